Source: an optimization exercise on an open RTL-to-GDS flow (aim: small area and a short achievable clock period). Production flows keep margins and buffers that such runs may drop. Where RTL was checked, it was by simulation tests only, not by an equivalence proof against the original. Order is by start time. A run may have started before the one above it ended, and the first run may already hold edits. Not every run is shown, and edits may drop behaviour that the tests do not exercise. The RTL of runs 2 to 9, 14, 15, 19, 21, 30, 32, 33, 36 to 39, 41 and 49 was laid out without a check of its function. The flow treats the clock pin as an ideal source, which a real chip does not have. Power is estimated from default activity; no workload was simulated.

[flow/run.sh]
#!/bin/bash
# synth_recipe.tcl (not shown) runs the flow's synth.tcl, then flattens the netlist and writes it again
# the make line also repeats each setting of config.mk as NAME=value (left out here)
make -C /OpenROAD-flow-scripts/flow DESIGN_CONFIG=/design/flow/config.mk WORK_HOME=/design/flow/orfs CLKGATE_MAP_FILE= SYNTH_SCRIPT=/design/flow/synth_recipe.tcl finish
[flow/config.mk]
export PLATFORM = sky130hd
export DESIGN_NAME = fpadder
export DESIGN_NICKNAME = fpadder
export VERILOG_FILES = /design/flow/design.v
export SDC_FILE = /design/flow/constraint.sdc
export NUM_CORES = 4
export LEC_CHECK = 0
export CAP_MARGIN = 20
export CORE_MARGIN = 2
export CORE_UTILIZATION = 40
export SLEW_MARGIN = 20
[flow/constraint.sdc]
create_clock -name core_clock -period 4.0 [get_ports {clk}]
set_input_delay 0.8000 -clock core_clock [delete_from_list [all_inputs] [get_ports {clk}]]
set_output_delay 0.8000 -clock core_clock [all_outputs]
set_load 0.01 [all_outputs]
[flow/design.v]
module fpadder( input [15:0] A, input [15:0] B, input clk, input rst, output reg [15:0] C);
reg sign_a, sign_b, sign_a1, sign_b1;
reg sign_c,sign_c1,sign_c2,sign_c3;
reg [4:0] exp_a, exp_b, exp_c, exp_c1,exp_c2,exp_c3;
reg [9:0] man_a, man_b;
reg [10:0] nor_man_a, nor_man_b, nor_man_a1, nor_man_b1;
reg [11:0] sum_c,sum_c1,sum_c2;
reg [11:0] nor_sum_c,nor_sum_c1;
reg [4:0] nor_exp_c,nor_exp_c1;
reg zero_in, zero1, zero2, zero3, zero4;
parameter d0 = 4'b0000,
		    d1 = 4'b0001,
		    d2 = 4'b0010,
		    d3 = 4'b0011,
		    d4 = 4'b0100,
		    d5 = 4'b0101,
		    d6 = 4'b0110,
		    d7 = 4'b0111,
		    d8 = 4'b1000,
		    d9 = 4'b1001;
always @(*)
	begin
	sign_a = A[15];     
	exp_a = A[14:10];
	man_a = A[9:0];
	sign_b = B[15];
	exp_b = B[14:10];
	man_b = B[9:0];
	end
always @(*) begin
	if (exp_a > exp_b) begin   
		exp_c = exp_a;
		nor_man_a = {1'b1, man_a};
		nor_man_b = {1'b1, man_b} >> (exp_a - exp_b);
		end
	else begin
		exp_c = exp_b;
		nor_man_b = {1'b1, man_b};
		nor_man_a = {1'b1, man_a} >> (exp_b - exp_a);
		end
end
always @(*) zero_in = (A==0) && (B==0);
always @(posedge clk) begin   
		zero1 <= zero_in;
		nor_man_a1 <= nor_man_a;
		nor_man_b1 <= nor_man_b;
		exp_c1 <= exp_c;
		sign_a1 <= sign_a;
		sign_b1 <= sign_b;
end
always @(*) begin
	if (sign_a1 == sign_b1) begin   
		sign_c1 = sign_a1;
		sum_c = nor_man_a1 + nor_man_b1;
	end
	else if(nor_man_a1 > nor_man_b1) begin  
			sign_c1 = sign_a1;
			sum_c = nor_man_a1 + ((~nor_man_b1) + 1'b1);
		end
	else begin
			sign_c1 = sign_b1;
			sum_c = nor_man_b1 + ((~nor_man_a1) + 1'b1);
		end
end
always @(posedge clk) begin  
	exp_c2 <= exp_c1;
	sign_c2 <= sign_c1;
	sum_c1 <= sum_c;
	zero2 <= zero1;
end
always @(posedge clk) begin  
	exp_c3 <= exp_c2;
	sign_c3 <= sign_c2;
	sum_c2 <= sum_c1;
	zero3 <= zero2;
end
always @(*) begin
	if (sum_c2[11] == 1'b1) begin      
		nor_sum_c1 = sum_c2 >> 1'b1;
		nor_exp_c1 = (exp_c3  + 'b01);
		end
	else if (sum_c2[10] == 1'b1) begin
		nor_sum_c1 = sum_c2 ;
		nor_exp_c1 = exp_c3 ;
		end
	else if (sum_c2[9] == 1'b1) begin
		nor_sum_c1 = sum_c2 << 2'b01;
		nor_exp_c1 = (exp_c3 - 'b01);
		end
	else if (sum_c2[8] == 1'b1) begin
		nor_sum_c1 = sum_c2 << 3'b10;
		nor_exp_c1 = (exp_c3 - 'b10);
		end
	else if (sum_c2[7] == 1'b1) begin
		nor_sum_c1 = sum_c2 << 2'b11;
		nor_exp_c1 = (exp_c3 - 'b11);
		end
	else if (sum_c2[6] == 1'b1) begin
		nor_sum_c1 = sum_c2 << 3'b100;
		nor_exp_c1 = (exp_c3 - 'b100);
		end
	else if (sum_c2[5] == 1'b1) begin
		nor_sum_c1 = sum_c2 << 3'b101;
		nor_exp_c1 = (exp_c3 - 'b101);
		end
	else if (sum_c2[4] == 1'b1) begin
		nor_sum_c1 = sum_c2 << 3'b110;
		nor_exp_c1 = (exp_c3 - 'b110);
		end
	else if (sum_c2[3] == 1'b1) begin
		nor_sum_c1 = sum_c2 << 3'b111;
		nor_exp_c1 = (exp_c3 - 'b111);
		end
	else if (sum_c2[2] == 1'b1) begin
		nor_sum_c1 = sum_c2 << 4'b1000;
		nor_exp_c1 = (exp_c3 - 'b1000);
		end
	else if (sum_c2[1] == 1'b1) begin
		nor_sum_c1 = sum_c2 << 4'b1001;
		nor_exp_c1 = (exp_c3 - 'b1001);
		end
	else begin
		nor_sum_c1 = sum_c2;
		nor_exp_c1 = exp_c3;
	end
end
always @(posedge clk) begin    
		nor_sum_c <= nor_sum_c1;
		nor_exp_c <= nor_exp_c1;
		sign_c <= sign_c3;
		zero4 <= zero3;
end
always @(*) begin
		if(zero4) begin  
				C = 0; end 
			else begin
		 C = {sign_c,nor_exp_c[4:0], nor_sum_c[9:0]};  
		end
end
endmodule
==> out/metrics.cfg, run 1 <==
[status]
status = no timing/DRC/antenna violations

[critical_path]
r2r-start = nor_man_a1[4]$_DFF_P_
path_class = input pin to flop
start_kind = input pin
reg2reg_to = sum_c1[10]$_DFF_P_
cp.required_ns = 4.24
worstPathArrival_ns = 3.48
r2r_cells = 11
cp-end-kind = flop
worstPathMaxFanout = 15
r2r_slack_ns = 0.78

[min_path]
hold_path_class = flop to flop
hold_start = sum_c1[2]$_DFF_P_
hold_end = sum_c2[2]$_DFF_P_
holdPathStages = 0

[clocking]
cts_buffer_depth = 2
clock_latency_ns = 0.35
cts_hold_repair.buffers = 0
cts_setup_buffers = 0
cts-root-buf = clkbuf_16
clk_pin_slew_ns = 0.07
cts_made_buffers = 9
ctsResizeCount = 0
h-tree-depth = 3
cts_tree = built
cts_num_sinks = 85

[synthesis]
ys.flop_type = dfxtp_1
async_flop_share_pct = 0
synth_cells = 761
yosys_warnings = 1
synth-edff-count = 0
syn_nets = 853
synth_area_sq_mm = 0.00606
yosysUniqueCellTypes = 66
syn_area_per_cell_sq_um = 7.97
synth_seq_cells = 85
synth-seq-area-share_pct = 28.1

[timing]
fmax_ghz = 0.309
timing.hold.ws_ns = 0.327
setup_tns_ns = 0
finClkSkew_ns = 0.0103
setup_viol = 0
worst_pin_slew_ns = 0.989
finalMaxSlewViolations = 0
fin_crit_sh_pct = 81.0
max-slew-margin-rel_pct = 34.0
hold_violations = 0
rsz0062_at_grt = no
period_needed_ns = 3.24

[grt]
grt_max_degree = 31
grt_pass1_vias = 5211
use_met1_pct = 25.7
grt.total_usage_pct = 19.7
antenna_found_initial = 0
grtUsageMet2_pct = 33.0
grt_use_met3_pct = 2.35
grt.busiest_layer = met2
grt_pass1_wl_um = 25500
grt_overflow = 0

[place]
place.port_buffers = 48
globalplace.congestion = 0.906
placed_area_sq_mm = 0.00662
dp_hpwl_um = 12100

[floorplan]
pin_count = 50
dieArea_sq_mm = 0.0162
rows = 44
die_x_um = 127
initial_utilization_pct = 41.4
core-area_sq_mm = 0.0146
die_h_um = 127

[drt]
first_iter_violations = 468
wl_um = 15700
ant_nets = 0
vias = 5543
drc = 0
wl_per_cell_um = 16.3
drt_pass1_iterations = 5
via_per_inst = 5.73

[pwr]
ir_worst_vdd_v = 0.000232
total_power_mw = 4.41
p_leak_nw = 2.89
cellPowerDensity_mw_per_mm2 = 638

[final_layout]
nNetsFinal = 870
syn_to_final_growth_pct = 14.1
num_antenna_cells = 0
fin_area_sq_mm = 0.00692
fill_cells = 1445
seq_area_sq_mm = 0.00170
multi_input_area_sq_mm = 0.00393
final_layout_size_suffix_gt1_share_pct = 5.62

[flow_run]
cap_violations = 0

-- cells in the final DEF (no fill, tap or decap), types with 6 or more instances in the layout --
cell type        netlist  final
nand2_1               64     64
nand3_1               23     23
a211oi_1              11     11
clkbuf_16              0      9
inv_1                 56     56
nand2b_1               6      6
ha_1                  53     53
a21o_1                11     11
clkdlybuf4s50_1        0     48
o211ai_1               7      7
nor2b_1               29     29
nor4_1                12     12
buf_4                  1      8
dfxtp_1               85     85
o31ai_1               15     15
a21oi_1               71     71
o22ai_1                7      7
xnor2_1               16     16
a31oi_1                8      8
xor2_1                 6      6
mux2i_1               25     25
o21ai_0               49     48
nor2_1                57     57
nor3_1                13     13
mux4_2                 6      6
-- Yosys cell counts, types with 15 or more instances --
| master | count | area share, % |
|---|---|---|
| dfxtp_1 | 85 | 28 |
| a21oi_1 | 71 | 5.9 |
| nand2_1 | 64 | 4.0 |
| nor2_1 | 57 | 3.5 |
| inv_1 | 56 | 3.5 |
| ha_1 | 53 | 11 |
| o21ai_0 | 49 | 4.0 |
| clkbuf_1 | 37 | 2.3 |
| nor2b_1 | 29 | 3.0 |
| mux2i_1 | 25 | 4.1 |
| nand3_1 | 23 | 1.9 |
| xnor2_1 | 16 | 2.3 |
| o31ai_1 | 15 | 1.9 |
-- cell type report --
| class | instances | share of cell area [%] |
|---|---|---|
| clock buffers | 9 | 3.26 |
| multi-input cells | 570 | 56.9 |
| flip-flops and latches | 85 | 24.6 |
| clock inverters | 7 | 1.10 |
| well taps | 184 | 3.33 |
| inverters | 56 | 3.04 |
| repair buffers | 56 | 7.81 |
-- worst max path at each step --
| stage | slack (ns) | cells after the start | to | from |
|---|---|---|---|---|
| 5_1_grt | 0.54 | 9 | nor_man_a1[0]$_DFF_P_ | A[11] |
| 6_report | 0.76 | 9 | nor_man_a1[0]$_DFF_P_ | A[11] |
| 4_1_cts | 0.76 | 9 | nor_man_a1[0]$_DFF_P_ | A[11] |
| 3_5_place_dp | 0.38 | 9 | nor_man_a1[0]$_DFF_P_ | A[11] |
| 3_3_place_gp | 0.43 | 9 | nor_man_a1[0]$_DFF_P_ | A[11] |
| 2_1_floorplan | 1.11 | 11 | nor_man_a1[0]$_DFF_P_ | B[10] |
-- kinds of logic after synthesis --
logic type / Yosys count / share of synthesized area (%)
xor gates and xnor gates: 22 / 3.18
DFF: 85 / 28.1
buffers and inverters: 106 / 7.04
adders and majority gates: 58 / 12.6
muxes: 33 / 6.73
and+or+nand+nor: 233 / 18.7
AOI/OAI and AO/OA: 224 / 23.7
-- registers in the layout (all words and copies together), names as in the netlist --
signal and cells:
sign_c 1, zero3 1, nor_man_b1 11, nor_sum_c 10
zero4 1, exp_c2 5, nor_man_a1 11, nor_exp_c 5
sign_b1 1, zero1 1, sign_a1 1, sum_c2 12
sum_c1 12, sign_c3 1, sign_c2 1, exp_c1 5
zero2 1, exp_c3 5
-- per-layer routing --
layer / part of all wire [%] / up-vias / wire, um
met1: 45 / 2603 / 7040
met5: 0 / - / 0
li1: - / 2719 / -
met4: 2.3 / 0 / 359
met3: 5.4 / 25 / 857
met2: 48 / 196 / 7480
-- metrics by stage --
step / worst slack [ns] / util, % / cells
3_3_place_gp: 0.431 / 45.2 / 951
3_5_place_dp: 0.380 / 45.2 / 951
5_1_grt: 0.544 / 47.2 / 967
4_1_cts: 0.765 / 47.2 / 967
2_1_floorplan: 1.11 / - / 761
6_report: 0.761 / 47.2 / 967
-- power breakdown --
part	internal [mW]	switching (mW)	leakage, nW
logic	0.944	1.16	2.03
clock network	0.443	0.376	0.149
registers	1.12	0.367	0.714
total	2.51	1.90	2.89
-- worst max-delay path, cell delays in order --
cell and delay (ns):
clkdlybuf4s50_1 0.59, inv_1 0.12, fa_1 0.98, mux2i_1 0.19, a21oi_1 0.26, mux2i_1 0.11
nor2_1 0.11, a21oi_1 0.05, o31ai_1 0.27
==> run 2, diff against run 1 <==
==> flow/design.v (replaced) <==
module fpadder(input [15:0] A, input [15:0] B, input clk, input rst, output reg [15:0] C);
wire        a_big = A[14:0] > B[14:0];
wire [4:0]  dab = A[14:10] - B[14:10];
wire [4:0]  dba = B[14:10] - A[14:10];
wire [4:0]  d   = a_big ? dab : dba;
reg        sign1, sub1;
reg [4:0]  exp1;
reg [9:0]  xm1, ym1;
reg [3:0]  sh1;
always @(posedge clk) begin
	sign1 <= a_big ? A[15] : B[15];
	sub1  <= A[15] ^ B[15];
	exp1  <= a_big ? A[14:10] : B[14:10];
	xm1   <= a_big ? A[9:0] : B[9:0];
	ym1   <= a_big ? B[9:0] : A[9:0];
	sh1   <= d[4] ? 4'hf : d[3:0];
end
reg        sign2, sub2;
reg [4:0]  exp2;
reg [9:0]  xm2;
reg [10:0] ym2;
always @(posedge clk) begin
	sign2 <= sign1;
	sub2  <= sub1;
	exp2  <= exp1;
	xm2   <= xm1;
	ym2   <= {1'b1, ym1} >> sh1;
end
reg        sign3;
reg [4:0]  exp3;
reg [11:0] s3;
always @(posedge clk) begin
	sign3 <= sign2;
	exp3  <= exp2;
	s3    <= sub2 ? {1'b0, 1'b1, xm2} - {1'b0, ym2} : {1'b0, 1'b1, xm2} + {1'b0, ym2};
end
reg [9:0] m;
reg [4:0] e;
wire zero = ~sign3 && exp3 == 5'd0 && s3 == 12'h800;
always @(*) begin
	casez (s3)
	12'b1???????????: begin m = s3[10:1];         e = exp3 + 5'd1; end
	12'b01??????????: begin m = s3[9:0];          e = exp3;        end
	12'b001?????????: begin m = {s3[8:0], 1'b0};  e = exp3 - 5'd1; end
	12'b0001????????: begin m = {s3[7:0], 2'b0};  e = exp3 - 5'd2; end
	12'b00001???????: begin m = {s3[6:0], 3'b0};  e = exp3 - 5'd3; end
	12'b000001??????: begin m = {s3[5:0], 4'b0};  e = exp3 - 5'd4; end
	12'b0000001?????: begin m = {s3[4:0], 5'b0};  e = exp3 - 5'd5; end
	12'b00000001????: begin m = {s3[3:0], 6'b0};  e = exp3 - 5'd6; end
	12'b000000001???: begin m = {s3[2:0], 7'b0};  e = exp3 - 5'd7; end
	12'b0000000001??: begin m = {s3[1:0], 8'b0};  e = exp3 - 5'd8; end
	12'b00000000001?: begin m = {s3[0], 9'b0};    e = exp3 - 5'd9; end
	default:          begin m = s3[9:0];          e = exp3;        end
	endcase
end
always @(posedge clk)
	C <= {sign3, e[4:1], e[0] & ~zero, m};
endmodule
--- a/flow/config.mk
+++ b/flow/config.mk
@@ -5,7 +5,9 @@
 export SDC_FILE = /design/flow/constraint.sdc
 export NUM_CORES = 4
 export LEC_CHECK = 0
+export ABC_CLOCK_PERIOD_IN_PS = 1700
 export CAP_MARGIN = 20
 export CORE_MARGIN = 2
 export CORE_UTILIZATION = 40
+export SETUP_SLACK_MARGIN = 2.3
 export SLEW_MARGIN = 20
==> run 2 against run 1 <==
- sequential cell count is 8 higher
- setup slack gained 0.63 ns
- design area grew 5.6%
- non-clock buffer count up 73
- fmax up 24%
- highest routed layer unchanged
- combinational power grew 53%
- synthesized area shrank 20%
- hold slack got worse by 0.00089 ns
- total power increased by 26%
- critical path depth stayed put
- critical path type is now flop to flop
- first-iteration DRC count decreased by 54%
- largest power group unchanged
- sequential power is 3% higher
==> out/metrics.cfg, run 2 <==
[status]
status = no timing/DRC/antenna violations

[grt]
grt_max_degree = 19
antenna_found_initial = 0
grt_overflow = 0
grt_pass1_vias = 4168
grt.total_usage_pct = 19.1
grt_pass1_wl_um = 19600

[synthesis]
yosys.area.top_type_share_pct = 38.3
synth-seq-area-share_pct = 38.3
synth_most_common_cell = dfxtp_1
yosys.area.top_type = dfxtp_1
synth_cells = 533
yosysUniqueCellTypes = 69
netlist_top_cells_area = dfxtp_1 38%, ha_1 9.5%, nor2_1 3.7%
ys.flop_type = dfxtp_1
synth_area_sq_mm = 0.00486
yosys_warnings = 1
synth-edff-count = 0
syn_area_per_cell_sq_um = 9.12
synth_seq_cells = 93
ys_top_cells_by_count = 93 x dfxtp_1, 48 x nor2_1, 41 x inv_1
async_flop_share_pct = 0
syn_nets = 609

[final_layout]
num_antenna_cells = 0
syn_to_final_growth_pct = 50.3
nNetsFinal = 723
fin_cells = 798
final_layout_size_suffix_gt1_share_pct = 48.1
reg_top3 = C (16), s3 (12), ym2 (11)
most-common-layout-cells = 77 x dfxtp_1, 49 x buf_4, 37 x nor2_1, 27 x buf_6
mostFrequentLayoutCell = dfxtp_1
largest-register = C
largest_register_ff_count = 16

[critical_path]
r2r_slack_ns = 1.39
reg2reg_to = C[14]$_DFF_P_
cp.required_ns = 4.24
r2r-start = s3[9]$_DFF_P_
cp-end-kind = flop
critPathLaunch = s3[9]$_DFF_P_
crit_end = C[14]$_DFF_P_
start_kind = flop
worstPathMaxFanout = 4
r2r_cells = 9
path_class = flop to flop
worstPathArrival_ns = 2.85

[timing]
hold_violations = 0
setup_viol = 0
fmax_ghz = 0.384
fin_crit_sh_pct = 65.2
period_needed_ns = 2.61
worst_pin_slew_ns = 0.530
setup_tns_ns = 0
rsz0062_at_grt = yes
finClkSkew_ns = 0.00747
max-slew-margin-rel_pct = 64.7
finalMaxSlewViolations = 0

[clocking]
cts_made_buffers = 9
clock_latency_ns = 0.34
cts_num_sinks = 93
cts_tree = built
cts_buffer_depth = 2
cts-root-buf = clkbuf_16
h-tree-depth = 3
clk_pin_slew_ns = 0.06

[drt]
ant_nets = 0
wl_um = 13000
via_per_inst = 5.45
wl_per_cell_um = 16.3
first_iter_violations = 217
drc = 0
drt_pass1_iterations = 8
vias = 4352

[floorplan]
die_x_um = 114
die_h_um = 114
initial_utilization_pct = 40.6
pin_count = 50
core-area_sq_mm = 0.0120
dieArea_sq_mm = 0.0131
rows = 40

[place]
globalplace.congestion = 0.888
dp_hpwl_um = 7990
place.port_buffers = 48
dp.cells = 704

[pwr]
p_leak_nw = 3.11
ir_worst_vdd_v = 0.000380
cellPowerDensity_mw_per_mm2 = 758

[flow_run]
cap_violations = 0

[min_path]
hold_path_class = flop to flop

-- run 2: cell families after synthesis --
| group | synth area share (%) |
|---|---|
| compound gates | 18.1 |
| xor+xnor | 4.86 |
| fa+ha+maj | 11.6 |
| buf+inv | 5.76 |
| flops | 38.3 |
| mux | 5.97 |
| simple gates | 15.4 |
-- run 2: stage by stage --
stage          utilization, %  hold slack, ns  worst slack, ns  power, mW  cell area [sq um]
2_1_floorplan               -           0.310             1.47       3.21               5130
3_3_place_gp             47.2           0.310            0.704       3.66               5650
3_5_place_dp             47.2           0.312            0.663       3.70               5650
4_1_cts                  57.0           0.327             1.41       5.17               6820
5_1_grt                  61.1           0.328             1.27       5.87               7310
6_report                 61.1           0.326             1.39       5.54               7310
-- run 2: layer usage --
layer	wire (um)	track usage (%)	vias up
met1	5480	22.2	2053
met4	498	9.76	0
met5	0	0	-
li1	-	-	2125
met3	510	3.34	48
met2	6540	33.6	126
-- run 2: where the power goes --
group          leakage [nW]  switching [mW]  internal, mW  total (mW)
clock                 0.135           0.346         0.435       0.782
sequential            0.784           0.308          1.24        1.54
combinational          2.19            1.51          1.71        3.22
total                  3.11            2.16          3.38        5.54
-- run 2: area by class of cell --
type                    count  area (sq um)
multi-input cells         372          3570
repair buffers            129          1200
flip-flops and latches     93          1900
clock inverters             5          36.3
clock buffers              10           239
inverters                  42           176
fillers                   944          4650
well taps                 147           184
-- run 2: worst min path at each step --
stage                          from         endpoint  slack (ns)  cells past startpoint
floorplan           exp1[0]$_DFF_P_  exp2[0]$_DFF_P_        0.31                      0
global placement    exp2[3]$_DFF_P_  exp3[3]$_DFF_P_        0.31                      0
detailed placement    sign1$_DFF_P_    sign2$_DFF_P_        0.31                      0
CTS                   sign1$_DFF_P_    sign2$_DFF_P_        0.33                      0
global route          sign1$_DFF_P_    sign2$_DFF_P_        0.33                      0
finish              exp1[4]$_DFF_P_  exp2[4]$_DFF_P_        0.33                      0
-- run 2: repair_timing --
action	in CTS	in global routing
gates resized for setup	272	103
endpoints found under the setup margin	73	66
hold buffers	0	0
pin swaps	58	50
setup buffers	56	18
gates cloned	2	3
-- run 2: worst max-delay path, cell delays in order (launching register included) --
cell      delay [ns]
dfxtp_4         0.35
or4_4           0.58
nor3_4          0.23
a211oi_2        0.10
buf_4           0.17
fa_2            0.37
a21o_1          0.20
a21oi_2         0.17
nand4b_1        0.12
a31o_1          0.22
==> run 3, diff against run 2 <==
==> flow/config.mk (replaced) <==
export PLATFORM = sky130hd
export DESIGN_NAME = fpadder
export DESIGN_NICKNAME = fpadder
export VERILOG_FILES = /design/flow/design.v
export SDC_FILE = /design/flow/constraint.sdc
export NUM_CORES = 4
export LEC_CHECK = 0
export CAP_MARGIN = 20
export CORE_MARGIN = 2
export CORE_UTILIZATION = 40
export SLEW_MARGIN = 20
==> run 3 against run 2 <==
- total power shrank 22%
- first-iteration DRC count fell by 16%
- design area decreased by 21%
- synthesized cell count stayed put
- combinational power fell by 39%
- largest cell class unchanged
==> out/metrics.cfg, run 3 <==
[status]
status = no timing/DRC/antenna violations

[drt]
first_iter_violations = 182
drc = 0
drt_pass1_iterations = 6
vias = 3800
wl_per_cell_um = 13.8
wl_um = 10000
ant_nets = 0
via_per_inst = 5.26

[clocking]
cts_num_sinks = 93
cts_tree = built
cts_made_buffers = 9
cts_hold_repair.buffers = 0
cts-root-buf = clkbuf_16
ctsResizeCount = 0
cts_buffer_depth = 2
clk_pin_slew_ns = 0.07
clock_latency_ns = 0.35
cts_setup_buffers = 0
h-tree-depth = 3

[grt]
grt_overflow = 0
grt_pass1_vias = 3652
grt.total_usage_pct = 16.3
grt_max_degree = 34
grt_pass1_wl_um = 16900
antenna_found_initial = 0

[synthesis]
yosys.area.top_type_share_pct = 38.3
synth_cells = 533
yosys_warnings = 1
yosysUniqueCellTypes = 69
synth-edff-count = 0
netlist_top_cells_area = dfxtp_1 38%, ha_1 9.5%, nor2_1 3.7%
synth-seq-area-share_pct = 38.3
ys_top_cells_by_count = 93 x dfxtp_1, 48 x nor2_1, 41 x inv_1
synth_seq_cells = 93
synth_most_common_cell = dfxtp_1
async_flop_share_pct = 0
syn_area_per_cell_sq_um = 9.12
yosys.area.top_type = dfxtp_1
ys.flop_type = dfxtp_1
synth_area_sq_mm = 0.00486
syn_nets = 609

[final_layout]
most-common-layout-cells = 93 x dfxtp_1, 48 x nor2_1, 48 x clkdlybuf4s50_1, 41 x inv_1, 38 x nand2_1
utilization_pct = 48.0
largest-register = C
largest_register_ff_count = 16
reg_top3 = C (16), s3 (12), ym2 (11)
final_layout_size_suffix_gt1_share_pct = 8.68
nNetsFinal = 647
mostFrequentLayoutCell = dfxtp_1
syn_to_final_growth_pct = 18.1
num_antenna_cells = 0

[floorplan]
die_x_um = 114
dieArea_sq_mm = 0.0131
die_h_um = 114
core-area_sq_mm = 0.0120
pin_count = 50
initial_utilization_pct = 40.6
rows = 40

[critical_path]
worstPathMaxFanout = 9
start_kind = flop
path_class = flop to flop
cp.required_ns = 4.24
cp-end-kind = flop
worstPathArrival_ns = 3.56

[place]
dp_hpwl_um = 7660
globalplace.congestion = 0.855
place.port_buffers = 48

[timing]
max-slew-margin-rel_pct = 54.6
finalMaxSlewViolations = 0
setup_viol = 0
setup_tns_ns = 0
worst_pin_slew_ns = 0.676
hold_violations = 0
finClkSkew_ns = 0.00826
fmax_ghz = 0.301
period_needed_ns = 3.32
fin_crit_sh_pct = 83.0
rsz0062_at_grt = no
timing.hold.ws_ns = 0.320

[pwr]
ir_worst_vdd_v = 0.000280
cellPowerDensity_mw_per_mm2 = 752
total_power_mw = 4.32
p_leak_nw = 2.42

[min_path]
hold_path_class = flop to flop

[flow_run]
cap_violations = 0

## run 3: cell families after synthesis
| family | share of synthesized area, % |
|---|---|
| buffers and inverters | 5.76 |
| and+or+nand+nor | 15.4 |
| DFF | 38.3 |
| AOI/OAI and AO/OA | 18.1 |
| xor gates and xnor gates | 4.86 |
| muxes | 5.97 |
| adders and majority gates | 11.6 |
## run 3: power by group
part | internal, mW | switching [mW]
Clock | 0.438 | 0.393
Sequential | 1.21 | 0.321
Combinational | 0.969 | 0.990
Total | 2.62 | 1.70
## run 3: metrics by stage
step	area (sq um)	setup WS [ns]	instances
4_1_cts	5740	0.677	723
3_3_place_gp	5450	0.349	707
3_5_place_dp	5450	0.310	707
6_report	5740	0.681	723
2_1_floorplan	4860	1.20	533
5_1_grt	5740	0.408	723
## run 3: path summary, 6_finish.rpt
| check | startpoint | to | slack [ns] | cells after the start |
|---|---|---|---|---|
| worst max-delay path | s3[10]$_DFF_P_ | C[13]$_DFF_P_ | 0.68 | 13 |
| worst min-delay path | exp2[0]$_DFF_P_ | exp3[0]$_DFF_P_ | 0.32 | 0 |
| worst max register to register | s3[10]$_DFF_P_ | C[13]$_DFF_P_ | 0.68 | 13 |
| worst min register to register | exp2[0]$_DFF_P_ | exp3[0]$_DFF_P_ | 0.32 | 0 |
## run 3: final cells by class
type                            instances  area [sq um]
Tap cell                              147           184
Fill cell                            1165          6220
Clock inverter                          7          66.3
Inverter                               42           159
Sequential cell                        93          1860
Multi-Input combinational cell        372          2730
Clock buffer                            9           225
Timing Repair Buffer                   53           518
## run 3: routing by layer
layer	vias to the layer above	wire [um]	GRT usage (%)
met5	-	0	0
li1	1957	-	-
met4	0	201	6.67
met1	1702	4540	20.2
met2	119	4760	27.5
met3	22	512	3.71
## run 3: worst max-delay path, cell delays in order (launching register included)
cell	delay [ns]
dfxtp_1	0.44
or4_4	0.59
nor2_4	0.21
o21ai_1	0.17
inv_1	0.10
nor3_1	0.05
buf_4	0.15
a211oi_1	0.39
ha_1	0.32
a21o_1	0.18
a21oi_1	0.16
xor2_1	0.19
nand2_1	0.07
a21o_1	0.19
==> run 4, diff against run 3 <==
==> flow/design.v (replaced) <==
module fpadder(input [15:0] A, input [15:0] B, input clk, input rst, output reg [15:0] C);
reg        sa1, sb1, abig1;
reg [4:0]  exp1, d1;
reg [9:0]  ma1, mb1;
always @(posedge clk) begin
	sa1   <= A[15];
	sb1   <= B[15];
	abig1 <= A[14:0] > B[14:0];
	exp1  <= (A[14:10] > B[14:10]) ? A[14:10] : B[14:10];
	d1    <= A[14:10] - B[14:10];
	ma1   <= A[9:0];
	mb1   <= B[9:0];
end
wire [9:0]  x  = abig1 ? ma1 : mb1;
wire [9:0]  y  = abig1 ? mb1 : ma1;
wire [4:0]  ad = abig1 ? d1 : -d1;           
wire [10:0] ys = {1'b1, y} >> ad[3:0];
reg        sign2, sub2;
reg [4:0]  exp2;
reg [9:0]  xm2;
reg [10:0] ym2;
always @(posedge clk) begin
	sign2 <= abig1 ? sa1 : sb1;
	sub2  <= sa1 ^ sb1;
	exp2  <= exp1;
	xm2   <= x;
	ym2   <= ad[4] ? 11'd0 : ys;
end
reg        sign3;
reg [4:0]  exp3;
reg [11:0] s3;
always @(posedge clk) begin
	sign3 <= sign2;
	exp3  <= exp2;
	s3    <= {1'b0, 1'b1, xm2} + ({1'b0, ym2} ^ {12{sub2}}) + {11'd0, sub2};
end
reg [3:0] k;
always @(*) begin
	casez (s3[11:1])
	11'b1??????????: k = 4'd0;
	11'b01?????????: k = 4'd1;
	11'b001????????: k = 4'd2;
	11'b0001???????: k = 4'd3;
	11'b00001??????: k = 4'd4;
	11'b000001?????: k = 4'd5;
	11'b0000001????: k = 4'd6;
	11'b00000001???: k = 4'd7;
	11'b000000001??: k = 4'd8;
	11'b0000000001?: k = 4'd9;
	11'b00000000001: k = 4'd10;
	default:         k = 4'd1;
	endcase
end
wire [12:0] w = {s3, 1'b0} << k;
wire [4:0]  e = exp3 + 5'd1 - {1'b0, k};
wire zero = ~sign3 && exp3 == 5'd0 && s3 == 12'h800;
always @(posedge clk)
	C <= {sign3, e[4:1], e[0] & ~zero, w[11:2]};
endmodule
--- a/flow/config.mk
+++ b/flow/config.mk
@@ -8,4 +8,5 @@
 export CAP_MARGIN = 20
 export CORE_MARGIN = 2
 export CORE_UTILIZATION = 40
+export SETUP_SLACK_MARGIN = 2.0
 export SLEW_MARGIN = 20
==> run 4 against run 3 <==
- synthesized area is 8.2% lower
- still clean
- register-to-register slack better by 1.0 ns
- clock power is 22% lower
- hold slack better by 0.015 ns
- setup slack better by 1.0 ns
- highest routed layer unchanged
- cell count is 5.9% lower
- sequential cell count is 2 higher
- total power is 4.9% higher
==> out/metrics.cfg, run 4 <==
[status]
status = no timing/DRC/antenna violations

[final_layout]
fin_cells = 680
largest_register_ff_count = 16
fill_cells = 933
final_layout_size_suffix_gt1_share_pct = 32.4
reg_top3 = C (16), s3 (12), ym2 (11)
mostFrequentLayoutCell = dfxtp_1
largest-register = C
syn_to_final_growth_pct = 37.9
fin_area_sq_mm = 0.00616
most-common-layout-cells = 86 x dfxtp_1, 41 x buf_4, 28 x inv_1, 27 x nor2_1
nNetsFinal = 605
utilization_pct = 56.5
num_antenna_cells = 0

[drt]
via_per_inst = 5.03
first_iter_violations = 80
vias = 3418
wl_um = 9630
drt_pass1_iterations = 4
wl_per_cell_um = 14.2
ant_nets = 0
drc = 0

[synthesis]
ys_top_cells_by_count = 95 x dfxtp_1, 37 x inv_1, 33 x ha_1
async_flop_share_pct = 0
synth_most_common_cell = dfxtp_1
synth_compound_area_share_pct = 13.5
syn_nets = 505
synth-edff-count = 0
synth_xor_xnor_area_share_pct = 5.89
synth-seq-area-share_pct = 42.6
yosys.area.top_type_share_pct = 42.6
synth_cells = 435
synth-simple-area-share_pct = 10.3
synth_top_family_by_area = compound AO/OA/AOI/OAI gates
ys.flop_type = dfxtp_1
synth.area.mux_share_pct = 12.3
yosysUniqueCellTypes = 53
synthAdderAreaFrac_pct = 10.6
yosys.area.top_type = dfxtp_1
synth_area_sq_mm = 0.00446
yosys_warnings = 1
netlist_top_cells_area = dfxtp_1 43%, ha_1 9.2%, mux4_2 4.5%
synth_seq_cells = 95
syn_area_per_cell_sq_um = 10.3

[floorplan]
rows = 38
dieArea_sq_mm = 0.0120
pin_count = 50
die_x_um = 110
core-area_sq_mm = 0.0109
initial_utilization_pct = 41.0
die_h_um = 110

[pwr]
power_frac_clock_pct = 14.2
switchingPower_mw = 1.71
comb_power_share_pct = 54.5
cellPowerDensity_mw_per_mm2 = 736
p_leak_nw = 2.65
p_int_mw = 2.82
ir_worst_vdd_v = 0.000329
switching_share_pct = 37.7
power_frac_seq_pct = 31.3
total_power_mw = 4.53

[grt]
grt_overflow = 0
antenna_found_initial = 0
grt_max_degree = 18
use_met1_pct = 17.3
grt_pass1_wl_um = 15000
grt_pass1_vias = 3353
grt.total_usage_pct = 16.2
grt.busiest_layer = met2
grt_use_met3_pct = 4.68
grtUsageMet2_pct = 29.3

[timing]
hold_violations = 0
period_needed_ns = 2.29
setup_tns_ns = 0
finClkSkew_ns = 0.00868
fmax_ghz = 0.436
timing.final.ws_setup_ns = 1.71
rsz0062_at_grt = yes
worst_pin_slew_ns = 0.492
finalMaxSlewViolations = 0
fin_crit_sh_pct = 57.4
max-slew-margin-rel_pct = 67.2
setup_viol = 0
timing.hold.ws_ns = 0.334

[critical_path]
cp_slowest_cell = or4_4
cpMostUsedCell = inv_2
worstPathArrival_ns = 2.56
worstPathMaxFanout = 4
crit_chain = or4_4, o221ai_4, inv_2, ha_4, inv_2, ha_4, inv_2, fa_2, inv_1
start_kind = flop
cp-end-kind = flop
cp.required_ns = 4.27
cpPeakStageDelay_ns = 0.58
r2r-start = s3[9]$_DFF_P_
r2r_slack_ns = 1.71
r2r_cells = 9
path_class = flop to flop
reg2reg_to = C[12]$_DFF_P_

[flow_run]
cap_violations = 0

[clocking]
cts_buffer_depth = 2
cts_num_sinks = 95
cts_hold_repair.buffers = 0
cts_made_buffers = 9
h-tree-depth = 3
cts_tree = built
clock_latency_ns = 0.36
clk_pin_slew_ns = 0.09
ctsResizeCount = 98
cts-root-buf = clkbuf_8
cts_setup_buffers = 37

[min_path]
hold_path_class = flop to flop
hold_end = exp2[4]$_DFF_P_
hold_start = exp1[4]$_DFF_P_
holdPathStages = 0

[place]
placed_area_sq_mm = 0.00519
place.port_buffers = 48
dp.cells = 613
globalplace.congestion = 0.983
dp_hpwl_um = 6590
pre_cts_slack_ns = 0.953

-- run 4: changes by cell type in the layout (fill, tap and decap cells not counted), moves of 9 or more --
| cell | previous run | this run |
|---|---|---|
| dlygate4sd2_1 | 0 | 20 |
| nor2_1 | 48 | 27 |
| nand2_1 | 38 | 20 |
| ha_4 | 0 | 12 |
| buf_4 | 5 | 41 |
| o21ai_0 | 31 | 5 |
| buf_6 | 0 | 12 |
| clkdlybuf4s50_1 | 48 | 17 |
| clkbuf_8 | 0 | 9 |
| inv_1 | 41 | 28 |
| a21oi_1 | 35 | 21 |
| ha_1 | 37 | 21 |
-- run 4: worst max path at each step --
stage                  startpoint  cells after the start         endpoint  slack [ns]
finish              s3[9]$_DFF_P_                      9    C[12]$_DFF_P_        1.71
global route         sub2$_DFF_P_                     13    s3[4]$_DFF_P_        1.64
CTS                  sub2$_DFF_P_                     13    s3[4]$_DFF_P_        1.71
detailed placement          B[12]                      9  exp1[3]$_DFF_P_        0.95
global placement            B[12]                      9  exp1[3]$_DFF_P_        0.99
floorplan           s3[4]$_DFF_P_                     12    C[12]$_DFF_P_        1.56
-- run 4: logic make-up after synthesis --
| family | count (synthesis) |
|---|---|
| adders and majority gates | 36 |
| AOI/OAI and AO/OA | 90 |
| and+or+nand+nor | 93 |
| muxes | 41 |
| DFF | 95 |
| buffers and inverters | 50 |
| xor gates and xnor gates | 30 |
-- run 4: power by group through the flow --
stage	Clock (mW)	Sequential, mW	Combinational [mW]
after floorplan	0	1.39	1.34
after global placement	0	1.42	1.72
after detailed placement	0	1.42	1.74
after CTS	0.662	1.41	2.09
after global routing	0.705	1.45	2.69
final	0.645	1.42	2.47
-- run 4: layout make-up --
type / instances / area [sq um] / area share, %
Multi-Input combinational cell: 290 / 2760 / 44.8
Sequential cell: 95 / 1930 / 31.3
Timing Repair Buffer: 101 / 936 / 15.2
Tap cell: 140 / 175 / 2.85
Inverter: 38 / 158 / 2.56
Clock buffer: 9 / 124 / 2.01
Clock inverter: 7 / 78.8 / 1.28
-- run 4: critical path: cells and delay by family (launching register included) --
family / cells / cell delay [ns]
adder cells (fa/ha/maj): 3 / 0.85
buffers and inverters: 4 / 0.22
AO/OA/AOI/OAI: 1 / 0.22
flip-flops: 1 / 0.35
AND/OR/NAND/NOR: 1 / 0.58
-- run 4: per-layer routing --
metal / up-vias / part of all wire [%]
li1: 1735 / -
met4: 0 / 2.1
met2: 68 / 54
met3: 19 / 3.5
met5: - / 0
met1: 1596 / 41
==> run 5, diff against run 4 <==
--- a/flow/config.mk
+++ b/flow/config.mk
@@ -8,5 +8,4 @@
 export CAP_MARGIN = 20
 export CORE_MARGIN = 2
 export CORE_UTILIZATION = 40
-export SETUP_SLACK_MARGIN = 2.0
 export SLEW_MARGIN = 20
==> run 5 against run 4 <==
- die area did not move
- total power fell by 15%
- critical path depth did not move
- register-to-register slack got worse by 0.60 ns
- global-route usage fell by 1.8 points
- synthesized area did not move
- combinational power fell by 33%
- highest routed layer unchanged
==> out/metrics.cfg, run 5 <==
[timing]
finClkSkew_ns = 0.00761
fmax_ghz = 0.346
fin_crit_sh_pct = 72.3
timing.hold.ws_ns = 0.329
finalMaxSlewViolations = 0
rsz0062_at_grt = no
setup_tns_ns = 0
hold_violations = 0
setup_viol = 0
max-slew-margin-rel_pct = 47.7
period_needed_ns = 2.89
worst_pin_slew_ns = 0.781

[critical_path]
r2r_slack_ns = 1.11
worstPathArrival_ns = 3.15
worstPathMaxFanout = 17
path_class = flop to flop
r2r-start = s3[5]$_DFF_P_
crit_chain = or4_4, nor3b_2, o31ai_1, o21a_1, ha_1, ha_1, inv_1, fa_1, xnor2_1
reg2reg_to = C[13]$_DFF_P_
cpPeakStageDelay_ns = 0.62
cp_slowest_cell = o21a_1
start_kind = flop
cp-end-kind = flop
crit_family = compound AO/OA/AOI/OAI gates
cp.required_ns = 4.26
r2r_cells = 9
cp_num_buf_inv = 1
cpMostUsedCell = ha_1

[grt]
grt_pass1_wl_um = 13500
grt_max_degree = 18
grt.total_usage_pct = 14.4
antenna_found_initial = 0
grt_overflow = 0
grt_pass1_vias = 3053

[synthesis]
async_flop_share_pct = 0
yosys.area.top_type = dfxtp_1
ys.flop_type = dfxtp_1
synth-edff-count = 0
yosys_warnings = 1
ys_top_cells_by_count = 95 x dfxtp_1, 37 x inv_1, 33 x ha_1
yosys.area.top_type_share_pct = 42.6
synth_most_common_cell = dfxtp_1
synth_seq_cells = 95
netlist_top_cells_area = dfxtp_1 43%, ha_1 9.2%, mux4_2 4.5%
syn_nets = 505
yosysUniqueCellTypes = 53
synth-seq-area-share_pct = 42.6
syn_area_per_cell_sq_um = 10.3
synth_cells = 435
synth_area_sq_mm = 0.00446

[clocking]
cts_num_sinks = 95
ctsResizeCount = 0
cts_buffer_depth = 2
clock_latency_ns = 0.36
cts_made_buffers = 9
clk_pin_slew_ns = 0.09
cts_setup_buffers = 0
h-tree-depth = 3
cts-root-buf = clkbuf_8
cts_hold_repair.buffers = 0
cts_tree = built

[drt]
dr_wl_met2_um = 3950
vias = 3157
drc = 0
routed.top_layer = met4
ant_nets = 0
first_iter_violations = 76
via_per_inst = 5.02
drt-met1-wl_um = 3370
wl_per_cell_um = 12.5
wl_met3_um = 286
drt_pass1_iterations = 4
wl_um = 7870

[min_path]
hold_start = exp2[1]$_DFF_P_
hold_path_class = flop to flop
hold_end = exp3[1]$_DFF_P_
holdPathStages = 0

[place]
place.port_buffers = 48
globalplace.congestion = 0.901
dp_hpwl_um = 6360

[final_layout]
largest_register_ff_count = 16
num_antenna_cells = 0
syn_to_final_growth_pct = 19.4
most-common-layout-cells = 95 x dfxtp_1, 48 x clkdlybuf4s50_1, 37 x inv_1, 33 x ha_1, 29 x nor2_1
final_layout_size_suffix_gt1_share_pct = 11.0
fill_cells = 1012
nNetsFinal = 554
utilization_pct = 48.9
reg_top3 = C (16), s3 (12), ym2 (11)
largest-register = C
mostFrequentLayoutCell = dfxtp_1

[pwr]
p_leak_nw = 2.28
ir_worst_vdd_v = 0.000295
cellPowerDensity_mw_per_mm2 = 722
total_power_mw = 3.85

[flow_run]
cap_violations = 0

[floorplan]
rows = 38
dieArea_sq_mm = 0.0120
die_x_um = 110
initial_utilization_pct = 41.0
pin_count = 50
die_h_um = 110
core-area_sq_mm = 0.0109

[status]
status = no timing/DRC/antenna violations

## run 5: cell counts after synthesis
No cell type changed its count.
## run 5: layer usage
metal | vias to the layer above | track usage (%)
met5 | - | 0
met4 | 0 | 7.50
met3 | 25 | 3.14
met2 | 69 | 25.6
met1 | 1431 | 16.2
li1 | 1632 | -
## run 5: cell type report
type / instances / area [sq um] / share of cell area, %
Tap cell: 140 / 175 / 3.29
Inverter: 38 / 143 / 2.68
Clock buffer: 9 / 124 / 2.32
Multi-Input combinational cell: 290 / 2350 / 44.0
Sequential cell: 95 / 1900 / 35.7
Clock inverter: 7 / 144 / 2.70
Timing Repair Buffer: 50 / 495 / 9.30
## run 5: stage by stage
step                setup slack (ns)  instances  cell area, sq um
finish                          1.11        629              5330
floorplan                       1.36        435              4460
global route                   0.831        629              5330
global placement               0.841        613              5060
detailed placement             0.817        613              5060
CTS                             1.12        629              5330
## run 5: where the power goes
part           internal [mW]  switching, mW
sequential              1.20          0.188
combinational          0.811          0.842
clock                  0.480          0.321
total                   2.50           1.35
## run 5: worst register-to-register path, stage by stage (launching register included)
cell	delay [ns]
dfxtp_1	0.51
or4_4	0.22
nor3b_2	0.04
o31ai_1	0.40
o21a_1	0.62
ha_1	0.28
ha_1	0.16
inv_1	0.05
fa_1	0.37
xnor2_1	0.13
## run 5: cells by family (layout without fill, tap and decap cells)
family	after synthesis	count (layout)	synth area share, %
flops	95	95	42.6
simple gates	93	93	10.3
fa+ha+maj	36	36	10.6
xor+xnor	30	30	5.89
buf+inv	50	104	4.85
compound gates	90	90	13.5
mux	41	41	12.3
## run 5: how the worst max path moves through the flow
stage,from,endpoint,slack [ns],depth (start not counted)
floorplan,sub2$_DFF_P_,s3[10]$_DFF_P_,1.36,9
global placement,B[12],exp1[3]$_DFF_P_,0.84,9
detailed placement,B[12],exp1[3]$_DFF_P_,0.82,9
CTS,s3[5]$_DFF_P_,C[13]$_DFF_P_,1.12,9
global route,s3[4]$_DFF_P_,C[13]$_DFF_P_,0.83,9
finish,s3[5]$_DFF_P_,C[13]$_DFF_P_,1.11,9
==> run 6, diff against run 5 <==
==> flow/design.v (replaced) <==
module fpadder(input [15:0] A, input [15:0] B, input clk, input rst, output reg [15:0] C);
wire [4:0] ea = A[14:10], eb = B[14:10];
wire       gte = ea > eb;
wire [4:0] dab = ea - eb;
wire [4:0] dba = eb - ea;
reg        sign1, sub1, tie1;
reg [4:0]  exp1, sh1;
reg [9:0]  xm1, ym1;
always @(posedge clk) begin
	sign1 <= (A[14:0] > B[14:0]) ? A[15] : B[15];
	sub1  <= A[15] ^ B[15];
	tie1  <= (ea == eb) && (A[9:0] > B[9:0]);
	exp1  <= gte ? ea : eb;
	sh1   <= gte ? dab : dba;
	xm1   <= gte ? A[9:0] : B[9:0];
	ym1   <= gte ? B[9:0] : A[9:0];
end
wire [10:0] ys = {1'b1, ym1} >> sh1[3:0];
wire [10:0] yv = tie1 ? {1'b1, xm1} : (sh1[4] ? 11'd0 : ys);
reg        sign2, sub2;
reg [4:0]  exp2;    
reg [9:0]  xm2;
reg [10:0] ym2;
always @(posedge clk) begin
	sign2 <= sign1;
	sub2  <= sub1;
	exp2  <= exp1 + 5'd1;
	xm2   <= tie1 ? ym1 : xm1;
	ym2   <= yv ^ {11{sub1}};
end
reg        sign3;
reg [4:0]  exp3;    
reg [11:0] s3;
always @(posedge clk) begin
	sign3 <= sign2;
	exp3  <= exp2;
	s3    <= {2'b01, xm2} + {sub2, ym2} + {11'd0, sub2};
end
reg [3:0] k;
always @(*) begin
	casez (s3[11:1])
	11'b1??????????: k = 4'd0;
	11'b01?????????: k = 4'd1;
	11'b001????????: k = 4'd2;
	11'b0001???????: k = 4'd3;
	11'b00001??????: k = 4'd4;
	11'b000001?????: k = 4'd5;
	11'b0000001????: k = 4'd6;
	11'b00000001???: k = 4'd7;
	11'b000000001??: k = 4'd8;
	11'b0000000001?: k = 4'd9;
	11'b00000000001: k = 4'd10;
	default:         k = 4'd1;
	endcase
end
wire [12:0] w = {s3, 1'b0} << k;
wire [4:0]  e = exp3 - {1'b0, k};
wire zero = ~sign3 && exp3 == 5'd1 && s3 == 12'h800;
always @(posedge clk)
	C <= {sign3, e[4:1], e[0] & ~zero, w[11:2]};
endmodule
--- a/flow/config.mk
+++ b/flow/config.mk
@@ -8,4 +8,5 @@
 export CAP_MARGIN = 20
 export CORE_MARGIN = 2
 export CORE_UTILIZATION = 40
+export SETUP_SLACK_MARGIN = 2.3
 export SLEW_MARGIN = 20
==> run 6 against run 5 <==
- first-iteration DRC count rose to 2.7 times the previous value
- register-to-register slack better by 0.77 ns
- count of clock-buffer cells in the layout up 1
- fmax grew 34%
- clock skew down 0.0016 ns
- setup slack improved by 0.73 ns
- synthesized area up 7.2%
- hold slack worse by 0.0081 ns
- combinational power is 46% higher
- design area up 36%
- critical endpoint is now sh1[4]$_DFF_P_
==> out/metrics.cfg, run 6 <==
[status]
status = no timing/DRC/antenna violations

[floorplan]
core-area_sq_mm = 0.0116
dieArea_sq_mm = 0.0129
pin_count = 50
die_x_um = 113
initial_utilization_pct = 41.4
rows = 39
die_h_um = 113

[critical_path]
cp_num_buf_inv = 5
reg2reg_to = s3[10]$_DFF_P_
cp-end-kind = flop
start_kind = input pin
crit_family = buffers and inverters
cp.required_ns = 4.22
critPathLaunch = A[11]
worstPathArrival_ns = 2.39
path_depth = 12
crit_chain = buf_8, inv_8, ha_4, nand4_1, buf_4, nor2_4, o21ai_4, buf_12, buf_8, nor3_4, a21oi_2, xor2_1
cpPeakStageDelay_ns = 0.26
r2r_cells = 10
cp_slowest_cell = ha_4
worstPathMaxFanout = 6
r2r_slack_ns = 1.88
crit_end = sh1[4]$_DFF_P_
cpMostUsedCell = buf_8
r2r-start = sub2$_DFF_P_
path_class = input pin to flop

[final_layout]
mostFrequentLayoutCell = dfxtp_1
num_antenna_cells = 0
syn_to_final_growth_pct = 51.5
multi_input_area_sq_mm = 0.00343
seq_area_sq_mm = 0.00194
largest-register = C
most-common-layout-cells = 79 x dfxtp_1, 46 x buf_4, 29 x buf_6, 23 x inv_1
reg_top3 = C (16), s3 (12), ym2 (11)
nNetsFinal = 677
largest_register_ff_count = 16
final_layout_size_suffix_gt1_share_pct = 51.6
fill_cells = 891
utilization_pct = 62.7
fin_area_sq_mm = 0.00725

[drt]
first_iter_violations = 206
wl_per_cell_um = 16.0
drc = 0
via_per_inst = 5.24
wl_um = 12000
vias = 3944
ant_nets = 0
drt_pass1_iterations = 4

[clocking]
clock_latency_ns = 0.34
cts_made_buffers = 9
cts_hold_repair.buffers = 0
cts_buffer_depth = 2
cts_num_sinks = 95
h-tree-depth = 3
clk_pin_slew_ns = 0.06
cts_tree = built
cts-root-buf = clkbuf_16

[pwr]
cellPowerDensity_mw_per_mm2 = 659
ir_worst_vdd_v = 0.000239
p_leak_nw = 3.01

[place]
placed_area_sq_mm = 0.00561
dp_hpwl_um = 7100
globalplace.congestion = 0.897
place.port_buffers = 48

[synthesis]
yosys_warnings = 1
synth-simple-area-share_pct = 11.2
synth-edff-count = 0
synth.area.mux_share_pct = 11.3
yosys.area.top_type = dfxtp_1
synth_seq_cells = 95
synth-seq-area-share_pct = 39.7
yosysUniqueCellTypes = 57
syn_area_per_cell_sq_um = 9.77
synth_cells = 490
yosys.area.top_type_share_pct = 39.7
syn_nets = 563
ys.flop_type = dfxtp_1
synth_compound_area_share_pct = 15.6
netlist_top_cells_area = dfxtp_1 40%, ha_1 8.9%, inv_1 3.3%
ys_top_cells_by_count = 95 x dfxtp_1, 42 x inv_1, 34 x ha_1
async_flop_share_pct = 0
synth_xor_xnor_area_share_pct = 5.67
synth_top_family_by_area = compound AO/OA/AOI/OAI gates
synthAdderAreaFrac_pct = 11.0
synth_most_common_cell = dfxtp_1
synth_area_sq_mm = 0.00479

[flow_run]
cap_violations = 0

[timing]
period_needed_ns = 2.17
setup_viol = 0
hold_violations = 0
worst_pin_slew_ns = 0.743
fmax_ghz = 0.462
finalMaxSlewViolations = 0
setup_tns_ns = 0
max-slew-margin-rel_pct = 50.4
finClkSkew_ns = 0.00605
fin_crit_sh_pct = 54.1
rsz0062_at_grt = yes

[grt]
grt.total_usage_pct = 17.8
grt_max_degree = 26
grt_overflow = 0
grt_pass1_wl_um = 18300
antenna_found_initial = 0
grt_pass1_vias = 3970

[min_path]
hold_path_class = flop to flop

-- run 6: changes by cell type after synthesis, moves of 6 or more --
cell,previous run,this run
o21ai_1,3,25
mux2_1,0,11
o21ai_0,13,6
nand2_1,21,27
nand3_1,3,9
nor2_1,29,23
-- run 6: power by group --
part	leakage (nW)	switching [mW]	internal, mW	total (mW)
sequential	0.804	0.245	1.27	1.51
combinational	2.06	1.12	1.30	2.41
clock	0.149	0.357	0.499	0.856
total	3.01	1.72	3.06	4.78
-- run 6: worst min-delay path by stage --
stage / from / to / slack [ns] / cells after the start
after floorplan: exp2[0]$_DFF_P_ / exp3[0]$_DFF_P_ / 0.31 / 0
after global placement: exp2[4]$_DFF_P_ / exp3[4]$_DFF_P_ / 0.31 / 0
after detailed placement: exp2[3]$_DFF_P_ / exp3[3]$_DFF_P_ / 0.31 / 0
after CTS: exp2[3]$_DFF_P_ / exp3[3]$_DFF_P_ / 0.32 / 0
after global routing: exp2[3]$_DFF_P_ / exp3[3]$_DFF_P_ / 0.33 / 0
final: exp2[3]$_DFF_P_ / exp3[3]$_DFF_P_ / 0.32 / 0
-- run 6: stage by stage --
| stage | hold WS, ns | std cells | worst slack [ns] | power (mW) |
|---|---|---|---|---|
| detailed placement | 0.313 | 663 | 0.684 | 3.15 |
| CTS | 0.323 | 731 | 1.87 | 4.58 |
| finish | 0.321 | 752 | 1.83 | 4.78 |
| floorplan | 0.310 | 490 | 1.70 | 2.71 |
| global placement | 0.314 | 663 | 0.717 | 3.12 |
| global route | 0.328 | 752 | 1.73 | 5.07 |
-- run 6: area by class of cell --
type | count | area share, %
clock buffers | 10 | 3.29
clock inverters | 6 | 0.811
inverters | 45 | 3.12
multi-input cells | 332 | 47.3
flip-flops and latches | 95 | 26.7
well taps | 143 | 2.47
repair buffers | 121 | 16.2
-- run 6: logic make-up after synthesis --
family | after synthesis
XOR/XNOR | 31
AND/OR/NAND/NOR | 105
flip-flops | 95
multiplexers | 42
adder cells (fa/ha/maj) | 39
AO/OA/AOI/OAI | 114
buffers and inverters | 64
-- run 6: layer usage --
layer / track usage, % / share of wire, % / vias to the layer above
met2: 32.3 / 53 / 108
met3: 3.61 / 3.8 / 20
met5: 0 / 0 / -
met4: 10.3 / 2.5 / 0
met1: 19.2 / 40 / 1840
li1: - / - / 1976
-- run 6: repair_timing --
action	CTS	global route
pin swaps	64	46
setup buffers	49	19
setup endpoints to repair	77	72
resized for setup	277	100
cloned	3	2
==> run 7, diff against run 6 <==
--- a/flow/config.mk
+++ b/flow/config.mk
@@ -8,5 +8,5 @@
 export CAP_MARGIN = 20
 export CORE_MARGIN = 2
 export CORE_UTILIZATION = 40
-export SETUP_SLACK_MARGIN = 2.3
+export SETUP_SLACK_MARGIN = 2.1
 export SLEW_MARGIN = 20
==> run 7 against run 6 <==
- combinational power down about 20%
- largest cell class unchanged
- core utilization down 3.9 points
- largest power group unchanged
- critical endpoint is now s3[10]$_DFF_P_
- first-iteration DRC count down 33%
- cell count down 2.9%
==> out/metrics.cfg, run 7 <==
[synthesis]
ys_top_cells_by_count = 95 x dfxtp_1, 42 x inv_1, 34 x ha_1
yosysUniqueCellTypes = 57
syn_area_per_cell_sq_um = 9.77
synth_area_sq_mm = 0.00479
ys.flop_type = dfxtp_1
yosys.area.top_type_share_pct = 39.7
synth-seq-area-share_pct = 39.7
synth_xor_xnor_area_share_pct = 5.67
synthAdderAreaFrac_pct = 11.0
syn_nets = 563
synth_cells = 490
synth_compound_area_share_pct = 15.6
synth_top_family_by_area = compound AO/OA/AOI/OAI gates
yosys.area.top_type = dfxtp_1
netlist_top_cells_area = dfxtp_1 40%, ha_1 8.9%, inv_1 3.3%
yosys_warnings = 1
synth_most_common_cell = dfxtp_1
synth.area.mux_share_pct = 11.3
synth-edff-count = 0
synth_seq_cells = 95
synth-simple-area-share_pct = 11.2
async_flop_share_pct = 0

[grt]
grtUsageMet2_pct = 31.1
grt_pass1_wl_um = 17700
grt_use_met3_pct = 2.92
grt_overflow = 0
grt_max_degree = 26
grt_pass1_vias = 3882
grt.busiest_layer = met2
antenna_found_initial = 0
grt.total_usage_pct = 17.2
use_met1_pct = 18.7

[critical_path]
start_kind = flop
r2r_slack_ns = 1.87
cp-end-kind = flop
r2r_cells = 10
reg2reg_to = s3[10]$_DFF_P_
r2r-start = sub2$_DFF_P_
cp.required_ns = 4.28
worstPathArrival_ns = 2.41
path_class = flop to flop
worstPathMaxFanout = 2

[drt]
vias = 3843
drt_pass1_iterations = 4
drc = 0
wl_per_cell_um = 15.2
via_per_inst = 5.26
first_iter_violations = 138
ant_nets = 0
wl_um = 11100

[clocking]
cts_hold_repair.buffers = 0
clock_latency_ns = 0.35
cts-root-buf = clkbuf_16
cts_tree = built
clk_pin_slew_ns = 0.06
cts_made_buffers = 9
cts_buffer_depth = 2
cts_num_sinks = 95
h-tree-depth = 3

[final_layout]
largest-register = C
nNetsFinal = 656
fin_area_sq_mm = 0.00680
syn_to_final_growth_pct = 42.1
largest_register_ff_count = 16
final_layout_size_suffix_gt1_share_pct = 42.1
most-common-layout-cells = 84 x dfxtp_1, 39 x buf_4, 23 x inv_1, 21 x nor2_1
num_antenna_cells = 0
reg_top3 = C (16), s3 (12), ym2 (11)
mostFrequentLayoutCell = dfxtp_1

[place]
placed_area_sq_mm = 0.00558
pre_cts_slack_ns = 0.796
dp_hpwl_um = 7160
globalplace.congestion = 0.872
place.port_buffers = 48

[pwr]
cellPowerDensity_mw_per_mm2 = 638
ir_worst_vdd_v = 0.000232
p_leak_nw = 2.86

[timing]
max-slew-margin-rel_pct = 52.1
finalMaxSlewViolations = 0
period_needed_ns = 2.13
timing.final.ws_setup_ns = 1.87
setup_tns_ns = 0
fmax_ghz = 0.469
fin_crit_sh_pct = 53.3
setup_viol = 0
hold_violations = 0
worst_pin_slew_ns = 0.717
rsz0062_at_grt = yes
finClkSkew_ns = 0.00352

[floorplan]
initial_utilization_pct = 41.4
core-area_sq_mm = 0.0116
rows = 39
die_x_um = 113
die_h_um = 113
pin_count = 50
dieArea_sq_mm = 0.0129

[min_path]
holdPathStages = 0
hold_start = exp2[2]$_DFF_P_
hold_path_class = flop to flop
hold_end = exp3[2]$_DFF_P_

[flow_run]
cap_violations = 0

[status]
status = no timing/DRC/antenna violations

run 7: cell counts after synthesis:
No cell type changed its count.
run 7: cell families (layout without fill, tap and decap cells):
logic type | count (synthesis) | after routing
mux | 42 | 42
simple gates | 105 | 105
compound gates | 114 | 115
buf+inv | 64 | 160
fa+ha+maj | 39 | 39
xor+xnor | 31 | 31
flops | 95 | 95
run 7: report_power, final:
part	leakage (nW)	internal (mW)	switching (mW)
Sequential	0.802	1.25	0.259
Combinational	1.91	1.01	0.938
Clock	0.153	0.537	0.353
Total	2.86	2.79	1.55
run 7: layout make-up:
class	instances	area [sq um]
fillers	920	4760
multi-input cells	332	3210
flip-flops and latches	95	1920
repair buffers	100	977
clock buffers	11	264
inverters	45	201
well taps	143	179
clock inverters	4	51.3
run 7: how the worst max path moves through the flow:
stage | to | start | depth (start not counted)
2_1_floorplan | xm1[1]$_DFF_P_ | A[12] | 8
3_3_place_gp | xm1[9]$_DFF_P_ | A[11] | 8
3_5_place_dp | xm1[9]$_DFF_P_ | A[11] | 8
4_1_cts | s3[10]$_DFF_P_ | sub2$_DFF_P_ | 10
5_1_grt | s3[10]$_DFF_P_ | sub2$_DFF_P_ | 10
6_report | s3[10]$_DFF_P_ | sub2$_DFF_P_ | 10
run 7: worst max-delay path: stages (launching register included):
cell and delay [ns]:
dfxtp_2 0.32, inv_2 0.05, fa_2 0.21, inv_2 0.04, fa_2 0.38, a21oi_4 0.16
o21ai_2 0.11, a2111oi_4 0.34, o31ai_2 0.11, a21oi_1 0.19, xor2_1 0.15
run 7: per-layer routing:
| layer | wire length [um] | vias up |
|---|---|---|
| li1 | - | 1924 |
| met1 | 4590 | 1794 |
| met2 | 5790 | 91 |
| met3 | 396 | 34 |
| met4 | 359 | 0 |
| met5 | 0 | - |
run 7: per-stage QoR:
stage | total power, mW | instances | hold WS (ns) | util, %
2_1_floorplan | 2.69 | 490 | 0.310 | -
4_1_cts | 4.29 | 722 | 0.322 | 57.0
3_5_place_dp | 3.14 | 663 | 0.312 | 48.2
5_1_grt | 4.61 | 730 | 0.326 | 58.8
3_3_place_gp | 3.11 | 663 | 0.313 | 48.2
6_report | 4.34 | 730 | 0.323 | 58.8
run 7: what timing repair did:
| item | 4_1_cts | 5_1_grt |
|---|---|---|
| pin swaps | 42 | 26 |
| gates resized for setup | 217 | 68 |
| gates cloned | 4 | 0 |
| buffers inserted | 40 | 8 |
| setup endpoints to repair | 70 | 51 |
==> run 8, diff against run 7 <==
--- a/flow/design.v
+++ b/flow/design.v
@@ -1,22 +1,22 @@
 module fpadder(input [15:0] A, input [15:0] B, input clk, input rst, output reg [15:0] C);
 wire [4:0] ea = A[14:10], eb = B[14:10];
-wire       gte = ea > eb;
+wire       gte  = ea > eb;
+wire       abig = A[14:0] > B[14:0];
 wire [4:0] dab = ea - eb;
 wire [4:0] dba = eb - ea;
-reg        sign1, sub1, tie1;
+reg        sign1, sub1;
 reg [4:0]  exp1, sh1;
 reg [9:0]  xm1, ym1;
 always @(posedge clk) begin
-	sign1 <= (A[14:0] > B[14:0]) ? A[15] : B[15];
+	sign1 <= abig ? A[15] : B[15];
 	sub1  <= A[15] ^ B[15];
-	tie1  <= (ea == eb) && (A[9:0] > B[9:0]);
 	exp1  <= gte ? ea : eb;
 	sh1   <= gte ? dab : dba;
-	xm1   <= gte ? A[9:0] : B[9:0];
-	ym1   <= gte ? B[9:0] : A[9:0];
+	xm1   <= abig ? A[9:0] : B[9:0];
+	ym1   <= abig ? B[9:0] : A[9:0];
 end
 wire [10:0] ys = {1'b1, ym1} >> sh1[3:0];
-wire [10:0] yv = tie1 ? {1'b1, xm1} : (sh1[4] ? 11'd0 : ys);
+wire [10:0] yv = sh1[4] ? 11'd0 : ys;
 reg        sign2, sub2;
 reg [4:0]  exp2;    
 reg [9:0]  xm2;
@@ -25,7 +25,7 @@
 	sign2 <= sign1;
 	sub2  <= sub1;
 	exp2  <= exp1 + 5'd1;
-	xm2   <= tie1 ? ym1 : xm1;
+	xm2   <= xm1;
 	ym2   <= yv ^ {11{sub1}};
 end
 reg        sign3;
--- a/flow/config.mk
+++ b/flow/config.mk
@@ -8,5 +8,5 @@
 export CAP_MARGIN = 20
 export CORE_MARGIN = 2
 export CORE_UTILIZATION = 40
-export SETUP_SLACK_MARGIN = 2.1
+export SETUP_SLACK_MARGIN = 1.8
 export SLEW_MARGIN = 20
==> run 8 against run 7 <==
- non-clock buffer count fell by 27
- global-route usage fell by 1.8 points
- core utilization fell by 4.6 points
- synthesized cell count fell by 3.7%
- synthesized area fell by 6.1%
- wire length fell by 19%
- largest cell class unchanged
==> out/metrics.cfg, run 8 <==
[synthesis]
yosysUniqueCellTypes = 58
synth.area.mux_share_pct = 7.68
synth_area_sq_mm = 0.00450
netlist_top_cells_area = dfxtp_1 42%, ha_1 9.7%, inv_1 3.6%
synth-seq-area-share_pct = 41.9
async_flop_share_pct = 0
ys_top_cells_by_count = 94 x dfxtp_1, 43 x inv_1, 35 x ha_1
synth_most_common_cell = dfxtp_1
synth_cells = 472
synth_seq_cells = 94
synth-edff-count = 0
synth_top_family_by_area = compound AO/OA/AOI/OAI gates
syn_area_per_cell_sq_um = 9.52
yosys_warnings = 1
synth_xor_xnor_area_share_pct = 5.65
ys.flop_type = dfxtp_1
yosys.area.top_type_share_pct = 41.9
synth_compound_area_share_pct = 14.5
syn_nets = 546
synth-simple-area-share_pct = 12.8
yosys.area.top_type = dfxtp_1
synthAdderAreaFrac_pct = 12.0

[timing]
worst_pin_slew_ns = 0.604
setup_tns_ns = 0
timing.final.ws_setup_ns = 1.55
timing.hold.ws_ns = 0.323
finClkSkew_ns = 0.0180
fmax_ghz = 0.408
fin_crit_sh_pct = 61.3
period_needed_ns = 2.45
finalMaxSlewViolations = 0
max-slew-margin-rel_pct = 59.7
setup_viol = 0
rsz0062_at_grt = yes
hold_violations = 0

[floorplan]
die_h_um = 110
core-area_sq_mm = 0.0109
pin_count = 50
die_x_um = 110
dieArea_sq_mm = 0.0121
rows = 38
initial_utilization_pct = 41.3

[pwr]
ir_worst_vdd_v = 0.000291
p_leak_nw = 2.56
cellPowerDensity_mw_per_mm2 = 632

[final_layout]
fill_cells = 957
most-common-layout-cells = 87 x dfxtp_1, 32 x nand2_1, 29 x inv_1, 27 x nor2_1, 24 x a21oi_1
mostFrequentLayoutCell = dfxtp_1
fin_area_sq_mm = 0.00590
largest-register = C
num_antenna_cells = 0
nNetsFinal = 615
syn_to_final_growth_pct = 31.3
largest_register_ff_count = 16
reg_top3 = C (16), s3 (12), ym2 (11)
final_layout_size_suffix_gt1_share_pct = 26.9

[place]
placed_area_sq_mm = 0.00519
pre_cts_slack_ns = 0.527
globalplace.congestion = 0.854
dp_hpwl_um = 6510
place.port_buffers = 48

[clocking]
cts_num_sinks = 94
cts_made_buffers = 9
cts_buffer_depth = 2
ctsResizeCount = 143
cts-root-buf = clkbuf_8
h-tree-depth = 3
clock_latency_ns = 0.35
cts_hold_repair.buffers = 0
cts_setup_buffers = 12
clk_pin_slew_ns = 0.10
cts_tree = built

[min_path]
holdPathStages = 0
hold_path_class = flop to flop
hold_start = exp2[4]$_DFF_P_
hold_end = exp3[4]$_DFF_P_

[grt]
grt_pass1_vias = 3260
antenna_found_initial = 1
grt.total_usage_pct = 15.4
grt_max_degree = 17
grt_pass1_wl_um = 14600
grt_overflow = 0

[critical_path]
crit_chain = buf_6, inv_2, ha_4, nand4_1, or2_4, or4_4, o31ai_4, buf_4, buf_16, mux2_4
r2r-start = ym2[0]$_DFF_P_
path_class = input pin to flop
start_kind = input pin
r2r_cells = 9
cp.required_ns = 4.25
worstPathMaxFanout = 7
crit_family = simple AND/OR/NAND/NOR gates
cpPeakStageDelay_ns = 0.43
worstPathArrival_ns = 2.70
cp-end-kind = flop
reg2reg_to = s3[11]$_DFF_P_
cp_num_buf_inv = 4
cp_slowest_cell = or4_4
r2r_slack_ns = 1.92

[drt]
drt_pass1_iterations = 4
vias = 3353
first_iter_violations = 118
wl_um = 8970
via_per_inst = 4.89
drc = 0
wl_per_cell_um = 13.1
ant_nets = 0

[flow_run]
cap_violations = 0

[status]
status = no timing/DRC/antenna violations

==> run 8: cell types whose count changed in the layout (fill, tap and decap cells not counted), moves of 7 or more <==
cell,delta
nor3_1,+7
buf_4,-17
clkbuf_16,-10
nand2_4,-7
o21ai_0,+9
mux2_2,-9
buf_6,-11
nand2_1,+18
clkdlybuf4s50_1,+16
clkbuf_8,+9
==> run 8: cell type report <==
type | instances | area, sq um | share of cell area [%]
clock buffers | 10 | 138 | 2.33
clock inverters | 6 | 93.8 | 1.59
inverters | 44 | 188 | 3.18
multi-input cells | 319 | 2700 | 45.7
flip-flops and latches | 94 | 1890 | 32.1
well taps | 140 | 175 | 2.97
repair buffers | 73 | 719 | 12.2
==> run 8: how the worst max path moves through the flow <==
| stage | startpoint | endpoint | slack [ns] | cells after the start |
|---|---|---|---|---|
| floorplan | A[12] | sign1$_DFF_P_ | 1.31 | 9 |
| global placement | A[12] | xm1[9]$_DFF_P_ | 0.55 | 9 |
| detailed placement | A[12] | xm1[9]$_DFF_P_ | 0.53 | 9 |
| CTS | A[12] | xm1[3]$_DFF_P_ | 1.49 | 10 |
| global route | B[3] | xm1[0]$_DFF_P_ | 1.48 | 13 |
| finish | B[14] | xm1[5]$_DFF_P_ | 1.55 | 10 |
==> run 8: metrics by stage <==
stage / utilization [%] / power [mW] / instances
after floorplan: - / 2.43 / 472
final: 54.2 / 3.73 / 686
after global placement: 47.7 / 2.84 / 648
after global routing: 54.2 / 4.01 / 686
after detailed placement: 47.7 / 2.86 / 648
after CTS: 53.1 / 3.69 / 678
==> run 8: kinds of logic after synthesis <==
group,Yosys count
buffers and inverters,59
muxes,30
xor gates and xnor gates,29
AOI/OAI and AO/OA,99
DFF,94
adders and majority gates,40
and+or+nand+nor,121
==> run 8: routing by layer <==
metal | wire length (um) | up-vias | global-route usage [%] | part of all wire (%)
met5 | 0 | - | 0 | 0
met4 | 155 | 0 | 5.52 | 1.7
met3 | 343 | 12 | 2.82 | 3.8
met2 | 4560 | 74 | 28.0 | 51
met1 | 3910 | 1509 | 17.9 | 44
li1 | - | 1758 | - | -
==> run 8: power breakdown <==
part | total, mW | leakage [nW] | switching [mW] | internal (mW)
Combinational | 1.58 | 1.65 | 0.775 | 0.805
Clock | 0.701 | 0.118 | 0.326 | 0.375
Sequential | 1.45 | 0.793 | 0.219 | 1.23
Total | 3.73 | 2.56 | 1.32 | 2.41
==> run 9, diff against run 8 <==
--- a/flow/config.mk
+++ b/flow/config.mk
@@ -8,5 +8,5 @@
 export CAP_MARGIN = 20
 export CORE_MARGIN = 2
 export CORE_UTILIZATION = 40
-export SETUP_SLACK_MARGIN = 1.8
+export SETUP_SLACK_MARGIN = 2.0
 export SLEW_MARGIN = 20
==> run 9 against run 8 <==
- still clean
- first-iteration DRC count fell by 14%
- wire length rose by 6.0%
- sequential power barely moved
- die area did not move
- clock skew fell by 0.0094 ns
- highest routed layer unchanged
==> out/metrics.cfg, run 9 <==
[pwr]
p_leak_nw = 2.77
ir_worst_vdd_v = 0.000334
cellPowerDensity_mw_per_mm2 = 618

[floorplan]
initial_utilization_pct = 41.3
core-area_sq_mm = 0.0109
dieArea_sq_mm = 0.0121
rows = 38
die_x_um = 110
die_h_um = 110
pin_count = 50

[drt]
wl_per_cell_um = 13.2
first_iter_violations = 102
wl_um = 9500
via_per_inst = 4.96
vias = 3561
drc = 0
drt_pass1_iterations = 4
ant_nets = 0

[grt]
grtUsageMet2_pct = 29.8
grt_use_met3_pct = 3.35
grt.total_usage_pct = 16.2
grt_pass1_vias = 3513
grt_max_degree = 19
antenna_found_initial = 0
grt_overflow = 0
grt_pass1_wl_um = 15400
grt.busiest_layer = met2
use_met1_pct = 17.8

[place]
placed_area_sq_mm = 0.00523
globalplace.congestion = 0.902
dp_hpwl_um = 6560
place.port_buffers = 48

[clocking]
cts_hold_repair.buffers = 0
cts_made_buffers = 9
cts_buffer_depth = 2
clk_pin_slew_ns = 0.09
cts-root-buf = clkbuf_8
cts_tree = built
clock_latency_ns = 0.36
cts_num_sinks = 94
h-tree-depth = 3

[synthesis]
synth-edff-count = 0
ys.flop_type = dfxtp_1
yosys_warnings = 1
synth_cells = 472
synth-seq-area-share_pct = 41.9
synth_area_sq_mm = 0.00450
async_flop_share_pct = 0
yosys.area.top_type = dfxtp_1
yosysUniqueCellTypes = 58
netlist_top_cells_area = dfxtp_1 42%, ha_1 9.7%, inv_1 3.6%
ys_top_cells_by_count = 94 x dfxtp_1, 43 x inv_1, 35 x ha_1
yosys.area.top_type_share_pct = 41.9
syn_nets = 546
syn_area_per_cell_sq_um = 9.52
synth_most_common_cell = dfxtp_1
synth_seq_cells = 94

[min_path]
hold_path_class = flop to flop
hold_start = xm1[3]$_DFF_P_

[final_layout]
syn_to_final_growth_pct = 39.0
reg_top3 = C (16), s3 (12), ym2 (11)
utilization_pct = 57.4
nNetsFinal = 647
mostFrequentLayoutCell = dfxtp_1
final_layout_size_suffix_gt1_share_pct = 36.3
fin_area_sq_mm = 0.00625
most-common-layout-cells = 82 x dfxtp_1, 36 x buf_4, 27 x nor2_1, 26 x inv_1, 24 x dlygate4sd2_1
largest_register_ff_count = 16
fill_cells = 903
num_antenna_cells = 0
largest-register = C

[timing]
period_needed_ns = 2.54
max-slew-margin-rel_pct = 59.4
finClkSkew_ns = 0.00861
fin_crit_sh_pct = 63.6
timing.hold.ws_ns = 0.334
finalMaxSlewViolations = 0
setup_viol = 0
fmax_ghz = 0.393
rsz0062_at_grt = yes
worst_pin_slew_ns = 0.609
setup_tns_ns = 0
hold_violations = 0

[critical_path]
cp.required_ns = 4.25
path_class = input pin to flop
start_kind = input pin
r2r-start = sub2$_DFF_P_
r2r_slack_ns = 1.94
cp-end-kind = flop
critPathLaunch = A[12]
worstPathArrival_ns = 2.79
worstPathMaxFanout = 7

[status]
status = no timing/DRC/antenna violations

[flow_run]
cap_violations = 0

-- run 9: cell count changes in the layout (fill, tap and decap cells not counted), sizes merged, moves of 2 or more --
cell           change
buf               +28
clkinvlp           +2
dlygate4sd2       +14
dlymetal6s2s       +2
clkdlybuf4s50     -16
clkbuf             +3
bufinv             -2
inv                +2
-- run 9: timing repair --
action	4_1_cts	5_1_grt
cloned	1	0
buffers inserted	36	16
gates resized for setup	171	63
pin swaps	37	26
setup endpoints to repair	64	42
-- run 9: cell families (layout without fill, tap and decap cells) --
group / count (synthesis) / count (layout) / synth area share (%)
buffers and inverters: 59 / 165 / 5.57
AND/OR/NAND/NOR: 121 / 121 / 12.8
AO/OA/AOI/OAI: 99 / 99 / 14.5
adder cells (fa/ha/maj): 40 / 40 / 12.0
multiplexers: 30 / 30 / 7.68
XOR/XNOR: 29 / 29 / 5.65
flip-flops: 94 / 94 / 41.9
-- run 9: worst max-delay path, cell delays in order --
cell and delay, ns:
buf_12 0.09, inv_12 0.03, ha_4 0.25, nand4_1 0.18, or2_4 0.32, buf_6 0.12, a2111oi_4 0.31, o31ai_4 0.12
buf_6 0.14, buf_8 0.13, mux2_4 0.29
-- run 9: routing by layer --
layer  wire (um)  vias to the layer above  share of wire, %
li1            -                     1832                 -
met1        4050                     1632                43
met2        4890                       75                52
met3         285                       22               3.0
met4         274                        0               2.9
met5           0                        -                 0
-- run 9: area by class of cell --
cell class / count / area, sq um / share of cell area, %
Multi-Input combinational cell: 319 / 2810 / 45.0
Sequential cell: 94 / 1910 / 30.6
Timing Repair Buffer: 105 / 970 / 15.5
Inverter: 44 / 188 / 3.00
Tap cell: 140 / 175 / 2.80
Clock buffer: 9 / 124 / 1.98
Clock inverter: 7 / 67.6 / 1.08
-- run 9: through the flow --
stage / setup slack [ns] / cells / total power, mW
CTS: 1.44 / 702 / 3.68
floorplan: 1.31 / 472 / 2.49
detailed placement: 0.196 / 649 / 2.90
global placement: 0.293 / 649 / 2.88
global route: 1.45 / 718 / 4.14
finish: 1.46 / 718 / 3.86
-- run 9: final timing paths --
kind | endpoint | cells past startpoint
worst max register to register | s3[10]$_DFF_P_ | 11
worst max-delay path | xm1[3]$_DFF_P_ | 11
worst min register to register | xm2[3]$_DFF_P_ | 0
worst min-delay path | xm2[3]$_DFF_P_ | 0
-- run 9: where the power goes --
group	switching, mW	internal [mW]
combinational	0.871	0.935
sequential	0.222	1.24
clock	0.353	0.241
==> run 10, diff against run 9 <==
--- a/flow/design.v
+++ b/flow/design.v
@@ -4,17 +4,20 @@
 wire       abig = A[14:0] > B[14:0];
 wire [4:0] dab = ea - eb;
 wire [4:0] dba = eb - ea;
-reg        sign1, sub1;
+reg        sign1, sub1, abig1;
 reg [4:0]  exp1, sh1;
-reg [9:0]  xm1, ym1;
+reg [9:0]  ma1, mb1;
 always @(posedge clk) begin
 	sign1 <= abig ? A[15] : B[15];
 	sub1  <= A[15] ^ B[15];
+	abig1 <= abig;
 	exp1  <= gte ? ea : eb;
 	sh1   <= gte ? dab : dba;
-	xm1   <= abig ? A[9:0] : B[9:0];
-	ym1   <= abig ? B[9:0] : A[9:0];
+	ma1   <= A[9:0];
+	mb1   <= B[9:0];
 end
+wire [9:0]  xm1 = abig1 ? ma1 : mb1;
+wire [9:0]  ym1 = abig1 ? mb1 : ma1;
 wire [10:0] ys = {1'b1, ym1} >> sh1[3:0];
 wire [10:0] yv = sh1[4] ? 11'd0 : ys;
 reg        sign2, sub2;
==> run 10 against run 9 <==
- still clean on timing, DRC and antenna
- hold slack lost 0.011 ns
- synthesized area up 1.3%
- setup slack better by 0.34 ns
- register-to-register slack worse by 0.10 ns
- core utilization is 0.19 points lower
- fmax rose by 16%
- total power up 6.6%
- die area up 1.3%
- non-clock buffer count decreased by 21
- critical path depth is 3 lower
- wire length up 2.5%
- sequential cell count up 1
- critical path type unchanged
==> out/metrics.cfg, run 10 <==
[timing]
timing.final.ws_setup_ns = 1.80
fmax_ghz = 0.454
setup_tns_ns = 0
finClkSkew_ns = 0.00462
setup_viol = 0
rsz0062_at_grt = yes
finalMaxSlewViolations = 0
period_needed_ns = 2.20
fin_crit_sh_pct = 55.0
max-slew-margin-rel_pct = 60.3
hold_violations = 0
worst_pin_slew_ns = 0.594

[synthesis]
synth-seq-area-share_pct = 41.8
syn_area_per_cell_sq_um = 9.99
synth_seq_cells = 95
yosysUniqueCellTypes = 63
yosys.area.top_type = dfxtp_1
synth_area_sq_mm = 0.00455
yosys_warnings = 1
yosys.area.top_type_share_pct = 41.8
syn_nets = 530
synth_most_common_cell = dfxtp_1
synth_cells = 456
netlist_top_cells_area = dfxtp_1 42%, ha_1 9.6%, mux2_2 4.2%
ys_top_cells_by_count = 95 x dfxtp_1, 44 x inv_1, 35 x ha_1
ys.flop_type = dfxtp_1
synth-edff-count = 0
async_flop_share_pct = 0

[drt]
first_iter_violations = 125
drc = 0
ant_nets = 0
via_per_inst = 5.18
wl_um = 9740
wl_per_cell_um = 14.3
drt_pass1_iterations = 4
vias = 3535

[critical_path]
r2r_cells = 10
start_kind = input pin
r2r-start = s3[4]$_DFF_P_
worstPathMaxFanout = 3
cp.required_ns = 4.23
worstPathArrival_ns = 2.43
r2r_slack_ns = 1.84
cp-end-kind = flop
reg2reg_to = C[14]$_DFF_P_
path_class = input pin to flop

[place]
dp.cells = 631
dp_hpwl_um = 6840
place.port_buffers = 48
pre_cts_slack_ns = 0.760
globalplace.congestion = 0.850

[floorplan]
rows = 38
die_x_um = 111
die_h_um = 111
core-area_sq_mm = 0.0110
pin_count = 50
initial_utilization_pct = 41.5
dieArea_sq_mm = 0.0123

[grt]
grt_pass1_wl_um = 15800
grt_max_degree = 18
antenna_found_initial = 0
grt_overflow = 0
grt.total_usage_pct = 15.6
grt_pass1_vias = 3484

[final_layout]
fill_cells = 944
final_layout_size_suffix_gt1_share_pct = 34.3
nNetsFinal = 612
largest_register_ff_count = 16
num_antenna_cells = 0
fin_cells = 683
reg_top3 = C (16), s3 (12), ym2 (11)
largest-register = C
most-common-layout-cells = 80 x dfxtp_1, 30 x buf_4, 29 x inv_1, 27 x nor2_1, 26 x a21oi_1
mostFrequentLayoutCell = dfxtp_1
syn_to_final_growth_pct = 37.9

[status]
status = no timing/DRC/antenna violations

[min_path]
hold_start = exp2[4]$_DFF_P_
hold_path_class = flop to flop
hold_end = exp3[4]$_DFF_P_
holdPathStages = 0

[pwr]
total_power_mw = 4.12
switchingPower_mw = 1.47
ir_worst_vdd_v = 0.000351
cellPowerDensity_mw_per_mm2 = 656
p_leak_nw = 2.69
power_frac_seq_pct = 35.8
p_int_mw = 2.65
switching_share_pct = 35.6
power_frac_clock_pct = 19.6
comb_power_share_pct = 44.7

[flow_run]
cap_violations = 0

[clocking]
cts_num_sinks = 95
clk_pin_slew_ns = 0.06
cts_made_buffers = 9
clock_latency_ns = 0.34
h-tree-depth = 3
cts-root-buf = clkbuf_16
cts_buffer_depth = 2
cts_tree = built

## run 10: routing by layer
layer | vias to the layer above | global-route usage [%] | routed length, um
li1 | 1774 | - | -
met1 | 1670 | 17.1 | 3980
met2 | 68 | 29.0 | 5250
met3 | 23 | 2.52 | 266
met4 | 0 | 7.25 | 235
met5 | - | 0 | 0
## run 10: layout make-up
class,count,area [sq um],share of cell area [%]
multi-input cells,302,2880,45.8
inverters,46,195,3.11
clock buffers,11,253,4.02
repair buffers,84,815,13.0
flip-flops and latches,95,1940,30.8
clock inverters,5,31.3,0.498
well taps,140,175,2.79
## run 10: through the flow
stage,area (sq um),util (%),hold WS [ns]
finish,6280,57.2,0.324
global route,6280,57.2,0.334
CTS,5940,54.1,0.322
detailed placement,5250,47.8,0.312
global placement,5250,47.8,0.313
floorplan,4680,-,0.310
## run 10: critical path, cell delays in order
cell	delay, ns
buf_12	0.09
inv_12	0.03
ha_4	0.26
nand4_1	0.19
nor3_4	0.33
o2111ai_2	0.15
a21oi_2	0.25
mux2_4	0.32
## run 10: how the worst max path moves through the flow
stage / from / depth (start not counted) / end
6_report: A[12] / 8 / sign1$_DFF_P_
5_1_grt: sub2$_DFF_P_ / 10 / s3[10]$_DFF_P_
4_1_cts: A[12] / 8 / sign1$_DFF_P_
3_5_place_dp: A[11] / 8 / sign1$_DFF_P_
3_3_place_gp: A[12] / 8 / sign1$_DFF_P_
2_1_floorplan: A[12] / 8 / sign1$_DFF_P_
## run 10: power groups by stage
stage	combinational, mW	sequential [mW]	clock [mW]
2_1_floorplan	1.10	1.42	0
3_3_place_gp	1.45	1.48	0
3_5_place_dp	1.47	1.48	0
4_1_cts	1.61	1.46	0.824
5_1_grt	2.01	1.51	0.863
6_report	1.84	1.47	0.806
## run 10: kinds of logic (layout without fill, tap and decap cells)
logic type | Yosys count | count (layout) | share of synthesized area [%]
DFF | 95 | 95 | 41.8
adders and majority gates | 40 | 40 | 11.8
and+or+nand+nor | 95 | 95 | 10.2
muxes | 34 | 34 | 9.75
buffers and inverters | 60 | 146 | 5.47
AOI/OAI and AO/OA | 102 | 103 | 15.2
xor gates and xnor gates | 30 | 30 | 5.77
## run 10: timing repair
action / 4_1_cts / 5_1_grt
hold buffers: 0 / 0
pin swaps: 28 / 24
resized for setup: 121 / 61
setup endpoints to repair: 36 / 31
setup buffers: 21 / 14
cloned: 1 / 0
==> run 11, diff against run 10 <==
==> flow/flow/run.sh (new file) <==
#!/bin/bash
# Standard layout, with plain buffers (not delay cells) on the ports.
set -euo pipefail
export BUFFER_PORTS_ARGS="-buffer_cell sky130_fd_sc_hd__buf_2"
bash standard.sh > standard.log 2>&1
==> flow/standard.sh (new file) <==
#!/bin/bash
# synth_recipe.tcl (not shown) runs the flow's synth.tcl, then flattens the netlist and writes it again
# the make line also repeats each setting of config.mk as NAME=value (left out here)
make -C /OpenROAD-flow-scripts/flow DESIGN_CONFIG=/design/flow/config.mk WORK_HOME=/design/flow/orfs CLKGATE_MAP_FILE= SYNTH_SCRIPT=/design/flow/synth_recipe.tcl "${@:-finish}"
removed: flow/run.sh
==> run 11 against run 10 <==
- design area fell by 6.1%
- clock power rose by 7.9%
- setup slack improved by 0.027 ns
- largest power group unchanged
- wire length fell by 3.7%
- combinational power fell by 8%
- clock skew rose by 0.0041 ns
==> out/metrics.cfg, run 11 <==
[status]
status = no timing/DRC/antenna violations

[floorplan]
pin_count = 50
core-area_sq_mm = 0.0110
die_h_um = 111
initial_utilization_pct = 41.5
die_x_um = 111
dieArea_sq_mm = 0.0123
rows = 38

[drt]
via_per_inst = 5.07
first_iter_violations = 111
ant_nets = 0
drt_pass1_iterations = 4
vias = 3460
wl_met3_um = 352
routed.top_layer = met4
wl_um = 9380
drc = 0
drt-met1-wl_um = 3870
wl_per_cell_um = 13.8
dr_wl_met2_um = 4980

[synthesis]
yosys.area.top_type = dfxtp_1
ys.flop_type = dfxtp_1
syn_nets = 530
ys_top_cells_by_count = 95 x dfxtp_1, 44 x inv_1, 35 x ha_1
syn_area_per_cell_sq_um = 9.99
synth-seq-area-share_pct = 41.8
synth_most_common_cell = dfxtp_1
synth-edff-count = 0
synth_area_sq_mm = 0.00455
yosysUniqueCellTypes = 63
synth_seq_cells = 95
synth_cells = 456
netlist_top_cells_area = dfxtp_1 42%, ha_1 9.6%, mux2_2 4.2%
async_flop_share_pct = 0
yosys_warnings = 1
yosys.area.top_type_share_pct = 41.8

[clocking]
cts-root-buf = clkbuf_16
cts_tree = built
h-tree-depth = 3
cts_buffer_depth = 2
cts_num_sinks = 95
cts_made_buffers = 9
clock_latency_ns = 0.34
clk_pin_slew_ns = 0.07

[timing]
max-slew-margin-rel_pct = 59.7
worst_pin_slew_ns = 0.603
rsz0062_at_grt = yes
fin_crit_sh_pct = 54.3
finClkSkew_ns = 0.00875
finalMaxSlewViolations = 0
setup_tns_ns = 0
timing.hold.ws_ns = 0.320
period_needed_ns = 2.17
setup_viol = 0
hold_violations = 0
fmax_ghz = 0.460

[pwr]
ir_worst_vdd_v = 0.000383
power_frac_clock_pct = 21.5
switching_share_pct = 35.7
p_int_mw = 2.60
switchingPower_mw = 1.44
comb_power_share_pct = 42.1
cellPowerDensity_mw_per_mm2 = 686
power_frac_seq_pct = 36.5
p_leak_nw = 2.58

[grt]
grt.total_usage_pct = 15.3
grt_max_degree = 17
grt_pass1_wl_um = 15400
grt_overflow = 0
grt_pass1_vias = 3407
antenna_found_initial = 0

[final_layout]
num_antenna_cells = 0
final_layout_size_suffix_gt1_share_pct = 35.6
syn_to_final_growth_pct = 29.5
nNetsFinal = 611
mostFrequentLayoutCell = dfxtp_1
largest-register = C
most-common-layout-cells = 80 x dfxtp_1, 40 x buf_2, 34 x inv_1, 32 x buf_4
largest_register_ff_count = 16
fin_area_sq_mm = 0.00590
reg_top3 = C (16), s3 (12), ym2 (11)

[place]
place.port_buffers = 48
placed_area_sq_mm = 0.00501
dp_hpwl_um = 6760
globalplace.congestion = 0.847

[min_path]
hold_path_class = flop to flop

[critical_path]
start_kind = flop
cp-end-kind = flop
worstPathArrival_ns = 2.45
cp.required_ns = 4.27
worstPathMaxFanout = 7
path_class = flop to flop

[flow_run]
cap_violations = 0

[run 11: worst paths after layout]
path | endpoint | from | depth (start not counted) | slack, ns
min | exp3[3]$_DFF_P_ | exp2[3]$_DFF_P_ | 0 | 0.32
max | C[14]$_DFF_P_ | s3[7]$_DFF_P_ | 10 | 1.83
max reg2reg | C[14]$_DFF_P_ | s3[7]$_DFF_P_ | 10 | 1.83
min reg2reg | exp3[3]$_DFF_P_ | exp2[3]$_DFF_P_ | 0 | 0.32
[run 11: cells by family after synthesis]
family                     count (synthesis)  share of synthesized area [%]
AOI/OAI and AO/OA                        102                           15.2
xor gates and xnor gates                  30                           5.77
adders and majority gates                 40                           11.8
buffers and inverters                     60                           5.47
DFF                                       95                           41.8
muxes                                     34                           9.75
and+or+nand+nor                           95                           10.2
[run 11: layout make-up]
class,instances,area (sq um)
clock buffer,11,243
clock inverter,5,63.8
multi-input combinational,301,2680
fill,936,5090
tap,140,175
inverter,46,200
sequential,95,1930
timing repair buffer,84,601
[run 11: timing repair]
action                     in CTS  in global routing
pin swaps                      16                 28
setup buffers                  15                 20
setup endpoints to repair      31                 17
hold buffers                    0                  0
gates resized for setup        47                 38
[run 11: metal layers]
metal,vias to the layer above,GRT usage (%)
li1,1761,-
met1,1608,17.3
met2,78,27.5
met3,13,3.50
met4,0,6.50
met5,-,0
[run 11: power by group through the flow]
stage          Combinational (mW)  Clock [mW]  Sequential [mW]
6_report                     1.70       0.870             1.47
5_1_grt                      1.88       0.928             1.51
4_1_cts                      1.49       0.890             1.46
3_5_place_dp                 1.37           0             1.47
3_3_place_gp                 1.35           0             1.47
2_1_floorplan                1.10           0             1.42
[run 11: stage by stage]
step                      instances  util [%]  setup WS [ns]  total power, mW
after CTS                       662      51.2           1.81             3.84
final                           682      53.7           1.83             4.05
after global routing            682      53.7           1.75             4.31
after global placement          631      45.6           1.16             2.82
after floorplan                 456         -           1.74             2.52
after detailed placement        631      45.6           1.17             2.84
[run 11: critical path, stage by stage, from the launching register on]
cell and delay (ns):
dfxtp_4 0.37, or4_4 0.57, nor2b_4 0.19, o41ai_4 0.09
inv_2 0.10, ha_4 0.14, fa_2 0.21, inv_2 0.03
a21o_1 0.15, a21oi_2 0.13, xor2_1 0.14
==> run 12, diff against run 11 <==
==> flow/run.sh (new file) <==
#!/bin/bash
# synth_recipe.tcl (not shown) runs the flow's synth.tcl, then flattens the netlist and writes it again
# the make line also repeats each setting of config.mk as NAME=value (left out here)
make -C /OpenROAD-flow-scripts/flow DESIGN_CONFIG=/design/flow/config.mk WORK_HOME=/design/flow/orfs CLKGATE_MAP_FILE= SYNTH_SCRIPT=/design/flow/synth_recipe.tcl finish
--- a/flow/config.mk
+++ b/flow/config.mk
@@ -10,3 +10,4 @@
 export CORE_UTILIZATION = 40
 export SETUP_SLACK_MARGIN = 2.0
 export SLEW_MARGIN = 20
+export TNS_END_PERCENT = 0
removed: flow/flow/run.sh
removed: flow/standard.sh
==> run 12 against run 11 <==
- count of clock-buffer cells in the layout down 2
- register-to-register slack worse by 0.02 ns
- clock skew down 0.00054 ns
- sequential share of layout area up 0.12 points
- largest power group unchanged
==> out/metrics.cfg, run 12 <==
[clocking]
h-tree-depth = 3
cts_hold_repair.buffers = 0
cts_made_buffers = 9
cts-root-buf = clkbuf_16
clock_latency_ns = 0.34
cts_num_sinks = 95
cts_buffer_depth = 2
cts_tree = built
clk_pin_slew_ns = 0.07

[final_layout]
seq_area_sq_mm = 0.00191
syn_to_final_growth_pct = 27.8
final_layout_size_suffix_gt1_share_pct = 24.4
largest_register_ff_count = 16
utilization_pct = 53.0
largest-register = C
nNetsFinal = 593
num_antenna_cells = 0
fill_cells = 998
multi_input_area_sq_mm = 0.00268
fin_cells = 664
most-common-layout-cells = 88 x dfxtp_1, 33 x inv_1, 30 x nor2_1, 30 x a21oi_1, 26 x nand2_1
fin_area_sq_mm = 0.00582
mostFrequentLayoutCell = dfxtp_1
reg_top3 = C (16), s3 (12), ym2 (11)

[floorplan]
initial_utilization_pct = 41.5
dieArea_sq_mm = 0.0123
rows = 38
pin_count = 50
core-area_sq_mm = 0.0110
die_x_um = 111
die_h_um = 111

[synthesis]
synth_cells = 456
synth_seq_cells = 95
yosysUniqueCellTypes = 63
netlist_top_cells_area = dfxtp_1 42%, ha_1 9.6%, mux2_2 4.2%
ys.flop_type = dfxtp_1
synth_most_common_cell = dfxtp_1
synth_area_sq_mm = 0.00455
async_flop_share_pct = 0
synth-edff-count = 0
yosys_warnings = 1
ys_top_cells_by_count = 95 x dfxtp_1, 44 x inv_1, 35 x ha_1
yosys.area.top_type = dfxtp_1
yosys.area.top_type_share_pct = 41.8
synth-seq-area-share_pct = 41.8
syn_nets = 530
syn_area_per_cell_sq_um = 9.99

[drt]
drt_pass1_iterations = 7
drt-met1-wl_um = 3770
dr_wl_met2_um = 4630
via_per_inst = 5.13
vias = 3409
wl_um = 8990
routed.top_layer = met4
drc = 0
wl_met3_um = 351
ant_nets = 0
first_iter_violations = 87
wl_per_cell_um = 13.5

[grt]
grt_overflow = 0
grt_pass1_vias = 3456
grt_max_degree = 19
grt.total_usage_pct = 15.3
grt_pass1_wl_um = 15600
antenna_found_initial = 0

[timing]
fmax_ghz = 0.455
setup_viol = 0
period_needed_ns = 2.20
max-slew-margin-rel_pct = 58.7
setup_tns_ns = 0
finClkSkew_ns = 0.00821
finalMaxSlewViolations = 0
timing.final.ws_setup_ns = 1.80
fin_crit_sh_pct = 54.9
timing.hold.ws_ns = 0.325
rsz0062_at_grt = yes
worst_pin_slew_ns = 0.619
hold_violations = 0

[place]
globalplace.congestion = 0.870
dp_hpwl_um = 6760
pre_cts_slack_ns = 0.773
dp.cells = 632
place.port_buffers = 48
placed_area_sq_mm = 0.00520

[critical_path]
cpPeakStageDelay_ns = 0.43
r2r_cells = 11
worstPathArrival_ns = 2.42
path_class = input pin to flop
cp.required_ns = 4.22
cp_slowest_cell = clkdlybuf4s50_1
crit_chain = clkdlybuf4s50_1, ha_1, inv_1, a21oi_1, o21ai_2, o2111ai_2, a21oi_2, mux2_4
start_kind = input pin
worstPathMaxFanout = 2
cp-end-kind = flop

[pwr]
total_power_mw = 3.85
p_leak_nw = 2.46
cellPowerDensity_mw_per_mm2 = 662
ir_worst_vdd_v = 0.000317

[flow_run]
cap_violations = 0

[min_path]
holdPathStages = 0
hold_path_class = flop to flop

[status]
status = no timing/DRC/antenna violations

-- run 12: cell types whose count changed in the layout (fill, tap and decap cells not counted), sizes merged, moves of 2 or more --
cell	previous run	this run
clkbuf	11	9
clkinv	0	2
buf	84	26
clkdlybuf4s50	0	23
dlygate4sd2	0	16
-- run 12: power breakdown --
part	switching (mW)	leakage [nW]	internal (mW)	total [mW]
Clock	0.379	0.140	0.434	0.813
Sequential	0.228	0.802	1.23	1.45
Combinational	0.777	1.52	0.808	1.58
-- run 12: layout make-up --
type                            instances  area share (%)
Timing Repair Buffer                   66            9.82
Inverter                               46            3.31
Tap cell                              140            3.01
Clock buffer                            9            3.87
Clock inverter                          7            1.10
Multi-Input combinational cell        301            46.0
Sequential cell                        95            32.9
-- run 12: worst paths after layout --
path / from / end / slack [ns]
max reg2reg: s3[5]$_DFF_P_ / C[14]$_DFF_P_ / 1.80
min: exp2[1]$_DFF_P_ / exp3[1]$_DFF_P_ / 0.33
max: B[0] / sign1$_DFF_P_ / 1.80
min reg2reg: exp2[1]$_DFF_P_ / exp3[1]$_DFF_P_ / 0.33
-- run 12: routing by layer --
layer	vias up	global-route usage, %
li1	1724	-
met1	1576	17.9
met2	84	26.9
met3	25	3.34
met4	0	6.92
met5	-	0
-- run 12: repair_timing --
item / 4_1_cts / 5_1_grt
endpoints found under the setup margin: 37 / 47
gates resized for setup: 107 / 9
hold endpoints to repair: 0 / 0
pin swaps: 23 / 1
setup buffers: 16 / 0
-- run 12: logic make-up after synthesis --
family,synth area share (%)
compound gates,15.2
xor+xnor,5.77
fa+ha+maj,11.8
buf+inv,5.47
flops,41.8
mux,9.75
simple gates,10.2
-- run 12: critical path, delay by kind of cell --
kind	cells	cell delay, ns
buffers and inverters	2	0.49
muxes	1	0.32
AOI/OAI and AO/OA	4	0.62
adders and majority gates	1	0.20
==> run 13, diff against run 12 <==
==> flow/flow/run.sh (new file) <==
#!/bin/bash
# Standard layout, with plain buffers (not delay cells) on the ports.
set -euo pipefail
export BUFFER_PORTS_ARGS="-buffer_cell sky130_fd_sc_hd__buf_2"
bash standard.sh > standard.log 2>&1
==> flow/standard.sh (new file) <==
#!/bin/bash
# synth_recipe.tcl (not shown) runs the flow's synth.tcl, then flattens the netlist and writes it again
# the make line also repeats each setting of config.mk as NAME=value (left out here)
make -C /OpenROAD-flow-scripts/flow DESIGN_CONFIG=/design/flow/config.mk WORK_HOME=/design/flow/orfs CLKGATE_MAP_FILE= SYNTH_SCRIPT=/design/flow/synth_recipe.tcl "${@:-finish}"
--- a/flow/config.mk
+++ b/flow/config.mk
@@ -7,7 +7,7 @@
 export LEC_CHECK = 0
 export CAP_MARGIN = 20
 export CORE_MARGIN = 2
-export CORE_UTILIZATION = 40
+export CORE_UTILIZATION = 60
+export CTS_BUF_LIST = sky130_fd_sc_hd__clkbuf_4 sky130_fd_sc_hd__clkbuf_8
 export SETUP_SLACK_MARGIN = 2.0
 export SLEW_MARGIN = 20
-export TNS_END_PERCENT = 0
removed: flow/run.sh
==> run 13 against run 12 <==
- die area down 32%
- hold slack worse by 0.0026 ns
- largest power group unchanged
- critical endpoint is now C[14]$_DFF_P_
- sequential power about the same
- clock power down 19%
- highest routed layer unchanged
- still clean
- sequential share of layout area up 0.68 points
==> out/metrics.cfg, run 13 <==
[clocking]
h-tree-depth = 3
cts_buffer_depth = 2
cts_made_buffers = 9
cts_tree = built
clk_pin_slew_ns = 0.09
clock_latency_ns = 0.35
cts_num_sinks = 95
cts_hold_repair.buffers = 0
cts-root-buf = clkbuf_8

[final_layout]
most-common-layout-cells = 85 x dfxtp_1, 40 x buf_2, 33 x inv_1, 29 x buf_4, 28 x ha_1
final_layout_size_suffix_gt1_share_pct = 35.3
largest_register_ff_count = 16
seq_area_sq_mm = 0.00192
syn_to_final_growth_pct = 25.6
multi_input_area_sq_mm = 0.00272
num_antenna_cells = 0
reg_top3 = C (16), s3 (12), ym2 (11)
nNetsFinal = 608
fill_cells = 510
fin_cells = 638
mostFrequentLayoutCell = dfxtp_1
largest-register = C

[critical_path]
cp_num_buf_inv = 2
worstPathMaxFanout = 5
cpMostUsedCell = inv_2
worstPathArrival_ns = 2.47
crit_family = simple AND/OR/NAND/NOR gates
cpPeakStageDelay_ns = 0.57
cp_slowest_cell = or4_4
cp.required_ns = 4.28
r2r_slack_ns = 1.82
start_kind = flop
cp-end-kind = flop
crit_chain = or4_4, nor2b_4, o41ai_4, inv_2, ha_4, fa_2, inv_2, a21o_1, a21oi_2, xor2_1
path_class = flop to flop

[place]
dp_hpwl_um = 6750
globalplace.congestion = 0.896
place.port_buffers = 48
dp.cells = 590

[pwr]
p_leak_nw = 2.52
ir_worst_vdd_v = 0.000265
cellPowerDensity_mw_per_mm2 = 669

[drt]
drc = 0
via_per_inst = 5.59
drt_pass1_iterations = 4
dr_wl_met2_um = 4980
first_iter_violations = 90
wl_um = 9600
routed.top_layer = met4
wl_per_cell_um = 15.0
wl_met3_um = 427
drt-met1-wl_um = 4030
ant_nets = 0
vias = 3565

[timing]
setup_viol = 0
max-slew-margin-rel_pct = 61.6
rsz0062_at_grt = yes
period_needed_ns = 2.18
timing.hold.ws_ns = 0.323
setup_tns_ns = 0
finClkSkew_ns = 0.00867
worst_pin_slew_ns = 0.575
hold_violations = 0
fin_crit_sh_pct = 54.6
fmax_ghz = 0.458
finalMaxSlewViolations = 0

[synthesis]
synth_seq_cells = 95
yosysUniqueCellTypes = 63
ys.flop_type = dfxtp_1
synth_area_sq_mm = 0.00455
synth-edff-count = 0
synth_most_common_cell = dfxtp_1
yosys_warnings = 1
yosys.area.top_type = dfxtp_1
netlist_top_cells_area = dfxtp_1 42%, ha_1 9.6%, mux2_2 4.2%
synth_cells = 456
ys_top_cells_by_count = 95 x dfxtp_1, 44 x inv_1, 35 x ha_1
async_flop_share_pct = 0
yosys.area.top_type_share_pct = 41.8
syn_nets = 530
syn_area_per_cell_sq_um = 9.99
synth-seq-area-share_pct = 41.8

[floorplan]
core-area_sq_mm = 0.00729
die_x_um = 91.1
pin_count = 50
rows = 31
dieArea_sq_mm = 0.00830
die_h_um = 91.1
initial_utilization_pct = 62.5

[grt]
grt.total_usage_pct = 22.5
grt_overflow = 0
antenna_found_initial = 0
grt_max_degree = 24
grt_pass1_wl_um = 15100
grt_pass1_vias = 3419

[min_path]
hold_path_class = flop to flop

[flow_run]
cap_violations = 0

[status]
status = no timing/DRC/antenna violations

## run 13: repair_timing
item / in CTS / in global routing
gates cloned: 0 / 1
pin swaps: 19 / 26
setup buffers: 14 / 17
resized for setup: 39 / 37
setup endpoints to repair: 22 / 20
## run 13: final cells by class
class | instances | share of cell area (%)
multi-input combinational | 302 | 47.5
sequential | 95 | 33.5
timing repair buffer | 80 | 9.75
inverter | 46 | 3.37
clock buffer | 11 | 2.54
tap | 99 | 2.16
clock inverter | 5 | 1.09
## run 13: where the power goes
part           switching, mW  leakage [nW]  internal, mW
combinational          0.880          1.60         0.831
clock                  0.336         0.109         0.321
sequential             0.230         0.802          1.23
## run 13: cells by family after synthesis
logic type,share of synthesized area [%]
flops,41.8
simple gates,10.2
xor+xnor,5.77
mux,9.75
fa+ha+maj,11.8
buf+inv,5.47
compound gates,15.2
## run 13: through the flow
stage / power (mW) / instance area [sq um] / setup slack [ns] / util (%)
final: 3.83 / 5720 / 1.82 / 78.5
after global routing: 4.09 / 5720 / 1.74 / 78.5
after CTS: 3.62 / 5410 / 1.76 / 74.2
after detailed placement: 2.86 / 4960 / 1.26 / 68.0
after global placement: 2.82 / 4960 / 1.32 / 68.0
after floorplan: 2.52 / 4680 / 1.74 / -
## run 13: worst reg2reg max path, cell delays in order (launching register included)
cell and delay, ns:
dfxtp_4 0.37, or4_4 0.57, nor2b_4 0.16, o41ai_4 0.08
inv_2 0.11, ha_4 0.14, fa_2 0.21, inv_2 0.03
a21o_1 0.15, a21oi_2 0.12, xor2_1 0.17
## run 13: worst paths after layout
check | start | to | cells past startpoint
worst max register to register | s3[7]$_DFF_P_ | C[14]$_DFF_P_ | 10
worst min register to register | exp2[2]$_DFF_P_ | exp3[2]$_DFF_P_ | 0
worst min-delay path | exp2[2]$_DFF_P_ | exp3[2]$_DFF_P_ | 0
worst max-delay path | s3[7]$_DFF_P_ | C[14]$_DFF_P_ | 10
## run 13: layer usage
metal  global-route usage, %  vias up
met5                       0        -
met4                    7.70        0
met3                    4.40       18
met2                    40.0      111
met1                    27.1     1675
li1                        -     1761
==> run 14, diff against run 13 <==
==> flow/design.v (replaced) <==
module fpadder(input [15:0] A, input [15:0] B, input clk, input rst, output reg [15:0] C);
function gt15(input [14:0] a, input [14:0] b);
	reg [15:0] g, e;
	reg [7:0] g1, e1;
	reg [3:0] g2, e2;
	reg [1:0] g3, e3;
	integer i;
	begin
		g = {1'b0, a & ~b};
		e = {1'b1, ~(a ^ b)};
		for (i = 0; i < 8; i = i + 1) begin
			g1[i] = g[2*i+1] | (e[2*i+1] & g[2*i]);
			e1[i] = e[2*i+1] & e[2*i];
		end
		for (i = 0; i < 4; i = i + 1) begin
			g2[i] = g1[2*i+1] | (e1[2*i+1] & g1[2*i]);
			e2[i] = e1[2*i+1] & e1[2*i];
		end
		for (i = 0; i < 2; i = i + 1) begin
			g3[i] = g2[2*i+1] | (e2[2*i+1] & g2[2*i]);
			e3[i] = e2[2*i+1] & e2[2*i];
		end
		gt15 = g3[1] | (e3[1] & g3[0]);
	end
endfunction
wire [4:0] ea = A[14:10], eb = B[14:10];
wire       gte  = ea > eb;
wire       abig = gt15(A[14:0], B[14:0]);
wire [4:0] dab = ea - eb;
wire [4:0] dba = eb - ea;
reg        sign1, sub1, abig1;
reg [4:0]  exp1, sh1;
reg [9:0]  ma1, mb1;
always @(posedge clk) begin
	sign1 <= abig ? A[15] : B[15];
	sub1  <= A[15] ^ B[15];
	abig1 <= abig;
	exp1  <= gte ? ea : eb;
	sh1   <= gte ? dab : dba;
	ma1   <= A[9:0];
	mb1   <= B[9:0];
end
wire [9:0]  xm1 = abig1 ? ma1 : mb1;
wire [9:0]  ym1 = abig1 ? mb1 : ma1;
wire [10:0] ys = {1'b1, ym1} >> sh1[3:0];
wire [10:0] yv = sh1[4] ? 11'd0 : ys;
reg        sign2, sub2;
reg [4:0]  exp2;    
reg [9:0]  xm2;
reg [10:0] ym2;
always @(posedge clk) begin
	sign2 <= sign1;
	sub2  <= sub1;
	exp2  <= exp1 + 5'd1;
	xm2   <= xm1;
	ym2   <= yv ^ {11{sub1}};
end
reg        sign3;
reg [4:0]  exp3;    
reg [11:0] s3;
always @(posedge clk) begin
	sign3 <= sign2;
	exp3  <= exp2;
	s3    <= {2'b01, xm2} + {sub2, ym2} + {11'd0, sub2};
end
wire [15:0] v = {s3[11:1], 5'b10000};
wire [3:0] nz;
wire [1:0] c4 [0:3];
genvar gi;
generate
	for (gi = 0; gi < 4; gi = gi + 1) begin : grp
		wire [3:0] q = v[4*gi+3:4*gi];
		assign nz[gi] = |q;
		assign c4[gi] = q[3] ? 2'd0 : q[2] ? 2'd1 : q[1] ? 2'd2 : 2'd3;
	end
endgenerate
wire       z8 = ~(nz[3] | nz[2]);                  
wire       z4 = z8 ? ~nz[1] : ~nz[3];              
wire [1:0] lo = z8 ? (nz[1] ? c4[1] : c4[0]) : (nz[3] ? c4[3] : c4[2]);
wire       none = ~|s3[11:1];
wire [12:0] w0 = {s3, 1'b0};
wire [12:0] w1 = z8 ? {w0[4:0], 8'd0} : w0;
wire [12:0] w2 = z4 ? {w1[8:0], 4'd0} : w1;
wire [12:0] w3 = lo[1] ? {w2[10:0], 2'd0} : w2;
wire [12:0] w4 = lo[0] ? {w3[11:0], 1'd0} : w3;
wire [9:0] m = none ? s3[9:0] : w4[11:2];
wire [1:0] kh = none ? 2'd0 : {z8, z4};
wire [1:0] kl = none ? 2'd1 : lo;
wire [2:0] eh0 = exp3[4:2] - {1'b0, kh};
wire [2:0] eh1 = exp3[4:2] - {1'b0, kh} - 3'd1;
wire [2:0] el  = {1'b0, exp3[1:0]} - {1'b0, kl};
wire [4:0] e   = {el[2] ? eh1 : eh0, el[1:0]};
wire zero = ~sign3 && exp3 == 5'd1 && s3 == 12'h800;
always @(posedge clk)
	C <= {sign3, e[4:1], e[0] & ~zero, m};
endmodule
--- a/flow/config.mk
+++ b/flow/config.mk
@@ -11,3 +11,4 @@
 export CTS_BUF_LIST = sky130_fd_sc_hd__clkbuf_4 sky130_fd_sc_hd__clkbuf_8
 export SETUP_SLACK_MARGIN = 2.0
 export SLEW_MARGIN = 20
+export TNS_END_PERCENT = 0
==> run 14 against run 13 <==
- still clean
- clock skew increased by 0.0022 ns
- cell count decreased by 4.2%
- sequential cell count unchanged
- sequential power about the same
- wire length decreased by 7.0%
- non-clock buffer count decreased by 16
- sequential share of layout area increased by 2.1 points
- die area increased by 0.53%
- first-iteration DRC count increased by 43%
- critical endpoint unchanged
==> out/metrics.cfg, run 14 <==
[status]
status = no timing/DRC/antenna violations

[clocking]
cts_hold_repair.buffers = 0
cts_num_sinks = 95
cts_tree = built
cts_buffer_depth = 2
cts-root-buf = clkbuf_8
clk_pin_slew_ns = 0.09
h-tree-depth = 3
cts_made_buffers = 9
clock_latency_ns = 0.35

[critical_path]
worstPathMaxFanout = 4
start_kind = flop
cp-end-kind = flop
cpPeakStageDelay_ns = 0.59
crit_chain = or4_4, nand2_4, inv_4, ha_4, fa_1, ha_2, nor2b_4, xnor2_1
worstPathArrival_ns = 2.53
cp.required_ns = 4.24
cp_slowest_cell = or4_4
path_class = flop to flop

[synthesis]
synthAdderAreaFrac_pct = 11.1
synth-edff-count = 0
synth_xor_xnor_area_share_pct = 4.78
netlist_top_cells_area = dfxtp_1 42%, ha_1 8.5%, mux2i_1 4.2%
synth_seq_cells = 95
synth_cells = 447
yosysUniqueCellTypes = 62
syn_nets = 518
ys.flop_type = dfxtp_1
ys_top_cells_by_count = 95 x dfxtp_1, 39 x inv_1, 31 x ha_1
yosys_warnings = 1
syn_area_per_cell_sq_um = 10.2
yosys.area.top_type_share_pct = 41.5
yosys.area.top_type = dfxtp_1
synth-seq-area-share_pct = 41.5
synth_most_common_cell = dfxtp_1
synth_top_family_by_area = compound AO/OA/AOI/OAI gates
synth-simple-area-share_pct = 11.5
synth.area.mux_share_pct = 11.6
synth_compound_area_share_pct = 14.4
synth_area_sq_mm = 0.00458
async_flop_share_pct = 0

[floorplan]
die_h_um = 91.4
die_x_um = 91.4
pin_count = 50
core-area_sq_mm = 0.00733
initial_utilization_pct = 62.5
rows = 31
dieArea_sq_mm = 0.00835

[final_layout]
final_layout_size_suffix_gt1_share_pct = 26.2
num_antenna_cells = 0
syn_to_final_growth_pct = 17.4
largest-register = C
utilization_pct = 73.4
fin_area_sq_mm = 0.00538
most-common-layout-cells = 89 x dfxtp_1, 48 x buf_2, 37 x inv_1, 26 x ha_1, 23 x nand2_1
reg_top3 = C (16), s3 (12), ym2 (11)
fin_cells = 611
largest_register_ff_count = 16
nNetsFinal = 578
mostFrequentLayoutCell = dfxtp_1

[timing]
fin_crit_sh_pct = 57.1
rsz0062_at_grt = yes
setup_viol = 0
timing.final.ws_setup_ns = 1.71
finalMaxSlewViolations = 0
setup_tns_ns = 0
period_needed_ns = 2.29
worst_pin_slew_ns = 0.672
max-slew-margin-rel_pct = 54.8
fmax_ghz = 0.438
hold_violations = 0
finClkSkew_ns = 0.0109

[grt]
grt.total_usage_pct = 22.2
grt_pass1_vias = 3266
antenna_found_initial = 0
grt_pass1_wl_um = 14800
grt_max_degree = 22
grt_overflow = 0

[drt]
via_per_inst = 5.60
first_iter_violations = 129
drt_pass1_iterations = 5
ant_nets = 0
wl_per_cell_um = 14.6
wl_um = 8920
vias = 3420
drc = 0

[place]
placed_area_sq_mm = 0.00495
pre_cts_slack_ns = 1.19
globalplace.congestion = 0.895
dp.cells = 579
place.port_buffers = 48
dp_hpwl_um = 6730

[pwr]
p_leak_nw = 2.39
cellPowerDensity_mw_per_mm2 = 677
ir_worst_vdd_v = 0.000242

[flow_run]
cap_violations = 0

[min_path]
hold_path_class = flop to flop

-- run 14: repair_timing --
| item | 4_1_cts | 5_1_grt |
|---|---|---|
| setup buffers | 7 | 9 |
| resized for setup | 16 | 4 |
| setup endpoints to repair | 36 | 32 |
| pin swaps | 5 | 5 |
-- run 14: cells by family (layout without fill, tap and decap cells) --
group	after synthesis	in the layout
buf+inv	55	120
mux	42	42
fa+ha+maj	37	37
xor+xnor	25	25
simple gates	97	97
flops	95	95
compound gates	96	96
-- run 14: power breakdown --
| part | total [mW] | internal (mW) | switching, mW |
|---|---|---|---|
| Sequential | 1.48 | 1.23 | 0.256 |
| Clock | 0.705 | 0.396 | 0.309 |
| Combinational | 1.45 | 0.724 | 0.727 |
-- run 14: layout make-up --
class | count | area [sq um]
clock buffers | 12 | 159
clock inverters | 4 | 77.6
fillers | 542 | 1950
inverters | 40 | 159
multi-input cells | 297 | 2580
flip-flops and latches | 95 | 1910
well taps | 99 | 124
repair buffers | 64 | 360
-- run 14: per-layer routing --
metal  up-vias  part of all wire (%)  track usage (%)
li1       1713                     -                -
met1      1602                    44             26.9
met2        86                    50             38.8
met3        19                   3.6             2.99
met4         0                   2.3             11.0
met5         -                     0                0
-- run 14: worst max-delay path, delay by kind of cell (launching register included) --
kind / cells / cell delay, ns
adders and majority gates: 3 / 0.86
and+or+nand+nor: 3 / 0.82
DFF: 1 / 0.36
xor gates and xnor gates: 1 / 0.12
buffers and inverters: 1 / 0.04
-- run 14: metrics by stage --
stage | hold slack [ns] | power (mW)
6_report | 0.327 | 3.64
2_1_floorplan | 0.310 | 2.46
4_1_cts | 0.329 | 3.58
3_3_place_gp | 0.311 | 2.76
3_5_place_dp | 0.313 | 2.78
5_1_grt | 0.337 | 3.87
-- run 14: path summary, 6_finish.rpt --
kind              slack, ns       startpoint  depth (start not counted)              end
setup reg to reg       1.71    s3[7]$_DFF_P_                          8    C[14]$_DFF_P_
hold / removal         0.33  exp2[2]$_DFF_P_                          0  exp3[2]$_DFF_P_
hold reg to reg        0.33  exp2[2]$_DFF_P_                          0  exp3[2]$_DFF_P_
setup / recovery       1.71    s3[7]$_DFF_P_                          8    C[14]$_DFF_P_
==> run 15, diff against run 14 <==
--- a/flow/config.mk
+++ b/flow/config.mk
@@ -9,6 +9,6 @@
 export CORE_MARGIN = 2
 export CORE_UTILIZATION = 60
 export CTS_BUF_LIST = sky130_fd_sc_hd__clkbuf_4 sky130_fd_sc_hd__clkbuf_8
-export SETUP_SLACK_MARGIN = 2.0
+export SETUP_SLACK_MARGIN = 2.3
 export SLEW_MARGIN = 20
 export TNS_END_PERCENT = 0
==> run 15 against run 14 <==
- clock skew did not move
- critical endpoint unchanged
- non-clock buffer count did not move
- design area did not move
- core utilization did not move
- wire length did not move
- combinational power barely moved
- critical path type unchanged
- cell count did not move
- hold slack did not move
- clock power barely moved
- still clean
- count of clock-buffer cells in the layout did not move
- setup slack did not move
==> out/metrics.cfg, run 15 <==
[status]
status = no timing/DRC/antenna violations

[synthesis]
syn_nets = 518
synth_cells = 447
synth_most_common_cell = dfxtp_1
yosysUniqueCellTypes = 62
synth-seq-area-share_pct = 41.5
yosys_warnings = 1
synth-edff-count = 0
yosys.area.top_type = dfxtp_1
yosys.area.top_type_share_pct = 41.5
syn_area_per_cell_sq_um = 10.2
async_flop_share_pct = 0
synth_seq_cells = 95
ys_top_cells_by_count = 95 x dfxtp_1, 39 x inv_1, 31 x ha_1
netlist_top_cells_area = dfxtp_1 42%, ha_1 8.5%, mux2i_1 4.2%
ys.flop_type = dfxtp_1
synth_area_sq_mm = 0.00458

[final_layout]
num_antenna_cells = 0
largest-register = C
mostFrequentLayoutCell = dfxtp_1
fin_cells = 611
syn_to_final_growth_pct = 17.4
reg_top3 = C (16), s3 (12), ym2 (11)
utilization_pct = 73.4
largest_register_ff_count = 16
nNetsFinal = 578
final_layout_size_suffix_gt1_share_pct = 26.2
most-common-layout-cells = 89 x dfxtp_1, 48 x buf_2, 37 x inv_1, 26 x ha_1, 23 x nand2_1

[drt]
wl_per_cell_um = 14.6
vias = 3420
first_iter_violations = 129
drt_pass1_iterations = 5
wl_um = 8920
drc = 0
via_per_inst = 5.60
ant_nets = 0

[floorplan]
die_x_um = 91.4
dieArea_sq_mm = 0.00835
initial_utilization_pct = 62.5
core-area_sq_mm = 0.00733
rows = 31
pin_count = 50
die_h_um = 91.4

[grt]
grt_max_degree = 22
grt_overflow = 0
grt_pass1_wl_um = 14800
antenna_found_initial = 0
grt_pass1_vias = 3266
grt.total_usage_pct = 22.2

[timing]
timing.final.ws_setup_ns = 1.71
max-slew-margin-rel_pct = 54.8
timing.hold.ws_ns = 0.327
period_needed_ns = 2.29
fmax_ghz = 0.438
rsz0062_at_grt = yes
finalMaxSlewViolations = 0
setup_viol = 0
hold_violations = 0
fin_crit_sh_pct = 57.1
finClkSkew_ns = 0.0109
worst_pin_slew_ns = 0.672
setup_tns_ns = 0

[clocking]
clk_pin_slew_ns = 0.09
cts_num_sinks = 95
cts_tree = built
clock_latency_ns = 0.35
cts_made_buffers = 9
h-tree-depth = 3
cts_hold_repair.buffers = 0
cts-root-buf = clkbuf_8
cts_buffer_depth = 2

[critical_path]
start_kind = flop
cpPeakStageDelay_ns = 0.59
crit_chain = or4_4, nand2_4, inv_4, ha_4, fa_1, ha_2, nor2b_4, xnor2_1
worstPathMaxFanout = 4
r2r_cells = 8
path_class = flop to flop
worstPathArrival_ns = 2.53
cp.required_ns = 4.24
crit_end = C[14]$_DFF_P_
r2r-start = s3[7]$_DFF_P_
reg2reg_to = C[14]$_DFF_P_
critPathLaunch = s3[7]$_DFF_P_
cp_slowest_cell = or4_4
cp-end-kind = flop
r2r_slack_ns = 1.71

[place]
dp.cells = 579
place.port_buffers = 48
globalplace.congestion = 0.895
dp_hpwl_um = 6730
pre_cts_slack_ns = 1.19

[pwr]
p_leak_nw = 2.39
cellPowerDensity_mw_per_mm2 = 677
ir_worst_vdd_v = 0.000242

[min_path]
hold_path_class = flop to flop

[flow_run]
cap_violations = 0

run 15: cell counts in the layout (fill, tap and decap cells not counted):
No cell type changed its count.
run 15: cell type report:
| type | count | area (sq um) |
|---|---|---|
| tap | 99 | 124 |
| fill | 542 | 1950 |
| inverter | 40 | 159 |
| sequential | 95 | 1910 |
| timing repair buffer | 64 | 360 |
| multi-input combinational | 297 | 2580 |
| clock buffer | 12 | 159 |
| clock inverter | 4 | 77.6 |
run 15: per-layer routing:
metal / part of all wire (%) / global-route usage (%) / vias up
met5: 0 / 0 / -
met1: 44 / 26.9 / 1602
met3: 3.6 / 2.99 / 19
met2: 50 / 38.8 / 86
li1: - / - / 1713
met4: 2.3 / 11.0 / 0
run 15: logic make-up after synthesis:
family / synth area share [%]
fa+ha+maj: 11.1
simple gates: 11.5
flops: 41.5
buf+inv: 5.11
xor+xnor: 4.78
mux: 11.6
compound gates: 14.4
run 15: what timing repair did:
action	4_1_cts	5_1_grt
pin swaps	5	5
gates resized for setup	16	4
setup endpoints to repair	43	44
buffers inserted	7	9
run 15: power by group:
part,switching (mW),leakage [nW],internal [mW],total [mW]
sequential,0.256,0.802,1.23,1.48
clock,0.309,0.120,0.396,0.705
combinational,0.727,1.47,0.724,1.45
run 15: per-stage QoR:
stage                     cell area, sq um  total power, mW
after floorplan                       4670             2.46
after global placement                4950             2.76
after detailed placement              4950             2.78
after CTS                             5300             3.58
after global routing                  5380             3.87
final                                 5380             3.64
run 15: worst min-delay path by stage:
stage | from | end | cells past startpoint
4_1_cts | exp2[2]$_DFF_P_ | exp3[2]$_DFF_P_ | 0
3_3_place_gp | sign2$_DFF_P_ | sign3$_DFF_P_ | 0
6_report | exp2[2]$_DFF_P_ | exp3[2]$_DFF_P_ | 0
3_5_place_dp | exp2[4]$_DFF_P_ | exp3[4]$_DFF_P_ | 0
2_1_floorplan | exp2[0]$_DFF_P_ | exp3[0]$_DFF_P_ | 0
5_1_grt | exp2[1]$_DFF_P_ | exp3[1]$_DFF_P_ | 0
run 15: critical path: cells and delay by family, from the launching register on:
family,cells,cell delay (ns)
AND/OR/NAND/NOR,3,0.82
flip-flops,1,0.36
XOR/XNOR,1,0.12
buffers and inverters,1,0.04
adder cells (fa/ha/maj),3,0.86
==> run 16, diff against run 15 <==
==> flow/design.v (replaced) <==
module fpadder(input [15:0] A, input [15:0] B, input clk, input rst, output reg [15:0] C);
wire [4:0] ea = A[14:10], eb = B[14:10];
wire       gte  = ea > eb;
wire       abig = A[14:0] > B[14:0];
wire [4:0] dab = ea - eb;
wire [4:0] dba = eb - ea;
reg        sign1, sub1, abig1;
reg [4:0]  exp1, sh1;
reg [9:0]  ma1, mb1;
always @(posedge clk) begin
	sign1 <= abig ? A[15] : B[15];
	sub1  <= A[15] ^ B[15];
	abig1 <= abig;
	exp1  <= gte ? ea : eb;
	sh1   <= gte ? dab : dba;
	ma1   <= A[9:0];
	mb1   <= B[9:0];
end
wire [9:0]  xm1 = abig1 ? ma1 : mb1;
wire [9:0]  ym1 = abig1 ? mb1 : ma1;
wire [10:0] ys = {1'b1, ym1} >> sh1[3:0];
wire [10:0] yv = sh1[4] ? 11'd0 : ys;
reg        sign2, sub2;
reg [4:0]  exp2;    
reg [9:0]  xm2;
reg [10:0] ym2;
always @(posedge clk) begin
	sign2 <= sign1;
	sub2  <= sub1;
	exp2  <= exp1 + 5'd1;
	xm2   <= xm1;
	ym2   <= yv ^ {11{sub1}};
end
reg        sign3;
reg [4:0]  exp3;    
reg [11:0] s3;
always @(posedge clk) begin
	sign3 <= sign2;
	exp3  <= exp2;
	s3    <= {2'b01, xm2} + {sub2, ym2} + {11'd0, sub2};
end
reg [3:0] k;
always @(*) begin
	casez (s3[11:1])
	11'b1??????????: k = 4'd0;
	11'b01?????????: k = 4'd1;
	11'b001????????: k = 4'd2;
	11'b0001???????: k = 4'd3;
	11'b00001??????: k = 4'd4;
	11'b000001?????: k = 4'd5;
	11'b0000001????: k = 4'd6;
	11'b00000001???: k = 4'd7;
	11'b000000001??: k = 4'd8;
	11'b0000000001?: k = 4'd9;
	11'b00000000001: k = 4'd10;
	default:         k = 4'd1;
	endcase
end
wire [12:0] w = {s3, 1'b0} << k;
wire [4:0]  e = exp3 - {1'b0, k};
wire zero = ~sign3 && exp3 == 5'd1 && s3 == 12'h800;
always @(posedge clk)
	C <= {sign3, e[4:1], e[0] & ~zero, w[11:2]};
endmodule
==> flow/config.mk (replaced) <==
export PLATFORM = sky130hd
export DESIGN_NAME = fpadder
export DESIGN_NICKNAME = fpadder
export VERILOG_FILES = /design/flow/design.v
export SDC_FILE = /design/flow/constraint.sdc
export NUM_CORES = 4
export LEC_CHECK = 0
export CAP_MARGIN = 20
export CORE_MARGIN = 2
export CORE_UTILIZATION = 40
export SETUP_SLACK_MARGIN = 2.0
export SLEW_MARGIN = 20
export TNS_END_PERCENT = 0
==> run 16 against run 15 <==
- sequential share of layout area decreased by 1.2 points
- fmax increased by 3.4%
- setup slack improved by 0.076 ns
- non-clock buffer count decreased by 1
- critical endpoint is now s3[10]$_DFF_P_
- largest cell class unchanged
- largest power group is now combinational logic
==> out/metrics.cfg, run 16 <==
[status]
status = no timing/DRC/antenna violations

[critical_path]
worstPathArrival_ns = 2.47
cpPeakStageDelay_ns = 0.42
worstPathMaxFanout = 2
r2r_slack_ns = 1.79
cp-end-kind = flop
cp.required_ns = 4.26
crit_family = compound AO/OA/AOI/OAI gates
start_kind = flop
cp_slowest_cell = a2111oi_4
crit_chain = inv_1, fa_2, inv_1, fa_2, a21oi_4, o21ai_4, a2111oi_4, o31ai_2, a21oi_1, xor2_1
path_class = flop to flop
cp_num_buf_inv = 2

[floorplan]
core-area_sq_mm = 0.0110
die_x_um = 111
pin_count = 50
dieArea_sq_mm = 0.0123
initial_utilization_pct = 41.5
rows = 38
die_h_um = 111

[synthesis]
synth-seq-area-share_pct = 41.8
ys.flop_type = dfxtp_1
synth_most_common_cell = dfxtp_1
synth-edff-count = 0
async_flop_share_pct = 0
yosysUniqueCellTypes = 63
syn_nets = 530
synth_cells = 456
synth_seq_cells = 95
synth_area_sq_mm = 0.00455
syn_area_per_cell_sq_um = 9.99
yosys_warnings = 1
yosys.area.top_type_share_pct = 41.8
netlist_top_cells_area = dfxtp_1 42%, ha_1 9.6%, mux2_2 4.2%
yosys.area.top_type = dfxtp_1
ys_top_cells_by_count = 95 x dfxtp_1, 44 x inv_1, 35 x ha_1

[flow_run]
cap_violations = 0

[timing]
setup_viol = 0
fin_crit_sh_pct = 55.2
fmax_ghz = 0.453
timing.hold.ws_ns = 0.322
finClkSkew_ns = 0.00572
rsz0062_at_grt = yes
hold_violations = 0
setup_tns_ns = 0
worst_pin_slew_ns = 0.608
timing.final.ws_setup_ns = 1.79
finalMaxSlewViolations = 0
period_needed_ns = 2.21
max-slew-margin-rel_pct = 59.4

[min_path]
hold_path_class = flop to flop

[final_layout]
multi_input_area_sq_mm = 0.00255
num_antenna_cells = 0
seq_area_sq_mm = 0.00191
most-common-layout-cells = 90 x dfxtp_1, 40 x buf_2, 39 x inv_1, 31 x nor2_1
largest_register_ff_count = 16
syn_to_final_growth_pct = 21.8
fill_cells = 1002
largest-register = C
reg_top3 = C (16), s3 (12), ym2 (11)
final_layout_size_suffix_gt1_share_pct = 26.9
mostFrequentLayoutCell = dfxtp_1
nNetsFinal = 590
fin_area_sq_mm = 0.00555

[drt]
ant_nets = 0
wl_um = 8830
wl_per_cell_um = 13.4
drc = 0
drt_pass1_iterations = 4
first_iter_violations = 79
via_per_inst = 5.10
vias = 3369

[clocking]
clk_pin_slew_ns = 0.06
cts_hold_repair.buffers = 0
cts-root-buf = clkbuf_16
cts_tree = built
h-tree-depth = 3
cts_made_buffers = 9
cts_buffer_depth = 2
clock_latency_ns = 0.33
cts_num_sinks = 95

[pwr]
total_power_mw = 3.80
p_leak_nw = 2.43
cellPowerDensity_mw_per_mm2 = 684
ir_worst_vdd_v = 0.000367

[grt]
grt_max_degree = 15
grt_pass1_vias = 3317
grt_overflow = 0
grt_pass1_wl_um = 15000
antenna_found_initial = 0
grt.total_usage_pct = 14.7

[place]
placed_area_sq_mm = 0.00496
dp_hpwl_um = 6570
globalplace.congestion = 0.849
place.port_buffers = 48
pre_cts_slack_ns = 1.17

run 16: worst register-to-register path, stage by stage, from the launching register on:
cell	delay (ns)
dfxtp_1	0.30
inv_1	0.07
fa_2	0.21
inv_1	0.06
fa_2	0.40
a21oi_4	0.18
o21ai_4	0.10
a2111oi_4	0.42
o31ai_2	0.10
a21oi_1	0.15
xor2_1	0.15
run 16: path summary, 6_finish.rpt:
check	end	start	cells past startpoint
hold / removal	sign3$_DFF_P_	sign2$_DFF_P_	0
setup reg to reg	s3[10]$_DFF_P_	ym2[0]$_DFF_P_	10
setup / recovery	s3[10]$_DFF_P_	ym2[0]$_DFF_P_	10
hold reg to reg	sign3$_DFF_P_	sign2$_DFF_P_	0
run 16: what timing repair did:
| item | in CTS | in global routing |
|---|---|---|
| pin swaps | 15 | 8 |
| setup endpoints to repair | 27 | 31 |
| gates cloned | 0 | 0 |
| hold endpoints to repair | 0 | 0 |
| gates resized for setup | 43 | 8 |
| setup buffers | 13 | 0 |
run 16: kinds of logic after synthesis:
group                    share of synthesized area (%)
AND/OR/NAND/NOR                                   10.2
buffers and inverters                             5.47
AO/OA/AOI/OAI                                     15.2
flip-flops                                        41.8
adder cells (fa/ha/maj)                           11.8
multiplexers                                      9.75
XOR/XNOR                                          5.77
run 16: cell type report:
cell class                 instances  share of cell area [%]
multi-input combinational        301                    46.0
sequential                        95                    34.4
timing repair buffer              63                    7.49
clock buffer                      12                    4.62
inverter                          46                    3.47
tap                              140                    3.16
clock inverter                     3                   0.767
run 16: stage by stage:
| step | util [%] | std cells |
|---|---|---|
| after floorplan | - | 456 |
| after global placement | 45.1 | 632 |
| after detailed placement | 45.1 | 632 |
| after CTS | 50.2 | 660 |
| after global routing | 50.5 | 660 |
| final | 50.5 | 660 |
run 16: power breakdown:
| group | switching, mW | internal [mW] | leakage, nW | total (mW) |
|---|---|---|---|---|
| registers | 0.223 | 1.22 | 0.802 | 1.45 |
| logic | 0.777 | 0.723 | 1.49 | 1.50 |
| clock network | 0.334 | 0.514 | 0.145 | 0.848 |
run 16: routing by layer:
metal  vias up  GRT usage, %  share of wire, %  wire length [um]
met5         -             0                 0                 0
met4         0          6.25               2.2               190
met3        16          3.23               3.3               288
met2        68          25.7                51              4500
met1      1570          17.3                44              3850
li1       1715             -                 -                 -
==> run 17, diff against run 16 <==
--- a/flow/config.mk
+++ b/flow/config.mk
@@ -7,7 +7,10 @@
 export LEC_CHECK = 0
 export CAP_MARGIN = 20
 export CORE_MARGIN = 2
-export CORE_UTILIZATION = 40
+export CORE_UTILIZATION = 65
+export CTS_BUF_LIST = sky130_fd_sc_hd__clkbuf_4 sky130_fd_sc_hd__clkbuf_8
+export CTS_CLUSTER_DIAMETER = 80
+export CTS_CLUSTER_SIZE = 50
 export SETUP_SLACK_MARGIN = 2.0
 export SLEW_MARGIN = 20
 export TNS_END_PERCENT = 0
==> run 17 against run 16 <==
- still clean on timing, DRC and antenna
- clock skew up 0.0014 ns
- register-to-register slack lost 0.03 ns
- global-route usage rose by 9.8 points
- via count fell by 0.12%
- cell count is 7.3% lower
- critical path depth stayed put
- sequential share of layout area increased by 1.6 points
- count of clock-buffer cells in the layout is 2 lower
- design area decreased by 4.5%
- combinational power barely moved
==> out/metrics.cfg, run 17 <==
[critical_path]
r2r_cells = 10
crit_family = compound AO/OA/AOI/OAI gates
r2r-start = sub2$_DFF_P_
crit_chain = inv_1, fa_2, inv_1, fa_2, a21oi_2, o21ai_2, a2111oi_4, o31ai_1, a21oi_1, xor2_1
worstPathArrival_ns = 2.53
start_kind = flop
worstPathMaxFanout = 2
reg2reg_to = s3[10]$_DFF_P_
path_depth = 10
cp-end-kind = flop
critPathLaunch = sub2$_DFF_P_
cp.required_ns = 4.28
r2r_slack_ns = 1.76
cp_num_buf_inv = 2
crit_end = s3[10]$_DFF_P_
cpPeakStageDelay_ns = 0.38
cp_slowest_cell = a2111oi_4
path_class = flop to flop

[pwr]
ir_worst_vdd_v = 0.000264
p_leak_nw = 2.34
cellPowerDensity_mw_per_mm2 = 680

[clocking]
cts_num_sinks = 95
cts-root-buf = clkbuf_8
cts_buffer_depth = 2
h-tree-depth = 3
clock_latency_ns = 0.35
cts_made_buffers = 9
cts_tree = built
clk_pin_slew_ns = 0.09

[drt]
via_per_inst = 5.50
vias = 3365
ant_nets = 0
routed.top_layer = met4
first_iter_violations = 156
drt-met1-wl_um = 3860
wl_per_cell_um = 14.6
drt_pass1_iterations = 5
wl_um = 8950
wl_met3_um = 299
drc = 0
dr_wl_met2_um = 4650

[synthesis]
ys.flop_type = dfxtp_1
synth_seq_cells = 95
yosysUniqueCellTypes = 63
yosys.area.top_type = dfxtp_1
synth_most_common_cell = dfxtp_1
synth-seq-area-share_pct = 41.8
synth_cells = 456
synth_area_sq_mm = 0.00455
netlist_top_cells_area = dfxtp_1 42%, ha_1 9.6%, mux2_2 4.2%
synth-edff-count = 0
syn_nets = 530
ys_top_cells_by_count = 95 x dfxtp_1, 44 x inv_1, 35 x ha_1
async_flop_share_pct = 0
syn_area_per_cell_sq_um = 9.99
yosys.area.top_type_share_pct = 41.8
yosys_warnings = 1

[timing]
finClkSkew_ns = 0.00715
timing.hold.ws_ns = 0.325
setup_tns_ns = 0
rsz0062_at_grt = yes
worst_pin_slew_ns = 0.590
fmax_ghz = 0.446
max-slew-margin-rel_pct = 60.6
setup_viol = 0
timing.final.ws_setup_ns = 1.76
hold_violations = 0
period_needed_ns = 2.24
finalMaxSlewViolations = 0
fin_crit_sh_pct = 56.0

[grt]
grt_pass1_wl_um = 14800
grt_overflow = 0
antenna_found_initial = 0
grt_pass1_vias = 3238
grt.total_usage_pct = 24.4
grt_max_degree = 24

[place]
place.port_buffers = 48
dp_hpwl_um = 6620
dp.cells = 588
pre_cts_slack_ns = 1.27
globalplace.congestion = 0.907

[floorplan]
die_x_um = 87.7
rows = 30
initial_utilization_pct = 67.0
die_h_um = 87.7
pin_count = 50
core-area_sq_mm = 0.00679
dieArea_sq_mm = 0.00769

[final_layout]
largest-register = C
most-common-layout-cells = 92 x dfxtp_1, 47 x buf_2, 42 x inv_1
nNetsFinal = 586
mostFrequentLayoutCell = dfxtp_1
num_antenna_cells = 0
final_layout_size_suffix_gt1_share_pct = 25.6
fin_cells = 612
syn_to_final_growth_pct = 16.3
reg_top3 = C (16), s3 (12), ym2 (11)
largest_register_ff_count = 16

[min_path]
hold_path_class = flop to flop

[flow_run]
cap_violations = 0

[status]
status = no timing/DRC/antenna violations

==> run 17: how the worst min path moves through the flow <==
stage / slack, ns / cells past startpoint / start / end
detailed placement: 0.31 / 0 / exp2[4]$_DFF_P_ / exp3[4]$_DFF_P_
CTS: 0.32 / 0 / exp2[2]$_DFF_P_ / exp3[2]$_DFF_P_
finish: 0.32 / 0 / exp2[2]$_DFF_P_ / exp3[2]$_DFF_P_
global route: 0.33 / 0 / exp2[2]$_DFF_P_ / exp3[2]$_DFF_P_
floorplan: 0.31 / 0 / exp2[0]$_DFF_P_ / exp3[0]$_DFF_P_
global placement: 0.31 / 0 / sign2$_DFF_P_ / sign3$_DFF_P_
==> run 17: per-layer routing <==
metal / global-route usage, % / up-vias
met1: 29.7 / 1545
met4: 9.23 / 0
met5: 0 / -
met3: 3.58 / 15
li1: - / 1711
met2: 43.7 / 94
==> run 17: per-stage QoR <==
step                util, %  instance area (sq um)  total power [mW]
floorplan                 -                   4610              2.46
global placement       72.2                   4900              2.76
detailed placement     72.2                   4900              2.80
CTS                    77.7                   5280              3.59
global route           78.0                   5300              3.85
finish                 78.0                   5300              3.60
==> run 17: what timing repair did <==
item / in CTS / in global routing
gates resized for setup: 24 / 2
pin swaps: 12 / 8
hold buffers: 0 / 0
cloned: 0 / 0
endpoints found under the setup margin: 24 / 29
setup buffers: 8 / 1
==> run 17: area by class of cell <==
cell class | instances | area (sq um)
Clock buffer | 10 | 131
Tap cell | 96 | 120
Fill cell | 456 | 1500
Multi-Input combinational cell | 301 | 2540
Timing Repair Buffer | 59 | 325
Sequential cell | 95 | 1910
Clock inverter | 5 | 83.8
Inverter | 46 | 188
==> run 17: cells by family (layout without fill, tap and decap cells) <==
| group | count (synthesis) | after routing | share of synthesized area, % |
|---|---|---|---|
| AOI/OAI and AO/OA | 102 | 102 | 15.2 |
| DFF | 95 | 95 | 41.8 |
| and+or+nand+nor | 95 | 95 | 10.2 |
| buffers and inverters | 60 | 120 | 5.47 |
| adders and majority gates | 40 | 40 | 11.8 |
| muxes | 34 | 34 | 9.75 |
| xor gates and xnor gates | 30 | 30 | 5.77 |
==> run 17: report_power, final <==
group          internal, mW  leakage [nW]  total (mW)  switching, mW
registers              1.22         0.802        1.44          0.216
logic                 0.703          1.44        1.49          0.790
clock network         0.357         0.102       0.673          0.317
total                  2.28          2.34        3.60           1.32
==> run 18, diff against run 17 <==
==> flow/flow/run.sh (replaced) <==
#!/bin/bash
# Standard layout, with plain buffers (not delay cells) on the ports, and the
# platform's don't-use list extended by slow wide gates (flow/dont_use.txt).
set -euo pipefail
export BUFFER_PORTS_ARGS="-buffer_cell sky130_fd_sc_hd__buf_2"
bash standard.sh "DONT_USE_CELLS=$(cat flow/dont_use.txt)" finish > standard.log 2>&1
==> flow/flow/dont_use.txt (new file) <==
sky130_fd_sc_hd__lpflow_bleeder_1 sky130_fd_sc_hd__lpflow_clkbufkapwr_1 sky130_fd_sc_hd__lpflow_clkbufkapwr_16 sky130_fd_sc_hd__lpflow_clkbufkapwr_2 sky130_fd_sc_hd__lpflow_clkbufkapwr_4 sky130_fd_sc_hd__lpflow_clkbufkapwr_8 sky130_fd_sc_hd__lpflow_clkinvkapwr_1 sky130_fd_sc_hd__lpflow_clkinvkapwr_16 sky130_fd_sc_hd__lpflow_clkinvkapwr_2 sky130_fd_sc_hd__lpflow_clkinvkapwr_4 sky130_fd_sc_hd__lpflow_clkinvkapwr_8 sky130_fd_sc_hd__lpflow_decapkapwr_12 sky130_fd_sc_hd__lpflow_decapkapwr_3 sky130_fd_sc_hd__lpflow_decapkapwr_4 sky130_fd_sc_hd__lpflow_decapkapwr_6 sky130_fd_sc_hd__lpflow_decapkapwr_8 sky130_fd_sc_hd__lpflow_inputiso0n_1 sky130_fd_sc_hd__lpflow_inputiso0p_1 sky130_fd_sc_hd__lpflow_inputiso1n_1 sky130_fd_sc_hd__lpflow_inputiso1p_1 sky130_fd_sc_hd__lpflow_inputisolatch_1 sky130_fd_sc_hd__lpflow_isobufsrc_1 sky130_fd_sc_hd__lpflow_isobufsrc_16 sky130_fd_sc_hd__lpflow_isobufsrc_2 sky130_fd_sc_hd__lpflow_isobufsrc_4 sky130_fd_sc_hd__lpflow_isobufsrc_8 sky130_fd_sc_hd__lpflow_isobufsrckapwr_16 sky130_fd_sc_hd__lpflow_lsbuf_lh_hl_isowell_tap_1 sky130_fd_sc_hd__lpflow_lsbuf_lh_hl_isowell_tap_2 sky130_fd_sc_hd__lpflow_lsbuf_lh_hl_isowell_tap_4 sky130_fd_sc_hd__lpflow_lsbuf_lh_isowell_4 sky130_fd_sc_hd__lpflow_lsbuf_lh_isowell_tap_1 sky130_fd_sc_hd__lpflow_lsbuf_lh_isowell_tap_2 sky130_fd_sc_hd__lpflow_lsbuf_lh_isowell_tap_4 sky130_fd_sc_hd__probe_p_8 sky130_fd_sc_hd__probec_p_8  sky130_fd_sc_hd__or4_* sky130_fd_sc_hd__or4b_* sky130_fd_sc_hd__or4bb_* sky130_fd_sc_hd__or3_* sky130_fd_sc_hd__or3b_* sky130_fd_sc_hd__nor4_* sky130_fd_sc_hd__nor4b_* sky130_fd_sc_hd__nor4bb_* sky130_fd_sc_hd__a2111o_* sky130_fd_sc_hd__a2111oi_* sky130_fd_sc_hd__o2111a_* sky130_fd_sc_hd__o2111ai_* sky130_fd_sc_hd__mux4_*
==> flow/config.mk (replaced) <==
export PLATFORM = sky130hd
export DESIGN_NAME = fpadder
export DESIGN_NICKNAME = fpadder
export VERILOG_FILES = /design/flow/design.v
export SDC_FILE = /design/flow/constraint.sdc
export NUM_CORES = 4
export LEC_CHECK = 0
export CAP_MARGIN = 20
export CORE_MARGIN = 2
export CORE_UTILIZATION = 40
export SETUP_SLACK_MARGIN = 2.0
export SLEW_MARGIN = 20
export TNS_END_PERCENT = 0
==> run 18 against run 17 <==
- cell count is 12% higher
- clock skew decreased by 0.0021 ns
- core utilization is 28 points lower
- fmax rose by 0.55%
- register-to-register slack improved by 0.04 ns
- hold slack improved by 0.0018 ns
- clock power up 25%
- non-clock buffer count is 6 higher
- synthesized area rose by 1.1%
- setup slack improved by 0.012 ns
==> out/metrics.cfg, run 18 <==
[floorplan]
pin_count = 50
die_h_um = 111
rows = 39
core-area_sq_mm = 0.0113
die_x_um = 111
dieArea_sq_mm = 0.0124
initial_utilization_pct = 40.7

[flow_run]
cap_violations = 0

[synthesis]
netlist_top_cells_area = dfxtp_1 41%, ha_1 9.5%, mux2i_1 6.5%
yosysUniqueCellTypes = 60
synth_area_sq_mm = 0.00461
synth_compound_area_share_pct = 14.4
yosys.area.top_type = dfxtp_1
synth-simple-area-share_pct = 11.3
synth-seq-area-share_pct = 41.3
synth-edff-count = 0
syn_nets = 548
synth_xor_xnor_area_share_pct = 5.70
ys.flop_type = dfxtp_1
synth.area.mux_share_pct = 10.8
syn_area_per_cell_sq_um = 9.72
synth_cells = 474
synth_most_common_cell = dfxtp_1
synth_top_family_by_area = compound AO/OA/AOI/OAI gates
synth_seq_cells = 95
ys_top_cells_by_count = 95 x dfxtp_1, 39 x inv_1, 36 x nor2_1
async_flop_share_pct = 0
yosys_warnings = 1
yosys.area.top_type_share_pct = 41.3
synthAdderAreaFrac_pct = 11.7

[drt]
vias = 3397
ant_nets = 0
drt_pass1_iterations = 6
via_per_inst = 4.96
wl_per_cell_um = 13.0
drc = 0
wl_um = 8880
first_iter_violations = 88

[final_layout]
final_layout_size_suffix_gt1_share_pct = 27.9
largest-register = C
mostFrequentLayoutCell = dfxtp_1
seq_area_sq_mm = 0.00193
syn_to_final_growth_pct = 23.2
fill_cells = 1064
fin_cells = 685
most-common-layout-cells = 84 x dfxtp_1, 42 x buf_2, 33 x nand2_1, 32 x nor2_1, 30 x mux2i_1
largest_register_ff_count = 16
num_antenna_cells = 0
nNetsFinal = 611
reg_top3 = C (16), s3 (12), ym2 (11)
multi_input_area_sq_mm = 0.00266

[clocking]
clk_pin_slew_ns = 0.06
cts_made_buffers = 9
h-tree-depth = 3
cts_tree = built
clock_latency_ns = 0.34
cts_num_sinks = 95
cts_hold_repair.buffers = 0
cts-root-buf = clkbuf_16
cts_buffer_depth = 2

[critical_path]
r2r-start = ym2[0]$_DFF_P_
cp_slowest_cell = mux2_4
cpPeakStageDelay_ns = 0.31
r2r_cells = 10
reg2reg_to = s3[10]$_DFF_P_
cp-end-kind = flop
r2r_slack_ns = 1.80
cp.required_ns = 4.23
worstPathArrival_ns = 2.46
crit_chain = buf_2, ha_4, nand4_1, nor3_2, nand2_1, a211o_1, a2bb2oi_4, mux2_4
worstPathMaxFanout = 2
path_class = input pin to flop
start_kind = input pin

[pwr]
cellPowerDensity_mw_per_mm2 = 675
ir_worst_vdd_v = 0.000369
p_leak_nw = 2.50

[timing]
rsz0062_at_grt = yes
fin_crit_sh_pct = 55.7
hold_violations = 0
period_needed_ns = 2.23
fmax_ghz = 0.449
max-slew-margin-rel_pct = 60.1
timing.final.ws_setup_ns = 1.77
worst_pin_slew_ns = 0.598
timing.hold.ws_ns = 0.327
setup_tns_ns = 0
finClkSkew_ns = 0.00505
setup_viol = 0
finalMaxSlewViolations = 0

[place]
place.port_buffers = 48
dp_hpwl_um = 6760
pre_cts_slack_ns = 1.10
dp.cells = 654
globalplace.congestion = 0.889

[min_path]
holdPathStages = 0
hold_path_class = flop to flop
hold_end = exp3[4]$_DFF_P_
hold_start = exp2[4]$_DFF_P_

[grt]
grt.total_usage_pct = 14.7
grt_pass1_vias = 3247
grt_pass1_wl_um = 14800
antenna_found_initial = 0
grt_max_degree = 20
grt_overflow = 0

[status]
status = no timing/DRC/antenna violations

## run 18: cell count changes after synthesis, sizes merged, moves of 4 or more
cell	change
nand2	+6
mux2i	+19
a21oi	-6
o21ai	+4
inv	-6
mux4	-6
nand2b	+4
nor2	+5
clkbuf	-4
## run 18: metrics by stage
step                instance area [sq um]  util [%]  total power, mW
floorplan                            4660         -             2.47
global placement                     5010      44.3             2.79
detailed placement                   5010      44.3             2.81
CTS                                  5510      48.6             3.73
global route                         5670      50.1             4.12
finish                               5670      50.1             3.83
## run 18: critical path, delay by kind of cell
kind | cells | cell delay (ns)
buffers and inverters | 1 | 0.12
AOI/OAI and AO/OA | 2 | 0.47
muxes | 1 | 0.31
and+or+nand+nor | 3 | 0.48
adders and majority gates | 1 | 0.26
## run 18: area by class of cell
class,instances,area share (%)
Sequential cell,95,34.1
Timing Repair Buffer,65,7.50
Clock inverter,6,1.19
Tap cell,143,3.15
Clock buffer,10,4.04
Inverter,40,3.11
Multi-Input combinational cell,326,46.9
## run 18: worst max-delay path by stage
stage,from,endpoint,slack (ns),cells after the start
floorplan,A[12],sign1$_DFF_P_,1.61,9
global placement,A[11],sign1$_DFF_P_,1.15,9
detailed placement,A[11],sign1$_DFF_P_,1.10,9
CTS,A[12],sign1$_DFF_P_,1.68,9
global route,ym2[0]$_DFF_P_,s3[10]$_DFF_P_,1.68,10
finish,A[14],sign1$_DFF_P_,1.77,8
## run 18: logic make-up (layout without fill, tap and decap cells)
group	after synthesis	count (layout)
xor+xnor	30	30
compound gates	98	98
mux	47	47
simple gates	111	111
fa+ha+maj	40	40
flops	95	95
buf+inv	53	121
## run 18: per-layer routing
| metal | global-route usage [%] | wire length [um] | vias to the layer above |
|---|---|---|---|
| li1 | - | - | 1770 |
| met1 | 17.1 | 3880 | 1513 |
| met2 | 25.3 | 4330 | 90 |
| met3 | 3.88 | 392 | 24 |
| met4 | 6.83 | 283 | 0 |
| met5 | 0 | 0 | - |
## run 18: repair_timing
item / in CTS / in global routing
pin swaps: 10 / 11
setup buffers: 9 / 6
hold endpoints to repair: 0 / 0
endpoints found under the setup margin: 25 / 32
gates resized for setup: 39 / 35
## run 18: where the power goes
part / internal [mW] / switching, mW / total [mW]
Sequential: 1.24 / 0.236 / 1.48
Clock: 0.487 / 0.353 / 0.841
Combinational: 0.733 / 0.776 / 1.51
==> run 19, diff against run 18 <==
--- a/flow/design.v
+++ b/flow/design.v
@@ -1,33 +1,30 @@
 module fpadder(input [15:0] A, input [15:0] B, input clk, input rst, output reg [15:0] C);
-wire [4:0] ea = A[14:10], eb = B[14:10];
-wire       gte  = ea > eb;
-wire       abig = A[14:0] > B[14:0];
-wire [4:0] dab = ea - eb;
-wire [4:0] dba = eb - ea;
-reg        sign1, sub1, abig1;
-reg [4:0]  exp1, sh1;
+reg        sa1, sb1, abig1;
+reg [4:0]  eb1, d1;
 reg [9:0]  ma1, mb1;
 always @(posedge clk) begin
-	sign1 <= abig ? A[15] : B[15];
-	sub1  <= A[15] ^ B[15];
-	abig1 <= abig;
-	exp1  <= gte ? ea : eb;
-	sh1   <= gte ? dab : dba;
+	sa1   <= A[15];
+	sb1   <= B[15];
+	abig1 <= A[14:0] > B[14:0];
+	eb1   <= B[14:10];
+	d1    <= A[14:10] - B[14:10];
 	ma1   <= A[9:0];
 	mb1   <= B[9:0];
 end
 wire [9:0]  xm1 = abig1 ? ma1 : mb1;
 wire [9:0]  ym1 = abig1 ? mb1 : ma1;
+wire [4:0]  sh1 = abig1 ? d1 : -d1;
 wire [10:0] ys = {1'b1, ym1} >> sh1[3:0];
 wire [10:0] yv = sh1[4] ? 11'd0 : ys;
+wire        sub1 = sa1 ^ sb1;
 reg        sign2, sub2;
 reg [4:0]  exp2;    
 reg [9:0]  xm2;
 reg [10:0] ym2;
 always @(posedge clk) begin
-	sign2 <= sign1;
+	sign2 <= abig1 ? sa1 : sb1;
 	sub2  <= sub1;
-	exp2  <= exp1 + 5'd1;
+	exp2  <= eb1 + (abig1 ? d1 : 5'd0) + 5'd1;
 	xm2   <= xm1;
 	ym2   <= yv ^ {11{sub1}};
 end
==> flow/flow/run.sh (replaced) <==
#!/bin/bash
# Standard layout, with plain buffers (not delay cells) on the ports.
set -euo pipefail
export BUFFER_PORTS_ARGS="-buffer_cell sky130_fd_sc_hd__buf_2"
bash standard.sh > standard.log 2>&1
--- a/flow/config.mk
+++ b/flow/config.mk
@@ -7,7 +7,10 @@
 export LEC_CHECK = 0
 export CAP_MARGIN = 20
 export CORE_MARGIN = 2
-export CORE_UTILIZATION = 40
+export CORE_UTILIZATION = 65
+export CTS_BUF_LIST = sky130_fd_sc_hd__clkbuf_4 sky130_fd_sc_hd__clkbuf_8
+export CTS_CLUSTER_DIAMETER = 80
+export CTS_CLUSTER_SIZE = 50
 export SETUP_SLACK_MARGIN = 2.0
 export SLEW_MARGIN = 20
 export TNS_END_PERCENT = 0
removed: flow/flow/dont_use.txt
==> run 19 against run 18 <==
- still clean
- critical endpoint is now C[14]$_DFF_P_
- sequential power is essentially flat
- sequential share of layout area grew 3.1 points
- largest power group unchanged
- fmax shrank 13%
==> out/metrics.cfg, run 19 <==
[floorplan]
core-area_sq_mm = 0.00679
pin_count = 50
die_x_um = 87.6
die_h_um = 87.6
initial_utilization_pct = 66.8
dieArea_sq_mm = 0.00767
rows = 30

[critical_path]
cp-end-kind = flop
worstPathMaxFanout = 7
crit_family = compound AO/OA/AOI/OAI gates
start_kind = flop
path_class = flop to flop
cp.required_ns = 4.28
cp_slowest_cell = or4_4
cpPeakStageDelay_ns = 0.54
crit_chain = or4_4, o31ai_4, o21ba_4, o21ai_4, inv_2, ha_1, inv_1, fa_2, a21o_1, a21oi_2, xor2_1
worstPathArrival_ns = 2.83
cp_num_buf_inv = 2

[synthesis]
ys_top_cells_by_count = 95 x dfxtp_1, 43 x inv_1, 34 x ha_1
netlist_top_cells_area = dfxtp_1 42%, ha_1 9.4%, xnor2_1 5.0%
yosys_warnings = 1
yosysUniqueCellTypes = 62
synth_area_sq_mm = 0.00454
syn_area_per_cell_sq_um = 10.4
synth-seq-area-share_pct = 41.9
syn_nets = 510
synth-edff-count = 0
yosys.area.top_type = dfxtp_1
async_flop_share_pct = 0
ys.flop_type = dfxtp_1
synth_seq_cells = 95
synth_cells = 437
synth_most_common_cell = dfxtp_1
yosys.area.top_type_share_pct = 41.9

[pwr]
power_frac_clock_pct = 15.6
ir_worst_vdd_v = 0.000318
switching_share_pct = 38.1
p_leak_nw = 2.32
total_power_mw = 3.65
switchingPower_mw = 1.39
p_int_mw = 2.26
cellPowerDensity_mw_per_mm2 = 710
power_frac_seq_pct = 39.8
comb_power_share_pct = 44.6

[place]
placed_area_sq_mm = 0.00489
globalplace.congestion = 0.927
place.port_buffers = 48
dp_hpwl_um = 6660

[timing]
setup_tns_ns = 0
rsz0062_at_grt = yes
period_needed_ns = 2.55
fmax_ghz = 0.392
worst_pin_slew_ns = 0.806
hold_violations = 0
finClkSkew_ns = 0.00701
fin_crit_sh_pct = 63.8
setup_viol = 0
finalMaxSlewViolations = 0
max-slew-margin-rel_pct = 45.9

[clocking]
clk_pin_slew_ns = 0.09
cts-root-buf = clkbuf_8
cts_num_sinks = 95
cts_made_buffers = 9
clock_latency_ns = 0.35
cts_buffer_depth = 2
h-tree-depth = 3
cts_tree = built

[status]
status = no timing/DRC/antenna violations

[final_layout]
utilization_pct = 75.6
largest_register_ff_count = 16
nNetsFinal = 567
fin_area_sq_mm = 0.00513
mostFrequentLayoutCell = dfxtp_1
num_antenna_cells = 0
reg_top3 = C (16), s3 (12), ym2 (11)
most-common-layout-cells = 90 x dfxtp_1, 48 x buf_2, 42 x inv_1, 34 x ha_1, 26 x nor2_1
final_layout_size_suffix_gt1_share_pct = 22.9
syn_to_final_growth_pct = 13.1
largest-register = C

[flow_run]
cap_violations = 0

[drt]
wl_um = 8650
ant_nets = 0
drc = 0
first_iter_violations = 125
drt_pass1_iterations = 4
via_per_inst = 5.51
vias = 3275
wl_per_cell_um = 14.6

[min_path]
hold_path_class = flop to flop

[grt]
grt_pass1_vias = 3172
grt_pass1_wl_um = 14100
grt.total_usage_pct = 24.0
antenna_found_initial = 0
grt_max_degree = 22
grt_overflow = 0

run 19: cell types whose count changed after synthesis, sizes merged, moves of 6 or more:
| cell | before | now |
|---|---|---|
| and2 | 0 | 6 |
| mux2i | 30 | 15 |
| o21ai | 22 | 8 |
| xnor2 | 18 | 26 |
| a21o | 6 | 13 |
| nor2 | 37 | 27 |
| mux4 | 0 | 9 |
| nand2 | 34 | 16 |
| xor2 | 12 | 5 |
run 19: cell families after synthesis:
logic type	synth area share [%]
mux	12.1
fa+ha+maj	11.6
compound gates	14.3
buf+inv	4.88
flops	41.9
xor+xnor	5.98
simple gates	9.34
run 19: final timing paths:
path,start,end,slack [ns],cells past startpoint
worst max-delay path,s3[4]$_DFF_P_,C[14]$_DFF_P_,1.45,11
worst min register to register,exp2[4]$_DFF_P_,exp3[4]$_DFF_P_,0.33,0
worst max register to register,s3[4]$_DFF_P_,C[14]$_DFF_P_,1.45,11
worst min-delay path,exp2[4]$_DFF_P_,exp3[4]$_DFF_P_,0.33,0
run 19: area by class of cell:
class | count | area (sq um)
flip-flops and latches | 95 | 1910
well taps | 96 | 120
fillers | 498 | 1660
multi-input cells | 288 | 2460
inverters | 44 | 165
repair buffers | 56 | 300
clock inverters | 4 | 31.3
clock buffers | 11 | 145
run 19: timing repair:
item / CTS / global route
hold buffers: 0 / 0
buffers inserted: 5 / 0
setup endpoints to repair: 36 / 37
gates resized for setup: 6 / 4
pin swaps: 6 / 1
run 19: power by group through the flow:
stage                     sequential [mW]  clock [mW]  combinational, mW
after floorplan                      1.40           0               1.23
after global placement               1.45           0               1.51
after detailed placement             1.46           0               1.55
after CTS                            1.44       0.580               1.62
after global routing                 1.49       0.616               1.80
final                                1.45       0.568               1.63
run 19: stage by stage:
stage,setup WS [ns],instances,hold WS [ns]
final,1.45,594,0.327
after global routing,1.38,594,0.335
after CTS,1.41,594,0.327
after detailed placement,1.23,574,0.312
after global placement,1.30,574,0.311
after floorplan,1.48,437,0.310
run 19: layer usage:
metal	GRT usage [%]	share of wire (%)
met4	9.79	2.3
met5	0	0
met3	5.18	3.5
met2	43.0	51
met1	27.7	43
==> run 20, diff against run 19 <==
--- a/flow/design.v
+++ b/flow/design.v
@@ -1,30 +1,33 @@
 module fpadder(input [15:0] A, input [15:0] B, input clk, input rst, output reg [15:0] C);
-reg        sa1, sb1, abig1;
-reg [4:0]  eb1, d1;
+wire [4:0] ea = A[14:10], eb = B[14:10];
+wire       gte  = ea > eb;
+wire       abig = A[14:0] > B[14:0];
+wire [4:0] dab = ea - eb;
+wire [4:0] dba = eb - ea;
+reg        sign1, sub1, abig1;
+reg [4:0]  exp1, sh1;
 reg [9:0]  ma1, mb1;
 always @(posedge clk) begin
-	sa1   <= A[15];
-	sb1   <= B[15];
-	abig1 <= A[14:0] > B[14:0];
-	eb1   <= B[14:10];
-	d1    <= A[14:10] - B[14:10];
+	sign1 <= abig ? A[15] : B[15];
+	sub1  <= A[15] ^ B[15];
+	abig1 <= abig;
+	exp1  <= gte ? ea : eb;
+	sh1   <= gte ? dab : dba;
 	ma1   <= A[9:0];
 	mb1   <= B[9:0];
 end
 wire [9:0]  xm1 = abig1 ? ma1 : mb1;
 wire [9:0]  ym1 = abig1 ? mb1 : ma1;
-wire [4:0]  sh1 = abig1 ? d1 : -d1;
 wire [10:0] ys = {1'b1, ym1} >> sh1[3:0];
 wire [10:0] yv = sh1[4] ? 11'd0 : ys;
-wire        sub1 = sa1 ^ sb1;
 reg        sign2, sub2;
 reg [4:0]  exp2;    
 reg [9:0]  xm2;
 reg [10:0] ym2;
 always @(posedge clk) begin
-	sign2 <= abig1 ? sa1 : sb1;
+	sign2 <= sign1;
 	sub2  <= sub1;
-	exp2  <= eb1 + (abig1 ? d1 : 5'd0) + 5'd1;
+	exp2  <= exp1 + 5'd1;
 	xm2   <= xm1;
 	ym2   <= yv ^ {11{sub1}};
 end
==> flow/flow/run.sh (replaced) <==
#!/bin/bash
# Standard layout, with plain buffers (not delay cells) on the ports.
set -euo pipefail
export BUFFER_PORTS_ARGS="-buffer_cell sky130_fd_sc_hd__buf_1"
bash standard.sh > standard.log 2>&1
==> run 20 against run 19 <==
- sequential cell count did not move
- global-route usage rose by 0.81 points
- critical endpoint unchanged
- wire length rose by 4.5%
- fmax rose by 15%
==> out/metrics.cfg, run 20 <==
[status]
status = no timing/DRC/antenna violations

[critical_path]
cp.required_ns = 4.29
worstPathMaxFanout = 4
cp_slowest_cell = or4_4
r2r_slack_ns = 1.78
crit_family = simple AND/OR/NAND/NOR gates
start_kind = flop
crit_chain = or4_4, nor2b_4, o41ai_2, buf_4, inv_4, ha_4, fa_2, inv_1, a21o_1, a21oi_2, xor2_1
worstPathArrival_ns = 2.51
cp_num_buf_inv = 3
path_class = flop to flop
cpPeakStageDelay_ns = 0.57
cp-end-kind = flop

[floorplan]
initial_utilization_pct = 67.0
pin_count = 50
core-area_sq_mm = 0.00679
die_x_um = 87.7
rows = 30
die_h_um = 87.7
dieArea_sq_mm = 0.00769

[final_layout]
seq_area_sq_mm = 0.00191
nNetsFinal = 598
fin_area_sq_mm = 0.00534
largest-register = C
num_antenna_cells = 0
fill_cells = 463
utilization_pct = 78.6
mostFrequentLayoutCell = dfxtp_1
final_layout_size_suffix_gt1_share_pct = 19.7
largest_register_ff_count = 16
most-common-layout-cells = 90 x dfxtp_1, 46 x buf_1, 39 x inv_1, 31 x nor2_1
reg_top3 = C (16), s3 (12), ym2 (11)
multi_input_area_sq_mm = 0.00256
syn_to_final_growth_pct = 17.2

[drt]
wl_um = 9040
via_per_inst = 5.49
drc = 0
first_iter_violations = 75
wl_per_cell_um = 14.5
vias = 3433
drt_pass1_iterations = 4
ant_nets = 0

[synthesis]
synth-simple-area-share_pct = 10.2
async_flop_share_pct = 0
syn_nets = 530
synth_top_family_by_area = compound AO/OA/AOI/OAI gates
yosys.area.top_type_share_pct = 41.8
synth-seq-area-share_pct = 41.8
yosys_warnings = 1
synthAdderAreaFrac_pct = 11.8
synth_seq_cells = 95
synth_compound_area_share_pct = 15.2
synth.area.mux_share_pct = 9.75
synth_most_common_cell = dfxtp_1
syn_area_per_cell_sq_um = 9.99
netlist_top_cells_area = dfxtp_1 42%, ha_1 9.6%, mux2_2 4.2%
synth-edff-count = 0
yosys.area.top_type = dfxtp_1
synth_xor_xnor_area_share_pct = 5.77
synth_cells = 456
ys.flop_type = dfxtp_1
ys_top_cells_by_count = 95 x dfxtp_1, 44 x inv_1, 35 x ha_1
yosysUniqueCellTypes = 63
synth_area_sq_mm = 0.00455

[clocking]
cts_tree = built
clk_pin_slew_ns = 0.09
cts-root-buf = clkbuf_8
cts_num_sinks = 95
clock_latency_ns = 0.36
cts_made_buffers = 9
h-tree-depth = 3
cts_buffer_depth = 2

[timing]
timing.final.ws_setup_ns = 1.78
fin_crit_sh_pct = 55.5
setup_tns_ns = 0
period_needed_ns = 2.22
setup_viol = 0
finalMaxSlewViolations = 0
hold_violations = 0
rsz0062_at_grt = yes
max-slew-margin-rel_pct = 60.7
finClkSkew_ns = 0.00882
worst_pin_slew_ns = 0.589
fmax_ghz = 0.451

[pwr]
ir_worst_vdd_v = 0.000246
power_frac_clock_pct = 17.3
cellPowerDensity_mw_per_mm2 = 677
switching_share_pct = 37.6
switchingPower_mw = 1.36
p_int_mw = 2.26
p_leak_nw = 2.27
comb_power_share_pct = 42.8
total_power_mw = 3.61
power_frac_seq_pct = 40.0

[flow_run]
cap_violations = 0

[place]
pre_cts_slack_ns = 1.23
globalplace.congestion = 0.896
dp_hpwl_um = 6560
place.port_buffers = 48
placed_area_sq_mm = 0.00484

[grt]
grt.total_usage_pct = 24.8
antenna_found_initial = 0
grt_max_degree = 24
grt_pass1_wl_um = 14700
grt_pass1_vias = 3219
grt_overflow = 0

[min_path]
hold_path_class = flop to flop

==> run 20: cell types whose count changed after synthesis, moves of 4 or more <==
| cell | delta |
|---|---|
| xor2_1 | +9 |
| mux4_2 | -5 |
| mux2i_1 | -4 |
| and2_1 | -6 |
| nor2_1 | +5 |
| nor2b_1 | -4 |
| nand2_1 | +12 |
| a211oi_1 | -7 |
| o21ai_0 | +10 |
| xnor2_1 | -10 |
| a21oi_1 | +7 |
| a21o_1 | -7 |
==> run 20: layout make-up <==
cell class / count / area share [%]
repair buffers: 71 / 6.70
well taps: 96 / 2.25
flip-flops and latches: 95 / 35.8
clock inverters: 5 / 1.10
clock buffers: 11 / 2.60
multi-input cells: 301 / 48.0
inverters: 46 / 3.52
==> run 20: path summary, 6_finish.rpt <==
path | from | endpoint | depth (start not counted)
hold / removal | exp2[4]$_DFF_P_ | exp3[4]$_DFF_P_ | 0
setup reg to reg | s3[4]$_DFF_P_ | C[14]$_DFF_P_ | 11
hold reg to reg | exp2[4]$_DFF_P_ | exp3[4]$_DFF_P_ | 0
setup / recovery | s3[4]$_DFF_P_ | C[14]$_DFF_P_ | 11
==> run 20: stage by stage <==
step / cells / hold WS, ns
after floorplan: 456 / 0.310
after global placement: 588 / 0.310
after detailed placement: 588 / 0.313
after CTS: 615 / 0.323
after global routing: 625 / 0.329
final: 625 / 0.324
==> run 20: kinds of logic after synthesis <==
group / after synthesis
AO/OA/AOI/OAI: 102
XOR/XNOR: 30
adder cells (fa/ha/maj): 40
buffers and inverters: 60
flip-flops: 95
multiplexers: 34
AND/OR/NAND/NOR: 95
==> run 20: what timing repair did <==
action                                  in CTS  in global routing
pin swaps                                   17                 13
gates resized for setup                     25                 12
endpoints found under the setup margin      24                 30
setup buffers                               11                 10
endpoints found under the hold margin        0                  0
hold buffers                                 0                  0
==> run 20: routing by layer <==
layer  vias to the layer above  routed length, um  GRT usage, %
met5                         -                  0             0
met4                         0                206          10.2
met3                        22                308          3.86
met2                        96               4680          43.4
met1                      1590               3850          30.4
li1                       1725                  -             -
==> run 20: power groups by stage <==
stage | clock (mW) | combinational [mW] | sequential (mW)
after floorplan | 0 | 1.06 | 1.40
after global placement | 0 | 1.30 | 1.45
after detailed placement | 0 | 1.32 | 1.46
after CTS | 0.634 | 1.45 | 1.43
after global routing | 0.670 | 1.72 | 1.48
final | 0.624 | 1.55 | 1.44
==> run 21, diff against run 20 <==
--- a/flow/design.v
+++ b/flow/design.v
@@ -31,13 +31,14 @@
 	xm2   <= xm1;
 	ym2   <= yv ^ {11{sub1}};
 end
+wire [12:0] s = {2'b01, xm2, 1'b1} + {sub2, ym2, sub2};
 reg        sign3;
 reg [4:0]  exp3;    
 reg [11:0] s3;
 always @(posedge clk) begin
 	sign3 <= sign2;
 	exp3  <= exp2;
-	s3    <= {2'b01, xm2} + {sub2, ym2} + {11'd0, sub2};
+	s3    <= s[12:1];
 end
 reg [3:0] k;
 always @(*) begin
@@ -57,7 +58,8 @@
 	endcase
 end
 wire [12:0] w = {s3, 1'b0} << k;
-wire [4:0]  e = exp3 - {1'b0, k};
+wire [5:0]  en = {exp3, 1'b1} + {1'b1, ~k, 1'b1};    
+wire [4:0]  e = en[5:1];
 wire zero = ~sign3 && exp3 == 5'd1 && s3 == 12'h800;
 always @(posedge clk)
 	C <= {sign3, e[4:1], e[0] & ~zero, w[11:2]};
==> flow/flow/run.sh (replaced) <==
#!/bin/bash
# Standard layout, with plain buffers (not delay cells) on the ports.
set -euo pipefail
export BUFFER_PORTS_ARGS="-buffer_cell sky130_fd_sc_hd__buf_2"
bash standard.sh > standard.log 2>&1
==> run 21 against run 20 <==
- sequential cell count unchanged
- largest power group unchanged
- synthesized area up 2.9%
- sequential share of layout area down 1.7 points
- global-route usage up 1.1 points
- combinational power up 12%
- critical path depth down 4
- highest routed layer unchanged
- fmax up 3.8%
- total power up 8.4%
- register-to-register slack better by 0.099 ns
==> out/metrics.cfg, run 21 <==
[status]
status = no timing/DRC/antenna violations

[floorplan]
rows = 30
core-area_sq_mm = 0.00687
initial_utilization_pct = 68.2
dieArea_sq_mm = 0.00790
die_h_um = 88.9
pin_count = 50
die_x_um = 88.9

[grt]
grt.total_usage_pct = 25.9
grt_pass1_wl_um = 15600
grt_overflow = 0
grt_pass1_vias = 3435
antenna_found_initial = 0
grt_max_degree = 18

[critical_path]
path_class = input pin to flop
worstPathArrival_ns = 2.41
worstPathMaxFanout = 9
r2r_slack_ns = 1.88
r2r-start = s3[7]$_DFF_P_
critPathLaunch = B[11]
r2r_cells = 7
cpPeakStageDelay_ns = 0.29
reg2reg_to = C[6]$_SDFF_PP0_
cp_slowest_cell = ha_4
crit_chain = buf_2, ha_4, nand4_1, buf_4, o22ai_4, mux2i_1, xor2_1
cp.required_ns = 4.27
crit_end = sh1[4]$_DFF_P_
cp-end-kind = flop
start_kind = input pin

[synthesis]
synth_area_sq_mm = 0.00469
yosysUniqueCellTypes = 57
syn_area_per_cell_sq_um = 10.1
yosys.area.top_type_share_pct = 40.6
ys_top_cells_by_count = 95 x dfxtp_1, 44 x inv_1, 35 x ha_1
synth_most_common_cell = dfxtp_1
synth_cells = 464
synth-seq-area-share_pct = 40.6
synth-edff-count = 0
yosys_warnings = 1
async_flop_share_pct = 0
synth_seq_cells = 95
ys.flop_type = dfxtp_1
yosys.area.top_type = dfxtp_1
netlist_top_cells_area = dfxtp_1 41%, ha_1 9.3%, mux4_2 5.3%
syn_nets = 537

[place]
globalplace.congestion = 0.924
pre_cts_slack_ns = 1.29
place.port_buffers = 48
dp.cells = 593
dp_hpwl_um = 6890

[final_layout]
largest-register = C
fill_cells = 414
fin_cells = 633
largest_register_ff_count = 16
syn_to_final_growth_pct = 20.3
num_antenna_cells = 0
most-common-layout-cells = 83 x dfxtp_1, 45 x buf_2, 39 x inv_1, 32 x nor2_1, 28 x ha_1
final_layout_size_suffix_gt1_share_pct = 30.5
mostFrequentLayoutCell = dfxtp_1
nNetsFinal = 605
reg_top3 = C (16), s3 (12), ym2 (11)

[drt]
first_iter_violations = 127
ant_nets = 0
wl_um = 9900
drc = 0
via_per_inst = 5.69
drt_pass1_iterations = 4
wl_per_cell_um = 15.6
vias = 3601

[clocking]
clk_pin_slew_ns = 0.09
cts_tree = built
clock_latency_ns = 0.36
h-tree-depth = 3
cts_buffer_depth = 2
cts_hold_repair.buffers = 0
cts_made_buffers = 9
cts-root-buf = clkbuf_8
cts_num_sinks = 95

[timing]
finalMaxSlewViolations = 0
period_needed_ns = 2.14
timing.final.ws_setup_ns = 1.86
setup_tns_ns = 0
hold_violations = 0
timing.hold.ws_ns = 0.333
fmax_ghz = 0.468
worst_pin_slew_ns = 0.588
setup_viol = 0
fin_crit_sh_pct = 53.5
rsz0062_at_grt = yes
finClkSkew_ns = 0.0113
max-slew-margin-rel_pct = 60.7

[pwr]
p_leak_nw = 2.47
cellPowerDensity_mw_per_mm2 = 695
ir_worst_vdd_v = 0.000331

[flow_run]
cap_violations = 0

[min_path]
hold_path_class = flop to flop

[run 21: kinds of logic after synthesis]
| family | count (synthesis) | synth area share (%) |
|---|---|---|
| multiplexers | 50 | 14.2 |
| adder cells (fa/ha/maj) | 39 | 11.1 |
| XOR/XNOR | 26 | 4.86 |
| buffers and inverters | 61 | 5.50 |
| AO/OA/AOI/OAI | 88 | 12.7 |
| AND/OR/NAND/NOR | 105 | 11.1 |
| flip-flops | 95 | 40.6 |
[run 21: through the flow]
stage               power, mW  instance area (sq um)  utilization, %
floorplan                2.59                   4750               -
global placement         2.88                   5010            73.0
detailed placement       2.94                   5010            73.0
CTS                      3.81                   5530            80.5
global route             4.15                   5640            82.1
finish                   3.92                   5640            82.1
[run 21: power by group]
group	leakage [nW]	internal, mW	switching [mW]
sequential	0.803	1.23	0.262
combinational	1.55	0.854	0.875
clock	0.110	0.363	0.328
total	2.47	2.45	1.47
[run 21: how the worst min path moves through the flow]
stage                                from  slack [ns]         endpoint  cells past startpoint
after CTS                 exp2[2]$_DFF_P_        0.33  exp3[2]$_DFF_P_                      0
after global routing      exp2[4]$_DFF_P_        0.34  exp3[4]$_DFF_P_                      0
after global placement    exp2[4]$_DFF_P_        0.31  exp3[4]$_DFF_P_                      0
after floorplan           exp2[0]$_DFF_P_        0.31  exp3[0]$_DFF_P_                      0
after detailed placement  exp2[2]$_DFF_P_        0.31  exp3[2]$_DFF_P_                      0
final                       sign1$_DFF_P_        0.33    sign2$_DFF_P_                      0
[run 21: critical path, delay by kind of cell]
family	cells	cell delay, ns
compound gates	1	0.27
xor+xnor	1	0.22
fa+ha+maj	1	0.29
buf+inv	2	0.36
mux	1	0.28
simple gates	1	0.18
[run 21: layout make-up]
type	count	area (sq um)	share of cell area, %
timing repair buffer	73	470	8.34
multi-input combinational	308	2710	48.1
tap	96	120	2.13
inverter	45	184	3.26
clock buffer	10	131	2.33
sequential	95	1930	34.2
clock inverter	6	93.8	1.66
[run 21: what timing repair did]
action / 4_1_cts / 5_1_grt
resized for setup: 43 / 9
buffers inserted: 16 / 8
gates cloned: 0 / 0
pin swaps: 13 / 13
setup endpoints to repair: 37 / 23
[run 21: per-layer routing]
metal / up-vias / GRT usage, % / share of wire (%)
li1: 1779 / - / -
met1: 1702 / 29.7 / 41
met2: 106 / 46.9 / 53
met3: 14 / 6.28 / 4.3
met4: 0 / 9.37 / 1.5
met5: - / 0 / 0
==> run 22, diff against run 21 <==
--- a/flow/design.v
+++ b/flow/design.v
@@ -1,33 +1,30 @@
 module fpadder(input [15:0] A, input [15:0] B, input clk, input rst, output reg [15:0] C);
-wire [4:0] ea = A[14:10], eb = B[14:10];
-wire       gte  = ea > eb;
-wire       abig = A[14:0] > B[14:0];
-wire [4:0] dab = ea - eb;
-wire [4:0] dba = eb - ea;
-reg        sign1, sub1, abig1;
-reg [4:0]  exp1, sh1;
+reg        sa1, sb1, abig1;
+reg [4:0]  eb1, d1;
 reg [9:0]  ma1, mb1;
 always @(posedge clk) begin
-	sign1 <= abig ? A[15] : B[15];
-	sub1  <= A[15] ^ B[15];
-	abig1 <= abig;
-	exp1  <= gte ? ea : eb;
-	sh1   <= gte ? dab : dba;
+	sa1   <= A[15];
+	sb1   <= B[15];
+	abig1 <= A[14:0] > B[14:0];
+	eb1   <= B[14:10];
+	d1    <= A[14:10] - B[14:10];
 	ma1   <= A[9:0];
 	mb1   <= B[9:0];
 end
 wire [9:0]  xm1 = abig1 ? ma1 : mb1;
 wire [9:0]  ym1 = abig1 ? mb1 : ma1;
+wire [4:0]  sh1 = abig1 ? d1 : -d1;
 wire [10:0] ys = {1'b1, ym1} >> sh1[3:0];
 wire [10:0] yv = sh1[4] ? 11'd0 : ys;
+wire        sub1 = sa1 ^ sb1;
 reg        sign2, sub2;
 reg [4:0]  exp2;    
 reg [9:0]  xm2;
 reg [10:0] ym2;
 always @(posedge clk) begin
-	sign2 <= sign1;
+	sign2 <= abig1 ? sa1 : sb1;
 	sub2  <= sub1;
-	exp2  <= exp1 + 5'd1;
+	exp2  <= eb1 + (abig1 ? d1 : 5'd0) + 5'd1;
 	xm2   <= xm1;
 	ym2   <= yv ^ {11{sub1}};
 end
==> flow/flow/run.sh (replaced) <==
#!/bin/bash
# Standard layout, with plain buffers (not delay cells) on the ports, and the
# platform's don't-use list extended by slow wide gates (flow/dont_use.txt).
set -euo pipefail
export BUFFER_PORTS_ARGS="-buffer_cell sky130_fd_sc_hd__buf_2"
bash standard.sh "DONT_USE_CELLS=$(cat flow/dont_use.txt)" finish > standard.log 2>&1
==> flow/flow/dont_use.txt (new file) <==
sky130_fd_sc_hd__lpflow_bleeder_1 sky130_fd_sc_hd__lpflow_clkbufkapwr_1 sky130_fd_sc_hd__lpflow_clkbufkapwr_16 sky130_fd_sc_hd__lpflow_clkbufkapwr_2 sky130_fd_sc_hd__lpflow_clkbufkapwr_4 sky130_fd_sc_hd__lpflow_clkbufkapwr_8 sky130_fd_sc_hd__lpflow_clkinvkapwr_1 sky130_fd_sc_hd__lpflow_clkinvkapwr_16 sky130_fd_sc_hd__lpflow_clkinvkapwr_2 sky130_fd_sc_hd__lpflow_clkinvkapwr_4 sky130_fd_sc_hd__lpflow_clkinvkapwr_8 sky130_fd_sc_hd__lpflow_decapkapwr_12 sky130_fd_sc_hd__lpflow_decapkapwr_3 sky130_fd_sc_hd__lpflow_decapkapwr_4 sky130_fd_sc_hd__lpflow_decapkapwr_6 sky130_fd_sc_hd__lpflow_decapkapwr_8 sky130_fd_sc_hd__lpflow_inputiso0n_1 sky130_fd_sc_hd__lpflow_inputiso0p_1 sky130_fd_sc_hd__lpflow_inputiso1n_1 sky130_fd_sc_hd__lpflow_inputiso1p_1 sky130_fd_sc_hd__lpflow_inputisolatch_1 sky130_fd_sc_hd__lpflow_isobufsrc_1 sky130_fd_sc_hd__lpflow_isobufsrc_16 sky130_fd_sc_hd__lpflow_isobufsrc_2 sky130_fd_sc_hd__lpflow_isobufsrc_4 sky130_fd_sc_hd__lpflow_isobufsrc_8 sky130_fd_sc_hd__lpflow_isobufsrckapwr_16 sky130_fd_sc_hd__lpflow_lsbuf_lh_hl_isowell_tap_1 sky130_fd_sc_hd__lpflow_lsbuf_lh_hl_isowell_tap_2 sky130_fd_sc_hd__lpflow_lsbuf_lh_hl_isowell_tap_4 sky130_fd_sc_hd__lpflow_lsbuf_lh_isowell_4 sky130_fd_sc_hd__lpflow_lsbuf_lh_isowell_tap_1 sky130_fd_sc_hd__lpflow_lsbuf_lh_isowell_tap_2 sky130_fd_sc_hd__lpflow_lsbuf_lh_isowell_tap_4 sky130_fd_sc_hd__probe_p_8 sky130_fd_sc_hd__probec_p_8   sky130_fd_sc_hd__or4_* sky130_fd_sc_hd__or4b_* sky130_fd_sc_hd__or4bb_* sky130_fd_sc_hd__or3_* sky130_fd_sc_hd__or3b_*
==> run 22 against run 21 <==
- core utilization is 3.2 points lower
- register-to-register slack worse by 0.05 ns
- sequential cell count did not move
- critical path type is now flop to flop
- largest cell class unchanged
- largest power group unchanged
==> out/metrics.cfg, run 22 <==
[critical_path]
cp.required_ns = 4.23
r2r-start = s3[8]$_DFF_P_
cp-end-kind = flop
crit_end = C[5]$_SDFF_PP0_
start_kind = flop
crit_family = compound AO/OA/AOI/OAI gates
worstPathMaxFanout = 5
path_class = flop to flop
r2r_slack_ns = 1.83
cpPeakStageDelay_ns = 0.36
cp_num_buf_inv = 1
reg2reg_to = C[5]$_SDFF_PP0_
cp_slowest_cell = dfxtp_4
path_depth = 8
worstPathArrival_ns = 2.40
crit_chain = nor4_4, a21bo_4, o21ai_4, buf_4, mux2i_2, nor2_1, a31oi_1, o22ai_1
r2r_cells = 8
critPathLaunch = s3[8]$_DFF_P_

[clocking]
clk_pin_slew_ns = 0.09
cts_made_buffers = 9
cts-root-buf = clkbuf_8
cts_num_sinks = 95
cts_buffer_depth = 2
clock_latency_ns = 0.36
h-tree-depth = 3
cts_tree = built

[status]
status = no timing/DRC/antenna violations

[timing]
worst_pin_slew_ns = 0.447
finalMaxSlewViolations = 0
fmax_ghz = 0.460
max-slew-margin-rel_pct = 70.2
setup_viol = 0
fin_crit_sh_pct = 54.3
finClkSkew_ns = 0.0107
rsz0062_at_grt = yes
timing.hold.ws_ns = 0.332
timing.final.ws_setup_ns = 1.83
period_needed_ns = 2.17
hold_violations = 0
setup_tns_ns = 0

[floorplan]
pin_count = 50
rows = 30
die_h_um = 88.3
core-area_sq_mm = 0.00683
die_x_um = 88.3
initial_utilization_pct = 67.6
dieArea_sq_mm = 0.00780

[drt]
wl_per_cell_um = 14.2
vias = 3394
drt_pass1_iterations = 4
ant_nets = 0
via_per_inst = 5.45
drc = 0
first_iter_violations = 103
wl_um = 8870

[synthesis]
synth_area_sq_mm = 0.00462
synth_cells = 455
ys.flop_type = dfxtp_1
yosys.area.top_type_share_pct = 41.2
synth_seq_cells = 95
synth_most_common_cell = dfxtp_1
ys_top_cells_by_count = 95 x dfxtp_1, 45 x inv_1, 35 x ha_1, 35 x nor2_1, 24 x a21oi_1
synth-edff-count = 0
syn_area_per_cell_sq_um = 10.1
netlist_top_cells_area = dfxtp_1 41%, ha_1 9.5%, mux4_2 4.4%
yosys_warnings = 1
async_flop_share_pct = 0
synth-seq-area-share_pct = 41.2
yosys.area.top_type = dfxtp_1
yosysUniqueCellTypes = 60
syn_nets = 528

[grt]
grt_pass1_vias = 3294
grt_overflow = 0
grt_pass1_wl_um = 14600
grt_max_degree = 21
antenna_found_initial = 0
grt.total_usage_pct = 24.3

[final_layout]
reg_top3 = C (16), s3 (12), ym2 (11)
mostFrequentLayoutCell = dfxtp_1
final_layout_size_suffix_gt1_share_pct = 28.5
fill_cells = 482
largest_register_ff_count = 16
num_antenna_cells = 0
largest-register = C
syn_to_final_growth_pct = 16.7
nNetsFinal = 596
most-common-layout-cells = 87 x dfxtp_1, 48 x buf_2, 42 x inv_1, 34 x nor2_1, 34 x ha_1

[place]
globalplace.congestion = 0.890
pre_cts_slack_ns = 1.45
place.port_buffers = 48
dp_hpwl_um = 6670

[pwr]
cellPowerDensity_mw_per_mm2 = 732
p_leak_nw = 2.44
ir_worst_vdd_v = 0.000325

[flow_run]
cap_violations = 0

[min_path]
hold_path_class = flop to flop
holdPathStages = 0

## run 22: cell count changes after synthesis, sizes merged, moves of 5 or more
cell,previous run,this run
nand3,15,8
mux2,20,13
nor3,13,7
nor2b,3,8
o211ai,6,0
xnor2,14,20
a31oi,1,8
a211oi,3,8
## run 22: how the worst min path moves through the flow
stage                    start         endpoint  slack (ns)
2_1_floorplan  exp2[0]$_DFF_P_  exp3[0]$_DFF_P_        0.31
3_3_place_gp     sign2$_DFF_P_    sign3$_DFF_P_        0.31
5_1_grt        exp2[2]$_DFF_P_  exp3[2]$_DFF_P_        0.34
4_1_cts        exp2[0]$_DFF_P_  exp3[0]$_DFF_P_        0.33
6_report       exp2[2]$_DFF_P_  exp3[2]$_DFF_P_        0.33
3_5_place_dp   exp2[2]$_DFF_P_  exp3[2]$_DFF_P_        0.31
## run 22: power by group
part           switching (mW)  internal, mW  total (mW)  leakage (nW)
Combinational           0.986         0.892        1.88          1.54
Clock                   0.328         0.291       0.619        0.0965
Sequential              0.215          1.24        1.45         0.803
## run 22: cell families after synthesis
family,share of synthesized area [%]
AOI/OAI and AO/OA,14.3
xor gates and xnor gates,6.18
adders and majority gates,11.2
buffers and inverters,4.96
DFF,41.2
muxes,11.0
and+or+nand+nor,11.2
## run 22: routing by layer
layer  track usage, %  share of wire, %
met1             29.2                43
met3             5.13               3.3
met5                0                 0
met4             8.68               1.6
met2             42.9                52
## run 22: what timing repair did
item,4_1_cts,5_1_grt
buffers inserted,9,6
gates resized for setup,18,15
pin swaps,8,3
hold buffers,0,0
endpoints found under the setup margin,29,31
## run 22: area by class of cell
cell class	instances	area (sq um)	area share, %
Multi-Input combinational cell	304	2590	48.0
Sequential cell	95	1920	35.7
Timing Repair Buffer	67	390	7.24
Inverter	46	175	3.25
Clock buffer	9	124	2.30
Tap cell	96	120	2.23
Clock inverter	6	68.8	1.28
## run 22: stage by stage
stage / util [%] / instance area [sq um] / cells / power (mW)
global route: 78.9 / 5390 / 623 / 4.23
global placement: 72.8 / 4980 / 593 / 3.05
finish: 78.9 / 5390 / 623 / 3.95
CTS: 77.6 / 5300 / 617 / 3.85
detailed placement: 72.8 / 4980 / 593 / 3.11
floorplan: - / 4640 / 455 / 2.73
## run 22: worst register-to-register path: cells and delay by family (launching register included)
family	cells	cell delay, ns
muxes	1	0.35
DFF	1	0.36
and+or+nand+nor	2	0.40
AOI/OAI and AO/OA	4	0.76
buffers and inverters	1	0.20
==> run 23, diff against run 22 <==
==> flow/flow/run.sh (replaced) <==
#!/bin/bash
# Standard layout, with plain buffers (not delay cells) on the ports.
set -euo pipefail
export BUFFER_PORTS_ARGS="-buffer_cell sky130_fd_sc_hd__buf_2"
bash standard.sh > standard.log 2>&1
--- a/flow/config.mk
+++ b/flow/config.mk
@@ -11,6 +11,6 @@
 export CTS_BUF_LIST = sky130_fd_sc_hd__clkbuf_4 sky130_fd_sc_hd__clkbuf_8
 export CTS_CLUSTER_DIAMETER = 80
 export CTS_CLUSTER_SIZE = 50
-export SETUP_SLACK_MARGIN = 2.0
+export SETUP_SLACK_MARGIN = 1.7
 export SLEW_MARGIN = 20
 export TNS_END_PERCENT = 0
removed: flow/flow/dont_use.txt
==> run 23 against run 22 <==
- still clean on timing, DRC and antenna
- core utilization fell by 3.7 points
- combinational power fell by about 10%
- first-iteration DRC count shrank 16%
- synthesized area fell by 0.60%
- setup slack got worse by 0.22 ns
- wire length is 9.0% lower
- critical path depth grew 2
- total power fell by 7.3%
- sequential share of layout area increased by 1.4 points
- critical path type unchanged
==> out/metrics.cfg, run 23 <==
[place]
placed_area_sq_mm = 0.00492
place.port_buffers = 48
globalplace.congestion = 0.882
dp_hpwl_um = 6310

[synthesis]
synth-simple-area-share_pct = 12.3
syn_nets = 532
syn_area_per_cell_sq_um = 10.0
netlist_top_cells_area = dfxtp_1 41%, ha_1 9.5%, xnor2_1 5.5%
synth_cells = 459
synth_area_sq_mm = 0.00459
synthAdderAreaFrac_pct = 11.3
synth_seq_cells = 95
async_flop_share_pct = 0
synth.area.mux_share_pct = 11.2
synth-edff-count = 0
synth_compound_area_share_pct = 11.7
yosysUniqueCellTypes = 55
yosys.area.top_type = dfxtp_1
yosys_warnings = 1
synth_xor_xnor_area_share_pct = 6.62
yosys.area.top_type_share_pct = 41.4
synth-seq-area-share_pct = 41.4
synth_most_common_cell = dfxtp_1
ys_top_cells_by_count = 95 x dfxtp_1, 43 x inv_1, 38 x nor2_1
ys.flop_type = dfxtp_1
synth_top_family_by_area = simple AND/OR/NAND/NOR gates

[critical_path]
r2r_cells = 10
r2r-start = s3[11]$_DFF_P_
reg2reg_to = C[14]$_DFF_P_
cp-end-kind = flop
r2r_slack_ns = 1.60
cp.required_ns = 4.24
worstPathArrival_ns = 2.64
path_class = flop to flop
start_kind = flop
worstPathMaxFanout = 10

[final_layout]
syn_to_final_growth_pct = 12.0
largest-register = C
reg_top3 = C (16), s3 (12), ym2 (11)
fill_cells = 509
final_layout_size_suffix_gt1_share_pct = 22.2
mostFrequentLayoutCell = dfxtp_1
fin_area_sq_mm = 0.00514
nNetsFinal = 586
most-common-layout-cells = 91 x dfxtp_1, 48 x buf_2, 42 x inv_1, 38 x nor2_1, 34 x ha_1
num_antenna_cells = 0
largest_register_ff_count = 16

[pwr]
power_frac_clock_pct = 14.9
switching_share_pct = 38.5
comb_power_share_pct = 46.2
p_clk_mw = 0.545
ir_worst_vdd_v = 0.000247
cellPowerDensity_mw_per_mm2 = 712
power-top-group = combinational logic
switchingPower_mw = 1.41
p_leak_nw = 2.31
p_int_mw = 2.25
power_frac_seq_pct = 38.9
powerComb_mw = 1.69
seq_cell_power_mw = 1.43

[drt]
vias = 3313
first_iter_violations = 87
wl_um = 8070
ant_nets = 0
drc = 0
via_per_inst = 5.40
wl_per_cell_um = 13.2
drt_pass1_iterations = 4

[timing]
finClkSkew_ns = 0.00408
max-slew-margin-rel_pct = 41.9
fmax_ghz = 0.417
period_needed_ns = 2.40
setup_viol = 0
setup_tns_ns = 0
hold_violations = 0
worst_pin_slew_ns = 0.865
fin_crit_sh_pct = 59.9
finalMaxSlewViolations = 0
rsz0062_at_grt = yes

[floorplan]
pin_count = 50
core-area_sq_mm = 0.00683
initial_utilization_pct = 67.2
die_h_um = 88.0
die_x_um = 88.0
rows = 30
dieArea_sq_mm = 0.00775

[clocking]
cts_num_sinks = 95
clk_pin_slew_ns = 0.09
h-tree-depth = 3
cts-root-buf = clkbuf_8
clock_latency_ns = 0.34
cts_buffer_depth = 2
cts_made_buffers = 9
cts_tree = built

[min_path]
hold_path_class = flop to flop
hold_start = sign2$_DFF_P_
hold_end = sign3$_DFF_P_
holdPathStages = 0

[grt]
grt_pass1_wl_um = 13200
grt_overflow = 0
grt.total_usage_pct = 22.1
grt_max_degree = 18
antenna_found_initial = 0
grt_pass1_vias = 2936

[status]
status = no timing/DRC/antenna violations

[flow_run]
cap_violations = 0

[run 23: repair_timing]
action	4_1_cts	5_1_grt
pin swaps	1	2
hold buffers	0	0
resized for setup	3	4
buffers inserted	1	2
endpoints found under the setup margin	21	16
[run 23: logic make-up after synthesis]
family,Yosys count
and+or+nand+nor,115
DFF,95
AOI/OAI and AO/OA,83
buffers and inverters,56
xor gates and xnor gates,33
adders and majority gates,39
muxes,38
[run 23: per-layer routing]
| layer | GRT usage (%) | vias up | routed length [um] |
|---|---|---|---|
| li1 | - | 1707 | - |
| met1 | 26.3 | 1514 | 3580 |
| met2 | 39.4 | 81 | 4050 |
| met3 | 4.62 | 11 | 333 |
| met4 | 7.85 | 0 | 108 |
| met5 | 0 | - | 0 |
[run 23: cell type report]
| cell class | count | area [sq um] | area share [%] |
|---|---|---|---|
| multi-input combinational | 308 | 2490 | 48.4 |
| sequential | 95 | 1910 | 37.1 |
| timing repair buffer | 54 | 285 | 5.55 |
| inverter | 45 | 171 | 3.33 |
| clock buffer | 9 | 124 | 2.41 |
| tap | 96 | 120 | 2.34 |
| clock inverter | 6 | 45.0 | 0.876 |
[run 23: worst max-delay path: stages (launching register included)]
cell and delay, ns:
dfxtp_2 0.35, or4_4 0.57, a21oi_4 0.16, a21o_4 0.23, inv_4 0.06, ha_4 0.16
fa_2 0.39, inv_1 0.06, a21o_1 0.11, a21oi_2 0.05, xor2_1 0.14
[run 23: how the worst max path moves through the flow]
stage                   startpoint             end  cells after the start
floorplan           s3[11]$_DFF_P_   C[14]$_DFF_P_                     11
global placement    s3[11]$_DFF_P_   C[14]$_DFF_P_                     10
detailed placement  s3[11]$_DFF_P_   C[14]$_DFF_P_                     10
CTS                 s3[11]$_DFF_P_   C[14]$_DFF_P_                     10
global route          sub2$_DFF_P_  s3[11]$_DFF_P_                      9
finish              s3[11]$_DFF_P_   C[14]$_DFF_P_                     10
[run 23: metrics by stage]
stage | power (mW) | hold slack [ns] | instances | setup slack, ns | utilization [%]
4_1_cts | 3.64 | 0.335 | 611 | 1.60 | 74.8
5_1_grt | 3.92 | 0.340 | 613 | 1.53 | 75.2
3_3_place_gp | 3.01 | 0.310 | 595 | 1.23 | 72.0
3_5_place_dp | 3.07 | 0.312 | 595 | 1.17 | 72.0
2_1_floorplan | 2.70 | 0.310 | 459 | 1.67 | -
6_report | 3.66 | 0.331 | 613 | 1.60 | 75.2
==> run 24, diff against run 23 <==
--- a/flow/config.mk
+++ b/flow/config.mk
@@ -11,6 +11,6 @@
 export CTS_BUF_LIST = sky130_fd_sc_hd__clkbuf_4 sky130_fd_sc_hd__clkbuf_8
 export CTS_CLUSTER_DIAMETER = 80
 export CTS_CLUSTER_SIZE = 50
-export SETUP_SLACK_MARGIN = 1.7
+export SETUP_SLACK_MARGIN = 2.5
 export SLEW_MARGIN = 20
 export TNS_END_PERCENT = 0
==> run 24 against run 23 <==
- largest power group unchanged
- design area grew 2.7%
- still clean on timing, DRC and antenna
- via count rose by 2.2%
- highest routed layer unchanged
- sequential cell count did not move
==> out/metrics.cfg, run 24 <==
[grt]
grt_pass1_wl_um = 13500
grt_pass1_vias = 2990
antenna_found_initial = 0
grt_max_degree = 18
grt_overflow = 0
grt.total_usage_pct = 22.5

[final_layout]
utilization_pct = 77.3
largest_register_ff_count = 16
final_layout_size_suffix_gt1_share_pct = 25.2
most-common-layout-cells = 86 x dfxtp_1, 48 x buf_2, 42 x inv_1, 37 x nor2_1, 34 x ha_1
syn_to_final_growth_pct = 15.0
fin_area_sq_mm = 0.00528
reg_top3 = C (16), s3 (12), ym2 (11)
largest-register = C
fin_cells = 620
num_antenna_cells = 0
fill_cells = 486
mostFrequentLayoutCell = dfxtp_1
nNetsFinal = 593

[synthesis]
synth_cells = 459
synth_area_sq_mm = 0.00459
ys_top_cells_by_count = 95 x dfxtp_1, 43 x inv_1, 38 x nor2_1
syn_nets = 532
netlist_top_cells_area = dfxtp_1 41%, ha_1 9.5%, xnor2_1 5.5%
ys.flop_type = dfxtp_1
yosys.area.top_type_share_pct = 41.4
syn_area_per_cell_sq_um = 10.0
synth-edff-count = 0
synth_seq_cells = 95
yosys.area.top_type = dfxtp_1
yosysUniqueCellTypes = 55
yosys_warnings = 1
synth-seq-area-share_pct = 41.4
synth_most_common_cell = dfxtp_1
async_flop_share_pct = 0

[min_path]
hold_end = sign3$_DFF_P_
hold_start = sign2$_DFF_P_
holdPathStages = 0
hold_path_class = flop to flop

[critical_path]
cp_slowest_cell = or4_4
worstPathMaxFanout = 3
cpPeakStageDelay_ns = 0.56
r2r_cells = 10
worstPathArrival_ns = 2.47
r2r-start = s3[8]$_DFF_P_
cp-end-kind = flop
start_kind = flop
r2r_slack_ns = 1.78
reg2reg_to = C[14]$_DFF_P_
crit_chain = or4_4, a21oi_4, a21o_4, inv_4, ha_4, fa_2, inv_1, a21o_1, a21oi_2, xor2_1
path_class = flop to flop
cp.required_ns = 4.25

[drt]
via_per_inst = 5.46
wl_per_cell_um = 13.7
first_iter_violations = 95
wl_um = 8510
drt_pass1_iterations = 4
drc = 0
vias = 3386
ant_nets = 0

[timing]
finalMaxSlewViolations = 0
timing.final.ws_setup_ns = 1.78
hold_violations = 0
period_needed_ns = 2.22
setup_tns_ns = 0
finClkSkew_ns = 0.00588
fmax_ghz = 0.450
worst_pin_slew_ns = 0.876
max-slew-margin-rel_pct = 41.2
fin_crit_sh_pct = 55.5
setup_viol = 0
rsz0062_at_grt = yes
timing.hold.ws_ns = 0.331

[flow_run]
cap_violations = 0

[floorplan]
pin_count = 50
dieArea_sq_mm = 0.00775
die_x_um = 88.0
rows = 30
initial_utilization_pct = 67.2
core-area_sq_mm = 0.00683
die_h_um = 88.0

[clocking]
cts_made_buffers = 9
clk_pin_slew_ns = 0.09
cts_tree = built
cts-root-buf = clkbuf_8
h-tree-depth = 3
cts_setup_buffers = 9
cts_num_sinks = 95
clock_latency_ns = 0.35
cts_buffer_depth = 2
ctsResizeCount = 17
cts_hold_repair.buffers = 0

[place]
pre_cts_slack_ns = 1.17
dp.cells = 595
placed_area_sq_mm = 0.00492
dp_hpwl_um = 6310
place.port_buffers = 48
globalplace.congestion = 0.882

[pwr]
total_power_mw = 3.82
ir_worst_vdd_v = 0.000250
p_leak_nw = 2.36
cellPowerDensity_mw_per_mm2 = 725

[status]
status = no timing/DRC/antenna violations

run 24: changes by cell type in the layout (fill, tap and decap cells not counted), moves of 2 or more:
cell     before  now
dfxtp_4       0    4
dfxtp_1      91   86
buf_4         6   11
buf_6         0    2
run 24: area by class of cell:
| type | count | area (sq um) | share of cell area, % |
|---|---|---|---|
| Clock inverter | 6 | 45.0 | 0.853 |
| Clock buffer | 9 | 124 | 2.35 |
| Timing Repair Buffer | 61 | 345 | 6.54 |
| Tap cell | 96 | 120 | 2.28 |
| Sequential cell | 95 | 1920 | 36.4 |
| Inverter | 45 | 171 | 3.25 |
| Multi-Input combinational cell | 308 | 2550 | 48.3 |
run 24: worst max-delay path, delay by kind of cell, from the launching register on:
| kind | cells | cell delay [ns] |
|---|---|---|
| adder cells (fa/ha/maj) | 2 | 0.49 |
| XOR/XNOR | 1 | 0.14 |
| AO/OA/AOI/OAI | 4 | 0.49 |
| flip-flops | 1 | 0.33 |
| buffers and inverters | 2 | 0.10 |
| AND/OR/NAND/NOR | 1 | 0.56 |
run 24: layer usage:
metal	up-vias	routed length, um	GRT usage [%]
met1	1544	3780	27.3
li1	1725	-	-
met4	0	218	8.82
met3	23	314	4.24
met5	-	0	0
met2	94	4200	39.6
run 24: worst max path at each step:
stage / from / endpoint / depth (start not counted)
floorplan: s3[11]$_DFF_P_ / C[14]$_DFF_P_ / 11
global placement: s3[11]$_DFF_P_ / C[14]$_DFF_P_ / 10
detailed placement: s3[11]$_DFF_P_ / C[14]$_DFF_P_ / 10
CTS: s3[8]$_DFF_P_ / C[14]$_DFF_P_ / 10
global route: sub2$_DFF_P_ / s3[11]$_DFF_P_ / 9
finish: s3[8]$_DFF_P_ / C[14]$_DFF_P_ / 10
run 24: kinds of logic (layout without fill, tap and decap cells):
logic type | Yosys count | count (layout) | share of synthesized area [%]
and+or+nand+nor | 115 | 115 | 12.3
DFF | 95 | 95 | 41.4
AOI/OAI and AO/OA | 83 | 83 | 11.7
buffers and inverters | 56 | 121 | 5.37
adders and majority gates | 39 | 39 | 11.3
muxes | 38 | 38 | 11.2
xor gates and xnor gates | 33 | 33 | 6.62
run 24: power breakdown:
part	total, mW	internal [mW]	leakage (nW)	switching, mW
Clock	0.551	0.225	0.0781	0.325
Combinational	1.83	0.872	1.47	0.958
Sequential	1.44	1.24	0.803	0.205
Total	3.82	2.34	2.36	1.49
==> run 25, diff against run 24 <==
--- a/flow/config.mk
+++ b/flow/config.mk
@@ -11,6 +11,6 @@
 export CTS_BUF_LIST = sky130_fd_sc_hd__clkbuf_4 sky130_fd_sc_hd__clkbuf_8
 export CTS_CLUSTER_DIAMETER = 80
 export CTS_CLUSTER_SIZE = 50
-export SETUP_SLACK_MARGIN = 2.5
+export SETUP_SLACK_MARGIN = 2.0
 export SLEW_MARGIN = 20
 export TNS_END_PERCENT = 0
==> run 25 against run 24 <==
- first-iteration DRC count did not move
- die area unchanged
- critical path depth stayed put
- non-clock buffer count stayed put
- cell count unchanged
- clock skew unchanged
- design area unchanged
- hold slack is the same
- setup slack did not move
- combinational power is essentially flat
- total power unchanged
- critical endpoint unchanged
- largest cell class unchanged
- highest routed layer unchanged
==> out/metrics.cfg, run 25 <==
[clocking]
clock_latency_ns = 0.35
cts_made_buffers = 9
cts-root-buf = clkbuf_8
cts_buffer_depth = 2
h-tree-depth = 3
cts_num_sinks = 95
cts_tree = built
cts_hold_repair.buffers = 0
clk_pin_slew_ns = 0.09

[floorplan]
die_h_um = 88.0
die_x_um = 88.0
rows = 30
core-area_sq_mm = 0.00683
dieArea_sq_mm = 0.00775
initial_utilization_pct = 67.2
pin_count = 50

[timing]
fin_crit_sh_pct = 55.5
finalMaxSlewViolations = 0
worst_pin_slew_ns = 0.876
setup_tns_ns = 0
setup_viol = 0
finClkSkew_ns = 0.00588
rsz0062_at_grt = yes
max-slew-margin-rel_pct = 41.2
period_needed_ns = 2.22
fmax_ghz = 0.450
hold_violations = 0

[synthesis]
yosys.area.top_type = dfxtp_1
netlist_top_cells_area = dfxtp_1 41%, ha_1 9.5%, xnor2_1 5.5%
synth-seq-area-share_pct = 41.4
ys_top_cells_by_count = 95 x dfxtp_1, 43 x inv_1, 38 x nor2_1
async_flop_share_pct = 0
synth_most_common_cell = dfxtp_1
yosysUniqueCellTypes = 55
synth-edff-count = 0
ys.flop_type = dfxtp_1
synth_area_sq_mm = 0.00459
yosys.area.top_type_share_pct = 41.4
synth_cells = 459
syn_nets = 532
syn_area_per_cell_sq_um = 10.0
yosys_warnings = 1
synth_seq_cells = 95

[min_path]
holdPathStages = 0
hold_end = sign3$_DFF_P_
hold_start = sign2$_DFF_P_
hold_path_class = flop to flop

[drt]
routed.top_layer = met4
drc = 0
first_iter_violations = 95
ant_nets = 0
drt-met1-wl_um = 3780
via_per_inst = 5.46
wl_per_cell_um = 13.7
vias = 3386
wl_um = 8510
dr_wl_met2_um = 4200
wl_met3_um = 314
drt_pass1_iterations = 4

[critical_path]
r2r-start = s3[8]$_DFF_P_
cp_num_buf_inv = 2
reg2reg_to = C[14]$_DFF_P_
worstPathArrival_ns = 2.47
r2r_cells = 10
r2r_slack_ns = 1.78
cp.required_ns = 4.25
crit_chain = or4_4, a21oi_4, a21o_4, inv_4, ha_4, fa_2, inv_1, a21o_1, a21oi_2, xor2_1
start_kind = flop
cp-end-kind = flop
cp_slowest_cell = or4_4
crit_family = simple AND/OR/NAND/NOR gates
path_class = flop to flop
worstPathMaxFanout = 3
cpPeakStageDelay_ns = 0.56

[grt]
grt.total_usage_pct = 22.5
grt_max_degree = 18
grt_pass1_vias = 2990
grt_pass1_wl_um = 13500
use_met1_pct = 27.3
grt_use_met3_pct = 4.24
grt.busiest_layer = met2
grtUsageMet2_pct = 39.6
antenna_found_initial = 0
grt_overflow = 0

[final_layout]
mostFrequentLayoutCell = dfxtp_1
utilization_pct = 77.3
nNetsFinal = 593
most-common-layout-cells = 86 x dfxtp_1, 48 x buf_2, 42 x inv_1, 37 x nor2_1, 34 x ha_1
syn_to_final_growth_pct = 15.0
largest_register_ff_count = 16
largest-register = C
final_layout_size_suffix_gt1_share_pct = 25.2
num_antenna_cells = 0
fill_cells = 486
reg_top3 = C (16), s3 (12), ym2 (11)

[status]
status = no timing/DRC/antenna violations

[pwr]
cellPowerDensity_mw_per_mm2 = 725
ir_worst_vdd_v = 0.000250
p_leak_nw = 2.36

[place]
dp_hpwl_um = 6310
globalplace.congestion = 0.882
place.port_buffers = 48

[flow_run]
cap_violations = 0

-- run 25: cell counts in the layout (fill, tap and decap cells not counted) --
Identical to the previous run, type by type.
-- run 25: logic make-up after synthesis --
group | count (synthesis) | synth area share (%)
buffers and inverters | 56 | 5.37
and+or+nand+nor | 115 | 12.3
xor gates and xnor gates | 33 | 6.62
DFF | 95 | 41.4
AOI/OAI and AO/OA | 83 | 11.7
adders and majority gates | 39 | 11.3
muxes | 38 | 11.2
-- run 25: what timing repair did --
item,CTS,global route
setup buffers,9,1
resized for setup,17,12
pin swaps,4,3
gates cloned,0,0
endpoints found under the setup margin,31,30
-- run 25: final cells by class --
cell class	count	area (sq um)	share of cell area, %
multi-input cells	308	2550	48.3
flip-flops and latches	95	1920	36.4
repair buffers	61	345	6.54
inverters	45	171	3.25
clock buffers	9	124	2.35
well taps	96	120	2.28
clock inverters	6	45.0	0.853
-- run 25: worst max path at each step --
stage	startpoint	end	slack [ns]	depth (start not counted)
final	s3[8]$_DFF_P_	C[14]$_DFF_P_	1.78	10
after global routing	sub2$_DFF_P_	s3[11]$_DFF_P_	1.72	9
after CTS	s3[8]$_DFF_P_	C[14]$_DFF_P_	1.80	10
after detailed placement	s3[11]$_DFF_P_	C[14]$_DFF_P_	1.17	10
after global placement	s3[11]$_DFF_P_	C[14]$_DFF_P_	1.23	10
after floorplan	s3[11]$_DFF_P_	C[14]$_DFF_P_	1.67	11
-- run 25: worst reg2reg max path, stage by stage (launching register included) --
cell and delay (ns):
dfxtp_2 0.33, or4_4 0.57, a21oi_4 0.16, a21o_4 0.17, inv_4 0.04, ha_4 0.15
fa_2 0.34, inv_1 0.06, a21o_1 0.11, a21oi_2 0.05, xor2_1 0.14
-- run 25: metrics by stage --
| step | instance area, sq um | power, mW | worst slack, ns | instances | hold slack (ns) |
|---|---|---|---|---|---|
| floorplan | 4610 | 2.70 | 1.67 | 459 | 0.310 |
| global placement | 4920 | 3.01 | 1.23 | 595 | 0.310 |
| detailed placement | 4920 | 3.07 | 1.17 | 595 | 0.312 |
| CTS | 5220 | 3.75 | 1.80 | 619 | 0.335 |
| global route | 5280 | 4.07 | 1.72 | 620 | 0.340 |
| finish | 5280 | 3.82 | 1.78 | 620 | 0.331 |
-- run 25: report_power, final --
group	internal, mW	leakage [nW]	switching (mW)
registers	1.24	0.803	0.205
clock network	0.225	0.0781	0.325
logic	0.872	1.47	0.958
==> run 26, diff against run 25 <==
--- a/flow/design.v
+++ b/flow/design.v
@@ -1,13 +1,14 @@
 module fpadder(input [15:0] A, input [15:0] B, input clk, input rst, output reg [15:0] C);
+wire [5:0] dbo = {1'b0, A[14:10]} - {1'b0, B[14:10]};
 reg        sa1, sb1, abig1;
 reg [4:0]  eb1, d1;
 reg [9:0]  ma1, mb1;
 always @(posedge clk) begin
 	sa1   <= A[15];
 	sb1   <= B[15];
-	abig1 <= A[14:0] > B[14:0];
+	abig1 <= ~dbo[5] & ((|dbo[4:0]) | (A[9:0] > B[9:0]));
 	eb1   <= B[14:10];
-	d1    <= A[14:10] - B[14:10];
+	d1    <= dbo[4:0];
 	ma1   <= A[9:0];
 	mb1   <= B[9:0];
 end
--- a/flow/config.mk
+++ b/flow/config.mk
@@ -8,9 +8,9 @@
 export CAP_MARGIN = 20
 export CORE_MARGIN = 2
 export CORE_UTILIZATION = 65
-export CTS_BUF_LIST = sky130_fd_sc_hd__clkbuf_4 sky130_fd_sc_hd__clkbuf_8
-export CTS_CLUSTER_DIAMETER = 80
-export CTS_CLUSTER_SIZE = 50
+export CTS_BUF_LIST = sky130_fd_sc_hd__clkbuf_8 sky130_fd_sc_hd__clkbuf_16
+export CTS_CLUSTER_DIAMETER = 500
+export CTS_CLUSTER_SIZE = 100
 export SETUP_SLACK_MARGIN = 2.0
 export SLEW_MARGIN = 20
 export TNS_END_PERCENT = 0
==> run 26 against run 25 <==
- die area grew 0.15%
- total power is 0.64% higher
- first-iteration DRC count rose by 26%
- critical path depth decreased by 2
- core utilization rose by 1.0 points
- wire length increased by 4.3%
- critical endpoint is now C[13]$_DFF_P_
- largest cell class unchanged
- largest power group unchanged
==> out/metrics.cfg, run 26 <==
[status]
status = no timing/DRC/antenna violations

[pwr]
p_leak_nw = 2.41
comb_power_share_pct = 45.9
cellPowerDensity_mw_per_mm2 = 720
power_frac_clock_pct = 16.8
power_frac_seq_pct = 37.3
p_int_mw = 2.40
ir_worst_vdd_v = 0.000326
switchingPower_mw = 1.45
switching_share_pct = 37.5

[drt]
vias = 3404
ant_nets = 0
wl_per_cell_um = 14.5
via_per_inst = 5.54
first_iter_violations = 120
drt_pass1_iterations = 5
drc = 0
wl_um = 8880

[clocking]
cts_tree = built
cts_num_sinks = 95
cts_buffer_depth = 2
cts_made_buffers = 9
clock_latency_ns = 0.35
clk_pin_slew_ns = 0.09
cts-root-buf = clkbuf_8
h-tree-depth = 3

[flow_run]
cap_violations = 0

[critical_path]
path_depth = 8
path_class = flop to flop
r2r_cells = 8
cp_num_buf_inv = 1
start_kind = flop
r2r-start = s3[2]$_DFF_P_
worstPathMaxFanout = 10
worstPathArrival_ns = 2.44
critPathLaunch = s3[2]$_DFF_P_
cp-end-kind = flop
crit_chain = and2b_2, a211o_2, a21bo_4, inv_4, ha_1, a21o_1, a21oi_1, xnor2_1
cp.required_ns = 4.29
cpPeakStageDelay_ns = 0.39
crit_family = compound AO/OA/AOI/OAI gates
cp_slowest_cell = dfxtp_4

[floorplan]
rows = 30
dieArea_sq_mm = 0.00776
pin_count = 50
die_x_um = 88.1
core-area_sq_mm = 0.00683
die_h_um = 88.1
initial_utilization_pct = 67.3

[timing]
fin_crit_sh_pct = 53.7
finClkSkew_ns = 0.00686
fmax_ghz = 0.465
worst_pin_slew_ns = 0.648
period_needed_ns = 2.15
timing.final.ws_setup_ns = 1.85
max-slew-margin-rel_pct = 56.6
timing.hold.ws_ns = 0.327
setup_tns_ns = 0
setup_viol = 0
rsz0062_at_grt = yes
hold_violations = 0
finalMaxSlewViolations = 0

[synthesis]
syn_nets = 523
syn_area_per_cell_sq_um = 10.2
synth_cells = 451
synth-edff-count = 0
synthAdderAreaFrac_pct = 11.0
async_flop_share_pct = 0
synth_xor_xnor_area_share_pct = 5.90
synth_area_sq_mm = 0.00460
yosys_warnings = 1
yosysUniqueCellTypes = 64
ys_top_cells_by_count = 95 x dfxtp_1, 43 x inv_1, 34 x ha_1
yosys.area.top_type = dfxtp_1
ys.flop_type = dfxtp_1
netlist_top_cells_area = dfxtp_1 41%, ha_1 9.3%, xnor2_1 5.0%
synth.area.mux_share_pct = 11.2
yosys.area.top_type_share_pct = 41.4
synth-simple-area-share_pct = 10.6
synth_compound_area_share_pct = 14.8
synth_top_family_by_area = compound AO/OA/AOI/OAI gates
synth-seq-area-share_pct = 41.4
synth_seq_cells = 95
synth_most_common_cell = dfxtp_1

[place]
dp_hpwl_um = 6490
globalplace.congestion = 0.860
pre_cts_slack_ns = 1.42
dp.cells = 585
place.port_buffers = 48
placed_area_sq_mm = 0.00495

[grt]
grt_pass1_vias = 3157
grt.total_usage_pct = 23.4
grt_max_degree = 33
grt_pass1_wl_um = 14100
antenna_found_initial = 0
grt_overflow = 0

[final_layout]
fin_area_sq_mm = 0.00535
multi_input_area_sq_mm = 0.00255
most-common-layout-cells = 86 x dfxtp_1, 48 x buf_2, 43 x inv_1, 33 x ha_1, 32 x nor2_1
fill_cells = 458
nNetsFinal = 585
mostFrequentLayoutCell = dfxtp_1
syn_to_final_growth_pct = 16.3
fin_cells = 614
reg_top3 = C (16), s3 (12), ym2 (11)
largest-register = C
seq_area_sq_mm = 0.00192
largest_register_ff_count = 16
num_antenna_cells = 0
final_layout_size_suffix_gt1_share_pct = 26.1

[min_path]
holdPathStages = 0
hold_start = exp2[3]$_DFF_P_
hold_path_class = flop to flop

run 26: logic make-up (layout without fill, tap and decap cells):
logic type | count (synthesis) | count (layout)
buf+inv | 57 | 124
flops | 95 | 95
xor+xnor | 31 | 31
fa+ha+maj | 38 | 38
simple gates | 96 | 96
compound gates | 96 | 96
mux | 38 | 38
run 26: power by group through the flow:
stage          sequential [mW]  combinational, mW  clock (mW)
2_1_floorplan             1.42               1.25           0
3_3_place_gp              1.43               1.55           0
3_5_place_dp              1.44               1.60           0
4_1_cts                   1.42               1.73       0.653
5_1_grt                   1.46               1.94       0.694
6_report                  1.44               1.77       0.646
run 26: final timing paths:
check	slack [ns]	to
max	1.85	C[13]$_DFF_P_
min	0.33	exp3[3]$_DFF_P_
max reg2reg	1.85	C[13]$_DFF_P_
min reg2reg	0.33	exp3[3]$_DFF_P_
run 26: cell type report:
cell class,instances,share of cell area (%)
clock buffers,11,2.83
clock inverters,5,1.05
inverters,45,3.21
multi-input cells,299,47.8
flip-flops and latches,95,35.9
well taps,96,2.25
repair buffers,63,6.97
run 26: timing repair:
action / in CTS / in global routing
setup endpoints to repair: 26 / 28
hold buffers: 0 / 0
pin swaps: 6 / 1
buffers inserted: 11 / 2
gates resized for setup: 15 / 6
run 26: per-layer routing:
layer / vias up / routed length, um / GRT usage (%)
met5: - / 0 / 0
met4: 0 / 165 / 7.99
met3: 17 / 306 / 5.18
met2: 72 / 4530 / 41.6
met1: 1597 / 3880 / 28.0
li1: 1718 / - / -
run 26: through the flow:
| stage | total power [mW] | utilization (%) |
|---|---|---|
| global route | 4.09 | 78.3 |
| floorplan | 2.67 | - |
| CTS | 3.81 | 77.6 |
| finish | 3.85 | 78.3 |
| global placement | 2.98 | 72.5 |
| detailed placement | 3.04 | 72.5 |
==> run 27, diff against run 26 <==
==> flow/config.mk (replaced) <==
export PLATFORM = sky130hd
export DESIGN_NAME = fpadder
export DESIGN_NICKNAME = fpadder
export VERILOG_FILES = /design/flow/design.v
export SDC_FILE = /design/flow/constraint.sdc
export NUM_CORES = 4
export LEC_CHECK = 0
export ABC_AREA = 1
export CAP_MARGIN = 20
export CORE_MARGIN = 2
export CORE_UTILIZATION = 65
export CTS_BUF_LIST = sky130_fd_sc_hd__clkbuf_4 sky130_fd_sc_hd__clkbuf_8
export CTS_CLUSTER_DIAMETER = 80
export CTS_CLUSTER_SIZE = 50
export SETUP_SLACK_MARGIN = 2.0
export SLEW_MARGIN = 20
export TNS_END_PERCENT = 0
==> run 27 against run 26 <==
- critical endpoint is now C[14]$_DFF_P_
- fmax rose by 6.7%
- non-clock buffer count rose by 4
- design area rose by 3.1%
- cell count rose by 24%
- synthesized cell count rose by 32%
- highest routed layer unchanged
- sequential share of layout area fell by 0.94 points
- sequential power barely moved
- sequential cell count did not move
- clock power rose by 11%
- via count rose by 21%
==> out/metrics.cfg, run 27 <==
[floorplan]
die_x_um = 88.6
initial_utilization_pct = 67.8
core-area_sq_mm = 0.00687
rows = 30
dieArea_sq_mm = 0.00786
pin_count = 50
die_h_um = 88.6

[pwr]
switching_share_pct = 41.2
power_frac_seq_pct = 34.8
cellPowerDensity_mw_per_mm2 = 746
p_leak_nw = 2.75
switchingPower_mw = 1.69
p_int_mw = 2.42
ir_worst_vdd_v = 0.000291
comb_power_share_pct = 47.7
power_frac_clock_pct = 17.5

[final_layout]
seq_area_sq_mm = 0.00193
mostFrequentLayoutCell = nand2_1
largest_register_ff_count = 16
fin_cells = 763
nNetsFinal = 734
fill_cells = 478
num_antenna_cells = 0
reg_top3 = C (16), s3 (12), ym2 (11)
largest-register = C
final_layout_size_suffix_gt1_share_pct = 22.5
most-common-layout-cells = 151 x nand2_1, 86 x dfxtp_1, 56 x inv_1, 52 x nand3_1, 48 x buf_2
multi_input_area_sq_mm = 0.00255
syn_to_final_growth_pct = 18.4

[critical_path]
start_kind = flop
cp-end-kind = flop
worstPathMaxFanout = 5
path_class = flop to flop
worstPathArrival_ns = 2.30
cp.required_ns = 4.29

[grt]
grt_overflow = 0
grt_max_degree = 32
grt_pass1_vias = 3881
grt_pass1_wl_um = 16000
antenna_found_initial = 0
grt.total_usage_pct = 26.2

[clocking]
h-tree-depth = 3
cts_hold_repair.buffers = 0
clk_pin_slew_ns = 0.09
cts_made_buffers = 9
clock_latency_ns = 0.36
cts_tree = built
cts_num_sinks = 95
cts-root-buf = clkbuf_8
cts_buffer_depth = 2

[synthesis]
syn_nets = 667
synth_area_sq_mm = 0.00466
synth_cells = 595
synth-seq-area-share_pct = 40.8
yosys.area.top_type = dfxtp_1
ys_top_cells_by_count = 152 x nand2_1, 95 x dfxtp_1, 61 x inv_1
netlist_top_cells_area = dfxtp_1 41%, nand2_1 12%, ha_1 9.1%
yosys_warnings = 1
synth_most_common_cell = nand2_1
synth-edff-count = 0
yosysUniqueCellTypes = 36
synth_seq_cells = 95
async_flop_share_pct = 0
syn_area_per_cell_sq_um = 7.83
ys.flop_type = dfxtp_1
yosys.area.top_type_share_pct = 40.8

[timing]
finClkSkew_ns = 0.0157
setup_tns_ns = 0
fmax_ghz = 0.497
setup_viol = 0
fin_crit_sh_pct = 50.3
finalMaxSlewViolations = 0
hold_violations = 0
worst_pin_slew_ns = 0.708
rsz0062_at_grt = yes
max-slew-margin-rel_pct = 52.6
period_needed_ns = 2.01

[status]
status = no timing/DRC/antenna violations

[drt]
wl_um = 10100
drc = 0
wl_per_cell_um = 13.2
vias = 4135
via_per_inst = 5.42
first_iter_violations = 203
ant_nets = 0
drt_pass1_iterations = 5

[min_path]
hold_path_class = flop to flop

[place]
globalplace.congestion = 0.905
dp_hpwl_um = 7410
dp.cells = 730
place.port_buffers = 48

[flow_run]
cap_violations = 0

run 27: final timing paths:
kind | from | endpoint | slack (ns) | cells past startpoint
worst max-delay path | s3[10]$_DFF_P_ | C[14]$_DFF_P_ | 1.99 | 11
worst min-delay path | sign2$_DFF_P_ | sign3$_DFF_P_ | 0.33 | 0
worst max register to register | s3[10]$_DFF_P_ | C[14]$_DFF_P_ | 1.99 | 11
worst min register to register | sign2$_DFF_P_ | sign3$_DFF_P_ | 0.33 | 0
run 27: metrics by stage:
stage	hold WS [ns]	total power, mW	area, sq um	utilization (%)	worst slack, ns
after floorplan	0.310	2.72	4690	-	1.96
after global placement	0.310	3.08	5010	72.9	1.26
after detailed placement	0.313	3.14	5010	72.9	1.24
after CTS	0.327	3.94	5360	78.0	1.91
after global routing	0.337	4.40	5510	80.3	1.90
final	0.330	4.11	5510	80.3	1.99
run 27: cell families after synthesis:
kind of cell,after synthesis,share of synthesized area [%]
flops,95,40.8
compound gates,82,9.94
fa+ha+maj,38,10.9
buf+inv,85,7.17
xor+xnor,32,6.18
simple gates,262,24.8
mux,1,0.215
run 27: repair_timing:
action,CTS,global route
pin swaps,6,6
resized for setup,14,26
setup endpoints to repair,23,18
hold endpoints to repair,0,0
buffers inserted,7,10
run 27: final cells by class:
cell class | instances | area share, %
clock buffer | 11 | 2.75
clock inverter | 5 | 1.57
inverter | 74 | 5.22
multi-input combinational | 415 | 46.3
sequential | 95 | 35.0
tap | 96 | 2.18
timing repair buffer | 67 | 7.01
run 27: critical path: stages, from the launching register on:
cell,delay [ns]
dfxtp_4,0.39
inv_2,0.07
nand2_4,0.09
nor2_1,0.06
nand2_2,0.12
nand2_2,0.09
a21oi_4,0.22
nand2_8,0.09
ha_4,0.18
fa_2,0.36
o21ai_2,0.13
xor2_1,0.16
run 27: per-layer routing:
layer	vias up	part of all wire (%)	global-route usage, %
met4	0	4.3	12.3
met3	37	4.4	5.04
met1	1885	38	26.4
met2	147	54	50.8
li1	2066	-	-
met5	-	0	0
run 27: power groups by stage:
stage / combinational, mW / sequential, mW / clock (mW)
6_report: 1.96 / 1.43 / 0.720
3_5_place_dp: 1.71 / 1.42 / 0
3_3_place_gp: 1.66 / 1.42 / 0
4_1_cts: 1.80 / 1.41 / 0.728
5_1_grt: 2.17 / 1.45 / 0.773
2_1_floorplan: 1.30 / 1.42 / 0
==> run 28, diff against run 27 <==
--- a/flow/design.v
+++ b/flow/design.v
@@ -1,22 +1,22 @@
 module fpadder(input [15:0] A, input [15:0] B, input clk, input rst, output reg [15:0] C);
 wire [5:0] dbo = {1'b0, A[14:10]} - {1'b0, B[14:10]};
+wire [4:0] dba = B[14:10] - A[14:10];
 reg        sa1, sb1, abig1;
-reg [4:0]  eb1, d1;
+reg [4:0]  eb1, ad1;
 reg [9:0]  ma1, mb1;
 always @(posedge clk) begin
 	sa1   <= A[15];
 	sb1   <= B[15];
 	abig1 <= ~dbo[5] & ((|dbo[4:0]) | (A[9:0] > B[9:0]));
 	eb1   <= B[14:10];
-	d1    <= dbo[4:0];
+	ad1   <= dbo[5] ? dba : dbo[4:0];
 	ma1   <= A[9:0];
 	mb1   <= B[9:0];
 end
 wire [9:0]  xm1 = abig1 ? ma1 : mb1;
 wire [9:0]  ym1 = abig1 ? mb1 : ma1;
-wire [4:0]  sh1 = abig1 ? d1 : -d1;
-wire [10:0] ys = {1'b1, ym1} >> sh1[3:0];
-wire [10:0] yv = sh1[4] ? 11'd0 : ys;
+wire [10:0] ys = {1'b1, ym1} >> ad1[3:0];
+wire [10:0] yv = ad1[4] ? 11'd0 : ys;
 wire        sub1 = sa1 ^ sb1;
 reg        sign2, sub2;
 reg [4:0]  exp2;    
@@ -25,7 +25,7 @@
 always @(posedge clk) begin
 	sign2 <= abig1 ? sa1 : sb1;
 	sub2  <= sub1;
-	exp2  <= eb1 + (abig1 ? d1 : 5'd0) + 5'd1;
+	exp2  <= eb1 + (abig1 ? ad1 : 5'd0) + 5'd1;
 	xm2   <= xm1;
 	ym2   <= yv ^ {11{sub1}};
 end
--- a/flow/config.mk
+++ b/flow/config.mk
@@ -5,7 +5,6 @@
 export SDC_FILE = /design/flow/constraint.sdc
 export NUM_CORES = 4
 export LEC_CHECK = 0
-export ABC_AREA = 1
 export CAP_MARGIN = 20
 export CORE_MARGIN = 2
 export CORE_UTILIZATION = 65
==> run 28 against run 27 <==
- sequential share of layout area is 0.44 points lower
- sequential power is 4% higher
- total power is 5.4% lower
- count of clock-buffer cells in the layout is 1 lower
- still clean
- non-clock buffer count is 3 lower
- die area is 3.5% higher
- critical path type unchanged
- fmax is 5.9% lower
- highest routed layer unchanged
==> out/metrics.cfg, run 28 <==
[pwr]
ir_worst_vdd_v = 0.000268
p_leak_nw = 2.50
cellPowerDensity_mw_per_mm2 = 700

[timing]
fin_crit_sh_pct = 53.5
period_needed_ns = 2.14
rsz0062_at_grt = yes
fmax_ghz = 0.468
finalMaxSlewViolations = 0
timing.final.ws_setup_ns = 1.86
setup_tns_ns = 0
setup_viol = 0
finClkSkew_ns = 0.0114
worst_pin_slew_ns = 0.577
hold_violations = 0
max-slew-margin-rel_pct = 61.5

[synthesis]
synth_most_common_cell = dfxtp_1
yosys.area.top_type = dfxtp_1
synth-edff-count = 0
synth-seq-area-share_pct = 39.4
ys.flop_type = dfxtp_1
synth_seq_cells = 95
yosys.area.top_type_share_pct = 39.4
async_flop_share_pct = 0
synth_area_sq_mm = 0.00483
netlist_top_cells_area = dfxtp_1 39%, ha_1 9.6%, mux2i_1 5.0%
syn_nets = 568
syn_area_per_cell_sq_um = 9.82
yosys_warnings = 1
ys_top_cells_by_count = 95 x dfxtp_1, 42 x inv_1, 37 x ha_1
yosysUniqueCellTypes = 53
synth_cells = 492

[clocking]
cts_made_buffers = 9
clk_pin_slew_ns = 0.09
cts_tree = built
cts-root-buf = clkbuf_8
cts_num_sinks = 95
cts_hold_repair.buffers = 0
cts_buffer_depth = 2
clock_latency_ns = 0.35
h-tree-depth = 3

[floorplan]
pin_count = 50
initial_utilization_pct = 66.9
dieArea_sq_mm = 0.00814
die_h_um = 90.2
die_x_um = 90.2
rows = 31
core-area_sq_mm = 0.00721

[grt]
grt_pass1_wl_um = 16800
antenna_found_initial = 0
grt_max_degree = 23
grt.total_usage_pct = 25.1
grt_overflow = 0
grt_pass1_vias = 3802

[critical_path]
crit_chain = or4_4, o21ai_4, o21ai_4, buf_4, mux2i_4, o221ai_2, a311o_1
critPathLaunch = s3[4]$_DFF_P_
worstPathArrival_ns = 2.38
start_kind = flop
worstPathMaxFanout = 12
cp.required_ns = 4.24
crit_family = compound AO/OA/AOI/OAI gates
cpPeakStageDelay_ns = 0.56
reg2reg_to = C[9]$_DFF_P_
r2r-start = s3[4]$_DFF_P_
r2r_slack_ns = 1.86
r2r_cells = 7
cp_num_buf_inv = 1
path_class = flop to flop
cp-end-kind = flop
cp_slowest_cell = or4_4
cpMostUsedCell = o21ai_4

[place]
place.port_buffers = 48
globalplace.congestion = 0.909
pre_cts_slack_ns = 1.36
dp_hpwl_um = 7140

[drt]
drc = 0
wl_um = 9880
via_per_inst = 5.67
first_iter_violations = 85
drt_pass1_iterations = 4
ant_nets = 0
wl_per_cell_um = 15.2
vias = 3688

[final_layout]
syn_to_final_growth_pct = 15.0
largest-register = C
fill_cells = 509
nNetsFinal = 623
mostFrequentLayoutCell = dfxtp_1
final_layout_size_suffix_gt1_share_pct = 24.6
largest_register_ff_count = 16
num_antenna_cells = 0
utilization_pct = 77.0
reg_top3 = C (16), s3 (12), ym2 (11)
most-common-layout-cells = 86 x dfxtp_1, 48 x buf_2, 41 x inv_1, 35 x ha_1, 30 x nor2_1

[min_path]
hold_path_class = flop to flop
hold_end = exp3[1]$_DFF_P_
hold_start = exp2[1]$_DFF_P_
holdPathStages = 0

[flow_run]
cap_violations = 0

[status]
status = no timing/DRC/antenna violations

run 28: changes by cell type after synthesis, moves of 13 or more:
cell	before	now
mux2_2	0	13
o21ai_0	30	14
inv_1	61	42
nand3_1	53	7
mux2i_1	1	24
xnor2_1	6	19
inv_2	13	0
nand2_1	152	24
run 28: kinds of logic after synthesis:
logic type	share of synthesized area, %
AND/OR/NAND/NOR	11.7
flip-flops	39.4
AO/OA/AOI/OAI	14.4
buffers and inverters	5.36
multiplexers	11.7
adder cells (fa/ha/maj)	11.7
XOR/XNOR	5.80
run 28: layout make-up:
class	instances	area, sq um	area share [%]
Clock inverter	6	67.6	1.22
Tap cell	99	124	2.23
Clock buffer	10	131	2.37
Sequential cell	95	1920	34.5
Multi-Input combinational cell	334	2780	50.1
Timing Repair Buffer	64	364	6.56
Inverter	43	169	3.04
run 28: power by group:
part           leakage [nW]  total [mW]  switching [mW]  internal, mW
Clock                 0.102       0.626           0.325         0.300
Combinational          1.60        1.78           0.925         0.853
Sequential            0.802        1.49           0.250          1.23
Total                  2.50        3.89            1.50          2.39
run 28: metrics by stage:
stage / power [mW] / area (sq um) / instances / hold slack, ns
floorplan: 2.68 / 4850 / 492 / 0.310
global placement: 2.99 / 5130 / 621 / 0.311
detailed placement: 3.04 / 5130 / 621 / 0.316
CTS: 3.85 / 5530 / 649 / 0.336
global route: 4.13 / 5550 / 651 / 0.348
finish: 3.89 / 5550 / 651 / 0.334
run 28: routing by layer:
metal / share of wire, % / vias up / track usage [%] / wire (um)
met5: 0 / - / 0 / 0
met4: 1.4 / 0 / 7.95 / 142
met3: 4.0 / 18 / 5.20 / 394
met2: 54 / 110 / 49.1 / 5330
met1: 41 / 1725 / 26.7 / 4010
li1: - / 1835 / - / -
run 28: worst max-delay path by stage:
| stage | end | slack, ns | cells past startpoint |
|---|---|---|---|
| 4_1_cts | C[14]$_DFF_P_ | 1.85 | 10 |
| 5_1_grt | abig1$_DFF_P_ | 1.75 | 10 |
| 3_5_place_dp | C[14]$_DFF_P_ | 1.36 | 10 |
| 2_1_floorplan | C[14]$_DFF_P_ | 1.71 | 12 |
| 6_report | C[9]$_DFF_P_ | 1.86 | 7 |
| 3_3_place_gp | C[14]$_DFF_P_ | 1.39 | 8 |
run 28: repair_timing:
item | in CTS | in global routing
resized for setup | 29 | 3
pin swaps | 8 | 4
buffers inserted | 12 | 2
endpoints found under the setup margin | 33 | 28
==> run 29, diff against run 28 <==
--- a/flow/design.v
+++ b/flow/design.v
@@ -1,22 +1,22 @@
 module fpadder(input [15:0] A, input [15:0] B, input clk, input rst, output reg [15:0] C);
 wire [5:0] dbo = {1'b0, A[14:10]} - {1'b0, B[14:10]};
-wire [4:0] dba = B[14:10] - A[14:10];
 reg        sa1, sb1, abig1;
-reg [4:0]  eb1, ad1;
+reg [4:0]  eb1, d1;
 reg [9:0]  ma1, mb1;
 always @(posedge clk) begin
 	sa1   <= A[15];
 	sb1   <= B[15];
 	abig1 <= ~dbo[5] & ((|dbo[4:0]) | (A[9:0] > B[9:0]));
 	eb1   <= B[14:10];
-	ad1   <= dbo[5] ? dba : dbo[4:0];
+	d1    <= dbo[4:0];
 	ma1   <= A[9:0];
 	mb1   <= B[9:0];
 end
 wire [9:0]  xm1 = abig1 ? ma1 : mb1;
 wire [9:0]  ym1 = abig1 ? mb1 : ma1;
-wire [10:0] ys = {1'b1, ym1} >> ad1[3:0];
-wire [10:0] yv = ad1[4] ? 11'd0 : ys;
+wire [4:0]  sh1 = abig1 ? d1 : -d1;
+wire [10:0] ys = {1'b1, ym1} >> sh1[3:0];
+wire [10:0] yv = sh1[4] ? 11'd0 : ys;
 wire        sub1 = sa1 ^ sb1;
 reg        sign2, sub2;
 reg [4:0]  exp2;    
@@ -25,7 +25,7 @@
 always @(posedge clk) begin
 	sign2 <= abig1 ? sa1 : sb1;
 	sub2  <= sub1;
-	exp2  <= eb1 + (abig1 ? ad1 : 5'd0) + 5'd1;
+	exp2  <= eb1 + (abig1 ? d1 : 5'd0) + 5'd1;
 	xm2   <= xm1;
 	ym2   <= yv ^ {11{sub1}};
 end
==> run 29 against run 28 <==
- register-to-register slack hardly changed
- still clean
- largest power group unchanged
- fmax is 0.46% lower
- first-iteration DRC count is 41% higher
- highest routed layer unchanged
- via count is 7.7% lower
- largest cell class unchanged
- critical endpoint is now C[13]$_DFF_P_
==> out/metrics.cfg, run 29 <==
[status]
status = no timing/DRC/antenna violations

[pwr]
switchingPower_mw = 1.44
cellPowerDensity_mw_per_mm2 = 721
comb_power_share_pct = 45.8
power_frac_seq_pct = 37.3
switching_share_pct = 37.4
total_power_mw = 3.86
power_frac_clock_pct = 17.0
p_int_mw = 2.41
ir_worst_vdd_v = 0.000326
p_leak_nw = 2.41

[floorplan]
rows = 30
die_x_um = 88.1
pin_count = 50
core-area_sq_mm = 0.00683
dieArea_sq_mm = 0.00776
die_h_um = 88.1
initial_utilization_pct = 67.3

[drt]
drc = 0
via_per_inst = 5.55
first_iter_violations = 120
ant_nets = 0
wl_per_cell_um = 14.5
wl_um = 8880
vias = 3405
drt_pass1_iterations = 5

[grt]
grtUsageMet2_pct = 41.6
grt_pass1_vias = 3157
antenna_found_initial = 0
use_met1_pct = 28.0
grt_use_met3_pct = 5.18
grt_pass1_wl_um = 14100
grt_overflow = 0
grt_max_degree = 33
grt.total_usage_pct = 23.4
grt.busiest_layer = met2

[synthesis]
synth_seq_cells = 95
synth-seq-area-share_pct = 41.4
yosys.area.top_type_share_pct = 41.4
synth_cells = 451
synth_xor_xnor_area_share_pct = 5.90
synth.area.mux_share_pct = 11.2
yosys_warnings = 1
syn_nets = 523
synth_most_common_cell = dfxtp_1
syn_area_per_cell_sq_um = 10.2
ys_top_cells_by_count = 95 x dfxtp_1, 43 x inv_1, 34 x ha_1
synthAdderAreaFrac_pct = 11.0
synth-simple-area-share_pct = 10.6
yosysUniqueCellTypes = 64
synth-edff-count = 0
ys.flop_type = dfxtp_1
yosys.area.top_type = dfxtp_1
synth_top_family_by_area = compound AO/OA/AOI/OAI gates
synth_area_sq_mm = 0.00460
async_flop_share_pct = 0
netlist_top_cells_area = dfxtp_1 41%, ha_1 9.3%, xnor2_1 5.0%
synth_compound_area_share_pct = 14.8

[critical_path]
path_class = flop to flop
cpPeakStageDelay_ns = 0.39
crit_chain = and2b_2, a211o_2, a21bo_4, inv_4, ha_1, a21o_1, a21oi_1, xnor2_1
cp-end-kind = flop
start_kind = flop
cp_slowest_cell = dfxtp_4
worstPathArrival_ns = 2.44
cp.required_ns = 4.29
worstPathMaxFanout = 10

[clocking]
cts_tree = built
clk_pin_slew_ns = 0.09
clock_latency_ns = 0.35
cts_buffer_depth = 2
cts-root-buf = clkbuf_8
cts_made_buffers = 9
h-tree-depth = 3
cts_num_sinks = 95

[place]
place.port_buffers = 48
dp.cells = 585
globalplace.congestion = 0.860
dp_hpwl_um = 6490

[timing]
fmax_ghz = 0.465
hold_violations = 0
setup_viol = 0
setup_tns_ns = 0
finalMaxSlewViolations = 0
fin_crit_sh_pct = 53.7
finClkSkew_ns = 0.00686
rsz0062_at_grt = yes
worst_pin_slew_ns = 0.648
max-slew-margin-rel_pct = 56.6
period_needed_ns = 2.15

[final_layout]
largest_register_ff_count = 16
num_antenna_cells = 0
fill_cells = 456
mostFrequentLayoutCell = dfxtp_1
nNetsFinal = 585
largest-register = C
reg_top3 = C (16), s3 (12), ym2 (11)
utilization_pct = 78.3
syn_to_final_growth_pct = 16.4
fin_cells = 614
final_layout_size_suffix_gt1_share_pct = 26.3
most-common-layout-cells = 86 x dfxtp_1, 48 x buf_2, 42 x inv_1, 33 x ha_1, 32 x nor2_1

[flow_run]
cap_violations = 0

[min_path]
hold_path_class = flop to flop

-- run 29: cell count changes in the layout (fill, tap and decap cells not counted), moves of 6 or more --
cell and delta:
xnor2_1 +6, nor3_1 -6, nand2_1 -9, mux2i_1 -11, a21oi_1 -6, xor2_1 -8
-- run 29: per-stage QoR --
step	cell area [sq um]	hold slack, ns	worst slack, ns
after floorplan	4650	0.310	1.86
after global placement	4950	0.310	1.52
after detailed placement	4950	0.312	1.42
after CTS	5310	0.328	1.85
after global routing	5350	0.332	1.77
final	5350	0.326	1.85
-- run 29: worst paths after layout --
path / endpoint / cells after the start / slack [ns] / start
max: C[13]$_DFF_P_ / 8 / 1.85 / s3[2]$_DFF_P_
min: exp3[3]$_DFF_P_ / 0 / 0.33 / exp2[3]$_DFF_P_
max reg2reg: C[13]$_DFF_P_ / 8 / 1.85 / s3[2]$_DFF_P_
min reg2reg: exp3[3]$_DFF_P_ / 0 / 0.33 / exp2[3]$_DFF_P_
-- run 29: power by group through the flow --
stage / registers (mW) / logic, mW / clock network [mW]
2_1_floorplan: 1.42 / 1.25 / 0
3_3_place_gp: 1.43 / 1.55 / 0
3_5_place_dp: 1.44 / 1.60 / 0
4_1_cts: 1.42 / 1.73 / 0.663
5_1_grt: 1.46 / 1.94 / 0.703
6_report: 1.44 / 1.77 / 0.655
-- run 29: cell type report --
class	instances	area (sq um)	area share, %
Sequential cell	95	1920	35.9
Clock inverter	4	52.6	0.982
Multi-Input combinational cell	299	2550	47.7
Timing Repair Buffer	63	373	6.97
Inverter	45	171	3.20
Clock buffer	12	159	2.97
Tap cell	96	120	2.24
-- run 29: per-layer routing --
layer,wire [um],up-vias
met2,4530,72
met3,306,17
met1,3870,1598
met4,165,0
li1,-,1718
met5,0,-
-- run 29: worst max-delay path, delay by kind of cell, from the launching register on --
family	cells	cell delay, ns
AO/OA/AOI/OAI	4	0.95
flip-flops	1	0.39
adder cells (fa/ha/maj)	1	0.24
AND/OR/NAND/NOR	1	0.23
XOR/XNOR	1	0.14
buffers and inverters	1	0.13
-- run 29: cells by family after synthesis --
group,Yosys count
compound gates,96
xor+xnor,31
fa+ha+maj,38
buf+inv,57
flops,95
mux,38
simple gates,96
-- run 29: what timing repair did --
item	CTS	global route
setup endpoints to repair	26	28
resized for setup	15	6
buffers inserted	11	2
hold buffers	0	0
pin swaps	6	1
==> run 30, diff against run 29 <==
--- a/flow/design.v
+++ b/flow/design.v
@@ -56,9 +56,21 @@
 	endcase
 end
 wire [12:0] w = {s3, 1'b0} << k;
-wire [5:0]  en = {exp3, 1'b1} + {1'b1, ~k, 1'b1};    
-wire [4:0]  e = en[5:1];
+wire [3:0] el = {1'b0, exp3[2:0]} - {1'b0, k[2:0]};
 wire zero = ~sign3 && exp3 == 5'd1 && s3 == 12'h800;
-always @(posedge clk)
-	C <= {sign3, e[4:1], e[0] & ~zero, w[11:2]};
+reg        sign4, k34, b34;
+reg [1:0]  eh4;
+reg [2:0]  el4;
+reg [9:0]  m4;
+always @(posedge clk) begin
+	sign4 <= sign3;
+	m4    <= w[11:2];
+	el4   <= {el[2:1], el[0] & ~zero};
+	eh4   <= exp3[4:3];
+	k34   <= k[3];
+	b34   <= el[3];
+end
+wire [1:0] eh = eh4 - {1'b0, k34} - {1'b0, b34};
+always @(*)
+	C = {sign4, eh, el4, m4};
 endmodule
--- a/flow/config.mk
+++ b/flow/config.mk
@@ -5,6 +5,7 @@
 export SDC_FILE = /design/flow/constraint.sdc
 export NUM_CORES = 4
 export LEC_CHECK = 0
+export ABC_AREA = 1
 export CAP_MARGIN = 20
 export CORE_MARGIN = 2
 export CORE_UTILIZATION = 65
==> run 30 against run 29 <==
- non-clock buffer count shrank 12
- count of clock-buffer cells in the layout shrank 2
- register-to-register slack lost 0.18 ns
- synthesized area grew 3.9%
- via count grew 16%
- largest cell class unchanged
- highest routed layer unchanged
==> out/metrics.cfg, run 30 <==
[final_layout]
reg_top3 = s3 (12), ym2 (11)
mostFrequentLayoutCell = nand2_1
fill_cells = 544
syn_to_final_growth_pct = 11.1
largest-register = s3
nNetsFinal = 723
most-common-layout-cells = 137 x nand2_1, 95 x dfxtp_1, 71 x inv_1, 58 x nand3_1, 48 x buf_2
num_antenna_cells = 0
final_layout_size_suffix_gt1_share_pct = 15.3
fin_area_sq_mm = 0.00531
utilization_pct = 74.0
fin_cells = 753
largest_register_ff_count = 12

[floorplan]
die_x_um = 89.7
dieArea_sq_mm = 0.00805
rows = 31
pin_count = 50
core-area_sq_mm = 0.00718
die_h_um = 89.7
initial_utilization_pct = 66.6

[grt]
grt_pass1_vias = 3814
grt_overflow = 0
grt_pass1_wl_um = 16300
grt_max_degree = 31
antenna_found_initial = 0
grt.total_usage_pct = 24.6

[pwr]
cellPowerDensity_mw_per_mm2 = 739
total_power_mw = 3.92
p_leak_nw = 2.71
ir_worst_vdd_v = 0.000299

[critical_path]
crit_family = adder cells
cpPeakStageDelay_ns = 0.59
critPathLaunch = eh4[0]$_DFF_P_
r2r-start = d1[0]$_DFF_P_
worstPathArrival_ns = 1.91
cp.required_ns = 3.20
reg2reg_to = ym2[0]$_DFF_P_
cp_num_buf_inv = 3
crit_chain = inv_2, fa_1, inv_2, ha_4, xor2_2, buf_2
start_kind = flop
cpMostUsedCell = inv_2
path_class = flop to output pin
worstPathMaxFanout = 2
r2r_slack_ns = 1.67
cp-end-kind = output pin
r2r_cells = 12
cp_slowest_cell = fa_1

[drt]
wl_per_cell_um = 12.5
routed.top_layer = met4
first_iter_violations = 140
drc = 0
drt_pass1_iterations = 4
ant_nets = 0
drt-met1-wl_um = 3820
via_per_inst = 5.26
wl_met3_um = 321
dr_wl_met2_um = 4970
vias = 3959
wl_um = 9420

[place]
dp.cells = 737
globalplace.congestion = 0.886
place.port_buffers = 48
pre_cts_slack_ns = 1.56
placed_area_sq_mm = 0.00510
dp_hpwl_um = 7450

[timing]
fmax_ghz = 0.369
fin_crit_sh_pct = 67.8
setup_viol = 0
hold_violations = 0
finalMaxSlewViolations = 0
setup_tns_ns = 0
worst_pin_slew_ns = 0.701
timing.final.ws_setup_ns = 1.29
finClkSkew_ns = 0.00835
max-slew-margin-rel_pct = 53.1
rsz0062_at_grt = yes
period_needed_ns = 2.71
timing.hold.ws_ns = 0.334

[synthesis]
syn_area_per_cell_sq_um = 7.95
synth_most_common_cell = nand2_1
syn_nets = 675
synth-edff-count = 0
synth_area_sq_mm = 0.00478
yosys.area.top_type_share_pct = 40.6
ys.flop_type = dfxtp_1
synth_cells = 601
yosys.area.top_type = dfxtp_1
netlist_top_cells_area = dfxtp_1 41%, nand2_1 11%, ha_1 9.2%
ys_top_cells_by_count = 138 x nand2_1, 97 x dfxtp_1, 73 x inv_1
synth_seq_cells = 97
synth-seq-area-share_pct = 40.6
yosysUniqueCellTypes = 42
async_flop_share_pct = 0
yosys_warnings = 1

[clocking]
cts_num_sinks = 97
cts_hold_repair.buffers = 0
h-tree-depth = 3
cts_setup_buffers = 0
cts_made_buffers = 9
cts_tree = built
clk_pin_slew_ns = 0.10
cts_buffer_depth = 2
cts-root-buf = clkbuf_8
clock_latency_ns = 0.37

[flow_run]
cap_violations = 0

[min_path]
hold_end = exp3[3]$_DFF_P_
hold_start = exp2[3]$_DFF_P_
hold_path_class = flop to flop
holdPathStages = 0

[status]
status = no timing/DRC/antenna violations

## run 30: cell count changes after synthesis, moves of 7 or more
cell,before,now
a21o_1,10,2
inv_1,43,73
nand3_1,9,58
mux2i_1,15,2
o21a_1,8,0
o21ai_0,13,26
xor2_1,5,26
nor2b_1,7,0
nand2_1,15,138
xnor2_1,26,7
mux4_2,9,0
mux2_2,12,0
a211oi_1,12,2
## run 30: how the worst max path moves through the flow
stage,end,slack [ns],cells after the start
floorplan,C[13],1.86,4
global placement,ym2[0]$_DFF_P_,1.58,12
detailed placement,ym2[0]$_DFF_P_,1.56,12
CTS,C[14],1.27,6
global route,C[13],1.22,6
finish,C[13],1.29,6
## run 30: worst register-to-register path: stages, from the launching register on
cell     delay [ns]
dfxtp_2        0.45
inv_1          0.22
ha_1           0.34
a21oi_1        0.15
buf_4          0.19
inv_1          0.13
or2_2          0.33
o21ai_0        0.09
o21ai_0        0.11
nand2_1        0.09
nand2_1        0.05
nand2_1        0.05
nand2_1        0.05
## run 30: repair_timing
action | CTS | global route
pin swaps | 0 | 2
setup endpoints to repair | 18 | 31
gates resized for setup | 0 | 7
## run 30: layout make-up
class / count / area (sq um) / share of cell area [%]
Tap cell: 99 / 124 / 2.33
Timing Repair Buffer: 51 / 263 / 4.95
Clock inverter: 6 / 58.8 / 1.11
Clock buffer: 10 / 138 / 2.59
Sequential cell: 97 / 1940 / 36.6
Inverter: 80 / 300 / 5.66
Multi-Input combinational cell: 410 / 2480 / 46.7
## run 30: logic make-up (layout without fill, tap and decap cells)
family / Yosys count / in the layout / synth area share [%]
buffers and inverters: 94 / 147 / 8.04
AO/OA/AOI/OAI: 75 / 75 / 9.27
multiplexers: 2 / 2 / 0.419
AND/OR/NAND/NOR: 260 / 260 / 24.3
XOR/XNOR: 33 / 33 / 6.05
flip-flops: 97 / 97 / 40.6
adder cells (fa/ha/maj): 40 / 40 / 11.3
## run 30: per-layer routing
layer / track usage (%) / vias to the layer above
met2: 46.7 / 102
met3: 4.78 / 28
met4: 11.2 / 0
li1: - / 2046
met1: 26.2 / 1783
met5: 0 / -
## run 30: report_power, final
group / leakage [nW] / internal, mW / switching (mW)
registers: 0.818 / 1.26 / 0.176
clock network: 0.0988 / 0.259 / 0.356
logic: 1.79 / 0.720 / 1.15
total: 2.71 / 2.24 / 1.69
==> run 31, diff against run 30 <==
==> flow/design.v (replaced) <==
module fpadder(input [15:0] A, input [15:0] B, input clk, input rst, output reg [15:0] C);
wire [5:0] dbo = {1'b0, A[14:10]} - {1'b0, B[14:10]};
wire [4:0] dba = B[14:10] - A[14:10];
reg        sa1, sb1, abig1;
reg [4:0]  eb1, ad1;
reg [9:0]  ma1, mb1;
always @(posedge clk) begin
	sa1   <= A[15];
	sb1   <= B[15];
	abig1 <= ~dbo[5] & ((|dbo[4:0]) | (A[9:0] > B[9:0]));
	eb1   <= B[14:10];
	ad1   <= dbo[5] ? dba : dbo[4:0];
	ma1   <= A[9:0];
	mb1   <= B[9:0];
end
wire [9:0]  xm1 = abig1 ? ma1 : mb1;
wire [9:0]  ym1 = abig1 ? mb1 : ma1;
wire [10:0] ys = {1'b1, ym1} >> ad1[3:0];
wire [10:0] yv = ad1[4] ? 11'd0 : ys;
wire        sub1 = sa1 ^ sb1;
reg        sign2, sub2;
reg [4:0]  exp2;    
reg [9:0]  xm2;
reg [10:0] ym2;
always @(posedge clk) begin
	sign2 <= abig1 ? sa1 : sb1;
	sub2  <= sub1;
	exp2  <= eb1 + (abig1 ? ad1 : 5'd0) + 5'd1;
	xm2   <= xm1;
	ym2   <= yv ^ {11{sub1}};
end
wire [12:0] s = {2'b01, xm2, 1'b1} + {sub2, ym2, sub2};
reg        sign3;
reg [4:0]  exp3;    
reg [11:0] s3;
always @(posedge clk) begin
	sign3 <= sign2;
	exp3  <= exp2;
	s3    <= s[12:1];
end
reg [3:0] k;
always @(*) begin
	casez (s3[11:1])
	11'b1??????????: k = 4'd0;
	11'b01?????????: k = 4'd1;
	11'b001????????: k = 4'd2;
	11'b0001???????: k = 4'd3;
	11'b00001??????: k = 4'd4;
	11'b000001?????: k = 4'd5;
	11'b0000001????: k = 4'd6;
	11'b00000001???: k = 4'd7;
	11'b000000001??: k = 4'd8;
	11'b0000000001?: k = 4'd9;
	11'b00000000001: k = 4'd10;
	default:         k = 4'd1;
	endcase
end
wire [12:0] w = {s3, 1'b0} << k;
wire [5:0]  en = {exp3, 1'b1} + {1'b1, ~k, 1'b1};    
wire [4:0]  e = en[5:1];
wire zero = ~sign3 && exp3 == 5'd1 && s3 == 12'h800;
always @(posedge clk)
	C <= {sign3, e[4:1], e[0] & ~zero, w[11:2]};
endmodule
==> run 31 against run 30 <==
- critical path depth increased by 2
- critical endpoint is now s3[9]$_DFF_P_
- highest routed layer unchanged
- hold slack got worse by 0.0036 ns
- sequential share of layout area decreased by 1.5 points
- synthesized cell count decreased by 2.8%
- total power decreased by 4.3%
- clock power decreased by 1%
- global-route usage increased by 0.51 points
- die area decreased by 0.93%
- core utilization increased by 2.5 points
- fmax increased by 35%
- non-clock buffer count increased by 11
- setup slack improved by 0.70 ns
==> out/metrics.cfg, run 31 <==
[floorplan]
dieArea_sq_mm = 0.00798
rows = 31
die_x_um = 89.3
die_h_um = 89.3
core-area_sq_mm = 0.00714
initial_utilization_pct = 66.3
pin_count = 50

[drt]
ant_nets = 0
via_per_inst = 5.22
drc = 0
vias = 3919
first_iter_violations = 102
wl_um = 9380
wl_per_cell_um = 12.5
drt_pass1_iterations = 4

[final_layout]
utilization_pct = 76.5
largest_register_ff_count = 16
nNetsFinal = 723
fill_cells = 555
fin_area_sq_mm = 0.00546
fin_cells = 751
mostFrequentLayoutCell = nand2_1
reg_top3 = C (16), s3 (12), ym2 (11)
final_layout_size_suffix_gt1_share_pct = 20.2
largest-register = C
num_antenna_cells = 0
most-common-layout-cells = 121 x nand2_1, 87 x dfxtp_1, 60 x inv_1, 49 x nand3_1, 48 x buf_2
syn_to_final_growth_pct = 15.4

[grt]
antenna_found_initial = 0
grt.total_usage_pct = 25.1
grt_overflow = 0
grt_pass1_wl_um = 15600
grt_max_degree = 34
grt_pass1_vias = 3739

[clocking]
cts_buffer_depth = 2
clock_latency_ns = 0.37
cts_tree = built
cts_hold_repair.buffers = 0
cts_made_buffers = 9
cts-root-buf = clkbuf_8
h-tree-depth = 3
cts_num_sinks = 95
clk_pin_slew_ns = 0.10

[flow_run]
cap_violations = 0

[critical_path]
worstPathMaxFanout = 3
cp-end-kind = flop
start_kind = flop
r2r_slack_ns = 1.99
cp.required_ns = 4.29
crit_end = s3[9]$_DFF_P_
path_class = flop to flop
r2r_cells = 8
reg2reg_to = s3[9]$_DFF_P_
critPathLaunch = sub2$_DFF_P_
worstPathArrival_ns = 2.30
r2r-start = sub2$_DFF_P_

[synthesis]
synth_cells = 584
ys_top_cells_by_count = 122 x nand2_1, 95 x dfxtp_1, 65 x inv_1
yosysUniqueCellTypes = 44
synth_most_common_cell = nand2_1
yosys.area.top_type_share_pct = 40.2
netlist_top_cells_area = dfxtp_1 40%, ha_1 9.8%, nand2_1 9.7%
synth_seq_cells = 95
yosys_warnings = 1
syn_nets = 660
synth-edff-count = 0
synth_area_sq_mm = 0.00473
ys.flop_type = dfxtp_1
synth-seq-area-share_pct = 40.2
syn_area_per_cell_sq_um = 8.10
yosys.area.top_type = dfxtp_1
async_flop_share_pct = 0

[timing]
timing.final.ws_setup_ns = 1.99
max-slew-margin-rel_pct = 30.7
setup_viol = 0
finalMaxSlewViolations = 0
setup_tns_ns = 0
period_needed_ns = 2.01
timing.hold.ws_ns = 0.330
finClkSkew_ns = 0.0140
fin_crit_sh_pct = 50.2
worst_pin_slew_ns = 1.04
fmax_ghz = 0.498
rsz0062_at_grt = yes
hold_violations = 0

[place]
dp_hpwl_um = 7360
place.port_buffers = 48
globalplace.congestion = 0.921
pre_cts_slack_ns = 1.76
placed_area_sq_mm = 0.00510
dp.cells = 723

[pwr]
cellPowerDensity_mw_per_mm2 = 688
total_power_mw = 3.75
ir_worst_vdd_v = 0.000265
p_leak_nw = 2.71

[status]
status = no timing/DRC/antenna violations

[min_path]
hold_path_class = flop to flop

## run 31: cell count changes after synthesis, moves of 5 or more
cell     previous run  this run
nand2_1           138       122
nand3_1            58        49
o21ai_0            26        38
nor2_1             26        31
nand4_1             9         3
inv_1              73        65
buf_2               7         2
## run 31: repair_timing
item | CTS | global route
setup endpoints to repair | 5 | 21
resized for setup | 14 | 9
pin swaps | 9 | 3
buffers inserted | 12 | 0
## run 31: per-layer routing
| layer | part of all wire (%) | vias to the layer above | global-route usage [%] | wire length [um] |
|---|---|---|---|---|
| met4 | 2.3 | 0 | 9.50 | 212 |
| met1 | 41 | 1772 | 27.3 | 3830 |
| met2 | 54 | 86 | 47.5 | 5030 |
| li1 | - | 2039 | - | - |
| met5 | 0 | - | 0 | 0 |
| met3 | 3.3 | 22 | 5.17 | 307 |
## run 31: worst min path at each step
stage,startpoint,depth (start not counted),endpoint
after detailed placement,exp2[1]$_DFF_P_,0,exp3[1]$_DFF_P_
after global routing,sign2$_DFF_P_,0,sign3$_DFF_P_
after floorplan,exp2[0]$_DFF_P_,0,exp3[0]$_DFF_P_
after global placement,exp2[4]$_DFF_P_,0,exp3[4]$_DFF_P_
after CTS,sign2$_DFF_P_,0,sign3$_DFF_P_
final,sign2$_DFF_P_,0,sign3$_DFF_P_
## run 31: layout make-up
type                            instances  area [sq um]  area share (%)
Inverter                               74           292            5.34
Sequential cell                        95          1920            35.2
Multi-Input combinational cell        405          2570            47.1
Clock inverter                          7          73.8            1.35
Clock buffer                            9           124            2.27
Tap cell                               99           124            2.27
Timing Repair Buffer                   62           357            6.53
## run 31: worst max-delay path, stage by stage, from the launching register on
cell and delay [ns]:
dfxtp_1 0.39, inv_1 0.08, fa_1 0.48, nor3_1 0.21, nor2_1 0.10, o21ai_0 0.32
nand3_1 0.12, nand2_1 0.10, xor2_1 0.14
## run 31: kinds of logic after synthesis
kind of cell / after synthesis / synth area share (%)
AO/OA/AOI/OAI: 89 / 10.6
XOR/XNOR: 34 / 6.29
buffers and inverters: 84 / 7.19
adder cells (fa/ha/maj): 42 / 11.9
flip-flops: 95 / 40.2
AND/OR/NAND/NOR: 239 / 23.6
multiplexers: 1 / 0.212
## run 31: power breakdown
group	leakage (nW)	total [mW]	switching [mW]	internal (mW)
Clock	0.101	0.606	0.361	0.245
Combinational	1.80	1.73	1.04	0.693
Sequential	0.802	1.42	0.177	1.24
==> run 32, diff against run 31 <==
--- a/flow/design.v
+++ b/flow/design.v
@@ -56,9 +56,22 @@
 	endcase
 end
 wire [12:0] w = {s3, 1'b0} << k;
-wire [5:0]  en = {exp3, 1'b1} + {1'b1, ~k, 1'b1};    
-wire [4:0]  e = en[5:1];
+wire [3:0] el  = {1'b0, exp3[2:0]} - {1'b0, k[2:0]};
+wire [1:0] eh0 = exp3[4:3] - {1'b0, k[3]};
+wire [1:0] eh1 = exp3[4:3] - {1'b0, k[3]} - 2'd1;
 wire zero = ~sign3 && exp3 == 5'd1 && s3 == 12'h800;
-always @(posedge clk)
-	C <= {sign3, e[4:1], e[0] & ~zero, w[11:2]};
+reg        sign4, b4;
+reg [1:0]  eh04, eh14;
+reg [2:0]  el4;
+reg [9:0]  m4;
+always @(posedge clk) begin
+	sign4 <= sign3;
+	m4    <= w[11:2];
+	el4   <= {el[2:1], el[0] & ~zero};
+	eh04  <= eh0;
+	eh14  <= eh1;
+	b4    <= el[3];
+end
+always @(*)
+	C = {sign4, b4 ? eh14 : eh04, el4, m4};
 endmodule
==> run 32 against run 31 <==
- design area increased by 0.60%
- core utilization shrank 0.37 points
- critical path depth up 2
- critical path type is now input pin to flop
- cell count rose by 2.3%
- hold slack worse by 0.011 ns
- critical endpoint is now abig1$_DFF_P_
- via count grew 0.33%
==> out/metrics.cfg, run 32 <==
[floorplan]
rows = 31
core-area_sq_mm = 0.00721
die_h_um = 90.2
dieArea_sq_mm = 0.00814
initial_utilization_pct = 67.0
pin_count = 50
die_x_um = 90.2

[synthesis]
async_flop_share_pct = 0
synth_most_common_cell = nand2_1
yosys_warnings = 1
synth_seq_cells = 98
syn_nets = 686
ys_top_cells_by_count = 151 x nand2_1, 98 x dfxtp_1, 71 x inv_1
ys.flop_type = dfxtp_1
synth_cells = 610
yosys.area.top_type_share_pct = 40.6
synth-seq-area-share_pct = 40.6
yosysUniqueCellTypes = 42
synth_area_sq_mm = 0.00483
netlist_top_cells_area = dfxtp_1 41%, nand2_1 12%, ha_1 9.6%
syn_area_per_cell_sq_um = 7.92
yosys.area.top_type = dfxtp_1
synth-edff-count = 0

[final_layout]
mostFrequentLayoutCell = nand2_1
syn_to_final_growth_pct = 13.6
num_antenna_cells = 0
reg_top3 = s3 (12), ym2 (11)
largest-register = s3
final_layout_size_suffix_gt1_share_pct = 19.1
nNetsFinal = 740
largest_register_ff_count = 12
most-common-layout-cells = 148 x nand2_1, 91 x dfxtp_1, 68 x inv_1, 55 x nand3_1, 48 x buf_2

[place]
place.port_buffers = 48
pre_cts_slack_ns = 1.52
globalplace.congestion = 0.892
dp_hpwl_um = 7410

[timing]
max-slew-margin-rel_pct = 52.2
finalMaxSlewViolations = 0
period_needed_ns = 2.05
setup_tns_ns = 0
hold_violations = 0
finClkSkew_ns = 0.0148
fin_crit_sh_pct = 51.2
timing.final.ws_setup_ns = 1.95
fmax_ghz = 0.489
setup_viol = 0
worst_pin_slew_ns = 0.714
rsz0062_at_grt = yes

[min_path]
hold_path_class = flop to flop
holdPathStages = 0
hold_end = exp3[4]$_DFF_P_
hold_start = exp2[4]$_DFF_P_

[drt]
vias = 3932
via_per_inst = 5.12
first_iter_violations = 105
wl_per_cell_um = 12.5
drt_pass1_iterations = 5
wl_um = 9590
drc = 0
ant_nets = 0

[clocking]
cts_tree = built
clk_pin_slew_ns = 0.11
cts_buffer_depth = 2
cts-root-buf = clkbuf_8
cts_made_buffers = 9
cts_num_sinks = 98
h-tree-depth = 3
clock_latency_ns = 0.36

[critical_path]
reg2reg_to = el4[2]$_DFF_P_
r2r-start = s3[3]$_DFF_P_
cp.required_ns = 4.23
cp-end-kind = flop
worstPathArrival_ns = 2.28
start_kind = input pin
r2r_slack_ns = 2.07
r2r_cells = 11
worstPathMaxFanout = 2
path_class = input pin to flop

[flow_run]
cap_violations = 0

[pwr]
cellPowerDensity_mw_per_mm2 = 686
ir_worst_vdd_v = 0.000285
p_leak_nw = 2.76

[grt]
grt_pass1_wl_um = 16000
grt_max_degree = 21
grt_pass1_vias = 3823
antenna_found_initial = 0
grt_overflow = 0
grt.total_usage_pct = 23.8

[status]
status = no timing/DRC/antenna violations

-- run 32: worst max path at each step --
stage,to,from
floorplan,ad1[2]$_DFF_P_,B[12]
global placement,ad1[2]$_DFF_P_,A[11]
detailed placement,ad1[2]$_DFF_P_,A[11]
CTS,abig1$_DFF_P_,A[10]
global route,abig1$_DFF_P_,A[10]
finish,abig1$_DFF_P_,A[10]
-- run 32: cells by family (layout without fill, tap and decap cells) --
logic type / count (synthesis) / after routing / share of synthesized area, %
simple gates: 270 / 270 / 25.0
flops: 98 / 98 / 40.6
buf+inv: 89 / 148 / 7.46
compound gates: 75 / 75 / 8.62
fa+ha+maj: 42 / 42 / 11.7
xor+xnor: 33 / 33 / 5.98
mux: 3 / 3 / 0.699
-- run 32: timing repair --
item,4_1_cts,5_1_grt
hold buffers,0,0
pin swaps,2,9
setup buffers,2,4
endpoints found under the setup margin,8,21
gates resized for setup,3,24
-- run 32: power by group --
| part | switching [mW] | internal (mW) | leakage (nW) |
|---|---|---|---|
| sequential | 0.193 | 1.28 | 0.827 |
| clock | 0.358 | 0.244 | 0.0966 |
| combinational | 1.04 | 0.653 | 1.84 |
-- run 32: layout make-up --
type	count	area, sq um
clock buffers	9	124
clock inverters	7	72.6
fillers	561	1720
inverters	77	294
multi-input cells	423	2610
flip-flops and latches	98	1970
well taps	99	124
repair buffers	55	293
-- run 32: layer usage --
metal	routed length, um	vias to the layer above	GRT usage, %	share of wire [%]
met4	246	0	10.5	2.6
met1	3990	1749	27.3	42
met5	0	-	0	0
met2	5040	91	44.0	53
li1	-	2072	-	-
met3	314	20	3.44	3.3
-- run 32: per-stage QoR --
stage | hold slack, ns | total power [mW] | cells | util (%) | instance area [sq um]
after detailed placement | 0.312 | 3.09 | 746 | 71.6 | 5170
final | 0.319 | 3.77 | 768 | 76.1 | 5490
after global routing | 0.321 | 4.07 | 768 | 76.1 | 5490
after floorplan | 0.310 | 2.70 | 610 | - | 4870
after global placement | 0.311 | 3.04 | 746 | 71.6 | 5170
after CTS | 0.320 | 3.73 | 764 | 74.7 | 5390
-- run 32: worst max-delay path, stage by stage --
cell and delay, ns:
buf_2 0.11, inv_2 0.06, ha_4 0.13, inv_2 0.04
fa_2 0.40, a21oi_2 0.15, o21ai_2 0.11, xnor2_2 0.20
and3_4 0.23, a21oi_2 0.05
==> run 33, diff against run 32 <==
--- a/flow/design.v
+++ b/flow/design.v
@@ -26,17 +26,18 @@
 	sign2 <= abig1 ? sa1 : sb1;
 	sub2  <= sub1;
 	exp2  <= eb1 + (abig1 ? ad1 : 5'd0) + 5'd1;
-	xm2   <= xm1;
-	ym2   <= yv ^ {11{sub1}};
+	xm2   <= xm1 ^ {10{sub1}};
+	ym2   <= yv;
 end
-wire [12:0] s = {2'b01, xm2, 1'b1} + {sub2, ym2, sub2};
+wire [11:0] t = {sub2, ~sub2, xm2} + {1'b0, ym2};
+wire [11:0] s = t ^ {12{sub2}};
 reg        sign3;
 reg [4:0]  exp3;    
 reg [11:0] s3;
 always @(posedge clk) begin
 	sign3 <= sign2;
 	exp3  <= exp2;
-	s3    <= s[12:1];
+	s3    <= s;
 end
 reg [3:0] k;
 always @(*) begin
==> run 33 against run 32 <==
- still clean
- clock skew rose by 0.0010 ns
- setup slack got worse by 0.010 ns
- combinational power rose by 14%
- first-iteration DRC count rose by 10%
- sequential power barely moved
- largest cell class unchanged
- largest power group unchanged
- highest routed layer unchanged
==> out/metrics.cfg, run 33 <==
[grt]
grt_overflow = 0
grt_pass1_vias = 3844
antenna_found_initial = 0
grt_max_degree = 32
grt_pass1_wl_um = 16200
grt.total_usage_pct = 24.0

[final_layout]
largest-register = s3
seq_area_sq_mm = 0.00198
nNetsFinal = 741
fin_area_sq_mm = 0.00558
syn_to_final_growth_pct = 13.8
mostFrequentLayoutCell = nand2_1
reg_top3 = s3 (12), ym2 (11)
final_layout_size_suffix_gt1_share_pct = 19.7
multi_input_area_sq_mm = 0.00262
largest_register_ff_count = 12
most-common-layout-cells = 120 x nand2_1, 88 x dfxtp_1, 76 x inv_1, 48 x buf_2, 46 x nand3_1
utilization_pct = 76.5
fill_cells = 570
num_antenna_cells = 0

[synthesis]
synth_seq_cells = 98
syn_nets = 682
yosys_warnings = 1
netlist_top_cells_area = dfxtp_1 40%, ha_1 9.7%, nand2_1 9.3%
synth-edff-count = 0
synth_cells = 605
yosys.area.top_type_share_pct = 40.0
async_flop_share_pct = 0
ys.flop_type = dfxtp_1
ys_top_cells_by_count = 121 x nand2_1, 98 x dfxtp_1, 79 x inv_1
yosysUniqueCellTypes = 41
synth_area_sq_mm = 0.00490
synth-seq-area-share_pct = 40.0
syn_area_per_cell_sq_um = 8.10
synth_most_common_cell = nand2_1
yosys.area.top_type = dfxtp_1

[critical_path]
cpPeakStageDelay_ns = 0.38
cp-end-kind = flop
r2r_cells = 11
path_class = flop to flop
worstPathArrival_ns = 2.32
cp.required_ns = 4.26
worstPathMaxFanout = 14
start_kind = flop
cp_slowest_cell = fa_1
crit_chain = inv_1, nand2_1, nor2_2, nand2_4, nand3_4, nor2_2, nand2_4, nand2_8, ha_2, fa_1, xnor2_1

[drt]
drc = 0
first_iter_violations = 116
via_per_inst = 5.14
ant_nets = 0
vias = 3950
wl_per_cell_um = 12.7
wl_um = 9750
drt_pass1_iterations = 5

[floorplan]
core-area_sq_mm = 0.00729
initial_utilization_pct = 67.2
rows = 31
die_x_um = 90.8
die_h_um = 90.8
dieArea_sq_mm = 0.00825
pin_count = 50

[place]
pre_cts_slack_ns = 1.65
placed_area_sq_mm = 0.00524
place.port_buffers = 48
globalplace.congestion = 0.945
dp_hpwl_um = 7620

[timing]
timing.final.ws_setup_ns = 1.94
finalMaxSlewViolations = 0
setup_viol = 0
worst_pin_slew_ns = 0.492
rsz0062_at_grt = yes
setup_tns_ns = 0
max-slew-margin-rel_pct = 67.1
fin_crit_sh_pct = 51.4
hold_violations = 0
fmax_ghz = 0.486
period_needed_ns = 2.06
finClkSkew_ns = 0.0158

[flow_run]
cap_violations = 0

[clocking]
cts_tree = built
cts-root-buf = clkbuf_8
cts_hold_repair.buffers = 0
clk_pin_slew_ns = 0.10
cts_num_sinks = 98
cts_buffer_depth = 2
clock_latency_ns = 0.36
cts_made_buffers = 9
h-tree-depth = 3

[pwr]
p_leak_nw = 2.82
total_power_mw = 3.98
cellPowerDensity_mw_per_mm2 = 713
ir_worst_vdd_v = 0.000271

[min_path]
holdPathStages = 0
hold_path_class = flop to flop

[status]
status = no timing/DRC/antenna violations

run 33: changes by cell type after synthesis, moves of 3 or more:
cell and change:
o21ai_1 -5, nand2_1 -30, o211ai_1 -3, inv_1 +8
xor2_1 +6, nand3_1 -10, nor2_1 +6, nand3_2 +4
nor2_4 -3, clkbuf_1 +4, xnor2_1 +5, o21ai_0 +11
o2111ai_1 +3
run 33: kinds of logic (layout without fill, tap and decap cells):
family	after synthesis	after routing	share of synthesized area [%]
xor gates and xnor gates	44	44	7.87
buffers and inverters	98	162	7.97
and+or+nand+nor	235	235	21.8
muxes	4	4	0.868
AOI/OAI and AO/OA	83	83	9.73
adders and majority gates	43	43	11.7
DFF	98	98	40.0
run 33: final cells by class:
class	instances	area share (%)
clock buffer	9	2.22
clock inverter	7	1.08
inverter	84	5.95
multi-input combinational	409	46.9
sequential	98	35.4
tap	99	2.22
timing repair buffer	62	6.19
run 33: final timing paths:
path	from	slack, ns	endpoint
worst max-delay path	s3[5]$_DFF_P_	1.94	el4[2]$_DFF_P_
worst min-delay path	sign2$_DFF_P_	0.32	sign3$_DFF_P_
worst max register to register	s3[5]$_DFF_P_	1.94	el4[2]$_DFF_P_
worst min register to register	sign2$_DFF_P_	0.32	sign3$_DFF_P_
run 33: worst max-delay path, delay by kind of cell, from the launching register on:
kind	cells	cell delay, ns
fa+ha+maj	2	0.59
xor+xnor	1	0.14
simple gates	7	0.76
flops	1	0.37
buf+inv	1	0.09
run 33: where the power goes:
group / total (mW) / leakage [nW] / switching, mW / internal (mW)
sequential: 1.47 / 0.824 / 0.196 / 1.28
clock: 0.586 / 0.0932 / 0.350 / 0.236
combinational: 1.92 / 1.91 / 1.14 / 0.782
run 33: through the flow:
stage          instances  hold WS [ns]
6_report             768         0.315
5_1_grt              768         0.324
4_1_cts              756         0.317
3_5_place_dp         740         0.312
3_3_place_gp         740         0.311
2_1_floorplan        605         0.310
run 33: metal layers:
| metal | track usage [%] | routed length, um | share of wire [%] | vias to the layer above |
|---|---|---|---|---|
| met3 | 4.17 | 381 | 3.9 | 23 |
| met1 | 25.8 | 3890 | 40 | 1753 |
| met2 | 46.7 | 5230 | 54 | 107 |
| met4 | 8.33 | 251 | 2.6 | 0 |
| li1 | - | - | - | 2067 |
| met5 | 0 | 0 | 0 | - |
run 33: repair_timing:
action	CTS	global route
buffers inserted	0	12
cloned	0	0
endpoints found under the setup margin	10	25
pin swaps	0	5
gates resized for setup	1	21
==> run 34, diff against run 33 <==
--- a/flow/design.v
+++ b/flow/design.v
@@ -26,18 +26,17 @@
 	sign2 <= abig1 ? sa1 : sb1;
 	sub2  <= sub1;
 	exp2  <= eb1 + (abig1 ? ad1 : 5'd0) + 5'd1;
-	xm2   <= xm1 ^ {10{sub1}};
-	ym2   <= yv;
+	xm2   <= xm1;
+	ym2   <= yv ^ {11{sub1}};
 end
-wire [11:0] t = {sub2, ~sub2, xm2} + {1'b0, ym2};
-wire [11:0] s = t ^ {12{sub2}};
+wire [12:0] s = {2'b01, xm2, 1'b1} + {sub2, ym2, sub2};
 reg        sign3;
 reg [4:0]  exp3;    
 reg [11:0] s3;
 always @(posedge clk) begin
 	sign3 <= sign2;
 	exp3  <= exp2;
-	s3    <= s;
+	s3    <= s[12:1];
 end
 reg [3:0] k;
 always @(*) begin
@@ -57,22 +56,9 @@
 	endcase
 end
 wire [12:0] w = {s3, 1'b0} << k;
-wire [3:0] el  = {1'b0, exp3[2:0]} - {1'b0, k[2:0]};
-wire [1:0] eh0 = exp3[4:3] - {1'b0, k[3]};
-wire [1:0] eh1 = exp3[4:3] - {1'b0, k[3]} - 2'd1;
+wire [5:0]  en = {exp3, 1'b1} + {1'b1, ~k, 1'b1};    
+wire [4:0]  e = en[5:1];
 wire zero = ~sign3 && exp3 == 5'd1 && s3 == 12'h800;
-reg        sign4, b4;
-reg [1:0]  eh04, eh14;
-reg [2:0]  el4;
-reg [9:0]  m4;
-always @(posedge clk) begin
-	sign4 <= sign3;
-	m4    <= w[11:2];
-	el4   <= {el[2:1], el[0] & ~zero};
-	eh04  <= eh0;
-	eh14  <= eh1;
-	b4    <= el[3];
-end
-always @(*)
-	C = {sign4, b4 ? eh14 : eh04, el4, m4};
+always @(posedge clk)
+	C <= {sign3, e[4:1], e[0] & ~zero, w[11:2]};
 endmodule
--- a/flow/config.mk
+++ b/flow/config.mk
@@ -8,10 +8,10 @@
 export ABC_AREA = 1
 export CAP_MARGIN = 20
 export CORE_MARGIN = 2
-export CORE_UTILIZATION = 65
+export CORE_UTILIZATION = 50
 export CTS_BUF_LIST = sky130_fd_sc_hd__clkbuf_4 sky130_fd_sc_hd__clkbuf_8
 export CTS_CLUSTER_DIAMETER = 80
 export CTS_CLUSTER_SIZE = 50
-export SETUP_SLACK_MARGIN = 2.0
+export SETUP_SLACK_MARGIN = 2.3
 export SLEW_MARGIN = 20
 export TNS_END_PERCENT = 0
==> run 34 against run 33 <==
- non-clock buffer count increased by 9
- die area increased by 24%
- wire length fell by 3.7%
- synthesized cell count down 3.5%
- sequential share of layout area fell by 1.2 points
- global-route usage decreased by 4.9 points
- critical path type unchanged
==> out/metrics.cfg, run 34 <==
[timing]
hold_violations = 0
finalMaxSlewViolations = 0
fmax_ghz = 0.510
setup_tns_ns = 0
worst_pin_slew_ns = 0.999
rsz0062_at_grt = yes
period_needed_ns = 1.96
setup_viol = 0
max-slew-margin-rel_pct = 33.2
timing.final.ws_setup_ns = 2.04
fin_crit_sh_pct = 49.0
finClkSkew_ns = 0.0126
timing.hold.ws_ns = 0.321

[place]
dp_hpwl_um = 7320
placed_area_sq_mm = 0.00512
globalplace.congestion = 0.853
dp.cells = 735
pre_cts_slack_ns = 1.74
place.port_buffers = 48

[pwr]
ir_worst_vdd_v = 0.000248
cellPowerDensity_mw_per_mm2 = 697
p_leak_nw = 2.76
total_power_mw = 3.91

[clocking]
clock_latency_ns = 0.35
h-tree-depth = 3
clk_pin_slew_ns = 0.10
cts_buffer_depth = 2
cts-root-buf = clkbuf_8
cts_num_sinks = 95
cts_made_buffers = 9
cts_tree = built

[flow_run]
cap_violations = 0

[critical_path]
r2r_slack_ns = 2.04
crit_chain = nor2_4, inv_2, nor2_4, nand2_2, nand3_4, nor2_4, nand2_8, nand2_8, ha_4, fa_2, o21ai_2, xnor2_1
crit_family = simple AND/OR/NAND/NOR gates
crit_end = C[14]$_DFF_P_
critPathLaunch = s3[9]$_DFF_P_
start_kind = flop
cp_num_buf_inv = 1
path_class = flop to flop
cpMostUsedCell = nor2_4
reg2reg_to = C[14]$_DFF_P_
worstPathArrival_ns = 2.26
r2r_cells = 12
cp_slowest_cell = dfxtp_4
r2r-start = s3[9]$_DFF_P_
path_depth = 12
cp.required_ns = 4.30
cpPeakStageDelay_ns = 0.37
worstPathMaxFanout = 4
cp-end-kind = flop

[grt]
grt_pass1_wl_um = 15500
grt.total_usage_pct = 19.1
antenna_found_initial = 0
grt_overflow = 0
grt_pass1_vias = 3608
grt_max_degree = 34

[synthesis]
yosys_warnings = 1
ys_top_cells_by_count = 122 x nand2_1, 95 x dfxtp_1, 65 x inv_1
synth-seq-area-share_pct = 40.2
async_flop_share_pct = 0
yosysUniqueCellTypes = 44
ys.flop_type = dfxtp_1
syn_area_per_cell_sq_um = 8.10
netlist_top_cells_area = dfxtp_1 40%, ha_1 9.8%, nand2_1 9.7%
yosys.area.top_type = dfxtp_1
synth_area_sq_mm = 0.00473
yosys.area.top_type_share_pct = 40.2
syn_nets = 660
synth_seq_cells = 95
synth_cells = 584
synth_most_common_cell = nand2_1
synth-edff-count = 0

[final_layout]
syn_to_final_growth_pct = 18.6
largest_register_ff_count = 16
mostFrequentLayoutCell = nand2_1
fin_cells = 772
utilization_pct = 61.0
reg_top3 = C (16), s3 (12), ym2 (11)
final_layout_size_suffix_gt1_share_pct = 22.4
largest-register = C
nNetsFinal = 732
fill_cells = 845
most-common-layout-cells = 120 x nand2_1, 86 x dfxtp_1, 60 x inv_1, 50 x buf_2, 49 x nand3_1
fin_area_sq_mm = 0.00561
num_antenna_cells = 0

[drt]
vias = 3905
wl_per_cell_um = 12.2
first_iter_violations = 118
via_per_inst = 5.06
wl_um = 9390
ant_nets = 0
drt_pass1_iterations = 4
drc = 0

[floorplan]
die_x_um = 101
core-area_sq_mm = 0.00920
dieArea_sq_mm = 0.0103
rows = 35
pin_count = 50
initial_utilization_pct = 51.4
die_h_um = 101

[status]
status = no timing/DRC/antenna violations

[min_path]
hold_path_class = flop to flop

-- run 34: timing repair --
action                     CTS  global route
hold endpoints to repair     0             0
setup endpoints to repair   33            35
resized for setup           22            17
cloned                       0             1
pin swaps                    8            10
hold buffers                 0             0
buffers inserted             9            11
-- run 34: worst min-delay path by stage --
stage	from	end	cells after the start
global placement	exp2[4]$_DFF_P_	exp3[4]$_DFF_P_	0
global route	exp2[4]$_DFF_P_	exp3[4]$_DFF_P_	0
CTS	exp2[0]$_DFF_P_	exp3[0]$_DFF_P_	0
floorplan	exp2[0]$_DFF_P_	exp3[0]$_DFF_P_	0
detailed placement	exp2[0]$_DFF_P_	exp3[0]$_DFF_P_	0
finish	exp2[4]$_DFF_P_	exp3[4]$_DFF_P_	0
-- run 34: report_power, final --
group	internal [mW]	switching, mW
Clock	0.302	0.344
Sequential	1.24	0.179
Combinational	0.784	1.06
Total	2.33	1.58
-- run 34: area by class of cell --
type	count	area [sq um]	share of cell area, %
clock buffers	9	124	2.21
clock inverters	7	85.1	1.52
inverters	74	292	5.20
multi-input cells	405	2610	46.5
flip-flops and latches	95	1920	34.3
well taps	111	139	2.48
repair buffers	71	437	7.78
-- run 34: metal layers --
layer | vias to the layer above | track usage, % | routed length (um)
li1 | 2047 | - | -
met1 | 1759 | 21.0 | 3940
met2 | 81 | 35.6 | 4950
met3 | 18 | 4.49 | 311
met4 | 0 | 6.96 | 201
met5 | - | 0 | 0
-- run 34: cells by family (layout without fill, tap and decap cells) --
group	count (synthesis)	in the layout	share of synthesized area, %
AO/OA/AOI/OAI	89	89	10.6
XOR/XNOR	34	34	6.29
multiplexers	1	1	0.212
flip-flops	95	95	40.2
AND/OR/NAND/NOR	239	239	23.6
adder cells (fa/ha/maj)	42	42	11.9
buffers and inverters	84	161	7.19
==> run 35, diff against run 34 <==
--- a/flow/config.mk
+++ b/flow/config.mk
@@ -8,10 +8,11 @@
 export ABC_AREA = 1
 export CAP_MARGIN = 20
 export CORE_MARGIN = 2
-export CORE_UTILIZATION = 50
+export CORE_UTILIZATION = 65
 export CTS_BUF_LIST = sky130_fd_sc_hd__clkbuf_4 sky130_fd_sc_hd__clkbuf_8
 export CTS_CLUSTER_DIAMETER = 80
 export CTS_CLUSTER_SIZE = 50
-export SETUP_SLACK_MARGIN = 2.3
+export GPL_TIMING_DRIVEN = 1
+export SETUP_SLACK_MARGIN = 2.0
 export SLEW_MARGIN = 20
 export TNS_END_PERCENT = 0
==> run 35 against run 34 <==
- clock power is 6.2% lower
- critical path depth is 4 lower
- first-iteration DRC count decreased by 14%
- global-route usage increased by 6.0 points
- largest power group unchanged
- highest routed layer unchanged
==> out/metrics.cfg, run 35 <==
[timing]
finalMaxSlewViolations = 0
fin_crit_sh_pct = 50.2
period_needed_ns = 2.01
finClkSkew_ns = 0.0140
timing.final.ws_setup_ns = 1.99
setup_viol = 0
rsz0062_at_grt = yes
hold_violations = 0
worst_pin_slew_ns = 1.04
max-slew-margin-rel_pct = 30.7
fmax_ghz = 0.498
setup_tns_ns = 0

[drt]
drt_pass1_iterations = 4
ant_nets = 0
vias = 3919
first_iter_violations = 102
drc = 0
wl_per_cell_um = 12.5
via_per_inst = 5.22
wl_um = 9380

[final_layout]
most-common-layout-cells = 121 x nand2_1, 87 x dfxtp_1, 60 x inv_1, 49 x nand3_1, 48 x buf_2
mostFrequentLayoutCell = nand2_1
nNetsFinal = 723
reg_top3 = C (16), s3 (12), ym2 (11)
fill_cells = 555
seq_area_sq_mm = 0.00192
num_antenna_cells = 0
largest_register_ff_count = 16
syn_to_final_growth_pct = 15.4
multi_input_area_sq_mm = 0.00257
largest-register = C
final_layout_size_suffix_gt1_share_pct = 20.2

[clocking]
cts_buffer_depth = 2
cts_tree = built
h-tree-depth = 3
cts_made_buffers = 9
clock_latency_ns = 0.37
cts_num_sinks = 95
clk_pin_slew_ns = 0.10
cts-root-buf = clkbuf_8

[synthesis]
async_flop_share_pct = 0
yosys_warnings = 1
synth-seq-area-share_pct = 40.2
syn_nets = 660
synth_seq_cells = 95
yosys.area.top_type = dfxtp_1
synth_most_common_cell = nand2_1
yosysUniqueCellTypes = 44
syn_area_per_cell_sq_um = 8.10
netlist_top_cells_area = dfxtp_1 40%, ha_1 9.8%, nand2_1 9.7%
ys_top_cells_by_count = 122 x nand2_1, 95 x dfxtp_1, 65 x inv_1
synth_area_sq_mm = 0.00473
yosys.area.top_type_share_pct = 40.2
synth-edff-count = 0
ys.flop_type = dfxtp_1
synth_cells = 584

[place]
globalplace.congestion = 0.921
pre_cts_slack_ns = 1.76
dp_hpwl_um = 7360
place.port_buffers = 48

[critical_path]
worstPathArrival_ns = 2.30
path_class = flop to flop
cp.required_ns = 4.29
start_kind = flop
cp-end-kind = flop
cp_slowest_cell = fa_1
crit_chain = inv_1, fa_1, nor3_1, nor2_1, o21ai_0, nand3_1, nand2_1, xor2_1
cpPeakStageDelay_ns = 0.48
worstPathMaxFanout = 3

[floorplan]
pin_count = 50
rows = 31
die_h_um = 89.3
die_x_um = 89.3
core-area_sq_mm = 0.00714
dieArea_sq_mm = 0.00798
initial_utilization_pct = 66.3

[grt]
grt.total_usage_pct = 25.1
grt_pass1_vias = 3739
grt_overflow = 0
antenna_found_initial = 0
grt_pass1_wl_um = 15600
grt_max_degree = 34

[pwr]
ir_worst_vdd_v = 0.000265
cellPowerDensity_mw_per_mm2 = 688
total_power_mw = 3.75
p_leak_nw = 2.71

[min_path]
hold_path_class = flop to flop

[status]
status = no timing/DRC/antenna violations

[flow_run]
cap_violations = 0

## run 35: worst paths after layout
path / slack [ns] / cells after the start / to / start
min reg2reg: 0.33 / 0 / sign3$_DFF_P_ / sign2$_DFF_P_
max: 1.99 / 8 / s3[9]$_DFF_P_ / sub2$_DFF_P_
max reg2reg: 1.99 / 8 / s3[9]$_DFF_P_ / sub2$_DFF_P_
min: 0.33 / 0 / sign3$_DFF_P_ / sign2$_DFF_P_
## run 35: report_power, final
part / total [mW] / internal (mW) / switching (mW) / leakage (nW)
sequential: 1.42 / 1.24 / 0.177 / 0.802
combinational: 1.73 / 0.693 / 1.04 / 1.80
clock: 0.606 / 0.245 / 0.361 / 0.101
## run 35: repair_timing
| item | 4_1_cts | 5_1_grt |
|---|---|---|
| setup buffers | 12 | 0 |
| hold buffers | 0 | 0 |
| setup endpoints to repair | 5 | 21 |
| gates resized for setup | 14 | 9 |
| pin swaps | 9 | 3 |
## run 35: cell families after synthesis
group | count (synthesis) | synth area share, %
XOR/XNOR | 34 | 6.29
flip-flops | 95 | 40.2
multiplexers | 1 | 0.212
adder cells (fa/ha/maj) | 42 | 11.9
AND/OR/NAND/NOR | 239 | 23.6
AO/OA/AOI/OAI | 89 | 10.6
buffers and inverters | 84 | 7.19
## run 35: critical path, delay by kind of cell (launching register included)
kind | cells | cell delay (ns)
adders and majority gates | 1 | 0.48
DFF | 1 | 0.39
AOI/OAI and AO/OA | 1 | 0.32
xor gates and xnor gates | 1 | 0.14
buffers and inverters | 1 | 0.08
and+or+nand+nor | 4 | 0.53
## run 35: per-stage QoR
stage          hold slack, ns  util (%)  instances  cell area, sq um
4_1_cts                 0.333      76.3        751              5440
3_5_place_dp            0.313      71.5        723              5100
6_report                0.330      76.5        751              5460
5_1_grt                 0.339      76.5        751              5460
2_1_floorplan           0.310         -        584              4800
3_3_place_gp            0.312      71.5        723              5100
## run 35: final cells by class
cell class	count	share of cell area, %
multi-input cells	405	47.1
flip-flops and latches	95	35.2
repair buffers	62	6.53
inverters	74	5.34
clock buffers	9	2.27
well taps	99	2.27
clock inverters	7	1.35
## run 35: layer usage
layer  GRT usage (%)  part of all wire [%]  up-vias
li1                -                     -     2039
met1            27.3                    41     1772
met2            47.5                    54       86
met3            5.17                   3.3       22
met4            9.50                   2.3        0
met5               0                     0        -
==> run 36, diff against run 35 <==
--- a/flow/design.v
+++ b/flow/design.v
@@ -26,17 +26,18 @@
 	sign2 <= abig1 ? sa1 : sb1;
 	sub2  <= sub1;
 	exp2  <= eb1 + (abig1 ? ad1 : 5'd0) + 5'd1;
-	xm2   <= xm1;
-	ym2   <= yv ^ {11{sub1}};
+	xm2   <= xm1 ^ {10{sub1}};
+	ym2   <= yv;
 end
-wire [12:0] s = {2'b01, xm2, 1'b1} + {sub2, ym2, sub2};
+wire [11:0] t = {sub2, ~sub2, xm2} + {1'b0, ym2};
+wire [11:0] s = t ^ {12{sub2}};
 reg        sign3;
 reg [4:0]  exp3;    
 reg [11:0] s3;
 always @(posedge clk) begin
 	sign3 <= sign2;
 	exp3  <= exp2;
-	s3    <= s[12:1];
+	s3    <= s;
 end
 reg [3:0] k;
 always @(*) begin
@@ -56,9 +57,22 @@
 	endcase
 end
 wire [12:0] w = {s3, 1'b0} << k;
-wire [5:0]  en = {exp3, 1'b1} + {1'b1, ~k, 1'b1};    
-wire [4:0]  e = en[5:1];
+wire [2:0] el  = {1'b0, exp3[1:0]} - {1'b0, k[1:0]};
+wire [2:0] eh0 = exp3[4:2] - {1'b0, k[3:2]};
+wire [2:0] eh1 = exp3[4:2] - {1'b0, k[3:2]} - 3'd1;
 wire zero = ~sign3 && exp3 == 5'd1 && s3 == 12'h800;
-always @(posedge clk)
-	C <= {sign3, e[4:1], e[0] & ~zero, w[11:2]};
+reg        sign4, b4;
+reg [2:0]  eh04, eh14;
+reg [1:0]  el4;
+reg [9:0]  m4;
+always @(posedge clk) begin
+	sign4 <= sign3;
+	m4    <= w[11:2];
+	el4   <= {el[1], el[0] & ~zero};
+	eh04  <= eh0;
+	eh14  <= eh1;
+	b4    <= el[2];
+end
+always @(*)
+	C = {sign4, b4 ? eh14 : eh04, el4, m4};
 endmodule
--- a/flow/config.mk
+++ b/flow/config.mk
@@ -12,7 +12,6 @@
 export CTS_BUF_LIST = sky130_fd_sc_hd__clkbuf_4 sky130_fd_sc_hd__clkbuf_8
 export CTS_CLUSTER_DIAMETER = 80
 export CTS_CLUSTER_SIZE = 50
-export GPL_TIMING_DRIVEN = 1
 export SETUP_SLACK_MARGIN = 2.0
 export SLEW_MARGIN = 20
 export TNS_END_PERCENT = 0
==> run 36 against run 35 <==
- still clean on timing, DRC and antenna
- synthesized area rose by 4.2%
- die area rose by 4.0%
- sequential share of layout area rose by 0.90 points
- setup slack got worse by 0.11 ns
- critical path depth did not move
- critical path type unchanged
==> out/metrics.cfg, run 36 <==
[grt]
grt_pass1_vias = 3696
grt.total_usage_pct = 23.2
grt_pass1_wl_um = 15700
grt_overflow = 0
grt_max_degree = 32
antenna_found_initial = 0

[critical_path]
cp-end-kind = flop
worstPathArrival_ns = 2.37
r2r_slack_ns = 1.88
cp.required_ns = 4.24
path_class = flop to flop
worstPathMaxFanout = 4
start_kind = flop

[drt]
via_per_inst = 5.12
wl_per_cell_um = 12.2
drc = 0
wl_um = 9050
ant_nets = 0
drt_pass1_iterations = 4
vias = 3811
first_iter_violations = 125

[floorplan]
die_x_um = 91.1
die_h_um = 91.1
core-area_sq_mm = 0.00729
dieArea_sq_mm = 0.00830
rows = 31
pin_count = 50
initial_utilization_pct = 67.6

[timing]
setup_viol = 0
finalMaxSlewViolations = 0
hold_violations = 0
period_needed_ns = 2.12
finClkSkew_ns = 0.0134
setup_tns_ns = 0
fmax_ghz = 0.471
worst_pin_slew_ns = 0.685
rsz0062_at_grt = yes
fin_crit_sh_pct = 53.1
timing.hold.ws_ns = 0.328
max-slew-margin-rel_pct = 54.3

[synthesis]
netlist_top_cells_area = dfxtp_1 40%, ha_1 9.4%, nand2_1 7.9%
synth_seq_cells = 99
yosysUniqueCellTypes = 41
synth-seq-area-share_pct = 40.2
yosys_warnings = 1
synth_most_common_cell = nand2_1
syn_area_per_cell_sq_um = 8.31
yosys.area.top_type_share_pct = 40.2
synth_cells = 593
synth_area_sq_mm = 0.00493
async_flop_share_pct = 0
yosys.area.top_type = dfxtp_1
ys_top_cells_by_count = 104 x nand2_1, 99 x dfxtp_1, 77 x inv_1
synth-edff-count = 0
ys.flop_type = dfxtp_1
syn_nets = 670

[clocking]
h-tree-depth = 3
cts_num_sinks = 99
cts-root-buf = clkbuf_8
clock_latency_ns = 0.35
clk_pin_slew_ns = 0.09
cts_tree = built
cts_made_buffers = 9
cts_buffer_depth = 2
cts_hold_repair.buffers = 0

[place]
place.port_buffers = 48
dp_hpwl_um = 7110
placed_area_sq_mm = 0.00523
globalplace.congestion = 0.917
dp.cells = 723

[final_layout]
fin_area_sq_mm = 0.00552
num_antenna_cells = 0
nNetsFinal = 717
multi_input_area_sq_mm = 0.00257
mostFrequentLayoutCell = nand2_1
reg_top3 = s3 (12), ym2 (11)
final_layout_size_suffix_gt1_share_pct = 17.8
most-common-layout-cells = 104 x nand2_1, 92 x dfxtp_1, 75 x inv_1, 48 x buf_2, 42 x nand3_1
seq_area_sq_mm = 0.00199
largest_register_ff_count = 12
syn_to_final_growth_pct = 12.0
fin_cells = 744
largest-register = s3
fill_cells = 593

[flow_run]
cap_violations = 0

[status]
status = no timing/DRC/antenna violations

[pwr]
cellPowerDensity_mw_per_mm2 = 710
p_leak_nw = 2.81
ir_worst_vdd_v = 0.000280
total_power_mw = 3.92

[min_path]
hold_path_class = flop to flop

==> run 36: changes by cell type in the layout (fill, tap and decap cells not counted), sizes merged, moves of 4 or more <==
cell    change
nand2      -20
xor2       +11
buf         -9
inv         +8
dfxtp       +4
mux2i       +4
nand3       -4
nor3        -4
o21bai      +4
==> run 36: worst max-delay path, stage by stage (launching register included) <==
cell	delay [ns]
dfxtp_1	0.34
inv_1	0.11
nand2_1	0.08
nor2_1	0.14
nand3_1	0.19
nand3_1	0.28
fa_1	0.50
ha_1	0.21
xor2_1	0.15
==> run 36: routing by layer <==
layer	track usage (%)	wire length (um)	vias up
met5	0	0	-
met4	11.0	188	0
met2	41.0	4560	90
met1	27.1	3930	1697
li1	-	-	2008
met3	3.98	367	16
==> run 36: cells by family after synthesis <==
group / count (synthesis) / synth area share (%)
buffers and inverters: 101 / 8.33
multiplexers: 8 / 1.70
flip-flops: 99 / 40.2
AO/OA/AOI/OAI: 90 / 10.3
adder cells (fa/ha/maj): 43 / 11.8
XOR/XNOR: 42 / 7.46
AND/OR/NAND/NOR: 210 / 20.2
==> run 36: layout make-up <==
class                      instances  area share [%]
inverter                          84            5.80
timing repair buffer              53            5.03
tap                               99            2.24
clock inverter                     6            1.72
clock buffer                      10            2.49
multi-input combinational        393            46.6
sequential                        99            36.1
==> run 36: what timing repair did <==
item	CTS	global route
buffers inserted	5	0
endpoints found under the setup margin	20	33
pin swaps	3	0
gates resized for setup	8	1
==> run 36: report_power, final <==
group          internal, mW  switching (mW)
registers              1.29           0.198
clock network         0.375           0.331
logic                 0.680            1.04
==> run 36: final timing paths <==
path | depth (start not counted) | start | endpoint
worst max register to register | 8 | s3[11]$_DFF_P_ | eh14[2]$_DFF_P_
worst min register to register | 0 | exp2[3]$_DFF_P_ | exp3[3]$_DFF_P_
worst max-delay path | 8 | s3[11]$_DFF_P_ | eh14[2]$_DFF_P_
worst min-delay path | 0 | exp2[3]$_DFF_P_ | exp3[3]$_DFF_P_
==> run 36: per-stage QoR <==
| stage | setup WS, ns | utilization, % |
|---|---|---|
| finish | 1.88 | 75.7 |
| global route | 1.73 | 75.7 |
| CTS | 1.89 | 75.6 |
| detailed placement | 1.68 | 71.7 |
| global placement | 1.72 | 71.7 |
| floorplan | 1.91 | - |
==> run 37, diff against run 36 <==
--- a/flow/config.mk
+++ b/flow/config.mk
@@ -8,10 +8,10 @@
 export ABC_AREA = 1
 export CAP_MARGIN = 20
 export CORE_MARGIN = 2
-export CORE_UTILIZATION = 65
+export CORE_UTILIZATION = 50
 export CTS_BUF_LIST = sky130_fd_sc_hd__clkbuf_4 sky130_fd_sc_hd__clkbuf_8
 export CTS_CLUSTER_DIAMETER = 80
 export CTS_CLUSTER_SIZE = 50
-export SETUP_SLACK_MARGIN = 2.0
+export SETUP_SLACK_MARGIN = 2.3
 export SLEW_MARGIN = 20
 export TNS_END_PERCENT = 0
==> run 37 against run 36 <==
- via count increased by 2.1%
- first-iteration DRC count down 21%
- setup slack gained 0.15 ns
- sequential cell count unchanged
- sequential share of layout area fell by 1.5 points
- design area rose by 5.3%
- total power up 7.0%
- wire length rose by 6.7%
- global-route usage fell by 3.5 points
- largest cell class unchanged
- sequential power barely moved
- cell count grew 6.0%
==> out/metrics.cfg, run 37 <==
[pwr]
total_power_mw = 4.19
ir_worst_vdd_v = 0.000272
cellPowerDensity_mw_per_mm2 = 721
p_leak_nw = 2.92

[final_layout]
mostFrequentLayoutCell = nand2_1
nNetsFinal = 728
fin_cells = 789
reg_top3 = s3 (12), ym2 (11)
largest-register = s3
most-common-layout-cells = 103 x nand2_1, 88 x dfxtp_1, 72 x inv_1, 44 x buf_2, 40 x nand3_1
fill_cells = 886
largest_register_ff_count = 12
num_antenna_cells = 0
syn_to_final_growth_pct = 18.0
final_layout_size_suffix_gt1_share_pct = 22.4

[synthesis]
synth-seq-area-share_pct = 40.2
synth_seq_cells = 99
synth_cells = 593
yosys.area.top_type_share_pct = 40.2
yosys.area.top_type = dfxtp_1
async_flop_share_pct = 0
ys.flop_type = dfxtp_1
syn_nets = 670
synth_area_sq_mm = 0.00493
syn_area_per_cell_sq_um = 8.31
netlist_top_cells_area = dfxtp_1 40%, ha_1 9.4%, nand2_1 7.9%
ys_top_cells_by_count = 104 x nand2_1, 99 x dfxtp_1, 77 x inv_1
yosysUniqueCellTypes = 41
yosys_warnings = 1
synth_most_common_cell = nand2_1
synth-edff-count = 0

[drt]
ant_nets = 0
drt_pass1_iterations = 5
via_per_inst = 4.93
first_iter_violations = 99
vias = 3892
wl_per_cell_um = 12.2
drc = 0
wl_um = 9660

[floorplan]
rows = 36
initial_utilization_pct = 50.9
core-area_sq_mm = 0.00968
die_h_um = 103
dieArea_sq_mm = 0.0107
die_x_um = 103
pin_count = 50

[clocking]
cts_hold_repair.buffers = 0
cts_num_sinks = 99
cts-root-buf = clkbuf_8
cts_made_buffers = 9
cts_buffer_depth = 2
clk_pin_slew_ns = 0.09
clock_latency_ns = 0.36
cts_tree = built
h-tree-depth = 3

[critical_path]
path_class = flop to output pin
worstPathMaxFanout = 3
cp-end-kind = output pin
start_kind = flop
cp.required_ns = 3.20
worstPathArrival_ns = 1.18
r2r_slack_ns = 2.05
r2r_cells = 10

[timing]
fmax_ghz = 0.506
hold_violations = 0
finClkSkew_ns = 0.0140
fin_crit_sh_pct = 49.4
setup_viol = 0
finalMaxSlewViolations = 0
max-slew-margin-rel_pct = 52.9
rsz0062_at_grt = yes
period_needed_ns = 1.98
setup_tns_ns = 0
worst_pin_slew_ns = 0.706

[place]
globalplace.congestion = 0.847
dp_hpwl_um = 7460
dp.cells = 757
place.port_buffers = 48

[grt]
antenna_found_initial = 0
grt.total_usage_pct = 19.7
grt_pass1_vias = 3731
grt_max_degree = 32
grt_overflow = 0
grt_pass1_wl_um = 16500

[min_path]
holdPathStages = 0
hold_path_class = flop to flop

[status]
status = no timing/DRC/antenna violations

[flow_run]
cap_violations = 0

run 37: cell count changes in the layout (fill, tap and decap cells not counted), moves of 4 or more:
cell	previous run	this run
buf_4	5	14
dfxtp_4	0	6
nor2_1	28	22
buf_6	0	5
nor2_4	3	8
buf_2	48	44
dfxtp_1	92	88
run 37: cells by family after synthesis:
family / after synthesis / share of synthesized area (%)
simple gates: 210 / 20.2
buf+inv: 101 / 8.33
flops: 99 / 40.2
compound gates: 90 / 10.3
fa+ha+maj: 43 / 11.8
xor+xnor: 42 / 7.46
mux: 8 / 1.70
run 37: per-stage QoR:
step | util, % | worst slack (ns) | hold WS, ns | instance area [sq um]
after CTS | 59.1 | 2.02 | 0.334 | 5730
after global placement | 54.5 | 1.69 | 0.312 | 5270
after detailed placement | 54.5 | 1.62 | 0.312 | 5280
final | 60.1 | 2.02 | 0.332 | 5820
after floorplan | - | 1.91 | 0.310 | 4970
after global routing | 60.1 | 1.97 | 0.339 | 5820
run 37: path summary, 6_finish.rpt:
| path | startpoint | to |
|---|---|---|
| worst min-delay path | exp2[2]$_DFF_P_ | exp3[2]$_DFF_P_ |
| worst min register to register | exp2[2]$_DFF_P_ | exp3[2]$_DFF_P_ |
| worst max register to register | s3[7]$_DFF_P_ | eh14[2]$_DFF_P_ |
| worst max-delay path | b4$_DFF_P_ | C[12] |
run 37: final cells by class:
cell class	instances	area [sq um]	share of cell area [%]
timing repair buffer	64	402	6.91
sequential	99	2010	34.6
inverter	84	320	5.51
multi-input combinational	393	2700	46.4
tap	133	166	2.86
clock inverter	6	87.6	1.51
clock buffer	10	131	2.26
run 37: worst max-delay path: stages (launching register included):
cell,delay [ns]
dfxtp_4,0.38
mux2_4,0.31
buf_6,0.12
run 37: routing by layer:
layer | GRT usage, % | vias up | share of wire (%)
met1 | 22.1 | 1758 | 42
met3 | 3.49 | 21 | 3.3
li1 | - | 2030 | -
met5 | 0 | - | 0
met2 | 36.9 | 83 | 53
met4 | 7.49 | 0 | 2.0
run 37: power breakdown:
part | internal (mW) | total (mW) | switching, mW
clock network | 0.360 | 0.694 | 0.334
logic | 0.850 | 1.99 | 1.14
registers | 1.31 | 1.51 | 0.204
total | 2.52 | 4.19 | 1.67
run 37: repair_timing:
| action | CTS | global route |
|---|---|---|
| setup buffers | 13 | 3 |
| pin swaps | 9 | 10 |
| resized for setup | 37 | 19 |
| endpoints found under the setup margin | 51 | 40 |
| cloned | 0 | 0 |
==> run 38, diff against run 37 <==
--- a/flow/design.v
+++ b/flow/design.v
@@ -58,8 +58,12 @@
 end
 wire [12:0] w = {s3, 1'b0} << k;
 wire [2:0] el  = {1'b0, exp3[1:0]} - {1'b0, k[1:0]};
-wire [2:0] eh0 = exp3[4:2] - {1'b0, k[3:2]};
-wire [2:0] eh1 = exp3[4:2] - {1'b0, k[3:2]} - 3'd1;
+wire [2:0] x0 = exp3[4:2];
+wire [2:0] x1 = exp3[4:2] - 3'd1;
+wire [2:0] x2 = exp3[4:2] - 3'd2;
+wire [2:0] x3 = exp3[4:2] - 3'd3;
+wire [2:0] eh0 = k[3] ? x2 : (k[2] ? x1 : x0);
+wire [2:0] eh1 = k[3] ? x3 : (k[2] ? x2 : x1);
 wire zero = ~sign3 && exp3 == 5'd1 && s3 == 12'h800;
 reg        sign4, b4;
 reg [2:0]  eh04, eh14;
--- a/flow/config.mk
+++ b/flow/config.mk
@@ -8,10 +8,10 @@
 export ABC_AREA = 1
 export CAP_MARGIN = 20
 export CORE_MARGIN = 2
-export CORE_UTILIZATION = 50
+export CORE_UTILIZATION = 65
 export CTS_BUF_LIST = sky130_fd_sc_hd__clkbuf_4 sky130_fd_sc_hd__clkbuf_8
 export CTS_CLUSTER_DIAMETER = 80
 export CTS_CLUSTER_SIZE = 50
-export SETUP_SLACK_MARGIN = 2.3
+export SETUP_SLACK_MARGIN = 2.0
 export SLEW_MARGIN = 20
 export TNS_END_PERCENT = 0
==> run 38 against run 37 <==
- highest routed layer unchanged
- first-iteration DRC count increased by 63%
- register-to-register slack got worse by 0.07 ns
- sequential power about the same
- still clean
- clock skew increased by 0.0039 ns
- critical path depth unchanged
- design area decreased by 4.7%
- largest power group unchanged
- core utilization increased by 16 points
- die area decreased by 22%
- critical endpoint is now C[13]
- combinational power decreased by 9%
- non-clock buffer count decreased by 11
==> out/metrics.cfg, run 38 <==
[final_layout]
nNetsFinal = 734
mostFrequentLayoutCell = nand2_1
final_layout_size_suffix_gt1_share_pct = 16.5
largest_register_ff_count = 12
reg_top3 = s3 (12), ym2 (11)
syn_to_final_growth_pct = 11.8
num_antenna_cells = 0
most-common-layout-cells = 116 x nand2_1, 97 x dfxtp_1, 79 x inv_1, 48 x buf_2, 47 x nand3_1
fin_cells = 761
largest-register = s3
utilization_pct = 75.6

[synthesis]
netlist_top_cells_area = dfxtp_1 40%, ha_1 9.6%, nand2_1 8.8%
yosys.area.top_type = dfxtp_1
syn_nets = 685
synth_seq_cells = 99
synth-edff-count = 0
synth_cells = 608
synth_most_common_cell = nand2_1
ys.flop_type = dfxtp_1
synth_area_sq_mm = 0.00496
yosysUniqueCellTypes = 45
async_flop_share_pct = 0
syn_area_per_cell_sq_um = 8.16
yosys_warnings = 1
yosys.area.top_type_share_pct = 39.9
ys_top_cells_by_count = 116 x nand2_1, 99 x dfxtp_1, 82 x inv_1
synth-seq-area-share_pct = 39.9

[pwr]
cellPowerDensity_mw_per_mm2 = 705
switchingPower_mw = 1.66
ir_worst_vdd_v = 0.000288
power_frac_clock_pct = 15.5
p_leak_nw = 2.78
power_frac_seq_pct = 37.9
p_int_mw = 2.25
switching_share_pct = 42.5
comb_power_share_pct = 46.6

[drt]
drt_pass1_iterations = 6
drc = 0
via_per_inst = 5.20
first_iter_violations = 161
vias = 3959
wl_um = 9570
ant_nets = 0
wl_per_cell_um = 12.6

[critical_path]
reg2reg_to = el4[1]$_DFF_P_
worstPathArrival_ns = 1.23
critPathLaunch = b4$_DFF_P_
crit_end = C[13]
path_class = flop to output pin
r2r_cells = 10
r2r_slack_ns = 1.98
start_kind = flop
r2r-start = s3[10]$_DFF_P_
cp.required_ns = 3.20
worstPathMaxFanout = 3
cp-end-kind = output pin

[grt]
grt_pass1_wl_um = 16400
grt.total_usage_pct = 24.2
grt_overflow = 0
antenna_found_initial = 0
grt_max_degree = 32
grt_pass1_vias = 3950

[timing]
period_needed_ns = 2.03
fin_crit_sh_pct = 50.7
hold_violations = 0
finClkSkew_ns = 0.0180
fmax_ghz = 0.494
rsz0062_at_grt = yes
worst_pin_slew_ns = 0.750
setup_viol = 0
max-slew-margin-rel_pct = 50.0
setup_tns_ns = 0
finalMaxSlewViolations = 0

[floorplan]
die_x_um = 91.4
core-area_sq_mm = 0.00733
initial_utilization_pct = 67.7
dieArea_sq_mm = 0.00835
die_h_um = 91.4
pin_count = 50
rows = 31

[min_path]
holdPathStages = 0
hold_end = exp3[3]$_DFF_P_
hold_start = exp2[3]$_DFF_P_
hold_path_class = flop to flop

[clocking]
cts_hold_repair.buffers = 0
cts-root-buf = clkbuf_8
cts_made_buffers = 9
cts_buffer_depth = 2
h-tree-depth = 3
clock_latency_ns = 0.36
cts_tree = built
cts_num_sinks = 99
clk_pin_slew_ns = 0.10

[place]
globalplace.congestion = 0.914
dp_hpwl_um = 7420
place.port_buffers = 48
dp.cells = 740

[flow_run]
cap_violations = 0

[status]
status = no timing/DRC/antenna violations

==> run 38: cell types whose count changed after synthesis, sizes merged, moves of 2 or more <==
| cell | delta |
|---|---|
| o21bai | -6 |
| inv | +3 |
| nand2 | +11 |
| nand3 | +2 |
| o221ai | +2 |
| o21ai | +2 |
| mux2i | -2 |
| xnor2 | +5 |
| buf | -7 |
| nor2 | +2 |
| xor2 | -2 |
| clkbuf | +5 |
==> run 38: stage by stage <==
step	hold WS [ns]	setup slack [ns]	cell area (sq um)	power (mW)
final	0.331	1.97	5540	3.91
after detailed placement	0.312	1.64	5300	3.22
after floorplan	0.310	1.94	5010	2.82
after CTS	0.326	1.96	5540	3.90
after global placement	0.312	1.67	5290	3.17
after global routing	0.337	1.88	5540	4.21
==> run 38: power by group through the flow <==
stage | clock network (mW) | registers (mW) | logic (mW)
global placement | 0 | 1.49 | 1.68
finish | 0.604 | 1.48 | 1.82
detailed placement | 0 | 1.50 | 1.72
global route | 0.655 | 1.51 | 2.05
CTS | 0.620 | 1.48 | 1.80
floorplan | 0 | 1.45 | 1.37
==> run 38: layout make-up <==
type,instances,area [sq um]
fillers,563,1790
clock inverters,6,57.6
inverters,86,339
clock buffers,10,131
flip-flops and latches,99,1980
multi-input cells,408,2630
well taps,99,124
repair buffers,53,278
==> run 38: repair_timing <==
item                       in CTS  in global routing
setup buffers                   5                  0
pin swaps                       2                  0
setup endpoints to repair      14                 34
resized for setup               4                  1
==> run 38: logic make-up (layout without fill, tap and decap cells) <==
kind of cell	Yosys count	in the layout	share of synthesized area (%)
mux	6	6	1.29
simple gates	224	224	20.7
compound gates	90	90	10.5
xor+xnor	45	45	7.94
fa+ha+maj	43	43	11.6
buf+inv	101	155	8.02
flops	99	99	39.9
==> run 38: critical path, cell delays in order, from the launching register on <==
cell	delay [ns]
dfxtp_1	0.39
mux2_2	0.34
buf_2	0.14
==> run 38: per-layer routing <==
metal | global-route usage [%] | vias to the layer above | wire length (um)
met2 | 45.2 | 115 | 4860
met1 | 26.0 | 1754 | 4000
met4 | 10.2 | 0 | 265
met5 | 0 | - | 0
met3 | 5.31 | 27 | 440
li1 | - | 2063 | -
==> run 39, diff against run 38 <==
--- a/flow/design.v
+++ b/flow/design.v
@@ -64,19 +64,8 @@
 wire [2:0] x3 = exp3[4:2] - 3'd3;
 wire [2:0] eh0 = k[3] ? x2 : (k[2] ? x1 : x0);
 wire [2:0] eh1 = k[3] ? x3 : (k[2] ? x2 : x1);
+wire [2:0] eh  = el[2] ? eh1 : eh0;
 wire zero = ~sign3 && exp3 == 5'd1 && s3 == 12'h800;
-reg        sign4, b4;
-reg [2:0]  eh04, eh14;
-reg [1:0]  el4;
-reg [9:0]  m4;
-always @(posedge clk) begin
-	sign4 <= sign3;
-	m4    <= w[11:2];
-	el4   <= {el[1], el[0] & ~zero};
-	eh04  <= eh0;
-	eh14  <= eh1;
-	b4    <= el[2];
-end
-always @(*)
-	C = {sign4, b4 ? eh14 : eh04, el4, m4};
+always @(posedge clk)
+	C <= {sign3, eh, el[1], el[0] & ~zero, w[11:2]};
 endmodule
==> run 39 against run 38 <==
- via count is 0.23% higher
- hold slack better by 0.0011 ns
- largest power group unchanged
- sequential share of layout area shrank 1.7 points
==> out/metrics.cfg, run 39 <==
[critical_path]
path_depth = 12
r2r_cells = 12
start_kind = flop
cp-end-kind = flop
cp_slowest_cell = dfxtp_1
r2r_slack_ns = 1.86
crit_family = adder cells
path_class = flop to flop
worstPathArrival_ns = 2.43
worstPathMaxFanout = 3
cp.required_ns = 4.28
cpPeakStageDelay_ns = 0.41
cp_num_buf_inv = 2
crit_chain = nor2_1, nand2_1, nand2_1, nand2_2, nand3_2, o21ai_4, ha_1, inv_1, fa_2, xor2_1, xor2_1, inv_1

[drt]
ant_nets = 0
drc = 0
drt_pass1_iterations = 7
vias = 3968
first_iter_violations = 164
wl_per_cell_um = 12.4
via_per_inst = 5.11
wl_um = 9580

[timing]
setup_viol = 0
setup_tns_ns = 0
timing.hold.ws_ns = 0.332
fmax_ghz = 0.466
rsz0062_at_grt = yes
finClkSkew_ns = 0.0115
fin_crit_sh_pct = 53.6
timing.final.ws_setup_ns = 1.86
hold_violations = 0
worst_pin_slew_ns = 0.742
max-slew-margin-rel_pct = 50.5
period_needed_ns = 2.14
finalMaxSlewViolations = 0

[pwr]
p_leak_nw = 2.85
total_power_mw = 4.07
cellPowerDensity_mw_per_mm2 = 724
ir_worst_vdd_v = 0.000289

[grt]
grt_pass1_wl_um = 16400
grt_pass1_vias = 3836
grt_overflow = 0
antenna_found_initial = 0
grt_max_degree = 32
grt.total_usage_pct = 24.5

[final_layout]
fin_area_sq_mm = 0.00562
seq_area_sq_mm = 0.00192
nNetsFinal = 746
num_antenna_cells = 0
multi_input_area_sq_mm = 0.00274
fill_cells = 602
syn_to_final_growth_pct = 12.1
utilization_pct = 73.9
largest_register_ff_count = 16
reg_top3 = C (16), s3 (12), ym2 (11)
final_layout_size_suffix_gt1_share_pct = 18.7
most-common-layout-cells = 116 x nand2_1, 85 x dfxtp_1, 83 x inv_1, 48 x buf_2, 43 x nand3_1
mostFrequentLayoutCell = nand2_1
largest-register = C
fin_cells = 776

[synthesis]
synth-edff-count = 0
yosys_warnings = 1
yosysUniqueCellTypes = 46
yosys.area.top_type_share_pct = 37.9
synth_seq_cells = 95
synth_area_sq_mm = 0.00501
ys.flop_type = dfxtp_1
ys_top_cells_by_count = 117 x nand2_1, 95 x dfxtp_1, 83 x inv_1
synth_cells = 620
yosys.area.top_type = dfxtp_1
async_flop_share_pct = 0
synth_most_common_cell = nand2_1
syn_area_per_cell_sq_um = 8.09
syn_nets = 697
netlist_top_cells_area = dfxtp_1 38%, ha_1 9.5%, nand2_1 8.8%
synth-seq-area-share_pct = 37.9

[floorplan]
rows = 32
dieArea_sq_mm = 0.00843
core-area_sq_mm = 0.00761
pin_count = 50
initial_utilization_pct = 65.9
die_h_um = 91.8
die_x_um = 91.8

[clocking]
clk_pin_slew_ns = 0.10
cts_buffer_depth = 2
cts-root-buf = clkbuf_8
cts_num_sinks = 95
cts_made_buffers = 9
cts_tree = built
h-tree-depth = 3
cts_hold_repair.buffers = 0
clock_latency_ns = 0.38

[min_path]
hold_path_class = flop to flop
holdPathStages = 0

[status]
status = no timing/DRC/antenna violations

[place]
globalplace.congestion = 0.990
pre_cts_slack_ns = 1.36
dp_hpwl_um = 7460
place.port_buffers = 48
placed_area_sq_mm = 0.00533
dp.cells = 755

[flow_run]
cap_violations = 0

run 39: cell count changes after synthesis, moves of 3 or more:
cell / previous run / this run
clkbuf_1: 11 / 8
dfxtp_1: 99 / 95
nor2_1: 29 / 34
mux2_2: 3 / 0
inv_2: 3 / 6
nand2_4: 1 / 5
nand3_1: 47 / 43
nand4_1: 4 / 8
run 39: area by class of cell:
class | count | area share (%)
well taps | 102 | 2.27
clock inverters | 7 | 1.69
clock buffers | 9 | 2.20
repair buffers | 53 | 4.94
inverters | 90 | 6.01
multi-input cells | 420 | 48.8
flip-flops and latches | 95 | 34.1
run 39: cells by family (layout without fill, tap and decap cells):
family | Yosys count | count (layout) | synth area share, %
AO/OA/AOI/OAI | 89 | 89 | 10.1
XOR/XNOR | 44 | 44 | 7.69
adder cells (fa/ha/maj) | 43 | 43 | 11.5
buffers and inverters | 105 | 159 | 8.36
flip-flops | 95 | 95 | 37.9
multiplexers | 3 | 3 | 0.599
AND/OR/NAND/NOR | 241 | 241 | 23.9
run 39: path summary, 6_finish.rpt:
check,startpoint,endpoint
max,s3[2]$_DFF_P_,C[12]$_DFF_P_
min,sign2$_DFF_P_,sign3$_DFF_P_
max reg2reg,s3[2]$_DFF_P_,C[12]$_DFF_P_
min reg2reg,sign2$_DFF_P_,sign3$_DFF_P_
run 39: metal layers:
layer  track usage (%)  part of all wire [%]  up-vias
met1              24.6                    39     1742
met3              4.93                   4.1       25
met2              47.9                    54      111
met4              11.1                   2.7        0
li1                  -                     -     2090
met5                 0                     0        -
run 39: timing repair:
item,in CTS,in global routing
pin swaps,6,0
buffers inserted,5,0
gates resized for setup,13,1
cloned,0,0
endpoints found under the setup margin,14,32
hold endpoints to repair,0,0
run 39: worst reg2reg max path: stages, from the launching register on:
cell,delay (ns)
dfxtp_1,0.41
nor2_1,0.08
nand2_1,0.09
nand2_1,0.07
nand2_2,0.12
nand3_2,0.11
o21ai_4,0.21
ha_1,0.17
inv_1,0.05
fa_2,0.36
xor2_1,0.18
xor2_1,0.17
inv_1,0.05
run 39: power by group:
| part | total (mW) | switching (mW) | leakage, nW | internal [mW] |
|---|---|---|---|---|
| Sequential | 1.43 | 0.195 | 0.799 | 1.23 |
| Combinational | 1.96 | 1.20 | 1.94 | 0.754 |
| Clock | 0.679 | 0.370 | 0.111 | 0.309 |
| Total | 4.07 | 1.77 | 2.85 | 2.30 |
==> run 40, diff against run 39 <==
--- a/flow/design.v
+++ b/flow/design.v
@@ -26,18 +26,17 @@
 	sign2 <= abig1 ? sa1 : sb1;
 	sub2  <= sub1;
 	exp2  <= eb1 + (abig1 ? ad1 : 5'd0) + 5'd1;
-	xm2   <= xm1 ^ {10{sub1}};
-	ym2   <= yv;
+	xm2   <= xm1;
+	ym2   <= yv ^ {11{sub1}};
 end
-wire [11:0] t = {sub2, ~sub2, xm2} + {1'b0, ym2};
-wire [11:0] s = t ^ {12{sub2}};
+wire [12:0] s = {2'b01, xm2, 1'b1} + {sub2, ym2, sub2};
 reg        sign3;
 reg [4:0]  exp3;    
 reg [11:0] s3;
 always @(posedge clk) begin
 	sign3 <= sign2;
 	exp3  <= exp2;
-	s3    <= s;
+	s3    <= s[12:1];
 end
 reg [3:0] k;
 always @(*) begin
@@ -57,15 +56,9 @@
 	endcase
 end
 wire [12:0] w = {s3, 1'b0} << k;
-wire [2:0] el  = {1'b0, exp3[1:0]} - {1'b0, k[1:0]};
-wire [2:0] x0 = exp3[4:2];
-wire [2:0] x1 = exp3[4:2] - 3'd1;
-wire [2:0] x2 = exp3[4:2] - 3'd2;
-wire [2:0] x3 = exp3[4:2] - 3'd3;
-wire [2:0] eh0 = k[3] ? x2 : (k[2] ? x1 : x0);
-wire [2:0] eh1 = k[3] ? x3 : (k[2] ? x2 : x1);
-wire [2:0] eh  = el[2] ? eh1 : eh0;
+wire [5:0]  en = {exp3, 1'b1} + {1'b1, ~k, 1'b1};    
+wire [4:0]  e = en[5:1];
 wire zero = ~sign3 && exp3 == 5'd1 && s3 == 12'h800;
 always @(posedge clk)
-	C <= {sign3, eh, el[1], el[0] & ~zero, w[11:2]};
+	C <= {sign3, e[4:1], e[0] & ~zero, w[11:2]};
 endmodule
==> flow/flow/run.sh (replaced) <==
#!/bin/bash
# Standard layout, with plain buffers (not delay cells) on the ports.
set -euo pipefail
export BUFFER_PORTS_ARGS="-buffer_cell sky130_fd_sc_hd__buf_1"
bash standard.sh > standard.log 2>&1
==> run 40 against run 39 <==
- wire length is 3.3% lower
- register-to-register slack better by 0.11 ns
- setup slack better by 0.11 ns
- first-iteration DRC count decreased by 10%
- sequential cell count stayed put
- cell count is 3.2% lower
- global-route usage up 0.13 points
- largest cell class unchanged
==> out/metrics.cfg, run 40 <==
[pwr]
p_int_mw = 2.17
switching_share_pct = 42.2
cellPowerDensity_mw_per_mm2 = 694
power-top-group = combinational logic
p_leak_nw = 2.58
power_frac_clock_pct = 16.1
p_clk_mw = 0.607
ir_worst_vdd_v = 0.000275
power_frac_seq_pct = 37.8
switchingPower_mw = 1.59
seq_cell_power_mw = 1.42
comb_power_share_pct = 46.1
powerComb_mw = 1.73

[synthesis]
synth_cells = 584
syn_area_per_cell_sq_um = 8.10
ys.flop_type = dfxtp_1
synth_area_sq_mm = 0.00473
yosys.area.top_type_share_pct = 40.2
yosys.area.top_type = dfxtp_1
synth-edff-count = 0
synth_seq_cells = 95
synth_most_common_cell = nand2_1
syn_nets = 660
async_flop_share_pct = 0
netlist_top_cells_area = dfxtp_1 40%, ha_1 9.8%, nand2_1 9.7%
synth-seq-area-share_pct = 40.2
ys_top_cells_by_count = 122 x nand2_1, 95 x dfxtp_1, 65 x inv_1
yosysUniqueCellTypes = 44
yosys_warnings = 1

[timing]
finalMaxSlewViolations = 0
finClkSkew_ns = 0.00901
fmax_ghz = 0.492
setup_tns_ns = 0
max-slew-margin-rel_pct = 30.9
worst_pin_slew_ns = 1.03
hold_violations = 0
fin_crit_sh_pct = 50.8
period_needed_ns = 2.03
setup_viol = 0
rsz0062_at_grt = yes

[drt]
first_iter_violations = 147
vias = 3936
wl_um = 9270
wl_per_cell_um = 12.3
via_per_inst = 5.24
drt_pass1_iterations = 5
drc = 0
ant_nets = 0

[floorplan]
initial_utilization_pct = 66.3
core-area_sq_mm = 0.00714
die_h_um = 89.3
dieArea_sq_mm = 0.00798
pin_count = 50
die_x_um = 89.3
rows = 31

[critical_path]
worstPathMaxFanout = 13
start_kind = flop
crit_chain = inv_2, nand2_4, nor2_1, nand2_2, o21ai_0, nor2_1, buf_4, inv_2, fa_2, o21ai_2, xnor2_1
cp-end-kind = flop
cp_num_buf_inv = 3
path_depth = 11
critPathLaunch = s3[6]$_DFF_P_
r2r-start = s3[6]$_DFF_P_
cpPeakStageDelay_ns = 0.45
r2r_slack_ns = 1.97
path_class = flop to flop
reg2reg_to = C[14]$_DFF_P_
worstPathArrival_ns = 2.32
crit_family = flip-flops
crit_end = C[14]$_DFF_P_
r2r_cells = 11
cp.required_ns = 4.29
cp_slowest_cell = dfxtp_1

[place]
globalplace.congestion = 0.960
dp_hpwl_um = 7120
place.port_buffers = 48

[grt]
grt_pass1_wl_um = 15400
grt_pass1_vias = 3664
grt_max_degree = 34
grt_overflow = 0
grt.total_usage_pct = 24.6
antenna_found_initial = 0

[final_layout]
nNetsFinal = 723
syn_to_final_growth_pct = 14.6
num_antenna_cells = 0
final_layout_size_suffix_gt1_share_pct = 13.3
utilization_pct = 76.0
reg_top3 = C (16), s3 (12), ym2 (11)
largest_register_ff_count = 16
mostFrequentLayoutCell = nand2_1
most-common-layout-cells = 120 x nand2_1, 88 x dfxtp_1, 60 x inv_1, 49 x nand3_1, 48 x buf_1
largest-register = C

[clocking]
clock_latency_ns = 0.35
cts_num_sinks = 95
cts_tree = built
clk_pin_slew_ns = 0.10
cts_buffer_depth = 2
h-tree-depth = 3
cts-root-buf = clkbuf_8
cts_made_buffers = 9
cts_hold_repair.buffers = 0

[min_path]
hold_path_class = flop to flop

[status]
status = no timing/DRC/antenna violations

[flow_run]
cap_violations = 0

## run 40: cell count changes after synthesis, moves of 3 or more
cell      previous run  this run
a21oi_1             26        23
clkbuf_1             8         4
inv_1               83        65
nand2_1            117       122
nand3_1             43        49
nand4_1              8         3
nor2_1              34        31
nor2_2               5         2
nor3_1               4         9
xor2_1              34        24
## run 40: cell families after synthesis
| kind of cell | after synthesis | share of synthesized area (%) |
|---|---|---|
| flops | 95 | 40.2 |
| fa+ha+maj | 42 | 11.9 |
| simple gates | 239 | 23.6 |
| mux | 1 | 0.212 |
| xor+xnor | 34 | 6.29 |
| compound gates | 89 | 10.6 |
| buf+inv | 84 | 7.19 |
## run 40: layer usage
layer  global-route usage (%)  vias to the layer above  routed length (um)
li1                         -                     2034                   -
met1                     27.9                     1767                3760
met2                     46.0                      111                4940
met3                     3.23                       24                 310
met4                     10.4                        0                 257
met5                        0                        -                   0
## run 40: timing repair
item | 4_1_cts | 5_1_grt
endpoints found under the setup margin | 7 | 19
buffers inserted | 6 | 6
resized for setup | 9 | 19
pin swaps | 4 | 6
## run 40: layout make-up
| cell class | instances | area (sq um) |
|---|---|---|
| inverters | 74 | 292 |
| fillers | 559 | 1720 |
| well taps | 99 | 124 |
| repair buffers | 62 | 293 |
| clock inverters | 7 | 68.8 |
| multi-input cells | 405 | 2600 |
| clock buffers | 9 | 124 |
| flip-flops and latches | 95 | 1920 |
## run 40: worst min path at each step
| stage | from | cells past startpoint | end | slack (ns) |
|---|---|---|---|---|
| after floorplan | exp2[0]$_DFF_P_ | 0 | exp3[0]$_DFF_P_ | 0.31 |
| after global placement | exp2[4]$_DFF_P_ | 0 | exp3[4]$_DFF_P_ | 0.31 |
| after detailed placement | exp2[0]$_DFF_P_ | 0 | exp3[0]$_DFF_P_ | 0.31 |
| after CTS | exp2[0]$_DFF_P_ | 0 | exp3[0]$_DFF_P_ | 0.34 |
| after global routing | exp2[2]$_DFF_P_ | 0 | exp3[2]$_DFF_P_ | 0.34 |
| final | exp2[0]$_DFF_P_ | 0 | exp3[0]$_DFF_P_ | 0.34 |
## run 40: through the flow
stage | hold WS, ns | std cells | setup slack [ns] | total power, mW | area (sq um)
CTS | 0.336 | 745 | 1.93 | 3.64 | 5310
floorplan | 0.310 | 584 | 1.98 | 2.64 | 4800
global route | 0.344 | 751 | 1.89 | 4.05 | 5420
global placement | 0.312 | 723 | 1.73 | 2.95 | 5040
finish | 0.336 | 751 | 1.97 | 3.76 | 5420
detailed placement | 0.312 | 723 | 1.64 | 2.99 | 5040
==> run 41, diff against run 40 <==
--- a/flow/design.v
+++ b/flow/design.v
@@ -26,17 +26,18 @@
 	sign2 <= abig1 ? sa1 : sb1;
 	sub2  <= sub1;
 	exp2  <= eb1 + (abig1 ? ad1 : 5'd0) + 5'd1;
-	xm2   <= xm1;
-	ym2   <= yv ^ {11{sub1}};
+	xm2   <= xm1 ^ {10{sub1}};
+	ym2   <= yv;
 end
-wire [12:0] s = {2'b01, xm2, 1'b1} + {sub2, ym2, sub2};
+wire [11:0] t = {sub2, ~sub2, xm2} + {1'b0, ym2};
+wire [11:0] s = t ^ {12{sub2}};
 reg        sign3;
 reg [4:0]  exp3;    
 reg [11:0] s3;
 always @(posedge clk) begin
 	sign3 <= sign2;
 	exp3  <= exp2;
-	s3    <= s[12:1];
+	s3    <= s;
 end
 reg [3:0] k;
 always @(*) begin
==> flow/flow/run.sh (replaced) <==
#!/bin/bash
# Standard layout, with plain buffers (not delay cells) on the ports.
set -euo pipefail
export BUFFER_PORTS_ARGS="-buffer_cell sky130_fd_sc_hd__buf_2"
bash standard.sh > standard.log 2>&1
==> run 41 against run 40 <==
- setup slack improved by 0.024 ns
- still clean on timing, DRC and antenna
- die area increased by 2.7%
- synthesized area increased by 2.8%
- global-route usage increased by 0.27 points
- largest power group unchanged
- sequential cell count unchanged
- hold slack got worse by 0.0025 ns
==> out/metrics.cfg, run 41 <==
[place]
dp_hpwl_um = 7400
pre_cts_slack_ns = 1.56
globalplace.congestion = 0.939
place.port_buffers = 48

[final_layout]
mostFrequentLayoutCell = nand2_1
largest_register_ff_count = 16
syn_to_final_growth_pct = 15.4
multi_input_area_sq_mm = 0.00268
num_antenna_cells = 0
largest-register = C
final_layout_size_suffix_gt1_share_pct = 21.4
seq_area_sq_mm = 0.00193
reg_top3 = C (16), s3 (12), ym2 (11)
utilization_pct = 77.4
nNetsFinal = 740
fill_cells = 534
most-common-layout-cells = 117 x nand2_1, 84 x dfxtp_1, 65 x inv_1, 48 x nand3_1, 48 x buf_2

[critical_path]
path_depth = 12
cpMostUsedCell = nand2_4
worstPathMaxFanout = 4
start_kind = flop
cp_slowest_cell = dfxtp_4
worstPathArrival_ns = 2.30
r2r_cells = 12
r2r_slack_ns = 1.99
crit_chain = inv_1, nand2_4, nor2_2, nand3_2, nand2_4, inv_2, nand2_4, nand2_8, ha_2, fa_2, o21ai_2, xnor2_1
crit_family = simple AND/OR/NAND/NOR gates
cp_num_buf_inv = 2
cp-end-kind = flop
reg2reg_to = C[14]$_DFF_P_
r2r-start = s3[7]$_DFF_P_
cp.required_ns = 4.29
path_class = flop to flop
cpPeakStageDelay_ns = 0.37

[synthesis]
syn_nets = 679
synth_seq_cells = 95
ys.flop_type = dfxtp_1
yosys_warnings = 1
synth_most_common_cell = nand2_1
synthAdderAreaFrac_pct = 11.8
synth-edff-count = 0
synth-simple-area-share_pct = 23.6
yosys.area.top_type = dfxtp_1
synth-seq-area-share_pct = 39.1
netlist_top_cells_area = dfxtp_1 39%, ha_1 9.8%, nand2_1 9.2%
yosys.area.top_type_share_pct = 39.1
synth_xor_xnor_area_share_pct = 7.92
syn_area_per_cell_sq_um = 8.08
synth.area.mux_share_pct = 0.617
synth_cells = 602
yosysUniqueCellTypes = 40
synth_top_family_by_area = simple AND/OR/NAND/NOR gates
synth_area_sq_mm = 0.00486
ys_top_cells_by_count = 119 x nand2_1, 95 x dfxtp_1, 66 x inv_1
synth_compound_area_share_pct = 9.34
async_flop_share_pct = 0

[timing]
setup_tns_ns = 0
finClkSkew_ns = 0.0131
max-slew-margin-rel_pct = 51.4
timing.final.ws_setup_ns = 1.99
hold_violations = 0
setup_viol = 0
timing.hold.ws_ns = 0.333
finalMaxSlewViolations = 0
period_needed_ns = 2.01
fin_crit_sh_pct = 50.2
rsz0062_at_grt = yes
worst_pin_slew_ns = 0.728
fmax_ghz = 0.498

[drt]
wl_met3_um = 369
vias = 4024
first_iter_violations = 171
wl_per_cell_um = 12.8
drc = 0
drt-met1-wl_um = 3900
drt_pass1_iterations = 5
wl_um = 9790
via_per_inst = 5.25
ant_nets = 0
dr_wl_met2_um = 5200
routed.top_layer = met4

[pwr]
total_power_mw = 4.16
p_leak_nw = 2.82
cellPowerDensity_mw_per_mm2 = 741
ir_worst_vdd_v = 0.000308

[min_path]
holdPathStages = 0
hold_end = sign3$_DFF_P_
hold_path_class = flop to flop
hold_start = sign2$_DFF_P_

[floorplan]
pin_count = 50
die_x_um = 90.5
core-area_sq_mm = 0.00725
rows = 31
initial_utilization_pct = 67.1
dieArea_sq_mm = 0.00819
die_h_um = 90.5

[grt]
grt_overflow = 0
grt_max_degree = 30
grt_pass1_vias = 3847
antenna_found_initial = 0
grt_pass1_wl_um = 16500
grt.total_usage_pct = 24.9

[clocking]
cts_tree = built
cts_buffer_depth = 2
clk_pin_slew_ns = 0.10
h-tree-depth = 3
clock_latency_ns = 0.37
cts-root-buf = clkbuf_8
cts_num_sinks = 95
cts_made_buffers = 9

[flow_run]
cap_violations = 0

[status]
status = no timing/DRC/antenna violations

-- run 41: cell types whose count changed in the layout (fill, tap and decap cells not counted), moves of 4 or more --
cell and change:
buf_1 -48, buf_2 +48, xor2_1 +10, inv_1 +5, nor2_1 +5, nor3_1 -5, dfxtp_1 -4, inv_2 -4
o21ai_1 -4
-- run 41: layout make-up --
class                      instances  area share [%]
clock inverter                     7            1.74
tap                               99            2.21
clock buffer                       9            2.21
timing repair buffer              64            6.49
multi-input combinational        416            47.6
inverter                          77            5.42
sequential                        95            34.3
-- run 41: layer usage --
layer | global-route usage (%) | vias to the layer above
met5 | 0 | -
li1 | - | 2070
met4 | 12.9 | 0
met3 | 5.84 | 31
met2 | 46.4 | 104
met1 | 25.6 | 1819
-- run 41: through the flow --
step                      area, sq um  instances
after floorplan                  4900        602
after global placement           5180        736
after detailed placement         5180        736
after CTS                        5500        758
after global routing             5610        767
final                            5610        767
-- run 41: kinds of logic after synthesis --
logic type               count (synthesis)
AO/OA/AOI/OAI                           82
XOR/XNOR                                44
adder cells (fa/ha/maj)                 43
buffers and inverters                   91
flip-flops                              95
multiplexers                             3
AND/OR/NAND/NOR                        244
-- run 41: worst max-delay path by stage --
stage                              start        endpoint  slack, ns
final                      s3[7]$_DFF_P_   C[14]$_DFF_P_       1.99
after global routing      s3[11]$_DFF_P_   C[13]$_DFF_P_       1.89
after CTS                  s3[9]$_DFF_P_   C[13]$_DFF_P_       1.96
after detailed placement  s3[10]$_DFF_P_   C[13]$_DFF_P_       1.56
after global placement     s3[6]$_DFF_P_   C[13]$_DFF_P_       1.59
after floorplan                    B[12]  ad1[1]$_DFF_P_       1.91
-- run 41: report_power, final --
part	internal, mW	total [mW]	switching, mW	leakage (nW)
clock	0.309	0.670	0.361	0.112
combinational	0.823	2.06	1.24	1.91
sequential	1.24	1.43	0.191	0.800
total	2.37	4.16	1.79	2.82
-- run 41: repair_timing --
action                                 CTS  global route
endpoints found under the hold margin    0             0
resized for setup                       23            11
pin swaps                                5             1
setup endpoints to repair               17            18
hold buffers                             0             0
buffers inserted                         6             9
==> run 42, diff against run 41 <==
--- a/flow/design.v
+++ b/flow/design.v
@@ -1,22 +1,21 @@
 module fpadder(input [15:0] A, input [15:0] B, input clk, input rst, output reg [15:0] C);
-wire [5:0] dbo = {1'b0, A[14:10]} - {1'b0, B[14:10]};
-wire [4:0] dba = B[14:10] - A[14:10];
 reg        sa1, sb1, abig1;
-reg [4:0]  eb1, ad1;
+reg [4:0]  eb1, d1;
 reg [9:0]  ma1, mb1;
 always @(posedge clk) begin
 	sa1   <= A[15];
 	sb1   <= B[15];
-	abig1 <= ~dbo[5] & ((|dbo[4:0]) | (A[9:0] > B[9:0]));
+	abig1 <= A[14:0] > B[14:0];
 	eb1   <= B[14:10];
-	ad1   <= dbo[5] ? dba : dbo[4:0];
+	d1    <= A[14:10] - B[14:10];
 	ma1   <= A[9:0];
 	mb1   <= B[9:0];
 end
 wire [9:0]  xm1 = abig1 ? ma1 : mb1;
 wire [9:0]  ym1 = abig1 ? mb1 : ma1;
-wire [10:0] ys = {1'b1, ym1} >> ad1[3:0];
-wire [10:0] yv = ad1[4] ? 11'd0 : ys;
+wire [4:0]  sh1 = abig1 ? d1 : -d1;
+wire [10:0] ys = {1'b1, ym1} >> sh1[3:0];
+wire [10:0] yv = sh1[4] ? 11'd0 : ys;
 wire        sub1 = sa1 ^ sb1;
 reg        sign2, sub2;
 reg [4:0]  exp2;    
@@ -25,19 +24,18 @@
 always @(posedge clk) begin
 	sign2 <= abig1 ? sa1 : sb1;
 	sub2  <= sub1;
-	exp2  <= eb1 + (abig1 ? ad1 : 5'd0) + 5'd1;
-	xm2   <= xm1 ^ {10{sub1}};
-	ym2   <= yv;
+	exp2  <= eb1 + (abig1 ? d1 : 5'd0) + 5'd1;
+	xm2   <= xm1;
+	ym2   <= yv ^ {11{sub1}};
 end
-wire [11:0] t = {sub2, ~sub2, xm2} + {1'b0, ym2};
-wire [11:0] s = t ^ {12{sub2}};
+wire [12:0] s = {2'b01, xm2, 1'b1} + {sub2, ym2, sub2};
 reg        sign3;
 reg [4:0]  exp3;    
 reg [11:0] s3;
 always @(posedge clk) begin
 	sign3 <= sign2;
 	exp3  <= exp2;
-	s3    <= s;
+	s3    <= s[12:1];
 end
 reg [3:0] k;
 always @(*) begin
==> run 42 against run 41 <==
- still clean
- clock power increased by 4.2%
- first-iteration DRC count decreased by 9.9%
- via count increased by 0.27%
- sequential share of layout area increased by 0.83 points
- non-clock buffer count increased by 1
- hold slack improved by 0.00088 ns
- synthesized cell count decreased by 1.0%
- largest power group unchanged
==> out/metrics.cfg, run 42 <==
[critical_path]
r2r-start = abig1$_DFF_P_
cp-end-kind = flop
path_class = flop to flop
worstPathArrival_ns = 2.22
cp_slowest_cell = dfxtp_4
worstPathMaxFanout = 19
cpMostUsedCell = nand2_1
cp.required_ns = 4.27
cpPeakStageDelay_ns = 0.42
start_kind = flop
r2r_cells = 12
r2r_slack_ns = 2.05
reg2reg_to = ym2[0]$_DFF_P_
crit_end = ym2[0]$_DFF_P_
crit_chain = inv_2, nand2_1, o21ai_1, nand2_1, o21ai_1, nand2_1, o21ai_1, nand2_1, a21oi_2, nand2_1, nand2_1, nand2_1
critPathLaunch = abig1$_DFF_P_

[clocking]
cts_made_buffers = 9
clk_pin_slew_ns = 0.09
cts_tree = built
cts_num_sinks = 95
cts-root-buf = clkbuf_8
cts_hold_repair.buffers = 0
h-tree-depth = 3
clock_latency_ns = 0.36
cts_buffer_depth = 2

[synthesis]
synth_most_common_cell = nand2_1
ys.flop_type = dfxtp_1
synth-edff-count = 0
yosysUniqueCellTypes = 40
yosys_warnings = 1
synth_seq_cells = 95
synth_cells = 596
ys_top_cells_by_count = 144 x nand2_1, 95 x dfxtp_1, 66 x inv_1
yosys.area.top_type_share_pct = 40.3
netlist_top_cells_area = dfxtp_1 40%, nand2_1 11%, ha_1 9.3%
async_flop_share_pct = 0
synth-seq-area-share_pct = 40.3
syn_area_per_cell_sq_um = 7.93
syn_nets = 669
synth_area_sq_mm = 0.00472
yosys.area.top_type = dfxtp_1

[place]
dp_hpwl_um = 7330
place.port_buffers = 48
globalplace.congestion = 0.902
dp.cells = 730
placed_area_sq_mm = 0.00501

[pwr]
ir_worst_vdd_v = 0.000251
cellPowerDensity_mw_per_mm2 = 725
p_leak_nw = 2.76
total_power_mw = 3.99

[floorplan]
dieArea_sq_mm = 0.00797
die_x_um = 89.3
die_h_um = 89.3
initial_utilization_pct = 66.2
pin_count = 50
core-area_sq_mm = 0.00714
rows = 31

[timing]
setup_viol = 0
timing.hold.ws_ns = 0.334
setup_tns_ns = 0
finClkSkew_ns = 0.00793
fin_crit_sh_pct = 48.7
hold_violations = 0
worst_pin_slew_ns = 0.828
period_needed_ns = 1.95
finalMaxSlewViolations = 0
max-slew-margin-rel_pct = 44.6
fmax_ghz = 0.513
rsz0062_at_grt = yes

[grt]
grt_pass1_vias = 3515
grt_overflow = 0
use_met1_pct = 29.7
grt.busiest_layer = met2
antenna_found_initial = 0
grt_pass1_wl_um = 15300
grt_use_met3_pct = 4.99
grt_max_degree = 34
grtUsageMet2_pct = 44.1
grt.total_usage_pct = 24.7

[drt]
drt_pass1_iterations = 5
wl_per_cell_um = 12.9
vias = 4035
drc = 0
ant_nets = 0
via_per_inst = 5.29
first_iter_violations = 154
wl_um = 9860

[final_layout]
multi_input_area_sq_mm = 0.00257
final_layout_size_suffix_gt1_share_pct = 20.5
mostFrequentLayoutCell = nand2_1
seq_area_sq_mm = 0.00194
largest_register_ff_count = 16
most-common-layout-cells = 140 x nand2_1, 84 x dfxtp_1, 65 x inv_1, 60 x nand3_1, 48 x buf_2
fin_cells = 763
num_antenna_cells = 0
reg_top3 = C (16), s3 (12), ym2 (11)
fin_area_sq_mm = 0.00551
largest-register = C
nNetsFinal = 732
fill_cells = 580
syn_to_final_growth_pct = 16.6

[flow_run]
cap_violations = 0

[min_path]
hold_path_class = flop to flop

[status]
status = no timing/DRC/antenna violations

==> run 42: what timing repair did <==
action,4_1_cts,5_1_grt
pin swaps,4,5
gates resized for setup,20,25
setup buffers,4,13
endpoints found under the setup margin,20,20
==> run 42: final cells by class <==
class | count | share of cell area (%)
multi-input combinational | 414 | 46.6
sequential | 95 | 35.1
timing repair buffer | 65 | 6.79
inverter | 74 | 5.15
clock buffer | 9 | 2.25
tap | 99 | 2.25
clock inverter | 7 | 1.82
==> run 42: power breakdown <==
part           internal [mW]  switching, mW
clock network          0.360          0.338
registers               1.25          0.181
logic                  0.751           1.11
==> run 42: critical path, delay by kind of cell, from the launching register on <==
| kind | cells | cell delay [ns] |
|---|---|---|
| compound gates | 4 | 0.58 |
| buf+inv | 1 | 0.30 |
| flops | 1 | 0.42 |
| simple gates | 7 | 0.56 |
==> run 42: cells by family (layout without fill, tap and decap cells) <==
group	Yosys count	count (layout)	share of synthesized area, %
adder cells (fa/ha/maj)	39	39	11.0
XOR/XNOR	29	29	5.54
flip-flops	95	95	40.3
AND/OR/NAND/NOR	263	263	25.8
AO/OA/AOI/OAI	83	83	9.77
buffers and inverters	87	155	7.63
==> run 42: layer usage <==
metal	vias up	wire length, um	share of wire, %
met5	-	0	0
met4	0	157	1.6
met3	17	413	4.2
met2	110	5100	52
met1	1833	4190	43
li1	2075	-	-
==> run 42: how the worst min path moves through the flow <==
stage / start / to / slack [ns] / depth (start not counted)
after floorplan: exp2[0]$_DFF_P_ / exp3[0]$_DFF_P_ / 0.31 / 0
after global placement: sign2$_DFF_P_ / sign3$_DFF_P_ / 0.31 / 0
after detailed placement: sign2$_DFF_P_ / sign3$_DFF_P_ / 0.31 / 0
after CTS: exp2[1]$_DFF_P_ / exp3[1]$_DFF_P_ / 0.34 / 0
after global routing: exp2[0]$_DFF_P_ / exp3[0]$_DFF_P_ / 0.34 / 0
final: exp2[3]$_DFF_P_ / exp3[3]$_DFF_P_ / 0.33 / 0
==> run 42: stage by stage <==
step                      utilization [%]  worst slack (ns)
after floorplan                         -              2.00
after global placement               70.1              1.22
after detailed placement             70.1              1.15
after CTS                            74.5              1.89
after global routing                 77.2              1.92
final                                77.2              2.05
==> run 43, diff against run 42 <==
--- a/flow/config.mk
+++ b/flow/config.mk
@@ -8,10 +8,10 @@
 export ABC_AREA = 1
 export CAP_MARGIN = 20
 export CORE_MARGIN = 2
-export CORE_UTILIZATION = 65
+export CORE_UTILIZATION = 50
 export CTS_BUF_LIST = sky130_fd_sc_hd__clkbuf_4 sky130_fd_sc_hd__clkbuf_8
 export CTS_CLUSTER_DIAMETER = 80
 export CTS_CLUSTER_SIZE = 50
-export SETUP_SLACK_MARGIN = 2.0
+export SETUP_SLACK_MARGIN = 2.3
 export SLEW_MARGIN = 20
 export TNS_END_PERCENT = 0
==> run 43 against run 42 <==
- still clean
- wire length down 0.76%
- via count shrank 2.1%
- critical path depth fell by 1
- largest power group unchanged
- highest routed layer unchanged
==> out/metrics.cfg, run 43 <==
[clocking]
cts_num_sinks = 95
cts_tree = built
clk_pin_slew_ns = 0.09
cts_hold_repair.buffers = 0
cts_made_buffers = 9
cts_buffer_depth = 2
clock_latency_ns = 0.34
h-tree-depth = 3
cts-root-buf = clkbuf_8

[synthesis]
synth-seq-area-share_pct = 40.3
yosys.area.top_type_share_pct = 40.3
netlist_top_cells_area = dfxtp_1 40%, nand2_1 11%, ha_1 9.3%
synth_most_common_cell = nand2_1
yosys.area.top_type = dfxtp_1
syn_area_per_cell_sq_um = 7.93
yosysUniqueCellTypes = 40
synth-edff-count = 0
synth_cells = 596
ys_top_cells_by_count = 144 x nand2_1, 95 x dfxtp_1, 66 x inv_1
syn_nets = 669
async_flop_share_pct = 0
ys.flop_type = dfxtp_1
yosys_warnings = 1
synth_seq_cells = 95
synth_area_sq_mm = 0.00472

[pwr]
p_int_mw = 2.39
p_leak_nw = 2.78
power_frac_clock_pct = 16.3
power_frac_seq_pct = 35.5
cellPowerDensity_mw_per_mm2 = 710
ir_worst_vdd_v = 0.000216
comb_power_share_pct = 48.3
switching_share_pct = 40.4
switchingPower_mw = 1.62
total_power_mw = 4.01

[place]
place.port_buffers = 48
pre_cts_slack_ns = 1.41
globalplace.congestion = 0.883
dp_hpwl_um = 7630

[timing]
hold_violations = 0
worst_pin_slew_ns = 0.883
timing.final.ws_setup_ns = 2.15
fin_crit_sh_pct = 46.3
period_needed_ns = 1.85
setup_viol = 0
timing.hold.ws_ns = 0.335
finClkSkew_ns = 0.0105
setup_tns_ns = 0
max-slew-margin-rel_pct = 40.9
fmax_ghz = 0.540
finalMaxSlewViolations = 0
rsz0062_at_grt = yes

[critical_path]
path_class = flop to flop
worstPathArrival_ns = 2.13
cp-end-kind = flop
cpPeakStageDelay_ns = 0.37
start_kind = flop
cp_slowest_cell = dfxtp_4
cp.required_ns = 4.28
crit_chain = nor2_2, nand2_1, inv_2, nand2_4, nand2_2, nor2_4, nand2_8, ha_4, fa_2, o21ai_2, xnor2_1
worstPathMaxFanout = 3

[final_layout]
largest_register_ff_count = 16
mostFrequentLayoutCell = nand2_1
fill_cells = 846
num_antenna_cells = 0
reg_top3 = C (16), s3 (12), ym2 (11)
nNetsFinal = 738
most-common-layout-cells = 138 x nand2_1, 83 x dfxtp_1, 64 x inv_1, 60 x nand3_1, 48 x buf_2
largest-register = C
syn_to_final_growth_pct = 19.4
final_layout_size_suffix_gt1_share_pct = 22.8

[floorplan]
rows = 35
core-area_sq_mm = 0.00920
dieArea_sq_mm = 0.0102
initial_utilization_pct = 51.4
die_x_um = 101
pin_count = 50
die_h_um = 101

[flow_run]
cap_violations = 0

[drt]
wl_um = 9790
ant_nets = 0
wl_per_cell_um = 12.5
drt_pass1_iterations = 5
vias = 3951
first_iter_violations = 120
via_per_inst = 5.06
drc = 0

[grt]
grt_max_degree = 34
grt_pass1_vias = 3802
grt.total_usage_pct = 20.5
antenna_found_initial = 0
grt_pass1_wl_um = 16700
grt_overflow = 0

[min_path]
hold_path_class = flop to flop

[status]
status = no timing/DRC/antenna violations

-- run 43: cell counts after synthesis --
Identical to the previous run, type by type.
-- run 43: cell families (layout without fill, tap and decap cells) --
family                     after synthesis  count (layout)  synth area share (%)
AOI/OAI and AO/OA                       83              83                  9.77
xor gates and xnor gates                29              29                  5.54
adders and majority gates               39              39                  11.0
buffers and inverters                   87             161                  7.63
DFF                                     95              95                  40.3
and+or+nand+nor                        263             263                  25.8
-- run 43: cell type report --
cell class | count | area, sq um | share of cell area (%)
multi-input cells | 414 | 2610 | 46.3
flip-flops and latches | 95 | 1940 | 34.4
repair buffers | 71 | 438 | 7.77
inverters | 74 | 297 | 5.26
clock buffers | 11 | 151 | 2.68
well taps | 111 | 139 | 2.46
clock inverters | 5 | 63.8 | 1.13
-- run 43: repair_timing --
| action | in CTS | in global routing |
|---|---|---|
| pin swaps | 14 | 7 |
| resized for setup | 32 | 21 |
| buffers inserted | 21 | 1 |
| setup endpoints to repair | 31 | 31 |
-- run 43: routing by layer --
metal	global-route usage (%)	routed length [um]	up-vias
met3	3.11	321	21
met4	9.46	265	0
met2	36.5	4900	79
met5	0	0	-
li1	-	-	2082
met1	24.2	4300	1769
-- run 43: stage by stage --
stage | util [%] | cell area [sq um] | std cells
finish | 61.3 | 5640 | 781
global route | 61.3 | 5640 | 781
CTS | 60.5 | 5560 | 780
detailed placement | 55.2 | 5080 | 743
global placement | 55.2 | 5080 | 743
floorplan | - | 4780 | 596
-- run 43: power groups by stage --
stage	logic, mW	registers [mW]	clock network (mW)
global placement	1.64	1.44	0
detailed placement	1.66	1.44	0
global route	2.19	1.45	0.716
finish	1.93	1.42	0.651
floorplan	1.29	1.42	0
CTS	1.89	1.41	0.672
-- run 43: final timing paths --
| kind | from | end | slack, ns | cells past startpoint |
|---|---|---|---|---|
| worst min-delay path | exp2[4]$_DFF_P_ | exp3[4]$_DFF_P_ | 0.33 | 0 |
| worst min register to register | exp2[4]$_DFF_P_ | exp3[4]$_DFF_P_ | 0.33 | 0 |
| worst max register to register | s3[4]$_DFF_P_ | C[14]$_DFF_P_ | 2.15 | 11 |
| worst max-delay path | s3[4]$_DFF_P_ | C[14]$_DFF_P_ | 2.15 | 11 |
-- run 43: worst max-delay path, delay by kind of cell, from the launching register on --
kind                     cells  cell delay (ns)
AND/OR/NAND/NOR              6             0.56
adder cells (fa/ha/maj)      2             0.52
flip-flops                   1             0.37
AO/OA/AOI/OAI                1             0.14
XOR/XNOR                     1             0.13
buffers and inverters        1             0.06
==> run 44, diff against run 43 <==
--- a/flow/config.mk
+++ b/flow/config.mk
@@ -12,6 +12,6 @@
 export CTS_BUF_LIST = sky130_fd_sc_hd__clkbuf_4 sky130_fd_sc_hd__clkbuf_8
 export CTS_CLUSTER_DIAMETER = 80
 export CTS_CLUSTER_SIZE = 50
-export SETUP_SLACK_MARGIN = 2.3
+export SETUP_SLACK_MARGIN = 2.6
 export SLEW_MARGIN = 20
 export TNS_END_PERCENT = 0
==> run 44 against run 43 <==
- global-route usage stayed put
- core utilization did not move
- via count unchanged
- sequential power hardly changed
- synthesized cell count unchanged
- wire length unchanged
- hold slack unchanged
- first-iteration DRC count unchanged
- design area unchanged
- largest cell class unchanged
- largest power group unchanged
==> out/metrics.cfg, run 44 <==
[synthesis]
synth.area.mux_share_pct = 0
synthAdderAreaFrac_pct = 11.0
synth_top_family_by_area = simple AND/OR/NAND/NOR gates
async_flop_share_pct = 0
synth_cells = 596
synth-seq-area-share_pct = 40.3
synth_seq_cells = 95
synth_area_sq_mm = 0.00472
yosys.area.top_type_share_pct = 40.3
synth_xor_xnor_area_share_pct = 5.53
yosys.area.top_type = dfxtp_1
ys.flop_type = dfxtp_1
synth-simple-area-share_pct = 25.8
synth-edff-count = 0
syn_nets = 669
synth_most_common_cell = nand2_1
syn_area_per_cell_sq_um = 7.93
netlist_top_cells_area = dfxtp_1 40%, nand2_1 11%, ha_1 9.3%
synth_compound_area_share_pct = 9.77
yosysUniqueCellTypes = 40
yosys_warnings = 1
ys_top_cells_by_count = 144 x nand2_1, 95 x dfxtp_1, 66 x inv_1

[timing]
fin_crit_sh_pct = 46.3
timing.hold.ws_ns = 0.335
timing.final.ws_setup_ns = 2.15
setup_tns_ns = 0
max-slew-margin-rel_pct = 40.9
finalMaxSlewViolations = 0
finClkSkew_ns = 0.0105
period_needed_ns = 1.85
rsz0062_at_grt = yes
setup_viol = 0
worst_pin_slew_ns = 0.883
fmax_ghz = 0.540
hold_violations = 0

[final_layout]
mostFrequentLayoutCell = nand2_1
largest_register_ff_count = 16
syn_to_final_growth_pct = 19.4
largest-register = C
fin_cells = 781
nNetsFinal = 738
seq_area_sq_mm = 0.00194
fill_cells = 846
fin_area_sq_mm = 0.00564
reg_top3 = C (16), s3 (12), ym2 (11)
most-common-layout-cells = 138 x nand2_1, 83 x dfxtp_1, 64 x inv_1, 60 x nand3_1, 48 x buf_2
final_layout_size_suffix_gt1_share_pct = 22.8
utilization_pct = 61.3
multi_input_area_sq_mm = 0.00261
num_antenna_cells = 0

[grt]
antenna_found_initial = 0
grt_overflow = 0
grt_max_degree = 34
grt_pass1_vias = 3802
grt.total_usage_pct = 20.5
grt_pass1_wl_um = 16700

[floorplan]
pin_count = 50
die_h_um = 101
dieArea_sq_mm = 0.0102
die_x_um = 101
initial_utilization_pct = 51.4
core-area_sq_mm = 0.00920
rows = 35

[place]
place.port_buffers = 48
pre_cts_slack_ns = 1.41
dp.cells = 743
placed_area_sq_mm = 0.00508
globalplace.congestion = 0.883
dp_hpwl_um = 7630

[clocking]
cts-root-buf = clkbuf_8
cts_made_buffers = 9
cts_num_sinks = 95
clock_latency_ns = 0.34
cts_tree = built
h-tree-depth = 3
cts_buffer_depth = 2
clk_pin_slew_ns = 0.09

[drt]
first_iter_violations = 120
drc = 0
via_per_inst = 5.06
wl_um = 9790
drt_pass1_iterations = 5
vias = 3951
ant_nets = 0
wl_per_cell_um = 12.5

[critical_path]
start_kind = flop
worstPathMaxFanout = 3
path_class = flop to flop
worstPathArrival_ns = 2.13
cp.required_ns = 4.28
cp-end-kind = flop

[pwr]
cellPowerDensity_mw_per_mm2 = 710
total_power_mw = 4.01
p_leak_nw = 2.78
ir_worst_vdd_v = 0.000216

[flow_run]
cap_violations = 0

[min_path]
hold_path_class = flop to flop

[status]
status = no timing/DRC/antenna violations

-- run 44: cell counts after synthesis --
Identical to the previous run, type by type.
-- run 44: routing by layer --
layer	track usage, %	vias up	share of wire, %
li1	-	2082	-
met1	24.2	1769	44
met2	36.5	79	50
met3	3.11	21	3.3
met4	9.46	0	2.7
met5	0	-	0
-- run 44: repair_timing --
item / 4_1_cts / 5_1_grt
resized for setup: 32 / 21
hold buffers: 0 / 0
endpoints found under the setup margin: 60 / 60
pin swaps: 14 / 7
setup buffers: 21 / 1
-- run 44: critical path, stage by stage (launching register included) --
cell	delay, ns
dfxtp_4	0.37
nor2_2	0.05
nand2_1	0.10
inv_2	0.06
nand2_4	0.09
nand2_2	0.07
nor2_4	0.18
nand2_8	0.07
ha_4	0.16
fa_2	0.36
o21ai_2	0.14
xnor2_1	0.13
-- run 44: area by class of cell --
class / instances / area share, %
multi-input combinational: 414 / 46.3
sequential: 95 / 34.4
clock buffer: 11 / 2.68
inverter: 74 / 5.26
timing repair buffer: 71 / 7.77
clock inverter: 5 / 1.13
tap: 111 / 2.46
-- run 44: power by group --
| part | internal (mW) | switching, mW | total (mW) |
|---|---|---|---|
| registers | 1.26 | 0.164 | 1.42 |
| clock network | 0.328 | 0.324 | 0.651 |
| logic | 0.801 | 1.13 | 1.93 |
| total | 2.39 | 1.62 | 4.01 |
-- run 44: final timing paths --
| path | slack (ns) | cells past startpoint | endpoint | from |
|---|---|---|---|---|
| worst max-delay path | 2.15 | 11 | C[14]$_DFF_P_ | s3[4]$_DFF_P_ |
| worst min register to register | 0.33 | 0 | exp3[4]$_DFF_P_ | exp2[4]$_DFF_P_ |
| worst max register to register | 2.15 | 11 | C[14]$_DFF_P_ | s3[4]$_DFF_P_ |
| worst min-delay path | 0.33 | 0 | exp3[4]$_DFF_P_ | exp2[4]$_DFF_P_ |
-- run 44: cells by family (layout without fill, tap and decap cells) --
kind of cell / count (synthesis) / after routing
AND/OR/NAND/NOR: 263 / 263
flip-flops: 95 / 95
buffers and inverters: 87 / 161
AO/OA/AOI/OAI: 83 / 83
adder cells (fa/ha/maj): 39 / 39
XOR/XNOR: 29 / 29
==> run 45, diff against run 44 <==
--- a/flow/config.mk
+++ b/flow/config.mk
@@ -8,10 +8,10 @@
 export ABC_AREA = 1
 export CAP_MARGIN = 20
 export CORE_MARGIN = 2
-export CORE_UTILIZATION = 50
+export CORE_UTILIZATION = 40
 export CTS_BUF_LIST = sky130_fd_sc_hd__clkbuf_4 sky130_fd_sc_hd__clkbuf_8
 export CTS_CLUSTER_DIAMETER = 80
 export CTS_CLUSTER_SIZE = 50
-export SETUP_SLACK_MARGIN = 2.6
+export SETUP_SLACK_MARGIN = 2.3
 export SLEW_MARGIN = 20
 export TNS_END_PERCENT = 0
==> run 45 against run 44 <==
- still clean on timing, DRC and antenna
- sequential power about the same
- count of clock-buffer cells in the layout grew 2
- critical path depth down 1
- via count is 0.56% lower
- synthesized area unchanged
- sequential share of layout area rose by 0.17 points
- combinational power down 3%
- clock power shrank 7.1%
- setup slack better by 0.028 ns
- clock skew is 0.00061 ns higher
- largest cell class unchanged
==> out/metrics.cfg, run 45 <==
[timing]
fmax_ghz = 0.548
setup_viol = 0
fin_crit_sh_pct = 45.6
finalMaxSlewViolations = 0
hold_violations = 0
setup_tns_ns = 0
worst_pin_slew_ns = 0.883
max-slew-margin-rel_pct = 41.0
timing.final.ws_setup_ns = 2.18
finClkSkew_ns = 0.0111
rsz0062_at_grt = yes
period_needed_ns = 1.82

[floorplan]
pin_count = 50
dieArea_sq_mm = 0.0127
die_x_um = 113
die_h_um = 113
core-area_sq_mm = 0.0115
rows = 39
initial_utilization_pct = 41.2

[grt]
grt_pass1_vias = 3764
grt.total_usage_pct = 15.5
grt_max_degree = 33
antenna_found_initial = 0
grt_pass1_wl_um = 15900
grt_overflow = 0

[drt]
wl_um = 9530
vias = 3929
via_per_inst = 4.86
wl_met3_um = 329
drc = 0
dr_wl_met2_um = 4840
first_iter_violations = 206
ant_nets = 0
drt_pass1_iterations = 4
routed.top_layer = met4
drt-met1-wl_um = 4130
wl_per_cell_um = 11.8

[synthesis]
yosys.area.top_type = dfxtp_1
synth-edff-count = 0
ys_top_cells_by_count = 144 x nand2_1, 95 x dfxtp_1, 66 x inv_1
yosys.area.top_type_share_pct = 40.3
synth_area_sq_mm = 0.00472
synth-seq-area-share_pct = 40.3
syn_area_per_cell_sq_um = 7.93
syn_nets = 669
ys.flop_type = dfxtp_1
async_flop_share_pct = 0
synth_most_common_cell = nand2_1
yosys_warnings = 1
synth_cells = 596
synth_seq_cells = 95
netlist_top_cells_area = dfxtp_1 40%, nand2_1 11%, ha_1 9.3%
yosysUniqueCellTypes = 40

[critical_path]
cpPeakStageDelay_ns = 0.37
start_kind = flop
cp-end-kind = flop
cp_slowest_cell = dfxtp_4
cp.required_ns = 4.30
worstPathArrival_ns = 2.13
worstPathMaxFanout = 4
crit_chain = nor2_4, inv_2, nor2_4, nand2_4, nand4_4, nand2_8, ha_4, fa_2, o21ai_2, xnor2_1
path_class = flop to flop
cpMostUsedCell = nor2_4

[place]
pre_cts_slack_ns = 1.38
placed_area_sq_mm = 0.00512
dp_hpwl_um = 7500
place.port_buffers = 48
globalplace.congestion = 0.857
dp.cells = 775

[final_layout]
reg_top3 = C (16), s3 (12), ym2 (11)
syn_to_final_growth_pct = 18.5
fin_area_sq_mm = 0.00560
mostFrequentLayoutCell = nand2_1
final_layout_size_suffix_gt1_share_pct = 22.1
utilization_pct = 48.8
most-common-layout-cells = 137 x nand2_1, 83 x dfxtp_1, 62 x inv_1, 60 x nand3_1, 48 x buf_2
fin_cells = 808
num_antenna_cells = 0
largest-register = C
nNetsFinal = 733
largest_register_ff_count = 16

[clocking]
clk_pin_slew_ns = 0.09
cts_made_buffers = 9
h-tree-depth = 3
cts_buffer_depth = 2
cts_tree = built
cts_num_sinks = 95
cts_hold_repair.buffers = 0
cts-root-buf = clkbuf_8
clock_latency_ns = 0.37

[flow_run]
cap_violations = 0

[pwr]
p_leak_nw = 2.75
comb_power_share_pct = 48.2
ir_worst_vdd_v = 0.000334
cellPowerDensity_mw_per_mm2 = 696
switchingPower_mw = 1.59
power_frac_seq_pct = 36.3
p_int_mw = 2.30
power_frac_clock_pct = 15.6
switching_share_pct = 40.8

[status]
status = no timing/DRC/antenna violations

[min_path]
hold_path_class = flop to flop

[run 45: cell counts after synthesis]
No cell type changed its count.
[run 45: final timing paths]
| check | depth (start not counted) | slack [ns] | from | endpoint |
|---|---|---|---|---|
| setup / recovery | 10 | 2.18 | s3[10]$_DFF_P_ | C[14]$_DFF_P_ |
| hold / removal | 0 | 0.32 | sign2$_DFF_P_ | sign3$_DFF_P_ |
| setup reg to reg | 10 | 2.18 | s3[10]$_DFF_P_ | C[14]$_DFF_P_ |
| hold reg to reg | 0 | 0.32 | sign2$_DFF_P_ | sign3$_DFF_P_ |
[run 45: cell type report]
class,count,area [sq um]
Fill cell,1124,5870
Multi-Input combinational cell,414,2590
Sequential cell,95,1940
Timing Repair Buffer,66,400
Inverter,74,292
Clock buffer,13,179
Tap cell,143,179
Clock inverter,3,15.0
[run 45: routing by layer]
layer  vias to the layer above  global-route usage (%)
li1                       2080                       -
met1                      1761                    17.3
met2                        71                    28.3
met3                        17                    3.08
met4                         0                    6.83
met5                         -                       0
[run 45: cell families (layout without fill, tap and decap cells)]
logic type                 count (synthesis)  after routing  synth area share (%)
xor gates and xnor gates                  29             29                  5.54
and+or+nand+nor                          263            263                  25.8
adders and majority gates                 39             39                  11.0
AOI/OAI and AO/OA                         83             83                  9.77
buffers and inverters                     87            156                  7.63
DFF                                       95             95                  40.3
[run 45: critical path: cells and delay by family, from the launching register on]
kind            cells  cell delay, ns
simple gates        5            0.54
fa+ha+maj           2            0.51
xor+xnor            1            0.12
buf+inv             1            0.07
flops               1            0.37
compound gates      1            0.13
[run 45: timing repair]
item	4_1_cts	5_1_grt
setup buffers	10	7
setup endpoints to repair	31	32
gates resized for setup	21	27
pin swaps	9	10
[run 45: stage by stage]
step | hold slack, ns | power (mW)
3_5_place_dp | 0.312 | 3.10
4_1_cts | 0.323 | 3.82
6_report | 0.318 | 3.89
2_1_floorplan | 0.310 | 2.72
5_1_grt | 0.330 | 4.20
3_3_place_gp | 0.313 | 3.07
[run 45: power groups by stage]
stage | clock network [mW] | logic, mW | registers (mW)
6_report | 0.605 | 1.87 | 1.41
5_1_grt | 0.659 | 2.10 | 1.44
4_1_cts | 0.626 | 1.77 | 1.42
3_5_place_dp | 0 | 1.66 | 1.43
3_3_place_gp | 0 | 1.64 | 1.43
2_1_floorplan | 0 | 1.29 | 1.42
==> run 46, diff against run 45 <==
==> flow/flow/run.sh (replaced) <==
#!/bin/bash
# Standard layout, with plain buffers (not delay cells) on the ports and a
# second setup repair after clock tree synthesis.
set -euo pipefail
export BUFFER_PORTS_ARGS="-buffer_cell sky130_fd_sc_hd__buf_2"
export POST_CTS_TCL="$PWD/flow/extra_repair.tcl"
bash standard.sh > standard.log 2>&1
==> flow/flow/extra_repair.tcl (new file) <==
# A second setup repair after CTS, from where the first one stopped.
estimate_parasitics -placement
repair_timing -setup -setup_margin $::env(SETUP_SLACK_MARGIN) -repair_tns 0 -verbose
detailed_placement
==> run 46 against run 45 <==
- hold slack improved by 0.0013 ns
- cell count down 0.12%
- largest cell class unchanged
- critical path type unchanged
- non-clock buffer count down 1
- sequential share of layout area grew 0.079 points
- clock skew shrank 0.0012 ns
- total power down 0.49%
- synthesized area unchanged
==> out/metrics.cfg, run 46 <==
[timing]
timing.final.ws_setup_ns = 2.14
max-slew-margin-rel_pct = 41.5
fmax_ghz = 0.538
finalMaxSlewViolations = 0
setup_tns_ns = 0
period_needed_ns = 1.86
rsz0062_at_grt = yes
fin_crit_sh_pct = 46.4
worst_pin_slew_ns = 0.875
hold_violations = 0
setup_viol = 0
finClkSkew_ns = 0.00994

[synthesis]
yosysUniqueCellTypes = 40
synth-edff-count = 0
yosys.area.top_type_share_pct = 40.3
ys.flop_type = dfxtp_1
syn_area_per_cell_sq_um = 7.93
ys_top_cells_by_count = 144 x nand2_1, 95 x dfxtp_1, 66 x inv_1
synth_area_sq_mm = 0.00472
netlist_top_cells_area = dfxtp_1 40%, nand2_1 11%, ha_1 9.3%
synth_most_common_cell = nand2_1
synth_cells = 596
synth-seq-area-share_pct = 40.3
async_flop_share_pct = 0
yosys.area.top_type = dfxtp_1
yosys_warnings = 1
synth_seq_cells = 95
syn_nets = 669

[final_layout]
most-common-layout-cells = 137 x nand2_1, 84 x dfxtp_1, 63 x inv_1, 60 x nand3_1, 48 x buf_2
largest_register_ff_count = 16
syn_to_final_growth_pct = 18.1
fin_area_sq_mm = 0.00558
reg_top3 = C (16), s3 (12), ym2 (11)
nNetsFinal = 732
final_layout_size_suffix_gt1_share_pct = 21.8
fin_cells = 807
largest-register = C
num_antenna_cells = 0
fill_cells = 1120
mostFrequentLayoutCell = nand2_1

[clocking]
clock_latency_ns = 0.37
cts_tree = built
clk_pin_slew_ns = 0.09
cts_num_sinks = 95

[grt]
grt_pass1_vias = 3830
grt_pass1_wl_um = 16100
grt_max_degree = 33
antenna_found_initial = 0
grt.total_usage_pct = 15.6
grt_overflow = 0

[pwr]
ir_worst_vdd_v = 0.000338
p_leak_nw = 2.75
cellPowerDensity_mw_per_mm2 = 694

[drt]
ant_nets = 0
drc = 0
drt_pass1_iterations = 4
first_iter_violations = 182
vias = 3939
wl_per_cell_um = 11.7
wl_um = 9470
via_per_inst = 4.88

[floorplan]
die_x_um = 113
die_h_um = 113
core-area_sq_mm = 0.0115
rows = 39
initial_utilization_pct = 41.2
dieArea_sq_mm = 0.0127
pin_count = 50

[flow_run]
cap_violations = 0

[critical_path]
crit_chain = nor2_4, nand2_2, nor2_4, nand2_2, nand4_4, nand2_8, ha_4, fa_2, o21ai_2, xnor2_1
path_class = flop to flop
worstPathArrival_ns = 2.15
cpPeakStageDelay_ns = 0.37
cp-end-kind = flop
worstPathMaxFanout = 4
cp_slowest_cell = dfxtp_4
cp.required_ns = 4.30
start_kind = flop

[place]
place.port_buffers = 48
placed_area_sq_mm = 0.00512
dp_hpwl_um = 7500
pre_cts_slack_ns = 1.38
globalplace.congestion = 0.857
dp.cells = 775

[status]
status = no timing/DRC/antenna violations

[min_path]
hold_path_class = flop to flop

==> run 46: cell count changes in the layout (fill, tap and decap cells not counted), sizes merged <==
| cell | previous run | this run |
|---|---|---|
| buf | 66 | 65 |
==> run 46: power breakdown <==
part | switching [mW] | internal [mW] | leakage [nW]
clock network | 0.311 | 0.291 | 0.105
logic | 1.11 | 0.750 | 1.84
registers | 0.161 | 1.25 | 0.804
==> run 46: worst max-delay path, delay by kind of cell (launching register included) <==
family	cells	cell delay, ns
simple gates	6	0.65
fa+ha+maj	2	0.51
flops	1	0.37
compound gates	1	0.13
xor+xnor	1	0.12
==> run 46: per-stage QoR <==
| stage | util, % | hold slack [ns] | total power, mW |
|---|---|---|---|
| after floorplan | - | 0.310 | 2.72 |
| after global placement | 44.6 | 0.313 | 3.07 |
| after detailed placement | 44.6 | 0.312 | 3.10 |
| after global routing | 48.7 | 0.330 | 4.19 |
| final | 48.7 | 0.319 | 3.87 |
==> run 46: area by class of cell <==
class	instances	area, sq um	share of cell area [%]
multi-input cells	414	2600	46.6
flip-flops and latches	95	1940	34.7
repair buffers	65	384	6.88
inverters	74	289	5.18
clock buffers	13	179	3.21
well taps	143	179	3.21
clock inverters	3	15.0	0.269
==> run 46: cell families (layout without fill, tap and decap cells) <==
kind of cell	Yosys count	after routing	share of synthesized area, %
AO/OA/AOI/OAI	83	83	9.77
flip-flops	95	95	40.3
XOR/XNOR	29	29	5.54
AND/OR/NAND/NOR	263	263	25.8
adder cells (fa/ha/maj)	39	39	11.0
buffers and inverters	87	155	7.63
==> run 46: final timing paths <==
kind	from	to	slack, ns	cells past startpoint
setup / recovery	s3[10]$_DFF_P_	C[14]$_DFF_P_	2.14	10
hold / removal	sign2$_DFF_P_	sign3$_DFF_P_	0.32	0
setup reg to reg	s3[10]$_DFF_P_	C[14]$_DFF_P_	2.14	10
hold reg to reg	sign2$_DFF_P_	sign3$_DFF_P_	0.32	0
==> run 46: routing by layer <==
metal	wire length [um]	GRT usage (%)
met5	0	0
met4	221	7.40
met3	360	3.08
met2	4810	28.4
met1	4080	17.5
==> run 47, diff against run 46 <==
--- a/flow/design.v
+++ b/flow/design.v
@@ -1,21 +1,22 @@
 module fpadder(input [15:0] A, input [15:0] B, input clk, input rst, output reg [15:0] C);
+wire [5:0] dbo = {1'b0, A[14:10]} - {1'b0, B[14:10]};
+wire [4:0] dba = B[14:10] - A[14:10];
 reg        sa1, sb1, abig1;
-reg [4:0]  eb1, d1;
+reg [4:0]  eb1, ad1;
 reg [9:0]  ma1, mb1;
 always @(posedge clk) begin
 	sa1   <= A[15];
 	sb1   <= B[15];
-	abig1 <= A[14:0] > B[14:0];
+	abig1 <= ~dbo[5] & ((|dbo[4:0]) | (A[9:0] > B[9:0]));
 	eb1   <= B[14:10];
-	d1    <= A[14:10] - B[14:10];
+	ad1   <= dbo[5] ? dba : dbo[4:0];
 	ma1   <= A[9:0];
 	mb1   <= B[9:0];
 end
 wire [9:0]  xm1 = abig1 ? ma1 : mb1;
 wire [9:0]  ym1 = abig1 ? mb1 : ma1;
-wire [4:0]  sh1 = abig1 ? d1 : -d1;
-wire [10:0] ys = {1'b1, ym1} >> sh1[3:0];
-wire [10:0] yv = sh1[4] ? 11'd0 : ys;
+wire [10:0] ys = {1'b1, ym1} >> ad1[3:0];
+wire [10:0] yv = ad1[4] ? 11'd0 : ys;
 wire        sub1 = sa1 ^ sb1;
 reg        sign2, sub2;
 reg [4:0]  exp2;    
@@ -24,7 +25,7 @@
 always @(posedge clk) begin
 	sign2 <= abig1 ? sa1 : sb1;
 	sub2  <= sub1;
-	exp2  <= eb1 + (abig1 ? d1 : 5'd0) + 5'd1;
+	exp2  <= eb1 + (abig1 ? ad1 : 5'd0) + 5'd1;
 	xm2   <= xm1;
 	ym2   <= yv ^ {11{sub1}};
 end
==> flow/flow/run.sh (replaced) <==
#!/bin/bash
# Standard layout, with plain buffers (not delay cells) on the ports.
set -euo pipefail
export BUFFER_PORTS_ARGS="-buffer_cell sky130_fd_sc_hd__buf_2"
bash standard.sh > standard.log 2>&1
removed: flow/flow/extra_repair.tcl
==> run 47 against run 46 <==
- still clean on timing, DRC and antenna
- wire length decreased by 3.6%
- global-route usage decreased by 0.62 points
- register-to-register slack got worse by 0.10 ns
- clock power about the same
- combinational power decreased by 8%
- critical endpoint unchanged
- largest power group unchanged
==> out/metrics.cfg, run 47 <==
[status]
status = no timing/DRC/antenna violations

[critical_path]
worstPathMaxFanout = 8
cp-end-kind = flop
cpPeakStageDelay_ns = 0.37
path_class = flop to flop
r2r_slack_ns = 2.04
critPathLaunch = s3[8]$_DFF_P_
cp_slowest_cell = dfxtp_4
cp.required_ns = 4.30
r2r_cells = 12
worstPathArrival_ns = 2.26
r2r-start = s3[8]$_DFF_P_
reg2reg_to = C[14]$_DFF_P_
crit_chain = nor2_4, inv_2, nor2_4, nand3_4, nand2_4, inv_4, nand2_8, nand2_8, ha_4, fa_2, o21ai_2, xnor2_1
crit_end = C[14]$_DFF_P_
start_kind = flop

[timing]
fin_crit_sh_pct = 49.0
rsz0062_at_grt = yes
max-slew-margin-rel_pct = 33.0
timing.final.ws_setup_ns = 2.04
period_needed_ns = 1.96
hold_violations = 0
finalMaxSlewViolations = 0
timing.hold.ws_ns = 0.323
worst_pin_slew_ns = 1.00
finClkSkew_ns = 0.00696
setup_tns_ns = 0
fmax_ghz = 0.510
setup_viol = 0

[synthesis]
yosysUniqueCellTypes = 44
ys_top_cells_by_count = 122 x nand2_1, 95 x dfxtp_1, 65 x inv_1
synth_most_common_cell = nand2_1
syn_nets = 660
yosys.area.top_type_share_pct = 40.2
yosys.area.top_type = dfxtp_1
ys.flop_type = dfxtp_1
synth_area_sq_mm = 0.00473
async_flop_share_pct = 0
synth-edff-count = 0
synth_seq_cells = 95
syn_area_per_cell_sq_um = 8.10
yosys_warnings = 1
netlist_top_cells_area = dfxtp_1 40%, ha_1 9.8%, nand2_1 9.7%
synth-seq-area-share_pct = 40.2
synth_cells = 584

[final_layout]
most-common-layout-cells = 121 x nand2_1, 88 x dfxtp_1, 61 x inv_1, 49 x nand3_1, 48 x buf_2
fin_cells = 797
reg_top3 = C (16), s3 (12), ym2 (11)
largest_register_ff_count = 16
num_antenna_cells = 0
largest-register = C
final_layout_size_suffix_gt1_share_pct = 20.5
fill_cells = 1101
nNetsFinal = 725
syn_to_final_growth_pct = 17.3
mostFrequentLayoutCell = nand2_1

[place]
place.port_buffers = 48
globalplace.congestion = 0.878
dp.cells = 767
dp_hpwl_um = 7210
pre_cts_slack_ns = 1.71

[drt]
vias = 3805
wl_met3_um = 376
drt_pass1_iterations = 4
via_per_inst = 4.77
first_iter_violations = 140
wl_per_cell_um = 11.5
dr_wl_met2_um = 4700
ant_nets = 0
drc = 0
routed.top_layer = met4
wl_um = 9130
drt-met1-wl_um = 3860

[min_path]
hold_start = exp2[1]$_DFF_P_
hold_path_class = flop to flop

[grt]
grt_overflow = 0
grt_pass1_vias = 3586
grt_pass1_wl_um = 15400
grt_max_degree = 34
grt.total_usage_pct = 15.0
antenna_found_initial = 0

[pwr]
cellPowerDensity_mw_per_mm2 = 674
p_leak_nw = 2.72
ir_worst_vdd_v = 0.000391

[floorplan]
dieArea_sq_mm = 0.0127
die_x_um = 113
initial_utilization_pct = 41.3
core-area_sq_mm = 0.0115
rows = 39
pin_count = 50
die_h_um = 113

[flow_run]
cap_violations = 0

[clocking]
h-tree-depth = 3
clock_latency_ns = 0.37
clk_pin_slew_ns = 0.09
cts_made_buffers = 9
cts-root-buf = clkbuf_8
cts_buffer_depth = 2
cts_num_sinks = 95
cts_tree = built
cts_hold_repair.buffers = 0

[run 47: worst min-delay path by stage]
stage	endpoint	slack [ns]	cells after the start
6_report	exp3[1]$_DFF_P_	0.32	0
5_1_grt	exp3[2]$_DFF_P_	0.34	0
4_1_cts	exp3[4]$_DFF_P_	0.33	0
3_5_place_dp	exp3[4]$_DFF_P_	0.31	0
3_3_place_gp	exp3[2]$_DFF_P_	0.31	0
2_1_floorplan	exp3[0]$_DFF_P_	0.31	0
[run 47: cell families (layout without fill, tap and decap cells)]
family                   count (synthesis)  count (layout)  synth area share, %
AO/OA/AOI/OAI                           89              89                 10.6
XOR/XNOR                                34              34                 6.29
adder cells (fa/ha/maj)                 42              42                 11.9
buffers and inverters                   84             154                 7.19
flip-flops                              95              95                 40.2
multiplexers                             1               1                0.212
AND/OR/NAND/NOR                        239             239                 23.6
[run 47: routing by layer]
layer,up-vias,global-route usage [%]
met3,15,3.70
met4,0,7.72
li1,2033,-
met1,1678,16.7
met5,-,0
met2,79,26.5
[run 47: report_power, final]
part           internal (mW)  total (mW)  switching, mW
clock network          0.291       0.602          0.311
registers               1.24        1.42          0.182
logic                  0.712        1.72           1.01
total                   2.24        3.74           1.50
[run 47: critical path: cells and delay by family, from the launching register on]
family          cells  cell delay (ns)
compound gates      1             0.13
xor+xnor            1             0.12
fa+ha+maj           2             0.51
buf+inv             2             0.11
flops               1             0.37
simple gates        6             0.64
[run 47: timing repair]
item / CTS / global route
setup buffers: 9 / 5
gates resized for setup: 22 / 3
pin swaps: 8 / 1
endpoints found under the setup margin: 32 / 35
endpoints found under the hold margin: 0 / 0
[run 47: metrics by stage]
stage / util, % / area (sq um) / power (mW)
2_1_floorplan: - / 4800 / 2.64
3_3_place_gp: 45.0 / 5160 / 2.98
3_5_place_dp: 45.0 / 5160 / 3.00
4_1_cts: 48.0 / 5510 / 3.74
5_1_grt: 48.4 / 5550 / 4.07
6_report: 48.4 / 5550 / 3.74
[run 47: layout make-up]
class | count | area [sq um] | area share, %
sequential | 95 | 1920 | 34.5
clock buffer | 14 | 180 | 3.25
timing repair buffer | 64 | 368 | 6.63
multi-input combinational | 405 | 2600 | 46.9
tap | 143 | 179 | 3.22
clock inverter | 2 | 13.8 | 0.248
inverter | 74 | 292 | 5.25
==> run 48, diff against run 47 <==
--- a/flow/design.v
+++ b/flow/design.v
@@ -1,22 +1,21 @@
 module fpadder(input [15:0] A, input [15:0] B, input clk, input rst, output reg [15:0] C);
-wire [5:0] dbo = {1'b0, A[14:10]} - {1'b0, B[14:10]};
-wire [4:0] dba = B[14:10] - A[14:10];
 reg        sa1, sb1, abig1;
-reg [4:0]  eb1, ad1;
+reg [4:0]  eb1, d1;
 reg [9:0]  ma1, mb1;
 always @(posedge clk) begin
 	sa1   <= A[15];
 	sb1   <= B[15];
-	abig1 <= ~dbo[5] & ((|dbo[4:0]) | (A[9:0] > B[9:0]));
+	abig1 <= A[14:0] > B[14:0];
 	eb1   <= B[14:10];
-	ad1   <= dbo[5] ? dba : dbo[4:0];
+	d1    <= A[14:10] - B[14:10];
 	ma1   <= A[9:0];
 	mb1   <= B[9:0];
 end
 wire [9:0]  xm1 = abig1 ? ma1 : mb1;
 wire [9:0]  ym1 = abig1 ? mb1 : ma1;
-wire [10:0] ys = {1'b1, ym1} >> ad1[3:0];
-wire [10:0] yv = ad1[4] ? 11'd0 : ys;
+wire [4:0]  sh1 = abig1 ? d1 : -d1;
+wire [10:0] ys = {1'b1, ym1} >> sh1[3:0];
+wire [10:0] yv = sh1[4] ? 11'd0 : ys;
 wire        sub1 = sa1 ^ sb1;
 reg        sign2, sub2;
 reg [4:0]  exp2;    
@@ -25,7 +24,7 @@
 always @(posedge clk) begin
 	sign2 <= abig1 ? sa1 : sb1;
 	sub2  <= sub1;
-	exp2  <= eb1 + (abig1 ? ad1 : 5'd0) + 5'd1;
+	exp2  <= eb1 + (abig1 ? d1 : 5'd0) + 5'd1;
 	xm2   <= xm1;
 	ym2   <= yv ^ {11{sub1}};
 end
--- a/flow/config.mk
+++ b/flow/config.mk
@@ -8,7 +8,7 @@
 export ABC_AREA = 1
 export CAP_MARGIN = 20
 export CORE_MARGIN = 2
-export CORE_UTILIZATION = 40
+export CORE_UTILIZATION = 30
 export CTS_BUF_LIST = sky130_fd_sc_hd__clkbuf_4 sky130_fd_sc_hd__clkbuf_8
 export CTS_CLUSTER_DIAMETER = 80
 export CTS_CLUSTER_SIZE = 50
==> run 48 against run 47 <==
- still clean
- design area rose by 2.8%
- wire length rose by 3.1%
- core utilization fell by 11 points
- critical path depth fell by 2
- cell count rose by 11%
- sequential cell count did not move
- clock power rose by 3.8%
- via count rose by 1.9%
- synthesized cell count rose by 2.1%
- sequential power barely moved
==> out/metrics.cfg, run 48 <==
[critical_path]
start_kind = flop
worstPathArrival_ns = 2.12
r2r_cells = 10
reg2reg_to = C[14]$_DFF_P_
cp.required_ns = 4.29
cp-end-kind = flop
path_class = flop to flop
worstPathMaxFanout = 4
r2r_slack_ns = 2.17
r2r-start = s3[6]$_DFF_P_

[timing]
setup_tns_ns = 0
setup_viol = 0
worst_pin_slew_ns = 0.423
fin_crit_sh_pct = 45.7
finClkSkew_ns = 0.0117
rsz0062_at_grt = yes
finalMaxSlewViolations = 0
max-slew-margin-rel_pct = 71.6
timing.final.ws_setup_ns = 2.17
period_needed_ns = 1.83
hold_violations = 0
timing.hold.ws_ns = 0.333
fmax_ghz = 0.548

[clocking]
cts_num_sinks = 95
cts_hold_repair.buffers = 0
clk_pin_slew_ns = 0.09
cts_buffer_depth = 2
cts_tree = built
cts_made_buffers = 9
h-tree-depth = 3
clock_latency_ns = 0.36
cts-root-buf = clkbuf_8

[place]
dp_hpwl_um = 7310
pre_cts_slack_ns = 1.57
placed_area_sq_mm = 0.00522
globalplace.congestion = 0.851
dp.cells = 845
place.port_buffers = 48

[synthesis]
yosys_warnings = 1
syn_nets = 669
yosysUniqueCellTypes = 40
syn_area_per_cell_sq_um = 7.93
yosys.area.top_type = dfxtp_1
synth-seq-area-share_pct = 40.3
synth_cells = 596
ys.flop_type = dfxtp_1
async_flop_share_pct = 0
netlist_top_cells_area = dfxtp_1 40%, nand2_1 11%, ha_1 9.3%
synth_area_sq_mm = 0.00472
yosys.area.top_type_share_pct = 40.3
ys_top_cells_by_count = 144 x nand2_1, 95 x dfxtp_1, 66 x inv_1
synth_most_common_cell = nand2_1
synth-edff-count = 0
synth_seq_cells = 95

[min_path]
hold_start = exp2[3]$_DFF_P_
holdPathStages = 0
hold_path_class = flop to flop
hold_end = exp3[3]$_DFF_P_

[final_layout]
mostFrequentLayoutCell = nand2_1
fin_area_sq_mm = 0.00571
utilization_pct = 37.3
num_antenna_cells = 0
final_layout_size_suffix_gt1_share_pct = 21.9
fin_cells = 881
largest-register = C
reg_top3 = C (16), s3 (12), ym2 (11)
syn_to_final_growth_pct = 20.8
nNetsFinal = 738
largest_register_ff_count = 16
most-common-layout-cells = 137 x nand2_1, 85 x dfxtp_1, 63 x inv_1, 60 x nand3_1, 48 x buf_2
fill_cells = 1624

[drt]
drc = 0
drt_pass1_iterations = 4
first_iter_violations = 137
via_per_inst = 4.40
wl_per_cell_um = 10.7
ant_nets = 0
wl_um = 9420
vias = 3879

[pwr]
ir_worst_vdd_v = 0.000267
p_leak_nw = 2.77
total_power_mw = 3.91
cellPowerDensity_mw_per_mm2 = 685

[grt]
antenna_found_initial = 0
grt.total_usage_pct = 12.0
grt_max_degree = 33
grt_pass1_vias = 3687
grt_overflow = 0
grt_pass1_wl_um = 16200

[floorplan]
initial_utilization_pct = 30.8
rows = 45
core-area_sq_mm = 0.0153
die_x_um = 129
pin_count = 50
dieArea_sq_mm = 0.0168
die_h_um = 129

[flow_run]
cap_violations = 0

[status]
status = no timing/DRC/antenna violations

==> run 48: changes by cell type after synthesis, sizes merged, moves of 3 or more <==
cell / before / now
xor2: 24 / 20
o21ai: 44 / 36
buf: 6 / 11
nor2: 36 / 26
nand3: 55 / 62
nand2: 132 / 149
a21oi: 24 / 31
or2: 0 / 3
nand4: 3 / 9
==> run 48: logic make-up after synthesis <==
family	after synthesis	synth area share, %
xor+xnor	29	5.54
simple gates	263	25.8
flops	95	40.3
fa+ha+maj	39	11.0
buf+inv	87	7.63
compound gates	83	9.77
==> run 48: critical path: stages, from the launching register on <==
cell and delay, ns:
dfxtp_4 0.35, nor2_4 0.17, nand2_4 0.09, nor2_4 0.10, nand2_4 0.08, nand4_4 0.13
nand2_8 0.06, ha_4 0.16, fa_2 0.35, o21ai_2 0.14, xnor2_1 0.13
==> run 48: power by group <==
group / switching, mW / total (mW) / internal, mW
registers: 0.159 / 1.41 / 1.25
logic: 1.10 / 1.87 / 0.780
clock network: 0.312 / 0.625 / 0.312
total: 1.57 / 3.91 / 2.34
==> run 48: how the worst max path moves through the flow <==
| stage | slack, ns | startpoint | to |
|---|---|---|---|
| floorplan | 2.12 | s3[11]$_DFF_P_ | C[14]$_DFF_P_ |
| global placement | 1.56 | d1[0]$_DFF_P_ | ym2[3]$_DFF_P_ |
| detailed placement | 1.57 | d1[0]$_DFF_P_ | ym2[3]$_DFF_P_ |
| CTS | 2.13 | s3[10]$_DFF_P_ | C[14]$_DFF_P_ |
| global route | 2.07 | s3[11]$_DFF_P_ | C[14]$_DFF_P_ |
| finish | 2.17 | s3[6]$_DFF_P_ | C[14]$_DFF_P_ |
==> run 48: layout make-up <==
cell class | instances | area [sq um] | share of cell area, %
Clock buffer | 12 | 146 | 2.57
Inverter | 74 | 298 | 5.22
Timing Repair Buffer | 71 | 425 | 7.46
Sequential cell | 95 | 1930 | 33.9
Tap cell | 211 | 264 | 4.63
Clock inverter | 4 | 53.8 | 0.943
Multi-Input combinational cell | 414 | 2580 | 45.3
==> run 48: what timing repair did <==
item	in CTS	in global routing
pin swaps	12	10
gates resized for setup	26	20
setup endpoints to repair	32	32
buffers inserted	15	5
==> run 48: layer usage <==
metal  track usage [%]  part of all wire (%)  vias to the layer above
met5                 0                     0                        -
met3              3.43                   4.1                       26
met2              20.9                    47                       91
met1              14.0                    46                     1670
met4              4.87                   2.9                        0
li1                  -                     -                     2092
==> run 49, diff against run 48 <==
--- a/flow/design.v
+++ b/flow/design.v
@@ -1,30 +1,33 @@
 module fpadder(input [15:0] A, input [15:0] B, input clk, input rst, output reg [15:0] C);
-reg        sa1, sb1, abig1;
-reg [4:0]  eb1, d1;
+wire [4:0] ea = A[14:10], eb = B[14:10];
+wire       gte  = ea > eb;
+wire       abig = A[14:0] > B[14:0];
+wire [4:0] dab = ea - eb;
+wire [4:0] dba = eb - ea;
+reg        sign1, sub1, abig1;
+reg [4:0]  exp1, sh1;
 reg [9:0]  ma1, mb1;
 always @(posedge clk) begin
-	sa1   <= A[15];
-	sb1   <= B[15];
-	abig1 <= A[14:0] > B[14:0];
-	eb1   <= B[14:10];
-	d1    <= A[14:10] - B[14:10];
+	sign1 <= abig ? A[15] : B[15];
+	sub1  <= A[15] ^ B[15];
+	abig1 <= abig;
+	exp1  <= gte ? ea : eb;
+	sh1   <= gte ? dab : dba;
 	ma1   <= A[9:0];
 	mb1   <= B[9:0];
 end
 wire [9:0]  xm1 = abig1 ? ma1 : mb1;
 wire [9:0]  ym1 = abig1 ? mb1 : ma1;
-wire [4:0]  sh1 = abig1 ? d1 : -d1;
 wire [10:0] ys = {1'b1, ym1} >> sh1[3:0];
 wire [10:0] yv = sh1[4] ? 11'd0 : ys;
-wire        sub1 = sa1 ^ sb1;
 reg        sign2, sub2;
 reg [4:0]  exp2;    
 reg [9:0]  xm2;
 reg [10:0] ym2;
 always @(posedge clk) begin
-	sign2 <= abig1 ? sa1 : sb1;
+	sign2 <= sign1;
 	sub2  <= sub1;
-	exp2  <= eb1 + (abig1 ? d1 : 5'd0) + 5'd1;
+	exp2  <= exp1 + 5'd1;
 	xm2   <= xm1;
 	ym2   <= yv ^ {11{sub1}};
 end
--- a/flow/config.mk
+++ b/flow/config.mk
@@ -8,7 +8,7 @@
 export ABC_AREA = 1
 export CAP_MARGIN = 20
 export CORE_MARGIN = 2
-export CORE_UTILIZATION = 30
+export CORE_UTILIZATION = 40
 export CTS_BUF_LIST = sky130_fd_sc_hd__clkbuf_4 sky130_fd_sc_hd__clkbuf_8
 export CTS_CLUSTER_DIAMETER = 80
 export CTS_CLUSTER_SIZE = 50
==> run 49 against run 48 <==
- die area shrank 23%
- still clean
- first-iteration DRC count rose by 11%
- total power is 0.13% higher
- clock power is 5.1% lower
- cell count down 6.7%
- sequential power increased by 4%
==> out/metrics.cfg, run 49 <==
[status]
status = no timing/DRC/antenna violations

[pwr]
cellPowerDensity_mw_per_mm2 = 681
ir_worst_vdd_v = 0.000214
p_leak_nw = 2.78

[critical_path]
worstPathMaxFanout = 7
worstPathArrival_ns = 2.22
cpPeakStageDelay_ns = 0.25
cp_slowest_cell = ha_4
path_class = input pin to flop
cp.required_ns = 4.24
cp-end-kind = flop
cpMostUsedCell = buf_4
start_kind = input pin
crit_chain = buf_4, inv_8, ha_4, a21oi_1, o21ai_1, nor2_2, nor2_4, buf_4, nand2_1, o21ai_0

[timing]
rsz0062_at_grt = yes
finalMaxSlewViolations = 0
finClkSkew_ns = 0.00764
period_needed_ns = 1.98
setup_tns_ns = 0
worst_pin_slew_ns = 0.400
setup_viol = 0
max-slew-margin-rel_pct = 73.2
fin_crit_sh_pct = 49.4
fmax_ghz = 0.506
hold_violations = 0
timing.hold.ws_ns = 0.331

[synthesis]
synth_most_common_cell = nand2_1
netlist_top_cells_area = dfxtp_1 39%, nand2_1 11%, ha_1 9.1%
yosysUniqueCellTypes = 45
syn_area_per_cell_sq_um = 7.95
ys_top_cells_by_count = 139 x nand2_1, 95 x dfxtp_1, 60 x inv_1
synth_area_sq_mm = 0.00482
synth-seq-area-share_pct = 39.4
yosys_warnings = 1
syn_nets = 680
synth-edff-count = 0
synth_cells = 607
async_flop_share_pct = 0
yosys.area.top_type = dfxtp_1
yosys.area.top_type_share_pct = 39.4
ys.flop_type = dfxtp_1
synth_seq_cells = 95

[grt]
grt_overflow = 0
grt.busiest_layer = met2
grt_max_degree = 28
antenna_found_initial = 0
use_met1_pct = 19.0
grtUsageMet2_pct = 29.1
grt_pass1_vias = 3757
grt_use_met3_pct = 3.99
grt.total_usage_pct = 16.4
grt_pass1_wl_um = 16800

[drt]
via_per_inst = 4.85
drt_pass1_iterations = 5
wl_per_cell_um = 12.3
drc = 0
wl_um = 10100
vias = 3990
first_iter_violations = 152
ant_nets = 0

[clocking]
h-tree-depth = 3
clk_pin_slew_ns = 0.08
cts-root-buf = clkbuf_8
cts_buffer_depth = 2
clock_latency_ns = 0.36
cts_num_sinks = 95
cts_tree = built
cts_made_buffers = 9

[floorplan]
pin_count = 50
initial_utilization_pct = 40.5
rows = 40
die_x_um = 114
die_h_um = 114
dieArea_sq_mm = 0.0130
core-area_sq_mm = 0.0119

[final_layout]
seq_area_sq_mm = 0.00193
multi_input_area_sq_mm = 0.00278
num_antenna_cells = 0
nNetsFinal = 744
final_layout_size_suffix_gt1_share_pct = 24.7
largest_register_ff_count = 16
syn_to_final_growth_pct = 19.1
reg_top3 = C (16), s3 (12), ym2 (11)
mostFrequentLayoutCell = nand2_1
largest-register = C
fill_cells = 1184
most-common-layout-cells = 132 x nand2_1, 86 x dfxtp_1, 58 x nand3_1, 54 x inv_1, 46 x buf_2
utilization_pct = 48.2

[flow_run]
cap_violations = 0

[place]
dp_hpwl_um = 7920
globalplace.congestion = 0.949
place.port_buffers = 48

[min_path]
hold_path_class = flop to flop

-- run 49: changes by cell type after synthesis, moves of 4 or more --
cell | before | now
o21ai_0 | 23 | 42
nor2_1 | 19 | 32
a31oi_1 | 4 | 0
nor3_1 | 9 | 3
o21ai_1 | 13 | 5
nand2_1 | 144 | 139
nand2_2 | 2 | 6
inv_1 | 66 | 60
-- run 49: metrics by stage --
stage	cell area (sq um)	setup slack, ns	instances	power (mW)
6_report	5740	2.02	822	3.91
5_1_grt	5740	1.97	822	4.25
4_1_cts	5620	2.05	816	3.86
3_5_place_dp	5240	1.36	791	3.11
3_3_place_gp	5240	1.37	791	3.09
2_1_floorplan	4900	1.92	607	2.75
-- run 49: final timing paths --
check	end	slack, ns	cells past startpoint	startpoint
max reg2reg	C[14]$_DFF_P_	2.07	10	s3[10]$_DFF_P_
min reg2reg	exp3[2]$_DFF_P_	0.33	0	exp2[2]$_DFF_P_
min	exp3[2]$_DFF_P_	0.33	0	exp2[2]$_DFF_P_
max	exp1[2]$_DFF_P_	2.02	10	A[12]
-- run 49: layout make-up --
class | instances | share of cell area, %
multi-input combinational | 430 | 48.5
tap | 147 | 3.20
clock inverter | 2 | 0.240
timing repair buffer | 65 | 6.62
clock buffer | 13 | 3.11
sequential | 95 | 33.5
inverter | 70 | 4.84
-- run 49: power breakdown --
part           leakage [nW]  total (mW)  switching [mW]  internal, mW
clock                 0.101       0.593           0.303         0.291
combinational          1.87        1.86            1.11         0.755
sequential            0.803        1.46           0.213          1.24
total                  2.78        3.91            1.62          2.29
-- run 49: cells by family after synthesis --
kind of cell,after synthesis,share of synthesized area (%)
fa+ha+maj,39,10.7
compound gates,83,9.13
buf+inv,82,7.19
mux,2,0.415
flops,95,39.4
simple gates,277,27.8
xor+xnor,29,5.27
-- run 49: critical path, delay by kind of cell --
family                     cells  cell delay (ns)
AOI/OAI and AO/OA              3             0.43
buffers and inverters          3             0.32
adders and majority gates      1             0.25
and+or+nand+nor                3             0.41
-- run 49: per-layer routing --
metal,wire (um),part of all wire (%),up-vias
li1,-,-,2103
met1,4440,44,1808
met2,5160,51,71
met3,397,3.9,8
met4,121,1.2,0
met5,0,0,-
-- run 49: timing repair --
item                                    CTS  global route
resized for setup                        35            22
setup buffers                            10             6
hold buffers                              0             0
endpoints found under the setup margin   32            37
pin swaps                                11            10
==> run 50, diff against run 49 <==
--- a/flow/design.v
+++ b/flow/design.v
@@ -1,33 +1,31 @@
 module fpadder(input [15:0] A, input [15:0] B, input clk, input rst, output reg [15:0] C);
-wire [4:0] ea = A[14:10], eb = B[14:10];
-wire       gte  = ea > eb;
-wire       abig = A[14:0] > B[14:0];
-wire [4:0] dab = ea - eb;
-wire [4:0] dba = eb - ea;
-reg        sign1, sub1, abig1;
-reg [4:0]  exp1, sh1;
+wire [5:0] dbo = {1'b0, A[14:10]} - {1'b0, B[14:10]};
+reg        sa1, sb1, abig1;
+reg [4:0]  eb1, d1;
 reg [9:0]  ma1, mb1;
 always @(posedge clk) begin
-	sign1 <= abig ? A[15] : B[15];
-	sub1  <= A[15] ^ B[15];
-	abig1 <= abig;
-	exp1  <= gte ? ea : eb;
-	sh1   <= gte ? dab : dba;
+	sa1   <= A[15];
+	sb1   <= B[15];
+	abig1 <= ~dbo[5] & ((|dbo[4:0]) | (A[9:0] > B[9:0]));
+	eb1   <= B[14:10];
+	d1    <= dbo[4:0];
 	ma1   <= A[9:0];
 	mb1   <= B[9:0];
 end
 wire [9:0]  xm1 = abig1 ? ma1 : mb1;
 wire [9:0]  ym1 = abig1 ? mb1 : ma1;
+wire [4:0]  sh1 = abig1 ? d1 : -d1;
 wire [10:0] ys = {1'b1, ym1} >> sh1[3:0];
 wire [10:0] yv = sh1[4] ? 11'd0 : ys;
+wire        sub1 = sa1 ^ sb1;
 reg        sign2, sub2;
 reg [4:0]  exp2;    
 reg [9:0]  xm2;
 reg [10:0] ym2;
 always @(posedge clk) begin
-	sign2 <= sign1;
+	sign2 <= abig1 ? sa1 : sb1;
 	sub2  <= sub1;
-	exp2  <= exp1 + 5'd1;
+	exp2  <= eb1 + (abig1 ? d1 : 5'd0) + 5'd1;
 	xm2   <= xm1;
 	ym2   <= yv ^ {11{sub1}};
 end
==> run 50 against run 49 <==
- still clean on timing, DRC and antenna
- total power is 2.3% higher
- fmax is 0.65% higher
- first-iteration DRC count is 8.6% lower
- sequential share of layout area is 0.92 points higher
- wire length is 5.0% lower
- sequential cell count stayed put
==> out/metrics.cfg, run 50 <==
[final_layout]
num_antenna_cells = 0
most-common-layout-cells = 151 x nand2_1, 85 x dfxtp_1, 57 x inv_1, 52 x nand3_1, 48 x buf_2
syn_to_final_growth_pct = 20.1
fin_area_sq_mm = 0.00559
largest_register_ff_count = 16
reg_top3 = C (16), s3 (12), ym2 (11)
largest-register = C
final_layout_size_suffix_gt1_share_pct = 23.4
mostFrequentLayoutCell = nand2_1
fin_cells = 817
nNetsFinal = 741
utilization_pct = 49.2

[timing]
timing.final.ws_setup_ns = 2.04
worst_pin_slew_ns = 0.634
setup_viol = 0
period_needed_ns = 1.96
max-slew-margin-rel_pct = 57.6
fin_crit_sh_pct = 49.1
hold_violations = 0
finalMaxSlewViolations = 0
rsz0062_at_grt = yes
fmax_ghz = 0.509
timing.hold.ws_ns = 0.324
setup_tns_ns = 0
finClkSkew_ns = 0.0132

[pwr]
switchingPower_mw = 1.65
total_power_mw = 4.00
cellPowerDensity_mw_per_mm2 = 716
power_frac_seq_pct = 35.5
comb_power_share_pct = 48.6
p_int_mw = 2.36
ir_worst_vdd_v = 0.000398
power_frac_clock_pct = 15.9
p_leak_nw = 2.77
switching_share_pct = 41.1

[synthesis]
async_flop_share_pct = 0
syn_nets = 667
synth-seq-area-share_pct = 40.8
yosys.area.top_type = dfxtp_1
ys.flop_type = dfxtp_1
syn_area_per_cell_sq_um = 7.83
yosysUniqueCellTypes = 36
synth_cells = 595
netlist_top_cells_area = dfxtp_1 41%, nand2_1 12%, ha_1 9.1%
yosys_warnings = 1
synth_area_sq_mm = 0.00466
ys_top_cells_by_count = 152 x nand2_1, 95 x dfxtp_1, 61 x inv_1
yosys.area.top_type_share_pct = 40.8
synth_most_common_cell = nand2_1
synth-edff-count = 0
synth_seq_cells = 95

[critical_path]
r2r_cells = 11
cp_num_buf_inv = 3
r2r-start = s3[10]$_DFF_P_
crit_family = simple AND/OR/NAND/NOR gates
path_class = flop to flop
critPathLaunch = s3[10]$_DFF_P_
reg2reg_to = C[14]$_DFF_P_
cpPeakStageDelay_ns = 0.37
worstPathArrival_ns = 2.25
r2r_slack_ns = 2.04
worstPathMaxFanout = 7
start_kind = flop
crit_chain = inv_2, nand2_4, nor2_1, nand2_2, nand3_4, buf_4, clkinvlp_4, ha_4, nand2_1, o21ai_2, xor2_1
crit_end = C[14]$_DFF_P_
cp.required_ns = 4.29
path_depth = 11
cp_slowest_cell = dfxtp_4
cp-end-kind = flop

[place]
place.port_buffers = 48
placed_area_sq_mm = 0.00507
pre_cts_slack_ns = 1.54
globalplace.congestion = 0.879
dp.cells = 778
dp_hpwl_um = 7590

[min_path]
holdPathStages = 0
hold_path_class = flop to flop

[floorplan]
core-area_sq_mm = 0.0114
die_x_um = 112
dieArea_sq_mm = 0.0125
pin_count = 50
initial_utilization_pct = 41.0
die_h_um = 112
rows = 39

[drt]
drt_pass1_iterations = 4
wl_um = 9610
via_per_inst = 4.75
ant_nets = 0
drc = 0
vias = 3880
wl_per_cell_um = 11.8
first_iter_violations = 139

[grt]
grt_max_degree = 32
antenna_found_initial = 0
grt_overflow = 0
grt_pass1_wl_um = 16300
grt.total_usage_pct = 15.8
grt_pass1_vias = 3699

[clocking]
clk_pin_slew_ns = 0.09
h-tree-depth = 3
cts-root-buf = clkbuf_8
cts_tree = built
clock_latency_ns = 0.36
cts_num_sinks = 95
cts_buffer_depth = 2
cts_made_buffers = 9

[status]
status = no timing/DRC/antenna violations

[flow_run]
cap_violations = 0

[run 50: repair_timing]
action / in CTS / in global routing
setup buffers: 12 / 11
endpoints found under the setup margin: 32 / 34
hold buffers: 0 / 0
pin swaps: 13 / 8
resized for setup: 25 / 18
cloned: 0 / 0
[run 50: kinds of logic (layout without fill, tap and decap cells)]
kind of cell,after synthesis,count (layout),share of synthesized area (%)
xor gates and xnor gates,32,32,6.18
adders and majority gates,38,38,10.9
DFF,95,95,40.8
AOI/OAI and AO/OA,82,82,9.94
buffers and inverters,85,164,7.17
and+or+nand+nor,262,262,24.8
muxes,1,1,0.215
[run 50: cell type report]
cell class                      instances  area [sq um]
Clock buffer                           10           138
Multi-Input combinational cell        415          2550
Timing Repair Buffer                   74           443
Tap cell                              143           179
Fill cell                            1154          5780
Inverter                               74           290
Clock inverter                          6          66.3
Sequential cell                        95          1930
[run 50: power by group through the flow]
| stage | combinational [mW] | clock [mW] | sequential (mW) |
|---|---|---|---|
| 2_1_floorplan | 1.30 | 0 | 1.42 |
| 3_3_place_gp | 1.70 | 0 | 1.43 |
| 3_5_place_dp | 1.72 | 0 | 1.43 |
| 4_1_cts | 1.85 | 0.657 | 1.42 |
| 5_1_grt | 2.20 | 0.696 | 1.45 |
| 6_report | 1.95 | 0.635 | 1.42 |
[run 50: worst min-delay path by stage]
stage	from	to	slack (ns)
3_3_place_gp	exp2[1]$_DFF_P_	exp3[1]$_DFF_P_	0.31
2_1_floorplan	exp2[0]$_DFF_P_	exp3[0]$_DFF_P_	0.31
4_1_cts	sign2$_DFF_P_	sign3$_DFF_P_	0.33
6_report	sign2$_DFF_P_	sign3$_DFF_P_	0.32
5_1_grt	exp2[2]$_DFF_P_	exp3[2]$_DFF_P_	0.34
3_5_place_dp	exp2[0]$_DFF_P_	exp3[0]$_DFF_P_	0.31
[run 50: layer usage]
| metal | GRT usage [%] | up-vias | part of all wire [%] |
|---|---|---|---|
| met2 | 28.8 | 68 | 51 |
| met1 | 18.4 | 1725 | 44 |
| li1 | - | 2073 | - |
| met3 | 3.10 | 14 | 3.5 |
| met5 | 0 | - | 0 |
| met4 | 5.51 | 0 | 1.8 |
==> run 51, diff against run 50 <==
--- a/flow/design.v
+++ b/flow/design.v
@@ -1,14 +1,13 @@
 module fpadder(input [15:0] A, input [15:0] B, input clk, input rst, output reg [15:0] C);
-wire [5:0] dbo = {1'b0, A[14:10]} - {1'b0, B[14:10]};
 reg        sa1, sb1, abig1;
 reg [4:0]  eb1, d1;
 reg [9:0]  ma1, mb1;
 always @(posedge clk) begin
 	sa1   <= A[15];
 	sb1   <= B[15];
-	abig1 <= ~dbo[5] & ((|dbo[4:0]) | (A[9:0] > B[9:0]));
+	abig1 <= A[14:0] > B[14:0];
 	eb1   <= B[14:10];
-	d1    <= dbo[4:0];
+	d1    <= A[14:10] - B[14:10];
 	ma1   <= A[9:0];
 	mb1   <= B[9:0];
 end
--- a/flow/config.mk
+++ b/flow/config.mk
@@ -14,4 +14,4 @@
 export CTS_CLUSTER_SIZE = 50
 export SETUP_SLACK_MARGIN = 2.3
 export SLEW_MARGIN = 20
-export TNS_END_PERCENT = 0
+export TNS_END_PERCENT = 10
==> run 51 against run 50 <==
- clock power down 11%
- clock skew down 0.0040 ns
- hold slack better by 0.0021 ns
- synthesized area is 1.5% higher
- first-iteration DRC count grew 94%
- register-to-register slack improved by 0.11 ns
- design area up 1.3%
- critical path type unchanged
- critical endpoint unchanged
==> out/metrics.cfg, run 51 <==
[floorplan]
dieArea_sq_mm = 0.0127
rows = 39
core-area_sq_mm = 0.0115
die_h_um = 113
pin_count = 50
initial_utilization_pct = 41.2
die_x_um = 113

[critical_path]
cpPeakStageDelay_ns = 0.36
cp.required_ns = 4.29
worstPathArrival_ns = 2.14
cp-end-kind = flop
crit_chain = nor2_4, nand2_4, nor2_4, nand2_4, nand4_4, nand2_8, ha_4, fa_2, o21ai_2, xnor2_1
cp_slowest_cell = dfxtp_4
worstPathMaxFanout = 4
path_class = flop to flop
start_kind = flop
r2r_slack_ns = 2.15

[synthesis]
yosys.area.top_type_share_pct = 40.3
synth-seq-area-share_pct = 40.3
synth_most_common_cell = nand2_1
syn_nets = 669
synth-edff-count = 0
yosys.area.top_type = dfxtp_1
async_flop_share_pct = 0
yosysUniqueCellTypes = 40
netlist_top_cells_area = dfxtp_1 40%, nand2_1 11%, ha_1 9.3%
ys.flop_type = dfxtp_1
syn_area_per_cell_sq_um = 7.93
synth_cells = 596
ys_top_cells_by_count = 144 x nand2_1, 95 x dfxtp_1, 66 x inv_1
yosys_warnings = 1
synth_area_sq_mm = 0.00472
synth_seq_cells = 95

[timing]
worst_pin_slew_ns = 0.802
rsz0062_at_grt = yes
fmax_ghz = 0.540
finClkSkew_ns = 0.00919
setup_tns_ns = 0
setup_viol = 0
finalMaxSlewViolations = 0
period_needed_ns = 1.85
fin_crit_sh_pct = 46.3
hold_violations = 0
timing.hold.ws_ns = 0.326
max-slew-margin-rel_pct = 46.4

[clocking]
h-tree-depth = 3
cts_buffer_depth = 2
cts_num_sinks = 95
cts-root-buf = clkbuf_8
cts_tree = built
clock_latency_ns = 0.36
clk_pin_slew_ns = 0.08
cts_made_buffers = 9

[grt]
grt_pass1_wl_um = 16700
grt_max_degree = 20
grt_pass1_vias = 3849
grt.total_usage_pct = 16.2
grt_overflow = 0
antenna_found_initial = 0

[pwr]
cellPowerDensity_mw_per_mm2 = 695
ir_worst_vdd_v = 0.000376
total_power_mw = 3.94
p_leak_nw = 2.78

[drt]
first_iter_violations = 269
vias = 3998
wl_met3_um = 303
wl_per_cell_um = 12.1
via_per_inst = 4.92
drt-met1-wl_um = 4100
ant_nets = 0
drc = 0
drt_pass1_iterations = 4
dr_wl_met2_um = 5050
routed.top_layer = met4
wl_um = 9820

[place]
dp_hpwl_um = 7460
place.port_buffers = 48
placed_area_sq_mm = 0.00511
globalplace.congestion = 0.845

[final_layout]
reg_top3 = C (16), s3 (12), ym2 (11)
syn_to_final_growth_pct = 19.9
nNetsFinal = 740
utilization_pct = 49.4
num_antenna_cells = 0
largest-register = C
mostFrequentLayoutCell = nand2_1
most-common-layout-cells = 138 x nand2_1, 82 x dfxtp_1, 65 x inv_1, 60 x nand3_1, 48 x buf_2
final_layout_size_suffix_gt1_share_pct = 23.4
fin_area_sq_mm = 0.00567
largest_register_ff_count = 16

[status]
status = no timing/DRC/antenna violations

[flow_run]
cap_violations = 0

[min_path]
hold_path_class = flop to flop

==> run 51: cell count changes after synthesis, moves of 5 or more <==
cell,change
nor2_1,-7
o21ai_1,+9
inv_1,+5
nand2_1,-8
o21ai_0,-7
inv_2,-5
nand2_2,-6
nand3_1,+7
xor2_1,-6
nor3_1,+6
==> run 51: critical path: cells and delay by family, from the launching register on <==
family          cells  cell delay, ns
fa+ha+maj           2            0.52
compound gates      1            0.13
simple gates        6            0.63
xor+xnor            1            0.12
flops               1            0.36
==> run 51: kinds of logic (layout without fill, tap and decap cells) <==
family / Yosys count / in the layout / synth area share [%]
and+or+nand+nor: 263 / 263 / 25.8
DFF: 95 / 95 / 40.3
adders and majority gates: 39 / 39 / 11.0
xor gates and xnor gates: 29 / 29 / 5.54
buffers and inverters: 87 / 161 / 7.63
AOI/OAI and AO/OA: 83 / 83 / 9.77
==> run 51: path summary, 6_finish.rpt <==
| path | from | end | depth (start not counted) |
|---|---|---|---|
| worst max-delay path | s3[7]$_DFF_P_ | C[14]$_DFF_P_ | 10 |
| worst min-delay path | exp2[2]$_DFF_P_ | exp3[2]$_DFF_P_ | 0 |
| worst max register to register | s3[7]$_DFF_P_ | C[14]$_DFF_P_ | 10 |
| worst min register to register | exp2[2]$_DFF_P_ | exp3[2]$_DFF_P_ | 0 |
==> run 51: stage by stage <==
step                      instances  setup WS, ns
final                           813          2.15
after detailed placement        774          1.39
after global placement          774          1.45
after global routing            813          2.05
after floorplan                 596          2.12
after CTS                       807          2.12
==> run 51: report_power, final <==
part           internal, mW  switching [mW]  total, mW
Combinational         0.816            1.14       1.96
Sequential             1.25           0.160       1.41
Clock                 0.266           0.298      0.565
==> run 51: final cells by class <==
| cell class | count | area [sq um] |
|---|---|---|
| fill | 1104 | 5800 |
| multi-input combinational | 414 | 2640 |
| sequential | 95 | 1940 |
| timing repair buffer | 73 | 444 |
| inverter | 74 | 294 |
| tap | 143 | 179 |
| clock buffer | 13 | 166 |
| clock inverter | 1 | 5.00 |
==> run 51: metal layers <==
layer	vias to the layer above	track usage, %
met4	0	9.11
met3	28	3.08
met2	70	29.8
met1	1813	17.2
li1	2087	-
met5	-	0
==> run 51: what timing repair did <==
action                                  CTS  global route
pin swaps                                11             6
buffers inserted                         19             6
cloned                                    0             0
endpoints found under the setup margin   30            30
hold endpoints to repair                  0             0
gates resized for setup                  30            20
hold buffers                              0             0
==> run 52, diff against run 51 <==
--- a/flow/config.mk
+++ b/flow/config.mk
@@ -8,10 +8,10 @@
 export ABC_AREA = 1
 export CAP_MARGIN = 20
 export CORE_MARGIN = 2
-export CORE_UTILIZATION = 40
+export CORE_UTILIZATION = 45
 export CTS_BUF_LIST = sky130_fd_sc_hd__clkbuf_4 sky130_fd_sc_hd__clkbuf_8
 export CTS_CLUSTER_DIAMETER = 80
 export CTS_CLUSTER_SIZE = 50
 export SETUP_SLACK_MARGIN = 2.3
 export SLEW_MARGIN = 20
-export TNS_END_PERCENT = 10
+export TNS_END_PERCENT = 0
==> run 52 against run 51 <==
- non-clock buffer count decreased by 4
- first-iteration DRC count decreased by 55%
- combinational power decreased by 2%
- fmax decreased by 1.3%
- hold slack got worse by 0.0056 ns
- via count decreased by 2.5%
- synthesized area unchanged
==> out/metrics.cfg, run 52 <==
[final_layout]
num_antenna_cells = 0
most-common-layout-cells = 139 x nand2_1, 81 x dfxtp_1, 63 x inv_1, 60 x nand3_1, 48 x buf_2
largest_register_ff_count = 16
largest-register = C
final_layout_size_suffix_gt1_share_pct = 22.8
fill_cells = 999
reg_top3 = C (16), s3 (12), ym2 (11)
syn_to_final_growth_pct = 20.1
mostFrequentLayoutCell = nand2_1
seq_area_sq_mm = 0.00194
multi_input_area_sq_mm = 0.00261
nNetsFinal = 736

[critical_path]
cp_slowest_cell = ha_1
path_class = input pin to flop
cpPeakStageDelay_ns = 0.32
cpMostUsedCell = a21oi_1
crit_chain = buf_2, inv_1, ha_1, a21o_1, a21oi_1, nor2_1, a211oi_1, a21oi_1
cp.required_ns = 4.24
start_kind = input pin
worstPathMaxFanout = 4
cp-end-kind = flop
worstPathArrival_ns = 2.11

[synthesis]
yosys.area.top_type = dfxtp_1
netlist_top_cells_area = dfxtp_1 40%, nand2_1 11%, ha_1 9.3%
synth.area.mux_share_pct = 0
syn_area_per_cell_sq_um = 7.93
synthAdderAreaFrac_pct = 11.0
synth-simple-area-share_pct = 25.8
synth-seq-area-share_pct = 40.3
yosysUniqueCellTypes = 40
yosys.area.top_type_share_pct = 40.3
synth_area_sq_mm = 0.00472
synth_top_family_by_area = simple AND/OR/NAND/NOR gates
synth_xor_xnor_area_share_pct = 5.53
synth-edff-count = 0
synth_most_common_cell = nand2_1
syn_nets = 669
synth_seq_cells = 95
synth_compound_area_share_pct = 9.77
yosys_warnings = 1
synth_cells = 596
ys.flop_type = dfxtp_1
ys_top_cells_by_count = 144 x nand2_1, 95 x dfxtp_1, 66 x inv_1
async_flop_share_pct = 0

[pwr]
cellPowerDensity_mw_per_mm2 = 719
ir_worst_vdd_v = 0.000297
p_leak_nw = 2.78

[floorplan]
rows = 37
dieArea_sq_mm = 0.0113
initial_utilization_pct = 46.0
core-area_sq_mm = 0.0103
pin_count = 50
die_h_um = 106
die_x_um = 106

[grt]
grt_overflow = 0
grt_pass1_vias = 3833
antenna_found_initial = 0
grt.total_usage_pct = 18.5
grt_max_degree = 33
grt_pass1_wl_um = 16800

[timing]
fin_crit_sh_pct = 46.9
timing.hold.ws_ns = 0.321
fmax_ghz = 0.533
worst_pin_slew_ns = 0.780
setup_tns_ns = 0
rsz0062_at_grt = yes
finClkSkew_ns = 0.0119
max-slew-margin-rel_pct = 47.8
period_needed_ns = 1.88
hold_violations = 0
finalMaxSlewViolations = 0
setup_viol = 0

[drt]
vias = 3899
wl_per_cell_um = 12.4
drt_pass1_iterations = 5
first_iter_violations = 122
drc = 0
ant_nets = 0
via_per_inst = 4.85
wl_um = 9940

[clocking]
cts_buffer_depth = 2
clock_latency_ns = 0.36
cts_hold_repair.buffers = 0
cts_num_sinks = 95
h-tree-depth = 3
cts_tree = built
cts_made_buffers = 9
clk_pin_slew_ns = 0.10
cts-root-buf = clkbuf_8

[status]
status = no timing/DRC/antenna violations

[min_path]
hold_path_class = flop to flop

[flow_run]
cap_violations = 0

[place]
globalplace.congestion = 0.841
place.port_buffers = 48
dp_hpwl_um = 7620

==> run 52: cell counts after synthesis <==
No cell type changed its count.
==> run 52: path summary, 6_finish.rpt <==
check	startpoint	end	slack [ns]	cells after the start
worst min register to register	exp2[4]$_DFF_P_	exp3[4]$_DFF_P_	0.32	0
worst min-delay path	exp2[4]$_DFF_P_	exp3[4]$_DFF_P_	0.32	0
worst max-delay path	B[12]	abig1$_DFF_P_	2.12	8
worst max register to register	s3[6]$_DFF_P_	C[14]$_DFF_P_	2.18	11
==> run 52: logic make-up (layout without fill, tap and decap cells) <==
logic type      count (synthesis)  in the layout
compound gates                 83             83
xor+xnor                       29             29
fa+ha+maj                      39             39
buf+inv                        87            159
flops                          95             95
simple gates                  263            263
==> run 52: what timing repair did <==
action | 4_1_cts | 5_1_grt
buffers inserted | 16 | 4
setup endpoints to repair | 31 | 33
pin swaps | 10 | 6
resized for setup | 25 | 24
==> run 52: where the power goes <==
group          leakage (nW)  switching [mW]  internal (mW)  total [mW]
clock                 0.116           0.328          0.416       0.744
sequential            0.804           0.162           1.25        1.41
combinational          1.86            1.13          0.798        1.92
==> run 52: final cells by class <==
cell class | instances | share of cell area [%]
Multi-Input combinational cell | 414 | 45.9
Sequential cell | 95 | 34.1
Tap cell | 136 | 3.00
Timing Repair Buffer | 69 | 7.52
Inverter | 74 | 5.14
Clock buffer | 9 | 2.18
Clock inverter | 7 | 2.09
==> run 52: worst max-delay path: cells and delay by family <==
family,cells,cell delay (ns)
fa+ha+maj,1,0.32
compound gates,4,0.80
buf+inv,2,0.13
simple gates,1,0.06
==> run 52: metal layers <==
metal	vias up	track usage, %	part of all wire (%)
met3	13	2.45	3.2
met5	-	0	0
met4	0	9.55	2.2
li1	2077	-	-
met2	69	34.3	52
met1	1740	20.6	43
==> run 52: per-stage QoR <==
step	instances	utilization, %	cell area [sq um]	total power, mW	setup slack (ns)
after floorplan	596	-	4780	2.72	2.12
after global placement	768	49.7	5110	3.08	1.42
after detailed placement	768	49.7	5110	3.10	1.34
after CTS	800	54.2	5570	4.04	2.12
after global routing	804	55.2	5670	4.40	2.08
final	804	55.2	5670	4.08	2.12

## re-timing with driven ports
The results above use ideal ports. As a check the final layouts listed here were re-extracted and re-timed, cells and wires unchanged.
Step 1, drivers: a clkbuf_16 drives clk and a buf_2 each remaining input, both assumed.
Step 2 moves the port delays by t, midway between the first and last clock arrival at a register: inputs arrive t later, outputs are due t later. That takes back most of the time a late clock gives input paths.
a / b / c = ideal ports / drivers / drivers and shift; a / b = the first two.
| run | t, ns | setup WS [ns] | worst setup path at the end | worst data-port slew with drivers (ns) | pins driven straight from the clock port |
|---|---|---|---|---|---|
| run 1 | 0.385 | 0.761 / 0.774 / 0.389 | input to register | 0.03 | 1 |
| run 2 | 0.377 | 1.393 / 1.393 / 1.167 | input to register | 0.05 | 1 |
| run 3 | 0.381 | 0.681 / 0.681 / 0.318 | input to register | 0.04 | 1 |
| run 4 | 0.387 | 1.705 / 1.705 / 1.633 | input to register | 0.04 | 1 |
| run 5 | 0.383 | 1.107 / 1.107 / 0.820 | input to register | 0.04 | 1 |
| run 6 | 0.371 | 1.835 / 1.822 / 1.451 | input to register | 0.07 | 1 |
| run 7 | 0.381 | 1.867 / 1.867 / 1.518 | input to register | 0.06 | 1 |
| run 8 | 0.375 | 1.548 / 1.520 / 1.145 | input to register | 0.06 | 1 |
| run 9 | 0.384 | 1.455 / 1.423 / 1.039 | input to register | 0.06 | 1 |
| run 10 | 0.376 | 1.799 / 1.773 / 1.397 | input to register | 0.06 | 1 |
| run 11 | 0.377 | 1.827 / 1.815 / 1.438 | input to register | 0.06 | 1 |
| run 12 | 0.371 | 1.804 / 1.804 / 1.447 | input to register | 0.04 | 1 |
| run 13 | 0.378 | 1.816 / 1.816 / 1.482 | input to register | 0.06 | 1 |
| run 14 | 0.375 | 1.715 / 1.715 / 1.564 | input to register | 0.03 | 1 |
| run 15 | 0.375 | 1.715 / 1.715 / 1.564 | input to register | 0.03 | 1 |
| run 16 | 0.364 | 1.790 / 1.771 / 1.406 | input to register | 0.06 | 1 |
| run 17 | 0.374 | 1.759 / 1.759 / 1.412 | input to register | 0.03 | 1 |
| run 18 | 0.374 | 1.771 / 1.762 / 1.388 | input to register | 0.06 | 1 |
| run 19 | 0.381 | 1.449 / 1.449 / 1.449 | register to register | 0.03 | 1 |
| run 20 | 0.380 | 1.781 / 1.781 / 1.445 | input to register | 0.04 | 1 |
| run 21 | 0.385 | 1.862 / 1.861 / 1.476 | input to register | 0.04 | 1 |
| run 22 | 0.384 | 1.828 / 1.828 / 1.578 | input to register | 0.03 | 1 |
| run 23 | 0.369 | 1.603 / 1.603 / 1.559 | input to register | 0.03 | 1 |
| run 24 | 0.377 | 1.779 / 1.779 / 1.558 | input to register | 0.03 | 1 |
| run 25 | 0.377 | 1.779 / 1.779 / 1.558 | input to register | 0.03 | 1 |
| run 26 | 0.381 | 1.852 / 1.852 / 1.704 | input to register | 0.03 | 1 |
| run 27 | 0.378 | 1.987 / 1.987 / 1.767 | input to register | 0.03 | 1 |
| run 28 | 0.379 | 1.861 / 1.861 / 1.503 | input to register | 0.03 | 1 |
| run 29 | 0.381 | 1.852 / 1.852 / 1.704 | input to register | 0.03 | 1 |
| run 30 | 0.395 | 1.289 / 1.257 / 1.639 | input to register | 0.03 | 1 |
| run 31 | 0.389 | 1.992 / 1.992 / 1.737 | input to register | 0.03 | 1 |
| run 32 | 0.382 | 1.953 / 1.966 / 1.584 | input to register | 0.04 | 1 |
| run 33 | 0.382 | 1.943 / 1.943 / 1.663 | input to register | 0.03 | 1 |
| run 34 | 0.382 | 2.039 / 2.039 / 1.745 | input to register | 0.03 | 1 |
| run 35 | 0.389 | 1.992 / 1.992 / 1.737 | input to register | 0.03 | 1 |
| run 36 | 0.386 | 1.877 / 1.877 / 1.670 | input to register | 0.03 | 1 |
| run 37 | 0.385 | 2.022 / 1.992 / 1.712 | input to register | 0.05 | 1 |
| run 38 | 0.388 | 1.974 / 1.940 / 1.663 | input to register | 0.03 | 1 |
| run 39 | 0.401 | 1.855 / 1.855 / 1.616 | input to register | 0.04 | 1 |
| run 40 | 0.382 | 1.969 / 1.969 / 1.647 | input to register | 0.03 | 1 |
| run 41 | 0.393 | 1.994 / 1.994 / 1.693 | input to register | 0.03 | 1 |
| run 42 | 0.388 | 2.052 / 2.052 / 1.835 | input to register | 0.03 | 1 |
| run 43 | 0.377 | 2.147 / 2.147 / 1.871 | input to register | 0.03 | 1 |
| run 44 | 0.377 | 2.147 / 2.147 / 1.871 | input to register | 0.03 | 1 |
| run 45 | 0.401 | 2.175 / 2.175 / 1.827 | input to register | 0.03 | 1 |
| run 46 | 0.392 | 2.143 / 2.143 / 1.824 | input to register | 0.03 | 1 |
| run 47 | 0.395 | 2.039 / 2.039 / 1.740 | input to register | 0.03 | 1 |
| run 48 | 0.389 | 2.174 / 2.174 / 1.818 | input to register | 0.03 | 1 |
| run 49 | 0.394 | 2.023 / 2.028 / 1.635 | input to register | 0.03 | 1 |
| run 50 | 0.386 | 2.036 / 2.036 / 1.706 | input to register | 0.03 | 1 |
| run 51 | 0.392 | 2.147 / 2.147 / 1.818 | input to register | 0.03 | 1 |
| run 52 | 0.381 | 2.122 / 2.130 / 1.749 | input to register | 0.03 | 1 |
After both steps setup and hold are still met in every run listed. The setup slack of run 9, which loses most, moves by -0.032 ns with the drivers and by -0.416 ns with both steps.
